This design comes from an exercise in tuning for small area on the open sky130 flow, not from production work. RTL that was checked went through simulation tests only; none was proved equivalent to the original. Order is by start time. A run may have started before the one above it ended, and the first run may already hold edits. The series may have gaps, and a smaller design here may also do less where the tests do not look. For runs 5, 8 to 10 and 15, only the layout was checked, not whether the RTL still works.

==> flow/design.v <==
module fft(clk,rst,fir_data,fir_valid,fft_data,fft_valid,freq,fft_fin);
input clk;
input rst;
input fir_valid;
input [15:0] fir_data;
output reg fft_valid,fft_fin;
output reg [31:0] fft_data;
output reg [3:0] freq;
integer i;
parameter signed w0_r = 20'h10000, w0_i = 20'h00000;
parameter signed w1_r = 20'h0EC83, w1_i = 20'hF9E09;
parameter signed w2_r = 20'h0B504, w2_i = 20'hF4AFC;
parameter signed w3_r = 20'h061F7, w3_i = 20'hF137D;
parameter signed w4_r = 20'h00000, w4_i = 20'hF0000;
parameter signed w5_r = 20'hF9E09, w5_i = 20'hF137D;
parameter signed w6_r = 20'hF4AFC, w6_i = 20'hF4AFC;
parameter signed w7_r = 20'hF137D, w7_i = 20'hF9E09;
reg [ 3:0] count_st1;
reg      fft1_state;
reg      fft1_state_n;
reg [ 2:0] count_st2;
reg      fft2_state;
reg      fft2_state_n;
reg [ 1:0] count_st3;
reg      fft3_state;
reg      fft3_state_n;
reg [ 3:0]  count_st4;
reg      fft4_state;
reg      fft4_state_n;
reg [15:0] fft_fifo1 [7:0];
reg [23:0] fft_fifo2_r [3:0];
reg [23:0] fft_fifo2_i [3:0];
reg [15:0] fft_fifo3_r [1:0];
reg [15:0] fft_fifo3_i [1:0];
reg [15:0] fft_fifo4_r ;
reg [15:0] fft_fifo4_i ;
reg signed [19:0] fft_st1_coeff_r_r;
reg signed [19:0] fft_st1_coeff_i_r;
reg rounds1_r;
reg rounds1;
reg signed [19:0] fft_st2_coeff_r_r;
reg rounds2_r2;
reg rounds2_r;
reg rounds2;
reg signed [15:0] fft_st1_out_r;
reg               fft_st1_sel_r;
reg signed [19:0] fft_st1_coeff_r;
reg signed [19:0] fft_st1_coeff_i;
reg signed [23:0] fft_st1_mr_r;
reg signed [23:0] fft_st1_mi_r;
reg               fft_st1_sel_r2;
reg               fft_st2_en_r;
reg               fft_st2_en_r2;
reg signed [19:0] fft_st2_coeff_r;
reg signed [19:0] fft_st2_coeff_i;
reg signed [23:0] fft_st2_outr_r;
reg signed [23:0] fft_st2_outi_r;
reg signed [15:0] fft_st2_mr_r;
reg signed [15:0] fft_st2_mi_r;
reg               fft_st3_en_r;
reg               fft_st3_en_r2;
reg signed [15:0] fft_st3_outr_r;
reg signed [15:0] fft_st3_outi_r;
reg               fft_st4_en_r;
reg signed [15:0] fft_st4_outr_r;
reg signed [15:0] fft_st4_outi_r;
wire       fft_st1_sel = (count_st1>=4'd8);
wire[15:0] fft_fifo1_out = fft_fifo1[7]; 
wire[15:0] fft_st1_add = fft_fifo1_out+fir_data;  
wire[15:0] fft_st1_sub = fft_fifo1_out-fir_data;  
wire[15:0] fft_fifo1_in = (fft_st1_sel==1'b0)?fir_data:fft_st1_sub; 
wire[15:0] fft_st1_out  = (fft_st1_sel==1'b0)?fft_fifo1_out:fft_st1_add; 
wire signed [35:0] fft_st1_mr = fft_st1_coeff_r_r* fft_st1_out_r;
wire signed [35:0] fft_st1_mi = fft_st1_coeff_i_r* fft_st1_out_r;
wire       fft_st2_sel = (count_st2>=4'd4);
wire[23:0] fft_fifo2_r_out = fft_fifo2_r[3];
wire[23:0] fft_fifo2_i_out = fft_fifo2_i[3];
wire[23:0] fft_st2_r_add = fft_fifo2_r_out+fft_st1_mr_r;  
wire[23:0] fft_st2_i_add = fft_fifo2_i_out+fft_st1_mi_r;
wire[23:0] fft_st2_r_sub = fft_fifo2_r_out-fft_st1_mr_r; 
wire[23:0] fft_st2_i_sub = fft_fifo2_i_out-fft_st1_mi_r; 
wire[23:0] fft_fifo2_r_in = (fft_st2_sel==1'b0)?fft_st1_mr_r:fft_st2_r_sub;
wire[23:0] fft_fifo2_i_in = (fft_st2_sel==1'b0)?fft_st1_mi_r:fft_st2_i_sub;
reg [23:0] fft_fifo2_add ;
reg [23:0] fft_fifo2_sub ;
wire[23:0] fft_st2_r_out  = (fft_st2_sel==1'b0)?fft_fifo2_add:fft_st2_r_add;
wire[23:0] fft_st2_i_out  = (fft_st2_sel==1'b0)?fft_fifo2_sub:fft_st2_i_add;
wire signed [43:0] fft_st2_mr = fft_st2_coeff_r_r* fft_st2_outr_r;
wire signed [43:0] fft_st2_mi = fft_st2_coeff_r_r* fft_st2_outi_r;
wire       fft_st3_sel = (count_st3>=4'd2);
wire[15:0] fft_fifo3_r_out = fft_fifo3_r[1];
wire[15:0] fft_fifo3_i_out = fft_fifo3_i[1];
wire       rounds2r_r3 =fft_st2_mr_r[15]&rounds2_r2;
wire       rounds2i_r3 =fft_st2_mi_r[15]&rounds2_r2;
wire[15:0] fft_st3_r_add = fft_fifo3_r_out+fft_st2_mr_r+rounds2r_r3;  
wire[15:0] fft_st3_i_add = fft_fifo3_i_out+fft_st2_mi_r+rounds2i_r3;
wire[15:0] fft_st3_r_sub = fft_fifo3_r_out-fft_st2_mr_r-rounds2r_r3; 
wire[15:0] fft_st3_i_sub = fft_fifo3_i_out-fft_st2_mi_r-rounds2i_r3; 
wire[15:0] fft_fifo3_r_in = (fft_st3_sel==1'b0)?fft_st2_mr_r:fft_st3_r_sub;
wire[15:0] fft_fifo3_i_in = (fft_st3_sel==1'b0)?fft_st2_mi_r:fft_st3_i_sub;
wire[15:0] fft_st3_r_out  = (fft_st3_sel==1'b0)?fft_fifo3_r_out:fft_st3_r_add;
wire[15:0] fft_st3_i_out  = (fft_st3_sel==1'b0)?fft_fifo3_i_out:fft_st3_i_add;
wire[15:0] fft_st3_r_out2 = (count_st3==2'd1)? fft_st3_i_out:fft_st3_r_out;
wire[15:0] fft_st3_i_out2 = (count_st3==2'd1)? -fft_st3_r_out:fft_st3_i_out;
wire       fft_st4_sel = (count_st4[0]>=1'd1);
wire[15:0] fft_fifo4_r_out = fft_fifo4_r;
wire[15:0] fft_fifo4_i_out = fft_fifo4_i;
wire[15:0] fft_st4_r_add = fft_fifo4_r_out+fft_st3_outr_r;  
wire[15:0] fft_st4_i_add = fft_fifo4_i_out+fft_st3_outi_r;
wire[15:0] fft_st4_r_sub = fft_fifo4_r_out-fft_st3_outr_r; 
wire[15:0] fft_st4_i_sub = fft_fifo4_i_out-fft_st3_outi_r; 
wire[15:0] fft_fifo4_r_in = (fft_st4_sel==1'b0)?fft_st3_outr_r:fft_st4_r_sub;
wire[15:0] fft_fifo4_i_in = (fft_st4_sel==1'b0)?fft_st3_outi_r:fft_st4_i_sub;
wire[15:0] fft_st4_r_out  = (fft_st4_sel==1'b0)?fft_fifo4_r_out:fft_st4_r_add;
wire[15:0] fft_st4_i_out  = (fft_st4_sel==1'b0)?fft_fifo4_i_out:fft_st4_i_add;
reg [3:0] freq_o;
always@(posedge clk)
  if(rst)begin
    fft_data <=0;
    fft_valid<=0;
    freq<=0;
    fft_fin<=0;
  end
  else begin
   fft_data <= {fft_st4_r_out,fft_st4_i_out};
   fft_valid<= fft4_state;
   freq     <= freq_o;
   fft_fin  <= (count_st4==4'd0&fft4_state);
  end 
always@(*)
  case(count_st4)
  4'd1: freq_o = 4'd0;
  4'd2: freq_o = 4'd8;
  4'd3: freq_o = 4'd4;
  4'd4: freq_o = 4'd12;
  4'd5: freq_o = 4'd2;
  4'd6: freq_o = 4'd10;
  4'd7: freq_o = 4'd6;
  4'd8: freq_o = 4'd14;
  4'd9: freq_o = 4'd1;
  4'd10: freq_o = 4'd9;
  4'd11: freq_o = 4'd5;
  4'd12: freq_o = 4'd13;
  4'd13: freq_o = 4'd3;
  4'd14: freq_o = 4'd11;
  4'd15: freq_o = 4'd7;
  4'd0: freq_o = 4'd15;
  endcase
always@(*)
  case(fft4_state)
  1'b0: if(fft_st4_en_r==1'b1 & count_st4[0]>=1'd0) fft4_state_n=1'b1; else fft4_state_n=1'b0;
  1'b1: if(fft_st4_en_r==1'b0 & count_st4[0]==1'd0) fft4_state_n=1'b0; else fft4_state_n=1'b1;
  endcase
always@(posedge clk)
  if(rst) fft4_state <=  0;
  else    fft4_state <=  fft4_state_n;
always@(posedge clk)
  if(rst)                count_st4 <=0;
  else if(fft_st4_en_r||fft4_state) count_st4 <= count_st4+4'd1;
always@(posedge clk)
  if(rst) begin
    fft_fifo4_r<=0;
    fft_fifo4_i<=0;
  end
  else begin 
    fft_fifo4_r<=fft_fifo4_r_in;
    fft_fifo4_i<=fft_fifo4_i_in;
  end
always@(*)
  case(fft3_state)
  1'b0: if(fft_st3_en_r2==1'b1 & count_st3>=4'd1) fft3_state_n=1'b1; else fft3_state_n=1'b0;
  1'b1: if(fft_st3_en_r2==1'b0 & count_st3==4'd1) fft3_state_n=1'b0; else fft3_state_n=1'b1;
  endcase
always@(posedge clk)
  if(rst) fft3_state <=  0;
  else    fft3_state <=  fft3_state_n;
always@(posedge clk)begin 
  if(rst) begin
    count_st3 <=0;
  end
  else if(fft_st3_en_r2||fft3_state) begin 
    count_st3 <= count_st3+2'd1;
  end 
end
always@(posedge clk)begin 
  if(rst) begin
     for(i=0;i<=1;i=i+1)begin
       fft_fifo3_r[i]<=0;
       fft_fifo3_i[i]<=0;
     end
  end
  else begin 
    fft_fifo3_r[0]<=fft_fifo3_r_in;
    fft_fifo3_i[0]<=fft_fifo3_i_in;
    for(i=1;i<=1;i=i+1)begin
      fft_fifo3_r[i]<=fft_fifo3_r[i-1]; 
      fft_fifo3_i[i]<=fft_fifo3_i[i-1];
    end
  end 
end
always@(posedge clk)begin 
  if(rst) begin
   fft_st3_outr_r<=0;
   fft_st3_outi_r<=0;
    fft_st4_en_r  <=0;
  end
  else begin 
   fft_st3_outr_r<=fft_st3_r_out2;
   fft_st3_outi_r<=fft_st3_i_out2;
    fft_st4_en_r  <=fft3_state;
 end 
end
always@(posedge clk)begin
  if(rst)begin
    fft_st2_coeff_r_r<=0;
    rounds2_r<=0;
  end
  else begin
    fft_st2_coeff_r_r<= fft_st2_coeff_r;
    rounds2_r<=rounds2;
  end
end
always@(*)
  case(fft2_state)
  1'b0: if(fft_st2_en_r2==1'b1 & count_st2>=4'd3) fft2_state_n=1'b1; else fft2_state_n=1'b0;
  1'b1: if(fft_st2_en_r2==1'b0 & count_st2==4'd3) fft2_state_n=1'b0; else fft2_state_n=1'b1;
  endcase
always@(posedge clk)
  if(rst) fft2_state <=  0;
  else    fft2_state <=  fft2_state_n;
always@(posedge clk)begin 
  if(rst) begin
    count_st2 <=0;
  end
  else if(fft_st2_en_r2||fft2_state) begin 
    count_st2 <= count_st2+3'd1;
  end 
end
always@(posedge clk)begin 
  if(rst) begin
     for(i=0;i<=3;i=i+1)begin
       fft_fifo2_r[i]<=0;
       fft_fifo2_i[i]<=0;
     end
  end
  else begin 
    fft_fifo2_r[0]<=fft_fifo2_r_in;
    fft_fifo2_i[0]<=fft_fifo2_i_in;
    for(i=1;i<=3;i=i+1)begin
      fft_fifo2_r[i]<=fft_fifo2_r[i-1]; 
      fft_fifo2_i[i]<=fft_fifo2_i[i-1];
    end
  end 
end
always@(posedge clk)begin 
  if(rst) begin
   fft_st2_outr_r<=0;
   fft_st2_outi_r<=0;
    fft_st2_mr_r  <= 0;
    fft_st2_mi_r  <= 0;
    fft_st3_en_r  <=0;
    fft_st3_en_r2 <=0;
    rounds2_r2    <=0;    
  end
  else begin 
   fft_st2_outr_r<=fft_st2_r_out;
   fft_st2_outi_r<=fft_st2_i_out;
    fft_st2_mr_r  <= fft_st2_mr[39:24];
    fft_st2_mi_r  <= fft_st2_mi[39:24];
    fft_st3_en_r  <=fft2_state;
    fft_st3_en_r2 <=fft_st3_en_r;
    rounds2_r2    <=rounds2_r;
 end 
end
always@(*)begin
  rounds2 =1'b0;	
  case(count_st2)
  3'd1: begin fft_st2_coeff_r = w2_r;   rounds2 =1'b1; fft_fifo2_add = fft_fifo2_r_out+fft_fifo2_i_out;  fft_fifo2_sub = fft_fifo2_i_out-fft_fifo2_r_out; end
  3'd2: begin fft_st2_coeff_r = w0_r;   fft_fifo2_add = fft_fifo2_i_out;  fft_fifo2_sub = -fft_fifo2_r_out; end
  3'd3: begin fft_st2_coeff_r = w6_r;   rounds2 =1'b1; fft_fifo2_add = fft_fifo2_r_out-fft_fifo2_i_out;  fft_fifo2_sub = fft_fifo2_i_out+fft_fifo2_r_out;end
  default:  begin fft_st2_coeff_r = w0_r;  fft_fifo2_add = fft_fifo2_r_out;  fft_fifo2_sub = fft_fifo2_i_out;  end
  endcase
end
always@(posedge clk)begin
  if(rst)begin
    fft_st1_coeff_r_r<=0;
    fft_st1_coeff_i_r<=0;
    rounds1_r<=0;
  end
  else begin
    fft_st1_coeff_r_r<= fft_st1_coeff_r;
    fft_st1_coeff_i_r<= fft_st1_coeff_i;
    rounds1_r<=rounds1;
  end
end
always@(*)
  case(fft1_state)
  1'b0: if(fir_valid==1'b1 & count_st1>=4'd7) fft1_state_n=1'b1; else fft1_state_n=1'b0;
  1'b1: if(fir_valid==1'b0 & count_st1==4'd7) fft1_state_n=1'b0; else fft1_state_n=1'b1;
  endcase
always@(posedge clk)
  if(rst) fft1_state <=  0;
  else    fft1_state <=  fft1_state_n;
always@(posedge clk)begin 
  if(rst) begin
    count_st1 <=0;
  end
  else if(fir_valid||fft1_state) begin 
    count_st1 <= count_st1+4'd1;
  end 
end
always@(posedge clk)begin 
  if(rst) begin
    for(i=0;i<=7;i=i+1)
	  fft_fifo1[i]<=0;
  end
  else begin 
    fft_fifo1[0]<=fft_fifo1_in;
    for(i=1;i<=7;i=i+1)
	  fft_fifo1[i]<=fft_fifo1[i-1];
  end 
end
always@(posedge clk)begin 
  if(rst) begin
    fft_st1_out_r <=0;
    fft_st1_mr_r  <=0;
    fft_st1_mi_r  <=0;
    fft_st2_en_r  <=0;
    fft_st2_en_r2 <=0;
  end
  else begin 
    fft_st1_out_r <= fft_st1_out;
    fft_st1_mr_r  <= fft_st1_mr[31:8]+(rounds1_r&fft_st1_mr[35]);
    fft_st1_mi_r  <= fft_st1_mi[31:8]+(rounds1_r&fft_st1_mi[35]);
    fft_st2_en_r  <= fft1_state;
    fft_st2_en_r2 <= fft_st2_en_r;
  end 
end
always@(*)begin
  rounds1=1'b0;	
  case(count_st1)
  4'd1:  begin fft_st1_coeff_r = w1_r;  fft_st1_coeff_i = w1_i; rounds1=1'b1; end
  4'd2: begin fft_st1_coeff_r = w2_r;  fft_st1_coeff_i = w2_i;rounds1=1'b1; end
  4'd3: begin fft_st1_coeff_r = w3_r;  fft_st1_coeff_i = w3_i;rounds1=1'b1; end
  4'd4: begin fft_st1_coeff_r = w4_r;  fft_st1_coeff_i = w4_i; end
  4'd5: begin fft_st1_coeff_r = w5_r;  fft_st1_coeff_i = w5_i;rounds1=1'b1; end
  4'd6: begin fft_st1_coeff_r = w6_r;  fft_st1_coeff_i = w6_i;rounds1=1'b1; end
  4'd7: begin fft_st1_coeff_r = w7_r;  fft_st1_coeff_i = w7_i;rounds1=1'b1; end
  default:  begin fft_st1_coeff_r = w0_r;  fft_st1_coeff_i = w0_i; end
  endcase
end
endmodule 
==> flow/run.sh <==
#!/bin/bash
# synth_recipe.tcl (not shown) runs the flow's synth.tcl, then flattens the netlist and writes it again
# the make line also repeats each setting of config.mk as NAME=value (left out here)
make -C /OpenROAD-flow-scripts/flow DESIGN_CONFIG=/design/flow/config.mk WORK_HOME=/design/flow/orfs CLKGATE_MAP_FILE= SYNTH_SCRIPT=/design/flow/synth_recipe.tcl finish
==> flow/config.mk <==
export PLATFORM = sky130hd
export DESIGN_NAME = fft
export DESIGN_NICKNAME = fft
export VERILOG_FILES = /design/flow/design.v
export SDC_FILE = /design/flow/constraint.sdc
export NUM_CORES = 4
export LEC_CHECK = 0
export CAP_MARGIN = 20
export CORE_MARGIN = 2
export CORE_UTILIZATION = 40
export SLEW_MARGIN = 20
==> flow/constraint.sdc <==
create_clock -name core_clock -period 12.0 [get_ports {clk}]
set_input_delay 2.4000 -clock core_clock [delete_from_list [all_inputs] [get_ports {clk}]]
set_output_delay 2.4000 -clock core_clock [all_outputs]
set_load 0.01 [all_outputs]
==> results by group, run 1 <==
Critical path
  – Top fanout value on the critical path: 20
  – Setup crit end kind: flip-flop
  – Kind of critical path: flip-flop to flip-flop
  – Arr. time, crit path: 10220 ps
  – Worst setup SP type: flip-flop
  – CP max-delay cell: dfxtp_1
  – Slowest stage delay, CP: 890 ps
  – Crit path required time: 12580 ps

Timing
  – Tmin final: 9640 ps
  – Fin. Hold Viols: 0
  – Final Cycle Share: 0.803
  – Worst Skew: 43.7 ps
  – RSZ-0062 raised after global routing: false
  – Maximum clock frequency: 104 MHz
  – Post-route setup slack: 2360 ps
  – Max-slew violation count: 0
  – Setup TNS Final: 0 ps
  – Setup violations, final: 0
  – Worst slew pin tran: 1130 ps
  – Hold Slack: 412 ps
  – Slew headroom: 0.243

Placed design
  – Post-DP HPWL: 173000 um
  – Number of port buffers: 56
  – Pre-CTS setup slack: 2420 ps
  – GP Congestion: 0.942

Yosys
  – Simple-Gate Fraction of Synth Area: 0.133
  – Mux cell area share after synthesis: 0.00999
  – Synth Area in XOR/XNOR: 0.0403
  – Sequential share of the synthesized area: 0.168
  – Adder-Cell Fraction of Synth Area: 0.452
  – Main synth FF type: dfxtp_1
  – Synth Warn #: 6
  – Post-synth EDFFs: 0
  – Synth unique cells: 95
  – Compound-gate portion of the synthesized area: 0.0971
  – Ys async rst share: 0
  – Post-Synthesis Cells: 8735
  – Largest family of logic cells by synthesized area: adder cells
  – Syn_area_per_cell: 9.28 um^2
  – Cell Area, Synth: 0.0810 mm^2
  – Yosys reg bits: 678

Layout
  – Core Util, Final: 0.433
  – Multi-input gate area: 0.0594 mm^2
  – Fill cells: 19600
  – FF+latch area: 0.0136 mm^2
  – Share of layout cells above drive strength 1: 0.0310
  – Nets: 10800
  – P&R area growth vs syn: 7.80%
  – Most frequent cells in the layout: 1858 x inv_1, 1333 x fa_1, 794 x ha_1
  – Leading cell type in the layout, fill and taps excluded: inv_1

Route
  – DR iter-0 viols: 3338
  – Drt total wl: 211000 um
  – DR DRC count: 0
  – Antenna viol nets, final: 0
  – Post-DR vias/cell: 5.04
  – Drt wl/cell: 18.6 um
  – Via Count: 57200
  – Pre-antenna DRT Iters: 5

GRT
  – Grt total ovfl: 0
  – Largest net degree at the start of global routing: 181
  – Vias in the first global route: 59700
  – Total Routing Usage GR: 0.209
  – Initial antenna violation count: 6
  – First-pass GRT wire length: 340000 um

Floorplan
  – Rows: 165
  – Core area: 0.202 mm^2
  – Die Y: 454 um
  – I/O pin count: 57
  – Die span in x: 454 um
  – Die area: 0.206 mm^2
  – Initial core utilization: 0.402

Clocking
  – CTS tree: done
  – Postcts setup bufs: 0
  – Post-CTS Resized: 0
  – Post-CTS Hold Buffers: 0
  – Clk buf depth: 3
  – H-tree depth: 3
  – Worst-skew pair later-pin latency: 710 ps
  – CTS sink count: 678
  – Clock Pin Slew Worst Setup and Hold Paths: 70 ps
  – Clk root buf: clkbuf_16
  – Num CTS Buffers: 82

Job
  – Max_cap viols: 0

Worst hold path
  – Hold Path Class: flip-flop to flip-flop

Outcome
  – Status: no timing/DRC/antenna violations
-- area by class of cell --
cell class | count | area share
tap | 2672 | 0.0383
antenna | 1 | 0.0000287
clock inverter | 51 | 0.0102
clock buffer | 103 | 0.0261
timing repair buffer | 91 | 0.00977
inverter | 1860 | 0.0799
sequential | 678 | 0.156
multi-input combinational | 5907 | 0.680
-- sequential cells by signal, indices dropped and copies added, names as in the netlist, 3 cells and up --
register / cells
fft_st2_outr_r: 24
count_st2: 3
fft_st1_coeff_r_r: 12
fft_st1_out_r: 16
fft_fifo2_i: 96
fft_st2_mi_r: 16
fft_fifo3_i: 32
fft_fifo2_r: 96
fft_fifo4_i: 16
count_st4: 4
fft_st3_outr_r: 16
fft_st3_outi_r: 16
fft_fifo4_r: 16
freq: 4
fft_data: 32
fft_st2_outi_r: 24
fft_st2_mr_r: 16
fft_fifo1: 128
count_st1: 4
fft_fifo3_r: 32
fft_st2_coeff_r_r: 4
fft_st1_coeff_i_r: 8
fft_st1_mi_r: 24
fft_st1_mr_r: 24
-- cell families after synthesis --
| logic type | count (synthesis) |
|---|---|
| fa+ha+maj | 2129 |
| mux | 80 |
| buf+inv | 2150 |
| compound gates | 1175 |
| flops | 678 |
| xor+xnor | 371 |
| simple gates | 2152 |
-- Yosys cell counts, drive strengths merged (226+ instances only) --
master,count,area [um^2]
a21oi,331,1660
and2,242,1510
clkbuf,251,942
dfxtp,678,13600
fa,1333,26700
ha,795,9950
inv,1860,6980
nand2,514,1930
nor2,535,2010
nor2b,352,2200
o21ai,226,1130
xnor2,272,2380
-- final timing paths --
kind                           start                 end  slack [ps]  depth (start not counted)
hold reg to reg   fft_fifo2_i[2][11]  fft_fifo2_i[3][11]         410                          1
setup reg to reg    fft_st1_out_r[4]    fft_st1_mr_r[20]        2360                         34
hold / removal    fft_fifo2_i[2][11]  fft_fifo2_i[3][11]         410                          1
setup / recovery    fft_st1_out_r[4]    fft_st1_mr_r[20]        2360                         34
-- worst max-delay path, delay by kind of cell (launching register included) --
| family | cells | cell delay, ps |
|---|---|---|
| fa+ha+maj | 9 | 3690 |
| flops | 1 | 890 |
| mux | 1 | 360 |
| xor+xnor | 1 | 330 |
| compound gates | 10 | 2060 |
| buf+inv | 6 | 580 |
| simple gates | 7 | 1650 |
-- layer usage --
metal / global-route usage / vias to the layer above / part of all wire / wire [um]
li1: - / 27100 / - / -
met1: 0.294 / 28700 / 0.46 / 98000
met2: 0.342 / 1189 / 0.46 / 97800
met3: 0.0211 / 269 / 0.042 / 8950
met4: 0.0592 / 0 / 0.029 / 6120
met5: 0 / - / 0 / 0
-- stage by stage --
step	area (um^2)	cells
2_1_floorplan	81000	8735
6_report	87300	11400
4_1_cts	87300	11400
5_1_grt	87300	11400
3_5_place_dp	84200	11200
3_3_place_gp	84200	11200
Power of run 1 is not shown: the default activity estimate is doubtful for this run.
==> inputs of run 2 (changes only) <==
==> flow/design.v (replaced) <==
module fft(clk,rst,fir_data,fir_valid,fft_data,fft_valid,freq,fft_fin);
input clk;
input rst;
input fir_valid;
input [15:0] fir_data;
output fft_valid,fft_fin;
output [31:0] fft_data;
output [3:0] freq;
integer i;
reg [3:0] cnt;
reg       run, fv, outv;
wire      adv = fir_valid | run;
always @(posedge clk)
  if (rst) begin
    cnt <= 4'd0; run <= 1'b0; fv <= 1'b0; outv <= 1'b0;
  end else begin
    if (adv) cnt <= cnt + 4'd1;
    run <= adv;
    if (adv && cnt == 4'd15) fv <= fir_valid;
    if (run && cnt == 4'd1)  outv <= fv;
  end
wire [3:0] q1 = cnt - 4'd1;    
wire [3:0] q2 = cnt - 4'd2;    
wire [3:0] q3 = cnt - 4'd3;    
assign fft_valid = outv;
assign fft_fin   = outv & (cnt == 4'd1);
assign freq      = {q2[0], q2[1], q2[2], q2[3]};
reg  [15:0] f1 [0:7];
wire [15:0] f1o = f1[7];
wire [15:0] a1 = f1o + fir_data;
wire [15:0] b1 = f1o - fir_data;
reg  [15:0] s1r;
always @(posedge clk) begin
  f1[0] <= cnt[3] ? b1 : fir_data;
  for (i = 1; i < 8; i = i + 1) f1[i] <= f1[i-1];
  s1r <= cnt[3] ? a1 : f1o;
end
wire signed [31:0] se = {{16{s1r[15]}}, s1r};
wire signed [31:0] mA = (se <<< 16) - (se <<< 12) - (se <<< 10) + (se <<< 7) + (se <<< 2) - se;    
wire signed [31:0] mB = (se <<< 15) - (se <<< 13) + (se <<< 9) - (se <<< 3) - se;                 
wire signed [31:0] mC = (se <<< 15) + (se <<< 14) - (se <<< 12) + (se <<< 10) + (se <<< 8) + (se <<< 2);  
wire s_pos = ~s1r[15] & (|s1r);
wire s_neg = s1r[15];
wire z8 = ~(|s1r[7:0]);
wire z6 = ~(|s1r[5:0]);
reg [31:0] mr, mi;
reg negr, negi, lzr, lzi;
wire rnd1 = ~q1[3] & (|q1[1:0]);
always @* begin
  mr = se <<< 16; mi = 32'd0; negr = 1'b0; negi = 1'b0; lzr = 1'b1; lzi = 1'b1;
  if (!q1[3]) case (q1[2:0])
    3'd0: begin mr = se <<< 16; mi = 32'd0; end
    3'd1: begin mr = mA; mi = mB; negi = 1'b1; lzr = z8; lzi = z8; end
    3'd2: begin mr = mC; mi = mC; negi = 1'b1; lzr = z6; lzi = z6; end
    3'd3: begin mr = mB; mi = mA; negi = 1'b1; lzr = z8; lzi = z8; end
    3'd4: begin mr = 32'd0; mi = se <<< 16; negi = 1'b1; end
    3'd5: begin mr = mB; mi = mA; negr = 1'b1; negi = 1'b1; lzr = z8; lzi = z8; end
    3'd6: begin mr = mC; mi = mC; negr = 1'b1; negi = 1'b1; lzr = z6; lzi = z6; end
    3'd7: begin mr = mA; mi = mB; negr = 1'b1; negi = 1'b1; lzr = z8; lzi = z8; end
  endcase
end
wire [23:0] Br = (negr ? ~mr[31:8] : mr[31:8]) + (negr & lzr) + (rnd1 & (negr ? s_pos : s_neg));
wire [23:0] Bi = (negi ? ~mi[31:8] : mi[31:8]) + (negi & lzi) + (rnd1 & (negi ? s_pos : s_neg));
reg  [23:0] f2r [0:3];
reg  [23:0] f2i [0:3];
wire [23:0] Fr = f2r[3];
wire [23:0] Fi = f2i[3];
wire sel2 = q1[2];
wire [1:0] r2 = q1[1:0];
reg  [23:0] ar, br_, ai, bi_;
reg  cr, ci;
always @* begin
  if (sel2) begin
    ar = Fr; br_ = Br; cr = 1'b0;
    ai = Fi; bi_ = Bi; ci = 1'b0;
  end else case (r2)
    2'd0: begin ar = Fr; br_ = 24'd0; cr = 1'b0; ai = Fi; bi_ = 24'd0; ci = 1'b0; end
    2'd1: begin ar = Fr; br_ = Fi;    cr = 1'b0; ai = Fi; bi_ = ~Fr;   ci = 1'b1; end
    2'd2: begin ar = Fi; br_ = 24'd0; cr = 1'b0; ai = 24'd0; bi_ = ~Fr; ci = 1'b1; end
    default: begin ar = Fr; br_ = ~Fi; cr = 1'b1; ai = Fi; bi_ = Fr;  ci = 1'b0; end
  endcase
end
wire [23:0] vr = ar + br_ + cr;
wire [23:0] vi = ai + bi_ + ci;
wire [23:0] Dr = Fr - Br;
wire [23:0] Di = Fi - Bi;
always @(posedge clk) begin
  f2r[0] <= sel2 ? Dr : Br;
  f2i[0] <= sel2 ? Di : Bi;
  for (i = 1; i < 4; i = i + 1) begin f2r[i] <= f2r[i-1]; f2i[i] <= f2i[i-1]; end
end
wire mulC = ~sel2 & r2[0];
wire neg2 = ~sel2 & (r2 == 2'd3);
wire signed [39:0] vre = {{16{vr[23]}}, vr};
wire signed [39:0] vie = {{16{vi[23]}}, vi};
wire signed [39:0] Pr = (vre <<< 15) + (vre <<< 14) - (vre <<< 12) + (vre <<< 10) + (vre <<< 8) + (vre <<< 2);
wire signed [39:0] Pi = (vie <<< 15) + (vie <<< 14) - (vie <<< 12) + (vie <<< 10) + (vie <<< 8) + (vie <<< 2);
wire [15:0] or2 = mulC ? ((neg2 ? ~Pr[39:24] : Pr[39:24]) + (neg2 & ~(|vr[21:0]))) : vr[23:8];
wire [15:0] oi2 = mulC ? ((neg2 ? ~Pi[39:24] : Pi[39:24]) + (neg2 & ~(|vi[21:0]))) : vi[23:8];
reg [15:0] s2r, s2i;
reg rf;
always @(posedge clk) begin
  s2r <= or2; s2i <= oi2; rf <= mulC;
end
reg  [15:0] f3r [0:1];
reg  [15:0] f3i [0:1];
wire [15:0] Gr = f3r[1];
wire [15:0] Gi = f3i[1];
wire sel3 = q2[1];
wire rr3 = rf & s2r[15];
wire ri3 = rf & s2i[15];
wire [15:0] u_r = Gr + s2r + rr3;
wire [15:0] u_i = Gi + s2i + ri3;
wire [15:0] d_r = Gr - s2r - rr3;
wire [15:0] d_i = Gi - s2i - ri3;
wire rot3 = (q2[1:0] == 2'd1);
reg [15:0] s3r, s3i;
always @(posedge clk) begin
  f3r[0] <= sel3 ? d_r : s2r;
  f3i[0] <= sel3 ? d_i : s2i;
  f3r[1] <= f3r[0];
  f3i[1] <= f3i[0];
  s3r <= sel3 ? u_r : (rot3 ? Gi : Gr);
  s3i <= sel3 ? u_i : (rot3 ? -Gr : Gi);
end
reg  [15:0] f4r, f4i;
wire sel4 = q3[0];
always @(posedge clk) begin
  f4r <= sel4 ? f4r - s3r : s3r;
  f4i <= sel4 ? f4i - s3i : s3i;
end
assign fft_data = sel4 ? {f4r + s3r, f4i + s3i} : {f4r, f4i};
endmodule
==> run 2 against run 1 <==
The layout now fails its checks (negative setup slack). Count of clock-buffer cells in the layout is 34 lower. Synthesized cell count is 37% lower. Highest routed layer unchanged. Clock skew is 33 ps lower. Non-clock buffer count is 927 higher. Fmax is 22% lower. Via count is 29% lower. Worst setup slack worse by 2600 ps. Flip-flop and latch count is 174 lower. Hold slack worse by 97 ps.
==> results by group, run 2 <==
Outcome
  – Status: finished with violations
  – Layout Check Fails: negative setup slack

Critical path
  – Most used cell, CP: fa_1
  – Kind of critical path: flip-flop to flip-flop
  – Top fanout value on the critical path: 7
  – Crit path required time: 12600 ps
  – Slowest stage delay, CP: 540 ps
  – Setup crit end kind: flip-flop
  – CP max-delay cell: fa_1
  – Worst setup SP type: flip-flop
  – Arr. time, crit path: 12890 ps

Layout
  – Most frequent cells in the layout: 922 x buf_4, 735 x inv_1, 614 x ha_1
  – Multi-input gate area: 0.0359 mm^2
  – Leading cell type in the layout, fill and taps excluded: buf_4
  – FF+latch area: 0.0101 mm^2
  – Nets: 7372
  – Share of layout cells above drive strength 1: 0.238
  – Largest registers: f1: 128 flops, f2i: 96 flops, f2r: 96 flops
  – Max reg flops: 128
  – Ant. Diodes: 0
  – P&R area growth vs syn: 28.7%
  – Most flops, register: f1
  – Fill cells: 10900
  – Post-route insts no fill: 7971

Clocking
  – Clk buf depth: 3
  – Post-CTS Hold Buffers: 0
  – CTS sink count: 504
  – H-tree depth: 2
  – Worst-skew pair later-pin latency: 660 ps
  – Num CTS Buffers: 55
  – CTS tree: done
  – Clock Pin Slew Worst Setup and Hold Paths: 70 ps
  – Clk root buf: clkbuf_16

Floorplan
  – Core area: 0.118 mm^2
  – Die Y: 348 um
  – Initial core utilization: 0.402
  – Die span in x: 348 um
  – Die area: 0.121 mm^2
  – I/O pin count: 57
  – Rows: 126

Placed design
  – Number of port buffers: 56
  – Pre-CTS setup slack: -689 ps
  – Post-DP HPWL: 112000 um
  – DP Cell Count: 7764
  – GP Congestion: 0.942

GRT
  – Vias in the first global route: 41500
  – Grt total ovfl: 0
  – Largest net degree at the start of global routing: 99
  – Total Routing Usage GR: 0.223
  – Initial antenna violation count: 0
  – First-pass GRT wire length: 217000 um

Yosys
  – Post-synth EDFFs: 0
  – Sequential share of the synthesized area: 0.213
  – Area share of the largest cell type after synthesis: 0.213
  – Main synth FF type: dfxtp_1
  – Count leader, synth: inv_1
  – Synth Warn #: 6
  – Yosys reg bits: 504
  – Ys async rst share: 0
  – Post-Synthesis Cells: 5467
  – Cell Area, Synth: 0.0473 mm^2
  – Top cells by count, synth: 755 x inv_1, 656 x ha_1, 504 x dfxtp_1
  – Post-synth top area cell: dfxtp_1
  – Synth top area cells: dfxtp_1 21%, ha_1 17%, fa_1 13%
  – Syn_area_per_cell: 8.65 um^2
  – Synth unique cells: 117

Timing
  – Fin. Hold Viols: 0
  – Setup TNS Final: -692 ps
  – Final Cycle Share: 1.02
  – Tmin final: 12290 ps
  – Hold Slack: 315 ps
  – Worst Skew: 11.0 ps
  – Setup violations, final: 4
  – Max-slew violation count: 0
  – Post-route setup slack: -290 ps
  – Worst slew pin tran: 987 ps
  – Maximum clock frequency: 81.4 MHz
  – Slew headroom: 0.338
  – RSZ-0062 raised after global routing: true

Job
  – Max_cap viols: 0

Route
  – DR iter-0 viols: 1887
  – Drt total wl: 137000 um
  – DR DRC count: 0
  – Drt wl/cell: 17.2 um
  – Pre-antenna DRT Iters: 5
  – Antenna viol nets, final: 0
  – Post-DR vias/cell: 5.11
  – Via Count: 40700

Worst hold path
  – Hold Path Class: flip-flop to flip-flop
## run 2: cells by family (layout without fill, tap and decap cells)
group	Yosys count	count (layout)	share of synthesized area
mux	129	129	0.0285
xor+xnor	418	418	0.0782
fa+ha+maj	968	968	0.305
flops	504	504	0.213
buf+inv	913	1881	0.0731
simple gates	1265	1265	0.132
compound gates	1270	1270	0.170
## run 2: repair_timing
action,in CTS,in global routing
setup buffers,47,61
gates resized for setup,149,280
pin swaps,70,156
endpoints found under the setup margin,18,25
## run 2: routing by layer
layer  wire, um  GRT usage  up-vias
met3       4440     0.0222      274
li1           -          -    20400
met4       6930      0.103        0
met5          0          0        -
met1      56100      0.255    19300
met2      69900      0.416      740
## run 2: cell type report
| cell class | count | area share |
|---|---|---|
| clock buffers | 69 | 0.0253 |
| clock inverters | 34 | 0.00849 |
| inverters | 760 | 0.0470 |
| multi-input cells | 4050 | 0.590 |
| flip-flops and latches | 504 | 0.166 |
| well taps | 1536 | 0.0316 |
| repair buffers | 1018 | 0.132 |
## run 2: path summary, 6_finish.rpt
path | startpoint | end | slack [ps] | cells after the start
min reg2reg | f1[6][9] | f1[7][9] | 320 | 0
max | s1r[15] | s2r[15] | -290 | 54
min | f1[6][9] | f1[7][9] | 320 | 0
max reg2reg | s1r[15] | s2r[15] | -290 | 54
## run 2: through the flow
step,instance area [um^2],util
after floorplan,47700,-
after global placement,56100,0.477
after detailed placement,56100,0.477
after CTS,59200,0.503
after global routing,60900,0.518
final,60900,0.518
## run 2: worst max-delay path, delay by kind of cell, from the launching register on
| kind | cells | cell delay, ps |
|---|---|---|
| and+or+nand+nor | 13 | 3270 |
| xor gates and xnor gates | 6 | 1210 |
| DFF | 1 | 360 |
| buffers and inverters | 13 | 1190 |
| adders and majority gates | 9 | 3900 |
| muxes | 1 | 300 |
| AOI/OAI and AO/OA | 12 | 1990 |
Power of run 2 is not shown: default switching activity piles up to over one toggle a cycle in this logic, so the estimate is an artifact.
--- run 3: outline of the changes from run 2 ---
flow/design.v: 133 -> 2834 lines; modules unchanged: 0
  fft: edited, 133 -> 2821 lines, shown in part
  fft_rca: new, 13 lines
==> module fft, changes in run 3, first 46 of 2869 lines <==
@@ -18,16 +18,19 @@
     run <= adv;
     if (adv && cnt == 4'd15) fv <= fir_valid;
-    if (run && cnt == 4'd1)  outv <= fv;
+    if (run && cnt == 4'd2)  outv <= fv;
   end
 wire [3:0] q1 = cnt - 4'd1;    
-wire [3:0] q2 = cnt - 4'd2;    
-wire [3:0] q3 = cnt - 4'd3;    
+wire [3:0] qb = cnt - 4'd2;    
+wire [3:0] qv = cnt - 4'd3;    
+wire [3:0] qs = cnt - 4'd4;    
+wire [3:0] qo = cnt - 4'd3;    
 assign fft_valid = outv;
-assign fft_fin   = outv & (cnt == 4'd1);
-assign freq      = {q2[0], q2[1], q2[2], q2[3]};
+assign fft_fin   = outv & (cnt == 4'd2);
+assign freq      = {qo[0], qo[1], qo[2], qo[3]};
 reg  [15:0] f1 [0:7];
 wire [15:0] f1o = f1[7];
-wire [15:0] a1 = f1o + fir_data;
-wire [15:0] b1 = f1o - fir_data;
+wire [15:0] a1, b1;
+fft_rca #(16) u_a1 (.a(f1o), .b(fir_data),  .ci(1'b0), .s(a1));
+fft_rca #(16) u_b1 (.a(f1o), .b(~fir_data), .ci(1'b1), .s(b1));
 reg  [15:0] s1r;
 always @(posedge clk) begin
@@ -36,42 +39,1343 @@
   s1r <= cnt[3] ? a1 : f1o;
 end
-wire signed [31:0] se = {{16{s1r[15]}}, s1r};
-wire signed [31:0] mA = (se <<< 16) - (se <<< 12) - (se <<< 10) + (se <<< 7) + (se <<< 2) - se;    
-wire signed [31:0] mB = (se <<< 15) - (se <<< 13) + (se <<< 9) - (se <<< 3) - se;                 
-wire signed [31:0] mC = (se <<< 15) + (se <<< 14) - (se <<< 12) + (se <<< 10) + (se <<< 8) + (se <<< 2);  
-wire s_pos = ~s1r[15] & (|s1r);
-wire s_neg = s1r[15];
-wire z8 = ~(|s1r[7:0]);
-wire z6 = ~(|s1r[5:0]);
-reg [31:0] mr, mi;
-reg negr, negi, lzr, lzi;
-wire rnd1 = ~q1[3] & (|q1[1:0]);
-always @* begin
-  mr = se <<< 16; mi = 32'd0; negr = 1'b0; negi = 1'b0; lzr = 1'b1; lzi = 1'b1;
-  if (!q1[3]) case (q1[2:0])
-    3'd0: begin mr = se <<< 16; mi = 32'd0; end
-    3'd1: begin mr = mA; mi = mB; negi = 1'b1; lzr = z8; lzi = z8; end
==> module fft_rca as of run 3 <==
module fft_rca #(parameter W = 16) (a, b, ci, s);
input  [W-1:0] a;
input  [W-1:0] b;
input          ci;
output [W-1:0] s;
wire [W:0] c;
assign c[0] = ci;
genvar k;
generate for (k = 0; k < W; k = k + 1) begin : g
  assign s[k]   = a[k] ^ b[k] ^ c[k];
  assign c[k+1] = (a[k] & b[k]) | (a[k] & c[k]) | (b[k] & c[k]);
end endgenerate
endmodule
==> run 3 against run 2 <==
The run now finishes clean. Sequential share of layout area rose by 11 points. Wire length fell by 37%. Cell count fell by 36%. Largest cell class unchanged. Worst setup slack improved by 720 ps. Non-clock buffer count fell by 918. Flip-flop and latch count rose by 63. Area after synthesis fell by 20%. Clock skew rose by 9.2 ps. First-iteration DRC count fell by 14%. Synthesized cell count fell by 30%. Core utilization fell by 7.1 points. Hold slack improved by 2.0 ps.
==> results by group, run 3 <==
Critical path
  – Worst reg2reg setup slack: 720 ps
  – Arr. time, crit path: 9170 ps
  – Setup crit end kind: output port
  – Worst setup SP type: flip-flop
  – Worst reg-to-reg path cell count: 33
  – Reg2reg end: vrr[23]
  – Critical Path End: fft_data[15]
  – Top fanout value on the critical path: 3
  – Crit path required time: 9600 ps
  – FF-to-FF Start: cnt[1]
  – Worst Setup SP: s2i[15]
  – Kind of critical path: flip-flop to output port

Layout
  – Fill cells: 8888
  – Share of layout cells above drive strength 1: 0.0532
  – FF+latch area: 0.0114 mm^2
  – Most flops, register: f1
  – Largest registers: f1: 128 flops, f2i: 96 flops, f2r: 96 flops
  – Finished Cell Area: 0.0417 mm^2
  – Max reg flops: 128
  – Most frequent cells in the layout: 641 x inv_1, 564 x dfxtp_1, 504 x fa_1
  – Nets: 4467
  – P&R area growth vs syn: 10.3%
  – Multi-input gate area: 0.0234 mm^2
  – Leading cell type in the layout, fill and taps excluded: inv_1

Yosys
  – Post-synth EDFFs: 0
  – Area share of the largest cell type after synthesis: 0.300
  – Top cells by count, synth: 644 x inv_1, 567 x dfxtp_1, 526 x fa_1
  – Synth Warn #: 6
  – Main synth FF type: dfxtp_1
  – Count leader, synth: inv_1
  – Sequential share of the synthesized area: 0.300
  – Synth unique cells: 73
  – Yosys reg bits: 567
  – Post-synth top area cell: dfxtp_1
  – Cell Area, Synth: 0.0378 mm^2
  – Ys async rst share: 0
  – Synth top area cells: dfxtp_1 30%, fa_1 28%, inv_1 6.4%
  – Post-Synthesis Cells: 3839
  – Syn_area_per_cell: 9.86 um^2

Outcome
  – Status: no timing/DRC/antenna violations

Floorplan
  – Die area: 0.0971 mm^2
  – Die Y: 312 um
  – Core area: 0.0935 mm^2
  – I/O pin count: 57
  – Initial core utilization: 0.405
  – Rows: 112
  – Die span in x: 312 um

Timing
  – Worst slew pin tran: 980 ps
  – Maximum clock frequency: 86.4 MHz
  – Worst Skew: 20.1 ps
  – Max-slew violation count: 0
  – Final Cycle Share: 0.965
  – Tmin final: 11570 ps
  – Slew headroom: 0.342
  – Setup violations, final: 0
  – Fin. Hold Viols: 0

Clocking
  – Clk root buf: clkbuf_16
  – CTS sink count: 567
  – Clk buf depth: 3
  – CTS tree: done
  – Num CTS Buffers: 55
  – H-tree depth: 2
  – Clock Pin Slew Worst Setup and Hold Paths: 70 ps
  – Post-CTS Hold Buffers: 0
  – Worst-skew pair later-pin latency: 610 ps

Placed design
  – Number of port buffers: 56
  – Dpl cell area: 0.0396 mm^2
  – Post-DP HPWL: 68200 um
  – GP Congestion: 0.886

Route
  – Antenna viol nets, final: 0
  – Via Count: 24400
  – Pre-antenna DRT Iters: 5
  – DR iter-0 viols: 1629
  – Drt total wl: 86900 um
  – Post-DR vias/cell: 4.78
  – DR DRC count: 0
  – Drt wl/cell: 17.0 um

Job
  – Max_cap viols: 0

GRT
  – Largest net degree at the start of global routing: 153
  – Vias in the first global route: 25100
  – Grt total ovfl: 0
  – Initial antenna violation count: 1
  – Total Routing Usage GR: 0.181
  – First-pass GRT wire length: 140000 um

Worst hold path
  – Hold Path Class: flip-flop to flip-flop
[run 3: changes by cell type after synthesis, sizes merged, moves of 77 or more]
cell,delta
nor3,-77
nor2,-145
ha,-540
a21oi,-247
inv,-112
fa,+218
[run 3: logic make-up after synthesis]
family                   after synthesis  synth area share
adder cells (fa/ha/maj)              706             0.334
buffers and inverters                836            0.0837
flip-flops                           567             0.300
multiplexers                         138            0.0368
AND/OR/NAND/NOR                      673            0.0758
XOR/XNOR                             386            0.0904
AO/OA/AOI/OAI                        533            0.0796
[run 3: final cells by class]
| type | count | area share |
|---|---|---|
| Antenna cell | 2 | 0.000120 |
| Clock inverter | 32 | 0.0113 |
| Multi-Input combinational cell | 2436 | 0.561 |
| Sequential cell | 567 | 0.272 |
| Inverter | 646 | 0.0582 |
| Clock buffer | 70 | 0.0370 |
| Tap cell | 1254 | 0.0376 |
| Timing Repair Buffer | 100 | 0.0220 |
[run 3: worst max-delay path, stage by stage, from the launching register on]
cell and delay, ps:
dfxtp_1 390, nand3_1 160, fa_1 450, fa_1 410, fa_1 400, fa_1 390
fa_1 400, fa_1 400, fa_1 390, fa_1 440, nand2_1 70, o21ai_0 190
fa_2 420, fa_2 380, fa_1 420, fa_1 420, fa_1 420, fa_1 430
fa_1 430, fa_1 430, mux2i_1 180, xnor2_1 130, nand2_1 80, xnor2_1 140
clkdlybuf4s50_1 570
[run 3: timing repair]
item	CTS	global route
setup buffers	3	0
gates resized for setup	2	30
endpoints found under the setup margin	3	3
pin swaps	1	0
cloned	0	0
[run 3: worst min path at each step]
stage / cells past startpoint / from / to / slack, ps
3_5_place_dp: 0 / f1[0][1] / f1[1][1] / 310
3_3_place_gp: 0 / f3r[0][6] / f3r[1][6] / 310
2_1_floorplan: 0 / f1[0][0] / f1[1][0] / 310
6_report: 0 / f2i[2][19] / f2i[3][19] / 320
5_1_grt: 0 / f2i[2][10] / f2i[3][10] / 330
4_1_cts: 0 / f2i[2][19] / f2i[3][19] / 320
[run 3: stage by stage]
stage / util / worst slack (ps) / instances / hold WS (ps) / TNS, ps
6_report: 0.446 / 426 / 5107 / 317 / 0
5_1_grt: 0.446 / -14.0 / 5105 / 327 / -14.0
4_1_cts: 0.446 / 1.88 / 5104 / 322 / 0
3_5_place_dp: 0.424 / 539 / 4999 / 312 / 0
3_3_place_gp: 0.424 / 621 / 4999 / 310 / 0
2_1_floorplan: - / 644 / 3839 / 310 / 0
[run 3: per-layer routing]
metal | wire length [um] | GRT usage | up-vias
met5 | 0 | 0 | -
met4 | 1990 | 0.0438 | 0
met2 | 41000 | 0.301 | 481
met3 | 3400 | 0.0183 | 119
li1 | - | - | 11800
met1 | 40500 | 0.255 | 12000
Power of run 3 is left out for the same reason.
==> run 4: too many edits to list; what changed since run 3 <==
flow/design.v: 2834 -> 2385 lines; modules unchanged: 0
  fft: edited, 2821 -> 2367 lines, shown in part
  fft_rca: edited, 13 -> 12 lines
  fft_fa: new, 6 lines
==> module fft, changes in run 4, first 41 of 2575 lines <==
@@ -69,166 +69,125 @@
 wire tac_1;
 wire tac_2;
-assign tac_1 = ac6[0] ^ isA ^ kac[0];
-assign tac_2 = (ac6[0] & isA) | (ac6[0] & kac[0]) | (isA & kac[0]);
+fft_fa u_tac_1 (.a(ac6[0]), .b(isA), .c(kac[0]), .s(tac_1), .co(tac_2));
 wire tac_3;
 wire tac_4;
-assign tac_3 = ac6[1] ^ kac[1] ^ tac_2;
-assign tac_4 = (ac6[1] & kac[1]) | (ac6[1] & tac_2) | (kac[1] & tac_2);
+fft_fa u_tac_3 (.a(ac6[1]), .b(kac[1]), .c(tac_2), .s(tac_3), .co(tac_4));
 wire tac_5;
 wire tac_6;
-assign tac_5 = ac5[0] ^ ac6[2] ^ kac[2];
-assign tac_6 = (ac5[0] & ac6[2]) | (ac5[0] & kac[2]) | (ac6[2] & kac[2]);
+fft_fa u_tac_5 (.a(ac5[0]), .b(ac6[2]), .c(kac[2]), .s(tac_5), .co(tac_6));
 wire tac_7;
 wire tac_8;
-assign tac_7 = ac5[1] ^ ac6[3] ^ kac[3];
-assign tac_8 = (ac5[1] & ac6[3]) | (ac5[1] & kac[3]) | (ac6[3] & kac[3]);
+fft_fa u_tac_7 (.a(ac5[1]), .b(ac6[3]), .c(kac[3]), .s(tac_7), .co(tac_8));
 wire tac_9;
 wire tac_10;
-assign tac_9 = ac5[2] ^ ac6[4] ^ kac[4];
-assign tac_10 = (ac5[2] & ac6[4]) | (ac5[2] & kac[4]) | (ac6[4] & kac[4]);
+fft_fa u_tac_9 (.a(ac5[2]), .b(ac6[4]), .c(kac[4]), .s(tac_9), .co(tac_10));
 wire tac_11;
 wire tac_12;
-assign tac_11 = ac5[3] ^ ac6[5] ^ kac[5];
-assign tac_12 = (ac5[3] & ac6[5]) | (ac5[3] & kac[5]) | (ac6[5] & kac[5]);
+fft_fa u_tac_11 (.a(ac5[3]), .b(ac6[5]), .c(kac[5]), .s(tac_11), .co(tac_12));
 wire tac_13;
 wire tac_14;
-assign tac_13 = ac5[4] ^ ac6[6] ^ kac[6];
-assign tac_14 = (ac5[4] & ac6[6]) | (ac5[4] & kac[6]) | (ac6[6] & kac[6]);
+fft_fa u_tac_13 (.a(ac5[4]), .b(ac6[6]), .c(kac[6]), .s(tac_13), .co(tac_14));
 wire tac_15;
 wire tac_16;
-assign tac_15 = ac4[0] ^ ac5[5] ^ ac6[7];
-assign tac_16 = (ac4[0] & ac5[5]) | (ac4[0] & ac6[7]) | (ac5[5] & ac6[7]);
+fft_fa u_tac_15 (.a(ac4[0]), .b(ac5[5]), .c(ac6[7]), .s(tac_15), .co(tac_16));
==> module fft_rca as of run 4 <==
module fft_rca #(parameter W = 16) (a, b, ci, s);
input  [W-1:0] a;
input  [W-1:0] b;
input          ci;
output [W-1:0] s;
wire [W:0] c;
assign c[0] = ci;
genvar k;
generate for (k = 0; k < W; k = k + 1) begin : g
  fft_fa u (.a(a[k]), .b(b[k]), .c(c[k]), .s(s[k]), .co(c[k+1]));
end endgenerate
endmodule
==> module fft_fa as of run 4 <==
module fft_fa (a, b, c, s, co);
input  a, b, c;
output s, co;
assign s  = a ^ b ^ c;
assign co = (a & b) | (a & c) | (b & c);
endmodule
--- a/flow/config.mk
+++ b/flow/config.mk
@@ -10,2 +10,4 @@
 export CORE_UTILIZATION = 40
 export SLEW_MARGIN = 20
+export SYNTH_HIERARCHICAL = 1
+export SYNTH_MINIMUM_KEEP_SIZE = 0
==> run 4 against run 3 <==
Non-clock buffer count rose by 30. First-iteration DRC count fell by 19%. Wire length fell by 5.3%. Critical path type unchanged. Still clean on timing, DRC and antenna. Global-route usage fell by 0.12 points. Core utilization rose by 0.70 points. Critical path depth fell by 1. Final area fell by 0.10%. Count of clock-buffer cells in the layout did not move. Clock skew rose by 20 ps. Worst setup slack got worse by 160 ps. Area after synthesis fell by 1.8%.
==> results by group, run 4 <==
Clocking
  – H-tree depth: 2
  – Worst-skew pair later-pin latency: 650 ps
  – Post-CTS Hold Buffers: 0
  – CTS tree: done
  – CTS sink count: 567
  – Num CTS Buffers: 57
  – Clock Pin Slew Worst Setup and Hold Paths: 60 ps
  – Clk buf depth: 3
  – Clk root buf: clkbuf_16

GRT
  – First-pass GRT wire length: 133000 um
  – Largest net degree at the start of global routing: 98
  – Vias in the first global route: 24000
  – Initial antenna violation count: 1
  – Grt total ovfl: 0
  – Total Routing Usage GR: 0.180

Worst hold path
  – Hold Path Class: flip-flop to flip-flop

Floorplan
  – Die Y: 309 um
  – Initial core utilization: 0.404
  – I/O pin count: 57
  – Core area: 0.0919 mm^2
  – Die span in x: 309 um
  – Die area: 0.0954 mm^2
  – Rows: 111

Yosys
  – Area share of the largest cell type after synthesis: 0.379
  – Synth Warn #: 12
  – Synth top area cells: fa_1 38%, dfxtp_1 31%, mux2_2 3.8%
  – Post-synth EDFFs: 0
  – Top cells by count, synth: 703 x fa_1, 567 x dfxtp_1, 322 x nand2_1
  – Yosys reg bits: 567
  – Sequential share of the synthesized area: 0.305
  – Count leader, synth: fa_1
  – Synth unique cells: 73
  – Cell Area, Synth: 0.0372 mm^2
  – Ys async rst share: 0
  – Main synth FF type: dfxtp_1
  – Post-synth top area cell: fa_1
  – Syn_area_per_cell: 11.6 um^2
  – Post-Synthesis Cells: 3211

Job
  – Max_cap viols: 0

Critical path
  – Arr. time, crit path: 9330 ps
  – Top fanout value on the critical path: 8
  – Setup crit end kind: output port
  – Crit path required time: 9600 ps
  – Worst setup SP type: flip-flop
  – Kind of critical path: flip-flop to output port

Timing
  – RSZ-0062 raised after global routing: false
  – Tmin final: 11730 ps
  – Setup TNS Final: 0 ps
  – Setup violations, final: 0
  – Worst slew pin tran: 1100 ps
  – Worst Skew: 39.7 ps
  – Max-slew violation count: 0
  – Fin. Hold Viols: 0
  – Final Cycle Share: 0.978
  – Maximum clock frequency: 85.2 MHz
  – Slew headroom: 0.260

Placed design
  – Number of port buffers: 56
  – Post-DP HPWL: 66300 um
  – GP Congestion: 0.907

Layout
  – Ant. Diodes: 0
  – Share of layout cells above drive strength 1: 0.111
  – Largest registers: f1: 128 flops, f2i: 96 flops, f2r: 96 flops
  – Max reg flops: 128
  – Most frequent cells in the layout: 703 x fa_1, 562 x dfxtp_1, 320 x nand2_1
  – Nets: 4092
  – Leading cell type in the layout, fill and taps excluded: fa_1
  – Most flops, register: f1
  – P&R area growth vs syn: 12.1%

Route
  – Pre-antenna DRT Iters: 5
  – Antenna viol nets, final: 0
  – Drt total wl: 82300 um
  – DR iter-0 viols: 1315
  – DR DRC count: 0
  – Post-DR vias/cell: 4.84
  – Via Count: 22200
  – Drt wl/cell: 17.9 um

Outcome
  – Status: no timing/DRC/antenna violations
run 4: Yosys stat by module, one instance, submodules excluded, excerpt:
module  cell area [um^2]  flip-flops and latches  cells inside  times used
fft                23100                     567          2508           1
fft_fa              20.0                       0             1         703
run 4: area by class of cell:
class / instances / area (um^2)
inverters: 284 / 1070
fillers: 8564 / 50300
flip-flops and latches: 567 / 11400
clock buffers: 70 / 1560
well taps: 1243 / 1560
repair buffers: 130 / 1130
multi-input cells: 2256 / 24500
clock inverters: 38 / 499
run 4: final timing paths:
kind / start / end / slack (ps) / cells after the start
min: f2r[2][11] / f2r[3][11] / 300 / 0
min reg2reg: f2r[2][11] / f2r[3][11] / 300 / 0
max reg2reg: cnt[0] / vir[23] / 680 / 32
max: cnt[2] / fft_data[31] / 270 / 23
run 4: cells by family (layout without fill, tap and decap cells):
| kind of cell | after synthesis | count (layout) | synth area share |
|---|---|---|---|
| adders and majority gates | 781 | 781 | 0.405 |
| and+or+nand+nor | 690 | 690 | 0.0838 |
| DFF | 567 | 567 | 0.305 |
| buffers and inverters | 417 | 522 | 0.0429 |
| AOI/OAI and AO/OA | 372 | 372 | 0.0602 |
| muxes | 236 | 236 | 0.0679 |
| xor gates and xnor gates | 146 | 146 | 0.0349 |
| other | 2 | 31 | 0.000202 |
run 4: repair_timing:
action,in CTS,in global routing
pin swaps,0,9
setup buffers,0,9
setup endpoints to repair,1,2
gates resized for setup,2,34
run 4: routing by layer:
layer	up-vias	global-route usage	routed length [um]
met2	444	0.313	41000
met5	-	0	10
li1	10400	-	-
met4	2	0.0604	2520
met1	11200	0.231	35300
met3	150	0.0245	3420
run 4: through the flow:
stage,cell area (um^2),utilization,hold WS (ps),setup WS (ps),cells
final,41700,0.453,295,266,4588
after detailed placement,39400,0.429,312,463,4471
after CTS,41500,0.451,283,19.1,4579
after global placement,39400,0.429,310,587,4471
after global routing,41700,0.453,295,3.56,4588
after floorplan,37300,-,310,74.3,3240
run 4: critical path, stage by stage (launching register included):
cell             delay, ps
dfxtp_4                390
nand3_1                170
inv_1                   80
fa_1                   400
fa_1                   400
fa_1                   400
fa_1                   400
fa_1                   400
fa_1                   400
fa_1                   440
a21oi_1                290
inv_1                  100
fa_1                   440
fa_1                   420
fa_1                   420
fa_1                   400
fa_1                   400
fa_1                   400
fa_1                   390
fa_1                   400
fa_1                   400
fa_1                   430
mux2_2                 270
clkdlybuf4s50_1        470
Power of run 4 is left out for the same reason.
==> inputs of run 5 (changes only) <==
--- a/flow/design.v
+++ b/flow/design.v
@@ -18,13 +18,13 @@
     run <= adv;
     if (adv && cnt == 4'd15) fv <= fir_valid;
-    if (run && cnt == 4'd2)  outv <= fv;
+    if (run && cnt == 4'd1)  outv <= fv;
   end
-wire [3:0] q1 = cnt - 4'd1;    
-wire [3:0] qb = cnt - 4'd2;    
-wire [3:0] qv = cnt - 4'd3;    
-wire [3:0] qs = cnt - 4'd4;    
-wire [3:0] qo = cnt - 4'd3;    
+wire [3:0] q1 = cnt;           
+wire [3:0] qb = cnt - 4'd1;    
+wire [3:0] qv = cnt - 4'd2;    
+wire [3:0] qs = cnt - 4'd3;    
+wire [3:0] qo = cnt - 4'd2;    
 assign fft_valid = outv;
-assign fft_fin   = outv & (cnt == 4'd2);
+assign fft_fin   = outv & (cnt == 4'd1);
 assign freq      = {qo[0], qo[1], qo[2], qo[3]};
 reg  [15:0] f1 [0:7];
@@ -33,9 +33,8 @@
 fft_rca #(16) u_a1 (.a(f1o), .b(fir_data),  .ci(1'b0), .s(a1));
 fft_rca #(16) u_b1 (.a(f1o), .b(~fir_data), .ci(1'b1), .s(b1));
-reg  [15:0] s1r;
+wire [15:0] s1r = f1o;    
 always @(posedge clk) begin
   f1[0] <= cnt[3] ? b1 : fir_data;
   for (i = 1; i < 8; i = i + 1) f1[i] <= f1[i-1];
-  s1r <= cnt[3] ? a1 : f1o;
 end
 wire isA  = ~q1[3] & q1[0];
@@ -399,7 +398,7 @@
 assign tac_210 = tac_17 & tac_209;
 wire tac_211;
-assign tac_211 = tac_23 ^ 1'b0;
+assign tac_211 = tac_23 ^ tac_210;
 wire tac_212;
-assign tac_212 = tac_23 & 1'b0;
+assign tac_212 = tac_23 & tac_210;
 wire tac_213;
 assign tac_213 = tac_29 ^ tac_212;
@@ -429,179 +428,144 @@
 wire tac_226;
 fft_fa u_tac_225 (.a(tac_78), .b(tac_89), .c(tac_224), .s(tac_225), .co(tac_226));
+assign pAC[8] = tac_211;
+assign pAC[9] = tac_213;
+assign pAC[10] = tac_215;
+assign pAC[11] = tac_217;
+assign pAC[12] = tac_219;
+assign pAC[13] = tac_221;
+assign pAC[14] = tac_223;
+assign pAC[15] = tac_225;
 wire tac_227;
-assign tac_227 = tac_23 ^ 1'b1;
 wire tac_228;
-assign tac_228 = tac_23 & 1'b1;
+assign tac_227 = tac_90 ^ tac_101 ^ 1'b0;
+assign tac_228 = (tac_90 & tac_101) | (tac_90 & 1'b0) | (tac_101 & 1'b0);
 wire tac_229;
-assign tac_229 = tac_29 ^ tac_228;
 wire tac_230;
-assign tac_230 = tac_29 & tac_228;
+fft_fa u_tac_229 (.a(tac_102), .b(tac_111), .c(tac_228), .s(tac_229), .co(tac_230));
 wire tac_231;
-assign tac_231 = tac_37 ^ tac_230;
+assign tac_231 = tac_121 ^ tac_230;
 wire tac_232;
-assign tac_232 = tac_37 & tac_230;
+assign tac_232 = tac_121 & tac_230;
 wire tac_233;
-assign tac_233 = tac_45 ^ tac_232;
+assign tac_233 = tac_131 ^ tac_232;
 wire tac_234;
-assign tac_234 = tac_45 & tac_232;
+assign tac_234 = tac_131 & tac_232;
 wire tac_235;
-assign tac_235 = tac_55 ^ tac_234;
+assign tac_235 = tac_141 ^ tac_234;
 wire tac_236;
-assign tac_236 = tac_55 & tac_234;
+assign tac_236 = tac_141 & tac_234;
 wire tac_237;
-assign tac_237 = tac_65 ^ tac_236;
+assign tac_237 = tac_151 ^ tac_236;
 wire tac_238;
-assign tac_238 = tac_65 & tac_236;
+assign tac_238 = tac_151 & tac_236;
 wire tac_239;
-assign tac_239 = tac_77 ^ tac_238;
+assign tac_239 = tac_161 ^ tac_238;
 wire tac_240;
-assign tac_240 = tac_77 & tac_238;
+assign tac_240 = tac_161 & tac_238;
 wire tac_241;
 wire tac_242;
-fft_fa u_tac_241 (.a(tac_78), .b(tac_89), .c(tac_240), .s(tac_241), .co(tac_242));
-assign pAC[8] = tac_210 ? tac_227 : tac_211;
-assign pAC[9] = tac_210 ? tac_229 : tac_213;
-assign pAC[10] = tac_210 ? tac_231 : tac_215;
-assign pAC[11] = tac_210 ? tac_233 : tac_217;
-assign pAC[12] = tac_210 ? tac_235 : tac_219;
-assign pAC[13] = tac_210 ? tac_237 : tac_221;
-assign pAC[14] = tac_210 ? tac_239 : tac_223;
-assign pAC[15] = tac_210 ? tac_241 : tac_225;
+fft_fa u_tac_241 (.a(tac_162), .b(tac_169), .c(tac_240), .s(tac_241), .co(tac_242));
 wire tac_243;
-assign tac_243 = tac_210 ? tac_242 : tac_226;
+assign tac_243 = tac_177 ^ tac_242;
 wire tac_244;
+assign tac_244 = tac_177 & tac_242;
 wire tac_245;
-assign tac_244 = tac_90 ^ tac_101 ^ 1'b0;
-assign tac_245 = (tac_90 & tac_101) | (tac_90 & 1'b0) | (tac_101 & 1'b0);
 wire tac_246;
+fft_fa u_tac_245 (.a(tac_178), .b(tac_183), .c(tac_244), .s(tac_245), .co(tac_246));
 wire tac_247;
-fft_fa u_tac_246 (.a(tac_102), .b(tac_111), .c(tac_245), .s(tac_246), .co(tac_247));
+assign tac_247 = tac_189 ^ tac_246;
 wire tac_248;
-assign tac_248 = tac_121 ^ tac_247;
+assign tac_248 = tac_189 & tac_246;
 wire tac_249;
-assign tac_249 = tac_121 & tac_247;
 wire tac_250;
-assign tac_250 = tac_131 ^ tac_249;
+fft_fa u_tac_249 (.a(tac_190), .b(tac_193), .c(tac_248), .s(tac_249), .co(tac_250));
 wire tac_251;
-assign tac_251 = tac_131 & tac_249;
+assign tac_251 = tac_197 ^ tac_250;
 wire tac_252;
-assign tac_252 = tac_141 ^ tac_251;
+assign tac_252 = tac_197 & tac_250;
 wire tac_253;
-assign tac_253 = tac_141 & tac_251;
 wire tac_254;
-assign tac_254 = tac_151 ^ tac_253;
+fft_fa u_tac_253 (.a(tac_198), .b(tac_199), .c(tac_252), .s(tac_253), .co(tac_254));
 wire tac_255;
-assign tac_255 = tac_151 & tac_253;
+assign tac_255 = tac_201 ^ tac_254;
 wire tac_256;
-assign tac_256 = tac_161 ^ tac_255;
+assign tac_256 = tac_201 & tac_254;
 wire tac_257;
-assign tac_257 = tac_161 & tac_255;
+assign tac_257 = ~ac1[15] ^ tac_202 ^ tac_256;
 wire tac_258;
 wire tac_259;
-fft_fa u_tac_258 (.a(tac_162), .b(tac_169), .c(tac_257), .s(tac_258), .co(tac_259));
+assign tac_258 = tac_90 ^ tac_101 ^ 1'b1;
+assign tac_259 = (tac_90 & tac_101) | (tac_90 & 1'b1) | (tac_101 & 1'b1);
 wire tac_260;
 wire tac_261;
-assign tac_260 = tac_90 ^ tac_101 ^ 1'b1;
-assign tac_261 = (tac_90 & tac_101) | (tac_90 & 1'b1) | (tac_101 & 1'b1);
+fft_fa u_tac_260 (.a(tac_102), .b(tac_111), .c(tac_259), .s(tac_260), .co(tac_261));
 wire tac_262;
+assign tac_262 = tac_121 ^ tac_261;
 wire tac_263;
-fft_fa u_tac_262 (.a(tac_102), .b(tac_111), .c(tac_261), .s(tac_262), .co(tac_263));
+assign tac_263 = tac_121 & tac_261;
 wire tac_264;
-assign tac_264 = tac_121 ^ tac_263;
+assign tac_264 = tac_131 ^ tac_263;
 wire tac_265;
-assign tac_265 = tac_121 & tac_263;
+assign tac_265 = tac_131 & tac_263;
 wire tac_266;
-assign tac_266 = tac_131 ^ tac_265;
+assign tac_266 = tac_141 ^ tac_265;
 wire tac_267;
-assign tac_267 = tac_131 & tac_265;
+assign tac_267 = tac_141 & tac_265;
 wire tac_268;
-assign tac_268 = tac_141 ^ tac_267;
+assign tac_268 = tac_151 ^ tac_267;
 wire tac_269;
-assign tac_269 = tac_141 & tac_267;
+assign tac_269 = tac_151 & tac_267;
 wire tac_270;
-assign tac_270 = tac_151 ^ tac_269;
+assign tac_270 = tac_161 ^ tac_269;
 wire tac_271;
-assign tac_271 = tac_151 & tac_269;
+assign tac_271 = tac_161 & tac_269;
 wire tac_272;
-assign tac_272 = tac_161 ^ tac_271;
 wire tac_273;
-assign tac_273 = tac_161 & tac_271;
+fft_fa u_tac_272 (.a(tac_162), .b(tac_169), .c(tac_271), .s(tac_272), .co(tac_273));
 wire tac_274;
+assign tac_274 = tac_177 ^ tac_273;
 wire tac_275;
-fft_fa u_tac_274 (.a(tac_162), .b(tac_169), .c(tac_273), .s(tac_274), .co(tac_275));
-assign pAC[16] = tac_243 ? tac_260 : tac_244;
-assign pAC[17] = tac_243 ? tac_262 : tac_246;
-assign pAC[18] = tac_243 ? tac_264 : tac_248;
-assign pAC[19] = tac_243 ? tac_266 : tac_250;
-assign pAC[20] = tac_243 ? tac_268 : tac_252;
-assign pAC[21] = tac_243 ? tac_270 : tac_254;
-assign pAC[22] = tac_243 ? tac_272 : tac_256;
-assign pAC[23] = tac_243 ? tac_274 : tac_258;
+assign tac_275 = tac_177 & tac_273;
 wire tac_276;
-assign tac_276 = tac_243 ? tac_275 : tac_259;
 wire tac_277;
-assign tac_277 = tac_177 ^ 1'b0;
+fft_fa u_tac_276 (.a(tac_178), .b(tac_183), .c(tac_275), .s(tac_276), .co(tac_277));
 wire tac_278;
-assign tac_278 = tac_177 & 1'b0;
+assign tac_278 = tac_189 ^ tac_277;
 wire tac_279;
+assign tac_279 = tac_189 & tac_277;
 wire tac_280;
-fft_fa u_tac_279 (.a(tac_178), .b(tac_183), .c(tac_278), .s(tac_279), .co(tac_280));
 wire tac_281;
-assign tac_281 = tac_189 ^ tac_280;
+fft_fa u_tac_280 (.a(tac_190), .b(tac_193), .c(tac_279), .s(tac_280), .co(tac_281));
 wire tac_282;
-assign tac_282 = tac_189 & tac_280;
+assign tac_282 = tac_197 ^ tac_281;
 wire tac_283;
+assign tac_283 = tac_197 & tac_281;
 wire tac_284;
-fft_fa u_tac_283 (.a(tac_190), .b(tac_193), .c(tac_282), .s(tac_283), .co(tac_284));
 wire tac_285;
-assign tac_285 = tac_197 ^ tac_284;
+fft_fa u_tac_284 (.a(tac_198), .b(tac_199), .c(tac_283), .s(tac_284), .co(tac_285));
 wire tac_286;
-assign tac_286 = tac_197 & tac_284;
+assign tac_286 = tac_201 ^ tac_285;
 wire tac_287;
+assign tac_287 = tac_201 & tac_285;
 wire tac_288;
-fft_fa u_tac_287 (.a(tac_198), .b(tac_199), .c(tac_286), .s(tac_287), .co(tac_288));
+assign tac_288 = ~ac1[15] ^ tac_202 ^ tac_287;
+assign pAC[16] = tac_226 ? tac_258 : tac_227;
+assign pAC[17] = tac_226 ? tac_260 : tac_229;
+assign pAC[18] = tac_226 ? tac_262 : tac_231;
+assign pAC[19] = tac_226 ? tac_264 : tac_233;
+assign pAC[20] = tac_226 ? tac_266 : tac_235;
+assign pAC[21] = tac_226 ? tac_268 : tac_237;
+assign pAC[22] = tac_226 ? tac_270 : tac_239;
+assign pAC[23] = tac_226 ? tac_272 : tac_241;
+assign pAC[24] = tac_226 ? tac_274 : tac_243;
+assign pAC[25] = tac_226 ? tac_276 : tac_245;
+assign pAC[26] = tac_226 ? tac_278 : tac_247;
+assign pAC[27] = tac_226 ? tac_280 : tac_249;
+assign pAC[28] = tac_226 ? tac_282 : tac_251;
+assign pAC[29] = tac_226 ? tac_284 : tac_253;
+assign pAC[30] = tac_226 ? tac_286 : tac_255;
+assign pAC[31] = tac_226 ? tac_288 : tac_257;
 wire tac_289;
-assign tac_289 = tac_201 ^ tac_288;
-wire tac_290;
-assign tac_290 = tac_201 & tac_288;
-wire tac_291;
-assign tac_291 = ~ac1[15] ^ tac_202 ^ tac_290;
-wire tac_292;
-assign tac_292 = tac_177 ^ 1'b1;
-wire tac_293;
-assign tac_293 = tac_177 & 1'b1;
-wire tac_294;
-wire tac_295;
-fft_fa u_tac_294 (.a(tac_178), .b(tac_183), .c(tac_293), .s(tac_294), .co(tac_295));
-wire tac_296;
-assign tac_296 = tac_189 ^ tac_295;
-wire tac_297;
-assign tac_297 = tac_189 & tac_295;
-wire tac_298;
-wire tac_299;
-fft_fa u_tac_298 (.a(tac_190), .b(tac_193), .c(tac_297), .s(tac_298), .co(tac_299));
-wire tac_300;
-assign tac_300 = tac_197 ^ tac_299;
-wire tac_301;
-assign tac_301 = tac_197 & tac_299;
-wire tac_302;
-wire tac_303;
-fft_fa u_tac_302 (.a(tac_198), .b(tac_199), .c(tac_301), .s(tac_302), .co(tac_303));
-wire tac_304;
-assign tac_304 = tac_201 ^ tac_303;
-wire tac_305;
-assign tac_305 = tac_201 & tac_303;
-wire tac_306;
-assign tac_306 = ~ac1[15] ^ tac_202 ^ tac_305;
-assign pAC[24] = tac_276 ? tac_292 : tac_277;
-assign pAC[25] = tac_276 ? tac_294 : tac_279;
-assign pAC[26] = tac_276 ? tac_296 : tac_281;
-assign pAC[27] = tac_276 ? tac_298 : tac_283;
-assign pAC[28] = tac_276 ? tac_300 : tac_285;
-assign pAC[29] = tac_276 ? tac_302 : tac_287;
-assign pAC[30] = tac_276 ? tac_304 : tac_289;
-assign pAC[31] = tac_276 ? tac_306 : tac_291;
-wire tac_307;
-assign tac_307 = tac_276 ? tac_305 : tac_290;
+assign tac_289 = tac_226 ? tac_287 : tac_256;
 wire tbc_1;
 wire tbc_2;
@@ -946,7 +910,7 @@
 assign tbc_216 = tbc_27 & tbc_215;
 wire tbc_217;
-assign tbc_217 = tbc_33 ^ 1'b0;
+assign tbc_217 = tbc_33 ^ tbc_216;
 wire tbc_218;
-assign tbc_218 = tbc_33 & 1'b0;
+assign tbc_218 = tbc_33 & tbc_216;
 wire tbc_219;
 wire tbc_220;
@@ -970,177 +934,148 @@
 wire tbc_232;
 fft_fa u_tbc_231 (.a(tbc_80), .b(tbc_91), .c(tbc_230), .s(tbc_231), .co(tbc_232));
+assign pBC[8] = tbc_217;
+assign pBC[9] = tbc_219;
+assign pBC[10] = tbc_221;
+assign pBC[11] = tbc_223;
+assign pBC[12] = tbc_225;
+assign pBC[13] = tbc_227;
+assign pBC[14] = tbc_229;
+assign pBC[15] = tbc_231;
 wire tbc_233;
-assign tbc_233 = tbc_33 ^ 1'b1;
+assign tbc_233 = tbc_103 ^ 1'b0;
 wire tbc_234;
-assign tbc_234 = tbc_33 & 1'b1;
+assign tbc_234 = tbc_103 & 1'b0;
 wire tbc_235;
+assign tbc_235 = tbc_115 ^ tbc_234;
 wire tbc_236;
-fft_fa u_tbc_235 (.a(tbc_34), .b(tbc_39), .c(tbc_234), .s(tbc_235), .co(tbc_236));
+assign tbc_236 = tbc_115 & tbc_234;
 wire tbc_237;
+assign tbc_237 = tbc_127 ^ tbc_236;
 wire tbc_238;
-fft_fa u_tbc_237 (.a(tbc_40), .b(tbc_45), .c(tbc_236), .s(tbc_237), .co(tbc_238));
+assign tbc_238 = tbc_127 & tbc_236;
 wire tbc_239;
 wire tbc_240;
-fft_fa u_tbc_239 (.a(tbc_46), .b(tbc_51), .c(tbc_238), .s(tbc_239), .co(tbc_240));
+fft_fa u_tbc_239 (.a(tbc_128), .b(tbc_137), .c(tbc_238), .s(tbc_239), .co(tbc_240));
 wire tbc_241;
+assign tbc_241 = tbc_147 ^ tbc_240;
 wire tbc_242;
-fft_fa u_tbc_241 (.a(tbc_52), .b(tbc_59), .c(tbc_240), .s(tbc_241), .co(tbc_242));
+assign tbc_242 = tbc_147 & tbc_240;
 wire tbc_243;
+assign tbc_243 = tbc_157 ^ tbc_242;
 wire tbc_244;
-fft_fa u_tbc_243 (.a(tbc_60), .b(tbc_69), .c(tbc_242), .s(tbc_243), .co(tbc_244));
+assign tbc_244 = tbc_157 & tbc_242;
 wire tbc_245;
+assign tbc_245 = tbc_167 ^ tbc_244;
 wire tbc_246;
-fft_fa u_tbc_245 (.a(tbc_70), .b(tbc_79), .c(tbc_244), .s(tbc_245), .co(tbc_246));
+assign tbc_246 = tbc_167 & tbc_244;
 wire tbc_247;
 wire tbc_248;
-fft_fa u_tbc_247 (.a(tbc_80), .b(tbc_91), .c(tbc_246), .s(tbc_247), .co(tbc_248));
-assign pBC[8] = tbc_216 ? tbc_233 : tbc_217;
-assign pBC[9] = tbc_216 ? tbc_235 : tbc_219;
-assign pBC[10] = tbc_216 ? tbc_237 : tbc_221;
-assign pBC[11] = tbc_216 ? tbc_239 : tbc_223;
-assign pBC[12] = tbc_216 ? tbc_241 : tbc_225;
-assign pBC[13] = tbc_216 ? tbc_243 : tbc_227;
-assign pBC[14] = tbc_216 ? tbc_245 : tbc_229;
-assign pBC[15] = tbc_216 ? tbc_247 : tbc_231;
+fft_fa u_tbc_247 (.a(tbc_168), .b(tbc_175), .c(tbc_246), .s(tbc_247), .co(tbc_248));
 wire tbc_249;
-assign tbc_249 = tbc_216 ? tbc_248 : tbc_232;
+assign tbc_249 = tbc_183 ^ tbc_248;
 wire tbc_250;
-assign tbc_250 = tbc_103 ^ 1'b0;
+assign tbc_250 = tbc_183 & tbc_248;
 wire tbc_251;
-assign tbc_251 = tbc_103 & 1'b0;
 wire tbc_252;
-assign tbc_252 = tbc_115 ^ tbc_251;
+fft_fa u_tbc_251 (.a(tbc_184), .b(tbc_189), .c(tbc_250), .s(tbc_251), .co(tbc_252));
 wire tbc_253;
-assign tbc_253 = tbc_115 & tbc_251;
+assign tbc_253 = tbc_195 ^ tbc_252;
 wire tbc_254;
-assign tbc_254 = tbc_127 ^ tbc_253;
+assign tbc_254 = tbc_195 & tbc_252;
 wire tbc_255;
-assign tbc_255 = tbc_127 & tbc_253;
 wire tbc_256;
+fft_fa u_tbc_255 (.a(tbc_196), .b(tbc_199), .c(tbc_254), .s(tbc_255), .co(tbc_256));
 wire tbc_257;
-fft_fa u_tbc_256 (.a(tbc_128), .b(tbc_137), .c(tbc_255), .s(tbc_256), .co(tbc_257));
+assign tbc_257 = tbc_203 ^ tbc_256;
 wire tbc_258;
-assign tbc_258 = tbc_147 ^ tbc_257;
+assign tbc_258 = tbc_203 & tbc_256;
 wire tbc_259;
-assign tbc_259 = tbc_147 & tbc_257;
 wire tbc_260;
-assign tbc_260 = tbc_157 ^ tbc_259;
+fft_fa u_tbc_259 (.a(tbc_204), .b(tbc_205), .c(tbc_258), .s(tbc_259), .co(tbc_260));
 wire tbc_261;
-assign tbc_261 = tbc_157 & tbc_259;
+assign tbc_261 = tbc_207 ^ tbc_260;
 wire tbc_262;
-assign tbc_262 = tbc_167 ^ tbc_261;
+assign tbc_262 = tbc_207 & tbc_260;
 wire tbc_263;
-assign tbc_263 = tbc_167 & tbc_261;
+assign tbc_263 = ~bc1[16] ^ tbc_208 ^ tbc_262;
 wire tbc_264;
+assign tbc_264 = tbc_103 ^ 1'b1;
 wire tbc_265;
-fft_fa u_tbc_264 (.a(tbc_168), .b(tbc_175), .c(tbc_263), .s(tbc_264), .co(tbc_265));
+assign tbc_265 = tbc_103 & 1'b1;
 wire tbc_266;
-assign tbc_266 = tbc_103 ^ 1'b1;
+assign tbc_266 = tbc_115 ^ tbc_265;
 wire tbc_267;
-assign tbc_267 = tbc_103 & 1'b1;
+assign tbc_267 = tbc_115 & tbc_265;
 wire tbc_268;
-assign tbc_268 = tbc_115 ^ tbc_267;
+assign tbc_268 = tbc_127 ^ tbc_267;
 wire tbc_269;
-assign tbc_269 = tbc_115 & tbc_267;
+assign tbc_269 = tbc_127 & tbc_267;
 wire tbc_270;
-assign tbc_270 = tbc_127 ^ tbc_269;
 wire tbc_271;
-assign tbc_271 = tbc_127 & tbc_269;
+fft_fa u_tbc_270 (.a(tbc_128), .b(tbc_137), .c(tbc_269), .s(tbc_270), .co(tbc_271));
 wire tbc_272;
+assign tbc_272 = tbc_147 ^ tbc_271;
 wire tbc_273;
-fft_fa u_tbc_272 (.a(tbc_128), .b(tbc_137), .c(tbc_271), .s(tbc_272), .co(tbc_273));
+assign tbc_273 = tbc_147 & tbc_271;
 wire tbc_274;
-assign tbc_274 = tbc_147 ^ tbc_273;
+assign tbc_274 = tbc_157 ^ tbc_273;
 wire tbc_275;
-assign tbc_275 = tbc_147 & tbc_273;
+assign tbc_275 = tbc_157 & tbc_273;
 wire tbc_276;
-assign tbc_276 = tbc_157 ^ tbc_275;
+assign tbc_276 = tbc_167 ^ tbc_275;
 wire tbc_277;
-assign tbc_277 = tbc_157 & tbc_275;
+assign tbc_277 = tbc_167 & tbc_275;
 wire tbc_278;
-assign tbc_278 = tbc_167 ^ tbc_277;
 wire tbc_279;
-assign tbc_279 = tbc_167 & tbc_277;
+fft_fa u_tbc_278 (.a(tbc_168), .b(tbc_175), .c(tbc_277), .s(tbc_278), .co(tbc_279));
 wire tbc_280;
+assign tbc_280 = tbc_183 ^ tbc_279;
 wire tbc_281;
-fft_fa u_tbc_280 (.a(tbc_168), .b(tbc_175), .c(tbc_279), .s(tbc_280), .co(tbc_281));
-assign pBC[16] = tbc_249 ? tbc_266 : tbc_250;
-assign pBC[17] = tbc_249 ? tbc_268 : tbc_252;
-assign pBC[18] = tbc_249 ? tbc_270 : tbc_254;
-assign pBC[19] = tbc_249 ? tbc_272 : tbc_256;
-assign pBC[20] = tbc_249 ? tbc_274 : tbc_258;
-assign pBC[21] = tbc_249 ? tbc_276 : tbc_260;
-assign pBC[22] = tbc_249 ? tbc_278 : tbc_262;
-assign pBC[23] = tbc_249 ? tbc_280 : tbc_264;
+assign tbc_281 = tbc_183 & tbc_279;
 wire tbc_282;
-assign tbc_282 = tbc_249 ? tbc_281 : tbc_265;
 wire tbc_283;
-assign tbc_283 = tbc_183 ^ 1'b0;
+fft_fa u_tbc_282 (.a(tbc_184), .b(tbc_189), .c(tbc_281), .s(tbc_282), .co(tbc_283));
 wire tbc_284;
-assign tbc_284 = tbc_183 & 1'b0;
+assign tbc_284 = tbc_195 ^ tbc_283;
 wire tbc_285;
+assign tbc_285 = tbc_195 & tbc_283;
 wire tbc_286;
-fft_fa u_tbc_285 (.a(tbc_184), .b(tbc_189), .c(tbc_284), .s(tbc_285), .co(tbc_286));
 wire tbc_287;
-assign tbc_287 = tbc_195 ^ tbc_286;
+fft_fa u_tbc_286 (.a(tbc_196), .b(tbc_199), .c(tbc_285), .s(tbc_286), .co(tbc_287));
 wire tbc_288;
-assign tbc_288 = tbc_195 & tbc_286;
+assign tbc_288 = tbc_203 ^ tbc_287;
 wire tbc_289;
+assign tbc_289 = tbc_203 & tbc_287;
 wire tbc_290;
-fft_fa u_tbc_289 (.a(tbc_196), .b(tbc_199), .c(tbc_288), .s(tbc_289), .co(tbc_290));
 wire tbc_291;
-assign tbc_291 = tbc_203 ^ tbc_290;
+fft_fa u_tbc_290 (.a(tbc_204), .b(tbc_205), .c(tbc_289), .s(tbc_290), .co(tbc_291));
 wire tbc_292;
-assign tbc_292 = tbc_203 & tbc_290;
+assign tbc_292 = tbc_207 ^ tbc_291;
 wire tbc_293;
+assign tbc_293 = tbc_207 & tbc_291;
 wire tbc_294;
-fft_fa u_tbc_293 (.a(tbc_204), .b(tbc_205), .c(tbc_292), .s(tbc_293), .co(tbc_294));
+assign tbc_294 = ~bc1[16] ^ tbc_208 ^ tbc_293;
+assign pBC[16] = tbc_232 ? tbc_264 : tbc_233;
+assign pBC[17] = tbc_232 ? tbc_266 : tbc_235;
+assign pBC[18] = tbc_232 ? tbc_268 : tbc_237;
+assign pBC[19] = tbc_232 ? tbc_270 : tbc_239;
+assign pBC[20] = tbc_232 ? tbc_272 : tbc_241;
+assign pBC[21] = tbc_232 ? tbc_274 : tbc_243;
+assign pBC[22] = tbc_232 ? tbc_276 : tbc_245;
+assign pBC[23] = tbc_232 ? tbc_278 : tbc_247;
+assign pBC[24] = tbc_232 ? tbc_280 : tbc_249;
+assign pBC[25] = tbc_232 ? tbc_282 : tbc_251;
+assign pBC[26] = tbc_232 ? tbc_284 : tbc_253;
+assign pBC[27] = tbc_232 ? tbc_286 : tbc_255;
+assign pBC[28] = tbc_232 ? tbc_288 : tbc_257;
+assign pBC[29] = tbc_232 ? tbc_290 : tbc_259;
+assign pBC[30] = tbc_232 ? tbc_292 : tbc_261;
+assign pBC[31] = tbc_232 ? tbc_294 : tbc_263;
 wire tbc_295;
-assign tbc_295 = tbc_207 ^ tbc_294;
-wire tbc_296;
-assign tbc_296 = tbc_207 & tbc_294;
-wire tbc_297;
-assign tbc_297 = ~bc1[16] ^ tbc_208 ^ tbc_296;
-wire tbc_298;
-assign tbc_298 = tbc_183 ^ 1'b1;
-wire tbc_299;
-assign tbc_299 = tbc_183 & 1'b1;
-wire tbc_300;
-wire tbc_301;
-fft_fa u_tbc_300 (.a(tbc_184), .b(tbc_189), .c(tbc_299), .s(tbc_300), .co(tbc_301));
-wire tbc_302;
-assign tbc_302 = tbc_195 ^ tbc_301;
-wire tbc_303;
-assign tbc_303 = tbc_195 & tbc_301;
-wire tbc_304;
-wire tbc_305;
-fft_fa u_tbc_304 (.a(tbc_196), .b(tbc_199), .c(tbc_303), .s(tbc_304), .co(tbc_305));
-wire tbc_306;
-assign tbc_306 = tbc_203 ^ tbc_305;
-wire tbc_307;
-assign tbc_307 = tbc_203 & tbc_305;
-wire tbc_308;
-wire tbc_309;
-fft_fa u_tbc_308 (.a(tbc_204), .b(tbc_205), .c(tbc_307), .s(tbc_308), .co(tbc_309));
-wire tbc_310;
-assign tbc_310 = tbc_207 ^ tbc_309;
-wire tbc_311;
-assign tbc_311 = tbc_207 & tbc_309;
-wire tbc_312;
-assign tbc_312 = ~bc1[16] ^ tbc_208 ^ tbc_311;
-assign pBC[24] = tbc_282 ? tbc_298 : tbc_283;
-assign pBC[25] = tbc_282 ? tbc_300 : tbc_285;
-assign pBC[26] = tbc_282 ? tbc_302 : tbc_287;
-assign pBC[27] = tbc_282 ? tbc_304 : tbc_289;
-assign pBC[28] = tbc_282 ? tbc_306 : tbc_291;
-assign pBC[29] = tbc_282 ? tbc_308 : tbc_293;
-assign pBC[30] = tbc_282 ? tbc_310 : tbc_295;
-assign pBC[31] = tbc_282 ? tbc_312 : tbc_297;
-wire tbc_313;
-assign tbc_313 = tbc_282 ? tbc_311 : tbc_296;
+assign tbc_295 = tbc_232 ? tbc_293 : tbc_262;
 wire q35 = ~q1[3] & q1[0] & (q1[2] ^ q1[1]);
 wire q4  = ~q1[3] & (q1[2:0] == 3'd4);
 wire q0P = q1[3] | (q1[2:0] == 3'd0);
-wire [23:0] Br = q35 ? pBC[31:8] : (q4 ? 24'd0 : pAC[31:8]);
+wire [23:0] Br = cnt[3] ? {a1, 8'd0} : (q35 ? pBC[31:8] : (q4 ? 24'd0 : pAC[31:8]));
 wire [23:0] Bi = (q35 | q4) ? pAC[31:8] : (q0P ? 24'd0 : pBC[31:8]);
 reg  [23:0] Brr, Bir;
@@ -1556,5 +1491,5 @@
 assign xcr_238 = (xvr[5] & kxc[7]) | (xvr[5] & xcr_237) | (kxc[7] & xcr_237);
 wire xcr_239;
-assign xcr_239 = xcr_1 & 1'b0;
+assign xcr_239 = xcr_1 & xcr_238;
 wire xcr_240;
 assign xcr_240 = (xcr_2 & xcr_3) | (xcr_2 & xcr_239) | (xcr_3 & xcr_239);
@@ -1566,5 +1501,5 @@
 assign xcr_243 = xcr_17 & xcr_242;
 wire xcr_244;
-assign xcr_244 = xcr_25 & xcr_243;
+assign xcr_244 = xcr_25 & 1'b0;
 wire xcr_245;
 assign xcr_245 = (xcr_26 & xcr_33) | (xcr_26 & xcr_244) | (xcr_33 & xcr_244);
@@ -1572,187 +1507,173 @@
 assign xcr_246 = xcr_43 & xcr_245;
 wire xcr_247;
-assign xcr_247 = xcr_1 & 1'b1;
+assign xcr_247 = xcr_53 & xcr_246;
 wire xcr_248;
-assign xcr_248 = (xcr_2 & xcr_3) | (xcr_2 & xcr_247) | (xcr_3 & xcr_247);
+assign xcr_248 = xcr_63 & xcr_247;
 wire xcr_249;
-assign xcr_249 = xcr_7 & xcr_248;
+assign xcr_249 = xcr_73 & xcr_248;
 wire xcr_250;
-assign xcr_250 = (xcr_8 & xcr_11) | (xcr_8 & xcr_249) | (xcr_11 & xcr_249);
+assign xcr_250 = xcr_83 & xcr_249;
 wire xcr_251;
-assign xcr_251 = xcr_17 & xcr_250;
+assign xcr_251 = xcr_93 & xcr_250;
 wire xcr_252;
-assign xcr_252 = xcr_25 & xcr_251;
+assign xcr_252 = xcr_103 & xcr_251;
 wire xcr_253;
-assign xcr_253 = (xcr_26 & xcr_33) | (xcr_26 & xcr_252) | (xcr_33 & xcr_252);
+assign xcr_253 = xcr_113 & xcr_252;
 wire xcr_254;
-assign xcr_254 = xcr_43 & xcr_253;
+assign xcr_254 = xcr_123 & xcr_253;
 wire xcr_255;
-assign xcr_255 = xcr_238 ? xcr_254 : xcr_246;
+assign xcr_255 = xcr_133 ^ xcr_254;
 wire xcr_256;
-assign xcr_256 = xcr_53 & 1'b0;
+assign xcr_256 = xcr_133 & xcr_254;
 wire xcr_257;
-assign xcr_257 = xcr_63 & xcr_256;
 wire xcr_258;
-assign xcr_258 = xcr_73 & xcr_257;
+fft_fa u_xcr_257 (.a(xcr_134), .b(xcr_143), .c(xcr_256), .s(xcr_257), .co(xcr_258));
 wire xcr_259;
-assign xcr_259 = xcr_83 & xcr_258;
+assign xcr_259 = xcr_25 & 1'b1;
 wire xcr_260;
-assign xcr_260 = xcr_93 & xcr_259;
+assign xcr_260 = (xcr_26 & xcr_33) | (xcr_26 & xcr_259) | (xcr_33 & xcr_259);
 wire xcr_261;
-assign xcr_261 = xcr_103 & xcr_260;
+assign xcr_261 = xcr_43 & xcr_260;
 wire xcr_262;
-assign xcr_262 = xcr_113 & xcr_261;
+assign xcr_262 = xcr_53 & xcr_261;
 wire xcr_263;
-assign xcr_263 = xcr_123 & xcr_262;
+assign xcr_263 = xcr_63 & xcr_262;
 wire xcr_264;
-assign xcr_264 = xcr_53 & 1'b1;
+assign xcr_264 = xcr_73 & xcr_263;
 wire xcr_265;
-assign xcr_265 = xcr_63 & xcr_264;
+assign xcr_265 = xcr_83 & xcr_264;
 wire xcr_266;
-assign xcr_266 = xcr_73 & xcr_265;
+assign xcr_266 = xcr_93 & xcr_265;
 wire xcr_267;
-assign xcr_267 = xcr_83 & xcr_266;
+assign xcr_267 = xcr_103 & xcr_266;
 wire xcr_268;
-assign xcr_268 = xcr_93 & xcr_267;
+assign xcr_268 = xcr_113 & xcr_267;
 wire xcr_269;
-assign xcr_269 = xcr_103 & xcr_268;
+assign xcr_269 = xcr_123 & xcr_268;
 wire xcr_270;
-assign xcr_270 = xcr_113 & xcr_269;
+assign xcr_270 = xcr_133 ^ xcr_269;
 wire xcr_271;
-assign xcr_271 = xcr_123 & xcr_270;
+assign xcr_271 = xcr_133 & xcr_269;
 wire xcr_272;
-assign xcr_272 = xcr_255 ? xcr_271 : xcr_263;
 wire xcr_273;
-assign xcr_273 = xcr_133 ^ 1'b0;
+fft_fa u_xcr_272 (.a(xcr_134), .b(xcr_143), .c(xcr_271), .s(xcr_272), .co(xcr_273));
+assign Pr[24] = xcr_243 ? xcr_270 : xcr_255;
+assign Pr[25] = xcr_243 ? xcr_272 : xcr_257;
 wire xcr_274;
-assign xcr_274 = xcr_133 & 1'b0;
+assign xcr_274 = xcr_243 ? xcr_273 : xcr_258;
 wire xcr_275;
+assign xcr_275 = xcr_153 ^ 1'b0;
 wire xcr_276;
-fft_fa u_xcr_275 (.a(xcr_134), .b(xcr_143), .c(xcr_274), .s(xcr_275), .co(xcr_276));
+assign xcr_276 = xcr_153 & 1'b0;
 wire xcr_277;
-assign xcr_277 = xcr_153 ^ xcr_276;
+assign xcr_277 = xcr_163 ^ xcr_276;
 wire xcr_278;
-assign xcr_278 = xcr_153 & xcr_276;
+assign xcr_278 = xcr_163 & xcr_276;
 wire xcr_279;
-assign xcr_279 = xcr_163 ^ xcr_278;
+assign xcr_279 = xcr_173 ^ xcr_278;
 wire xcr_280;
-assign xcr_280 = xcr_163 & xcr_278;
+assign xcr_280 = xcr_173 & xcr_278;
 wire xcr_281;
-assign xcr_281 = xcr_173 ^ xcr_280;
+assign xcr_281 = xcr_183 ^ xcr_280;
 wire xcr_282;
-assign xcr_282 = xcr_173 & xcr_280;
+assign xcr_282 = xcr_183 & xcr_280;
 wire xcr_283;
-assign xcr_283 = xcr_183 ^ xcr_282;
+assign xcr_283 = xcr_193 ^ xcr_282;
 wire xcr_284;
-assign xcr_284 = xcr_183 & xcr_282;
+assign xcr_284 = xcr_193 & xcr_282;
 wire xcr_285;
-assign xcr_285 = xcr_193 ^ xcr_284;
 wire xcr_286;
-assign xcr_286 = xcr_193 & xcr_284;
+fft_fa u_xcr_285 (.a(xcr_194), .b(xcr_201), .c(xcr_284), .s(xcr_285), .co(xcr_286));
 wire xcr_287;
+assign xcr_287 = xcr_209 ^ xcr_286;
 wire xcr_288;
-fft_fa u_xcr_287 (.a(xcr_194), .b(xcr_201), .c(xcr_286), .s(xcr_287), .co(xcr_288));
+assign xcr_288 = xcr_209 & xcr_286;
 wire xcr_289;
-assign xcr_289 = xcr_133 ^ 1'b1;
 wire xcr_290;
-assign xcr_290 = xcr_133 & 1'b1;
+fft_fa u_xcr_289 (.a(xcr_210), .b(xcr_215), .c(xcr_288), .s(xcr_289), .co(xcr_290));
 wire xcr_291;
+assign xcr_291 = xcr_221 ^ xcr_290;
 wire xcr_292;
-fft_fa u_xcr_291 (.a(xcr_134), .b(xcr_143), .c(xcr_290), .s(xcr_291), .co(xcr_292));
+assign xcr_292 = xcr_221 & xcr_290;
 wire xcr_293;
-assign xcr_293 = xcr_153 ^ xcr_292;
 wire xcr_294;
-assign xcr_294 = xcr_153 & xcr_292;
+fft_fa u_xcr_293 (.a(xcr_222), .b(xcr_225), .c(xcr_292), .s(xcr_293), .co(xcr_294));
 wire xcr_295;
-assign xcr_295 = xcr_163 ^ xcr_294;
 wire xcr_296;
-assign xcr_296 = xcr_163 & xcr_294;
+fft_fa u_xcr_295 (.a(xcr_226), .b(xcr_227), .c(xcr_294), .s(xcr_295), .co(xcr_296));
 wire xcr_297;
-assign xcr_297 = xcr_173 ^ xcr_296;
+assign xcr_297 = xcr_229 ^ xcr_296;
 wire xcr_298;
-assign xcr_298 = xcr_173 & xcr_296;
+assign xcr_298 = xcr_229 & xcr_296;
 wire xcr_299;
-assign xcr_299 = xcr_183 ^ xcr_298;
 wire xcr_300;
-assign xcr_300 = xcr_183 & xcr_298;
+fft_fa u_xcr_299 (.a(~xvr[23]), .b(xcr_230), .c(xcr_298), .s(xcr_299), .co(xcr_300));
 wire xcr_301;
-assign xcr_301 = xcr_193 ^ xcr_300;
+assign xcr_301 = 1'b1 ^ xcr_300;
 wire xcr_302;
-assign xcr_302 = xcr_193 & xcr_300;
+assign xcr_302 = xcr_153 ^ 1'b1;
 wire xcr_303;
+assign xcr_303 = xcr_153 & 1'b1;
 wire xcr_304;
-fft_fa u_xcr_303 (.a(xcr_194), .b(xcr_201), .c(xcr_302), .s(xcr_303), .co(xcr_304));
-assign Pr[24] = xcr_272 ? xcr_289 : xcr_273;
-assign Pr[25] = xcr_272 ? xcr_291 : xcr_275;
-assign Pr[26] = xcr_272 ? xcr_293 : xcr_277;
-assign Pr[27] = xcr_272 ? xcr_295 : xcr_279;
-assign Pr[28] = xcr_272 ? xcr_297 : xcr_281;
-assign Pr[29] = xcr_272 ? xcr_299 : xcr_283;
-assign Pr[30] = xcr_272 ? xcr_301 : xcr_285;
-assign Pr[31] = xcr_272 ? xcr_303 : xcr_287;
+assign xcr_304 = xcr_163 ^ xcr_303;
 wire xcr_305;
-assign xcr_305 = xcr_272 ? xcr_304 : xcr_288;
+assign xcr_305 = xcr_163 & xcr_303;
 wire xcr_306;
-assign xcr_306 = xcr_209 ^ 1'b0;
+assign xcr_306 = xcr_173 ^ xcr_305;
 wire xcr_307;
-assign xcr_307 = xcr_209 & 1'b0;
+assign xcr_307 = xcr_173 & xcr_305;
 wire xcr_308;
+assign xcr_308 = xcr_183 ^ xcr_307;
 wire xcr_309;
-fft_fa u_xcr_308 (.a(xcr_210), .b(xcr_215), .c(xcr_307), .s(xcr_308), .co(xcr_309));
+assign xcr_309 = xcr_183 & xcr_307;
 wire xcr_310;
-assign xcr_310 = xcr_221 ^ xcr_309;
+assign xcr_310 = xcr_193 ^ xcr_309;
 wire xcr_311;
-assign xcr_311 = xcr_221 & xcr_309;
+assign xcr_311 = xcr_193 & xcr_309;
 wire xcr_312;
 wire xcr_313;
-fft_fa u_xcr_312 (.a(xcr_222), .b(xcr_225), .c(xcr_311), .s(xcr_312), .co(xcr_313));
+fft_fa u_xcr_312 (.a(xcr_194), .b(xcr_201), .c(xcr_311), .s(xcr_312), .co(xcr_313));
 wire xcr_314;
+assign xcr_314 = xcr_209 ^ xcr_313;
 wire xcr_315;
-fft_fa u_xcr_314 (.a(xcr_226), .b(xcr_227), .c(xcr_313), .s(xcr_314), .co(xcr_315));
+assign xcr_315 = xcr_209 & xcr_313;
 wire xcr_316;
-assign xcr_316 = xcr_229 ^ xcr_315;
 wire xcr_317;
-assign xcr_317 = xcr_229 & xcr_315;
+fft_fa u_xcr_316 (.a(xcr_210), .b(xcr_215), .c(xcr_315), .s(xcr_316), .co(xcr_317));
 wire xcr_318;
+assign xcr_318 = xcr_221 ^ xcr_317;
 wire xcr_319;
-fft_fa u_xcr_318 (.a(~xvr[23]), .b(xcr_230), .c(xcr_317), .s(xcr_318), .co(xcr_319));
+assign xcr_319 = xcr_221 & xcr_317;
 wire xcr_320;
-assign xcr_320 = 1'b1 ^ xcr_319;
 wire xcr_321;
-assign xcr_321 = xcr_209 ^ 1'b1;
+fft_fa u_xcr_320 (.a(xcr_222), .b(xcr_225), .c(xcr_319), .s(xcr_320), .co(xcr_321));
 wire xcr_322;
-assign xcr_322 = xcr_209 & 1'b1;
 wire xcr_323;
+fft_fa u_xcr_322 (.a(xcr_226), .b(xcr_227), .c(xcr_321), .s(xcr_322), .co(xcr_323));
 wire xcr_324;
-fft_fa u_xcr_323 (.a(xcr_210), .b(xcr_215), .c(xcr_322), .s(xcr_323), .co(xcr_324));
+assign xcr_324 = xcr_229 ^ xcr_323;
 wire xcr_325;
-assign xcr_325 = xcr_221 ^ xcr_324;
+assign xcr_325 = xcr_229 & xcr_323;
 wire xcr_326;
-assign xcr_326 = xcr_221 & xcr_324;
 wire xcr_327;
+fft_fa u_xcr_326 (.a(~xvr[23]), .b(xcr_230), .c(xcr_325), .s(xcr_326), .co(xcr_327));
 wire xcr_328;
-fft_fa u_xcr_327 (.a(xcr_222), .b(xcr_225), .c(xcr_326), .s(xcr_327), .co(xcr_328));
+assign xcr_328 = 1'b1 ^ xcr_327;
+assign Pr[26] = xcr_274 ? xcr_302 : xcr_275;
+assign Pr[27] = xcr_274 ? xcr_304 : xcr_277;
+assign Pr[28] = xcr_274 ? xcr_306 : xcr_279;
+assign Pr[29] = xcr_274 ? xcr_308 : xcr_281;
+assign Pr[30] = xcr_274 ? xcr_310 : xcr_283;
+assign Pr[31] = xcr_274 ? xcr_312 : xcr_285;
+assign Pr[32] = xcr_274 ? xcr_314 : xcr_287;
+assign Pr[33] = xcr_274 ? xcr_316 : xcr_289;
+assign Pr[34] = xcr_274 ? xcr_318 : xcr_291;
+assign Pr[35] = xcr_274 ? xcr_320 : xcr_293;
+assign Pr[36] = xcr_274 ? xcr_322 : xcr_295;
+assign Pr[37] = xcr_274 ? xcr_324 : xcr_297;
+assign Pr[38] = xcr_274 ? xcr_326 : xcr_299;
+assign Pr[39] = xcr_274 ? xcr_328 : xcr_301;
 wire xcr_329;
-wire xcr_330;
-fft_fa u_xcr_329 (.a(xcr_226), .b(xcr_227), .c(xcr_328), .s(xcr_329), .co(xcr_330));
-wire xcr_331;
-assign xcr_331 = xcr_229 ^ xcr_330;
-wire xcr_332;
-assign xcr_332 = xcr_229 & xcr_330;
-wire xcr_333;
-wire xcr_334;
-fft_fa u_xcr_333 (.a(~xvr[23]), .b(xcr_230), .c(xcr_332), .s(xcr_333), .co(xcr_334));
-wire xcr_335;
-assign xcr_335 = 1'b1 ^ xcr_334;
-assign Pr[32] = xcr_305 ? xcr_321 : xcr_306;
-assign Pr[33] = xcr_305 ? xcr_323 : xcr_308;
-assign Pr[34] = xcr_305 ? xcr_325 : xcr_310;
-assign Pr[35] = xcr_305 ? xcr_327 : xcr_312;
-assign Pr[36] = xcr_305 ? xcr_329 : xcr_314;
-assign Pr[37] = xcr_305 ? xcr_331 : xcr_316;
-assign Pr[38] = xcr_305 ? xcr_333 : xcr_318;
-assign Pr[39] = xcr_305 ? xcr_335 : xcr_320;
-wire xcr_336;
-assign xcr_336 = xcr_305 ? xcr_334 : xcr_319;
+assign xcr_329 = xcr_274 ? xcr_327 : xcr_300;
 wire xci_1;
 wire xci_2;
@@ -2127,5 +2048,5 @@
 assign xci_238 = (xvi[5] & kxc[7]) | (xvi[5] & xci_237) | (kxc[7] & xci_237);
 wire xci_239;
-assign xci_239 = xci_1 & 1'b0;
+assign xci_239 = xci_1 & xci_238;
 wire xci_240;
 assign xci_240 = (xci_2 & xci_3) | (xci_2 & xci_239) | (xci_3 & xci_239);
@@ -2137,5 +2058,5 @@
 assign xci_243 = xci_17 & xci_242;
 wire xci_244;
-assign xci_244 = xci_25 & xci_243;
+assign xci_244 = xci_25 & 1'b0;
 wire xci_245;
 assign xci_245 = (xci_26 & xci_33) | (xci_26 & xci_244) | (xci_33 & xci_244);
@@ -2143,187 +2064,173 @@
 assign xci_246 = xci_43 & xci_245;
 wire xci_247;
-assign xci_247 = xci_1 & 1'b1;
+assign xci_247 = xci_53 & xci_246;
 wire xci_248;
-assign xci_248 = (xci_2 & xci_3) | (xci_2 & xci_247) | (xci_3 & xci_247);
+assign xci_248 = xci_63 & xci_247;
 wire xci_249;
-assign xci_249 = xci_7 & xci_248;
+assign xci_249 = xci_73 & xci_248;
 wire xci_250;
-assign xci_250 = (xci_8 & xci_11) | (xci_8 & xci_249) | (xci_11 & xci_249);
+assign xci_250 = xci_83 & xci_249;
 wire xci_251;
-assign xci_251 = xci_17 & xci_250;
+assign xci_251 = xci_93 & xci_250;
 wire xci_252;
-assign xci_252 = xci_25 & xci_251;
+assign xci_252 = xci_103 & xci_251;
 wire xci_253;
-assign xci_253 = (xci_26 & xci_33) | (xci_26 & xci_252) | (xci_33 & xci_252);
+assign xci_253 = xci_113 & xci_252;
 wire xci_254;
-assign xci_254 = xci_43 & xci_253;
+assign xci_254 = xci_123 & xci_253;
 wire xci_255;
-assign xci_255 = xci_238 ? xci_254 : xci_246;
+assign xci_255 = xci_133 ^ xci_254;
 wire xci_256;
-assign xci_256 = xci_53 & 1'b0;
+assign xci_256 = xci_133 & xci_254;
 wire xci_257;
-assign xci_257 = xci_63 & xci_256;
 wire xci_258;
-assign xci_258 = xci_73 & xci_257;
+fft_fa u_xci_257 (.a(xci_134), .b(xci_143), .c(xci_256), .s(xci_257), .co(xci_258));
 wire xci_259;
-assign xci_259 = xci_83 & xci_258;
+assign xci_259 = xci_25 & 1'b1;
 wire xci_260;
-assign xci_260 = xci_93 & xci_259;
+assign xci_260 = (xci_26 & xci_33) | (xci_26 & xci_259) | (xci_33 & xci_259);
 wire xci_261;
-assign xci_261 = xci_103 & xci_260;
+assign xci_261 = xci_43 & xci_260;
 wire xci_262;
-assign xci_262 = xci_113 & xci_261;
+assign xci_262 = xci_53 & xci_261;
 wire xci_263;
-assign xci_263 = xci_123 & xci_262;
+assign xci_263 = xci_63 & xci_262;
 wire xci_264;
-assign xci_264 = xci_53 & 1'b1;
+assign xci_264 = xci_73 & xci_263;
 wire xci_265;
-assign xci_265 = xci_63 & xci_264;
+assign xci_265 = xci_83 & xci_264;
 wire xci_266;
-assign xci_266 = xci_73 & xci_265;
+assign xci_266 = xci_93 & xci_265;
 wire xci_267;
-assign xci_267 = xci_83 & xci_266;
+assign xci_267 = xci_103 & xci_266;
 wire xci_268;
-assign xci_268 = xci_93 & xci_267;
+assign xci_268 = xci_113 & xci_267;
 wire xci_269;
-assign xci_269 = xci_103 & xci_268;
+assign xci_269 = xci_123 & xci_268;
 wire xci_270;
-assign xci_270 = xci_113 & xci_269;
+assign xci_270 = xci_133 ^ xci_269;
 wire xci_271;
-assign xci_271 = xci_123 & xci_270;
+assign xci_271 = xci_133 & xci_269;
 wire xci_272;
-assign xci_272 = xci_255 ? xci_271 : xci_263;
 wire xci_273;
-assign xci_273 = xci_133 ^ 1'b0;
+fft_fa u_xci_272 (.a(xci_134), .b(xci_143), .c(xci_271), .s(xci_272), .co(xci_273));
+assign Pi[24] = xci_243 ? xci_270 : xci_255;
+assign Pi[25] = xci_243 ? xci_272 : xci_257;
 wire xci_274;
-assign xci_274 = xci_133 & 1'b0;
+assign xci_274 = xci_243 ? xci_273 : xci_258;
 wire xci_275;
+assign xci_275 = xci_153 ^ 1'b0;
 wire xci_276;
-fft_fa u_xci_275 (.a(xci_134), .b(xci_143), .c(xci_274), .s(xci_275), .co(xci_276));
+assign xci_276 = xci_153 & 1'b0;
 wire xci_277;
-assign xci_277 = xci_153 ^ xci_276;
+assign xci_277 = xci_163 ^ xci_276;
 wire xci_278;
-assign xci_278 = xci_153 & xci_276;
+assign xci_278 = xci_163 & xci_276;
 wire xci_279;
-assign xci_279 = xci_163 ^ xci_278;
+assign xci_279 = xci_173 ^ xci_278;
 wire xci_280;
-assign xci_280 = xci_163 & xci_278;
+assign xci_280 = xci_173 & xci_278;
 wire xci_281;
-assign xci_281 = xci_173 ^ xci_280;
+assign xci_281 = xci_183 ^ xci_280;
 wire xci_282;
-assign xci_282 = xci_173 & xci_280;
+assign xci_282 = xci_183 & xci_280;
 wire xci_283;
-assign xci_283 = xci_183 ^ xci_282;
+assign xci_283 = xci_193 ^ xci_282;
 wire xci_284;
-assign xci_284 = xci_183 & xci_282;
+assign xci_284 = xci_193 & xci_282;
 wire xci_285;
-assign xci_285 = xci_193 ^ xci_284;
 wire xci_286;
-assign xci_286 = xci_193 & xci_284;
+fft_fa u_xci_285 (.a(xci_194), .b(xci_201), .c(xci_284), .s(xci_285), .co(xci_286));
 wire xci_287;
+assign xci_287 = xci_209 ^ xci_286;
 wire xci_288;
-fft_fa u_xci_287 (.a(xci_194), .b(xci_201), .c(xci_286), .s(xci_287), .co(xci_288));
+assign xci_288 = xci_209 & xci_286;
 wire xci_289;
-assign xci_289 = xci_133 ^ 1'b1;
 wire xci_290;
-assign xci_290 = xci_133 & 1'b1;
+fft_fa u_xci_289 (.a(xci_210), .b(xci_215), .c(xci_288), .s(xci_289), .co(xci_290));
 wire xci_291;
+assign xci_291 = xci_221 ^ xci_290;
 wire xci_292;
-fft_fa u_xci_291 (.a(xci_134), .b(xci_143), .c(xci_290), .s(xci_291), .co(xci_292));
+assign xci_292 = xci_221 & xci_290;
 wire xci_293;
-assign xci_293 = xci_153 ^ xci_292;
 wire xci_294;
-assign xci_294 = xci_153 & xci_292;
+fft_fa u_xci_293 (.a(xci_222), .b(xci_225), .c(xci_292), .s(xci_293), .co(xci_294));
 wire xci_295;
-assign xci_295 = xci_163 ^ xci_294;
 wire xci_296;
-assign xci_296 = xci_163 & xci_294;
+fft_fa u_xci_295 (.a(xci_226), .b(xci_227), .c(xci_294), .s(xci_295), .co(xci_296));
 wire xci_297;
-assign xci_297 = xci_173 ^ xci_296;
+assign xci_297 = xci_229 ^ xci_296;
 wire xci_298;
-assign xci_298 = xci_173 & xci_296;
+assign xci_298 = xci_229 & xci_296;
 wire xci_299;
-assign xci_299 = xci_183 ^ xci_298;
 wire xci_300;
-assign xci_300 = xci_183 & xci_298;
+fft_fa u_xci_299 (.a(~xvi[23]), .b(xci_230), .c(xci_298), .s(xci_299), .co(xci_300));
 wire xci_301;
-assign xci_301 = xci_193 ^ xci_300;
+assign xci_301 = 1'b1 ^ xci_300;
 wire xci_302;
-assign xci_302 = xci_193 & xci_300;
+assign xci_302 = xci_153 ^ 1'b1;
 wire xci_303;
+assign xci_303 = xci_153 & 1'b1;
 wire xci_304;
-fft_fa u_xci_303 (.a(xci_194), .b(xci_201), .c(xci_302), .s(xci_303), .co(xci_304));
-assign Pi[24] = xci_272 ? xci_289 : xci_273;
-assign Pi[25] = xci_272 ? xci_291 : xci_275;
-assign Pi[26] = xci_272 ? xci_293 : xci_277;
-assign Pi[27] = xci_272 ? xci_295 : xci_279;
-assign Pi[28] = xci_272 ? xci_297 : xci_281;
-assign Pi[29] = xci_272 ? xci_299 : xci_283;
-assign Pi[30] = xci_272 ? xci_301 : xci_285;
-assign Pi[31] = xci_272 ? xci_303 : xci_287;
+assign xci_304 = xci_163 ^ xci_303;
 wire xci_305;
-assign xci_305 = xci_272 ? xci_304 : xci_288;
+assign xci_305 = xci_163 & xci_303;
 wire xci_306;
-assign xci_306 = xci_209 ^ 1'b0;
+assign xci_306 = xci_173 ^ xci_305;
 wire xci_307;
-assign xci_307 = xci_209 & 1'b0;
+assign xci_307 = xci_173 & xci_305;
 wire xci_308;
+assign xci_308 = xci_183 ^ xci_307;
 wire xci_309;
-fft_fa u_xci_308 (.a(xci_210), .b(xci_215), .c(xci_307), .s(xci_308), .co(xci_309));
+assign xci_309 = xci_183 & xci_307;
 wire xci_310;
-assign xci_310 = xci_221 ^ xci_309;
+assign xci_310 = xci_193 ^ xci_309;
 wire xci_311;
-assign xci_311 = xci_221 & xci_309;
+assign xci_311 = xci_193 & xci_309;
 wire xci_312;
 wire xci_313;
-fft_fa u_xci_312 (.a(xci_222), .b(xci_225), .c(xci_311), .s(xci_312), .co(xci_313));
+fft_fa u_xci_312 (.a(xci_194), .b(xci_201), .c(xci_311), .s(xci_312), .co(xci_313));
 wire xci_314;
+assign xci_314 = xci_209 ^ xci_313;
 wire xci_315;
-fft_fa u_xci_314 (.a(xci_226), .b(xci_227), .c(xci_313), .s(xci_314), .co(xci_315));
+assign xci_315 = xci_209 & xci_313;
 wire xci_316;
-assign xci_316 = xci_229 ^ xci_315;
 wire xci_317;
-assign xci_317 = xci_229 & xci_315;
+fft_fa u_xci_316 (.a(xci_210), .b(xci_215), .c(xci_315), .s(xci_316), .co(xci_317));
 wire xci_318;
+assign xci_318 = xci_221 ^ xci_317;
 wire xci_319;
-fft_fa u_xci_318 (.a(~xvi[23]), .b(xci_230), .c(xci_317), .s(xci_318), .co(xci_319));
+assign xci_319 = xci_221 & xci_317;
 wire xci_320;
-assign xci_320 = 1'b1 ^ xci_319;
 wire xci_321;
-assign xci_321 = xci_209 ^ 1'b1;
+fft_fa u_xci_320 (.a(xci_222), .b(xci_225), .c(xci_319), .s(xci_320), .co(xci_321));
 wire xci_322;
-assign xci_322 = xci_209 & 1'b1;
 wire xci_323;
+fft_fa u_xci_322 (.a(xci_226), .b(xci_227), .c(xci_321), .s(xci_322), .co(xci_323));
 wire xci_324;
-fft_fa u_xci_323 (.a(xci_210), .b(xci_215), .c(xci_322), .s(xci_323), .co(xci_324));
+assign xci_324 = xci_229 ^ xci_323;
 wire xci_325;
-assign xci_325 = xci_221 ^ xci_324;
+assign xci_325 = xci_229 & xci_323;
 wire xci_326;
-assign xci_326 = xci_221 & xci_324;
 wire xci_327;
+fft_fa u_xci_326 (.a(~xvi[23]), .b(xci_230), .c(xci_325), .s(xci_326), .co(xci_327));
 wire xci_328;
-fft_fa u_xci_327 (.a(xci_222), .b(xci_225), .c(xci_326), .s(xci_327), .co(xci_328));
+assign xci_328 = 1'b1 ^ xci_327;
+assign Pi[26] = xci_274 ? xci_302 : xci_275;
+assign Pi[27] = xci_274 ? xci_304 : xci_277;
+assign Pi[28] = xci_274 ? xci_306 : xci_279;
+assign Pi[29] = xci_274 ? xci_308 : xci_281;
+assign Pi[30] = xci_274 ? xci_310 : xci_283;
+assign Pi[31] = xci_274 ? xci_312 : xci_285;
+assign Pi[32] = xci_274 ? xci_314 : xci_287;
+assign Pi[33] = xci_274 ? xci_316 : xci_289;
+assign Pi[34] = xci_274 ? xci_318 : xci_291;
+assign Pi[35] = xci_274 ? xci_320 : xci_293;
+assign Pi[36] = xci_274 ? xci_322 : xci_295;
+assign Pi[37] = xci_274 ? xci_324 : xci_297;
+assign Pi[38] = xci_274 ? xci_326 : xci_299;
+assign Pi[39] = xci_274 ? xci_328 : xci_301;
 wire xci_329;
-wire xci_330;
-fft_fa u_xci_329 (.a(xci_226), .b(xci_227), .c(xci_328), .s(xci_329), .co(xci_330));
-wire xci_331;
-assign xci_331 = xci_229 ^ xci_330;
-wire xci_332;
-assign xci_332 = xci_229 & xci_330;
-wire xci_333;
-wire xci_334;
-fft_fa u_xci_333 (.a(~xvi[23]), .b(xci_230), .c(xci_332), .s(xci_333), .co(xci_334));
-wire xci_335;
-assign xci_335 = 1'b1 ^ xci_334;
-assign Pi[32] = xci_305 ? xci_321 : xci_306;
-assign Pi[33] = xci_305 ? xci_323 : xci_308;
-assign Pi[34] = xci_305 ? xci_325 : xci_310;
-assign Pi[35] = xci_305 ? xci_327 : xci_312;
-assign Pi[36] = xci_305 ? xci_329 : xci_314;
-assign Pi[37] = xci_305 ? xci_331 : xci_316;
-assign Pi[38] = xci_305 ? xci_333 : xci_318;
-assign Pi[39] = xci_305 ? xci_335 : xci_320;
-wire xci_336;
-assign xci_336 = xci_305 ? xci_334 : xci_319;
+assign xci_329 = xci_274 ? xci_327 : xci_300;
 reg [15:0] s2r, s2i;
 always @(posedge clk) begin
==> run 5 against run 4 <==
Area after synthesis fell by 2.2%. Die area is 2.1% lower. First-iteration DRC count shrank 5.7%. Core utilization hardly changed. Highest routed layer is now met4.
==> results by group, run 5 <==
Layout
  – Max reg flops: 128
  – P&R area growth vs syn: 12.1%
  – Leading cell type in the layout, fill and taps excluded: fa_1
  – Largest registers: f1: 128 flops, f2i: 96 flops, f2r: 96 flops
  – Finished Cell Area: 0.0408 mm^2
  – Post-route insts no fill: 4401
  – Share of layout cells above drive strength 1: 0.112
  – Nets: 3983
  – Core Util, Final: 0.453
  – Most flops, register: f1
  – Most frequent cells in the layout: 677 x fa_1, 549 x dfxtp_1, 277 x inv_1
  – Fill cells: 8329

Outcome
  – Status: no timing/DRC/antenna violations

Timing
  – Max-slew violation count: 0
  – Worst slew pin tran: 1020 ps
  – Setup violations, final: 0
  – Final Cycle Share: 0.976
  – Worst Skew: 59.3 ps
  – RSZ-0062 raised after global routing: true
  – Tmin final: 11710 ps
  – Fin. Hold Viols: 0
  – Post-route setup slack: 287 ps
  – Maximum clock frequency: 85.4 MHz
  – Slew headroom: 0.315

Critical path
  – Largest delay contributor family on the critical path: adder cells
  – FF-to-FF Start: cnt[0]
  – Setup crit end kind: output port
  – Worst setup SP type: flip-flop
  – Most used cell, CP: fa_1
  – Crit path required time: 9600 ps
  – Worst reg-to-reg path cell count: 30
  – Kind of critical path: flip-flop to output port
  – Worst reg2reg setup slack: 380 ps
  – Arr. time, crit path: 9310 ps
  – Top fanout value on the critical path: 4
  – Reg2reg end: vrr[23]
  – Slowest stage delay, CP: 480 ps
  – Worst path bufs/invs: 3
  – CP max-delay cell: fa_1

Placed design
  – Dpl cell area: 0.0386 mm^2
  – DP Cell Count: 4295
  – Number of port buffers: 56
  – Post-DP HPWL: 66000 um
  – GP Congestion: 0.877
  – Pre-CTS setup slack: 23.0 ps

Yosys
  – Sequential share of the synthesized area: 0.303
  – Cell Area, Synth: 0.0364 mm^2
  – Syn_area_per_cell: 11.8 um^2
  – Post-synth EDFFs: 0
  – Top cells by count, synth: 702 x fa_1, 551 x dfxtp_1, 278 x nand2_1
  – Post-synth top area cell: fa_1
  – Area share of the largest cell type after synthesis: 0.386
  – Synth Warn #: 12
  – Synth top area cells: fa_1 39%, dfxtp_1 30%, mux2_2 3.7%
  – Synth unique cells: 53
  – Post-Synthesis Cells: 3093
  – Count leader, synth: fa_1
  – Yosys reg bits: 551
  – Ys async rst share: 0
  – Main synth FF type: dfxtp_1

Route
  – Drt total wl: 82200 um
  – Post-DR vias/cell: 4.86
  – Drt wl/cell: 18.7 um
  – Antenna viol nets, final: 0
  – Pre-antenna DRT Iters: 5
  – DR DRC count: 0
  – Via Count: 21400
  – DR iter-0 viols: 1240

Clocking
  – Clock Pin Slew Worst Setup and Hold Paths: 60 ps
  – Num CTS Buffers: 56
  – CTS tree: done
  – Worst-skew pair later-pin latency: 650 ps
  – Clk buf depth: 3
  – Clk root buf: clkbuf_16
  – H-tree depth: 2
  – Post-CTS Hold Buffers: 0
  – CTS sink count: 551

Floorplan
  – Die area: 0.0933 mm^2
  – Die span in x: 306 um
  – Rows: 110
  – Die Y: 306 um
  – Core area: 0.0900 mm^2
  – I/O pin count: 57
  – Initial core utilization: 0.404

GRT
  – Vias in the first global route: 23100
  – Largest net degree at the start of global routing: 138
  – First-pass GRT wire length: 131000 um
  – Total Routing Usage GR: 0.182
  – Initial antenna violation count: 0
  – Grt total ovfl: 0

Worst hold path
  – Startpoint of the worst hold path: f3r[0][2]
  – Hold Path Depth: 0
  – Hold Path Class: flip-flop to flip-flop
  – Hold Path End: f3r[1][2]

Job
  – Max_cap viols: 0
-- run 5: per-stage QoR --
stage                     setup TNS [ps]  hold slack (ps)
final                                  0              309
after global routing               -18.5              306
after CTS                              0              301
after detailed placement               0              312
after global placement                 0              310
after floorplan                        0              310
-- run 5: routing by layer --
| layer | up-vias | GRT usage | routed length (um) |
|---|---|---|---|
| met4 | 0 | 0.0554 | 2300 |
| met1 | 10900 | 0.237 | 35600 |
| met3 | 106 | 0.0277 | 3550 |
| li1 | 9988 | - | - |
| met2 | 438 | 0.313 | 40700 |
| met5 | - | 0 | 0 |
-- run 5: final cells by class --
cell class | instances | area, um^2 | share of cell area
multi-input cells | 2153 | 24000 | 0.588
flip-flops and latches | 551 | 11000 | 0.271
clock buffers | 66 | 1490 | 0.0365
well taps | 1176 | 1470 | 0.0361
repair buffers | 136 | 1180 | 0.0291
inverters | 280 | 1050 | 0.0258
clock inverters | 38 | 554 | 0.0136
diodes | 1 | 2.50 | 0.0000614
-- run 5: how the worst max path moves through the flow --
stage | start | endpoint | slack [ps] | cells after the start
6_report | cnt[0] | fft_data[31] | 290 | 27
5_1_grt | cnt[0] | fft_data[15] | -10 | 29
4_1_cts | cnt[0] | fft_data[14] | 40 | 27
3_5_place_dp | cnt[0] | vrr[23] | 20 | 30
3_3_place_gp | cnt[0] | vrr[23] | 140 | 30
2_1_floorplan | cnt[0] | vrr[23] | 380 | 32
-- run 5: Yosys stat by module (local to each module, per instance), excerpt --
| module | area [um^2] | cells |
|---|---|---|
| fft | 22300 | 2391 |
| fft_fa | 20.0 | 1 |
-- run 5: cells by family after synthesis --
logic type,Yosys count,share of synthesized area
compound gates,365,0.0578
xor+xnor,138,0.0332
fa+ha+maj,790,0.416
buf+inv,413,0.0438
flops,551,0.303
mux,238,0.0696
other cells,2,0.000207
simple gates,596,0.0756
-- run 5: timing repair --
item	CTS	global route
pin swaps	0	1
endpoints found under the setup margin	3	5
hold endpoints to repair	0	0
resized for setup	32	21
buffers inserted	0	1
Power of run 5 is left out for the same reason.
==> inputs of run 6 (changes only) <==
--- a/flow/design.v
+++ b/flow/design.v
@@ -1087,4 +1087,6 @@
 wire [23:0] Fr = f2r[3];
 wire [23:0] Fi = f2i[3];
+wire [23:0] F2r = f2r[2];     
+wire [23:0] F2i = f2i[2];     
 wire sel2 = qb[2];
 wire [1:0] r2 = qb[1:0];
@@ -1096,8 +1098,8 @@
     ai = Fi; bi_ = Bir; ci = 1'b0;
   end else case (r2)
-    2'd0: begin ar = Fr; br_ = 24'd0; cr = 1'b0; ai = Fi; bi_ = 24'd0; ci = 1'b0; end
-    2'd1: begin ar = Fr; br_ = Fi;    cr = 1'b0; ai = Fi; bi_ = ~Fr;   ci = 1'b1; end
-    2'd2: begin ar = Fi; br_ = 24'd0; cr = 1'b0; ai = 24'd0; bi_ = ~Fr; ci = 1'b1; end
-    default: begin ar = Fr; br_ = ~Fi; cr = 1'b1; ai = Fi; bi_ = Fr;  ci = 1'b0; end
+    2'd0: begin ar = F2i; br_ = ~F2r; cr = 1'b1; ai = Fi;    bi_ = 24'd0; ci = 1'b0; end
+    2'd1: begin ar = Fr;  br_ = Fi;   cr = 1'b0; ai = Fi;    bi_ = ~Fr;   ci = 1'b1; end
+    2'd2: begin ar = F2i; br_ = F2r;  cr = 1'b0; ai = 24'd0; bi_ = ~Fr;   ci = 1'b1; end
+    default: begin ar = Fr; br_ = ~Fi; cr = 1'b1; ai = Fi;   bi_ = Fr;    ci = 1'b0; end
   endcase
 end
@@ -1107,15 +1109,18 @@
 fft_rca #(24) u_dr (.a(Fr), .b(~Brr), .ci(1'b1), .s(Dr));
 fft_rca #(24) u_di (.a(Fi), .b(~Bir), .ci(1'b1), .s(Di));
-reg [23:0] vrr, vir;
+reg [23:0] vrr, vir, wx;
 always @(posedge clk) begin
   f2r[0] <= sel2 ? Dr : Brr;
   f2i[0] <= sel2 ? Di : Bir;
   for (i = 1; i < 4; i = i + 1) begin f2r[i] <= f2r[i-1]; f2i[i] <= f2i[i-1]; end
-  vrr <= vr; vir <= vi;
+  vrr <= (~sel2 & ~r2[0]) ? (r2[1] ? Fi : Fr) : vr;
+  vir <= vi;
+  wx  <= vr;
 end
-wire mulC = ~qv[2] & qv[0];
-wire neg2 = ~qv[2] & (qv[1:0] == 2'd3);
-wire [23:0] xvr = vrr ^ {24{neg2}};
-wire [23:0] xvi = vir ^ {24{neg2}};
+wire tph  = ~qv[2];
+wire mulC = tph & qv[0];
+wire neg2 = tph & qv[1];
+wire [23:0] xin = (tph & ~qv[0]) ? wx : vrr;
+wire [23:0] xvr = xin ^ {24{neg2}};
 wire [15:0] kxc = neg2 ? 16'd46340 : 16'd0;
 wire xcr_1;
@@ -1676,565 +1681,9 @@
 wire xcr_329;
 assign xcr_329 = xcr_274 ? xcr_327 : xcr_300;
-wire xci_1;
-wire xci_2;
-fft_fa u_xci_1 (.a(xvi[0]), .b(xvi[6]), .c(kxc[8]), .s(xci_1), .co(xci_2));
-wire xci_3;
-wire xci_4;
-fft_fa u_xci_3 (.a(xvi[1]), .b(xvi[7]), .c(kxc[9]), .s(xci_3), .co(xci_4));
-wire xci_5;
-wire xci_6;
-fft_fa u_xci_5 (.a(xvi[0]), .b(xvi[2]), .c(xvi[8]), .s(xci_5), .co(xci_6));
-wire xci_7;
-wire xci_8;
-fft_fa u_xci_7 (.a(kxc[10]), .b(xci_4), .c(xci_5), .s(xci_7), .co(xci_8));
-wire xci_9;
-wire xci_10;
-fft_fa u_xci_9 (.a(xvi[1]), .b(xvi[3]), .c(xvi[9]), .s(xci_9), .co(xci_10));
-wire xci_11;
-wire xci_12;
-fft_fa u_xci_11 (.a(kxc[11]), .b(xci_6), .c(xci_9), .s(xci_11), .co(xci_12));
-wire xci_13;
-wire xci_14;
-fft_fa u_xci_13 (.a(xvi[0]), .b(xvi[2]), .c(xvi[4]), .s(xci_13), .co(xci_14));
-wire xci_15;
-wire xci_16;
-fft_fa u_xci_15 (.a(xvi[10]), .b(kxc[12]), .c(xci_10), .s(xci_15), .co(xci_16));
-wire xci_17;
-wire xci_18;
-fft_fa u_xci_17 (.a(xci_13), .b(xci_12), .c(xci_15), .s(xci_17), .co(xci_18));
-wire xci_19;
-wire xci_20;
-fft_fa u_xci_19 (.a(xvi[0]), .b(xvi[1]), .c(xvi[3]), .s(xci_19), .co(xci_20));
-wire xci_21;
-wire xci_22;
-fft_fa u_xci_21 (.a(xvi[5]), .b(xvi[11]), .c(kxc[13]), .s(xci_21), .co(xci_22));
-wire xci_23;
-wire xci_24;
-fft_fa u_xci_23 (.a(xci_14), .b(xci_19), .c(xci_21), .s(xci_23), .co(xci_24));
-wire xci_25;
-wire xci_26;
-fft_fa u_xci_25 (.a(xci_16), .b(xci_23), .c(xci_18), .s(xci_25), .co(xci_26));
-wire xci_27;
-wire xci_28;
-fft_fa u_xci_27 (.a(xvi[1]), .b(xvi[2]), .c(xvi[4]), .s(xci_27), .co(xci_28));
-wire xci_29;
-wire xci_30;
-fft_fa u_xci_29 (.a(xvi[6]), .b(xvi[12]), .c(kxc[14]), .s(xci_29), .co(xci_30));
-wire xci_31;
-wire xci_32;
-fft_fa u_xci_31 (.a(xci_20), .b(xci_22), .c(xci_27), .s(xci_31), .co(xci_32));
-wire xci_33;
-wire xci_34;
-fft_fa u_xci_33 (.a(xci_29), .b(xci_24), .c(xci_31), .s(xci_33), .co(xci_34));
-wire xci_35;
-wire xci_36;
-fft_fa u_xci_35 (.a(xvi[0]), .b(xvi[2]), .c(xvi[3]), .s(xci_35), .co(xci_36));
-wire xci_37;
-wire xci_38;
-fft_fa u_xci_37 (.a(xvi[5]), .b(xvi[7]), .c(xvi[13]), .s(xci_37), .co(xci_38));
-wire xci_39;
-wire xci_40;
-fft_fa u_xci_39 (.a(kxc[15]), .b(xci_28), .c(xci_30), .s(xci_39), .co(xci_40));
-wire xci_41;
-wire xci_42;
-fft_fa u_xci_41 (.a(xci_35), .b(xci_37), .c(xci_32), .s(xci_41), .co(xci_42));
-wire xci_43;
-wire xci_44;
-fft_fa u_xci_43 (.a(xci_39), .b(xci_34), .c(xci_41), .s(xci_43), .co(xci_44));
-wire xci_45;
-wire xci_46;
-fft_fa u_xci_45 (.a(xvi[1]), .b(xvi[3]), .c(xvi[4]), .s(xci_45), .co(xci_46));
-wire xci_47;
-wire xci_48;
-fft_fa u_xci_47 (.a(xvi[6]), .b(xvi[8]), .c(xvi[14]), .s(xci_47), .co(xci_48));
-wire xci_49;
-wire xci_50;
-fft_fa u_xci_49 (.a(xci_36), .b(xci_38), .c(xci_45), .s(xci_49), .co(xci_50));
-wire xci_51;
-wire xci_52;
-fft_fa u_xci_51 (.a(xci_47), .b(xci_40), .c(xci_49), .s(xci_51), .co(xci_52));
-wire xci_53;
-wire xci_54;
-fft_fa u_xci_53 (.a(xci_42), .b(xci_51), .c(xci_44), .s(xci_53), .co(xci_54));
-wire xci_55;
-wire xci_56;
-fft_fa u_xci_55 (.a(xvi[2]), .b(xvi[4]), .c(xvi[5]), .s(xci_55), .co(xci_56));
-wire xci_57;
-wire xci_58;
-fft_fa u_xci_57 (.a(xvi[7]), .b(xvi[9]), .c(xvi[15]), .s(xci_57), .co(xci_58));
-wire xci_59;
-wire xci_60;
-fft_fa u_xci_59 (.a(xci_46), .b(xci_48), .c(xci_55), .s(xci_59), .co(xci_60));
-wire xci_61;
-wire xci_62;
-fft_fa u_xci_61 (.a(xci_57), .b(xci_50), .c(xci_59), .s(xci_61), .co(xci_62));
-wire xci_63;
-wire xci_64;
-fft_fa u_xci_63 (.a(xci_52), .b(xci_61), .c(xci_54), .s(xci_63), .co(xci_64));
-wire xci_65;
-wire xci_66;
-fft_fa u_xci_65 (.a(xvi[3]), .b(xvi[5]), .c(xvi[6]), .s(xci_65), .co(xci_66));
-wire xci_67;
-wire xci_68;
-fft_fa u_xci_67 (.a(xvi[8]), .b(xvi[10]), .c(xvi[16]), .s(xci_67), .co(xci_68));
-wire xci_69;
-wire xci_70;
-fft_fa u_xci_69 (.a(xci_56), .b(xci_58), .c(xci_65), .s(xci_69), .co(xci_70));
-wire xci_71;
-wire xci_72;
-fft_fa u_xci_71 (.a(xci_67), .b(xci_60), .c(xci_69), .s(xci_71), .co(xci_72));
-wire xci_73;
-wire xci_74;
-fft_fa u_xci_73 (.a(xci_62), .b(xci_71), .c(xci_64), .s(xci_73), .co(xci_74));
-wire xci_75;
-wire xci_76;
-fft_fa u_xci_75 (.a(xvi[4]), .b(xvi[6]), .c(xvi[7]), .s(xci_75), .co(xci_76));
-wire xci_77;
-wire xci_78;
-fft_fa u_xci_77 (.a(xvi[9]), .b(xvi[11]), .c(xvi[17]), .s(xci_77), .co(xci_78));
-wire xci_79;
-wire xci_80;
-fft_fa u_xci_79 (.a(xci_66), .b(xci_68), .c(xci_75), .s(xci_79), .co(xci_80));
-wire xci_81;
-wire xci_82;
-fft_fa u_xci_81 (.a(xci_77), .b(xci_70), .c(xci_79), .s(xci_81), .co(xci_82));
-wire xci_83;
-wire xci_84;
-fft_fa u_xci_83 (.a(xci_72), .b(xci_81), .c(xci_74), .s(xci_83), .co(xci_84));
-wire xci_85;
-wire xci_86;
-fft_fa u_xci_85 (.a(xvi[5]), .b(xvi[7]), .c(xvi[8]), .s(xci_85), .co(xci_86));
-wire xci_87;
-wire xci_88;
-fft_fa u_xci_87 (.a(xvi[10]), .b(xvi[12]), .c(xvi[18]), .s(xci_87), .co(xci_88));
-wire xci_89;
-wire xci_90;
-fft_fa u_xci_89 (.a(xci_76), .b(xci_78), .c(xci_85), .s(xci_89), .co(xci_90));
-wire xci_91;
-wire xci_92;
-fft_fa u_xci_91 (.a(xci_87), .b(xci_80), .c(xci_89), .s(xci_91), .co(xci_92));
-wire xci_93;
-wire xci_94;
-fft_fa u_xci_93 (.a(xci_82), .b(xci_91), .c(xci_84), .s(xci_93), .co(xci_94));
-wire xci_95;
-wire xci_96;
-fft_fa u_xci_95 (.a(xvi[6]), .b(xvi[8]), .c(xvi[9]), .s(xci_95), .co(xci_96));
-wire xci_97;
-wire xci_98;
-fft_fa u_xci_97 (.a(xvi[11]), .b(xvi[13]), .c(xvi[19]), .s(xci_97), .co(xci_98));
-wire xci_99;
-wire xci_100;
-fft_fa u_xci_99 (.a(xci_86), .b(xci_88), .c(xci_95), .s(xci_99), .co(xci_100));
-wire xci_101;
-wire xci_102;
-fft_fa u_xci_101 (.a(xci_97), .b(xci_90), .c(xci_99), .s(xci_101), .co(xci_102));
-wire xci_103;
-wire xci_104;
-fft_fa u_xci_103 (.a(xci_92), .b(xci_101), .c(xci_94), .s(xci_103), .co(xci_104));
-wire xci_105;
-wire xci_106;
-fft_fa u_xci_105 (.a(xvi[7]), .b(xvi[9]), .c(xvi[10]), .s(xci_105), .co(xci_106));
-wire xci_107;
-wire xci_108;
-fft_fa u_xci_107 (.a(xvi[12]), .b(xvi[14]), .c(xvi[20]), .s(xci_107), .co(xci_108));
-wire xci_109;
-wire xci_110;
-fft_fa u_xci_109 (.a(xci_96), .b(xci_98), .c(xci_105), .s(xci_109), .co(xci_110));
-wire xci_111;
-wire xci_112;
-fft_fa u_xci_111 (.a(xci_107), .b(xci_100), .c(xci_109), .s(xci_111), .co(xci_112));
-wire xci_113;
-wire xci_114;
-fft_fa u_xci_113 (.a(xci_102), .b(xci_111), .c(xci_104), .s(xci_113), .co(xci_114));
-wire xci_115;
-wire xci_116;
-fft_fa u_xci_115 (.a(xvi[8]), .b(xvi[10]), .c(xvi[11]), .s(xci_115), .co(xci_116));
-wire xci_117;
-wire xci_118;
-fft_fa u_xci_117 (.a(xvi[13]), .b(xvi[15]), .c(xvi[21]), .s(xci_117), .co(xci_118));
-wire xci_119;
-wire xci_120;
-fft_fa u_xci_119 (.a(xci_106), .b(xci_108), .c(xci_115), .s(xci_119), .co(xci_120));
-wire xci_121;
-wire xci_122;
-fft_fa u_xci_121 (.a(xci_117), .b(xci_110), .c(xci_119), .s(xci_121), .co(xci_122));
-wire xci_123;
-wire xci_124;
-fft_fa u_xci_123 (.a(xci_112), .b(xci_121), .c(xci_114), .s(xci_123), .co(xci_124));
-wire xci_125;
-wire xci_126;
-fft_fa u_xci_125 (.a(xvi[9]), .b(xvi[11]), .c(xvi[12]), .s(xci_125), .co(xci_126));
-wire xci_127;
-wire xci_128;
-fft_fa u_xci_127 (.a(xvi[14]), .b(xvi[16]), .c(xvi[22]), .s(xci_127), .co(xci_128));
-wire xci_129;
-wire xci_130;
-fft_fa u_xci_129 (.a(xci_116), .b(xci_118), .c(xci_125), .s(xci_129), .co(xci_130));
-wire xci_131;
-wire xci_132;
-fft_fa u_xci_131 (.a(xci_127), .b(xci_120), .c(xci_129), .s(xci_131), .co(xci_132));
-wire xci_133;
-wire xci_134;
-fft_fa u_xci_133 (.a(xci_122), .b(xci_131), .c(xci_124), .s(xci_133), .co(xci_134));
-wire xci_135;
-wire xci_136;
-fft_fa u_xci_135 (.a(xvi[10]), .b(xvi[12]), .c(xvi[13]), .s(xci_135), .co(xci_136));
-wire xci_137;
-wire xci_138;
-fft_fa u_xci_137 (.a(xvi[15]), .b(xvi[17]), .c(~xvi[23]), .s(xci_137), .co(xci_138));
-wire xci_139;
-wire xci_140;
-assign xci_139 = 1'b1 ^ xci_126 ^ xci_128;
-assign xci_140 = (1'b1 & xci_126) | (1'b1 & xci_128) | (xci_126 & xci_128);
-wire xci_141;
-wire xci_142;
-fft_fa u_xci_141 (.a(xci_135), .b(xci_137), .c(xci_130), .s(xci_141), .co(xci_142));
-wire xci_143;
-wire xci_144;
-fft_fa u_xci_143 (.a(xci_139), .b(xci_132), .c(xci_141), .s(xci_143), .co(xci_144));
-wire xci_145;
-wire xci_146;
-fft_fa u_xci_145 (.a(xvi[11]), .b(xvi[13]), .c(xvi[14]), .s(xci_145), .co(xci_146));
-wire xci_147;
-wire xci_148;
-assign xci_147 = xvi[16] ^ xvi[18] ^ 1'b1;
-assign xci_148 = (xvi[16] & xvi[18]) | (xvi[16] & 1'b1) | (xvi[18] & 1'b1);
-wire xci_149;
-wire xci_150;
-fft_fa u_xci_149 (.a(xci_136), .b(xci_138), .c(xci_145), .s(xci_149), .co(xci_150));
-wire xci_151;
-wire xci_152;
-fft_fa u_xci_151 (.a(xci_147), .b(xci_140), .c(xci_149), .s(xci_151), .co(xci_152));
-wire xci_153;
-wire xci_154;
-fft_fa u_xci_153 (.a(xci_142), .b(xci_151), .c(xci_144), .s(xci_153), .co(xci_154));
-wire xci_155;
-wire xci_156;
-fft_fa u_xci_155 (.a(xvi[12]), .b(xvi[14]), .c(xvi[15]), .s(xci_155), .co(xci_156));
-wire xci_157;
-wire xci_158;
-assign xci_157 = xvi[17] ^ xvi[19] ^ 1'b1;
-assign xci_158 = (xvi[17] & xvi[19]) | (xvi[17] & 1'b1) | (xvi[19] & 1'b1);
-wire xci_159;
-wire xci_160;
-fft_fa u_xci_159 (.a(xci_146), .b(xci_148), .c(xci_155), .s(xci_159), .co(xci_160));
-wire xci_161;
-wire xci_162;
-fft_fa u_xci_161 (.a(xci_157), .b(xci_150), .c(xci_159), .s(xci_161), .co(xci_162));
-wire xci_163;
-wire xci_164;
-fft_fa u_xci_163 (.a(xci_152), .b(xci_161), .c(xci_154), .s(xci_163), .co(xci_164));
-wire xci_165;
-wire xci_166;
-fft_fa u_xci_165 (.a(xvi[13]), .b(xvi[15]), .c(xvi[16]), .s(xci_165), .co(xci_166));
-wire xci_167;
-wire xci_168;
-assign xci_167 = xvi[18] ^ xvi[20] ^ 1'b1;
-assign xci_168 = (xvi[18] & xvi[20]) | (xvi[18] & 1'b1) | (xvi[20] & 1'b1);
-wire xci_169;
-wire xci_170;
-fft_fa u_xci_169 (.a(xci_156), .b(xci_158), .c(xci_165), .s(xci_169), .co(xci_170));
-wire xci_171;
-wire xci_172;
-fft_fa u_xci_171 (.a(xci_167), .b(xci_160), .c(xci_169), .s(xci_171), .co(xci_172));
-wire xci_173;
-wire xci_174;
-fft_fa u_xci_173 (.a(xci_162), .b(xci_171), .c(xci_164), .s(xci_173), .co(xci_174));
-wire xci_175;
-wire xci_176;
-fft_fa u_xci_175 (.a(xvi[14]), .b(xvi[16]), .c(xvi[17]), .s(xci_175), .co(xci_176));
-wire xci_177;
-wire xci_178;
-assign xci_177 = xvi[19] ^ xvi[21] ^ 1'b1;
-assign xci_178 = (xvi[19] & xvi[21]) | (xvi[19] & 1'b1) | (xvi[21] & 1'b1);
-wire xci_179;
-wire xci_180;
-fft_fa u_xci_179 (.a(xci_166), .b(xci_168), .c(xci_175), .s(xci_179), .co(xci_180));
-wire xci_181;
-wire xci_182;
-fft_fa u_xci_181 (.a(xci_177), .b(xci_170), .c(xci_179), .s(xci_181), .co(xci_182));
-wire xci_183;
-wire xci_184;
-fft_fa u_xci_183 (.a(xci_172), .b(xci_181), .c(xci_174), .s(xci_183), .co(xci_184));
-wire xci_185;
-wire xci_186;
-fft_fa u_xci_185 (.a(xvi[15]), .b(xvi[17]), .c(xvi[18]), .s(xci_185), .co(xci_186));
-wire xci_187;
-wire xci_188;
-assign xci_187 = xvi[20] ^ xvi[22] ^ 1'b1;
-assign xci_188 = (xvi[20] & xvi[22]) | (xvi[20] & 1'b1) | (xvi[22] & 1'b1);
-wire xci_189;
-wire xci_190;
-fft_fa u_xci_189 (.a(xci_176), .b(xci_178), .c(xci_185), .s(xci_189), .co(xci_190));
-wire xci_191;
-wire xci_192;
-fft_fa u_xci_191 (.a(xci_187), .b(xci_180), .c(xci_189), .s(xci_191), .co(xci_192));
-wire xci_193;
-wire xci_194;
-fft_fa u_xci_193 (.a(xci_182), .b(xci_191), .c(xci_184), .s(xci_193), .co(xci_194));
-wire xci_195;
-wire xci_196;
-fft_fa u_xci_195 (.a(xvi[16]), .b(xvi[18]), .c(xvi[19]), .s(xci_195), .co(xci_196));
-wire xci_197;
-wire xci_198;
-fft_fa u_xci_197 (.a(xvi[21]), .b(~xvi[23]), .c(xci_186), .s(xci_197), .co(xci_198));
-wire xci_199;
-wire xci_200;
-fft_fa u_xci_199 (.a(xci_188), .b(xci_195), .c(xci_190), .s(xci_199), .co(xci_200));
-wire xci_201;
-wire xci_202;
-fft_fa u_xci_201 (.a(xci_197), .b(xci_192), .c(xci_199), .s(xci_201), .co(xci_202));
-wire xci_203;
-wire xci_204;
-fft_fa u_xci_203 (.a(xvi[17]), .b(xvi[19]), .c(xvi[20]), .s(xci_203), .co(xci_204));
-wire xci_205;
-wire xci_206;
-assign xci_205 = xvi[22] ^ 1'b1 ^ xci_196;
-assign xci_206 = (xvi[22] & 1'b1) | (xvi[22] & xci_196) | (1'b1 & xci_196);
-wire xci_207;
-wire xci_208;
-fft_fa u_xci_207 (.a(xci_203), .b(xci_198), .c(xci_205), .s(xci_207), .co(xci_208));
-wire xci_209;
-wire xci_210;
-fft_fa u_xci_209 (.a(xci_200), .b(xci_207), .c(xci_202), .s(xci_209), .co(xci_210));
-wire xci_211;
-wire xci_212;
-fft_fa u_xci_211 (.a(xvi[18]), .b(xvi[20]), .c(xvi[21]), .s(xci_211), .co(xci_212));
-wire xci_213;
-wire xci_214;
-fft_fa u_xci_213 (.a(~xvi[23]), .b(xci_204), .c(xci_211), .s(xci_213), .co(xci_214));
-wire xci_215;
-wire xci_216;
-fft_fa u_xci_215 (.a(xci_206), .b(xci_213), .c(xci_208), .s(xci_215), .co(xci_216));
-wire xci_217;
-wire xci_218;
-fft_fa u_xci_217 (.a(xvi[19]), .b(xvi[21]), .c(xvi[22]), .s(xci_217), .co(xci_218));
-wire xci_219;
-wire xci_220;
-assign xci_219 = 1'b1 ^ xci_212 ^ xci_217;
-assign xci_220 = (1'b1 & xci_212) | (1'b1 & xci_217) | (xci_212 & xci_217);
-wire xci_221;
-wire xci_222;
-fft_fa u_xci_221 (.a(xci_214), .b(xci_219), .c(xci_216), .s(xci_221), .co(xci_222));
-wire xci_223;
-wire xci_224;
-fft_fa u_xci_223 (.a(xvi[20]), .b(xvi[22]), .c(~xvi[23]), .s(xci_223), .co(xci_224));
-wire xci_225;
-wire xci_226;
-fft_fa u_xci_225 (.a(xci_218), .b(xci_223), .c(xci_220), .s(xci_225), .co(xci_226));
-wire xci_227;
-wire xci_228;
-fft_fa u_xci_227 (.a(xvi[21]), .b(~xvi[23]), .c(xci_224), .s(xci_227), .co(xci_228));
-wire xci_229;
-wire xci_230;
-assign xci_229 = xvi[22] ^ 1'b1 ^ xci_228;
-assign xci_230 = (xvi[22] & 1'b1) | (xvi[22] & xci_228) | (1'b1 & xci_228);
-wire [39:24] Pi;
-wire xci_231;
-assign xci_231 = kxc[0] & 1'b0;
-wire xci_232;
-assign xci_232 = kxc[1] & xci_231;
-wire xci_233;
-assign xci_233 = (xvi[0] & kxc[2]) | (xvi[0] & xci_232) | (kxc[2] & xci_232);
-wire xci_234;
-assign xci_234 = (xvi[1] & kxc[3]) | (xvi[1] & xci_233) | (kxc[3] & xci_233);
-wire xci_235;
-assign xci_235 = (xvi[2] & kxc[4]) | (xvi[2] & xci_234) | (kxc[4] & xci_234);
-wire xci_236;
-assign xci_236 = (xvi[3] & kxc[5]) | (xvi[3] & xci_235) | (kxc[5] & xci_235);
-wire xci_237;
-assign xci_237 = (xvi[4] & kxc[6]) | (xvi[4] & xci_236) | (kxc[6] & xci_236);
-wire xci_238;
-assign xci_238 = (xvi[5] & kxc[7]) | (xvi[5] & xci_237) | (kxc[7] & xci_237);
-wire xci_239;
-assign xci_239 = xci_1 & xci_238;
-wire xci_240;
-assign xci_240 = (xci_2 & xci_3) | (xci_2 & xci_239) | (xci_3 & xci_239);
-wire xci_241;
-assign xci_241 = xci_7 & xci_240;
-wire xci_242;
-assign xci_242 = (xci_8 & xci_11) | (xci_8 & xci_241) | (xci_11 & xci_241);
-wire xci_243;
-assign xci_243 = xci_17 & xci_242;
-wire xci_244;
-assign xci_244 = xci_25 & 1'b0;
-wire xci_245;
-assign xci_245 = (xci_26 & xci_33) | (xci_26 & xci_244) | (xci_33 & xci_244);
-wire xci_246;
-assign xci_246 = xci_43 & xci_245;
-wire xci_247;
-assign xci_247 = xci_53 & xci_246;
-wire xci_248;
-assign xci_248 = xci_63 & xci_247;
-wire xci_249;
-assign xci_249 = xci_73 & xci_248;
-wire xci_250;
-assign xci_250 = xci_83 & xci_249;
-wire xci_251;
-assign xci_251 = xci_93 & xci_250;
-wire xci_252;
-assign xci_252 = xci_103 & xci_251;
-wire xci_253;
-assign xci_253 = xci_113 & xci_252;
-wire xci_254;
-assign xci_254 = xci_123 & xci_253;
-wire xci_255;
-assign xci_255 = xci_133 ^ xci_254;
-wire xci_256;
-assign xci_256 = xci_133 & xci_254;
-wire xci_257;
-wire xci_258;
-fft_fa u_xci_257 (.a(xci_134), .b(xci_143), .c(xci_256), .s(xci_257), .co(xci_258));
-wire xci_259;
-assign xci_259 = xci_25 & 1'b1;
-wire xci_260;
-assign xci_260 = (xci_26 & xci_33) | (xci_26 & xci_259) | (xci_33 & xci_259);
-wire xci_261;
-assign xci_261 = xci_43 & xci_260;
-wire xci_262;
-assign xci_262 = xci_53 & xci_261;
-wire xci_263;
-assign xci_263 = xci_63 & xci_262;
-wire xci_264;
-assign xci_264 = xci_73 & xci_263;
-wire xci_265;
-assign xci_265 = xci_83 & xci_264;
-wire xci_266;
-assign xci_266 = xci_93 & xci_265;
-wire xci_267;
-assign xci_267 = xci_103 & xci_266;
-wire xci_268;
-assign xci_268 = xci_113 & xci_267;
-wire xci_269;
-assign xci_269 = xci_123 & xci_268;
-wire xci_270;
-assign xci_270 = xci_133 ^ xci_269;
-wire xci_271;
-assign xci_271 = xci_133 & xci_269;
-wire xci_272;
-wire xci_273;
-fft_fa u_xci_272 (.a(xci_134), .b(xci_143), .c(xci_271), .s(xci_272), .co(xci_273));
-assign Pi[24] = xci_243 ? xci_270 : xci_255;
-assign Pi[25] = xci_243 ? xci_272 : xci_257;
-wire xci_274;
-assign xci_274 = xci_243 ? xci_273 : xci_258;
-wire xci_275;
-assign xci_275 = xci_153 ^ 1'b0;
-wire xci_276;
-assign xci_276 = xci_153 & 1'b0;
-wire xci_277;
-assign xci_277 = xci_163 ^ xci_276;
-wire xci_278;
-assign xci_278 = xci_163 & xci_276;
-wire xci_279;
-assign xci_279 = xci_173 ^ xci_278;
-wire xci_280;
-assign xci_280 = xci_173 & xci_278;
-wire xci_281;
-assign xci_281 = xci_183 ^ xci_280;
-wire xci_282;
-assign xci_282 = xci_183 & xci_280;
-wire xci_283;
-assign xci_283 = xci_193 ^ xci_282;
-wire xci_284;
-assign xci_284 = xci_193 & xci_282;
-wire xci_285;
-wire xci_286;
-fft_fa u_xci_285 (.a(xci_194), .b(xci_201), .c(xci_284), .s(xci_285), .co(xci_286));
-wire xci_287;
-assign xci_287 = xci_209 ^ xci_286;
-wire xci_288;
-assign xci_288 = xci_209 & xci_286;
-wire xci_289;
-wire xci_290;
-fft_fa u_xci_289 (.a(xci_210), .b(xci_215), .c(xci_288), .s(xci_289), .co(xci_290));
-wire xci_291;
-assign xci_291 = xci_221 ^ xci_290;
-wire xci_292;
-assign xci_292 = xci_221 & xci_290;
-wire xci_293;
-wire xci_294;
-fft_fa u_xci_293 (.a(xci_222), .b(xci_225), .c(xci_292), .s(xci_293), .co(xci_294));
-wire xci_295;
-wire xci_296;
-fft_fa u_xci_295 (.a(xci_226), .b(xci_227), .c(xci_294), .s(xci_295), .co(xci_296));
-wire xci_297;
-assign xci_297 = xci_229 ^ xci_296;
-wire xci_298;
-assign xci_298 = xci_229 & xci_296;
-wire xci_299;
-wire xci_300;
-fft_fa u_xci_299 (.a(~xvi[23]), .b(xci_230), .c(xci_298), .s(xci_299), .co(xci_300));
-wire xci_301;
-assign xci_301 = 1'b1 ^ xci_300;
-wire xci_302;
-assign xci_302 = xci_153 ^ 1'b1;
-wire xci_303;
-assign xci_303 = xci_153 & 1'b1;
-wire xci_304;
-assign xci_304 = xci_163 ^ xci_303;
-wire xci_305;
-assign xci_305 = xci_163 & xci_303;
-wire xci_306;
-assign xci_306 = xci_173 ^ xci_305;
-wire xci_307;
-assign xci_307 = xci_173 & xci_305;
-wire xci_308;
-assign xci_308 = xci_183 ^ xci_307;
-wire xci_309;
-assign xci_309 = xci_183 & xci_307;
-wire xci_310;
-assign xci_310 = xci_193 ^ xci_309;
-wire xci_311;
-assign xci_311 = xci_193 & xci_309;
-wire xci_312;
-wire xci_313;
-fft_fa u_xci_312 (.a(xci_194), .b(xci_201), .c(xci_311), .s(xci_312), .co(xci_313));
-wire xci_314;
-assign xci_314 = xci_209 ^ xci_313;
-wire xci_315;
-assign xci_315 = xci_209 & xci_313;
-wire xci_316;
-wire xci_317;
-fft_fa u_xci_316 (.a(xci_210), .b(xci_215), .c(xci_315), .s(xci_316), .co(xci_317));
-wire xci_318;
-assign xci_318 = xci_221 ^ xci_317;
-wire xci_319;
-assign xci_319 = xci_221 & xci_317;
-wire xci_320;
-wire xci_321;
-fft_fa u_xci_320 (.a(xci_222), .b(xci_225), .c(xci_319), .s(xci_320), .co(xci_321));
-wire xci_322;
-wire xci_323;
-fft_fa u_xci_322 (.a(xci_226), .b(xci_227), .c(xci_321), .s(xci_322), .co(xci_323));
-wire xci_324;
-assign xci_324 = xci_229 ^ xci_323;
-wire xci_325;
-assign xci_325 = xci_229 & xci_323;
-wire xci_326;
-wire xci_327;
-fft_fa u_xci_326 (.a(~xvi[23]), .b(xci_230), .c(xci_325), .s(xci_326), .co(xci_327));
-wire xci_328;
-assign xci_328 = 1'b1 ^ xci_327;
-assign Pi[26] = xci_274 ? xci_302 : xci_275;
-assign Pi[27] = xci_274 ? xci_304 : xci_277;
-assign Pi[28] = xci_274 ? xci_306 : xci_279;
-assign Pi[29] = xci_274 ? xci_308 : xci_281;
-assign Pi[30] = xci_274 ? xci_310 : xci_283;
-assign Pi[31] = xci_274 ? xci_312 : xci_285;
-assign Pi[32] = xci_274 ? xci_314 : xci_287;
-assign Pi[33] = xci_274 ? xci_316 : xci_289;
-assign Pi[34] = xci_274 ? xci_318 : xci_291;
-assign Pi[35] = xci_274 ? xci_320 : xci_293;
-assign Pi[36] = xci_274 ? xci_322 : xci_295;
-assign Pi[37] = xci_274 ? xci_324 : xci_297;
-assign Pi[38] = xci_274 ? xci_326 : xci_299;
-assign Pi[39] = xci_274 ? xci_328 : xci_301;
-wire xci_329;
-assign xci_329 = xci_274 ? xci_327 : xci_300;
-reg [15:0] s2r, s2i;
+reg [15:0] s2r, s2i, h;
 always @(posedge clk) begin
+  h   <= Pr[39:24];
   s2r <= mulC ? Pr[39:24] : vrr[23:8];
-  s2i <= mulC ? Pi[39:24] : vir[23:8];
+  s2i <= mulC ? h : vir[23:8];
 end
 reg  [15:0] f3r [0:1];
--- a/flow/config.mk
+++ b/flow/config.mk
@@ -8,5 +8,6 @@
 export CAP_MARGIN = 20
 export CORE_MARGIN = 2
-export CORE_UTILIZATION = 40
+export CORE_UTILIZATION = 65
+export PLACE_DENSITY = 0.75
 export SLEW_MARGIN = 20
 export SYNTH_HIERARCHICAL = 1
==> run 6 against run 5 <==
Still clean on timing, DRC and antenna. Count of clock-buffer cells in the layout grew 7. Worst setup slack lost 8.1 ps. Global-route usage grew 12 points. Via count grew 2.1%. Highest routed layer is now met5.
==> results by group, run 6 <==
Outcome
  – Status: no timing/DRC/antenna violations

Yosys
  – Count leader, synth: fa_1
  – Synth top area cells: fa_1 33%, dfxtp_1 33%, mux2_2 4.2%
  – Main synth FF type: dfxtp_1
  – Post-synth EDFFs: 0
  – Synth unique cells: 52
  – Top cells by count, synth: 584 x fa_1, 583 x dfxtp_1, 314 x nand2_1
  – Syn_area_per_cell: 11.3 um^2
  – Ys async rst share: 0
  – Synth Warn #: 12
  – Post-synth top area cell: fa_1
  – Yosys reg bits: 583
  – Post-Synthesis Cells: 3099
  – Sequential share of the synthesized area: 0.334
  – Cell Area, Synth: 0.0350 mm^2
  – Area share of the largest cell type after synthesis: 0.334

Floorplan
  – Core area: 0.0529 mm^2
  – Die area: 0.0557 mm^2
  – Rows: 84
  – Die Y: 236 um
  – I/O pin count: 57
  – Die span in x: 236 um
  – Initial core utilization: 0.661

Timing
  – Tmin final: 11720 ps
  – Setup violations, final: 0
  – Worst slew pin tran: 1080 ps
  – Fin. Hold Viols: 0
  – Worst Skew: 17.8 ps
  – Maximum clock frequency: 85.3 MHz
  – Final Cycle Share: 0.977
  – RSZ-0062 raised after global routing: true
  – Slew headroom: 0.273
  – Post-route setup slack: 279 ps
  – Max-slew violation count: 0

Critical path
  – Top fanout value on the critical path: 3
  – Arr. time, crit path: 9320 ps
  – Largest delay contributor family on the critical path: adder cells
  – Crit path required time: 9600 ps
  – CP max-delay cell: fa_2
  – Most used cell, CP: fa_2
  – Worst reg-to-reg path cell count: 32
  – Worst reg2reg setup slack: 400 ps
  – Worst setup SP type: flip-flop
  – Slowest stage delay, CP: 540 ps
  – Worst path bufs/invs: 5
  – FF-to-FF Start: cnt[1]
  – Worst Setup SP: cnt[0]
  – Setup crit end kind: output port
  – Kind of critical path: flip-flop to output port
  – Reg2reg end: vrr[23]

Layout
  – Most flops, register: f1
  – Share of layout cells above drive strength 1: 0.117
  – Fill cells: 3678
  – Most frequent cells in the layout: 581 x dfxtp_1, 549 x fa_1, 310 x nand2_1
  – Multi-input gate area: 0.0219 mm^2
  – Max reg flops: 128
  – FF+latch area: 0.0117 mm^2
  – Ant. Diodes: 0
  – Largest registers: f1: 128 flops, f2i: 96 flops, f2r: 96 flops
  – Leading cell type in the layout, fill and taps excluded: dfxtp_1
  – P&R area growth vs syn: 10.4%
  – Post-route insts no fill: 3890
  – Nets: 3840

Clocking
  – Clk root buf: clkbuf_16
  – CTS sink count: 583
  – Clk buf depth: 3
  – Num CTS Buffers: 58
  – CTS tree: done
  – Clock Pin Slew Worst Setup and Hold Paths: 70 ps
  – Worst-skew pair later-pin latency: 610 ps
  – H-tree depth: 2

GRT
  – Largest net degree at the start of global routing: 122
  – Initial antenna violation count: 1
  – Grt total ovfl: 0
  – Total Routing Usage GR: 0.302
  – First-pass GRT wire length: 130000 um
  – Vias in the first global route: 23900

Placed design
  – Pre-CTS setup slack: 79.2 ps
  – Number of port buffers: 56
  – DP Cell Count: 3780
  – GP Congestion: 0.942
  – Post-DP HPWL: 62800 um

Route
  – Via Count: 21900
  – DR DRC count: 0
  – Drt wl/cell: 20.7 um
  – Pre-antenna DRT Iters: 6
  – Post-DR vias/cell: 5.62
  – DR iter-0 viols: 1640
  – Antenna viol nets, final: 0
  – Drt total wl: 80700 um

Job
  – Max_cap viols: 0

Worst hold path
  – Hold Path Depth: 0
  – Hold Path Class: flip-flop to flip-flop
  – Startpoint of the worst hold path: f2r[1][19]
  – Hold Path End: f2r[2][19]
## run 6: area by class of cell
class / count / share of cell area
multi-input cells: 2112 / 0.569
well taps: 688 / 0.0223
clock buffers: 73 / 0.0412
repair buffers: 127 / 0.0291
clock inverters: 33 / 0.00921
inverters: 274 / 0.0267
flip-flops and latches: 583 / 0.303
## run 6: cells by family (layout without fill, tap and decap cells)
kind of cell | after synthesis | after routing | share of synthesized area
compound gates | 437 | 437 | 0.0717
xor+xnor | 108 | 108 | 0.0271
fa+ha+maj | 669 | 669 | 0.365
buf+inv | 424 | 507 | 0.0461
flops | 583 | 583 | 0.334
mux | 259 | 259 | 0.0790
other cells | 2 | 22 | 0.000215
simple gates | 617 | 617 | 0.0775
## run 6: worst max path at each step
stage	to	cells past startpoint
after CTS	fft_data[15]	29
after global routing	fft_data[15]	29
after global placement	fft_data[15]	29
after floorplan	vrr[23]	33
after detailed placement	fft_data[15]	29
final	fft_data[15]	29
## run 6: per-module statistics from Yosys (local to each module, per instance), a selection
module,cells inside,area [um^2]
fft,2515,23300
fft_fa,1,20.0
## run 6: what timing repair did
item	4_1_cts	5_1_grt
buffers inserted	0	4
pin swaps	1	6
resized for setup	30	34
hold buffers	0	0
endpoints found under the setup margin	4	7
## run 6: layer usage
metal	track usage	up-vias	part of all wire
li1	-	10000	-
met1	0.397	11100	0.42
met2	0.513	596	0.49
met3	0.0394	181	0.047
met4	0.115	2	0.038
met5	0	-	0.00015
## run 6: metrics by stage
step | setup TNS [ps] | util | cell area [um^2] | hold slack (ps)
after floorplan | 0 | - | 35000 | 310
after global placement | 0 | 0.690 | 36500 | 310
after detailed placement | 0 | 0.690 | 36500 | 312
after CTS | -103 | 0.727 | 38500 | 313
after global routing | -72.2 | 0.730 | 38600 | 318
final | 0 | 0.730 | 38600 | 312
Power of run 6 is left out for the same reason.
==> inputs of run 7 (changes only) <==
--- a/flow/config.mk
+++ b/flow/config.mk
@@ -9,4 +9,6 @@
 export CORE_MARGIN = 2
 export CORE_UTILIZATION = 65
+export CTS_CLUSTER_DIAMETER = 50
+export CTS_CLUSTER_SIZE = 25
 export PLACE_DENSITY = 0.75
 export SLEW_MARGIN = 20
==> run 7 against run 6 <==
Core utilization barely moved. Wire length rose by 0.18%. Area after synthesis did not move. Still clean. Critical path depth fell by 1. Via count fell by 0.11%.
==> results by group, run 7 <==
Floorplan
  – Initial core utilization: 0.661
  – Die area: 0.0557 mm^2
  – Core area: 0.0529 mm^2
  – Die span in x: 236 um
  – Die Y: 236 um
  – Rows: 84
  – I/O pin count: 57

Yosys
  – Ys async rst share: 0
  – Cell Area, Synth: 0.0350 mm^2
  – Main synth FF type: dfxtp_1
  – Compound-gate portion of the synthesized area: 0.0717
  – Post-synth EDFFs: 0
  – Mux cell area share after synthesis: 0.0790
  – Post-synth top area cell: fa_1
  – Syn_area_per_cell: 11.3 um^2
  – Synth Area in XOR/XNOR: 0.0271
  – Synth Warn #: 12
  – Yosys reg bits: 583
  – Synth top area cells: fa_1 33%, dfxtp_1 33%, mux2_2 4.2%
  – Count leader, synth: fa_1
  – Post-Synthesis Cells: 3099
  – Largest family of logic cells by synthesized area: adder cells
  – Area share of the largest cell type after synthesis: 0.334
  – Sequential share of the synthesized area: 0.334
  – Synth unique cells: 52
  – Simple-Gate Fraction of Synth Area: 0.0775
  – Top cells by count, synth: 584 x fa_1, 583 x dfxtp_1, 314 x nand2_1
  – Adder-Cell Fraction of Synth Area: 0.365

Layout
  – Max reg flops: 128
  – Nets: 3833
  – Ant. Diodes: 0
  – Core Util, Final: 0.730
  – FF+latch area: 0.0117 mm^2
  – Most flops, register: f1
  – Share of layout cells above drive strength 1: 0.117
  – Fill cells: 3668
  – P&R area growth vs syn: 10.4%
  – Largest registers: f1: 128 flops, f2i: 96 flops, f2r: 96 flops
  – Multi-input gate area: 0.0219 mm^2
  – Leading cell type in the layout, fill and taps excluded: dfxtp_1
  – Most frequent cells in the layout: 581 x dfxtp_1, 543 x fa_1, 310 x nand2_1

Clocking
  – Num CTS Buffers: 51
  – H-tree depth: 2
  – Clock Pin Slew Worst Setup and Hold Paths: 80 ps
  – CTS sink count: 583
  – Clk root buf: clkbuf_16
  – Clk buf depth: 3
  – Post-CTS Hold Buffers: 0
  – Worst-skew pair later-pin latency: 620 ps
  – CTS tree: done

Timing
  – Slew headroom: 0.268
  – Tmin final: 11720 ps
  – Setup violations, final: 0
  – Hold Slack: 317 ps
  – Final Cycle Share: 0.977
  – Worst Skew: 30.6 ps
  – Maximum clock frequency: 85.3 MHz
  – Worst slew pin tran: 1090 ps
  – Fin. Hold Viols: 0
  – RSZ-0062 raised after global routing: false
  – Max-slew violation count: 0
  – Setup TNS Final: 0 ps

Critical path
  – Arr. time, crit path: 9320 ps
  – CP max-delay cell: fa_1
  – Top fanout value on the critical path: 3
  – Most used cell, CP: fa_1
  – Worst setup SP type: flip-flop
  – Worst Setup SP: cnt[0]
  – Crit path required time: 9600 ps
  – Kind of critical path: flip-flop to output port
  – Setup crit end kind: output port
  – Slowest stage delay, CP: 490 ps
  – FF-to-FF Start: cnt[1]

GRT
  – Largest net degree at the start of global routing: 122
  – Grt total ovfl: 0
  – Total Routing Usage GR: 0.303
  – Initial antenna violation count: 1
  – Vias in the first global route: 24100
  – First-pass GRT wire length: 131000 um

Outcome
  – Status: no timing/DRC/antenna violations

Route
  – Via Count: 21800
  – DR DRC count: 0
  – Drt total wl: 80800 um
  – Drt wl/cell: 20.8 um
  – Post-DR vias/cell: 5.63
  – Pre-antenna DRT Iters: 6
  – Antenna viol nets, final: 0
  – DR iter-0 viols: 1527

Job
  – Max_cap viols: 0

Placed design
  – GP Congestion: 0.942
  – Number of port buffers: 56
  – Post-DP HPWL: 62800 um

Worst hold path
  – Hold Path Class: flip-flop to flip-flop
  – Startpoint of the worst hold path: f2r[1][19]
==> run 7: layout make-up <==
| type | instances | area share |
|---|---|---|
| multi-input combinational | 2112 | 0.569 |
| sequential | 583 | 0.303 |
| clock buffer | 54 | 0.0344 |
| timing repair buffer | 127 | 0.0291 |
| inverter | 274 | 0.0267 |
| tap | 688 | 0.0223 |
| clock inverter | 42 | 0.0160 |
==> run 7: final timing paths <==
path	endpoint	slack, ps	cells after the start
hold / removal	f2r[2][19]	320	0
hold reg to reg	f2r[2][19]	320	0
setup / recovery	fft_data[31]	280	28
setup reg to reg	vrr[23]	480	32
==> run 7: stage by stage <==
stage	worst slack, ps	cell area, um^2	instances
after floorplan	246	35000	3119
after global placement	226	36500	3780
after detailed placement	79.2	36500	3780
after CTS	-31.7	38500	3876
after global routing	1.84	38600	3880
final	279	38600	3880
==> run 7: layer usage <==
metal | vias up | GRT usage | wire length [um] | share of wire
met4 | 2 | 0.118 | 3220 | 0.040
met3 | 185 | 0.0419 | 4160 | 0.052
li1 | 9987 | - | - | -
met1 | 11000 | 0.396 | 33400 | 0.41
met2 | 625 | 0.516 | 40000 | 0.50
met5 | - | 0 | 12 | 0.00015
==> run 7: worst max-delay path, delay by kind of cell (launching register included) <==
kind | cells | cell delay [ps]
AND/OR/NAND/NOR | 3 | 300
flip-flops | 1 | 370
buffers and inverters | 4 | 570
multiplexers | 1 | 260
adder cells (fa/ha/maj) | 19 | 7080
AO/OA/AOI/OAI | 1 | 130
==> run 7: logic make-up after synthesis <==
group / count (synthesis)
compound gates: 437
flops: 583
fa+ha+maj: 669
mux: 259
simple gates: 617
xor+xnor: 108
other cells: 2
buf+inv: 424
==> run 7: repair_timing <==
| item | CTS | global route |
|---|---|---|
| buffers inserted | 0 | 4 |
| pin swaps | 1 | 5 |
| gates resized for setup | 35 | 31 |
| setup endpoints to repair | 4 | 6 |
==> run 7: modules after synthesis, one instance, submodules excluded, excerpt <==
module / cells / area, um^2 / copies in the design
fft: 2515 / 23300 / 1
fft_fa: 1 / 20.0 / 584
Power of run 7 is left out for the same reason.
==> inputs of run 8 (changes only) <==
--- a/flow/design.v
+++ b/flow/design.v
@@ -1104,10 +1104,12 @@
   endcase
 end
-wire [23:0] vr, vi, Dr, Di;
+wire [23:0] vr, Dr, Di;
+wire [23:8] vi;
 fft_rca #(24) u_vr (.a(ar), .b(br_), .ci(cr), .s(vr));
-fft_rca #(24) u_vi (.a(ai), .b(bi_), .ci(ci), .s(vi));
+fft_rcah #(24, 8) u_vi (.a(ai), .b(bi_), .ci(ci), .s(vi[23:8]));
 fft_rca #(24) u_dr (.a(Fr), .b(~Brr), .ci(1'b1), .s(Dr));
 fft_rca #(24) u_di (.a(Fi), .b(~Bir), .ci(1'b1), .s(Di));
-reg [23:0] vrr, vir, wx;
+reg [23:0] vrr, wx;
+reg [23:8] vir;
 always @(posedge clk) begin
   f2r[0] <= sel2 ? Dr : Brr;
@@ -1695,10 +1697,10 @@
 wire rr3  = rf & s2r[15];
 wire ri3  = rf & s2i[15];
+wire rot3 = (qs[1:0] == 2'd1);
 wire [15:0] u_r, u_i, d_r, d_i;
-fft_rca #(16) u_ur (.a(Gr), .b(s2r),  .ci(rr3),  .s(u_r));
-fft_rca #(16) u_ui (.a(Gi), .b(s2i),  .ci(ri3),  .s(u_i));
+fft_rca #(16) u_ur (.a(rot3 ? Gi : Gr), .b(s2r & {16{sel3}}),  .ci(rr3 & sel3),  .s(u_r));
+fft_rca #(16) u_ui (.a(rot3 ? Gr : Gi), .b(s2i & {16{sel3}}),  .ci(ri3 & sel3),  .s(u_i));
 fft_rca #(16) u_dr3 (.a(Gr), .b(~s2r), .ci(~rr3), .s(d_r));
 fft_rca #(16) u_di3 (.a(Gi), .b(~s2i), .ci(~ri3), .s(d_i));
-wire rot3 = (qs[1:0] == 2'd1);
 always @(posedge clk) begin
   f3r[0] <= sel3 ? d_r : s2r;
@@ -1707,12 +1709,12 @@
   f3i[1] <= f3i[0];
 end
-wire [15:0] yr = sel3 ? u_r : (rot3 ? Gi : Gr);
-wire [15:0] yi = sel3 ? u_i : (rot3 ? Gr : Gi);
+wire [15:0] yr = u_r;
+wire [15:0] yi = u_i;
 reg  [15:0] f4r, f4i;
 wire sel4 = qs[0];
 wire [15:0] ar4, sr4, ai4, si4;
-fft_rca #(16) u_ar4 (.a(f4r), .b(yr),  .ci(1'b0), .s(ar4));
+fft_rca #(16) u_ar4 (.a(f4r), .b(yr & {16{sel4}}),  .ci(1'b0), .s(ar4));
 fft_rca #(16) u_sr4 (.a(f4r), .b(~yr), .ci(1'b1), .s(sr4));
-fft_rca #(16) u_ai4 (.a(f4i), .b(yi),  .ci(1'b0), .s(ai4));
+fft_rca #(16) u_ai4 (.a(f4i), .b(yi & {16{sel4}}),  .ci(1'b0), .s(ai4));
 fft_rca #(16) u_si4 (.a(f4i), .b(~yi), .ci(1'b1), .s(si4));
 always @(posedge clk) begin
@@ -1720,5 +1722,5 @@
   f4i <= sel4 ? (rot3 ? ai4 : si4) : yi;
 end
-assign fft_data = sel4 ? {ar4, (rot3 ? si4 : ai4)} : {f4r, f4i};
+assign fft_data = {ar4, (rot3 ? si4 : ai4)};
 endmodule
 module fft_rca #(parameter W = 16) (a, b, ci, s);
@@ -1734,4 +1736,20 @@
 end endgenerate
 endmodule
+module fft_rcah #(parameter W = 24, parameter L = 8) (a, b, ci, s);
+input  [W-1:0] a;
+input  [W-1:0] b;
+input          ci;
+output [W-1:L] s;
+wire [W:0] c;
+assign c[0] = ci;
+genvar k;
+generate for (k = 0; k < W; k = k + 1) begin : g
+  if (k < L) begin : lo
+    assign c[k+1] = (a[k] & b[k]) | (a[k] & c[k]) | (b[k] & c[k]);
+  end else begin : hi
+    fft_fa u (.a(a[k]), .b(b[k]), .c(c[k]), .s(s[k]), .co(c[k+1]));
+  end
+end endgenerate
+endmodule
 module fft_fa (a, b, c, s, co);
 input  a, b, c;
--- a/flow/config.mk
+++ b/flow/config.mk
@@ -9,6 +9,5 @@
 export CORE_MARGIN = 2
 export CORE_UTILIZATION = 65
-export CTS_CLUSTER_DIAMETER = 50
-export CTS_CLUSTER_SIZE = 25
+export CTS_BUF_LIST = sky130_fd_sc_hd__clkbuf_4
 export PLACE_DENSITY = 0.75
 export SLEW_MARGIN = 20
==> run 8 against run 7 <==
Still clean. Non-clock buffer count is 13 lower. Critical path depth is 2 lower. Clock skew is 45 ps higher. Sequential share of layout area is 0.38 points higher. Area after synthesis is 1.2% lower. Via count is 0.60% higher. Fmax is 0.77% lower. Worst setup slack worse by 91 ps. Synthesized cell count is 3.0% lower. Register-to-register slack worse by 40 ps. Final area is 1.2% lower. Critical path type unchanged.
==> results by group, run 8 <==
Outcome
  – Status: no timing/DRC/antenna violations

Yosys
  – Count leader, synth: dfxtp_1
  – Post-synth top area cell: dfxtp_1
  – Post-Synthesis Cells: 3006
  – Main synth FF type: dfxtp_1
  – Area share of the largest cell type after synthesis: 0.338
  – Ys async rst share: 0
  – Post-synth EDFFs: 0
  – Synth Warn #: 12
  – Cell Area, Synth: 0.0345 mm^2
  – Syn_area_per_cell: 11.5 um^2
  – Synth unique cells: 62
  – Sequential share of the synthesized area: 0.338
  – Top cells by count, synth: 583 x dfxtp_1, 576 x fa_1, 276 x inv_1
  – Synth top area cells: dfxtp_1 34%, fa_1 33%, mux2_2 4.9%
  – Yosys reg bits: 583

Route
  – Antenna viol nets, final: 0
  – Drt wl/cell: 20.8 um
  – DR DRC count: 0
  – DR iter-0 viols: 1412
  – Pre-antenna DRT Iters: 5
  – Post-DR vias/cell: 5.57
  – Met3 routed WL: 4490 um
  – Wire length on met1: 30700 um
  – Drt total wl: 82000 um
  – Via Count: 22000
  – Metal2 WL: 42000 um
  – Max Used Layer: met4

Placed design
  – Dpl cell area: 0.0359 mm^2
  – GP Congestion: 0.970
  – Number of port buffers: 56
  – Post-DP HPWL: 63900 um

Floorplan
  – Die Y: 235 um
  – Core area: 0.0526 mm^2
  – Initial core utilization: 0.657
  – Die span in x: 235 um
  – Die area: 0.0550 mm^2
  – Rows: 84
  – I/O pin count: 57

Layout
  – Max reg flops: 128
  – P&R area growth vs syn: 10.4%
  – Share of layout cells above drive strength 1: 0.165
  – Most frequent cells in the layout: 580 x dfxtp_1, 526 x fa_1, 263 x inv_1
  – Leading cell type in the layout, fill and taps excluded: dfxtp_1
  – Most flops, register: f1
  – Multi-input gate area: 0.0215 mm^2
  – Fill cells: 3744
  – Nets: 3821
  – Largest registers: f1: 128 flops, f2i: 96 flops, f2r: 96 flops
  – FF+latch area: 0.0117 mm^2
  – Finished Cell Area: 0.0381 mm^2

Critical path
  – FF-to-FF Start: cnt[0]
  – Worst setup SP type: flip-flop
  – Kind of critical path: flip-flop to output port
  – Top fanout value on the critical path: 3
  – Reg2reg end: vrr[23]
  – Worst reg-to-reg path cell count: 31
  – Setup crit end kind: output port
  – Arr. time, crit path: 9410 ps
  – Worst Setup SP: cnt[0]
  – Worst reg2reg setup slack: 440 ps
  – Crit path required time: 9600 ps
  – Critical Path End: fft_data[31]

Job
  – Max_cap viols: 0

GRT
  – Grt total ovfl: 0
  – Vias in the first global route: 24100
  – Total Routing Usage GR: 0.314
  – Initial antenna violation count: 2
  – Largest net degree at the start of global routing: 105
  – First-pass GRT wire length: 129000 um

Clocking
  – Clk buf depth: 3
  – CTS sink count: 583
  – CTS tree: done
  – Clock Pin Slew Worst Setup and Hold Paths: 70 ps
  – H-tree depth: 4
  – Num CTS Buffers: 148
  – Clk root buf: clkbuf_4
  – Worst-skew pair later-pin latency: 990 ps

Timing
  – Max-slew violation count: 0
  – Fin. Hold Viols: 0
  – Setup violations, final: 0
  – Slew headroom: 0.195
  – Setup TNS Final: 0 ps
  – Final Cycle Share: 0.984
  – Worst slew pin tran: 1210 ps
  – Maximum clock frequency: 84.7 MHz
  – Tmin final: 11810 ps
  – Worst Skew: 75.9 ps

Worst hold path
  – Hold Path Class: flip-flop to flip-flop
[run 8: worst min-delay path by stage]
stage	startpoint	endpoint	slack, ps	cells after the start
2_1_floorplan	f1[0][0]	f1[1][0]	310	0
3_3_place_gp	f3r[0][3]	f3r[1][3]	310	0
3_5_place_dp	f1[1][3]	f1[2][3]	310	0
4_1_cts	f2r[1][0]	f2r[2][0]	260	0
5_1_grt	f2r[0][23]	f2r[1][23]	280	0
6_report	f2r[0][23]	f2r[1][23]	270	0
[run 8: modules after synthesis, one instance, submodules excluded, a selection]
| module | cell area [um^2] | cells inside |
|---|---|---|
| fft | 22900 | 2417 |
| fft_fa | 20.0 | 1 |
[run 8: cell families after synthesis]
| logic type | share of synthesized area |
|---|---|
| other | 0.000217 |
| XOR/XNOR | 0.0281 |
| flip-flops | 0.338 |
| buffers and inverters | 0.0468 |
| multiplexers | 0.0784 |
| adder cells (fa/ha/maj) | 0.364 |
| AO/OA/AOI/OAI | 0.0657 |
| AND/OR/NAND/NOR | 0.0788 |
[run 8: critical path, cell delays in order (launching register included)]
cell             delay, ps
dfxtp_4                380
ha_2                   190
inv_2                   40
ha_1                   280
nor2b_4                150
buf_4                  140
and2_1                 160
fa_1                   380
fa_2                   380
fa_1                   390
fa_1                   400
fa_2                   360
fa_2                   350
fa_1                   400
fa_2                   370
fa_2                   360
fa_2                   370
fa_2                   400
fa_2                   360
fa_2                   360
fa_1                   480
inv_2                   90
nor2_1                  60
fa_1                   420
fa_1                   380
fa_1                   550
clkdlybuf4s15_2        240
[run 8: metal layers]
metal | track usage | vias to the layer above
li1 | - | 10000
met1 | 0.361 | 11000
met2 | 0.543 | 769
met3 | 0.0615 | 217
met4 | 0.191 | 0
met5 | 0 | -
[run 8: area by class of cell]
type | instances | share of cell area
Clock inverter | 50 | 0.0105
Inverter | 279 | 0.0276
Tap cell | 688 | 0.0226
Timing Repair Buffer | 114 | 0.0269
Clock buffer | 209 | 0.0412
Antenna cell | 4 | 0.000263
Sequential cell | 583 | 0.306
Multi-Input combinational cell | 2020 | 0.565
[run 8: through the flow]
stage | std cells | utilization | hold slack, ps | worst slack, ps
floorplan | 3026 | - | 310 | 325
global placement | 3680 | 0.684 | 310 | 319
detailed placement | 3680 | 0.684 | 312 | 93.9
CTS | 3942 | 0.724 | 261 | 7.36
global route | 3946 | 0.725 | 282 | -48.3
finish | 3947 | 0.725 | 267 | 189
[run 8: timing repair]
item / 4_1_cts / 5_1_grt
gates cloned: 0 / 0
setup buffers: 3 / 1
hold buffers: 0 / 0
pin swaps: 3 / 3
endpoints found under the setup margin: 6 / 5
resized for setup: 52 / 28
Power of run 8 is left out for the same reason.
==> inputs of run 9 (changes only) <==
--- a/flow/config.mk
+++ b/flow/config.mk
@@ -9,5 +9,7 @@
 export CORE_MARGIN = 2
 export CORE_UTILIZATION = 65
-export CTS_BUF_LIST = sky130_fd_sc_hd__clkbuf_4
+export CTS_BUF_LIST = sky130_fd_sc_hd__clkbuf_8
+export CTS_CLUSTER_DIAMETER = 50
+export CTS_CLUSTER_SIZE = 16
 export PLACE_DENSITY = 0.75
 export SLEW_MARGIN = 20
==> run 9 against run 8 <==
Final area shrank 2.6%. Global-route usage is 0.86 points lower. First-iteration DRC count down 3.2%. Synthesized cell count unchanged. Critical endpoint is now fft_data[15]. Wire length is 2.3% lower. Fmax increased by 0.69%. Non-clock buffer count stayed put. Core utilization down 1.9 points. Clock skew is 15 ps lower. Worst setup slack gained 81 ps. Critical path depth shrank 1. Area after synthesis is the same.
==> results by group, run 9 <==
Outcome
  – Status: no timing/DRC/antenna violations

Timing
  – Slew headroom: 0.220
  – Worst slew pin tran: 1170 ps
  – Setup TNS Final: 0 ps
  – Fin. Hold Viols: 0
  – Setup violations, final: 0
  – Maximum clock frequency: 85.2 MHz
  – Worst Skew: 61.3 ps
  – Tmin final: 11730 ps
  – Max-slew violation count: 0
  – RSZ-0062 raised after global routing: false
  – Final Cycle Share: 0.978

Clocking
  – Clk root buf: clkbuf_8
  – Worst-skew pair later-pin latency: 720 ps
  – CTS sink count: 583
  – Clock Pin Slew Worst Setup and Hold Paths: 110 ps
  – Num CTS Buffers: 54
  – CTS tree: done
  – H-tree depth: 2
  – Post-CTS Hold Buffers: 0
  – Clk buf depth: 3

GRT
  – Vias in the first global route: 23200
  – Largest net degree at the start of global routing: 105
  – Grt total ovfl: 0
  – Total Routing Usage GR: 0.306
  – First-pass GRT wire length: 127000 um
  – Initial antenna violation count: 0

Placed design
  – Post-DP HPWL: 63900 um
  – GP Congestion: 0.970
  – Number of port buffers: 56

Layout
  – Largest registers: f1: 128 flops, f2i: 96 flops, f2r: 96 flops
  – P&R area growth vs syn: 7.51%
  – Most flops, register: f1
  – Share of layout cells above drive strength 1: 0.118
  – Leading cell type in the layout, fill and taps excluded: dfxtp_1
  – Max reg flops: 128
  – Ant. Diodes: 0
  – Most frequent cells in the layout: 580 x dfxtp_1, 549 x fa_1, 269 x inv_1
  – Nets: 3727

Critical path
  – Top fanout value on the critical path: 3
  – Arr. time, crit path: 9330 ps
  – Slowest stage delay, CP: 560 ps
  – Worst path bufs/invs: 3
  – Setup crit end kind: output port
  – Kind of critical path: flip-flop to output port
  – CP max-delay cell: fa_2
  – Most used cell, CP: fa_1
  – Largest delay contributor family on the critical path: adder cells
  – Worst setup SP type: flip-flop
  – Crit path required time: 9600 ps

Route
  – Pre-antenna DRT Iters: 7
  – Antenna viol nets, final: 0
  – Post-DR vias/cell: 5.67
  – DR iter-0 viols: 1367
  – Via Count: 21400
  – Drt wl/cell: 21.2 um
  – Drt total wl: 80100 um
  – DR DRC count: 0

Floorplan
  – Rows: 84
  – Core area: 0.0526 mm^2
  – Initial core utilization: 0.657
  – Die area: 0.0550 mm^2
  – I/O pin count: 57
  – Die Y: 235 um
  – Die span in x: 235 um

Yosys
  – Mux cell area share after synthesis: 0.0784
  – Yosys reg bits: 583
  – Area share of the largest cell type after synthesis: 0.338
  – Top cells by count, synth: 583 x dfxtp_1, 576 x fa_1, 276 x inv_1
  – Syn_area_per_cell: 11.5 um^2
  – Synth unique cells: 62
  – Synth Warn #: 12
  – Largest family of logic cells by synthesized area: adder cells
  – Count leader, synth: dfxtp_1
  – Post-Synthesis Cells: 3006
  – Synth top area cells: dfxtp_1 34%, fa_1 33%, mux2_2 4.9%
  – Compound-gate portion of the synthesized area: 0.0657
  – Adder-Cell Fraction of Synth Area: 0.364
  – Post-synth top area cell: dfxtp_1
  – Main synth FF type: dfxtp_1
  – Synth Area in XOR/XNOR: 0.0281
  – Sequential share of the synthesized area: 0.338
  – Cell Area, Synth: 0.0345 mm^2
  – Ys async rst share: 0
  – Simple-Gate Fraction of Synth Area: 0.0788
  – Post-synth EDFFs: 0

Job
  – Max_cap viols: 0

Worst hold path
  – Hold Path Class: flip-flop to flip-flop
-- run 9: cell counts after synthesis --
No cell type changed its count.
-- run 9: what timing repair did --
action / 4_1_cts / 5_1_grt
endpoints found under the hold margin: 0 / 0
resized for setup: 16 / 37
setup buffers: 3 / 1
setup endpoints to repair: 4 / 5
pin swaps: 0 / 3
-- run 9: per-module statistics from Yosys, one instance, submodules excluded, a selection --
module / times used / cells / cell area, um^2 / flip-flops and latches
fft_fa: 576 / 1 / 20.0 / 0
fft: 1 / 2417 / 22900 / 583
-- run 9: path summary, 6_finish.rpt --
| path | from | to | slack [ps] | cells after the start |
|---|---|---|---|---|
| worst max register to register | cnt[0] | vrr[23] | 380 | 34 |
| worst min-delay path | f2r[0][17] | f2r[1][17] | 280 | 0 |
| worst max-delay path | cnt[0] | fft_data[15] | 270 | 25 |
| worst min register to register | f2r[0][17] | f2r[1][17] | 280 | 0 |
-- run 9: logic make-up (layout without fill, tap and decap cells) --
group                    after synthesis  after routing
multiplexers                         251            251
flip-flops                           583            583
AO/OA/AOI/OAI                        374            374
AND/OR/NAND/NOR                      603            603
XOR/XNOR                             110            110
other                                  2             22
buffers and inverters                423            482
adder cells (fa/ha/maj)              660            660
-- run 9: per-layer routing --
layer	GRT usage	share of wire
met4	0.169	0.065
met5	0	0
met3	0.0480	0.050
met2	0.536	0.51
met1	0.360	0.38
-- run 9: area by class of cell --
class | count | area, um^2
multi-input cells | 2020 | 21500
repair buffers | 114 | 1020
inverters | 279 | 1050
well taps | 688 | 861
clock buffers | 55 | 757
fillers | 3801 | 15400
clock inverters | 34 | 305
flip-flops and latches | 583 | 11700
-- run 9: stage by stage --
step	utilization	area, um^2	hold WS, ps	setup WS (ps)	std cells
floorplan	-	34600	310	325	3026
global placement	0.684	35900	310	319	3680
detailed placement	0.684	35900	312	93.9	3680
CTS	0.705	37100	283	1.48	3772
global route	0.707	37100	293	19.3	3773
finish	0.707	37100	281	269	3773
Power of run 9 is left out for the same reason.
==> inputs of run 10 (changes only) <==
--- a/flow/config.mk
+++ b/flow/config.mk
@@ -9,7 +9,5 @@
 export CORE_MARGIN = 2
 export CORE_UTILIZATION = 65
-export CTS_BUF_LIST = sky130_fd_sc_hd__clkbuf_8
-export CTS_CLUSTER_DIAMETER = 50
-export CTS_CLUSTER_SIZE = 16
+export CTS_BUF_LIST = sky130_fd_sc_hd__clkbuf_4 sky130_fd_sc_hd__clkbuf_8 sky130_fd_sc_hd__clkbuf_16
 export PLACE_DENSITY = 0.75
 export SLEW_MARGIN = 20
==> run 10 against run 9 <==
First-iteration DRC count grew 11%. Critical endpoint is now fft_data[31]. Clock skew down 25 ps. Count of clock-buffer cells in the layout is 17 higher. Non-clock buffer count unchanged. Global-route usage up 0.52 points. Core utilization rose by 1.9 points. Still clean. Wire length is 2.0% higher. Critical path type unchanged. Sequential share of layout area decreased by 0.83 points. Fmax fell by 1.3%. Largest cell class unchanged.
==> results by group, run 10 <==
Yosys
  – Post-Synthesis Cells: 3006
  – Count leader, synth: dfxtp_1
  – Area share of the largest cell type after synthesis: 0.338
  – Post-synth EDFFs: 0
  – Synth unique cells: 62
  – Cell Area, Synth: 0.0345 mm^2
  – Top cells by count, synth: 583 x dfxtp_1, 576 x fa_1, 276 x inv_1
  – Synth top area cells: dfxtp_1 34%, fa_1 33%, mux2_2 4.9%
  – Ys async rst share: 0
  – Post-synth top area cell: dfxtp_1
  – Sequential share of the synthesized area: 0.338
  – Main synth FF type: dfxtp_1
  – Synth Warn #: 12
  – Yosys reg bits: 583
  – Syn_area_per_cell: 11.5 um^2

Timing
  – Worst Skew: 36.2 ps
  – RSZ-0062 raised after global routing: true
  – Final Cycle Share: 0.990
  – Maximum clock frequency: 84.2 MHz
  – Setup TNS Final: 0 ps
  – Setup violations, final: 0
  – Fin. Hold Viols: 0
  – Max-slew violation count: 0
  – Worst slew pin tran: 1200 ps
  – Slew headroom: 0.197
  – Tmin final: 11880 ps

Layout
  – Finished Cell Area: 0.0381 mm^2
  – Ant. Diodes: 0
  – Largest registers: f1: 128 flops, f2i: 96 flops, f2r: 96 flops
  – Share of layout cells above drive strength 1: 0.116
  – Most flops, register: f1
  – P&R area growth vs syn: 10.4%
  – Core Util, Final: 0.726
  – Max reg flops: 128
  – Most frequent cells in the layout: 580 x dfxtp_1, 565 x fa_1, 274 x inv_1
  – Leading cell type in the layout, fill and taps excluded: dfxtp_1
  – Nets: 3730

Clocking
  – Clk root buf: clkbuf_16
  – Num CTS Buffers: 57
  – CTS sink count: 583
  – Worst-skew pair later-pin latency: 640 ps
  – Post-CTS Hold Buffers: 0
  – H-tree depth: 2
  – CTS tree: done
  – Clk buf depth: 3
  – Clock Pin Slew Worst Setup and Hold Paths: 60 ps

Critical path
  – Arr. time, crit path: 9480 ps
  – Worst reg-to-reg path cell count: 31
  – Worst setup SP type: flip-flop
  – Setup crit end kind: output port
  – Top fanout value on the critical path: 3
  – FF-to-FF Start: cnt[1]
  – Kind of critical path: flip-flop to output port
  – Crit path required time: 9600 ps
  – Reg2reg end: vrr[23]
  – Worst reg2reg setup slack: 310 ps

GRT
  – Initial antenna violation count: 0
  – Vias in the first global route: 23400
  – Largest net degree at the start of global routing: 105
  – Total Routing Usage GR: 0.311
  – Grt total ovfl: 0
  – First-pass GRT wire length: 129000 um

Worst hold path
  – Hold Path Depth: 0
  – Startpoint of the worst hold path: f2r[1][20]
  – Hold Path End: f2r[2][20]
  – Hold Path Class: flip-flop to flip-flop

Floorplan
  – Initial core utilization: 0.657
  – Die span in x: 235 um
  – I/O pin count: 57
  – Core area: 0.0526 mm^2
  – Rows: 84
  – Die area: 0.0550 mm^2
  – Die Y: 235 um

Placed design
  – Post-DP HPWL: 63900 um
  – GP Congestion: 0.970
  – Dpl cell area: 0.0359 mm^2
  – Number of port buffers: 56

Route
  – Drt total wl: 81700 um
  – Drt wl/cell: 21.5 um
  – DR DRC count: 0
  – Antenna viol nets, final: 0
  – Pre-antenna DRT Iters: 5
  – Post-DR vias/cell: 5.66
  – DR iter-0 viols: 1522
  – Via Count: 21500

Outcome
  – Status: no timing/DRC/antenna violations

Job
  – Max_cap viols: 0
run 10: changes by cell type in the layout (fill, tap and decap cells not counted), moves of 4 or more:
| cell | change |
|---|---|
| clkbuf_16 | +58 |
| bufinv_16 | +8 |
| inv_1 | +5 |
| fa_2 | -16 |
| inv_2 | -8 |
| fa_1 | +16 |
| clkbuf_8 | -45 |
| clkbuf_4 | +4 |
| inv_8 | -5 |
| clkinvlp_4 | +5 |
run 10: repair_timing:
action,in CTS,in global routing
pin swaps,0,2
hold endpoints to repair,0,0
setup endpoints to repair,4,5
gates cloned,0,0
buffers inserted,2,2
gates resized for setup,19,8
run 10: critical path: stages, from the launching register on:
cell             delay, ps
dfxtp_4                370
ha_2                   210
inv_2                   50
ha_1                   290
nor2b_4                150
buf_4                  140
and2_1                 160
fa_1                   380
fa_2                   380
fa_1                   390
fa_1                   390
fa_1                   400
fa_1                   400
fa_1                   390
fa_1                   400
fa_1                   410
fa_1                   400
fa_1                   390
fa_1                   410
fa_1                   420
fa_1                   470
inv_1                  120
nor2_1                  70
fa_1                   420
fa_1                   390
fa_1                   580
clkdlybuf4s15_1        250
run 10: cell families after synthesis:
group,share of synthesized area
compound gates,0.0657
xor+xnor,0.0281
fa+ha+maj,0.364
buf+inv,0.0468
flops,0.338
mux,0.0784
other cells,0.000217
simple gates,0.0788
run 10: worst max-delay path by stage:
stage | to | from | cells past startpoint | slack [ps]
CTS | fft_data[31] | cnt[0] | 26 | 7
floorplan | vrr[23] | cnt[0] | 33 | 330
global placement | fft_data[15] | cnt[1] | 26 | 320
detailed placement | fft_data[15] | cnt[1] | 26 | 90
global route | fft_data[31] | cnt[1] | 23 | -140
finish | fft_data[31] | cnt[0] | 26 | 120
run 10: layout make-up:
class / instances / area [um^2]
fillers: 3643 / 14400
inverters: 279 / 1050
flip-flops and latches: 583 / 11700
clock inverters: 36 / 492
clock buffers: 72 / 1620
multi-input cells: 2020 / 21400
well taps: 688 / 861
repair buffers: 114 / 1020
run 10: per-layer routing:
| layer | wire length (um) | up-vias | GRT usage | part of all wire |
|---|---|---|---|---|
| li1 | - | 9717 | - | - |
| met1 | 30600 | 10800 | 0.365 | 0.38 |
| met2 | 41600 | 695 | 0.543 | 0.51 |
| met3 | 4100 | 237 | 0.0477 | 0.050 |
| met4 | 5390 | 0 | 0.180 | 0.066 |
| met5 | 0 | - | 0 | 0 |
run 10: Yosys stat by module (local to each module, per instance), excerpt:
| module | cells | area, um^2 |
|---|---|---|
| fft | 2417 | 22900 |
| fft_fa | 1 | 20.0 |
run 10: through the flow:
step	setup WS (ps)	hold slack (ps)	instances
3_3_place_gp	319	310	3680
5_1_grt	-140	303	3792
2_1_floorplan	325	310	3026
4_1_cts	7.31	292	3790
6_report	119	292	3792
3_5_place_dp	93.9	312	3680
Power of run 10 is left out for the same reason.
==> inputs of run 11 (changes only) <==
--- a/flow/design.v
+++ b/flow/design.v
@@ -21,5 +21,4 @@
   end
 wire [3:0] q1 = cnt;           
-wire [3:0] qb = cnt - 4'd1;    
 wire [3:0] qv = cnt - 4'd2;    
 wire [3:0] qs = cnt - 4'd3;    
@@ -57,12 +56,11 @@
 wire [16:0] kac = sgA ? (isA ? 17'd60547 : (isC ? 17'd46340 : 17'd65536)) : 17'd0;
 wire        rac = e1 & snz & (s1r[15] ^ sgA);
-wire [16:0] bc1 = isA ? {sb[15], sb} : {sb, 1'b0};
-wire [16:0] bc2 = ~(isA ? {sb[15], sb} : {sb, 1'b0});
-wire [16:0] bc3 = isA ? {sb[15], sb} : {sb, 1'b0};
-wire [17:0] bc4 = isA ? ~{sb[15], sb, 1'b0} : {sb[15], sb[15], sb};
-wire [15:0] bc5 = {16{isA}} & ~sb;
-wire [15:0] bc6 = {16{isC}} & sb;
-wire [15:0] bc7 = {16{isC}} & ~sb;
-wire [15:0] kbc = sgB ? (isA ? 16'd25079 : 16'd46340) : 16'd0;
+wire [15:0] bc1 = sb;
+wire [15:0] bc2 = ~sb;
+wire [15:0] bc3 = sb;
+wire [15:0] bc4 = ~sb;
+wire [15:0] bc5 = ~sb;
+wire [15:0] kbc = sgB ? 16'd25079 : 16'd0;
+wire z2 = (|s1r) & ~(|s1r[5:0]);
 wire        rbc = e1 & snz & (s1r[15] ^ sgB);
 wire tac_1;
@@ -570,5 +568,6 @@
 wire tbc_1;
 wire tbc_2;
-fft_fa u_tbc_1 (.a(bc5[0]), .b(isA), .c(kbc[0]), .s(tbc_1), .co(tbc_2));
+assign tbc_1 = bc5[0] ^ 1'b1 ^ kbc[0];
+assign tbc_2 = (bc5[0] & 1'b1) | (bc5[0] & kbc[0]) | (1'b1 & kbc[0]);
 wire tbc_3;
 wire tbc_4;
@@ -576,510 +575,410 @@
 wire tbc_5;
 wire tbc_6;
-fft_fa u_tbc_5 (.a(bc4[0]), .b(isA), .c(bc5[2]), .s(tbc_5), .co(tbc_6));
+fft_fa u_tbc_5 (.a(bc5[2]), .b(kbc[2]), .c(tbc_4), .s(tbc_5), .co(tbc_6));
 wire tbc_7;
 wire tbc_8;
-fft_fa u_tbc_7 (.a(kbc[2]), .b(tbc_5), .c(tbc_4), .s(tbc_7), .co(tbc_8));
+assign tbc_7 = bc4[0] ^ 1'b1 ^ bc5[3];
+assign tbc_8 = (bc4[0] & 1'b1) | (bc4[0] & bc5[3]) | (1'b1 & bc5[3]);
 wire tbc_9;
 wire tbc_10;
-fft_fa u_tbc_9 (.a(bc4[1]), .b(bc5[3]), .c(kbc[3]), .s(tbc_9), .co(tbc_10));
+fft_fa u_tbc_9 (.a(kbc[3]), .b(tbc_7), .c(tbc_6), .s(tbc_9), .co(tbc_10));
 wire tbc_11;
 wire tbc_12;
-fft_fa u_tbc_11 (.a(tbc_6), .b(tbc_9), .c(tbc_8), .s(tbc_11), .co(tbc_12));
+fft_fa u_tbc_11 (.a(bc4[1]), .b(bc5[4]), .c(kbc[4]), .s(tbc_11), .co(tbc_12));
 wire tbc_13;
 wire tbc_14;
-fft_fa u_tbc_13 (.a(bc4[2]), .b(bc5[4]), .c(kbc[4]), .s(tbc_13), .co(tbc_14));
+fft_fa u_tbc_13 (.a(tbc_8), .b(tbc_11), .c(tbc_10), .s(tbc_13), .co(tbc_14));
 wire tbc_15;
 wire tbc_16;
-fft_fa u_tbc_15 (.a(tbc_10), .b(tbc_13), .c(tbc_12), .s(tbc_15), .co(tbc_16));
+fft_fa u_tbc_15 (.a(bc4[2]), .b(bc5[5]), .c(kbc[5]), .s(tbc_15), .co(tbc_16));
 wire tbc_17;
 wire tbc_18;
-fft_fa u_tbc_17 (.a(bc4[3]), .b(bc5[5]), .c(kbc[5]), .s(tbc_17), .co(tbc_18));
+fft_fa u_tbc_17 (.a(tbc_12), .b(tbc_15), .c(tbc_14), .s(tbc_17), .co(tbc_18));
 wire tbc_19;
 wire tbc_20;
-fft_fa u_tbc_19 (.a(tbc_14), .b(tbc_17), .c(tbc_16), .s(tbc_19), .co(tbc_20));
+fft_fa u_tbc_19 (.a(bc4[3]), .b(bc5[6]), .c(kbc[6]), .s(tbc_19), .co(tbc_20));
 wire tbc_21;
 wire tbc_22;
-fft_fa u_tbc_21 (.a(bc4[4]), .b(bc5[6]), .c(kbc[6]), .s(tbc_21), .co(tbc_22));
+fft_fa u_tbc_21 (.a(tbc_16), .b(tbc_19), .c(tbc_18), .s(tbc_21), .co(tbc_22));
 wire tbc_23;
 wire tbc_24;
-fft_fa u_tbc_23 (.a(tbc_18), .b(tbc_21), .c(tbc_20), .s(tbc_23), .co(tbc_24));
+fft_fa u_tbc_23 (.a(bc4[4]), .b(bc5[7]), .c(kbc[7]), .s(tbc_23), .co(tbc_24));
 wire tbc_25;
 wire tbc_26;
-fft_fa u_tbc_25 (.a(bc4[5]), .b(bc5[7]), .c(kbc[7]), .s(tbc_25), .co(tbc_26));
+fft_fa u_tbc_25 (.a(tbc_20), .b(tbc_23), .c(tbc_22), .s(tbc_25), .co(tbc_26));
 wire tbc_27;
 wire tbc_28;
-fft_fa u_tbc_27 (.a(tbc_22), .b(tbc_25), .c(tbc_24), .s(tbc_27), .co(tbc_28));
+fft_fa u_tbc_27 (.a(bc4[5]), .b(bc5[8]), .c(kbc[8]), .s(tbc_27), .co(tbc_28));
 wire tbc_29;
 wire tbc_30;
-fft_fa u_tbc_29 (.a(bc4[6]), .b(bc5[8]), .c(bc6[0]), .s(tbc_29), .co(tbc_30));
+fft_fa u_tbc_29 (.a(rbc), .b(tbc_24), .c(tbc_27), .s(tbc_29), .co(tbc_30));
 wire tbc_31;
 wire tbc_32;
-fft_fa u_tbc_31 (.a(kbc[8]), .b(rbc), .c(tbc_26), .s(tbc_31), .co(tbc_32));
+fft_fa u_tbc_31 (.a(bc3[0]), .b(bc4[6]), .c(bc5[9]), .s(tbc_31), .co(tbc_32));
 wire tbc_33;
 wire tbc_34;
-fft_fa u_tbc_33 (.a(tbc_29), .b(tbc_31), .c(tbc_28), .s(tbc_33), .co(tbc_34));
+fft_fa u_tbc_33 (.a(kbc[9]), .b(tbc_28), .c(tbc_31), .s(tbc_33), .co(tbc_34));
 wire tbc_35;
 wire tbc_36;
-fft_fa u_tbc_35 (.a(bc3[0]), .b(bc4[7]), .c(bc5[9]), .s(tbc_35), .co(tbc_36));
+fft_fa u_tbc_35 (.a(bc3[1]), .b(bc4[7]), .c(bc5[10]), .s(tbc_35), .co(tbc_36));
 wire tbc_37;
 wire tbc_38;
-fft_fa u_tbc_37 (.a(bc6[1]), .b(kbc[9]), .c(tbc_30), .s(tbc_37), .co(tbc_38));
+fft_fa u_tbc_37 (.a(kbc[10]), .b(tbc_32), .c(tbc_35), .s(tbc_37), .co(tbc_38));
 wire tbc_39;
 wire tbc_40;
-fft_fa u_tbc_39 (.a(tbc_35), .b(tbc_32), .c(tbc_37), .s(tbc_39), .co(tbc_40));
+fft_fa u_tbc_39 (.a(bc3[2]), .b(bc4[8]), .c(bc5[11]), .s(tbc_39), .co(tbc_40));
 wire tbc_41;
 wire tbc_42;
-fft_fa u_tbc_41 (.a(bc3[1]), .b(bc4[8]), .c(bc5[10]), .s(tbc_41), .co(tbc_42));
+fft_fa u_tbc_41 (.a(kbc[11]), .b(tbc_36), .c(tbc_39), .s(tbc_41), .co(tbc_42));
 wire tbc_43;
 wire tbc_44;
-fft_fa u_tbc_43 (.a(bc6[2]), .b(kbc[10]), .c(tbc_36), .s(tbc_43), .co(tbc_44));
+fft_fa u_tbc_43 (.a(bc3[3]), .b(bc4[9]), .c(bc5[12]), .s(tbc_43), .co(tbc_44));
 wire tbc_45;
 wire tbc_46;
-fft_fa u_tbc_45 (.a(tbc_41), .b(tbc_38), .c(tbc_43), .s(tbc_45), .co(tbc_46));
+fft_fa u_tbc_45 (.a(kbc[12]), .b(tbc_40), .c(tbc_43), .s(tbc_45), .co(tbc_46));
 wire tbc_47;
 wire tbc_48;
-fft_fa u_tbc_47 (.a(bc3[2]), .b(bc4[9]), .c(bc5[11]), .s(tbc_47), .co(tbc_48));
+assign tbc_47 = bc2[0] ^ 1'b1 ^ bc3[4];
+assign tbc_48 = (bc2[0] & 1'b1) | (bc2[0] & bc3[4]) | (1'b1 & bc3[4]);
 wire tbc_49;
 wire tbc_50;
-fft_fa u_tbc_49 (.a(bc6[3]), .b(kbc[11]), .c(tbc_42), .s(tbc_49), .co(tbc_50));
+fft_fa u_tbc_49 (.a(bc4[10]), .b(bc5[13]), .c(kbc[13]), .s(tbc_49), .co(tbc_50));
 wire tbc_51;
 wire tbc_52;
-fft_fa u_tbc_51 (.a(tbc_47), .b(tbc_44), .c(tbc_49), .s(tbc_51), .co(tbc_52));
+fft_fa u_tbc_51 (.a(tbc_44), .b(tbc_47), .c(tbc_49), .s(tbc_51), .co(tbc_52));
 wire tbc_53;
 wire tbc_54;
-fft_fa u_tbc_53 (.a(bc3[3]), .b(bc4[10]), .c(bc5[12]), .s(tbc_53), .co(tbc_54));
+fft_fa u_tbc_53 (.a(bc2[1]), .b(bc3[5]), .c(bc4[11]), .s(tbc_53), .co(tbc_54));
 wire tbc_55;
 wire tbc_56;
-fft_fa u_tbc_55 (.a(bc6[4]), .b(bc7[0]), .c(isC), .s(tbc_55), .co(tbc_56));
+fft_fa u_tbc_55 (.a(bc5[14]), .b(kbc[14]), .c(tbc_48), .s(tbc_55), .co(tbc_56));
 wire tbc_57;
 wire tbc_58;
-fft_fa u_tbc_57 (.a(kbc[12]), .b(tbc_48), .c(tbc_53), .s(tbc_57), .co(tbc_58));
+fft_fa u_tbc_57 (.a(tbc_50), .b(tbc_53), .c(tbc_52), .s(tbc_57), .co(tbc_58));
 wire tbc_59;
 wire tbc_60;
-fft_fa u_tbc_59 (.a(tbc_55), .b(tbc_50), .c(tbc_57), .s(tbc_59), .co(tbc_60));
+fft_fa u_tbc_59 (.a(bc1[0]), .b(bc2[2]), .c(bc3[6]), .s(tbc_59), .co(tbc_60));
 wire tbc_61;
 wire tbc_62;
-assign tbc_61 = bc2[0] ^ 1'b1 ^ bc3[4];
-assign tbc_62 = (bc2[0] & 1'b1) | (bc2[0] & bc3[4]) | (1'b1 & bc3[4]);
+fft_fa u_tbc_61 (.a(bc4[12]), .b(~bc5[15]), .c(kbc[15]), .s(tbc_61), .co(tbc_62));
 wire tbc_63;
 wire tbc_64;
-fft_fa u_tbc_63 (.a(bc4[11]), .b(bc5[13]), .c(bc6[5]), .s(tbc_63), .co(tbc_64));
+assign tbc_63 = 1'b1 ^ tbc_54 ^ tbc_59;
+assign tbc_64 = (1'b1 & tbc_54) | (1'b1 & tbc_59) | (tbc_54 & tbc_59);
 wire tbc_65;
 wire tbc_66;
-fft_fa u_tbc_65 (.a(bc7[1]), .b(kbc[13]), .c(tbc_54), .s(tbc_65), .co(tbc_66));
+fft_fa u_tbc_65 (.a(tbc_61), .b(tbc_56), .c(tbc_63), .s(tbc_65), .co(tbc_66));
 wire tbc_67;
 wire tbc_68;
-fft_fa u_tbc_67 (.a(tbc_56), .b(tbc_61), .c(tbc_63), .s(tbc_67), .co(tbc_68));
+fft_fa u_tbc_67 (.a(bc1[1]), .b(bc2[3]), .c(bc3[7]), .s(tbc_67), .co(tbc_68));
 wire tbc_69;
 wire tbc_70;
-fft_fa u_tbc_69 (.a(tbc_58), .b(tbc_65), .c(tbc_67), .s(tbc_69), .co(tbc_70));
+assign tbc_69 = bc4[13] ^ 1'b1 ^ tbc_60;
+assign tbc_70 = (bc4[13] & 1'b1) | (bc4[13] & tbc_60) | (1'b1 & tbc_60);
 wire tbc_71;
 wire tbc_72;
-fft_fa u_tbc_71 (.a(bc2[1]), .b(bc3[5]), .c(bc4[12]), .s(tbc_71), .co(tbc_72));
+fft_fa u_tbc_71 (.a(tbc_62), .b(tbc_67), .c(tbc_64), .s(tbc_71), .co(tbc_72));
 wire tbc_73;
 wire tbc_74;
-fft_fa u_tbc_73 (.a(bc5[14]), .b(bc6[6]), .c(bc7[2]), .s(tbc_73), .co(tbc_74));
+fft_fa u_tbc_73 (.a(tbc_69), .b(tbc_66), .c(tbc_71), .s(tbc_73), .co(tbc_74));
 wire tbc_75;
 wire tbc_76;
-fft_fa u_tbc_75 (.a(kbc[14]), .b(tbc_62), .c(tbc_64), .s(tbc_75), .co(tbc_76));
+fft_fa u_tbc_75 (.a(bc1[2]), .b(bc2[4]), .c(bc3[8]), .s(tbc_75), .co(tbc_76));
 wire tbc_77;
 wire tbc_78;
-fft_fa u_tbc_77 (.a(tbc_71), .b(tbc_73), .c(tbc_66), .s(tbc_77), .co(tbc_78));
+assign tbc_77 = bc4[14] ^ 1'b1 ^ tbc_68;
+assign tbc_78 = (bc4[14] & 1'b1) | (bc4[14] & tbc_68) | (1'b1 & tbc_68);
 wire tbc_79;
 wire tbc_80;
-fft_fa u_tbc_79 (.a(tbc_68), .b(tbc_75), .c(tbc_77), .s(tbc_79), .co(tbc_80));
+fft_fa u_tbc_79 (.a(tbc_75), .b(tbc_70), .c(tbc_77), .s(tbc_79), .co(tbc_80));
 wire tbc_81;
 wire tbc_82;
-fft_fa u_tbc_81 (.a(bc1[0]), .b(bc2[2]), .c(bc3[6]), .s(tbc_81), .co(tbc_82));
+fft_fa u_tbc_81 (.a(tbc_72), .b(tbc_79), .c(tbc_74), .s(tbc_81), .co(tbc_82));
 wire tbc_83;
 wire tbc_84;
-fft_fa u_tbc_83 (.a(bc4[13]), .b(~bc5[15]), .c(bc6[7]), .s(tbc_83), .co(tbc_84));
+fft_fa u_tbc_83 (.a(bc1[3]), .b(bc2[5]), .c(bc3[9]), .s(tbc_83), .co(tbc_84));
 wire tbc_85;
 wire tbc_86;
-assign tbc_85 = bc7[3] ^ kbc[15] ^ 1'b1;
-assign tbc_86 = (bc7[3] & kbc[15]) | (bc7[3] & 1'b1) | (kbc[15] & 1'b1);
+fft_fa u_tbc_85 (.a(~bc4[15]), .b(tbc_76), .c(tbc_83), .s(tbc_85), .co(tbc_86));
 wire tbc_87;
 wire tbc_88;
-fft_fa u_tbc_87 (.a(tbc_72), .b(tbc_74), .c(tbc_81), .s(tbc_87), .co(tbc_88));
+fft_fa u_tbc_87 (.a(tbc_78), .b(tbc_85), .c(tbc_80), .s(tbc_87), .co(tbc_88));
 wire tbc_89;
 wire tbc_90;
-fft_fa u_tbc_89 (.a(tbc_83), .b(tbc_85), .c(tbc_76), .s(tbc_89), .co(tbc_90));
+fft_fa u_tbc_89 (.a(bc1[4]), .b(bc2[6]), .c(bc3[10]), .s(tbc_89), .co(tbc_90));
 wire tbc_91;
 wire tbc_92;
-fft_fa u_tbc_91 (.a(tbc_87), .b(tbc_78), .c(tbc_89), .s(tbc_91), .co(tbc_92));
+assign tbc_91 = 1'b1 ^ tbc_84 ^ tbc_89;
+assign tbc_92 = (1'b1 & tbc_84) | (1'b1 & tbc_89) | (tbc_84 & tbc_89);
 wire tbc_93;
 wire tbc_94;
-fft_fa u_tbc_93 (.a(bc1[1]), .b(bc2[3]), .c(bc3[7]), .s(tbc_93), .co(tbc_94));
+fft_fa u_tbc_93 (.a(tbc_86), .b(tbc_91), .c(tbc_88), .s(tbc_93), .co(tbc_94));
 wire tbc_95;
 wire tbc_96;
-fft_fa u_tbc_95 (.a(bc4[14]), .b(bc6[8]), .c(bc7[4]), .s(tbc_95), .co(tbc_96));
+fft_fa u_tbc_95 (.a(bc1[5]), .b(bc2[7]), .c(bc3[11]), .s(tbc_95), .co(tbc_96));
 wire tbc_97;
 wire tbc_98;
-assign tbc_97 = 1'b1 ^ tbc_82 ^ tbc_84;
-assign tbc_98 = (1'b1 & tbc_82) | (1'b1 & tbc_84) | (tbc_82 & tbc_84);
+assign tbc_97 = 1'b1 ^ tbc_90 ^ tbc_95;
+assign tbc_98 = (1'b1 & tbc_90) | (1'b1 & tbc_95) | (tbc_90 & tbc_95);
 wire tbc_99;
 wire tbc_100;
-fft_fa u_tbc_99 (.a(tbc_86), .b(tbc_93), .c(tbc_95), .s(tbc_99), .co(tbc_100));
+fft_fa u_tbc_99 (.a(tbc_92), .b(tbc_97), .c(tbc_94), .s(tbc_99), .co(tbc_100));
 wire tbc_101;
 wire tbc_102;
-fft_fa u_tbc_101 (.a(tbc_88), .b(tbc_97), .c(tbc_99), .s(tbc_101), .co(tbc_102));
+fft_fa u_tbc_101 (.a(bc1[6]), .b(bc2[8]), .c(bc3[12]), .s(tbc_101), .co(tbc_102));
 wire tbc_103;
 wire tbc_104;
-fft_fa u_tbc_103 (.a(tbc_90), .b(tbc_101), .c(tbc_92), .s(tbc_103), .co(tbc_104));
+assign tbc_103 = 1'b1 ^ tbc_96 ^ tbc_101;
+assign tbc_104 = (1'b1 & tbc_96) | (1'b1 & tbc_101) | (tbc_96 & tbc_101);
 wire tbc_105;
 wire tbc_106;
-fft_fa u_tbc_105 (.a(bc1[2]), .b(bc2[4]), .c(bc3[8]), .s(tbc_105), .co(tbc_106));
+fft_fa u_tbc_105 (.a(tbc_98), .b(tbc_103), .c(tbc_100), .s(tbc_105), .co(tbc_106));
 wire tbc_107;
 wire tbc_108;
-fft_fa u_tbc_107 (.a(bc4[15]), .b(bc6[9]), .c(bc7[5]), .s(tbc_107), .co(tbc_108));
+fft_fa u_tbc_107 (.a(bc1[7]), .b(bc2[9]), .c(bc3[13]), .s(tbc_107), .co(tbc_108));
 wire tbc_109;
 wire tbc_110;
-assign tbc_109 = 1'b1 ^ tbc_94 ^ tbc_96;
-assign tbc_110 = (1'b1 & tbc_94) | (1'b1 & tbc_96) | (tbc_94 & tbc_96);
+assign tbc_109 = 1'b1 ^ tbc_102 ^ tbc_107;
+assign tbc_110 = (1'b1 & tbc_102) | (1'b1 & tbc_107) | (tbc_102 & tbc_107);
 wire tbc_111;
 wire tbc_112;
-fft_fa u_tbc_111 (.a(tbc_105), .b(tbc_107), .c(tbc_98), .s(tbc_111), .co(tbc_112));
+fft_fa u_tbc_111 (.a(tbc_104), .b(tbc_109), .c(tbc_106), .s(tbc_111), .co(tbc_112));
 wire tbc_113;
 wire tbc_114;
-fft_fa u_tbc_113 (.a(tbc_100), .b(tbc_109), .c(tbc_111), .s(tbc_113), .co(tbc_114));
+fft_fa u_tbc_113 (.a(bc1[8]), .b(bc2[10]), .c(bc3[14]), .s(tbc_113), .co(tbc_114));
 wire tbc_115;
 wire tbc_116;
-fft_fa u_tbc_115 (.a(tbc_102), .b(tbc_113), .c(tbc_104), .s(tbc_115), .co(tbc_116));
+assign tbc_115 = 1'b1 ^ tbc_108 ^ tbc_113;
+assign tbc_116 = (1'b1 & tbc_108) | (1'b1 & tbc_113) | (tbc_108 & tbc_113);
 wire tbc_117;
 wire tbc_118;
-fft_fa u_tbc_117 (.a(bc1[3]), .b(bc2[5]), .c(bc3[9]), .s(tbc_117), .co(tbc_118));
+fft_fa u_tbc_117 (.a(tbc_110), .b(tbc_115), .c(tbc_112), .s(tbc_117), .co(tbc_118));
 wire tbc_119;
 wire tbc_120;
-fft_fa u_tbc_119 (.a(bc4[16]), .b(bc6[10]), .c(bc7[6]), .s(tbc_119), .co(tbc_120));
+fft_fa u_tbc_119 (.a(bc1[9]), .b(bc2[11]), .c(~bc3[15]), .s(tbc_119), .co(tbc_120));
 wire tbc_121;
 wire tbc_122;
-assign tbc_121 = 1'b1 ^ tbc_106 ^ tbc_108;
-assign tbc_122 = (1'b1 & tbc_106) | (1'b1 & tbc_108) | (tbc_106 & tbc_108);
+fft_fa u_tbc_121 (.a(tbc_114), .b(tbc_119), .c(tbc_116), .s(tbc_121), .co(tbc_122));
 wire tbc_123;
 wire tbc_124;
-fft_fa u_tbc_123 (.a(tbc_117), .b(tbc_119), .c(tbc_110), .s(tbc_123), .co(tbc_124));
+assign tbc_123 = bc1[10] ^ bc2[12] ^ 1'b1;
+assign tbc_124 = (bc1[10] & bc2[12]) | (bc1[10] & 1'b1) | (bc2[12] & 1'b1);
 wire tbc_125;
 wire tbc_126;
-fft_fa u_tbc_125 (.a(tbc_121), .b(tbc_112), .c(tbc_123), .s(tbc_125), .co(tbc_126));
+fft_fa u_tbc_125 (.a(tbc_120), .b(tbc_123), .c(tbc_122), .s(tbc_125), .co(tbc_126));
 wire tbc_127;
 wire tbc_128;
-fft_fa u_tbc_127 (.a(tbc_114), .b(tbc_125), .c(tbc_116), .s(tbc_127), .co(tbc_128));
+assign tbc_127 = bc1[11] ^ bc2[13] ^ 1'b1;
+assign tbc_128 = (bc1[11] & bc2[13]) | (bc1[11] & 1'b1) | (bc2[13] & 1'b1);
 wire tbc_129;
 wire tbc_130;
-fft_fa u_tbc_129 (.a(bc1[4]), .b(bc2[6]), .c(bc3[10]), .s(tbc_129), .co(tbc_130));
+fft_fa u_tbc_129 (.a(tbc_124), .b(tbc_127), .c(tbc_126), .s(tbc_129), .co(tbc_130));
 wire tbc_131;
 wire tbc_132;
-fft_fa u_tbc_131 (.a(~bc4[17]), .b(bc6[11]), .c(bc7[7]), .s(tbc_131), .co(tbc_132));
+assign tbc_131 = bc1[12] ^ bc2[14] ^ 1'b1;
+assign tbc_132 = (bc1[12] & bc2[14]) | (bc1[12] & 1'b1) | (bc2[14] & 1'b1);
 wire tbc_133;
 wire tbc_134;
-fft_fa u_tbc_133 (.a(tbc_118), .b(tbc_120), .c(tbc_129), .s(tbc_133), .co(tbc_134));
+fft_fa u_tbc_133 (.a(tbc_128), .b(tbc_131), .c(tbc_130), .s(tbc_133), .co(tbc_134));
 wire tbc_135;
 wire tbc_136;
-fft_fa u_tbc_135 (.a(tbc_131), .b(tbc_122), .c(tbc_133), .s(tbc_135), .co(tbc_136));
+fft_fa u_tbc_135 (.a(bc1[13]), .b(~bc2[15]), .c(tbc_132), .s(tbc_135), .co(tbc_136));
 wire tbc_137;
 wire tbc_138;
-fft_fa u_tbc_137 (.a(tbc_124), .b(tbc_135), .c(tbc_126), .s(tbc_137), .co(tbc_138));
+assign tbc_137 = bc1[14] ^ 1'b1 ^ tbc_136;
+assign tbc_138 = (bc1[14] & 1'b1) | (bc1[14] & tbc_136) | (1'b1 & tbc_136);
+wire [31:8] pBC;
 wire tbc_139;
+assign tbc_139 = tbc_1 & 1'b0;
 wire tbc_140;
-fft_fa u_tbc_139 (.a(bc1[5]), .b(bc2[7]), .c(bc3[11]), .s(tbc_139), .co(tbc_140));
+assign tbc_140 = tbc_3 & tbc_139;
 wire tbc_141;
+assign tbc_141 = tbc_5 & tbc_140;
 wire tbc_142;
-assign tbc_141 = bc6[12] ^ bc7[8] ^ 1'b1;
-assign tbc_142 = (bc6[12] & bc7[8]) | (bc6[12] & 1'b1) | (bc7[8] & 1'b1);
+assign tbc_142 = tbc_9 & tbc_141;
 wire tbc_143;
+assign tbc_143 = tbc_13 & tbc_142;
 wire tbc_144;
-fft_fa u_tbc_143 (.a(tbc_130), .b(tbc_132), .c(tbc_139), .s(tbc_143), .co(tbc_144));
+assign tbc_144 = tbc_17 & tbc_143;
 wire tbc_145;
+assign tbc_145 = tbc_21 & tbc_144;
 wire tbc_146;
-fft_fa u_tbc_145 (.a(tbc_141), .b(tbc_134), .c(tbc_143), .s(tbc_145), .co(tbc_146));
+assign tbc_146 = tbc_25 & tbc_145;
 wire tbc_147;
 wire tbc_148;
-fft_fa u_tbc_147 (.a(tbc_136), .b(tbc_145), .c(tbc_138), .s(tbc_147), .co(tbc_148));
+fft_fa u_tbc_147 (.a(tbc_26), .b(tbc_29), .c(tbc_146), .s(tbc_147), .co(tbc_148));
 wire tbc_149;
 wire tbc_150;
-fft_fa u_tbc_149 (.a(bc1[6]), .b(bc2[8]), .c(bc3[12]), .s(tbc_149), .co(tbc_150));
+fft_fa u_tbc_149 (.a(tbc_30), .b(tbc_33), .c(tbc_148), .s(tbc_149), .co(tbc_150));
 wire tbc_151;
 wire tbc_152;
-assign tbc_151 = bc6[13] ^ bc7[9] ^ 1'b1;
-assign tbc_152 = (bc6[13] & bc7[9]) | (bc6[13] & 1'b1) | (bc7[9] & 1'b1);
+fft_fa u_tbc_151 (.a(tbc_34), .b(tbc_37), .c(tbc_150), .s(tbc_151), .co(tbc_152));
 wire tbc_153;
 wire tbc_154;
-fft_fa u_tbc_153 (.a(tbc_140), .b(tbc_142), .c(tbc_149), .s(tbc_153), .co(tbc_154));
+fft_fa u_tbc_153 (.a(tbc_38), .b(tbc_41), .c(tbc_152), .s(tbc_153), .co(tbc_154));
 wire tbc_155;
 wire tbc_156;
-fft_fa u_tbc_155 (.a(tbc_151), .b(tbc_144), .c(tbc_153), .s(tbc_155), .co(tbc_156));
+fft_fa u_tbc_155 (.a(tbc_42), .b(tbc_45), .c(tbc_154), .s(tbc_155), .co(tbc_156));
 wire tbc_157;
 wire tbc_158;
-fft_fa u_tbc_157 (.a(tbc_146), .b(tbc_155), .c(tbc_148), .s(tbc_157), .co(tbc_158));
+fft_fa u_tbc_157 (.a(tbc_46), .b(tbc_51), .c(tbc_156), .s(tbc_157), .co(tbc_158));
 wire tbc_159;
 wire tbc_160;
-fft_fa u_tbc_159 (.a(bc1[7]), .b(bc2[9]), .c(bc3[13]), .s(tbc_159), .co(tbc_160));
+fft_fa u_tbc_159 (.a(tbc_55), .b(tbc_57), .c(tbc_158), .s(tbc_159), .co(tbc_160));
 wire tbc_161;
 wire tbc_162;
-assign tbc_161 = bc6[14] ^ bc7[10] ^ 1'b1;
-assign tbc_162 = (bc6[14] & bc7[10]) | (bc6[14] & 1'b1) | (bc7[10] & 1'b1);
+fft_fa u_tbc_161 (.a(tbc_58), .b(tbc_65), .c(tbc_160), .s(tbc_161), .co(tbc_162));
+assign pBC[8] = tbc_147;
+assign pBC[9] = tbc_149;
+assign pBC[10] = tbc_151;
+assign pBC[11] = tbc_153;
+assign pBC[12] = tbc_155;
+assign pBC[13] = tbc_157;
+assign pBC[14] = tbc_159;
+assign pBC[15] = tbc_161;
 wire tbc_163;
+assign tbc_163 = tbc_73 ^ 1'b0;
 wire tbc_164;
-fft_fa u_tbc_163 (.a(tbc_150), .b(tbc_152), .c(tbc_159), .s(tbc_163), .co(tbc_164));
+assign tbc_164 = tbc_73 & 1'b0;
 wire tbc_165;
+assign tbc_165 = tbc_81 ^ tbc_164;
 wire tbc_166;
-fft_fa u_tbc_165 (.a(tbc_161), .b(tbc_154), .c(tbc_163), .s(tbc_165), .co(tbc_166));
+assign tbc_166 = tbc_81 & tbc_164;
 wire tbc_167;
 wire tbc_168;
-fft_fa u_tbc_167 (.a(tbc_156), .b(tbc_165), .c(tbc_158), .s(tbc_167), .co(tbc_168));
+fft_fa u_tbc_167 (.a(tbc_82), .b(tbc_87), .c(tbc_166), .s(tbc_167), .co(tbc_168));
 wire tbc_169;
+assign tbc_169 = tbc_93 ^ tbc_168;
 wire tbc_170;
-fft_fa u_tbc_169 (.a(bc1[8]), .b(bc2[10]), .c(bc3[14]), .s(tbc_169), .co(tbc_170));
+assign tbc_170 = tbc_93 & tbc_168;
 wire tbc_171;
+assign tbc_171 = tbc_99 ^ tbc_170;
 wire tbc_172;
-fft_fa u_tbc_171 (.a(~bc6[15]), .b(bc7[11]), .c(tbc_160), .s(tbc_171), .co(tbc_172));
+assign tbc_172 = tbc_99 & tbc_170;
 wire tbc_173;
+assign tbc_173 = tbc_105 ^ tbc_172;
 wire tbc_174;
-fft_fa u_tbc_173 (.a(tbc_162), .b(tbc_169), .c(tbc_164), .s(tbc_173), .co(tbc_174));
+assign tbc_174 = tbc_105 & tbc_172;
 wire tbc_175;
+assign tbc_175 = tbc_111 ^ tbc_174;
 wire tbc_176;
-fft_fa u_tbc_175 (.a(tbc_171), .b(tbc_166), .c(tbc_173), .s(tbc_175), .co(tbc_176));
+assign tbc_176 = tbc_111 & tbc_174;
 wire tbc_177;
+assign tbc_177 = tbc_117 ^ tbc_176;
 wire tbc_178;
-fft_fa u_tbc_177 (.a(bc1[9]), .b(bc2[11]), .c(bc3[15]), .s(tbc_177), .co(tbc_178));
+assign tbc_178 = tbc_117 & tbc_176;
 wire tbc_179;
 wire tbc_180;
-assign tbc_179 = bc7[12] ^ 1'b1 ^ tbc_170;
-assign tbc_180 = (bc7[12] & 1'b1) | (bc7[12] & tbc_170) | (1'b1 & tbc_170);
+fft_fa u_tbc_179 (.a(tbc_118), .b(tbc_121), .c(tbc_178), .s(tbc_179), .co(tbc_180));
 wire tbc_181;
+assign tbc_181 = tbc_125 ^ tbc_180;
 wire tbc_182;
-fft_fa u_tbc_181 (.a(tbc_177), .b(tbc_172), .c(tbc_179), .s(tbc_181), .co(tbc_182));
+assign tbc_182 = tbc_125 & tbc_180;
 wire tbc_183;
+assign tbc_183 = tbc_129 ^ tbc_182;
 wire tbc_184;
-fft_fa u_tbc_183 (.a(tbc_174), .b(tbc_181), .c(tbc_176), .s(tbc_183), .co(tbc_184));
+assign tbc_184 = tbc_129 & tbc_182;
 wire tbc_185;
+assign tbc_185 = tbc_133 ^ tbc_184;
 wire tbc_186;
-fft_fa u_tbc_185 (.a(bc1[10]), .b(bc2[12]), .c(~bc3[16]), .s(tbc_185), .co(tbc_186));
+assign tbc_186 = tbc_133 & tbc_184;
 wire tbc_187;
 wire tbc_188;
-fft_fa u_tbc_187 (.a(bc7[13]), .b(tbc_178), .c(tbc_185), .s(tbc_187), .co(tbc_188));
+fft_fa u_tbc_187 (.a(tbc_134), .b(tbc_135), .c(tbc_186), .s(tbc_187), .co(tbc_188));
 wire tbc_189;
+assign tbc_189 = tbc_137 ^ tbc_188;
 wire tbc_190;
-fft_fa u_tbc_189 (.a(tbc_180), .b(tbc_187), .c(tbc_182), .s(tbc_189), .co(tbc_190));
+assign tbc_190 = tbc_137 & tbc_188;
 wire tbc_191;
 wire tbc_192;
-fft_fa u_tbc_191 (.a(bc1[11]), .b(bc2[13]), .c(bc7[14]), .s(tbc_191), .co(tbc_192));
+fft_fa u_tbc_191 (.a(~bc1[15]), .b(tbc_138), .c(tbc_190), .s(tbc_191), .co(tbc_192));
 wire tbc_193;
+assign tbc_193 = 1'b1 ^ tbc_192;
 wire tbc_194;
-assign tbc_193 = 1'b1 ^ tbc_186 ^ tbc_191;
-assign tbc_194 = (1'b1 & tbc_186) | (1'b1 & tbc_191) | (tbc_186 & tbc_191);
+assign tbc_194 = tbc_73 ^ 1'b1;
 wire tbc_195;
+assign tbc_195 = tbc_73 & 1'b1;
 wire tbc_196;
-fft_fa u_tbc_195 (.a(tbc_188), .b(tbc_193), .c(tbc_190), .s(tbc_195), .co(tbc_196));
+assign tbc_196 = tbc_81 ^ tbc_195;
 wire tbc_197;
+assign tbc_197 = tbc_81 & tbc_195;
 wire tbc_198;
-fft_fa u_tbc_197 (.a(bc1[12]), .b(bc2[14]), .c(~bc7[15]), .s(tbc_197), .co(tbc_198));
 wire tbc_199;
+fft_fa u_tbc_198 (.a(tbc_82), .b(tbc_87), .c(tbc_197), .s(tbc_198), .co(tbc_199));
 wire tbc_200;
-fft_fa u_tbc_199 (.a(tbc_192), .b(tbc_197), .c(tbc_194), .s(tbc_199), .co(tbc_200));
+assign tbc_200 = tbc_93 ^ tbc_199;
 wire tbc_201;
+assign tbc_201 = tbc_93 & tbc_199;
 wire tbc_202;
-assign tbc_201 = bc1[13] ^ bc2[15] ^ 1'b1;
-assign tbc_202 = (bc1[13] & bc2[15]) | (bc1[13] & 1'b1) | (bc2[15] & 1'b1);
+assign tbc_202 = tbc_99 ^ tbc_201;
 wire tbc_203;
+assign tbc_203 = tbc_99 & tbc_201;
 wire tbc_204;
-fft_fa u_tbc_203 (.a(tbc_198), .b(tbc_201), .c(tbc_200), .s(tbc_203), .co(tbc_204));
+assign tbc_204 = tbc_105 ^ tbc_203;
 wire tbc_205;
+assign tbc_205 = tbc_105 & tbc_203;
 wire tbc_206;
-fft_fa u_tbc_205 (.a(bc1[14]), .b(~bc2[16]), .c(tbc_202), .s(tbc_205), .co(tbc_206));
+assign tbc_206 = tbc_111 ^ tbc_205;
 wire tbc_207;
+assign tbc_207 = tbc_111 & tbc_205;
 wire tbc_208;
-assign tbc_207 = bc1[15] ^ 1'b1 ^ tbc_206;
-assign tbc_208 = (bc1[15] & 1'b1) | (bc1[15] & tbc_206) | (1'b1 & tbc_206);
-wire [31:8] pBC;
+assign tbc_208 = tbc_117 ^ tbc_207;
 wire tbc_209;
-assign tbc_209 = tbc_1 & 1'b0;
+assign tbc_209 = tbc_117 & tbc_207;
 wire tbc_210;
-assign tbc_210 = tbc_3 & tbc_209;
 wire tbc_211;
-assign tbc_211 = tbc_7 & tbc_210;
+fft_fa u_tbc_210 (.a(tbc_118), .b(tbc_121), .c(tbc_209), .s(tbc_210), .co(tbc_211));
 wire tbc_212;
-assign tbc_212 = tbc_11 & tbc_211;
+assign tbc_212 = tbc_125 ^ tbc_211;
 wire tbc_213;
-assign tbc_213 = tbc_15 & tbc_212;
+assign tbc_213 = tbc_125 & tbc_211;
 wire tbc_214;
-assign tbc_214 = tbc_19 & tbc_213;
+assign tbc_214 = tbc_129 ^ tbc_213;
 wire tbc_215;
-assign tbc_215 = tbc_23 & tbc_214;
+assign tbc_215 = tbc_129 & tbc_213;
 wire tbc_216;
-assign tbc_216 = tbc_27 & tbc_215;
+assign tbc_216 = tbc_133 ^ tbc_215;
 wire tbc_217;
-assign tbc_217 = tbc_33 ^ tbc_216;
+assign tbc_217 = tbc_133 & tbc_215;
 wire tbc_218;
-assign tbc_218 = tbc_33 & tbc_216;
 wire tbc_219;
+fft_fa u_tbc_218 (.a(tbc_134), .b(tbc_135), .c(tbc_217), .s(tbc_218), .co(tbc_219));
 wire tbc_220;
-fft_fa u_tbc_219 (.a(tbc_34), .b(tbc_39), .c(tbc_218), .s(tbc_219), .co(tbc_220));
+assign tbc_220 = tbc_137 ^ tbc_219;
 wire tbc_221;
+assign tbc_221 = tbc_137 & tbc_219;
 wire tbc_222;
-fft_fa u_tbc_221 (.a(tbc_40), .b(tbc_45), .c(tbc_220), .s(tbc_221), .co(tbc_222));
 wire tbc_223;
+fft_fa u_tbc_222 (.a(~bc1[15]), .b(tbc_138), .c(tbc_221), .s(tbc_222), .co(tbc_223));
 wire tbc_224;
-fft_fa u_tbc_223 (.a(tbc_46), .b(tbc_51), .c(tbc_222), .s(tbc_223), .co(tbc_224));
+assign tbc_224 = 1'b1 ^ tbc_223;
+assign pBC[16] = tbc_162 ? tbc_194 : tbc_163;
+assign pBC[17] = tbc_162 ? tbc_196 : tbc_165;
+assign pBC[18] = tbc_162 ? tbc_198 : tbc_167;
+assign pBC[19] = tbc_162 ? tbc_200 : tbc_169;
+assign pBC[20] = tbc_162 ? tbc_202 : tbc_171;
+assign pBC[21] = tbc_162 ? tbc_204 : tbc_173;
+assign pBC[22] = tbc_162 ? tbc_206 : tbc_175;
+assign pBC[23] = tbc_162 ? tbc_208 : tbc_177;
+assign pBC[24] = tbc_162 ? tbc_210 : tbc_179;
+assign pBC[25] = tbc_162 ? tbc_212 : tbc_181;
+assign pBC[26] = tbc_162 ? tbc_214 : tbc_183;
+assign pBC[27] = tbc_162 ? tbc_216 : tbc_185;
+assign pBC[28] = tbc_162 ? tbc_218 : tbc_187;
+assign pBC[29] = tbc_162 ? tbc_220 : tbc_189;
+assign pBC[30] = tbc_162 ? tbc_222 : tbc_191;
+assign pBC[31] = tbc_162 ? tbc_224 : tbc_193;
 wire tbc_225;
-wire tbc_226;
-fft_fa u_tbc_225 (.a(tbc_52), .b(tbc_59), .c(tbc_224), .s(tbc_225), .co(tbc_226));
-wire tbc_227;
-wire tbc_228;
-fft_fa u_tbc_227 (.a(tbc_60), .b(tbc_69), .c(tbc_226), .s(tbc_227), .co(tbc_228));
-wire tbc_229;
-wire tbc_230;
-fft_fa u_tbc_229 (.a(tbc_70), .b(tbc_79), .c(tbc_228), .s(tbc_229), .co(tbc_230));
-wire tbc_231;
-wire tbc_232;
-fft_fa u_tbc_231 (.a(tbc_80), .b(tbc_91), .c(tbc_230), .s(tbc_231), .co(tbc_232));
-assign pBC[8] = tbc_217;
-assign pBC[9] = tbc_219;
-assign pBC[10] = tbc_221;
-assign pBC[11] = tbc_223;
-assign pBC[12] = tbc_225;
-assign pBC[13] = tbc_227;
-assign pBC[14] = tbc_229;
-assign pBC[15] = tbc_231;
-wire tbc_233;
-assign tbc_233 = tbc_103 ^ 1'b0;
-wire tbc_234;
-assign tbc_234 = tbc_103 & 1'b0;
-wire tbc_235;
-assign tbc_235 = tbc_115 ^ tbc_234;
-wire tbc_236;
-assign tbc_236 = tbc_115 & tbc_234;
-wire tbc_237;
-assign tbc_237 = tbc_127 ^ tbc_236;
-wire tbc_238;
-assign tbc_238 = tbc_127 & tbc_236;
-wire tbc_239;
-wire tbc_240;
-fft_fa u_tbc_239 (.a(tbc_128), .b(tbc_137), .c(tbc_238), .s(tbc_239), .co(tbc_240));
-wire tbc_241;
-assign tbc_241 = tbc_147 ^ tbc_240;
-wire tbc_242;
-assign tbc_242 = tbc_147 & tbc_240;
-wire tbc_243;
-assign tbc_243 = tbc_157 ^ tbc_242;
-wire tbc_244;
-assign tbc_244 = tbc_157 & tbc_242;
-wire tbc_245;
-assign tbc_245 = tbc_167 ^ tbc_244;
-wire tbc_246;
-assign tbc_246 = tbc_167 & tbc_244;
-wire tbc_247;
-wire tbc_248;
-fft_fa u_tbc_247 (.a(tbc_168), .b(tbc_175), .c(tbc_246), .s(tbc_247), .co(tbc_248));
-wire tbc_249;
-assign tbc_249 = tbc_183 ^ tbc_248;
-wire tbc_250;
-assign tbc_250 = tbc_183 & tbc_248;
-wire tbc_251;
-wire tbc_252;
-fft_fa u_tbc_251 (.a(tbc_184), .b(tbc_189), .c(tbc_250), .s(tbc_251), .co(tbc_252));
-wire tbc_253;
-assign tbc_253 = tbc_195 ^ tbc_252;
-wire tbc_254;
-assign tbc_254 = tbc_195 & tbc_252;
-wire tbc_255;
-wire tbc_256;
-fft_fa u_tbc_255 (.a(tbc_196), .b(tbc_199), .c(tbc_254), .s(tbc_255), .co(tbc_256));
-wire tbc_257;
-assign tbc_257 = tbc_203 ^ tbc_256;
-wire tbc_258;
-assign tbc_258 = tbc_203 & tbc_256;
-wire tbc_259;
-wire tbc_260;
-fft_fa u_tbc_259 (.a(tbc_204), .b(tbc_205), .c(tbc_258), .s(tbc_259), .co(tbc_260));
-wire tbc_261;
-assign tbc_261 = tbc_207 ^ tbc_260;
-wire tbc_262;
-assign tbc_262 = tbc_207 & tbc_260;
-wire tbc_263;
-assign tbc_263 = ~bc1[16] ^ tbc_208 ^ tbc_262;
-wire tbc_264;
-assign tbc_264 = tbc_103 ^ 1'b1;
-wire tbc_265;
-assign tbc_265 = tbc_103 & 1'b1;
-wire tbc_266;
-assign tbc_266 = tbc_115 ^ tbc_265;
-wire tbc_267;
-assign tbc_267 = tbc_115 & tbc_265;
-wire tbc_268;
-assign tbc_268 = tbc_127 ^ tbc_267;
-wire tbc_269;
-assign tbc_269 = tbc_127 & tbc_267;
-wire tbc_270;
-wire tbc_271;
-fft_fa u_tbc_270 (.a(tbc_128), .b(tbc_137), .c(tbc_269), .s(tbc_270), .co(tbc_271));
-wire tbc_272;
-assign tbc_272 = tbc_147 ^ tbc_271;
-wire tbc_273;
-assign tbc_273 = tbc_147 & tbc_271;
-wire tbc_274;
-assign tbc_274 = tbc_157 ^ tbc_273;
-wire tbc_275;
-assign tbc_275 = tbc_157 & tbc_273;
-wire tbc_276;
-assign tbc_276 = tbc_167 ^ tbc_275;
-wire tbc_277;
-assign tbc_277 = tbc_167 & tbc_275;
-wire tbc_278;
-wire tbc_279;
-fft_fa u_tbc_278 (.a(tbc_168), .b(tbc_175), .c(tbc_277), .s(tbc_278), .co(tbc_279));
-wire tbc_280;
-assign tbc_280 = tbc_183 ^ tbc_279;
-wire tbc_281;
-assign tbc_281 = tbc_183 & tbc_279;
-wire tbc_282;
-wire tbc_283;
-fft_fa u_tbc_282 (.a(tbc_184), .b(tbc_189), .c(tbc_281), .s(tbc_282), .co(tbc_283));
-wire tbc_284;
-assign tbc_284 = tbc_195 ^ tbc_283;
-wire tbc_285;
-assign tbc_285 = tbc_195 & tbc_283;
-wire tbc_286;
-wire tbc_287;
-fft_fa u_tbc_286 (.a(tbc_196), .b(tbc_199), .c(tbc_285), .s(tbc_286), .co(tbc_287));
-wire tbc_288;
-assign tbc_288 = tbc_203 ^ tbc_287;
-wire tbc_289;
-assign tbc_289 = tbc_203 & tbc_287;
-wire tbc_290;
-wire tbc_291;
-fft_fa u_tbc_290 (.a(tbc_204), .b(tbc_205), .c(tbc_289), .s(tbc_290), .co(tbc_291));
-wire tbc_292;
-assign tbc_292 = tbc_207 ^ tbc_291;
-wire tbc_293;
-assign tbc_293 = tbc_207 & tbc_291;
-wire tbc_294;
-assign tbc_294 = ~bc1[16] ^ tbc_208 ^ tbc_293;
-assign pBC[16] = tbc_232 ? tbc_264 : tbc_233;
-assign pBC[17] = tbc_232 ? tbc_266 : tbc_235;
-assign pBC[18] = tbc_232 ? tbc_268 : tbc_237;
-assign pBC[19] = tbc_232 ? tbc_270 : tbc_239;
-assign pBC[20] = tbc_232 ? tbc_272 : tbc_241;
-assign pBC[21] = tbc_232 ? tbc_274 : tbc_243;
-assign pBC[22] = tbc_232 ? tbc_276 : tbc_245;
-assign pBC[23] = tbc_232 ? tbc_278 : tbc_247;
-assign pBC[24] = tbc_232 ? tbc_280 : tbc_249;
-assign pBC[25] = tbc_232 ? tbc_282 : tbc_251;
-assign pBC[26] = tbc_232 ? tbc_284 : tbc_253;
-assign pBC[27] = tbc_232 ? tbc_286 : tbc_255;
-assign pBC[28] = tbc_232 ? tbc_288 : tbc_257;
-assign pBC[29] = tbc_232 ? tbc_290 : tbc_259;
-assign pBC[30] = tbc_232 ? tbc_292 : tbc_261;
-assign pBC[31] = tbc_232 ? tbc_294 : tbc_263;
-wire tbc_295;
-assign tbc_295 = tbc_232 ? tbc_293 : tbc_262;
+assign tbc_225 = tbc_162 ? tbc_223 : tbc_192;
 wire q35 = ~q1[3] & q1[0] & (q1[2] ^ q1[1]);
 wire q4  = ~q1[3] & (q1[2:0] == 3'd4);
 wire q0P = q1[3] | (q1[2:0] == 3'd0);
 wire [23:0] Br = cnt[3] ? {a1, 8'd0} : (q35 ? pBC[31:8] : (q4 ? 24'd0 : pAC[31:8]));
-wire [23:0] Bi = (q35 | q4) ? pAC[31:8] : (q0P ? 24'd0 : pBC[31:8]);
+wire q17 = ~q1[3] & q1[0] & ~(q1[2] ^ q1[1]);
+wire [23:0] Bi = q17 ? pBC[31:8] : (q0P ? 24'd0 : pAC[31:8]);
 reg  [23:0] Brr, Bir;
+reg         z2r;
 always @(posedge clk) begin
-  Brr <= Br; Bir <= Bi;
+  Brr <= Br; Bir <= Bi; z2r <= z2;
 end
 reg  [23:0] f2r [0:3];
@@ -1089,4 +988,10 @@
 wire [23:0] F2r = f2r[2];     
 wire [23:0] F2i = f2i[2];     
+reg  [2:0] qb;
+reg        t2;
+always @(posedge clk) begin
+  qb <= cnt[2:0];
+  t2 <= (cnt == 4'd2);
+end
 wire sel2 = qb[2];
 wire [1:0] r2 = qb[1:0];
@@ -1108,5 +1013,5 @@
 fft_rca #(24) u_vr (.a(ar), .b(br_), .ci(cr), .s(vr));
 fft_rcah #(24, 8) u_vi (.a(ai), .b(bi_), .ci(ci), .s(vi[23:8]));
-fft_rca #(24) u_dr (.a(Fr), .b(~Brr), .ci(1'b1), .s(Dr));
+fft_rca #(24) u_dr (.a(t2 ? {23'd0, z2r} : Fr), .b(~Brr), .ci(1'b1), .s(Dr));
 fft_rca #(24) u_di (.a(Fi), .b(~Bir), .ci(1'b1), .s(Di));
 reg [23:0] vrr, wx;
@@ -1114,5 +1019,5 @@
 always @(posedge clk) begin
   f2r[0] <= sel2 ? Dr : Brr;
-  f2i[0] <= sel2 ? Di : Bir;
+  f2i[0] <= sel2 ? Di : (t2 ? Dr : Bir);
   for (i = 1; i < 4; i = i + 1) begin f2r[i] <= f2r[i-1]; f2i[i] <= f2i[i-1]; end
   vrr <= (~sel2 & ~r2[0]) ? (r2[1] ? Fi : Fr) : vr;
--- a/flow/config.mk
+++ b/flow/config.mk
@@ -9,5 +9,7 @@
 export CORE_MARGIN = 2
 export CORE_UTILIZATION = 65
-export CTS_BUF_LIST = sky130_fd_sc_hd__clkbuf_4 sky130_fd_sc_hd__clkbuf_8 sky130_fd_sc_hd__clkbuf_16
+export CTS_BUF_LIST = sky130_fd_sc_hd__clkbuf_8
+export CTS_CLUSTER_DIAMETER = 50
+export CTS_CLUSTER_SIZE = 16
 export PLACE_DENSITY = 0.75
 export SLEW_MARGIN = 20
==> run 11 against run 10 <==
Critical endpoint is now fft_data[15]. Cell count down 2.4%. Non-clock buffer count decreased by 10. Still clean. Area after synthesis decreased by 3.0%. Critical path type unchanged. Synthesized cell count shrank 2.2%.
==> results by group, run 11 <==
Timing
  – Fin. Hold Viols: 0
  – Maximum clock frequency: 85.2 MHz
  – Final Cycle Share: 0.978
  – RSZ-0062 raised after global routing: true
  – Worst slew pin tran: 1070 ps
  – Slew headroom: 0.282
  – Worst Skew: 58.1 ps
  – Max-slew violation count: 0
  – Setup violations, final: 0
  – Tmin final: 11740 ps

Clocking
  – Clk buf depth: 3
  – Worst-skew pair later-pin latency: 690 ps
  – CTS sink count: 588
  – H-tree depth: 2
  – CTS tree: done
  – Num CTS Buffers: 54
  – Clock Pin Slew Worst Setup and Hold Paths: 100 ps
  – Clk root buf: clkbuf_8
  – Post-CTS Hold Buffers: 0

Yosys
  – Area share of the largest cell type after synthesis: 0.351
  – Syn_area_per_cell: 11.4 um^2
  – Yosys reg bits: 588
  – Ys async rst share: 0
  – Count leader, synth: dfxtp_1
  – Synth top area cells: dfxtp_1 35%, fa_1 32%, mux2_2 4.4%
  – Post-synth EDFFs: 0
  – Post-synth top area cell: dfxtp_1
  – Sequential share of the synthesized area: 0.351
  – Cell Area, Synth: 0.0335 mm^2
  – Synth Warn #: 12
  – Main synth FF type: dfxtp_1
  – Synth unique cells: 59
  – Post-Synthesis Cells: 2940
  – Top cells by count, synth: 588 x dfxtp_1, 537 x fa_1, 279 x inv_1

Floorplan
  – I/O pin count: 57
  – Core area: 0.0511 mm^2
  – Die Y: 231 um
  – Die span in x: 231 um
  – Initial core utilization: 0.655
  – Rows: 83
  – Die area: 0.0534 mm^2

Job
  – Max_cap viols: 0

GRT
  – Grt total ovfl: 0
  – Vias in the first global route: 22200
  – Largest net degree at the start of global routing: 88
  – First-pass GRT wire length: 121000 um
  – Total Routing Usage GR: 0.293
  – Initial antenna violation count: 0

Placed design
  – GP Congestion: 0.923
  – Dpl cell area: 0.0348 mm^2
  – Number of port buffers: 56
  – Post-DP HPWL: 59300 um

Outcome
  – Status: no timing/DRC/antenna violations

Critical path
  – Worst setup SP type: flip-flop
  – Worst path bufs/invs: 3
  – Crit path required time: 9600 ps
  – Most used cell, CP: fa_1
  – Top fanout value on the critical path: 6
  – Arr. time, crit path: 9340 ps
  – Slowest stage delay, CP: 560 ps
  – Worst reg2reg setup slack: 510 ps
  – FF-to-FF Start: qb[1]
  – CP max-delay cell: fa_2
  – Kind of critical path: flip-flop to output port
  – Worst Setup SP: cnt[1]
  – Largest delay contributor family on the critical path: adder cells
  – Setup crit end kind: output port

Route
  – DR iter-0 viols: 1565
  – Antenna viol nets, final: 0
  – Drt wl/cell: 20.1 um
  – Drt total wl: 74300 um
  – Pre-antenna DRT Iters: 5
  – DR DRC count: 0
  – Post-DR vias/cell: 5.55
  – Via Count: 20600

Worst hold path
  – Startpoint of the worst hold path: f3r[0][5]
  – Hold Path Class: flip-flop to flip-flop

Layout
  – Largest registers: f1: 128 flops, f2i: 96 flops, f2r: 96 flops
  – Max reg flops: 128
  – FF+latch area: 0.0118 mm^2
  – Most frequent cells in the layout: 583 x dfxtp_1, 518 x fa_1, 265 x inv_1
  – Leading cell type in the layout, fill and taps excluded: dfxtp_1
  – Nets: 3620
  – Fill cells: 3790
  – Finished Cell Area: 0.0361 mm^2
  – P&R area growth vs syn: 7.85%
  – Multi-input gate area: 0.0204 mm^2
  – Most flops, register: f1
  – Share of layout cells above drive strength 1: 0.111
  – Ant. Diodes: 0
-- run 11: cell count changes in the layout (fill, tap and decap cells not counted), sizes merged, moves of 19 or more --
cell	before	now
nor2	177	214
xnor2	78	47
a21oi	77	118
nand2	239	204
mux2i	99	118
o221ai	24	0
fa	576	537
nor2b	11	36
a211oi	25	49
mux2	152	131
-- run 11: timing repair --
item	in CTS	in global routing
pin swaps	0	3
buffers inserted	0	6
endpoints found under the setup margin	3	4
gates resized for setup	16	34
-- run 11: routing by layer --
metal  GRT usage  part of all wire  vias to the layer above  routed length (um)
li1            -                 -                     9478                   -
met1       0.381              0.41                    10300               30600
met2       0.508              0.51                      588               37800
met3      0.0353             0.042                      167                3120
met4       0.107             0.038                        0                2830
met5           0                 0                        -                   0
-- run 11: logic make-up (layout without fill, tap and decap cells) --
group | count (synthesis) | in the layout | synth area share
buf+inv | 415 | 472 | 0.0473
fa+ha+maj | 617 | 617 | 0.351
mux | 249 | 249 | 0.0794
other cells | 2 | 25 | 0.000224
xor+xnor | 87 | 87 | 0.0230
simple gates | 583 | 583 | 0.0778
flops | 588 | 588 | 0.351
compound gates | 399 | 399 | 0.0702
-- run 11: per-module statistics from Yosys (local to each module, per instance), a selection --
module  cells inside  flops+latches  area (um^2)
fft             2390            588        22600
fft_fa             1              0         20.0
-- run 11: path summary, 6_finish.rpt --
path	end	depth (start not counted)
worst max register to register	vrr[23]	33
worst min-delay path	f3r[1][5]	0
worst min register to register	f3r[1][5]	0
worst max-delay path	fft_data[15]	25
-- run 11: area by class of cell --
class / instances / area share
clock buffer: 61 / 0.0232
clock inverter: 27 / 0.00783
inverter: 280 / 0.0293
multi-input combinational: 1960 / 0.564
sequential: 588 / 0.326
tap: 680 / 0.0236
timing repair buffer: 104 / 0.0258
-- run 11: per-stage QoR --
stage	utilization	TNS [ps]	hold WS [ps]	setup slack (ps)	cells
finish	0.707	0	308	259	3700
global route	0.707	-23.3	301	-23.3	3700
CTS	0.704	0	295	0.367	3694
detailed placement	0.682	0	312	212	3606
global placement	0.681	0	310	485	3606
floorplan	-	0	310	390	2963
Power of run 11 is left out for the same reason.
==> inputs of run 12 (changes only) <==
--- a/flow/config.mk
+++ b/flow/config.mk
@@ -6,5 +6,5 @@
 export NUM_CORES = 4
 export LEC_CHECK = 0
-export CAP_MARGIN = 20
+export CAP_MARGIN = 0
 export CORE_MARGIN = 2
 export CORE_UTILIZATION = 65
@@ -13,5 +13,5 @@
 export CTS_CLUSTER_SIZE = 16
 export PLACE_DENSITY = 0.75
-export SLEW_MARGIN = 20
+export SLEW_MARGIN = 0
 export SYNTH_HIERARCHICAL = 1
 export SYNTH_MINIMUM_KEEP_SIZE = 0
==> run 12 against run 11 <==
Synthesized cell count unchanged. Core utilization hardly changed. Final area hardly changed. Critical endpoint unchanged. Non-clock buffer count is 1 higher. Via count down 0.35%. Hold slack improved by 7.3 ps. Global-route usage hardly changed. Register-to-register slack got worse by 40 ps. First-iteration DRC count down 0.64%. Clock skew shrank 23 ps.
==> results by group, run 12 <==
Yosys
  – Main synth FF type: dfxtp_1
  – Count leader, synth: dfxtp_1
  – Sequential share of the synthesized area: 0.351
  – Synth top area cells: dfxtp_1 35%, fa_1 32%, mux2_2 4.4%
  – Syn_area_per_cell: 11.4 um^2
  – Ys async rst share: 0
  – Post-synth EDFFs: 0
  – Yosys reg bits: 588
  – Synth unique cells: 59
  – Post-synth top area cell: dfxtp_1
  – Area share of the largest cell type after synthesis: 0.351
  – Top cells by count, synth: 588 x dfxtp_1, 537 x fa_1, 279 x inv_1
  – Synth Warn #: 12
  – Cell Area, Synth: 0.0335 mm^2
  – Post-Synthesis Cells: 2940

Critical path
  – Worst Setup SP: cnt[1]
  – Worst reg-to-reg path cell count: 33
  – Setup crit end kind: output port
  – FF-to-FF Start: qb[1]
  – Kind of critical path: flip-flop to output port
  – Worst setup SP type: flip-flop
  – Reg2reg end: vrr[23]
  – Critical Path End: fft_data[15]
  – Top fanout value on the critical path: 6
  – Crit path required time: 9600 ps
  – Arr. time, crit path: 9320 ps
  – Worst reg2reg setup slack: 470 ps

Layout
  – Leading cell type in the layout, fill and taps excluded: dfxtp_1
  – Nets: 3621
  – Core Util, Final: 0.707
  – Largest registers: f1: 128 flops, f2i: 96 flops, f2r: 96 flops
  – P&R area growth vs syn: 7.80%
  – Finished Cell Area: 0.0361 mm^2
  – Most frequent cells in the layout: 583 x dfxtp_1, 516 x fa_1, 267 x inv_1
  – Most flops, register: f1
  – Share of layout cells above drive strength 1: 0.110
  – Max reg flops: 128

Outcome
  – Status: no timing/DRC/antenna violations

Placed design
  – Dpl cell area: 0.0348 mm^2
  – Number of port buffers: 56
  – GP Congestion: 0.923
  – Post-DP HPWL: 59200 um

Clocking
  – Num CTS Buffers: 54
  – Worst-skew pair later-pin latency: 680 ps
  – Clock Pin Slew Worst Setup and Hold Paths: 90 ps
  – Clk root buf: clkbuf_8
  – H-tree depth: 2
  – CTS tree: done
  – Clk buf depth: 3
  – CTS sink count: 588

GRT
  – First-pass GRT wire length: 121000 um
  – Initial antenna violation count: 1
  – Grt total ovfl: 0
  – Largest net degree at the start of global routing: 88
  – Total Routing Usage GR: 0.293
  – Vias in the first global route: 22200

Floorplan
  – Initial core utilization: 0.655
  – Rows: 83
  – Die span in x: 231 um
  – Core area: 0.0511 mm^2
  – Die area: 0.0534 mm^2
  – Die Y: 231 um
  – I/O pin count: 57

Route
  – Via Count: 20500
  – Drt wl/cell: 20.1 um
  – Max Used Layer: met4
  – DR iter-0 viols: 1555
  – DR DRC count: 0
  – Wire length on met1: 30600 um
  – Met3 routed WL: 3120 um
  – Pre-antenna DRT Iters: 5
  – Post-DR vias/cell: 5.53
  – Antenna viol nets, final: 0
  – Metal2 WL: 37500 um
  – Drt total wl: 74300 um

Timing
  – Setup violations, final: 0
  – Worst slew pin tran: 1240 ps
  – Final Cycle Share: 0.977
  – Max-slew violation count: 0
  – Worst Skew: 35.1 ps
  – Slew headroom: 0.171
  – Fin. Hold Viols: 0
  – Maximum clock frequency: 85.3 MHz
  – Tmin final: 11720 ps

Worst hold path
  – Hold Path Class: flip-flop to flip-flop

Job
  – Max_cap viols: 0
[run 12: worst min-delay path by stage]
stage | endpoint | start | depth (start not counted)
floorplan | f1[1][0] | f1[0][0] | 0
global placement | f2r[2][5] | f2r[1][5] | 0
detailed placement | f1[5][5] | f1[4][5] | 0
CTS | f3r[1][5] | f3r[0][5] | 0
global route | f3r[1][5] | f3r[0][5] | 0
finish | f1[6][10] | f1[5][10] | 0
[run 12: area by class of cell]
cell class	instances	area (um^2)
clock inverters	27	287
flip-flops and latches	588	11800
inverters	280	1060
clock buffers	61	840
diodes	1	2.50
repair buffers	105	942
multi-input cells	1960	20300
well taps	680	851
fillers	3817	15000
[run 12: kinds of logic (layout without fill, tap and decap cells)]
group,Yosys count,in the layout,synth area share
adder cells (fa/ha/maj),617,617,0.351
flip-flops,588,588,0.351
AND/OR/NAND/NOR,583,583,0.0778
buffers and inverters,415,473,0.0473
AO/OA/AOI/OAI,399,399,0.0702
multiplexers,249,249,0.0794
XOR/XNOR,87,87,0.0230
other,2,26,0.000224
[run 12: what timing repair did]
| action | 4_1_cts | 5_1_grt |
|---|---|---|
| setup endpoints to repair | 3 | 4 |
| setup buffers | 0 | 7 |
| hold buffers | 0 | 0 |
| pin swaps | 0 | 3 |
| resized for setup | 16 | 34 |
[run 12: per-layer routing]
layer,up-vias,global-route usage
li1,9485,-
met1,10300,0.378
met2,534,0.507
met3,167,0.0340
met4,0,0.116
met5,-,0
[run 12: per-module statistics from Yosys (local to each module, per instance), excerpt]
module / flops+latches / cells / times used
fft: 588 / 2390 / 1
fft_fa: 0 / 1 / 537
[run 12: metrics by stage]
step / cells / setup slack [ps] / setup TNS (ps) / hold WS [ps]
floorplan: 2963 / 390 / 0 / 310
global placement: 3606 / 485 / 0 / 310
detailed placement: 3606 / 212 / 0 / 312
CTS: 3694 / 13.3 / 0 / 313
global route: 3702 / -13.5 / -13.5 / 311
finish: 3702 / 277 / 0 / 315
[run 12: critical path, cell delays in order (launching register included)]
cell and delay (ps):
dfxtp_4 410, ha_4 160, inv_1 50, ha_1 290, nor2b_4 150, and2_4 170, fa_1 450, fa_2 550
inv_1 70, fa_1 410, fa_1 380, fa_1 380, fa_1 380, fa_1 380, fa_1 390, fa_1 400
fa_1 390, fa_2 370, fa_2 350, fa_2 350, fa_1 400, fa_1 410, fa_2 370, fa_1 450
mux2_2 270, dlygate4sd2_1 280
Power of run 12 is left out for the same reason.
==> inputs of run 13 (changes only) <==
--- a/flow/design.v
+++ b/flow/design.v
@@ -426,16 +426,7 @@
 wire tac_226;
 fft_fa u_tac_225 (.a(tac_78), .b(tac_89), .c(tac_224), .s(tac_225), .co(tac_226));
-assign pAC[8] = tac_211;
-assign pAC[9] = tac_213;
-assign pAC[10] = tac_215;
-assign pAC[11] = tac_217;
-assign pAC[12] = tac_219;
-assign pAC[13] = tac_221;
-assign pAC[14] = tac_223;
-assign pAC[15] = tac_225;
 wire tac_227;
 wire tac_228;
-assign tac_227 = tac_90 ^ tac_101 ^ 1'b0;
-assign tac_228 = (tac_90 & tac_101) | (tac_90 & 1'b0) | (tac_101 & 1'b0);
+fft_fa u_tac_227 (.a(tac_90), .b(tac_101), .c(tac_226), .s(tac_227), .co(tac_228));
 wire tac_229;
 wire tac_230;
@@ -464,8 +455,24 @@
 wire tac_242;
 fft_fa u_tac_241 (.a(tac_162), .b(tac_169), .c(tac_240), .s(tac_241), .co(tac_242));
+assign pAC[8] = tac_211;
+assign pAC[9] = tac_213;
+assign pAC[10] = tac_215;
+assign pAC[11] = tac_217;
+assign pAC[12] = tac_219;
+assign pAC[13] = tac_221;
+assign pAC[14] = tac_223;
+assign pAC[15] = tac_225;
+assign pAC[16] = tac_227;
+assign pAC[17] = tac_229;
+assign pAC[18] = tac_231;
+assign pAC[19] = tac_233;
+assign pAC[20] = tac_235;
+assign pAC[21] = tac_237;
+assign pAC[22] = tac_239;
+assign pAC[23] = tac_241;
 wire tac_243;
-assign tac_243 = tac_177 ^ tac_242;
+assign tac_243 = tac_177 ^ 1'b0;
 wire tac_244;
-assign tac_244 = tac_177 & tac_242;
+assign tac_244 = tac_177 & 1'b0;
 wire tac_245;
 wire tac_246;
@@ -492,78 +499,40 @@
 assign tac_257 = ~ac1[15] ^ tac_202 ^ tac_256;
 wire tac_258;
+assign tac_258 = tac_177 ^ 1'b1;
 wire tac_259;
-assign tac_258 = tac_90 ^ tac_101 ^ 1'b1;
-assign tac_259 = (tac_90 & tac_101) | (tac_90 & 1'b1) | (tac_101 & 1'b1);
+assign tac_259 = tac_177 & 1'b1;
 wire tac_260;
 wire tac_261;
-fft_fa u_tac_260 (.a(tac_102), .b(tac_111), .c(tac_259), .s(tac_260), .co(tac_261));
+fft_fa u_tac_260 (.a(tac_178), .b(tac_183), .c(tac_259), .s(tac_260), .co(tac_261));
 wire tac_262;
-assign tac_262 = tac_121 ^ tac_261;
+assign tac_262 = tac_189 ^ tac_261;
 wire tac_263;
-assign tac_263 = tac_121 & tac_261;
+assign tac_263 = tac_189 & tac_261;
 wire tac_264;
-assign tac_264 = tac_131 ^ tac_263;
 wire tac_265;
-assign tac_265 = tac_131 & tac_263;
+fft_fa u_tac_264 (.a(tac_190), .b(tac_193), .c(tac_263), .s(tac_264), .co(tac_265));
 wire tac_266;
-assign tac_266 = tac_141 ^ tac_265;
+assign tac_266 = tac_197 ^ tac_265;
 wire tac_267;
-assign tac_267 = tac_141 & tac_265;
+assign tac_267 = tac_197 & tac_265;
 wire tac_268;
-assign tac_268 = tac_151 ^ tac_267;
 wire tac_269;
-assign tac_269 = tac_151 & tac_267;
+fft_fa u_tac_268 (.a(tac_198), .b(tac_199), .c(tac_267), .s(tac_268), .co(tac_269));
 wire tac_270;
-assign tac_270 = tac_161 ^ tac_269;
+assign tac_270 = tac_201 ^ tac_269;
 wire tac_271;
-assign tac_271 = tac_161 & tac_269;
+assign tac_271 = tac_201 & tac_269;
 wire tac_272;
+assign tac_272 = ~ac1[15] ^ tac_202 ^ tac_271;
+assign pAC[24] = tac_242 ? tac_258 : tac_243;
+assign pAC[25] = tac_242 ? tac_260 : tac_245;
+assign pAC[26] = tac_242 ? tac_262 : tac_247;
+assign pAC[27] = tac_242 ? tac_264 : tac_249;
+assign pAC[28] = tac_242 ? tac_266 : tac_251;
+assign pAC[29] = tac_242 ? tac_268 : tac_253;
+assign pAC[30] = tac_242 ? tac_270 : tac_255;
+assign pAC[31] = tac_242 ? tac_272 : tac_257;
 wire tac_273;
-fft_fa u_tac_272 (.a(tac_162), .b(tac_169), .c(tac_271), .s(tac_272), .co(tac_273));
-wire tac_274;
-assign tac_274 = tac_177 ^ tac_273;
-wire tac_275;
-assign tac_275 = tac_177 & tac_273;
-wire tac_276;
-wire tac_277;
-fft_fa u_tac_276 (.a(tac_178), .b(tac_183), .c(tac_275), .s(tac_276), .co(tac_277));
-wire tac_278;
-assign tac_278 = tac_189 ^ tac_277;
-wire tac_279;
-assign tac_279 = tac_189 & tac_277;
-wire tac_280;
-wire tac_281;
-fft_fa u_tac_280 (.a(tac_190), .b(tac_193), .c(tac_279), .s(tac_280), .co(tac_281));
-wire tac_282;
-assign tac_282 = tac_197 ^ tac_281;
-wire tac_283;
-assign tac_283 = tac_197 & tac_281;
-wire tac_284;
-wire tac_285;
-fft_fa u_tac_284 (.a(tac_198), .b(tac_199), .c(tac_283), .s(tac_284), .co(tac_285));
-wire tac_286;
-assign tac_286 = tac_201 ^ tac_285;
-wire tac_287;
-assign tac_287 = tac_201 & tac_285;
-wire tac_288;
-assign tac_288 = ~ac1[15] ^ tac_202 ^ tac_287;
-assign pAC[16] = tac_226 ? tac_258 : tac_227;
-assign pAC[17] = tac_226 ? tac_260 : tac_229;
-assign pAC[18] = tac_226 ? tac_262 : tac_231;
-assign pAC[19] = tac_226 ? tac_264 : tac_233;
-assign pAC[20] = tac_226 ? tac_266 : tac_235;
-assign pAC[21] = tac_226 ? tac_268 : tac_237;
-assign pAC[22] = tac_226 ? tac_270 : tac_239;
-assign pAC[23] = tac_226 ? tac_272 : tac_241;
-assign pAC[24] = tac_226 ? tac_274 : tac_243;
-assign pAC[25] = tac_226 ? tac_276 : tac_245;
-assign pAC[26] = tac_226 ? tac_278 : tac_247;
-assign pAC[27] = tac_226 ? tac_280 : tac_249;
-assign pAC[28] = tac_226 ? tac_282 : tac_251;
-assign pAC[29] = tac_226 ? tac_284 : tac_253;
-assign pAC[30] = tac_226 ? tac_286 : tac_255;
-assign pAC[31] = tac_226 ? tac_288 : tac_257;
-wire tac_289;
-assign tac_289 = tac_226 ? tac_287 : tac_256;
+assign tac_273 = tac_242 ? tac_271 : tac_256;
 wire tbc_1;
 wire tbc_2;
@@ -829,16 +798,8 @@
 wire tbc_162;
 fft_fa u_tbc_161 (.a(tbc_58), .b(tbc_65), .c(tbc_160), .s(tbc_161), .co(tbc_162));
-assign pBC[8] = tbc_147;
-assign pBC[9] = tbc_149;
-assign pBC[10] = tbc_151;
-assign pBC[11] = tbc_153;
-assign pBC[12] = tbc_155;
-assign pBC[13] = tbc_157;
-assign pBC[14] = tbc_159;
-assign pBC[15] = tbc_161;
 wire tbc_163;
-assign tbc_163 = tbc_73 ^ 1'b0;
+assign tbc_163 = tbc_73 ^ tbc_162;
 wire tbc_164;
-assign tbc_164 = tbc_73 & 1'b0;
+assign tbc_164 = tbc_73 & tbc_162;
 wire tbc_165;
 assign tbc_165 = tbc_81 ^ tbc_164;
@@ -868,7 +829,24 @@
 wire tbc_178;
 assign tbc_178 = tbc_117 & tbc_176;
+assign pBC[8] = tbc_147;
+assign pBC[9] = tbc_149;
+assign pBC[10] = tbc_151;
+assign pBC[11] = tbc_153;
+assign pBC[12] = tbc_155;
+assign pBC[13] = tbc_157;
+assign pBC[14] = tbc_159;
+assign pBC[15] = tbc_161;
+assign pBC[16] = tbc_163;
+assign pBC[17] = tbc_165;
+assign pBC[18] = tbc_167;
+assign pBC[19] = tbc_169;
+assign pBC[20] = tbc_171;
+assign pBC[21] = tbc_173;
+assign pBC[22] = tbc_175;
+assign pBC[23] = tbc_177;
 wire tbc_179;
 wire tbc_180;
-fft_fa u_tbc_179 (.a(tbc_118), .b(tbc_121), .c(tbc_178), .s(tbc_179), .co(tbc_180));
+assign tbc_179 = tbc_118 ^ tbc_121 ^ 1'b0;
+assign tbc_180 = (tbc_118 & tbc_121) | (tbc_118 & 1'b0) | (tbc_121 & 1'b0);
 wire tbc_181;
 assign tbc_181 = tbc_125 ^ tbc_180;
@@ -896,79 +874,41 @@
 assign tbc_193 = 1'b1 ^ tbc_192;
 wire tbc_194;
-assign tbc_194 = tbc_73 ^ 1'b1;
 wire tbc_195;
-assign tbc_195 = tbc_73 & 1'b1;
+assign tbc_194 = tbc_118 ^ tbc_121 ^ 1'b1;
+assign tbc_195 = (tbc_118 & tbc_121) | (tbc_118 & 1'b1) | (tbc_121 & 1'b1);
 wire tbc_196;
-assign tbc_196 = tbc_81 ^ tbc_195;
+assign tbc_196 = tbc_125 ^ tbc_195;
 wire tbc_197;
-assign tbc_197 = tbc_81 & tbc_195;
+assign tbc_197 = tbc_125 & tbc_195;
 wire tbc_198;
+assign tbc_198 = tbc_129 ^ tbc_197;
 wire tbc_199;
-fft_fa u_tbc_198 (.a(tbc_82), .b(tbc_87), .c(tbc_197), .s(tbc_198), .co(tbc_199));
+assign tbc_199 = tbc_129 & tbc_197;
 wire tbc_200;
-assign tbc_200 = tbc_93 ^ tbc_199;
+assign tbc_200 = tbc_133 ^ tbc_199;
 wire tbc_201;
-assign tbc_201 = tbc_93 & tbc_199;
+assign tbc_201 = tbc_133 & tbc_199;
 wire tbc_202;
-assign tbc_202 = tbc_99 ^ tbc_201;
 wire tbc_203;
-assign tbc_203 = tbc_99 & tbc_201;
+fft_fa u_tbc_202 (.a(tbc_134), .b(tbc_135), .c(tbc_201), .s(tbc_202), .co(tbc_203));
 wire tbc_204;
-assign tbc_204 = tbc_105 ^ tbc_203;
+assign tbc_204 = tbc_137 ^ tbc_203;
 wire tbc_205;
-assign tbc_205 = tbc_105 & tbc_203;
+assign tbc_205 = tbc_137 & tbc_203;
 wire tbc_206;
-assign tbc_206 = tbc_111 ^ tbc_205;
 wire tbc_207;
-assign tbc_207 = tbc_111 & tbc_205;
+fft_fa u_tbc_206 (.a(~bc1[15]), .b(tbc_138), .c(tbc_205), .s(tbc_206), .co(tbc_207));
 wire tbc_208;
-assign tbc_208 = tbc_117 ^ tbc_207;
+assign tbc_208 = 1'b1 ^ tbc_207;
+assign pBC[24] = tbc_178 ? tbc_194 : tbc_179;
+assign pBC[25] = tbc_178 ? tbc_196 : tbc_181;
+assign pBC[26] = tbc_178 ? tbc_198 : tbc_183;
+assign pBC[27] = tbc_178 ? tbc_200 : tbc_185;
+assign pBC[28] = tbc_178 ? tbc_202 : tbc_187;
+assign pBC[29] = tbc_178 ? tbc_204 : tbc_189;
+assign pBC[30] = tbc_178 ? tbc_206 : tbc_191;
+assign pBC[31] = tbc_178 ? tbc_208 : tbc_193;
 wire tbc_209;
-assign tbc_209 = tbc_117 & tbc_207;
-wire tbc_210;
-wire tbc_211;
-fft_fa u_tbc_210 (.a(tbc_118), .b(tbc_121), .c(tbc_209), .s(tbc_210), .co(tbc_211));
-wire tbc_212;
-assign tbc_212 = tbc_125 ^ tbc_211;
-wire tbc_213;
-assign tbc_213 = tbc_125 & tbc_211;
-wire tbc_214;
-assign tbc_214 = tbc_129 ^ tbc_213;
-wire tbc_215;
-assign tbc_215 = tbc_129 & tbc_213;
-wire tbc_216;
-assign tbc_216 = tbc_133 ^ tbc_215;
-wire tbc_217;
-assign tbc_217 = tbc_133 & tbc_215;
-wire tbc_218;
-wire tbc_219;
-fft_fa u_tbc_218 (.a(tbc_134), .b(tbc_135), .c(tbc_217), .s(tbc_218), .co(tbc_219));
-wire tbc_220;
-assign tbc_220 = tbc_137 ^ tbc_219;
-wire tbc_221;
-assign tbc_221 = tbc_137 & tbc_219;
-wire tbc_222;
-wire tbc_223;
-fft_fa u_tbc_222 (.a(~bc1[15]), .b(tbc_138), .c(tbc_221), .s(tbc_222), .co(tbc_223));
-wire tbc_224;
-assign tbc_224 = 1'b1 ^ tbc_223;
-assign pBC[16] = tbc_162 ? tbc_194 : tbc_163;
-assign pBC[17] = tbc_162 ? tbc_196 : tbc_165;
-assign pBC[18] = tbc_162 ? tbc_198 : tbc_167;
-assign pBC[19] = tbc_162 ? tbc_200 : tbc_169;
-assign pBC[20] = tbc_162 ? tbc_202 : tbc_171;
-assign pBC[21] = tbc_162 ? tbc_204 : tbc_173;
-assign pBC[22] = tbc_162 ? tbc_206 : tbc_175;
-assign pBC[23] = tbc_162 ? tbc_208 : tbc_177;
-assign pBC[24] = tbc_162 ? tbc_210 : tbc_179;
-assign pBC[25] = tbc_162 ? tbc_212 : tbc_181;
-assign pBC[26] = tbc_162 ? tbc_214 : tbc_183;
-assign pBC[27] = tbc_162 ? tbc_216 : tbc_185;
-assign pBC[28] = tbc_162 ? tbc_218 : tbc_187;
-assign pBC[29] = tbc_162 ? tbc_220 : tbc_189;
-assign pBC[30] = tbc_162 ? tbc_222 : tbc_191;
-assign pBC[31] = tbc_162 ? tbc_224 : tbc_193;
-wire tbc_225;
-assign tbc_225 = tbc_162 ? tbc_223 : tbc_192;
+assign tbc_209 = tbc_178 ? tbc_207 : tbc_192;
 wire q35 = ~q1[3] & q1[0] & (q1[2] ^ q1[1]);
 wire q4  = ~q1[3] & (q1[2:0] == 3'd4);
@@ -1413,5 +1353,5 @@
 assign xcr_243 = xcr_17 & xcr_242;
 wire xcr_244;
-assign xcr_244 = xcr_25 & 1'b0;
+assign xcr_244 = xcr_25 & xcr_243;
 wire xcr_245;
 assign xcr_245 = (xcr_26 & xcr_33) | (xcr_26 & xcr_244) | (xcr_33 & xcr_244);
@@ -1419,5 +1359,5 @@
 assign xcr_246 = xcr_43 & xcr_245;
 wire xcr_247;
-assign xcr_247 = xcr_53 & xcr_246;
+assign xcr_247 = xcr_53 & 1'b0;
 wire xcr_248;
 assign xcr_248 = xcr_63 & xcr_247;
@@ -1442,150 +1382,144 @@
 fft_fa u_xcr_257 (.a(xcr_134), .b(xcr_143), .c(xcr_256), .s(xcr_257), .co(xcr_258));
 wire xcr_259;
-assign xcr_259 = xcr_25 & 1'b1;
+assign xcr_259 = xcr_153 ^ xcr_258;
 wire xcr_260;
-assign xcr_260 = (xcr_26 & xcr_33) | (xcr_26 & xcr_259) | (xcr_33 & xcr_259);
+assign xcr_260 = xcr_153 & xcr_258;
 wire xcr_261;
-assign xcr_261 = xcr_43 & xcr_260;
+assign xcr_261 = xcr_163 ^ xcr_260;
 wire xcr_262;
-assign xcr_262 = xcr_53 & xcr_261;
+assign xcr_262 = xcr_163 & xcr_260;
 wire xcr_263;
-assign xcr_263 = xcr_63 & xcr_262;
+assign xcr_263 = xcr_53 & 1'b1;
 wire xcr_264;
-assign xcr_264 = xcr_73 & xcr_263;
+assign xcr_264 = xcr_63 & xcr_263;
 wire xcr_265;
-assign xcr_265 = xcr_83 & xcr_264;
+assign xcr_265 = xcr_73 & xcr_264;
 wire xcr_266;
-assign xcr_266 = xcr_93 & xcr_265;
+assign xcr_266 = xcr_83 & xcr_265;
 wire xcr_267;
-assign xcr_267 = xcr_103 & xcr_266;
+assign xcr_267 = xcr_93 & xcr_266;
 wire xcr_268;
-assign xcr_268 = xcr_113 & xcr_267;
+assign xcr_268 = xcr_103 & xcr_267;
 wire xcr_269;
-assign xcr_269 = xcr_123 & xcr_268;
+assign xcr_269 = xcr_113 & xcr_268;
 wire xcr_270;
-assign xcr_270 = xcr_133 ^ xcr_269;
+assign xcr_270 = xcr_123 & xcr_269;
 wire xcr_271;
-assign xcr_271 = xcr_133 & xcr_269;
+assign xcr_271 = xcr_133 ^ xcr_270;
 wire xcr_272;
+assign xcr_272 = xcr_133 & xcr_270;
 wire xcr_273;
-fft_fa u_xcr_272 (.a(xcr_134), .b(xcr_143), .c(xcr_271), .s(xcr_272), .co(xcr_273));
-assign Pr[24] = xcr_243 ? xcr_270 : xcr_255;
-assign Pr[25] = xcr_243 ? xcr_272 : xcr_257;
 wire xcr_274;
-assign xcr_274 = xcr_243 ? xcr_273 : xcr_258;
+fft_fa u_xcr_273 (.a(xcr_134), .b(xcr_143), .c(xcr_272), .s(xcr_273), .co(xcr_274));
 wire xcr_275;
-assign xcr_275 = xcr_153 ^ 1'b0;
+assign xcr_275 = xcr_153 ^ xcr_274;
 wire xcr_276;
-assign xcr_276 = xcr_153 & 1'b0;
+assign xcr_276 = xcr_153 & xcr_274;
 wire xcr_277;
 assign xcr_277 = xcr_163 ^ xcr_276;
 wire xcr_278;
 assign xcr_278 = xcr_163 & xcr_276;
+assign Pr[24] = xcr_246 ? xcr_271 : xcr_255;
+assign Pr[25] = xcr_246 ? xcr_273 : xcr_257;
+assign Pr[26] = xcr_246 ? xcr_275 : xcr_259;
+assign Pr[27] = xcr_246 ? xcr_277 : xcr_261;
 wire xcr_279;
-assign xcr_279 = xcr_173 ^ xcr_278;
+assign xcr_279 = xcr_246 ? xcr_278 : xcr_262;
 wire xcr_280;
-assign xcr_280 = xcr_173 & xcr_278;
+assign xcr_280 = xcr_173 ^ 1'b0;
 wire xcr_281;
-assign xcr_281 = xcr_183 ^ xcr_280;
+assign xcr_281 = xcr_173 & 1'b0;
 wire xcr_282;
-assign xcr_282 = xcr_183 & xcr_280;
+assign xcr_282 = xcr_183 ^ xcr_281;
 wire xcr_283;
-assign xcr_283 = xcr_193 ^ xcr_282;
+assign xcr_283 = xcr_183 & xcr_281;
 wire xcr_284;
-assign xcr_284 = xcr_193 & xcr_282;
+assign xcr_284 = xcr_193 ^ xcr_283;
 wire xcr_285;
+assign xcr_285 = xcr_193 & xcr_283;
 wire xcr_286;
-fft_fa u_xcr_285 (.a(xcr_194), .b(xcr_201), .c(xcr_284), .s(xcr_285), .co(xcr_286));
 wire xcr_287;
-assign xcr_287 = xcr_209 ^ xcr_286;
+fft_fa u_xcr_286 (.a(xcr_194), .b(xcr_201), .c(xcr_285), .s(xcr_286), .co(xcr_287));
 wire xcr_288;
-assign xcr_288 = xcr_209 & xcr_286;
+assign xcr_288 = xcr_209 ^ xcr_287;
 wire xcr_289;
+assign xcr_289 = xcr_209 & xcr_287;
 wire xcr_290;
-fft_fa u_xcr_289 (.a(xcr_210), .b(xcr_215), .c(xcr_288), .s(xcr_289), .co(xcr_290));
 wire xcr_291;
-assign xcr_291 = xcr_221 ^ xcr_290;
+fft_fa u_xcr_290 (.a(xcr_210), .b(xcr_215), .c(xcr_289), .s(xcr_290), .co(xcr_291));
 wire xcr_292;
-assign xcr_292 = xcr_221 & xcr_290;
+assign xcr_292 = xcr_221 ^ xcr_291;
 wire xcr_293;
+assign xcr_293 = xcr_221 & xcr_291;
 wire xcr_294;
-fft_fa u_xcr_293 (.a(xcr_222), .b(xcr_225), .c(xcr_292), .s(xcr_293), .co(xcr_294));
 wire xcr_295;
+fft_fa u_xcr_294 (.a(xcr_222), .b(xcr_225), .c(xcr_293), .s(xcr_294), .co(xcr_295));
 wire xcr_296;
-fft_fa u_xcr_295 (.a(xcr_226), .b(xcr_227), .c(xcr_294), .s(xcr_295), .co(xcr_296));
 wire xcr_297;
-assign xcr_297 = xcr_229 ^ xcr_296;
+fft_fa u_xcr_296 (.a(xcr_226), .b(xcr_227), .c(xcr_295), .s(xcr_296), .co(xcr_297));
 wire xcr_298;
-assign xcr_298 = xcr_229 & xcr_296;
+assign xcr_298 = xcr_229 ^ xcr_297;
 wire xcr_299;
+assign xcr_299 = xcr_229 & xcr_297;
 wire xcr_300;
-fft_fa u_xcr_299 (.a(~xvr[23]), .b(xcr_230), .c(xcr_298), .s(xcr_299), .co(xcr_300));
 wire xcr_301;
-assign xcr_301 = 1'b1 ^ xcr_300;
+fft_fa u_xcr_300 (.a(~xvr[23]), .b(xcr_230), .c(xcr_299), .s(xcr_300), .co(xcr_301));
 wire xcr_302;
-assign xcr_302 = xcr_153 ^ 1'b1;
+assign xcr_302 = 1'b1 ^ xcr_301;
 wire xcr_303;
-assign xcr_303 = xcr_153 & 1'b1;
+assign xcr_303 = xcr_173 ^ 1'b1;
 wire xcr_304;
-assign xcr_304 = xcr_163 ^ xcr_303;
+assign xcr_304 = xcr_173 & 1'b1;
 wire xcr_305;
-assign xcr_305 = xcr_163 & xcr_303;
+assign xcr_305 = xcr_183 ^ xcr_304;
 wire xcr_306;
-assign xcr_306 = xcr_173 ^ xcr_305;
+assign xcr_306 = xcr_183 & xcr_304;
 wire xcr_307;
-assign xcr_307 = xcr_173 & xcr_305;
+assign xcr_307 = xcr_193 ^ xcr_306;
 wire xcr_308;
-assign xcr_308 = xcr_183 ^ xcr_307;
+assign xcr_308 = xcr_193 & xcr_306;
 wire xcr_309;
-assign xcr_309 = xcr_183 & xcr_307;
 wire xcr_310;
-assign xcr_310 = xcr_193 ^ xcr_309;
+fft_fa u_xcr_309 (.a(xcr_194), .b(xcr_201), .c(xcr_308), .s(xcr_309), .co(xcr_310));
 wire xcr_311;
-assign xcr_311 = xcr_193 & xcr_309;
+assign xcr_311 = xcr_209 ^ xcr_310;
 wire xcr_312;
+assign xcr_312 = xcr_209 & xcr_310;
 wire xcr_313;
-fft_fa u_xcr_312 (.a(xcr_194), .b(xcr_201), .c(xcr_311), .s(xcr_312), .co(xcr_313));
 wire xcr_314;
-assign xcr_314 = xcr_209 ^ xcr_313;
+fft_fa u_xcr_313 (.a(xcr_210), .b(xcr_215), .c(xcr_312), .s(xcr_313), .co(xcr_314));
 wire xcr_315;
-assign xcr_315 = xcr_209 & xcr_313;
+assign xcr_315 = xcr_221 ^ xcr_314;
 wire xcr_316;
+assign xcr_316 = xcr_221 & xcr_314;
 wire xcr_317;
-fft_fa u_xcr_316 (.a(xcr_210), .b(xcr_215), .c(xcr_315), .s(xcr_316), .co(xcr_317));
 wire xcr_318;
-assign xcr_318 = xcr_221 ^ xcr_317;
+fft_fa u_xcr_317 (.a(xcr_222), .b(xcr_225), .c(xcr_316), .s(xcr_317), .co(xcr_318));
 wire xcr_319;
-assign xcr_319 = xcr_221 & xcr_317;
 wire xcr_320;
+fft_fa u_xcr_319 (.a(xcr_226), .b(xcr_227), .c(xcr_318), .s(xcr_319), .co(xcr_320));
 wire xcr_321;
-fft_fa u_xcr_320 (.a(xcr_222), .b(xcr_225), .c(xcr_319), .s(xcr_320), .co(xcr_321));
+assign xcr_321 = xcr_229 ^ xcr_320;
 wire xcr_322;
+assign xcr_322 = xcr_229 & xcr_320;
 wire xcr_323;
-fft_fa u_xcr_322 (.a(xcr_226), .b(xcr_227), .c(xcr_321), .s(xcr_322), .co(xcr_323));
 wire xcr_324;
-assign xcr_324 = xcr_229 ^ xcr_323;
+fft_fa u_xcr_323 (.a(~xvr[23]), .b(xcr_230), .c(xcr_322), .s(xcr_323), .co(xcr_324));
 wire xcr_325;
-assign xcr_325 = xcr_229 & xcr_323;
+assign xcr_325 = 1'b1 ^ xcr_324;
+assign Pr[28] = xcr_279 ? xcr_303 : xcr_280;
+assign Pr[29] = xcr_279 ? xcr_305 : xcr_282;
+assign Pr[30] = xcr_279 ? xcr_307 : xcr_284;
+assign Pr[31] = xcr_279 ? xcr_309 : xcr_286;
+assign Pr[32] = xcr_279 ? xcr_311 : xcr_288;
+assign Pr[33] = xcr_279 ? xcr_313 : xcr_290;
+assign Pr[34] = xcr_279 ? xcr_315 : xcr_292;
+assign Pr[35] = xcr_279 ? xcr_317 : xcr_294;
+assign Pr[36] = xcr_279 ? xcr_319 : xcr_296;
+assign Pr[37] = xcr_279 ? xcr_321 : xcr_298;
+assign Pr[38] = xcr_279 ? xcr_323 : xcr_300;
+assign Pr[39] = xcr_279 ? xcr_325 : xcr_302;
 wire xcr_326;
-wire xcr_327;
-fft_fa u_xcr_326 (.a(~xvr[23]), .b(xcr_230), .c(xcr_325), .s(xcr_326), .co(xcr_327));
-wire xcr_328;
-assign xcr_328 = 1'b1 ^ xcr_327;
-assign Pr[26] = xcr_274 ? xcr_302 : xcr_275;
-assign Pr[27] = xcr_274 ? xcr_304 : xcr_277;
-assign Pr[28] = xcr_274 ? xcr_306 : xcr_279;
-assign Pr[29] = xcr_274 ? xcr_308 : xcr_281;
-assign Pr[30] = xcr_274 ? xcr_310 : xcr_283;
-assign Pr[31] = xcr_274 ? xcr_312 : xcr_285;
-assign Pr[32] = xcr_274 ? xcr_314 : xcr_287;
-assign Pr[33] = xcr_274 ? xcr_316 : xcr_289;
-assign Pr[34] = xcr_274 ? xcr_318 : xcr_291;
-assign Pr[35] = xcr_274 ? xcr_320 : xcr_293;
-assign Pr[36] = xcr_274 ? xcr_322 : xcr_295;
-assign Pr[37] = xcr_274 ? xcr_324 : xcr_297;
-assign Pr[38] = xcr_274 ? xcr_326 : xcr_299;
-assign Pr[39] = xcr_274 ? xcr_328 : xcr_301;
-wire xcr_329;
-assign xcr_329 = xcr_274 ? xcr_327 : xcr_300;
+assign xcr_326 = xcr_279 ? xcr_324 : xcr_301;
 reg [15:0] s2r, s2i, h;
 always @(posedge clk) begin
--- a/flow/config.mk
+++ b/flow/config.mk
@@ -6,5 +6,6 @@
 export NUM_CORES = 4
 export LEC_CHECK = 0
-export CAP_MARGIN = 0
+export ABC_AREA = 1
+export CAP_MARGIN = 20
 export CORE_MARGIN = 2
 export CORE_UTILIZATION = 65
@@ -13,5 +14,5 @@
 export CTS_CLUSTER_SIZE = 16
 export PLACE_DENSITY = 0.75
-export SLEW_MARGIN = 0
+export SLEW_MARGIN = 20
 export SYNTH_HIERARCHICAL = 1
 export SYNTH_MINIMUM_KEEP_SIZE = 0
==> run 13 against run 12 <==
Clock skew is 46 ps higher. Flip-flop and latch count unchanged. Via count grew 7.1%. Largest cell class unchanged. Critical path type unchanged. Core utilization increased by 0.22 points. Die area is 1.4% lower. Final area shrank 1.5%. Area after synthesis down 1.4%. Critical path depth increased by 1. Count of clock-buffer cells in the layout shrank 4. Register-to-register slack better by 90 ps. First-iteration DRC count is 5.1% higher. Sequential share of layout area up 0.49 points.
==> results by group, run 13 <==
Yosys
  – Top cells by count, synth: 588 x dfxtp_1, 559 x nand2_1, 533 x fa_1
  – Count leader, synth: dfxtp_1
  – Synth unique cells: 44
  – Post-synth EDFFs: 0
  – Synth top area cells: dfxtp_1 36%, fa_1 32%, nand2_1 6.4%
  – Main synth FF type: dfxtp_1
  – Cell Area, Synth: 0.0330 mm^2
  – Yosys reg bits: 588
  – Post-Synthesis Cells: 3249
  – Synth Warn #: 12
  – Ys async rst share: 0
  – Post-synth top area cell: dfxtp_1
  – Area share of the largest cell type after synthesis: 0.356
  – Syn_area_per_cell: 10.2 um^2
  – Sequential share of the synthesized area: 0.356

Timing
  – Final Cycle Share: 0.982
  – Maximum clock frequency: 84.8 MHz
  – Tmin final: 11790 ps
  – Worst Skew: 80.7 ps
  – Max-slew violation count: 0
  – Slew headroom: 0.311
  – Setup violations, final: 0
  – Worst slew pin tran: 1030 ps
  – Hold Slack: 285 ps
  – Fin. Hold Viols: 0

Floorplan
  – Core area: 0.0502 mm^2
  – Die span in x: 229 um
  – Die area: 0.0526 mm^2
  – Initial core utilization: 0.658
  – I/O pin count: 57
  – Rows: 82
  – Die Y: 229 um

Route
  – Antenna viol nets, final: 0
  – Drt total wl: 76600 um
  – DR DRC count: 0
  – Post-DR vias/cell: 5.49
  – Drt wl/cell: 19.2 um
  – DR iter-0 viols: 1635
  – Via Count: 21900
  – Pre-antenna DRT Iters: 8

Critical path
  – Kind of critical path: flip-flop to output port
  – Slowest stage delay, CP: 530 ps
  – Setup crit end kind: output port
  – Crit path required time: 9600 ps
  – Arr. time, crit path: 9390 ps
  – CP max-delay cell: clkdlybuf4s50_1
  – Most used cell, CP: fa_1
  – Reg2reg end: vrr[23]
  – Worst setup SP type: flip-flop
  – Worst reg-to-reg path cell count: 32
  – Top fanout value on the critical path: 22
  – Worst reg2reg setup slack: 560 ps
  – FF-to-FF Start: qb[1]

GRT
  – Total Routing Usage GR: 0.305
  – Initial antenna violation count: 1
  – Grt total ovfl: 0
  – Largest net degree at the start of global routing: 74
  – Vias in the first global route: 23500
  – First-pass GRT wire length: 125000 um

Placed design
  – Post-DP HPWL: 59900 um
  – Number of port buffers: 56
  – GP Congestion: 0.983
  – Dpl cell area: 0.0343 mm^2
  – DP Cell Count: 3905

Clocking
  – CTS tree: done
  – Postcts setup bufs: 0
  – Clock Pin Slew Worst Setup and Hold Paths: 100 ps
  – Worst-skew pair later-pin latency: 710 ps
  – Clk root buf: clkbuf_8
  – Num CTS Buffers: 56
  – Post-CTS Hold Buffers: 0
  – Clk buf depth: 3
  – CTS sink count: 588
  – H-tree depth: 2

Worst hold path
  – Hold Path Class: flip-flop to flip-flop
  – Hold Path End: f2r[2][18]
  – Startpoint of the worst hold path: f2r[1][18]
  – Hold Path Depth: 0

Layout
  – Ant. Diodes: 0
  – Finished Cell Area: 0.0356 mm^2
  – Max reg flops: 128
  – Largest registers: f1: 128 flops, f2i: 96 flops, f2r: 96 flops
  – P&R area growth vs syn: 7.68%
  – Post-route insts no fill: 3995
  – Fill cells: 3749
  – Most flops, register: f1
  – Most frequent cells in the layout: 583 x dfxtp_1, 557 x nand2_1, 525 x fa_1
  – Leading cell type in the layout, fill and taps excluded: dfxtp_1
  – Nets: 3931
  – Share of layout cells above drive strength 1: 0.0599
  – Core Util, Final: 0.709

Job
  – Max_cap viols: 0

Outcome
  – Status: no timing/DRC/antenna violations
-- run 13: cell types whose count changed after synthesis, sizes merged, moves of 50 or more --
cell and change:
mux2 -117, nand2 +359, mux2i -104, a21oi -50
o21ai +67, inv +200, and2 -65
-- run 13: critical path: cells and delay by family (launching register included) --
kind	cells	cell delay, ps
buffers and inverters	5	1000
DFF	1	350
and+or+nand+nor	3	210
adders and majority gates	18	7140
-- run 13: layout make-up --
type	count	area, um^2	share of cell area
clock buffers	57	785	0.0221
clock inverters	33	384	0.0108
inverters	482	1810	0.0510
multi-input cells	2060	19000	0.535
flip-flops and latches	588	11800	0.331
well taps	672	841	0.0236
repair buffers	103	925	0.0260
-- run 13: worst max path at each step --
| stage | from | endpoint | slack [ps] |
|---|---|---|---|
| 6_report | cnt[0] | fft_data[31] | 210 |
| 5_1_grt | cnt[1] | fft_data[15] | -50 |
| 4_1_cts | cnt[0] | fft_data[31] | 1 |
| 3_5_place_dp | cnt[1] | fft_data[15] | 160 |
| 3_3_place_gp | cnt[1] | fft_data[15] | 460 |
| 2_1_floorplan | cnt[0] | fft_data[15] | 290 |
-- run 13: modules after synthesis, one instance, submodules excluded, excerpt --
module,cell area [um^2],flip-flops and latches,cells,times used
fft_fa,20.0,0,1,533
fft,22200,588,2677,1
-- run 13: logic make-up after synthesis --
| family | after synthesis | share of synthesized area |
|---|---|---|
| buf+inv | 625 | 0.0724 |
| simple gates | 826 | 0.0975 |
| fa+ha+maj | 621 | 0.356 |
| compound gates | 493 | 0.0902 |
| other cells | 2 | 0.000227 |
| xor+xnor | 66 | 0.0177 |
| flops | 588 | 0.356 |
| mux | 28 | 0.00902 |
-- run 13: metrics by stage --
step | setup TNS (ps) | setup WS [ps]
6_report | 0 | 210
5_1_grt | -64.1 | -46.4
4_1_cts | 0 | 1.43
3_5_place_dp | 0 | 165
3_3_place_gp | 0 | 455
2_1_floorplan | 0 | 294
-- run 13: repair_timing --
item | in CTS | in global routing
setup endpoints to repair | 4 | 3
gates resized for setup | 16 | 23
pin swaps | 1 | 3
-- run 13: layer usage --
layer	global-route usage	vias up	wire (um)	part of all wire
met5	0	-	0	0
met4	0.116	0	2970	0.039
met3	0.0452	163	4600	0.060
met2	0.523	717	38300	0.50
met1	0.395	10900	30700	0.40
li1	-	10100	-	-
Power of run 13 is left out for the same reason.
==> inputs of run 14 (changes only) <==
--- a/flow/config.mk
+++ b/flow/config.mk
@@ -9,9 +9,9 @@
 export CAP_MARGIN = 20
 export CORE_MARGIN = 2
-export CORE_UTILIZATION = 65
+export CORE_UTILIZATION = 80
 export CTS_BUF_LIST = sky130_fd_sc_hd__clkbuf_8
 export CTS_CLUSTER_DIAMETER = 50
 export CTS_CLUSTER_SIZE = 16
-export PLACE_DENSITY = 0.75
+export PLACE_DENSITY = 0.88
 export SLEW_MARGIN = 20
 export SYNTH_HIERARCHICAL = 1
==> run 14 against run 13 <==
Worst setup slack better by 25 ps. Register-to-register slack worse by 170 ps. Still clean. Die area is 18% lower.
==> results by group, run 14 <==
Clocking
  – Worst-skew pair later-pin latency: 700 ps
  – CTS sink count: 588
  – Num CTS Buffers: 51
  – Clk buf depth: 3
  – CTS tree: done
  – Post-CTS Hold Buffers: 0
  – H-tree depth: 2
  – Clk root buf: clkbuf_8
  – Clock Pin Slew Worst Setup and Hold Paths: 100 ps

GRT
  – Largest net degree at the start of global routing: 71
  – Vias in the first global route: 24800
  – Initial antenna violation count: 0
  – Total Routing Usage GR: 0.393
  – Grt total ovfl: 0
  – First-pass GRT wire length: 131000 um

Critical path
  – Slowest stage delay, CP: 530 ps
  – Crit path depth: 25
  – Worst path bufs/invs: 3
  – Worst setup SP type: flip-flop
  – Most used cell, CP: fa_1
  – Worst reg-to-reg path cell count: 32
  – CP max-delay cell: fa_1
  – Arr. time, crit path: 9360 ps
  – Top fanout value on the critical path: 5
  – Kind of critical path: flip-flop to output port
  – Crit path required time: 9600 ps
  – Reg2reg end: vrr[23]
  – Setup crit end kind: output port
  – Worst Setup SP: cnt[1]
  – Worst reg2reg setup slack: 390 ps
  – FF-to-FF Start: qb[1]
  – Critical Path End: fft_data[31]
  – Largest delay contributor family on the critical path: adder cells

Route
  – Drt wl/cell: 21.2 um
  – DR iter-0 viols: 2519
  – Via Count: 23100
  – Pre-antenna DRT Iters: 7
  – Antenna viol nets, final: 0
  – Drt total wl: 81200 um
  – DR DRC count: 0
  – Post-DR vias/cell: 6.02

Timing
  – Worst Skew: 59.8 ps
  – Tmin final: 11760 ps
  – Setup violations, final: 0
  – Max-slew violation count: 0
  – Final Cycle Share: 0.980
  – Worst slew pin tran: 1050 ps
  – Slew headroom: 0.300
  – Maximum clock frequency: 85.0 MHz
  – Fin. Hold Viols: 0

Layout
  – Nets: 3919
  – P&R area growth vs syn: 6.58%
  – Post-route insts no fill: 3837
  – Most frequent cells in the layout: 583 x dfxtp_1, 557 x nand2_1, 530 x fa_1
  – Largest registers: f1: 128 flops, f2i: 96 flops, f2r: 96 flops
  – Most flops, register: f1
  – Leading cell type in the layout, fill and taps excluded: dfxtp_1
  – Max reg flops: 128
  – Share of layout cells above drive strength 1: 0.0515
  – Fill cells: 2134

Yosys
  – Top cells by count, synth: 588 x dfxtp_1, 559 x nand2_1, 533 x fa_1
  – Synth top area cells: dfxtp_1 36%, fa_1 32%, nand2_1 6.4%
  – Synth unique cells: 44
  – Count leader, synth: dfxtp_1
  – Post-Synthesis Cells: 3249
  – Yosys reg bits: 588
  – Post-synth top area cell: dfxtp_1
  – Area share of the largest cell type after synthesis: 0.356
  – Synth Warn #: 12
  – Main synth FF type: dfxtp_1
  – Sequential share of the synthesized area: 0.356
  – Syn_area_per_cell: 10.2 um^2
  – Post-synth EDFFs: 0
  – Ys async rst share: 0
  – Cell Area, Synth: 0.0330 mm^2

Floorplan
  – Die area: 0.0429 mm^2
  – Die span in x: 207 um
  – Core area: 0.0408 mm^2
  – Initial core utilization: 0.809
  – I/O pin count: 57
  – Rows: 74
  – Die Y: 207 um

Outcome
  – Status: no timing/DRC/antenna violations

Worst hold path
  – Hold Path Class: flip-flop to flip-flop

Job
  – Max_cap viols: 0

Placed design
  – GP Congestion: 0.998
  – Number of port buffers: 56
  – DP Cell Count: 3756
  – Post-DP HPWL: 61500 um
[run 14: cell counts after synthesis]
Identical to the previous run, type by type.
[run 14: final cells by class]
type                       instances  area, um^2  area share
multi-input combinational       2060       19000       0.540
sequential                       588       11800       0.335
inverter                         482        1810      0.0515
timing repair buffer              96         892      0.0253
clock buffer                      51         702      0.0199
tap                              532         666      0.0189
clock inverter                    27         320     0.00910
antenna                            1        2.50   0.0000711
[run 14: layer usage]
metal	vias to the layer above	wire (um)	track usage	share of wire
li1	10100	-	-	-
met1	11400	29300	0.488	0.36
met2	1283	39500	0.644	0.49
met3	355	6710	0.0755	0.083
met4	0	5620	0.239	0.069
met5	-	0	0	0
[run 14: how the worst min path moves through the flow]
| stage | cells past startpoint | to | start | slack, ps |
|---|---|---|---|---|
| after floorplan | 0 | f1[1][0] | f1[0][0] | 310 |
| after global placement | 0 | f3r[1][14] | f3r[0][14] | 310 |
| after detailed placement | 0 | f1[5][7] | f1[4][7] | 310 |
| after CTS | 0 | f2r[1][19] | f2r[0][19] | 320 |
| after global routing | 0 | f2r[1][19] | f2r[0][19] | 310 |
| final | 0 | f2r[1][19] | f2r[0][19] | 310 |
[run 14: timing repair]
action / 4_1_cts / 5_1_grt
setup buffers: 0 / 1
gates cloned: 1 / 0
gates resized for setup: 10 / 16
setup endpoints to repair: 4 / 3
pin swaps: 0 / 3
[run 14: stage by stage]
| step | TNS, ps | util | hold slack, ps | setup WS, ps | area (um^2) |
|---|---|---|---|---|---|
| CTS | -29.2 | 0.861 | 316 | -29.2 | 35200 |
| finish | 0 | 0.862 | 307 | 236 | 35200 |
| detailed placement | 0 | 0.835 | 312 | 196 | 34100 |
| global route | -1.57 | 0.862 | 307 | -1.57 | 35200 |
| global placement | 0 | 0.835 | 310 | 516 | 34100 |
| floorplan | 0 | - | 310 | 294 | 33100 |
[run 14: cell families (layout without fill, tap and decap cells)]
family | Yosys count | after routing | share of synthesized area
flops | 588 | 588 | 0.356
mux | 28 | 28 | 0.00902
fa+ha+maj | 621 | 621 | 0.356
simple gates | 826 | 826 | 0.0975
other cells | 2 | 27 | 0.000227
buf+inv | 625 | 656 | 0.0724
compound gates | 493 | 493 | 0.0902
xor+xnor | 66 | 66 | 0.0177
[run 14: per-module statistics from Yosys (local to each module, per instance), excerpt]
module  cells  flip-flops and latches  copies in the design  cell area [um^2]
fft      2677                     588                     1             22200
fft_fa      1                       0                   533              20.0
Power of run 14 is left out for the same reason.
==> inputs of run 15 (changes only) <==
--- a/flow/design.v
+++ b/flow/design.v
@@ -936,17 +936,14 @@
 wire sel2 = qb[2];
 wire [1:0] r2 = qb[1:0];
-reg  [23:0] ar, br_, ai, bi_;
-reg  cr, ci;
-always @* begin
-  if (sel2) begin
-    ar = Fr; br_ = Brr; cr = 1'b0;
-    ai = Fi; bi_ = Bir; ci = 1'b0;
-  end else case (r2)
-    2'd0: begin ar = F2i; br_ = ~F2r; cr = 1'b1; ai = Fi;    bi_ = 24'd0; ci = 1'b0; end
-    2'd1: begin ar = Fr;  br_ = Fi;   cr = 1'b0; ai = Fi;    bi_ = ~Fr;   ci = 1'b1; end
-    2'd2: begin ar = F2i; br_ = F2r;  cr = 1'b0; ai = 24'd0; bi_ = ~Fr;   ci = 1'b1; end
-    default: begin ar = Fr; br_ = ~Fi; cr = 1'b1; ai = Fi;   bi_ = Fr;    ci = 1'b0; end
-  endcase
-end
+wire tb = ~sel2;
+wire [23:0] ar  = (tb & (r2 == 2'd2)) ? Fi : Fr;
+wire [23:0] br_ = sel2 ? Brr : ({24{r2[0]}} & (Fi ^ {24{r2[1]}}));
+wire        cr  = tb & (r2 == 2'd3);
+wire [23:0] ai  = {24{~(tb & r2[1])}} & Fi;
+wire [23:0] bi_ = sel2 ? Bir : ({24{r2[1]}} & ~Fr);
+wire        ci  = tb & r2[1];
+wire [23:0] adi = tb ? F2i : Fi;
+wire [23:0] bdi = sel2 ? ~Bir : (F2r ^ {24{~r2[1]}});
+wire        cdi = ~(tb & r2[1]);
 wire [23:0] vr, Dr, Di;
 wire [23:8] vi;
@@ -954,14 +951,15 @@
 fft_rcah #(24, 8) u_vi (.a(ai), .b(bi_), .ci(ci), .s(vi[23:8]));
 fft_rca #(24) u_dr (.a(t2 ? {23'd0, z2r} : Fr), .b(~Brr), .ci(1'b1), .s(Dr));
-fft_rca #(24) u_di (.a(Fi), .b(~Bir), .ci(1'b1), .s(Di));
+fft_rca #(24) u_di (.a(adi), .b(bdi), .ci(cdi), .s(Di));
 reg [23:0] vrr, wx;
 reg [23:8] vir;
+wire [15:0] Xo;
 always @(posedge clk) begin
   f2r[0] <= sel2 ? Dr : Brr;
   f2i[0] <= sel2 ? Di : (t2 ? Dr : Bir);
   for (i = 1; i < 4; i = i + 1) begin f2r[i] <= f2r[i-1]; f2i[i] <= f2i[i-1]; end
-  vrr <= (~sel2 & ~r2[0]) ? (r2[1] ? Fi : Fr) : vr;
+  vrr <= vr;
   vir <= vi;
-  wx  <= vr;
+  wx  <= (tb & r2[0]) ? {8'd0, Xo} : Di;
 end
 wire tph  = ~qv[2];
@@ -1522,9 +1520,9 @@
 wire xcr_326;
 assign xcr_326 = xcr_279 ? xcr_324 : xcr_301;
-reg [15:0] s2r, s2i, h;
+assign Xo = Pr[39:24];
+reg [15:0] s2r, s2i;
 always @(posedge clk) begin
-  h   <= Pr[39:24];
   s2r <= mulC ? Pr[39:24] : vrr[23:8];
-  s2i <= mulC ? h : vir[23:8];
+  s2i <= mulC ? wx[15:0] : vir[23:8];
 end
 reg  [15:0] f3r [0:1];
--- a/flow/config.mk
+++ b/flow/config.mk
@@ -9,9 +9,9 @@
 export CAP_MARGIN = 20
 export CORE_MARGIN = 2
-export CORE_UTILIZATION = 80
+export CORE_UTILIZATION = 88
 export CTS_BUF_LIST = sky130_fd_sc_hd__clkbuf_8
 export CTS_CLUSTER_DIAMETER = 50
 export CTS_CLUSTER_SIZE = 16
-export PLACE_DENSITY = 0.88
+export PLACE_DENSITY = 0.93
 export SLEW_MARGIN = 20
 export SYNTH_HIERARCHICAL = 1
==> run 15 against run 14 <==
The run now fails in 5_1_grt. Synthesized cell count down 1.9%. Area after synthesis down 1.9%.
==> results by group, run 15 <==
Yosys
  – Yosys reg bits: 572
  – Syn_area_per_cell: 10.2 um^2
  – Synth top area cells: dfxtp_1 35%, fa_1 33%, nand2_1 6.2%
  – Post-Synthesis Cells: 3186
  – Post-synth EDFFs: 0
  – Sequential share of the synthesized area: 0.354
  – Post-synth top area cell: dfxtp_1
  – Synth unique cells: 42
  – Main synth FF type: dfxtp_1
  – Synth Warn #: 12
  – Cell Area, Synth: 0.0324 mm^2
  – Count leader, synth: dfxtp_1
  – Top cells by count, synth: 572 x dfxtp_1, 537 x nand2_1, 533 x fa_1
  – Area share of the largest cell type after synthesis: 0.354
  – Ys async rst share: 0

Floorplan
  – Die Y: 196 um
  – Rows: 70
  – Initial core utilization: 0.889
  – Die span in x: 196 um
  – I/O pin count: 57

GRT
  – Grt total ovfl: 151
  – Total Routing Usage GR: 0.819
  – Initial antenna violation count: 26
  – Largest net degree at the start of global routing: 72

Placed design
  – Post-DP HPWL: 68500 um
  – GP Congestion: 1.00
  – Number of port buffers: 56

Clocking
  – Clk root buf: clkbuf_8
  – H-tree depth: 2
  – Num CTS Buffers: 50
  – CTS sink count: 572
  – Postcts setup bufs: 0
  – Post-CTS Hold Buffers: 0
  – Clk buf depth: 3

Timing
  – GR repair worst EP: fft_data[15]
  – Worst endpoint type: top-level output

Outcome
  – Halt Stage: 5_1_grt
  – Stop err: [ERROR GRT-0232] Routing congestion too high. Check the congestion heatmap in the GUI.
  – Status: stopped before the end
run 15: layer usage:
layer  GRT overflow  global-route usage
met5              3               0.397
met4             65               0.824
met3              7               0.707
met2             76               0.951
met1              0               0.816
run 15: kinds of logic after synthesis:
logic type / after synthesis / share of synthesized area
AO/OA/AOI/OAI: 454 / 0.0782
XOR/XNOR: 112 / 0.0303
adder cells (fa/ha/maj): 617 / 0.362
buffers and inverters: 626 / 0.0735
flip-flops: 572 / 0.354
multiplexers: 27 / 0.00873
other: 2 / 0.000232
AND/OR/NAND/NOR: 776 / 0.0933
run 15: worst max-delay path by stage:
stage	start	to	slack [ps]
2_1_floorplan	cnt[0]	fft_data[15]	370
4_1_cts	cnt[0]	fft_data[31]	10
3_5_place_dp	cnt[1]	fft_data[15]	300
3_3_place_gp	cnt[1]	fft_data[15]	660
run 15: Yosys stat by module (local to each module, per instance), excerpt:
module  times used  area, um^2  cells inside  flops+latches
fft_fa         533        20.0             1              0
fft              1       21500          2614            572
run 15: through the flow:
stage,cells,cell area (um^2),worst slack (ps),hold slack (ps)
4_1_cts,3708,34400,10.7,279
3_5_place_dp,3636,33400,303,312
3_3_place_gp,3636,33400,658,310
2_1_floorplan,3209,32500,373,310
run 15: what timing repair did:
item | CTS
endpoints found under the setup margin | 3
pin swaps | 1
cloned | 0
resized for setup | 15
==> inputs of run 16 (changes only) <==
==> flow/design.v (replaced) <==
module fft(clk,rst,fir_data,fir_valid,fft_data,fft_valid,freq,fft_fin);
input clk;
input rst;
input fir_valid;
input [15:0] fir_data;
output fft_valid,fft_fin;
output [31:0] fft_data;
output [3:0] freq;
integer i;
reg [3:0] cnt;
reg       run, fv, outv;
wire      adv = fir_valid | run;
always @(posedge clk)
  if (rst) begin
    cnt <= 4'd0; run <= 1'b0; fv <= 1'b0; outv <= 1'b0;
  end else begin
    if (adv) cnt <= cnt + 4'd1;
    run <= adv;
    if (adv && cnt == 4'd15) fv <= fir_valid;
    if (run && cnt == 4'd1)  outv <= fv;
  end
wire [3:0] q1 = cnt;           
wire [3:0] qv = cnt - 4'd2;    
wire [3:0] qs = cnt - 4'd3;    
wire [3:0] qo = cnt - 4'd2;    
assign fft_valid = outv;
assign fft_fin   = outv & (cnt == 4'd1);
assign freq      = {qo[0], qo[1], qo[2], qo[3]};
reg  [15:0] f1 [0:7];
wire [15:0] f1o = f1[7];
wire [15:0] a1, b1;
fft_rca #(16) u_a1 (.a(f1o), .b(fir_data),  .ci(1'b0), .s(a1));
fft_rca #(16) u_b1 (.a(f1o), .b(~fir_data), .ci(1'b1), .s(b1));
wire [15:0] s1r = f1o;    
always @(posedge clk) begin
  f1[0] <= cnt[3] ? b1 : fir_data;
  for (i = 1; i < 8; i = i + 1) f1[i] <= f1[i-1];
end
wire isA  = ~q1[3] & q1[0];
wire isC  = ~q1[3] & (q1[1:0] == 2'd2);
wire en_nP = isA | isC;
wire sgA  = ~q1[3] & (q1[2] | (q1[1] & q1[0]));
wire sgB  = ~(q1[2:0] == 3'd3);
wire e1   = ~q1[3] & (|q1[1:0]);
wire snz  = |s1r;
wire [15:0] sa = s1r ^ {16{sgA}};
wire [15:0] sb = s1r ^ {16{sgB}};
wire [15:0] ac1 = sa;
wire [15:0] ac2 = {16{en_nP}} & ~sa;
wire [15:0] ac3 = {16{en_nP}} & (sa ^ {16{isA}});
wire        ac2c = en_nP & ~sgA;
wire        ac3c = en_nP & (isA ^ sgA);
wire        ac4a = isA & sgA;
wire        ac4c = isC & sgA;
wire        ac5c = en_nP & sgA;
wire        ac6c = isA & ~sgA;
wire        ac7c = isC & ~sgA;
wire [16:0] ac4 = isA ? {sa[15], sa} : (isC ? {sa, 1'b0} : 17'd0);
wire [15:0] ac5 = {16{en_nP}} & sa;
wire [15:0] ac6 = {16{isA}} & ~sa;
wire [15:0] ac7 = {16{isC}} & ~sa;
wire        rac = e1 & snz & (s1r[15] ^ sgA);
wire [15:0] bc1 = sb;
wire [15:0] bc2 = ~sb;
wire [15:0] bc3 = sb;
wire [15:0] bc4 = ~sb;
wire [15:0] bc5 = ~sb;
wire z2 = (|s1r) & ~(|s1r[5:0]);
wire        rbc = e1 & snz & (s1r[15] ^ sgB);
wire tac_1;
wire tac_2;
fft_fa u_tac_1 (.a(ac5[0]), .b(ac5c), .c(ac6[2]), .s(tac_1), .co(tac_2));
wire tac_3;
wire tac_4;
fft_fa u_tac_3 (.a(ac5[1]), .b(ac6[3]), .c(tac_2), .s(tac_3), .co(tac_4));
wire tac_5;
wire tac_6;
fft_fa u_tac_5 (.a(ac5[2]), .b(ac6[4]), .c(tac_4), .s(tac_5), .co(tac_6));
wire tac_7;
wire tac_8;
fft_fa u_tac_7 (.a(ac5[3]), .b(ac6[5]), .c(tac_6), .s(tac_7), .co(tac_8));
wire tac_9;
wire tac_10;
fft_fa u_tac_9 (.a(ac5[4]), .b(ac6[6]), .c(tac_8), .s(tac_9), .co(tac_10));
wire tac_11;
wire tac_12;
fft_fa u_tac_11 (.a(ac4[0]), .b(ac4a), .c(ac5[5]), .s(tac_11), .co(tac_12));
wire tac_13;
wire tac_14;
fft_fa u_tac_13 (.a(ac6[7]), .b(tac_11), .c(tac_10), .s(tac_13), .co(tac_14));
wire tac_15;
wire tac_16;
fft_fa u_tac_15 (.a(ac4[1]), .b(ac4c), .c(ac5[6]), .s(tac_15), .co(tac_16));
wire tac_17;
wire tac_18;
fft_fa u_tac_17 (.a(ac6[8]), .b(rac), .c(tac_12), .s(tac_17), .co(tac_18));
wire tac_19;
wire tac_20;
fft_fa u_tac_19 (.a(tac_15), .b(tac_17), .c(tac_14), .s(tac_19), .co(tac_20));
wire tac_21;
wire tac_22;
fft_fa u_tac_21 (.a(ac4[2]), .b(ac5[7]), .c(ac6[9]), .s(tac_21), .co(tac_22));
wire tac_23;
wire tac_24;
fft_fa u_tac_23 (.a(tac_16), .b(tac_21), .c(tac_18), .s(tac_23), .co(tac_24));
wire tac_25;
wire tac_26;
fft_fa u_tac_25 (.a(ac3[0]), .b(ac3c), .c(ac4[3]), .s(tac_25), .co(tac_26));
wire tac_27;
wire tac_28;
fft_fa u_tac_27 (.a(ac5[8]), .b(ac6[10]), .c(tac_22), .s(tac_27), .co(tac_28));
wire tac_29;
wire tac_30;
fft_fa u_tac_29 (.a(tac_25), .b(tac_27), .c(tac_24), .s(tac_29), .co(tac_30));
wire tac_31;
wire tac_32;
fft_fa u_tac_31 (.a(ac3[1]), .b(ac4[4]), .c(ac5[9]), .s(tac_31), .co(tac_32));
wire tac_33;
wire tac_34;
fft_fa u_tac_33 (.a(ac6[11]), .b(tac_26), .c(tac_31), .s(tac_33), .co(tac_34));
wire tac_35;
wire tac_36;
fft_fa u_tac_35 (.a(tac_28), .b(tac_33), .c(tac_30), .s(tac_35), .co(tac_36));
wire tac_37;
wire tac_38;
fft_fa u_tac_37 (.a(ac2[0]), .b(ac2c), .c(ac3[2]), .s(tac_37), .co(tac_38));
wire tac_39;
wire tac_40;
fft_fa u_tac_39 (.a(ac4[5]), .b(ac5[10]), .c(ac6[12]), .s(tac_39), .co(tac_40));
wire tac_41;
wire tac_42;
fft_fa u_tac_41 (.a(tac_32), .b(tac_37), .c(tac_39), .s(tac_41), .co(tac_42));
wire tac_43;
wire tac_44;
fft_fa u_tac_43 (.a(tac_34), .b(tac_41), .c(tac_36), .s(tac_43), .co(tac_44));
wire tac_45;
wire tac_46;
fft_fa u_tac_45 (.a(ac2[1]), .b(ac3[3]), .c(ac4[6]), .s(tac_45), .co(tac_46));
wire tac_47;
wire tac_48;
fft_fa u_tac_47 (.a(ac5[11]), .b(ac6[13]), .c(tac_38), .s(tac_47), .co(tac_48));
wire tac_49;
wire tac_50;
fft_fa u_tac_49 (.a(tac_40), .b(tac_45), .c(tac_42), .s(tac_49), .co(tac_50));
wire tac_51;
wire tac_52;
fft_fa u_tac_51 (.a(tac_47), .b(tac_49), .c(tac_44), .s(tac_51), .co(tac_52));
wire tac_53;
wire tac_54;
fft_fa u_tac_53 (.a(ac2[2]), .b(ac3[4]), .c(ac4[7]), .s(tac_53), .co(tac_54));
wire tac_55;
wire tac_56;
fft_fa u_tac_55 (.a(ac5[12]), .b(ac6[14]), .c(ac7[0]), .s(tac_55), .co(tac_56));
wire tac_57;
wire tac_58;
fft_fa u_tac_57 (.a(ac7c), .b(tac_46), .c(tac_53), .s(tac_57), .co(tac_58));
wire tac_59;
wire tac_60;
fft_fa u_tac_59 (.a(tac_55), .b(tac_48), .c(tac_57), .s(tac_59), .co(tac_60));
wire tac_61;
wire tac_62;
fft_fa u_tac_61 (.a(tac_50), .b(tac_59), .c(tac_52), .s(tac_61), .co(tac_62));
wire tac_63;
wire tac_64;
fft_fa u_tac_63 (.a(ac2[3]), .b(ac3[5]), .c(ac4[8]), .s(tac_63), .co(tac_64));
wire tac_65;
wire tac_66;
fft_fa u_tac_65 (.a(ac5[13]), .b(~ac6[15]), .c(ac7[1]), .s(tac_65), .co(tac_66));
wire tac_67;
wire tac_68;
assign tac_67 = 1'b1 ^ tac_54 ^ tac_56;
assign tac_68 = (1'b1 & tac_54) | (1'b1 & tac_56) | (tac_54 & tac_56);
wire tac_69;
wire tac_70;
fft_fa u_tac_69 (.a(tac_63), .b(tac_65), .c(tac_58), .s(tac_69), .co(tac_70));
wire tac_71;
wire tac_72;
fft_fa u_tac_71 (.a(tac_67), .b(tac_60), .c(tac_69), .s(tac_71), .co(tac_72));
wire tac_73;
wire tac_74;
fft_fa u_tac_73 (.a(ac1[0]), .b(sgA), .c(ac2[4]), .s(tac_73), .co(tac_74));
wire tac_75;
wire tac_76;
fft_fa u_tac_75 (.a(ac3[6]), .b(ac4[9]), .c(ac5[14]), .s(tac_75), .co(tac_76));
wire tac_77;
wire tac_78;
assign tac_77 = ac7[2] ^ 1'b1 ^ tac_64;
assign tac_78 = (ac7[2] & 1'b1) | (ac7[2] & tac_64) | (1'b1 & tac_64);
wire tac_79;
wire tac_80;
fft_fa u_tac_79 (.a(tac_66), .b(tac_73), .c(tac_75), .s(tac_79), .co(tac_80));
wire tac_81;
wire tac_82;
fft_fa u_tac_81 (.a(tac_68), .b(tac_77), .c(tac_79), .s(tac_81), .co(tac_82));
wire tac_83;
wire tac_84;
fft_fa u_tac_83 (.a(tac_70), .b(tac_81), .c(tac_72), .s(tac_83), .co(tac_84));
wire tac_85;
wire tac_86;
fft_fa u_tac_85 (.a(ac1[1]), .b(ac2[5]), .c(ac3[7]), .s(tac_85), .co(tac_86));
wire tac_87;
wire tac_88;
fft_fa u_tac_87 (.a(ac4[10]), .b(~ac5[15]), .c(ac7[3]), .s(tac_87), .co(tac_88));
wire tac_89;
wire tac_90;
fft_fa u_tac_89 (.a(tac_74), .b(tac_76), .c(tac_85), .s(tac_89), .co(tac_90));
wire tac_91;
wire tac_92;
fft_fa u_tac_91 (.a(tac_87), .b(tac_78), .c(tac_80), .s(tac_91), .co(tac_92));
wire tac_93;
wire tac_94;
fft_fa u_tac_93 (.a(tac_89), .b(tac_82), .c(tac_91), .s(tac_93), .co(tac_94));
wire tac_95;
wire tac_96;
fft_fa u_tac_95 (.a(ac1[2]), .b(ac2[6]), .c(ac3[8]), .s(tac_95), .co(tac_96));
wire tac_97;
wire tac_98;
assign tac_97 = ac4[11] ^ ac7[4] ^ 1'b1;
assign tac_98 = (ac4[11] & ac7[4]) | (ac4[11] & 1'b1) | (ac7[4] & 1'b1);
wire tac_99;
wire tac_100;
fft_fa u_tac_99 (.a(tac_86), .b(tac_88), .c(tac_95), .s(tac_99), .co(tac_100));
wire tac_101;
wire tac_102;
fft_fa u_tac_101 (.a(tac_97), .b(tac_90), .c(tac_99), .s(tac_101), .co(tac_102));
wire tac_103;
wire tac_104;
fft_fa u_tac_103 (.a(tac_92), .b(tac_101), .c(tac_94), .s(tac_103), .co(tac_104));
wire tac_105;
wire tac_106;
fft_fa u_tac_105 (.a(ac1[3]), .b(ac2[7]), .c(ac3[9]), .s(tac_105), .co(tac_106));
wire tac_107;
wire tac_108;
assign tac_107 = ac4[12] ^ ac7[5] ^ 1'b1;
assign tac_108 = (ac4[12] & ac7[5]) | (ac4[12] & 1'b1) | (ac7[5] & 1'b1);
wire tac_109;
wire tac_110;
fft_fa u_tac_109 (.a(tac_96), .b(tac_98), .c(tac_105), .s(tac_109), .co(tac_110));
wire tac_111;
wire tac_112;
fft_fa u_tac_111 (.a(tac_107), .b(tac_100), .c(tac_109), .s(tac_111), .co(tac_112));
wire tac_113;
wire tac_114;
fft_fa u_tac_113 (.a(tac_102), .b(tac_111), .c(tac_104), .s(tac_113), .co(tac_114));
wire tac_115;
wire tac_116;
fft_fa u_tac_115 (.a(ac1[4]), .b(ac2[8]), .c(ac3[10]), .s(tac_115), .co(tac_116));
wire tac_117;
wire tac_118;
assign tac_117 = ac4[13] ^ ac7[6] ^ 1'b1;
assign tac_118 = (ac4[13] & ac7[6]) | (ac4[13] & 1'b1) | (ac7[6] & 1'b1);
wire tac_119;
wire tac_120;
fft_fa u_tac_119 (.a(tac_106), .b(tac_108), .c(tac_115), .s(tac_119), .co(tac_120));
wire tac_121;
wire tac_122;
fft_fa u_tac_121 (.a(tac_117), .b(tac_110), .c(tac_119), .s(tac_121), .co(tac_122));
wire tac_123;
wire tac_124;
fft_fa u_tac_123 (.a(tac_112), .b(tac_121), .c(tac_114), .s(tac_123), .co(tac_124));
wire tac_125;
wire tac_126;
fft_fa u_tac_125 (.a(ac1[5]), .b(ac2[9]), .c(ac3[11]), .s(tac_125), .co(tac_126));
wire tac_127;
wire tac_128;
assign tac_127 = ac4[14] ^ ac7[7] ^ 1'b1;
assign tac_128 = (ac4[14] & ac7[7]) | (ac4[14] & 1'b1) | (ac7[7] & 1'b1);
wire tac_129;
wire tac_130;
fft_fa u_tac_129 (.a(tac_116), .b(tac_118), .c(tac_125), .s(tac_129), .co(tac_130));
wire tac_131;
wire tac_132;
fft_fa u_tac_131 (.a(tac_127), .b(tac_120), .c(tac_129), .s(tac_131), .co(tac_132));
wire tac_133;
wire tac_134;
fft_fa u_tac_133 (.a(tac_122), .b(tac_131), .c(tac_124), .s(tac_133), .co(tac_134));
wire tac_135;
wire tac_136;
fft_fa u_tac_135 (.a(ac1[6]), .b(ac2[10]), .c(ac3[12]), .s(tac_135), .co(tac_136));
wire tac_137;
wire tac_138;
assign tac_137 = ac4[15] ^ ac7[8] ^ 1'b1;
assign tac_138 = (ac4[15] & ac7[8]) | (ac4[15] & 1'b1) | (ac7[8] & 1'b1);
wire tac_139;
wire tac_140;
fft_fa u_tac_139 (.a(tac_126), .b(tac_128), .c(tac_135), .s(tac_139), .co(tac_140));
wire tac_141;
wire tac_142;
fft_fa u_tac_141 (.a(tac_137), .b(tac_130), .c(tac_139), .s(tac_141), .co(tac_142));
wire tac_143;
wire tac_144;
fft_fa u_tac_143 (.a(tac_132), .b(tac_141), .c(tac_134), .s(tac_143), .co(tac_144));
wire tac_145;
wire tac_146;
fft_fa u_tac_145 (.a(ac1[7]), .b(ac2[11]), .c(ac3[13]), .s(tac_145), .co(tac_146));
wire tac_147;
wire tac_148;
fft_fa u_tac_147 (.a(~ac4[16]), .b(ac7[9]), .c(tac_136), .s(tac_147), .co(tac_148));
wire tac_149;
wire tac_150;
fft_fa u_tac_149 (.a(tac_138), .b(tac_145), .c(tac_140), .s(tac_149), .co(tac_150));
wire tac_151;
wire tac_152;
fft_fa u_tac_151 (.a(tac_147), .b(tac_142), .c(tac_149), .s(tac_151), .co(tac_152));
wire tac_153;
wire tac_154;
fft_fa u_tac_153 (.a(ac1[8]), .b(ac2[12]), .c(ac3[14]), .s(tac_153), .co(tac_154));
wire tac_155;
wire tac_156;
assign tac_155 = ac7[10] ^ 1'b1 ^ tac_146;
assign tac_156 = (ac7[10] & 1'b1) | (ac7[10] & tac_146) | (1'b1 & tac_146);
wire tac_157;
wire tac_158;
fft_fa u_tac_157 (.a(tac_153), .b(tac_148), .c(tac_155), .s(tac_157), .co(tac_158));
wire tac_159;
wire tac_160;
fft_fa u_tac_159 (.a(tac_150), .b(tac_157), .c(tac_152), .s(tac_159), .co(tac_160));
wire tac_161;
wire tac_162;
fft_fa u_tac_161 (.a(ac1[9]), .b(ac2[13]), .c(~ac3[15]), .s(tac_161), .co(tac_162));
wire tac_163;
wire tac_164;
fft_fa u_tac_163 (.a(ac7[11]), .b(tac_154), .c(tac_161), .s(tac_163), .co(tac_164));
wire tac_165;
wire tac_166;
fft_fa u_tac_165 (.a(tac_156), .b(tac_163), .c(tac_158), .s(tac_165), .co(tac_166));
wire tac_167;
wire tac_168;
fft_fa u_tac_167 (.a(ac1[10]), .b(ac2[14]), .c(ac7[12]), .s(tac_167), .co(tac_168));
wire tac_169;
wire tac_170;
assign tac_169 = 1'b1 ^ tac_162 ^ tac_167;
assign tac_170 = (1'b1 & tac_162) | (1'b1 & tac_167) | (tac_162 & tac_167);
wire tac_171;
wire tac_172;
fft_fa u_tac_171 (.a(tac_164), .b(tac_169), .c(tac_166), .s(tac_171), .co(tac_172));
wire tac_173;
wire tac_174;
fft_fa u_tac_173 (.a(ac1[11]), .b(~ac2[15]), .c(ac7[13]), .s(tac_173), .co(tac_174));
wire tac_175;
wire tac_176;
fft_fa u_tac_175 (.a(tac_168), .b(tac_173), .c(tac_170), .s(tac_175), .co(tac_176));
wire tac_177;
wire tac_178;
assign tac_177 = ac1[12] ^ ac7[14] ^ 1'b1;
assign tac_178 = (ac1[12] & ac7[14]) | (ac1[12] & 1'b1) | (ac7[14] & 1'b1);
wire tac_179;
wire tac_180;
fft_fa u_tac_179 (.a(tac_174), .b(tac_177), .c(tac_176), .s(tac_179), .co(tac_180));
wire tac_181;
wire tac_182;
fft_fa u_tac_181 (.a(ac1[13]), .b(~ac7[15]), .c(tac_178), .s(tac_181), .co(tac_182));
wire tac_183;
wire tac_184;
assign tac_183 = ac1[14] ^ 1'b1 ^ tac_182;
assign tac_184 = (ac1[14] & 1'b1) | (ac1[14] & tac_182) | (1'b1 & tac_182);
wire [31:8] pAC;
wire tac_185;
assign tac_185 = (ac6[0] & ac6c) | (ac6[0] & 1'b0) | (ac6c & 1'b0);
wire tac_186;
assign tac_186 = ac6[1] & tac_185;
wire tac_187;
assign tac_187 = tac_1 & tac_186;
wire tac_188;
assign tac_188 = tac_3 & tac_187;
wire tac_189;
assign tac_189 = tac_5 & tac_188;
wire tac_190;
assign tac_190 = tac_7 & tac_189;
wire tac_191;
assign tac_191 = tac_9 & tac_190;
wire tac_192;
assign tac_192 = tac_13 & tac_191;
wire tac_193;
assign tac_193 = tac_19 ^ tac_192;
wire tac_194;
assign tac_194 = tac_19 & tac_192;
wire tac_195;
wire tac_196;
fft_fa u_tac_195 (.a(tac_20), .b(tac_23), .c(tac_194), .s(tac_195), .co(tac_196));
wire tac_197;
assign tac_197 = tac_29 ^ tac_196;
wire tac_198;
assign tac_198 = tac_29 & tac_196;
wire tac_199;
assign tac_199 = tac_35 ^ tac_198;
wire tac_200;
assign tac_200 = tac_35 & tac_198;
wire tac_201;
assign tac_201 = tac_43 ^ tac_200;
wire tac_202;
assign tac_202 = tac_43 & tac_200;
wire tac_203;
assign tac_203 = tac_51 ^ tac_202;
wire tac_204;
assign tac_204 = tac_51 & tac_202;
wire tac_205;
assign tac_205 = tac_61 ^ tac_204;
wire tac_206;
assign tac_206 = tac_61 & tac_204;
wire tac_207;
wire tac_208;
fft_fa u_tac_207 (.a(tac_62), .b(tac_71), .c(tac_206), .s(tac_207), .co(tac_208));
wire tac_209;
assign tac_209 = tac_83 ^ tac_208;
wire tac_210;
assign tac_210 = tac_83 & tac_208;
wire tac_211;
wire tac_212;
fft_fa u_tac_211 (.a(tac_84), .b(tac_93), .c(tac_210), .s(tac_211), .co(tac_212));
wire tac_213;
assign tac_213 = tac_103 ^ tac_212;
wire tac_214;
assign tac_214 = tac_103 & tac_212;
wire tac_215;
assign tac_215 = tac_113 ^ tac_214;
wire tac_216;
assign tac_216 = tac_113 & tac_214;
wire tac_217;
assign tac_217 = tac_123 ^ tac_216;
wire tac_218;
assign tac_218 = tac_123 & tac_216;
wire tac_219;
assign tac_219 = tac_133 ^ tac_218;
wire tac_220;
assign tac_220 = tac_133 & tac_218;
wire tac_221;
assign tac_221 = tac_143 ^ tac_220;
wire tac_222;
assign tac_222 = tac_143 & tac_220;
wire tac_223;
wire tac_224;
fft_fa u_tac_223 (.a(tac_144), .b(tac_151), .c(tac_222), .s(tac_223), .co(tac_224));
wire tac_225;
assign tac_225 = tac_159 ^ tac_224;
wire tac_226;
assign tac_226 = tac_159 & tac_224;
wire tac_227;
wire tac_228;
fft_fa u_tac_227 (.a(tac_160), .b(tac_165), .c(tac_226), .s(tac_227), .co(tac_228));
wire tac_229;
assign tac_229 = tac_171 ^ tac_228;
wire tac_230;
assign tac_230 = tac_171 & tac_228;
wire tac_231;
wire tac_232;
fft_fa u_tac_231 (.a(tac_172), .b(tac_175), .c(tac_230), .s(tac_231), .co(tac_232));
wire tac_233;
assign tac_233 = tac_179 ^ tac_232;
wire tac_234;
assign tac_234 = tac_179 & tac_232;
wire tac_235;
wire tac_236;
fft_fa u_tac_235 (.a(tac_180), .b(tac_181), .c(tac_234), .s(tac_235), .co(tac_236));
wire tac_237;
assign tac_237 = tac_183 ^ tac_236;
wire tac_238;
assign tac_238 = tac_183 & tac_236;
wire tac_239;
assign tac_239 = ~ac1[15] ^ tac_184 ^ tac_238;
assign pAC[8] = tac_193;
assign pAC[9] = tac_195;
assign pAC[10] = tac_197;
assign pAC[11] = tac_199;
assign pAC[12] = tac_201;
assign pAC[13] = tac_203;
assign pAC[14] = tac_205;
assign pAC[15] = tac_207;
assign pAC[16] = tac_209;
assign pAC[17] = tac_211;
assign pAC[18] = tac_213;
assign pAC[19] = tac_215;
assign pAC[20] = tac_217;
assign pAC[21] = tac_219;
assign pAC[22] = tac_221;
assign pAC[23] = tac_223;
assign pAC[24] = tac_225;
assign pAC[25] = tac_227;
assign pAC[26] = tac_229;
assign pAC[27] = tac_231;
assign pAC[28] = tac_233;
assign pAC[29] = tac_235;
assign pAC[30] = tac_237;
assign pAC[31] = tac_239;
wire tbc_1;
wire tbc_2;
fft_fa u_tbc_1 (.a(bc4[0]), .b(~sgB), .c(bc5[3]), .s(tbc_1), .co(tbc_2));
wire tbc_3;
wire tbc_4;
fft_fa u_tbc_3 (.a(bc4[1]), .b(bc5[4]), .c(tbc_2), .s(tbc_3), .co(tbc_4));
wire tbc_5;
wire tbc_6;
fft_fa u_tbc_5 (.a(bc4[2]), .b(bc5[5]), .c(tbc_4), .s(tbc_5), .co(tbc_6));
wire tbc_7;
wire tbc_8;
fft_fa u_tbc_7 (.a(bc4[3]), .b(bc5[6]), .c(tbc_6), .s(tbc_7), .co(tbc_8));
wire tbc_9;
wire tbc_10;
fft_fa u_tbc_9 (.a(bc4[4]), .b(bc5[7]), .c(tbc_8), .s(tbc_9), .co(tbc_10));
wire tbc_11;
wire tbc_12;
fft_fa u_tbc_11 (.a(bc4[5]), .b(bc5[8]), .c(rbc), .s(tbc_11), .co(tbc_12));
wire tbc_13;
wire tbc_14;
fft_fa u_tbc_13 (.a(bc3[0]), .b(sgB), .c(bc4[6]), .s(tbc_13), .co(tbc_14));
wire tbc_15;
wire tbc_16;
fft_fa u_tbc_15 (.a(bc5[9]), .b(tbc_12), .c(tbc_13), .s(tbc_15), .co(tbc_16));
wire tbc_17;
wire tbc_18;
fft_fa u_tbc_17 (.a(bc3[1]), .b(bc4[7]), .c(bc5[10]), .s(tbc_17), .co(tbc_18));
wire tbc_19;
wire tbc_20;
fft_fa u_tbc_19 (.a(tbc_14), .b(tbc_17), .c(tbc_16), .s(tbc_19), .co(tbc_20));
wire tbc_21;
wire tbc_22;
fft_fa u_tbc_21 (.a(bc3[2]), .b(bc4[8]), .c(bc5[11]), .s(tbc_21), .co(tbc_22));
wire tbc_23;
wire tbc_24;
fft_fa u_tbc_23 (.a(tbc_18), .b(tbc_21), .c(tbc_20), .s(tbc_23), .co(tbc_24));
wire tbc_25;
wire tbc_26;
fft_fa u_tbc_25 (.a(bc3[3]), .b(bc4[9]), .c(bc5[12]), .s(tbc_25), .co(tbc_26));
wire tbc_27;
wire tbc_28;
fft_fa u_tbc_27 (.a(tbc_22), .b(tbc_25), .c(tbc_24), .s(tbc_27), .co(tbc_28));
wire tbc_29;
wire tbc_30;
fft_fa u_tbc_29 (.a(bc2[0]), .b(~sgB), .c(bc3[4]), .s(tbc_29), .co(tbc_30));
wire tbc_31;
wire tbc_32;
fft_fa u_tbc_31 (.a(bc4[10]), .b(bc5[13]), .c(tbc_26), .s(tbc_31), .co(tbc_32));
wire tbc_33;
wire tbc_34;
fft_fa u_tbc_33 (.a(tbc_29), .b(tbc_31), .c(tbc_28), .s(tbc_33), .co(tbc_34));
wire tbc_35;
wire tbc_36;
fft_fa u_tbc_35 (.a(bc2[1]), .b(bc3[5]), .c(bc4[11]), .s(tbc_35), .co(tbc_36));
wire tbc_37;
wire tbc_38;
fft_fa u_tbc_37 (.a(bc5[14]), .b(tbc_30), .c(tbc_35), .s(tbc_37), .co(tbc_38));
wire tbc_39;
wire tbc_40;
fft_fa u_tbc_39 (.a(tbc_32), .b(tbc_37), .c(tbc_34), .s(tbc_39), .co(tbc_40));
wire tbc_41;
wire tbc_42;
fft_fa u_tbc_41 (.a(bc1[0]), .b(sgB), .c(bc2[2]), .s(tbc_41), .co(tbc_42));
wire tbc_43;
wire tbc_44;
fft_fa u_tbc_43 (.a(bc3[6]), .b(bc4[12]), .c(~bc5[15]), .s(tbc_43), .co(tbc_44));
wire tbc_45;
wire tbc_46;
assign tbc_45 = 1'b1 ^ tbc_36 ^ tbc_41;
assign tbc_46 = (1'b1 & tbc_36) | (1'b1 & tbc_41) | (tbc_36 & tbc_41);
wire tbc_47;
wire tbc_48;
fft_fa u_tbc_47 (.a(tbc_43), .b(tbc_38), .c(tbc_45), .s(tbc_47), .co(tbc_48));
wire tbc_49;
wire tbc_50;
fft_fa u_tbc_49 (.a(bc1[1]), .b(bc2[3]), .c(bc3[7]), .s(tbc_49), .co(tbc_50));
wire tbc_51;
wire tbc_52;
assign tbc_51 = bc4[13] ^ 1'b1 ^ tbc_42;
assign tbc_52 = (bc4[13] & 1'b1) | (bc4[13] & tbc_42) | (1'b1 & tbc_42);
wire tbc_53;
wire tbc_54;
fft_fa u_tbc_53 (.a(tbc_44), .b(tbc_49), .c(tbc_46), .s(tbc_53), .co(tbc_54));
wire tbc_55;
wire tbc_56;
fft_fa u_tbc_55 (.a(tbc_51), .b(tbc_48), .c(tbc_53), .s(tbc_55), .co(tbc_56));
wire tbc_57;
wire tbc_58;
fft_fa u_tbc_57 (.a(bc1[2]), .b(bc2[4]), .c(bc3[8]), .s(tbc_57), .co(tbc_58));
wire tbc_59;
wire tbc_60;
assign tbc_59 = bc4[14] ^ 1'b1 ^ tbc_50;
assign tbc_60 = (bc4[14] & 1'b1) | (bc4[14] & tbc_50) | (1'b1 & tbc_50);
wire tbc_61;
wire tbc_62;
fft_fa u_tbc_61 (.a(tbc_57), .b(tbc_52), .c(tbc_59), .s(tbc_61), .co(tbc_62));
wire tbc_63;
wire tbc_64;
fft_fa u_tbc_63 (.a(tbc_54), .b(tbc_61), .c(tbc_56), .s(tbc_63), .co(tbc_64));
wire tbc_65;
wire tbc_66;
fft_fa u_tbc_65 (.a(bc1[3]), .b(bc2[5]), .c(bc3[9]), .s(tbc_65), .co(tbc_66));
wire tbc_67;
wire tbc_68;
fft_fa u_tbc_67 (.a(~bc4[15]), .b(tbc_58), .c(tbc_65), .s(tbc_67), .co(tbc_68));
wire tbc_69;
wire tbc_70;
fft_fa u_tbc_69 (.a(tbc_60), .b(tbc_67), .c(tbc_62), .s(tbc_69), .co(tbc_70));
wire tbc_71;
wire tbc_72;
fft_fa u_tbc_71 (.a(bc1[4]), .b(bc2[6]), .c(bc3[10]), .s(tbc_71), .co(tbc_72));
wire tbc_73;
wire tbc_74;
assign tbc_73 = 1'b1 ^ tbc_66 ^ tbc_71;
assign tbc_74 = (1'b1 & tbc_66) | (1'b1 & tbc_71) | (tbc_66 & tbc_71);
wire tbc_75;
wire tbc_76;
fft_fa u_tbc_75 (.a(tbc_68), .b(tbc_73), .c(tbc_70), .s(tbc_75), .co(tbc_76));
wire tbc_77;
wire tbc_78;
fft_fa u_tbc_77 (.a(bc1[5]), .b(bc2[7]), .c(bc3[11]), .s(tbc_77), .co(tbc_78));
wire tbc_79;
wire tbc_80;
assign tbc_79 = 1'b1 ^ tbc_72 ^ tbc_77;
assign tbc_80 = (1'b1 & tbc_72) | (1'b1 & tbc_77) | (tbc_72 & tbc_77);
wire tbc_81;
wire tbc_82;
fft_fa u_tbc_81 (.a(tbc_74), .b(tbc_79), .c(tbc_76), .s(tbc_81), .co(tbc_82));
wire tbc_83;
wire tbc_84;
fft_fa u_tbc_83 (.a(bc1[6]), .b(bc2[8]), .c(bc3[12]), .s(tbc_83), .co(tbc_84));
wire tbc_85;
wire tbc_86;
assign tbc_85 = 1'b1 ^ tbc_78 ^ tbc_83;
assign tbc_86 = (1'b1 & tbc_78) | (1'b1 & tbc_83) | (tbc_78 & tbc_83);
wire tbc_87;
wire tbc_88;
fft_fa u_tbc_87 (.a(tbc_80), .b(tbc_85), .c(tbc_82), .s(tbc_87), .co(tbc_88));
wire tbc_89;
wire tbc_90;
fft_fa u_tbc_89 (.a(bc1[7]), .b(bc2[9]), .c(bc3[13]), .s(tbc_89), .co(tbc_90));
wire tbc_91;
wire tbc_92;
assign tbc_91 = 1'b1 ^ tbc_84 ^ tbc_89;
assign tbc_92 = (1'b1 & tbc_84) | (1'b1 & tbc_89) | (tbc_84 & tbc_89);
wire tbc_93;
wire tbc_94;
fft_fa u_tbc_93 (.a(tbc_86), .b(tbc_91), .c(tbc_88), .s(tbc_93), .co(tbc_94));
wire tbc_95;
wire tbc_96;
fft_fa u_tbc_95 (.a(bc1[8]), .b(bc2[10]), .c(bc3[14]), .s(tbc_95), .co(tbc_96));
wire tbc_97;
wire tbc_98;
assign tbc_97 = 1'b1 ^ tbc_90 ^ tbc_95;
assign tbc_98 = (1'b1 & tbc_90) | (1'b1 & tbc_95) | (tbc_90 & tbc_95);
wire tbc_99;
wire tbc_100;
fft_fa u_tbc_99 (.a(tbc_92), .b(tbc_97), .c(tbc_94), .s(tbc_99), .co(tbc_100));
wire tbc_101;
wire tbc_102;
fft_fa u_tbc_101 (.a(bc1[9]), .b(bc2[11]), .c(~bc3[15]), .s(tbc_101), .co(tbc_102));
wire tbc_103;
wire tbc_104;
fft_fa u_tbc_103 (.a(tbc_96), .b(tbc_101), .c(tbc_98), .s(tbc_103), .co(tbc_104));
wire tbc_105;
wire tbc_106;
assign tbc_105 = bc1[10] ^ bc2[12] ^ 1'b1;
assign tbc_106 = (bc1[10] & bc2[12]) | (bc1[10] & 1'b1) | (bc2[12] & 1'b1);
wire tbc_107;
wire tbc_108;
fft_fa u_tbc_107 (.a(tbc_102), .b(tbc_105), .c(tbc_104), .s(tbc_107), .co(tbc_108));
wire tbc_109;
wire tbc_110;
assign tbc_109 = bc1[11] ^ bc2[13] ^ 1'b1;
assign tbc_110 = (bc1[11] & bc2[13]) | (bc1[11] & 1'b1) | (bc2[13] & 1'b1);
wire tbc_111;
wire tbc_112;
fft_fa u_tbc_111 (.a(tbc_106), .b(tbc_109), .c(tbc_108), .s(tbc_111), .co(tbc_112));
wire tbc_113;
wire tbc_114;
assign tbc_113 = bc1[12] ^ bc2[14] ^ 1'b1;
assign tbc_114 = (bc1[12] & bc2[14]) | (bc1[12] & 1'b1) | (bc2[14] & 1'b1);
wire tbc_115;
wire tbc_116;
fft_fa u_tbc_115 (.a(tbc_110), .b(tbc_113), .c(tbc_112), .s(tbc_115), .co(tbc_116));
wire tbc_117;
wire tbc_118;
fft_fa u_tbc_117 (.a(bc1[13]), .b(~bc2[15]), .c(tbc_114), .s(tbc_117), .co(tbc_118));
wire tbc_119;
wire tbc_120;
assign tbc_119 = bc1[14] ^ 1'b1 ^ tbc_118;
assign tbc_120 = (bc1[14] & 1'b1) | (bc1[14] & tbc_118) | (1'b1 & tbc_118);
wire [31:8] pBC;
wire tbc_121;
assign tbc_121 = (bc5[0] & ~sgB) | (bc5[0] & 1'b0) | (~sgB & 1'b0);
wire tbc_122;
assign tbc_122 = bc5[1] & tbc_121;
wire tbc_123;
assign tbc_123 = bc5[2] & tbc_122;
wire tbc_124;
assign tbc_124 = tbc_1 & tbc_123;
wire tbc_125;
assign tbc_125 = tbc_3 & tbc_124;
wire tbc_126;
assign tbc_126 = tbc_5 & tbc_125;
wire tbc_127;
assign tbc_127 = tbc_7 & tbc_126;
wire tbc_128;
assign tbc_128 = tbc_9 & tbc_127;
wire tbc_129;
wire tbc_130;
fft_fa u_tbc_129 (.a(tbc_10), .b(tbc_11), .c(tbc_128), .s(tbc_129), .co(tbc_130));
wire tbc_131;
assign tbc_131 = tbc_15 ^ tbc_130;
wire tbc_132;
assign tbc_132 = tbc_15 & tbc_130;
wire tbc_133;
assign tbc_133 = tbc_19 ^ tbc_132;
wire tbc_134;
assign tbc_134 = tbc_19 & tbc_132;
wire tbc_135;
assign tbc_135 = tbc_23 ^ tbc_134;
wire tbc_136;
assign tbc_136 = tbc_23 & tbc_134;
wire tbc_137;
assign tbc_137 = tbc_27 ^ tbc_136;
wire tbc_138;
assign tbc_138 = tbc_27 & tbc_136;
wire tbc_139;
assign tbc_139 = tbc_33 ^ tbc_138;
wire tbc_140;
assign tbc_140 = tbc_33 & tbc_138;
wire tbc_141;
assign tbc_141 = tbc_39 ^ tbc_140;
wire tbc_142;
assign tbc_142 = tbc_39 & tbc_140;
wire tbc_143;
wire tbc_144;
fft_fa u_tbc_143 (.a(tbc_40), .b(tbc_47), .c(tbc_142), .s(tbc_143), .co(tbc_144));
wire tbc_145;
assign tbc_145 = tbc_55 ^ tbc_144;
wire tbc_146;
assign tbc_146 = tbc_55 & tbc_144;
wire tbc_147;
assign tbc_147 = tbc_63 ^ tbc_146;
wire tbc_148;
assign tbc_148 = tbc_63 & tbc_146;
wire tbc_149;
wire tbc_150;
fft_fa u_tbc_149 (.a(tbc_64), .b(tbc_69), .c(tbc_148), .s(tbc_149), .co(tbc_150));
wire tbc_151;
assign tbc_151 = tbc_75 ^ tbc_150;
wire tbc_152;
assign tbc_152 = tbc_75 & tbc_150;
wire tbc_153;
assign tbc_153 = tbc_81 ^ tbc_152;
wire tbc_154;
assign tbc_154 = tbc_81 & tbc_152;
wire tbc_155;
assign tbc_155 = tbc_87 ^ tbc_154;
wire tbc_156;
assign tbc_156 = tbc_87 & tbc_154;
wire tbc_157;
assign tbc_157 = tbc_93 ^ tbc_156;
wire tbc_158;
assign tbc_158 = tbc_93 & tbc_156;
wire tbc_159;
assign tbc_159 = tbc_99 ^ tbc_158;
wire tbc_160;
assign tbc_160 = tbc_99 & tbc_158;
wire tbc_161;
wire tbc_162;
fft_fa u_tbc_161 (.a(tbc_100), .b(tbc_103), .c(tbc_160), .s(tbc_161), .co(tbc_162));
wire tbc_163;
assign tbc_163 = tbc_107 ^ tbc_162;
wire tbc_164;
assign tbc_164 = tbc_107 & tbc_162;
wire tbc_165;
assign tbc_165 = tbc_111 ^ tbc_164;
wire tbc_166;
assign tbc_166 = tbc_111 & tbc_164;
wire tbc_167;
assign tbc_167 = tbc_115 ^ tbc_166;
wire tbc_168;
assign tbc_168 = tbc_115 & tbc_166;
wire tbc_169;
wire tbc_170;
fft_fa u_tbc_169 (.a(tbc_116), .b(tbc_117), .c(tbc_168), .s(tbc_169), .co(tbc_170));
wire tbc_171;
assign tbc_171 = tbc_119 ^ tbc_170;
wire tbc_172;
assign tbc_172 = tbc_119 & tbc_170;
wire tbc_173;
wire tbc_174;
fft_fa u_tbc_173 (.a(~bc1[15]), .b(tbc_120), .c(tbc_172), .s(tbc_173), .co(tbc_174));
wire tbc_175;
assign tbc_175 = 1'b1 ^ tbc_174;
assign pBC[8] = tbc_129;
assign pBC[9] = tbc_131;
assign pBC[10] = tbc_133;
assign pBC[11] = tbc_135;
assign pBC[12] = tbc_137;
assign pBC[13] = tbc_139;
assign pBC[14] = tbc_141;
assign pBC[15] = tbc_143;
assign pBC[16] = tbc_145;
assign pBC[17] = tbc_147;
assign pBC[18] = tbc_149;
assign pBC[19] = tbc_151;
assign pBC[20] = tbc_153;
assign pBC[21] = tbc_155;
assign pBC[22] = tbc_157;
assign pBC[23] = tbc_159;
assign pBC[24] = tbc_161;
assign pBC[25] = tbc_163;
assign pBC[26] = tbc_165;
assign pBC[27] = tbc_167;
assign pBC[28] = tbc_169;
assign pBC[29] = tbc_171;
assign pBC[30] = tbc_173;
assign pBC[31] = tbc_175;
wire q35 = ~q1[3] & q1[0] & (q1[2] ^ q1[1]);
wire q4  = ~q1[3] & (q1[2:0] == 3'd4);
wire q0P = q1[3] | (q1[2:0] == 3'd0);
wire [23:0] Br = cnt[3] ? {a1, 8'd0} : (q35 ? pBC[31:8] : (q4 ? 24'd0 : pAC[31:8]));
wire q17 = ~q1[3] & q1[0] & ~(q1[2] ^ q1[1]);
wire [23:0] Bi = q17 ? pBC[31:8] : (q0P ? 24'd0 : pAC[31:8]);
reg  [23:0] Brr, Bir;
reg         z2r;
always @(posedge clk) begin
  Brr <= Br; Bir <= Bi; z2r <= z2;
end
reg  [23:0] f2r [0:3];
reg  [23:0] f2i [0:3];
wire [23:0] Fr = f2r[3];
wire [23:0] Fi = f2i[3];
wire [23:0] F2r = f2r[2];     
wire [23:0] F2i = f2i[2];     
reg  [2:0] qb;
reg        t2;
always @(posedge clk) begin
  qb <= cnt[2:0];
  t2 <= (cnt == 4'd2);
end
wire sel2 = qb[2];
wire [1:0] r2 = qb[1:0];
wire tb = ~sel2;
wire [23:0] ar  = (tb & (r2 == 2'd2)) ? Fi : Fr;
wire [23:0] br_ = sel2 ? Brr : ({24{r2[0]}} & (Fi ^ {24{r2[1]}}));
wire        cr  = tb & (r2 == 2'd3);
wire [23:0] ai  = {24{~(tb & r2[1])}} & Fi;
wire [23:0] bi_ = sel2 ? Bir : ({24{r2[1]}} & ~Fr);
wire        ci  = tb & r2[1];
wire [23:0] adi = tb ? F2i : Fi;
wire [23:0] bdi = sel2 ? ~Bir : (F2r ^ {24{~r2[1]}});
wire        cdi = ~(tb & r2[1]);
wire [23:0] vr, Dr, Di;
wire [23:8] vi;
fft_rca #(24) u_vr (.a(ar), .b(br_), .ci(cr), .s(vr));
fft_rcah #(24, 8) u_vi (.a(ai), .b(bi_), .ci(ci), .s(vi[23:8]));
fft_rca #(24) u_dr (.a(t2 ? {23'd0, z2r} : Fr), .b(~Brr), .ci(1'b1), .s(Dr));
fft_rca #(24) u_di (.a(adi), .b(bdi), .ci(cdi), .s(Di));
reg [23:0] vrr, wx;
reg [23:8] vir;
wire [15:0] Xo;
always @(posedge clk) begin
  f2r[0] <= sel2 ? Dr : Brr;
  f2i[0] <= sel2 ? Di : (t2 ? Dr : Bir);
  for (i = 1; i < 4; i = i + 1) begin f2r[i] <= f2r[i-1]; f2i[i] <= f2i[i-1]; end
  vrr <= vr;
  vir <= vi;
  wx  <= (tb & r2[0]) ? {8'd0, Xo} : Di;
end
wire tph  = ~qv[2];
wire mulC = tph & qv[0];
wire neg2 = tph & qv[1];
wire [23:0] xin = (tph & ~qv[0]) ? wx : vrr;
wire [23:0] xvr = xin ^ {24{neg2}};
wire [15:0] kxc = neg2 ? 16'd46340 : 16'd0;
wire xcr_1;
wire xcr_2;
fft_fa u_xcr_1 (.a(xvr[0]), .b(xvr[6]), .c(kxc[8]), .s(xcr_1), .co(xcr_2));
wire xcr_3;
wire xcr_4;
fft_fa u_xcr_3 (.a(xvr[1]), .b(xvr[7]), .c(kxc[9]), .s(xcr_3), .co(xcr_4));
wire xcr_5;
wire xcr_6;
fft_fa u_xcr_5 (.a(xvr[0]), .b(xvr[2]), .c(xvr[8]), .s(xcr_5), .co(xcr_6));
wire xcr_7;
wire xcr_8;
fft_fa u_xcr_7 (.a(kxc[10]), .b(xcr_4), .c(xcr_5), .s(xcr_7), .co(xcr_8));
wire xcr_9;
wire xcr_10;
fft_fa u_xcr_9 (.a(xvr[1]), .b(xvr[3]), .c(xvr[9]), .s(xcr_9), .co(xcr_10));
wire xcr_11;
wire xcr_12;
fft_fa u_xcr_11 (.a(kxc[11]), .b(xcr_6), .c(xcr_9), .s(xcr_11), .co(xcr_12));
wire xcr_13;
wire xcr_14;
fft_fa u_xcr_13 (.a(xvr[0]), .b(xvr[2]), .c(xvr[4]), .s(xcr_13), .co(xcr_14));
wire xcr_15;
wire xcr_16;
fft_fa u_xcr_15 (.a(xvr[10]), .b(kxc[12]), .c(xcr_10), .s(xcr_15), .co(xcr_16));
wire xcr_17;
wire xcr_18;
fft_fa u_xcr_17 (.a(xcr_13), .b(xcr_12), .c(xcr_15), .s(xcr_17), .co(xcr_18));
wire xcr_19;
wire xcr_20;
fft_fa u_xcr_19 (.a(xvr[0]), .b(xvr[1]), .c(xvr[3]), .s(xcr_19), .co(xcr_20));
wire xcr_21;
wire xcr_22;
fft_fa u_xcr_21 (.a(xvr[5]), .b(xvr[11]), .c(kxc[13]), .s(xcr_21), .co(xcr_22));
wire xcr_23;
wire xcr_24;
fft_fa u_xcr_23 (.a(xcr_14), .b(xcr_19), .c(xcr_21), .s(xcr_23), .co(xcr_24));
wire xcr_25;
wire xcr_26;
fft_fa u_xcr_25 (.a(xcr_16), .b(xcr_23), .c(xcr_18), .s(xcr_25), .co(xcr_26));
wire xcr_27;
wire xcr_28;
fft_fa u_xcr_27 (.a(xvr[1]), .b(xvr[2]), .c(xvr[4]), .s(xcr_27), .co(xcr_28));
wire xcr_29;
wire xcr_30;
fft_fa u_xcr_29 (.a(xvr[6]), .b(xvr[12]), .c(kxc[14]), .s(xcr_29), .co(xcr_30));
wire xcr_31;
wire xcr_32;
fft_fa u_xcr_31 (.a(xcr_20), .b(xcr_22), .c(xcr_27), .s(xcr_31), .co(xcr_32));
wire xcr_33;
wire xcr_34;
fft_fa u_xcr_33 (.a(xcr_29), .b(xcr_24), .c(xcr_31), .s(xcr_33), .co(xcr_34));
wire xcr_35;
wire xcr_36;
fft_fa u_xcr_35 (.a(xvr[0]), .b(xvr[2]), .c(xvr[3]), .s(xcr_35), .co(xcr_36));
wire xcr_37;
wire xcr_38;
fft_fa u_xcr_37 (.a(xvr[5]), .b(xvr[7]), .c(xvr[13]), .s(xcr_37), .co(xcr_38));
wire xcr_39;
wire xcr_40;
fft_fa u_xcr_39 (.a(kxc[15]), .b(xcr_28), .c(xcr_30), .s(xcr_39), .co(xcr_40));
wire xcr_41;
wire xcr_42;
fft_fa u_xcr_41 (.a(xcr_35), .b(xcr_37), .c(xcr_32), .s(xcr_41), .co(xcr_42));
wire xcr_43;
wire xcr_44;
fft_fa u_xcr_43 (.a(xcr_39), .b(xcr_34), .c(xcr_41), .s(xcr_43), .co(xcr_44));
wire xcr_45;
wire xcr_46;
fft_fa u_xcr_45 (.a(xvr[1]), .b(xvr[3]), .c(xvr[4]), .s(xcr_45), .co(xcr_46));
wire xcr_47;
wire xcr_48;
fft_fa u_xcr_47 (.a(xvr[6]), .b(xvr[8]), .c(xvr[14]), .s(xcr_47), .co(xcr_48));
wire xcr_49;
wire xcr_50;
fft_fa u_xcr_49 (.a(xcr_36), .b(xcr_38), .c(xcr_45), .s(xcr_49), .co(xcr_50));
wire xcr_51;
wire xcr_52;
fft_fa u_xcr_51 (.a(xcr_47), .b(xcr_40), .c(xcr_49), .s(xcr_51), .co(xcr_52));
wire xcr_53;
wire xcr_54;
fft_fa u_xcr_53 (.a(xcr_42), .b(xcr_51), .c(xcr_44), .s(xcr_53), .co(xcr_54));
wire xcr_55;
wire xcr_56;
fft_fa u_xcr_55 (.a(xvr[2]), .b(xvr[4]), .c(xvr[5]), .s(xcr_55), .co(xcr_56));
wire xcr_57;
wire xcr_58;
fft_fa u_xcr_57 (.a(xvr[7]), .b(xvr[9]), .c(xvr[15]), .s(xcr_57), .co(xcr_58));
wire xcr_59;
wire xcr_60;
fft_fa u_xcr_59 (.a(xcr_46), .b(xcr_48), .c(xcr_55), .s(xcr_59), .co(xcr_60));
wire xcr_61;
wire xcr_62;
fft_fa u_xcr_61 (.a(xcr_57), .b(xcr_50), .c(xcr_59), .s(xcr_61), .co(xcr_62));
wire xcr_63;
wire xcr_64;
fft_fa u_xcr_63 (.a(xcr_52), .b(xcr_61), .c(xcr_54), .s(xcr_63), .co(xcr_64));
wire xcr_65;
wire xcr_66;
fft_fa u_xcr_65 (.a(xvr[3]), .b(xvr[5]), .c(xvr[6]), .s(xcr_65), .co(xcr_66));
wire xcr_67;
wire xcr_68;
fft_fa u_xcr_67 (.a(xvr[8]), .b(xvr[10]), .c(xvr[16]), .s(xcr_67), .co(xcr_68));
wire xcr_69;
wire xcr_70;
fft_fa u_xcr_69 (.a(xcr_56), .b(xcr_58), .c(xcr_65), .s(xcr_69), .co(xcr_70));
wire xcr_71;
wire xcr_72;
fft_fa u_xcr_71 (.a(xcr_67), .b(xcr_60), .c(xcr_69), .s(xcr_71), .co(xcr_72));
wire xcr_73;
wire xcr_74;
fft_fa u_xcr_73 (.a(xcr_62), .b(xcr_71), .c(xcr_64), .s(xcr_73), .co(xcr_74));
wire xcr_75;
wire xcr_76;
fft_fa u_xcr_75 (.a(xvr[4]), .b(xvr[6]), .c(xvr[7]), .s(xcr_75), .co(xcr_76));
wire xcr_77;
wire xcr_78;
fft_fa u_xcr_77 (.a(xvr[9]), .b(xvr[11]), .c(xvr[17]), .s(xcr_77), .co(xcr_78));
wire xcr_79;
wire xcr_80;
fft_fa u_xcr_79 (.a(xcr_66), .b(xcr_68), .c(xcr_75), .s(xcr_79), .co(xcr_80));
wire xcr_81;
wire xcr_82;
fft_fa u_xcr_81 (.a(xcr_77), .b(xcr_70), .c(xcr_79), .s(xcr_81), .co(xcr_82));
wire xcr_83;
wire xcr_84;
fft_fa u_xcr_83 (.a(xcr_72), .b(xcr_81), .c(xcr_74), .s(xcr_83), .co(xcr_84));
wire xcr_85;
wire xcr_86;
fft_fa u_xcr_85 (.a(xvr[5]), .b(xvr[7]), .c(xvr[8]), .s(xcr_85), .co(xcr_86));
wire xcr_87;
wire xcr_88;
fft_fa u_xcr_87 (.a(xvr[10]), .b(xvr[12]), .c(xvr[18]), .s(xcr_87), .co(xcr_88));
wire xcr_89;
wire xcr_90;
fft_fa u_xcr_89 (.a(xcr_76), .b(xcr_78), .c(xcr_85), .s(xcr_89), .co(xcr_90));
wire xcr_91;
wire xcr_92;
fft_fa u_xcr_91 (.a(xcr_87), .b(xcr_80), .c(xcr_89), .s(xcr_91), .co(xcr_92));
wire xcr_93;
wire xcr_94;
fft_fa u_xcr_93 (.a(xcr_82), .b(xcr_91), .c(xcr_84), .s(xcr_93), .co(xcr_94));
wire xcr_95;
wire xcr_96;
fft_fa u_xcr_95 (.a(xvr[6]), .b(xvr[8]), .c(xvr[9]), .s(xcr_95), .co(xcr_96));
wire xcr_97;
wire xcr_98;
fft_fa u_xcr_97 (.a(xvr[11]), .b(xvr[13]), .c(xvr[19]), .s(xcr_97), .co(xcr_98));
wire xcr_99;
wire xcr_100;
fft_fa u_xcr_99 (.a(xcr_86), .b(xcr_88), .c(xcr_95), .s(xcr_99), .co(xcr_100));
wire xcr_101;
wire xcr_102;
fft_fa u_xcr_101 (.a(xcr_97), .b(xcr_90), .c(xcr_99), .s(xcr_101), .co(xcr_102));
wire xcr_103;
wire xcr_104;
fft_fa u_xcr_103 (.a(xcr_92), .b(xcr_101), .c(xcr_94), .s(xcr_103), .co(xcr_104));
wire xcr_105;
wire xcr_106;
fft_fa u_xcr_105 (.a(xvr[7]), .b(xvr[9]), .c(xvr[10]), .s(xcr_105), .co(xcr_106));
wire xcr_107;
wire xcr_108;
fft_fa u_xcr_107 (.a(xvr[12]), .b(xvr[14]), .c(xvr[20]), .s(xcr_107), .co(xcr_108));
wire xcr_109;
wire xcr_110;
fft_fa u_xcr_109 (.a(xcr_96), .b(xcr_98), .c(xcr_105), .s(xcr_109), .co(xcr_110));
wire xcr_111;
wire xcr_112;
fft_fa u_xcr_111 (.a(xcr_107), .b(xcr_100), .c(xcr_109), .s(xcr_111), .co(xcr_112));
wire xcr_113;
wire xcr_114;
fft_fa u_xcr_113 (.a(xcr_102), .b(xcr_111), .c(xcr_104), .s(xcr_113), .co(xcr_114));
wire xcr_115;
wire xcr_116;
fft_fa u_xcr_115 (.a(xvr[8]), .b(xvr[10]), .c(xvr[11]), .s(xcr_115), .co(xcr_116));
wire xcr_117;
wire xcr_118;
fft_fa u_xcr_117 (.a(xvr[13]), .b(xvr[15]), .c(xvr[21]), .s(xcr_117), .co(xcr_118));
wire xcr_119;
wire xcr_120;
fft_fa u_xcr_119 (.a(xcr_106), .b(xcr_108), .c(xcr_115), .s(xcr_119), .co(xcr_120));
wire xcr_121;
wire xcr_122;
fft_fa u_xcr_121 (.a(xcr_117), .b(xcr_110), .c(xcr_119), .s(xcr_121), .co(xcr_122));
wire xcr_123;
wire xcr_124;
fft_fa u_xcr_123 (.a(xcr_112), .b(xcr_121), .c(xcr_114), .s(xcr_123), .co(xcr_124));
wire xcr_125;
wire xcr_126;
fft_fa u_xcr_125 (.a(xvr[9]), .b(xvr[11]), .c(xvr[12]), .s(xcr_125), .co(xcr_126));
wire xcr_127;
wire xcr_128;
fft_fa u_xcr_127 (.a(xvr[14]), .b(xvr[16]), .c(xvr[22]), .s(xcr_127), .co(xcr_128));
wire xcr_129;
wire xcr_130;
fft_fa u_xcr_129 (.a(xcr_116), .b(xcr_118), .c(xcr_125), .s(xcr_129), .co(xcr_130));
wire xcr_131;
wire xcr_132;
fft_fa u_xcr_131 (.a(xcr_127), .b(xcr_120), .c(xcr_129), .s(xcr_131), .co(xcr_132));
wire xcr_133;
wire xcr_134;
fft_fa u_xcr_133 (.a(xcr_122), .b(xcr_131), .c(xcr_124), .s(xcr_133), .co(xcr_134));
wire xcr_135;
wire xcr_136;
fft_fa u_xcr_135 (.a(xvr[10]), .b(xvr[12]), .c(xvr[13]), .s(xcr_135), .co(xcr_136));
wire xcr_137;
wire xcr_138;
fft_fa u_xcr_137 (.a(xvr[15]), .b(xvr[17]), .c(~xvr[23]), .s(xcr_137), .co(xcr_138));
wire xcr_139;
wire xcr_140;
assign xcr_139 = 1'b1 ^ xcr_126 ^ xcr_128;
assign xcr_140 = (1'b1 & xcr_126) | (1'b1 & xcr_128) | (xcr_126 & xcr_128);
wire xcr_141;
wire xcr_142;
fft_fa u_xcr_141 (.a(xcr_135), .b(xcr_137), .c(xcr_130), .s(xcr_141), .co(xcr_142));
wire xcr_143;
wire xcr_144;
fft_fa u_xcr_143 (.a(xcr_139), .b(xcr_132), .c(xcr_141), .s(xcr_143), .co(xcr_144));
wire xcr_145;
wire xcr_146;
fft_fa u_xcr_145 (.a(xvr[11]), .b(xvr[13]), .c(xvr[14]), .s(xcr_145), .co(xcr_146));
wire xcr_147;
wire xcr_148;
assign xcr_147 = xvr[16] ^ xvr[18] ^ 1'b1;
assign xcr_148 = (xvr[16] & xvr[18]) | (xvr[16] & 1'b1) | (xvr[18] & 1'b1);
wire xcr_149;
wire xcr_150;
fft_fa u_xcr_149 (.a(xcr_136), .b(xcr_138), .c(xcr_145), .s(xcr_149), .co(xcr_150));
wire xcr_151;
wire xcr_152;
fft_fa u_xcr_151 (.a(xcr_147), .b(xcr_140), .c(xcr_149), .s(xcr_151), .co(xcr_152));
wire xcr_153;
wire xcr_154;
fft_fa u_xcr_153 (.a(xcr_142), .b(xcr_151), .c(xcr_144), .s(xcr_153), .co(xcr_154));
wire xcr_155;
wire xcr_156;
fft_fa u_xcr_155 (.a(xvr[12]), .b(xvr[14]), .c(xvr[15]), .s(xcr_155), .co(xcr_156));
wire xcr_157;
wire xcr_158;
assign xcr_157 = xvr[17] ^ xvr[19] ^ 1'b1;
assign xcr_158 = (xvr[17] & xvr[19]) | (xvr[17] & 1'b1) | (xvr[19] & 1'b1);
wire xcr_159;
wire xcr_160;
fft_fa u_xcr_159 (.a(xcr_146), .b(xcr_148), .c(xcr_155), .s(xcr_159), .co(xcr_160));
wire xcr_161;
wire xcr_162;
fft_fa u_xcr_161 (.a(xcr_157), .b(xcr_150), .c(xcr_159), .s(xcr_161), .co(xcr_162));
wire xcr_163;
wire xcr_164;
fft_fa u_xcr_163 (.a(xcr_152), .b(xcr_161), .c(xcr_154), .s(xcr_163), .co(xcr_164));
wire xcr_165;
wire xcr_166;
fft_fa u_xcr_165 (.a(xvr[13]), .b(xvr[15]), .c(xvr[16]), .s(xcr_165), .co(xcr_166));
wire xcr_167;
wire xcr_168;
assign xcr_167 = xvr[18] ^ xvr[20] ^ 1'b1;
assign xcr_168 = (xvr[18] & xvr[20]) | (xvr[18] & 1'b1) | (xvr[20] & 1'b1);
wire xcr_169;
wire xcr_170;
fft_fa u_xcr_169 (.a(xcr_156), .b(xcr_158), .c(xcr_165), .s(xcr_169), .co(xcr_170));
wire xcr_171;
wire xcr_172;
fft_fa u_xcr_171 (.a(xcr_167), .b(xcr_160), .c(xcr_169), .s(xcr_171), .co(xcr_172));
wire xcr_173;
wire xcr_174;
fft_fa u_xcr_173 (.a(xcr_162), .b(xcr_171), .c(xcr_164), .s(xcr_173), .co(xcr_174));
wire xcr_175;
wire xcr_176;
fft_fa u_xcr_175 (.a(xvr[14]), .b(xvr[16]), .c(xvr[17]), .s(xcr_175), .co(xcr_176));
wire xcr_177;
wire xcr_178;
assign xcr_177 = xvr[19] ^ xvr[21] ^ 1'b1;
assign xcr_178 = (xvr[19] & xvr[21]) | (xvr[19] & 1'b1) | (xvr[21] & 1'b1);
wire xcr_179;
wire xcr_180;
fft_fa u_xcr_179 (.a(xcr_166), .b(xcr_168), .c(xcr_175), .s(xcr_179), .co(xcr_180));
wire xcr_181;
wire xcr_182;
fft_fa u_xcr_181 (.a(xcr_177), .b(xcr_170), .c(xcr_179), .s(xcr_181), .co(xcr_182));
wire xcr_183;
wire xcr_184;
fft_fa u_xcr_183 (.a(xcr_172), .b(xcr_181), .c(xcr_174), .s(xcr_183), .co(xcr_184));
wire xcr_185;
wire xcr_186;
fft_fa u_xcr_185 (.a(xvr[15]), .b(xvr[17]), .c(xvr[18]), .s(xcr_185), .co(xcr_186));
wire xcr_187;
wire xcr_188;
assign xcr_187 = xvr[20] ^ xvr[22] ^ 1'b1;
assign xcr_188 = (xvr[20] & xvr[22]) | (xvr[20] & 1'b1) | (xvr[22] & 1'b1);
wire xcr_189;
wire xcr_190;
fft_fa u_xcr_189 (.a(xcr_176), .b(xcr_178), .c(xcr_185), .s(xcr_189), .co(xcr_190));
wire xcr_191;
wire xcr_192;
fft_fa u_xcr_191 (.a(xcr_187), .b(xcr_180), .c(xcr_189), .s(xcr_191), .co(xcr_192));
wire xcr_193;
wire xcr_194;
fft_fa u_xcr_193 (.a(xcr_182), .b(xcr_191), .c(xcr_184), .s(xcr_193), .co(xcr_194));
wire xcr_195;
wire xcr_196;
fft_fa u_xcr_195 (.a(xvr[16]), .b(xvr[18]), .c(xvr[19]), .s(xcr_195), .co(xcr_196));
wire xcr_197;
wire xcr_198;
fft_fa u_xcr_197 (.a(xvr[21]), .b(~xvr[23]), .c(xcr_186), .s(xcr_197), .co(xcr_198));
wire xcr_199;
wire xcr_200;
fft_fa u_xcr_199 (.a(xcr_188), .b(xcr_195), .c(xcr_190), .s(xcr_199), .co(xcr_200));
wire xcr_201;
wire xcr_202;
fft_fa u_xcr_201 (.a(xcr_197), .b(xcr_192), .c(xcr_199), .s(xcr_201), .co(xcr_202));
wire xcr_203;
wire xcr_204;
fft_fa u_xcr_203 (.a(xvr[17]), .b(xvr[19]), .c(xvr[20]), .s(xcr_203), .co(xcr_204));
wire xcr_205;
wire xcr_206;
assign xcr_205 = xvr[22] ^ 1'b1 ^ xcr_196;
assign xcr_206 = (xvr[22] & 1'b1) | (xvr[22] & xcr_196) | (1'b1 & xcr_196);
wire xcr_207;
wire xcr_208;
fft_fa u_xcr_207 (.a(xcr_203), .b(xcr_198), .c(xcr_205), .s(xcr_207), .co(xcr_208));
wire xcr_209;
wire xcr_210;
fft_fa u_xcr_209 (.a(xcr_200), .b(xcr_207), .c(xcr_202), .s(xcr_209), .co(xcr_210));
wire xcr_211;
wire xcr_212;
fft_fa u_xcr_211 (.a(xvr[18]), .b(xvr[20]), .c(xvr[21]), .s(xcr_211), .co(xcr_212));
wire xcr_213;
wire xcr_214;
fft_fa u_xcr_213 (.a(~xvr[23]), .b(xcr_204), .c(xcr_211), .s(xcr_213), .co(xcr_214));
wire xcr_215;
wire xcr_216;
fft_fa u_xcr_215 (.a(xcr_206), .b(xcr_213), .c(xcr_208), .s(xcr_215), .co(xcr_216));
wire xcr_217;
wire xcr_218;
fft_fa u_xcr_217 (.a(xvr[19]), .b(xvr[21]), .c(xvr[22]), .s(xcr_217), .co(xcr_218));
wire xcr_219;
wire xcr_220;
assign xcr_219 = 1'b1 ^ xcr_212 ^ xcr_217;
assign xcr_220 = (1'b1 & xcr_212) | (1'b1 & xcr_217) | (xcr_212 & xcr_217);
wire xcr_221;
wire xcr_222;
fft_fa u_xcr_221 (.a(xcr_214), .b(xcr_219), .c(xcr_216), .s(xcr_221), .co(xcr_222));
wire xcr_223;
wire xcr_224;
fft_fa u_xcr_223 (.a(xvr[20]), .b(xvr[22]), .c(~xvr[23]), .s(xcr_223), .co(xcr_224));
wire xcr_225;
wire xcr_226;
fft_fa u_xcr_225 (.a(xcr_218), .b(xcr_223), .c(xcr_220), .s(xcr_225), .co(xcr_226));
wire xcr_227;
wire xcr_228;
fft_fa u_xcr_227 (.a(xvr[21]), .b(~xvr[23]), .c(xcr_224), .s(xcr_227), .co(xcr_228));
wire xcr_229;
wire xcr_230;
assign xcr_229 = xvr[22] ^ 1'b1 ^ xcr_228;
assign xcr_230 = (xvr[22] & 1'b1) | (xvr[22] & xcr_228) | (1'b1 & xcr_228);
wire [39:24] Pr;
wire xcr_231;
assign xcr_231 = kxc[0] & 1'b0;
wire xcr_232;
assign xcr_232 = kxc[1] & xcr_231;
wire xcr_233;
assign xcr_233 = (xvr[0] & kxc[2]) | (xvr[0] & xcr_232) | (kxc[2] & xcr_232);
wire xcr_234;
assign xcr_234 = (xvr[1] & kxc[3]) | (xvr[1] & xcr_233) | (kxc[3] & xcr_233);
wire xcr_235;
assign xcr_235 = (xvr[2] & kxc[4]) | (xvr[2] & xcr_234) | (kxc[4] & xcr_234);
wire xcr_236;
assign xcr_236 = (xvr[3] & kxc[5]) | (xvr[3] & xcr_235) | (kxc[5] & xcr_235);
wire xcr_237;
assign xcr_237 = (xvr[4] & kxc[6]) | (xvr[4] & xcr_236) | (kxc[6] & xcr_236);
wire xcr_238;
assign xcr_238 = (xvr[5] & kxc[7]) | (xvr[5] & xcr_237) | (kxc[7] & xcr_237);
wire xcr_239;
assign xcr_239 = xcr_1 & xcr_238;
wire xcr_240;
assign xcr_240 = (xcr_2 & xcr_3) | (xcr_2 & xcr_239) | (xcr_3 & xcr_239);
wire xcr_241;
assign xcr_241 = xcr_7 & xcr_240;
wire xcr_242;
assign xcr_242 = (xcr_8 & xcr_11) | (xcr_8 & xcr_241) | (xcr_11 & xcr_241);
wire xcr_243;
assign xcr_243 = xcr_17 & xcr_242;
wire xcr_244;
assign xcr_244 = xcr_25 & xcr_243;
wire xcr_245;
assign xcr_245 = (xcr_26 & xcr_33) | (xcr_26 & xcr_244) | (xcr_33 & xcr_244);
wire xcr_246;
assign xcr_246 = xcr_43 & xcr_245;
wire xcr_247;
assign xcr_247 = xcr_53 & xcr_246;
wire xcr_248;
assign xcr_248 = xcr_63 & xcr_247;
wire xcr_249;
assign xcr_249 = xcr_73 & 1'b0;
wire xcr_250;
assign xcr_250 = xcr_83 & xcr_249;
wire xcr_251;
assign xcr_251 = xcr_93 & xcr_250;
wire xcr_252;
assign xcr_252 = xcr_103 & xcr_251;
wire xcr_253;
assign xcr_253 = xcr_113 & xcr_252;
wire xcr_254;
assign xcr_254 = xcr_123 & xcr_253;
wire xcr_255;
assign xcr_255 = xcr_133 ^ xcr_254;
wire xcr_256;
assign xcr_256 = xcr_133 & xcr_254;
wire xcr_257;
wire xcr_258;
fft_fa u_xcr_257 (.a(xcr_134), .b(xcr_143), .c(xcr_256), .s(xcr_257), .co(xcr_258));
wire xcr_259;
assign xcr_259 = xcr_153 ^ xcr_258;
wire xcr_260;
assign xcr_260 = xcr_153 & xcr_258;
wire xcr_261;
assign xcr_261 = xcr_163 ^ xcr_260;
wire xcr_262;
assign xcr_262 = xcr_163 & xcr_260;
wire xcr_263;
assign xcr_263 = xcr_173 ^ xcr_262;
wire xcr_264;
assign xcr_264 = xcr_173 & xcr_262;
wire xcr_265;
assign xcr_265 = xcr_183 ^ xcr_264;
wire xcr_266;
assign xcr_266 = xcr_183 & xcr_264;
wire xcr_267;
assign xcr_267 = xcr_73 & 1'b1;
wire xcr_268;
assign xcr_268 = xcr_83 & xcr_267;
wire xcr_269;
assign xcr_269 = xcr_93 & xcr_268;
wire xcr_270;
assign xcr_270 = xcr_103 & xcr_269;
wire xcr_271;
assign xcr_271 = xcr_113 & xcr_270;
wire xcr_272;
assign xcr_272 = xcr_123 & xcr_271;
wire xcr_273;
assign xcr_273 = xcr_133 ^ xcr_272;
wire xcr_274;
assign xcr_274 = xcr_133 & xcr_272;
wire xcr_275;
wire xcr_276;
fft_fa u_xcr_275 (.a(xcr_134), .b(xcr_143), .c(xcr_274), .s(xcr_275), .co(xcr_276));
wire xcr_277;
assign xcr_277 = xcr_153 ^ xcr_276;
wire xcr_278;
assign xcr_278 = xcr_153 & xcr_276;
wire xcr_279;
assign xcr_279 = xcr_163 ^ xcr_278;
wire xcr_280;
assign xcr_280 = xcr_163 & xcr_278;
wire xcr_281;
assign xcr_281 = xcr_173 ^ xcr_280;
wire xcr_282;
assign xcr_282 = xcr_173 & xcr_280;
wire xcr_283;
assign xcr_283 = xcr_183 ^ xcr_282;
wire xcr_284;
assign xcr_284 = xcr_183 & xcr_282;
assign Pr[24] = xcr_248 ? xcr_273 : xcr_255;
assign Pr[25] = xcr_248 ? xcr_275 : xcr_257;
assign Pr[26] = xcr_248 ? xcr_277 : xcr_259;
assign Pr[27] = xcr_248 ? xcr_279 : xcr_261;
assign Pr[28] = xcr_248 ? xcr_281 : xcr_263;
assign Pr[29] = xcr_248 ? xcr_283 : xcr_265;
wire xcr_285;
assign xcr_285 = xcr_248 ? xcr_284 : xcr_266;
wire xcr_286;
assign xcr_286 = xcr_193 ^ 1'b0;
wire xcr_287;
assign xcr_287 = xcr_193 & 1'b0;
wire xcr_288;
wire xcr_289;
fft_fa u_xcr_288 (.a(xcr_194), .b(xcr_201), .c(xcr_287), .s(xcr_288), .co(xcr_289));
wire xcr_290;
assign xcr_290 = xcr_209 ^ xcr_289;
wire xcr_291;
assign xcr_291 = xcr_209 & xcr_289;
wire xcr_292;
wire xcr_293;
fft_fa u_xcr_292 (.a(xcr_210), .b(xcr_215), .c(xcr_291), .s(xcr_292), .co(xcr_293));
wire xcr_294;
assign xcr_294 = xcr_221 ^ xcr_293;
wire xcr_295;
assign xcr_295 = xcr_221 & xcr_293;
wire xcr_296;
wire xcr_297;
fft_fa u_xcr_296 (.a(xcr_222), .b(xcr_225), .c(xcr_295), .s(xcr_296), .co(xcr_297));
wire xcr_298;
wire xcr_299;
fft_fa u_xcr_298 (.a(xcr_226), .b(xcr_227), .c(xcr_297), .s(xcr_298), .co(xcr_299));
wire xcr_300;
assign xcr_300 = xcr_229 ^ xcr_299;
wire xcr_301;
assign xcr_301 = xcr_229 & xcr_299;
wire xcr_302;
wire xcr_303;
fft_fa u_xcr_302 (.a(~xvr[23]), .b(xcr_230), .c(xcr_301), .s(xcr_302), .co(xcr_303));
wire xcr_304;
assign xcr_304 = 1'b1 ^ xcr_303;
wire xcr_305;
assign xcr_305 = xcr_193 ^ 1'b1;
wire xcr_306;
assign xcr_306 = xcr_193 & 1'b1;
wire xcr_307;
wire xcr_308;
fft_fa u_xcr_307 (.a(xcr_194), .b(xcr_201), .c(xcr_306), .s(xcr_307), .co(xcr_308));
wire xcr_309;
assign xcr_309 = xcr_209 ^ xcr_308;
wire xcr_310;
assign xcr_310 = xcr_209 & xcr_308;
wire xcr_311;
wire xcr_312;
fft_fa u_xcr_311 (.a(xcr_210), .b(xcr_215), .c(xcr_310), .s(xcr_311), .co(xcr_312));
wire xcr_313;
assign xcr_313 = xcr_221 ^ xcr_312;
wire xcr_314;
assign xcr_314 = xcr_221 & xcr_312;
wire xcr_315;
wire xcr_316;
fft_fa u_xcr_315 (.a(xcr_222), .b(xcr_225), .c(xcr_314), .s(xcr_315), .co(xcr_316));
wire xcr_317;
wire xcr_318;
fft_fa u_xcr_317 (.a(xcr_226), .b(xcr_227), .c(xcr_316), .s(xcr_317), .co(xcr_318));
wire xcr_319;
assign xcr_319 = xcr_229 ^ xcr_318;
wire xcr_320;
assign xcr_320 = xcr_229 & xcr_318;
wire xcr_321;
wire xcr_322;
fft_fa u_xcr_321 (.a(~xvr[23]), .b(xcr_230), .c(xcr_320), .s(xcr_321), .co(xcr_322));
wire xcr_323;
assign xcr_323 = 1'b1 ^ xcr_322;
assign Pr[30] = xcr_285 ? xcr_305 : xcr_286;
assign Pr[31] = xcr_285 ? xcr_307 : xcr_288;
assign Pr[32] = xcr_285 ? xcr_309 : xcr_290;
assign Pr[33] = xcr_285 ? xcr_311 : xcr_292;
assign Pr[34] = xcr_285 ? xcr_313 : xcr_294;
assign Pr[35] = xcr_285 ? xcr_315 : xcr_296;
assign Pr[36] = xcr_285 ? xcr_317 : xcr_298;
assign Pr[37] = xcr_285 ? xcr_319 : xcr_300;
assign Pr[38] = xcr_285 ? xcr_321 : xcr_302;
assign Pr[39] = xcr_285 ? xcr_323 : xcr_304;
wire xcr_324;
assign xcr_324 = xcr_285 ? xcr_322 : xcr_303;
assign Xo = Pr[39:24];
reg [15:0] s2r, s2i;
always @(posedge clk) begin
  s2r <= mulC ? Pr[39:24] : vrr[23:8];
  s2i <= mulC ? wx[15:0] : vir[23:8];
end
reg  [15:0] f3r [0:1];
reg  [15:0] f3i [0:1];
wire [15:0] Gr = f3r[1];
wire [15:0] Gi = f3i[1];
wire sel3 = qs[1];
wire rf   = ~qs[2] & qs[0];
wire rr3  = rf & s2r[15];
wire ri3  = rf & s2i[15];
wire rot3 = (qs[1:0] == 2'd1);
wire [15:0] u_r, u_i, d_r, d_i;
fft_rca #(16) u_ur (.a(rot3 ? Gi : Gr), .b(s2r & {16{sel3}}),  .ci(rr3 & sel3),  .s(u_r));
fft_rca #(16) u_ui (.a(rot3 ? Gr : Gi), .b(s2i & {16{sel3}}),  .ci(ri3 & sel3),  .s(u_i));
fft_rca #(16) u_dr3 (.a(Gr), .b(~s2r), .ci(~rr3), .s(d_r));
fft_rca #(16) u_di3 (.a(Gi), .b(~s2i), .ci(~ri3), .s(d_i));
always @(posedge clk) begin
  f3r[0] <= sel3 ? d_r : s2r;
  f3i[0] <= sel3 ? d_i : s2i;
  f3r[1] <= f3r[0];
  f3i[1] <= f3i[0];
end
wire [15:0] yr = u_r;
wire [15:0] yi = u_i;
reg  [15:0] f4r, f4i;
wire sel4 = qs[0];
wire [15:0] ar4, sr4, ai4, si4;
fft_rca #(16) u_ar4 (.a(f4r), .b(yr & {16{sel4}}),  .ci(1'b0), .s(ar4));
fft_rca #(16) u_sr4 (.a(f4r), .b(~yr), .ci(1'b1), .s(sr4));
fft_rca #(16) u_ai4 (.a(f4i), .b(yi & {16{sel4}}),  .ci(1'b0), .s(ai4));
fft_rca #(16) u_si4 (.a(f4i), .b(~yi), .ci(1'b1), .s(si4));
always @(posedge clk) begin
  f4r <= sel4 ? sr4 : yr;
  f4i <= sel4 ? (rot3 ? ai4 : si4) : yi;
end
assign fft_data = {ar4, (rot3 ? si4 : ai4)};
endmodule
module fft_rca #(parameter W = 16) (a, b, ci, s);
input  [W-1:0] a;
input  [W-1:0] b;
input          ci;
output [W-1:0] s;
wire [W:0] c;
assign c[0] = ci;
genvar k;
generate for (k = 0; k < W; k = k + 1) begin : g
  fft_fa u (.a(a[k]), .b(b[k]), .c(c[k]), .s(s[k]), .co(c[k+1]));
end endgenerate
endmodule
module fft_rcah #(parameter W = 24, parameter L = 8) (a, b, ci, s);
input  [W-1:0] a;
input  [W-1:0] b;
input          ci;
output [W-1:L] s;
wire [W:0] c;
assign c[0] = ci;
genvar k;
generate for (k = 0; k < W; k = k + 1) begin : g
  if (k < L) begin : lo
    assign c[k+1] = (a[k] & b[k]) | (a[k] & c[k]) | (b[k] & c[k]);
  end else begin : hi
    fft_fa u (.a(a[k]), .b(b[k]), .c(c[k]), .s(s[k]), .co(c[k+1]));
  end
end endgenerate
endmodule
module fft_fa (a, b, c, s, co);
input  a, b, c;
output s, co;
assign s  = a ^ b ^ c;
assign co = (a & b) | (a & c) | (b & c);
endmodule
--- a/flow/config.mk
+++ b/flow/config.mk
@@ -9,9 +9,9 @@
 export CAP_MARGIN = 20
 export CORE_MARGIN = 2
-export CORE_UTILIZATION = 88
+export CORE_UTILIZATION = 80
 export CTS_BUF_LIST = sky130_fd_sc_hd__clkbuf_8
 export CTS_CLUSTER_DIAMETER = 50
 export CTS_CLUSTER_SIZE = 16
-export PLACE_DENSITY = 0.93
+export PLACE_DENSITY = 0.88
 export SLEW_MARGIN = 20
 export SYNTH_HIERARCHICAL = 1
==> run 16 against run 15 <==
Now clean on timing, DRC and antenna. Area after synthesis shrank 1.5%. Synthesized cell count shrank 1.4%.
==> results by group, run 16 <==
GRT
  – Initial antenna violation count: 0
  – First-pass GRT wire length: 125000 um
  – Largest net degree at the start of global routing: 72
  – Grt total ovfl: 0
  – Vias in the first global route: 23600
  – Total Routing Usage GR: 0.397

Yosys
  – Ys async rst share: 0
  – Post-Synthesis Cells: 3142
  – Sequential share of the synthesized area: 0.359
  – Count leader, synth: dfxtp_1
  – Synth Warn #: 12
  – Yosys reg bits: 572
  – Syn_area_per_cell: 10.1 um^2
  – Cell Area, Synth: 0.0319 mm^2
  – Top cells by count, synth: 572 x dfxtp_1, 513 x nand2_1, 508 x fa_1
  – Post-synth EDFFs: 0
  – Main synth FF type: dfxtp_1
  – Post-synth top area cell: dfxtp_1
  – Area share of the largest cell type after synthesis: 0.359
  – Synth unique cells: 47
  – Synth top area cells: dfxtp_1 36%, fa_1 32%, nand2_1 6.0%

Critical path
  – Crit path required time: 9600 ps
  – Arr. time, crit path: 9250 ps
  – Setup crit end kind: output port
  – Top fanout value on the critical path: 10
  – Kind of critical path: flip-flop to output port
  – Slowest stage delay, CP: 560 ps
  – Most used cell, CP: fa_1
  – Worst reg-to-reg path cell count: 40
  – CP max-delay cell: clkdlybuf4s50_1
  – Worst setup SP type: flip-flop

Timing
  – RSZ-0062 raised after global routing: false
  – Final Cycle Share: 0.970
  – Slew headroom: 0.336
  – Worst slew pin tran: 992 ps
  – Setup TNS Final: 0 ps
  – Maximum clock frequency: 85.9 MHz
  – Worst Skew: 61.3 ps
  – Fin. Hold Viols: 0
  – Setup violations, final: 0
  – Max-slew violation count: 0
  – Tmin final: 11650 ps

Floorplan
  – Die Y: 204 um
  – Core area: 0.0395 mm^2
  – Rows: 73
  – Die span in x: 204 um
  – Die area: 0.0415 mm^2
  – Initial core utilization: 0.806
  – I/O pin count: 57

Clocking
  – H-tree depth: 2
  – Worst-skew pair later-pin latency: 690 ps
  – Num CTS Buffers: 51
  – CTS tree: done
  – CTS sink count: 572
  – Clk root buf: clkbuf_8
  – Post-CTS Hold Buffers: 0
  – Clock Pin Slew Worst Setup and Hold Paths: 100 ps
  – Clk buf depth: 3

Route
  – Drt wl/cell: 21.3 um
  – Post-DR vias/cell: 5.99
  – Drt total wl: 79500 um
  – Antenna viol nets, final: 0
  – DR DRC count: 0
  – Pre-antenna DRT Iters: 11
  – Via Count: 22400
  – DR iter-0 viols: 2202

Layout
  – Leading cell type in the layout, fill and taps excluded: dfxtp_1
  – Ant. Diodes: 0
  – Largest registers: f1: 128 flops, f2i: 96 flops, f2r: 96 flops
  – Nets: 3802
  – P&R area growth vs syn: 6.79%
  – Most flops, register: f1
  – Most frequent cells in the layout: 566 x dfxtp_1, 513 x nand2_1, 503 x fa_1
  – Share of layout cells above drive strength 1: 0.0571
  – Max reg flops: 128

Worst hold path
  – Hold Path Depth: 0
  – Hold Path Class: flip-flop to flip-flop

Placed design
  – Post-DP HPWL: 61400 um
  – GP Congestion: 0.983
  – Number of port buffers: 56

Outcome
  – Status: no timing/DRC/antenna violations

Job
  – Max_cap viols: 0
run 16: Yosys stat by module (local to each module, per instance), excerpt:
| module | times used | area, um^2 | cells inside | flops+latches |
|---|---|---|---|---|
| fft_fa | 508 | 20.0 | 1 | 0 |
| fft | 1 | 21500 | 2595 | 572 |
run 16: cell type report:
class	count	area, um^2
Multi-Input combinational cell	1957	18100
Sequential cell	572	11500
Fill cell	1966	5510
Inverter	488	1840
Timing Repair Buffer	108	963
Clock buffer	56	771
Tap cell	525	657
Clock inverter	24	236
run 16: worst max-delay path: cells and delay by family (launching register included):
kind	cells	cell delay, ps
AOI/OAI and AO/OA	1	150
adders and majority gates	17	6810
buffers and inverters	6	1060
DFF	1	390
and+or+nand+nor	2	140
run 16: path summary, 6_finish.rpt:
| path | endpoint | slack, ps | startpoint |
|---|---|---|---|
| setup / recovery | fft_data[14] | 350 | cnt[1] |
| hold reg to reg | f2r[2][10] | 300 | f2r[1][10] |
| hold / removal | f2r[2][10] | 300 | f2r[1][10] |
| setup reg to reg | Brr[23] | 420 | cnt[2] |
run 16: kinds of logic after synthesis:
logic type | Yosys count | share of synthesized area
simple gates | 770 | 0.0946
buf+inv | 623 | 0.0757
fa+ha+maj | 605 | 0.357
flops | 572 | 0.359
compound gates | 442 | 0.0769
xor+xnor | 106 | 0.0291
mux | 22 | 0.00722
other cells | 2 | 0.000236
run 16: through the flow:
step | utilization | std cells | hold WS, ps | cell area, um^2 | worst slack [ps]
2_1_floorplan | - | 3152 | 310 | 31900 | 345
3_3_place_gp | 0.833 | 3646 | 310 | 32900 | 725
3_5_place_dp | 0.833 | 3646 | 312 | 32900 | 384
4_1_cts | 0.859 | 3726 | 300 | 34000 | 18.0
5_1_grt | 0.861 | 3730 | 309 | 34000 | 19.7
6_report | 0.861 | 3730 | 303 | 34000 | 354
run 16: routing by layer:
metal | up-vias | track usage | routed length (um) | share of wire
li1 | 9670 | - | - | -
met1 | 11000 | 0.483 | 28500 | 0.36
met2 | 1314 | 0.667 | 39200 | 0.49
met3 | 360 | 0.0670 | 6320 | 0.080
met4 | 0 | 0.241 | 5440 | 0.068
met5 | - | 0 | 0 | 0
run 16: repair_timing:
action,in CTS,in global routing
resized for setup,6,19
setup endpoints to repair,2,3
buffers inserted,0,4
pin swaps,0,2
hold endpoints to repair,0,0
Power of run 16 is left out for the same reason.
==> inputs of run 17 (changes only) <==
--- a/flow/design.v
+++ b/flow/design.v
@@ -810,8 +810,10 @@
 wire q17 = ~q1[3] & q1[0] & ~(q1[2] ^ q1[1]);
 wire [23:0] Bi = q17 ? pBC[31:8] : (q0P ? 24'd0 : pAC[31:8]);
-reg  [23:0] Brr, Bir;
+reg  [23:0] nBr, nBi;         
+wire [23:0] Brr = ~nBr;
+wire [23:0] Bir = ~nBi;
 reg         z2r;
 always @(posedge clk) begin
-  Brr <= Br; Bir <= Bi; z2r <= z2;
+  nBr <= ~Br; nBi <= ~Bi; z2r <= z2;
 end
 reg  [23:0] f2r [0:3];
@@ -1410,8 +1412,10 @@
 assign xcr_324 = xcr_285 ? xcr_322 : xcr_303;
 assign Xo = Pr[39:24];
-reg [15:0] s2r, s2i;
+reg [15:0] n2r, n2i;
+wire [15:0] s2r = ~n2r;
+wire [15:0] s2i = ~n2i;
 always @(posedge clk) begin
-  s2r <= mulC ? Pr[39:24] : vrr[23:8];
-  s2i <= mulC ? wx[15:0] : vir[23:8];
+  n2r <= ~(mulC ? Pr[39:24] : vrr[23:8]);
+  n2i <= ~(mulC ? wx[15:0] : vir[23:8]);
 end
 reg  [15:0] f3r [0:1];
--- a/flow/config.mk
+++ b/flow/config.mk
@@ -9,9 +9,9 @@
 export CAP_MARGIN = 20
 export CORE_MARGIN = 2
-export CORE_UTILIZATION = 80
+export CORE_UTILIZATION = 70
 export CTS_BUF_LIST = sky130_fd_sc_hd__clkbuf_8
 export CTS_CLUSTER_DIAMETER = 50
 export CTS_CLUSTER_SIZE = 16
-export PLACE_DENSITY = 0.88
+export PLACE_DENSITY = 0.8
 export SLEW_MARGIN = 20
 export SYNTH_HIERARCHICAL = 1
==> run 17 against run 16 <==
Final area fell by 1.3%. Cell count fell by 3.8%. Via count fell by 9.4%. Core utilization fell by 10 points. Global-route usage fell by 6.3 points. Wire length fell by 6.9%. Still clean. Fmax fell by 0.62%. Die area rose by 12%. Critical path depth rose by 1. Non-clock buffer count rose by 3.
==> results by group, run 17 <==
Floorplan
  – Initial core utilization: 0.710
  – Rows: 77
  – Core area: 0.0442 mm^2
  – I/O pin count: 57
  – Die area: 0.0465 mm^2
  – Die Y: 216 um
  – Die span in x: 216 um

Yosys
  – Synth Warn #: 12
  – Yosys reg bits: 572
  – Area share of the largest cell type after synthesis: 0.365
  – Top cells by count, synth: 572 x dfxtp_1, 508 x fa_1, 378 x nand2_1
  – Main synth FF type: dfxtp_1
  – Post-synth EDFFs: 0
  – Cell Area, Synth: 0.0314 mm^2
  – Post-Synthesis Cells: 2938
  – Syn_area_per_cell: 10.7 um^2
  – Sequential share of the synthesized area: 0.365
  – Synth top area cells: dfxtp_1 36%, fa_1 32%, o21ai_0 5.0%
  – Synth unique cells: 45
  – Post-synth top area cell: dfxtp_1
  – Ys async rst share: 0
  – Count leader, synth: dfxtp_1

Clocking
  – CTS sink count: 572
  – H-tree depth: 2
  – Worst-skew pair later-pin latency: 680 ps
  – Clock Pin Slew Worst Setup and Hold Paths: 100 ps
  – Num CTS Buffers: 49
  – CTS tree: done
  – Clk buf depth: 3
  – Clk root buf: clkbuf_8

GRT
  – Total Routing Usage GR: 0.334
  – Initial antenna violation count: 0
  – Vias in the first global route: 21800
  – Grt total ovfl: 0
  – Largest net degree at the start of global routing: 98
  – First-pass GRT wire length: 119000 um

Critical path
  – Most used cell, CP: fa_1
  – Worst path bufs/invs: 4
  – Slowest stage delay, CP: 500 ps
  – Top fanout value on the critical path: 5
  – Kind of critical path: flip-flop to output port
  – Worst setup SP type: flip-flop
  – Largest delay contributor family on the critical path: adder cells
  – CP max-delay cell: fa_1
  – Crit path required time: 9600 ps
  – Setup crit end kind: output port
  – Arr. time, crit path: 9320 ps
  – Worst Setup SP: cnt[1]
  – FF-to-FF Start: qb[2]

Layout
  – Largest registers: f1: 128 flops, f2i: 96 flops, f2r: 96 flops
  – Fill cells: 2933
  – Leading cell type in the layout, fill and taps excluded: dfxtp_1
  – Share of layout cells above drive strength 1: 0.0624
  – Ant. Diodes: 0
  – Nets: 3598
  – Max reg flops: 128
  – P&R area growth vs syn: 7.05%
  – Core Util, Final: 0.760
  – Most flops, register: f1
  – Most frequent cells in the layout: 566 x dfxtp_1, 505 x fa_1, 377 x nand2_1

Worst hold path
  – Startpoint of the worst hold path: f2r[0][3]
  – Hold Path Class: flip-flop to flip-flop

Timing
  – Max-slew violation count: 0
  – Slew headroom: 0.324
  – RSZ-0062 raised after global routing: true
  – Worst Skew: 44.9 ps
  – Maximum clock frequency: 85.3 MHz
  – Final Cycle Share: 0.977
  – Fin. Hold Viols: 0
  – Tmin final: 11720 ps
  – Worst slew pin tran: 1010 ps
  – Setup violations, final: 0

Route
  – DR iter-0 viols: 1777
  – Pre-antenna DRT Iters: 6
  – Drt wl/cell: 20.6 um
  – Antenna viol nets, final: 0
  – Drt total wl: 74000 um
  – DR DRC count: 0
  – Post-DR vias/cell: 5.65
  – Via Count: 20300

Placed design
  – Post-DP HPWL: 59300 um
  – Number of port buffers: 56
  – GP Congestion: 1.04

Outcome
  – Status: no timing/DRC/antenna violations

Job
  – Max_cap viols: 0
run 17: final cells by class:
type                            count  area (um^2)  area share
Sequential cell                   572        11500       0.341
Clock buffer                       50          688      0.0205
Inverter                          360         1360      0.0405
Tap cell                          592          741      0.0221
Clock inverter                     23          275     0.00820
Multi-Input combinational cell   1880        18100       0.538
Timing Repair Buffer              111          990      0.0295
run 17: worst paths after layout:
check / to / slack (ps) / depth (start not counted)
max reg2reg: vrr[23] / 810 / 30
max: fft_data[15] / 280 / 27
min reg2reg: f2r[1][3] / 320 / 0
min: f2r[1][3] / 320 / 0
run 17: modules after synthesis, one instance, submodules excluded, a selection:
module,cell area (um^2),flops+latches,copies in the design
fft,21000,572,1
fft_fa,20.0,0,508
run 17: cell families after synthesis:
kind of cell,after synthesis,synth area share
muxes,41,0.0137
xor gates and xnor gates,106,0.0303
adders and majority gates,605,0.363
and+or+nand+nor,640,0.0806
DFF,572,0.365
other,2,0.000239
buffers and inverters,496,0.0615
AOI/OAI and AO/OA,476,0.0859
run 17: per-layer routing:
metal / wire length [um] / track usage / vias to the layer above
met4: 3100 / 0.134 / 0
li1: - / - / 9233
met5: 0 / 0 / -
met2: 36100 / 0.553 / 755
met1: 30100 / 0.447 / 10100
met3: 4780 / 0.0492 / 175
run 17: what timing repair did:
| action | 4_1_cts | 5_1_grt |
|---|---|---|
| setup buffers | 2 | 0 |
| resized for setup | 12 | 12 |
| setup endpoints to repair | 2 | 3 |
| endpoints found under the hold margin | 0 | 0 |
| cloned | 0 | 0 |
| hold buffers | 0 | 0 |
| pin swaps | 1 | 1 |
run 17: per-stage QoR:
| step | setup TNS, ps | setup slack (ps) | hold WS (ps) | instance area, um^2 | instances |
|---|---|---|---|---|---|
| after floorplan | 0 | 460 | 310 | 31400 | 2948 |
| after global placement | 0 | 656 | 309 | 32500 | 3512 |
| after detailed placement | 0 | 388 | 312 | 32500 | 3512 |
| after CTS | 0 | 23.4 | 318 | 33600 | 3587 |
| after global routing | -24.8 | -24.8 | 312 | 33600 | 3588 |
| final | 0 | 282 | 316 | 33600 | 3588 |
Power of run 17 is left out for the same reason.
==> inputs of run 18 (changes only) <==
--- a/flow/config.mk
+++ b/flow/config.mk
@@ -11,6 +11,6 @@
 export CORE_UTILIZATION = 70
 export CTS_BUF_LIST = sky130_fd_sc_hd__clkbuf_8
-export CTS_CLUSTER_DIAMETER = 50
-export CTS_CLUSTER_SIZE = 16
+export CTS_CLUSTER_DIAMETER = 45
+export CTS_CLUSTER_SIZE = 22
 export PLACE_DENSITY = 0.8
 export SLEW_MARGIN = 20
==> run 18 against run 17 <==
Critical path depth is the same. Largest cell class unchanged. Non-clock buffer count decreased by 1. Wire length rose by 0.50%. Fmax down 0.17%. Synthesized cell count stayed put. Critical path type unchanged. Register-to-register slack improved by 20 ps.
==> results by group, run 18 <==
Yosys
  – Synth top area cells: dfxtp_1 36%, fa_1 32%, o21ai_0 5.0%
  – Area share of the largest cell type after synthesis: 0.365
  – Cell Area, Synth: 0.0314 mm^2
  – Post-Synthesis Cells: 2938
  – Main synth FF type: dfxtp_1
  – Ys async rst share: 0
  – Post-synth top area cell: dfxtp_1
  – Yosys reg bits: 572
  – Count leader, synth: dfxtp_1
  – Synth Warn #: 12
  – Sequential share of the synthesized area: 0.365
  – Syn_area_per_cell: 10.7 um^2
  – Top cells by count, synth: 572 x dfxtp_1, 508 x fa_1, 378 x nand2_1
  – Synth unique cells: 45
  – Post-synth EDFFs: 0

Clocking
  – Clk buf depth: 3
  – Clock Pin Slew Worst Setup and Hold Paths: 110 ps
  – CTS sink count: 572
  – CTS tree: done
  – Num CTS Buffers: 53
  – Post-CTS Hold Buffers: 0
  – Worst-skew pair later-pin latency: 690 ps
  – Clk root buf: clkbuf_8
  – H-tree depth: 2

Layout
  – Leading cell type in the layout, fill and taps excluded: dfxtp_1
  – P&R area growth vs syn: 8.04%
  – Post-route insts no fill: 3610
  – Max reg flops: 128
  – FF+latch area: 0.0115 mm^2
  – Ant. Diodes: 0
  – Share of layout cells above drive strength 1: 0.0716
  – Largest registers: f1: 128 flops, f2i: 96 flops, f2r: 96 flops
  – Most flops, register: f1
  – Nets: 3601
  – Most frequent cells in the layout: 566 x dfxtp_1, 505 x fa_1, 377 x nand2_1
  – Finished Cell Area: 0.0339 mm^2
  – Fill cells: 2897
  – Multi-input gate area: 0.0181 mm^2

Timing
  – Max-slew violation count: 0
  – Maximum clock frequency: 85.2 MHz
  – Post-route setup slack: 262 ps
  – Worst Skew: 50.2 ps
  – Tmin final: 11740 ps
  – Setup violations, final: 0
  – Worst slew pin tran: 1020 ps
  – Final Cycle Share: 0.978
  – Fin. Hold Viols: 0
  – RSZ-0062 raised after global routing: true
  – Slew headroom: 0.319

Route
  – Post-DR vias/cell: 5.64
  – DR DRC count: 0
  – DR iter-0 viols: 1655
  – Via Count: 20400
  – Antenna viol nets, final: 0
  – Pre-antenna DRT Iters: 6
  – Drt wl/cell: 20.6 um
  – Drt total wl: 74400 um

Placed design
  – Post-DP HPWL: 59300 um
  – Dpl cell area: 0.0325 mm^2
  – DP Cell Count: 3512
  – GP Congestion: 1.04
  – Number of port buffers: 56
  – Pre-CTS setup slack: 388 ps

Critical path
  – Worst reg-to-reg path cell count: 30
  – Worst setup SP type: flip-flop
  – FF-to-FF Start: qb[2]
  – Arr. time, crit path: 9340 ps
  – Kind of critical path: flip-flop to output port
  – Setup crit end kind: output port
  – Reg2reg end: vrr[23]
  – Worst reg2reg setup slack: 830 ps
  – Top fanout value on the critical path: 4
  – Crit path required time: 9600 ps

Outcome
  – Status: no timing/DRC/antenna violations

GRT
  – Grt total ovfl: 0
  – Total Routing Usage GR: 0.335
  – Initial antenna violation count: 0
  – Largest net degree at the start of global routing: 98
  – Vias in the first global route: 22000
  – First-pass GRT wire length: 119000 um

Floorplan
  – Die area: 0.0465 mm^2
  – Die span in x: 216 um
  – Die Y: 216 um
  – Rows: 77
  – Core area: 0.0442 mm^2
  – I/O pin count: 57
  – Initial core utilization: 0.710

Worst hold path
  – Hold Path Class: flip-flop to flip-flop
  – Startpoint of the worst hold path: f2r[0][18]
  – Hold Path Depth: 0
  – Hold Path End: f2r[1][18]

Job
  – Max_cap viols: 0
run 18: cell counts after synthesis:
Identical to the previous run, type by type.
run 18: how the worst max path moves through the flow:
stage / cells past startpoint / endpoint / from / slack (ps)
after detailed placement: 26 / fft_data[15] / cnt[1] / 390
after floorplan: 30 / fft_data[15] / cnt[0] / 460
after CTS: 27 / fft_data[15] / cnt[0] / 40
final: 27 / fft_data[15] / cnt[0] / 260
after global placement: 26 / fft_data[15] / cnt[1] / 660
after global routing: 27 / fft_data[15] / cnt[0] / -70
run 18: worst max-delay path: stages, from the launching register on:
cell	delay [ps]
dfxtp_2	370
buf_4	150
inv_4	60
ha_2	320
clkinv_1	140
nor2_1	220
fa_1	480
inv_2	110
nor2_1	70
fa_1	420
fa_1	390
fa_1	400
fa_1	400
fa_1	390
fa_1	390
fa_1	380
fa_1	390
fa_1	410
fa_1	410
fa_2	370
fa_1	380
fa_1	390
fa_1	390
fa_1	390
fa_1	500
inv_1	50
o21ai_1	120
clkbuf_2	150
run 18: cell families after synthesis:
family / Yosys count / share of synthesized area
muxes: 41 / 0.0137
and+or+nand+nor: 640 / 0.0806
adders and majority gates: 605 / 0.363
other: 2 / 0.000239
xor gates and xnor gates: 106 / 0.0303
AOI/OAI and AO/OA: 476 / 0.0859
buffers and inverters: 496 / 0.0615
DFF: 572 / 0.365
run 18: metal layers:
metal  part of all wire  vias up  track usage
met2               0.49      736        0.556
li1                   -     9267            -
met5                  0        -            0
met3              0.059      171       0.0454
met4              0.043        0        0.141
met1               0.41    10200        0.447
run 18: per-stage QoR:
stage / util / TNS [ps] / hold slack, ps
floorplan: - / 0 / 310
detailed placement: 0.736 / 0 / 312
global placement: 0.736 / 0 / 309
finish: 0.767 / 0 / 320
global route: 0.767 / -67.7 / 321
CTS: 0.766 / 0 / 319
run 18: what timing repair did:
item,in CTS,in global routing
setup buffers,1,0
pin swaps,1,1
gates resized for setup,15,13
endpoints found under the setup margin,2,3
run 18: layout make-up:
cell class                 instances  share of cell area
clock buffer                      55              0.0223
clock inverter                    41              0.0155
inverter                         360              0.0400
multi-input combinational       1880               0.533
sequential                       572               0.338
tap                              592              0.0219
timing repair buffer             110              0.0291
run 18: Yosys stat by module, one instance, submodules excluded, excerpt:
module,copies in the design,area (um^2),cells,flip-flops and latches
fft,1,21000,2391,572
fft_fa,508,20.0,1,0
Power of run 18 is left out for the same reason.
==> inputs of run 19 (changes only) <==
--- a/flow/design.v
+++ b/flow/design.v
@@ -856,5 +856,5 @@
   vrr <= vr;
   vir <= vi;
-  wx  <= (tb & r2[0]) ? {8'd0, Xo} : Di;
+  wx  <= {Di[23:16], (tb & r2[0]) ? Xo : Di[15:0]};
 end
 wire tph  = ~qv[2];
--- a/flow/config.mk
+++ b/flow/config.mk
@@ -11,6 +11,6 @@
 export CORE_UTILIZATION = 70
 export CTS_BUF_LIST = sky130_fd_sc_hd__clkbuf_8
-export CTS_CLUSTER_DIAMETER = 45
-export CTS_CLUSTER_SIZE = 22
+export CTS_CLUSTER_DIAMETER = 50
+export CTS_CLUSTER_SIZE = 16
 export PLACE_DENSITY = 0.8
 export SLEW_MARGIN = 20
==> run 19 against run 18 <==
Fmax is 0.28% higher. Area after synthesis hardly changed. Synthesized cell count is 0.82% lower. Via count is 0.72% lower. Hold slack worse by 6.4 ps. Global-route usage is 0.18 points higher. Non-clock buffer count is 1 higher. First-iteration DRC count is 10% higher. Flip-flop and latch count stayed put. Worst setup slack better by 33 ps. Sequential share of layout area is 0.26 points higher. Largest cell class unchanged. Highest routed layer is now met5.
==> results by group, run 19 <==
Route
  – Pre-antenna DRT Iters: 6
  – Antenna viol nets, final: 0
  – DR iter-0 viols: 1820
  – DR DRC count: 0
  – Via Count: 20200
  – Drt total wl: 74300 um
  – Post-DR vias/cell: 5.66
  – Drt wl/cell: 20.8 um

Floorplan
  – Initial core utilization: 0.709
  – Die area: 0.0465 mm^2
  – Die Y: 216 um
  – Rows: 77
  – Core area: 0.0442 mm^2
  – Die span in x: 216 um
  – I/O pin count: 57

Yosys
  – Synth unique cells: 45
  – Cell Area, Synth: 0.0314 mm^2
  – Synth Warn #: 12
  – Synth top area cells: dfxtp_1 37%, fa_1 32%, o21ai_0 4.7%
  – Sequential share of the synthesized area: 0.365
  – Main synth FF type: dfxtp_1
  – Ys async rst share: 0
  – Area share of the largest cell type after synthesis: 0.365
  – Count leader, synth: dfxtp_1
  – Post-Synthesis Cells: 2914
  – Yosys reg bits: 572
  – Top cells by count, synth: 572 x dfxtp_1, 508 x fa_1, 371 x nand2_1
  – Post-synth EDFFs: 0
  – Post-synth top area cell: dfxtp_1
  – Syn_area_per_cell: 10.8 um^2

Clocking
  – CTS sink count: 572
  – Worst-skew pair later-pin latency: 690 ps
  – Num CTS Buffers: 52
  – Post-CTS Hold Buffers: 0
  – CTS tree: done
  – Clock Pin Slew Worst Setup and Hold Paths: 100 ps
  – Clk buf depth: 3
  – H-tree depth: 2
  – Clk root buf: clkbuf_8

GRT
  – First-pass GRT wire length: 120000 um
  – Initial antenna violation count: 2
  – Vias in the first global route: 21900
  – Largest net degree at the start of global routing: 107
  – Total Routing Usage GR: 0.337
  – Grt total ovfl: 0

Critical path
  – Worst setup SP type: flip-flop
  – Worst reg-to-reg path cell count: 29
  – Top fanout value on the critical path: 4
  – Setup crit end kind: output port
  – Worst Setup SP: cnt[0]
  – Crit path required time: 9600 ps
  – FF-to-FF Start: qb[1]
  – Kind of critical path: flip-flop to output port
  – Arr. time, crit path: 9310 ps

Worst hold path
  – Startpoint of the worst hold path: f2r[0][15]
  – Hold Path Class: flip-flop to flip-flop
  – Hold Path Depth: 0

Timing
  – Worst slew pin tran: 1010 ps
  – Maximum clock frequency: 85.4 MHz
  – Final Cycle Share: 0.975
  – Setup violations, final: 0
  – Worst Skew: 43.1 ps
  – Tmin final: 11710 ps
  – Fin. Hold Viols: 0
  – Slew headroom: 0.326
  – Setup TNS Final: 0 ps
  – Max-slew violation count: 0

Layout
  – Leading cell type in the layout, fill and taps excluded: dfxtp_1
  – Core Util, Final: 0.761
  – P&R area growth vs syn: 7.30%
  – Largest registers: f1: 128 flops, f2i: 96 flops, f2r: 96 flops
  – Finished Cell Area: 0.0336 mm^2
  – Most frequent cells in the layout: 566 x dfxtp_1, 503 x fa_1, 370 x nand2_1
  – Share of layout cells above drive strength 1: 0.0688
  – Max reg flops: 128
  – Nets: 3577
  – Most flops, register: f1

Outcome
  – Status: no timing/DRC/antenna violations

Placed design
  – GP Congestion: 0.925
  – Number of port buffers: 56
  – Post-DP HPWL: 58800 um
  – Dpl cell area: 0.0325 mm^2

Job
  – Max_cap viols: 0
run 19: cell types whose count changed after synthesis, moves of 7 or more:
cell	previous run	this run
nand2_1	378	371
o21a_1	3	11
nor2_1	204	196
inv_1	349	341
o21ai_0	311	296
o211ai_1	12	20
run 19: timing repair:
item,in CTS,in global routing
buffers inserted,2,0
resized for setup,9,17
pin swaps,1,2
endpoints found under the setup margin,3,4
run 19: final timing paths:
path | endpoint | slack, ps
max | fft_data[15] | 290
min | f2r[1][15] | 310
max reg2reg | vrr[23] | 840
min reg2reg | f2r[1][15] | 310
run 19: cells by family after synthesis:
kind of cell,after synthesis,share of synthesized area
simple gates,625,0.0794
fa+ha+maj,605,0.363
flops,572,0.365
buf+inv,488,0.0609
compound gates,475,0.0871
xor+xnor,106,0.0303
mux,41,0.0137
other cells,2,0.000240
run 19: cell type report:
cell class	instances	area, um^2
diodes	1	2.50
clock buffers	54	743
clock inverters	26	314
fillers	2947	10600
inverters	352	1330
multi-input cells	1864	18100
flip-flops and latches	572	11500
well taps	592	741
repair buffers	111	972
run 19: routing by layer:
layer  vias up  share of wire  global-route usage
met5         -        0.00017                   0
met4         2          0.042               0.136
met3       174          0.055              0.0554
met2       695           0.50               0.573
met1     10100           0.40               0.433
li1       9202              -                   -
run 19: critical path, stage by stage (launching register included):
cell and delay (ps):
dfxtp_4 390, ha_2 200, inv_1 90, ha_4 310
nand3b_1 150, nor2_2 170, fa_1 440, inv_2 100
nor2_1 60, fa_2 390, fa_1 390, fa_1 400
fa_1 390, fa_1 390, fa_2 360, fa_1 380
fa_1 390, fa_1 400, fa_1 400, fa_1 390
fa_2 350, fa_1 390, fa_1 410, fa_1 410
fa_1 490, inv_1 50, o21ai_1 110, clkdlybuf4s15_2 240
run 19: modules after synthesis (local to each module, per instance), a selection:
module  cells  flops+latches  cell area, um^2  copies in the design
fft      2367            572            21000                     1
fft_fa      1              0             20.0                   508
run 19: metrics by stage:
step	instances	hold slack [ps]	setup slack [ps]
2_1_floorplan	2924	310	326
3_3_place_gp	3489	309	564
3_5_place_dp	3489	312	357
4_1_cts	3571	306	19.5
5_1_grt	3572	317	-9.67
6_report	3572	314	295
Power of run 19 is left out for the same reason.
==> inputs of run 20 (changes only) <==
--- a/flow/config.mk
+++ b/flow/config.mk
@@ -9,9 +9,9 @@
 export CAP_MARGIN = 20
 export CORE_MARGIN = 2
-export CORE_UTILIZATION = 70
+export CORE_UTILIZATION = 78
 export CTS_BUF_LIST = sky130_fd_sc_hd__clkbuf_8
 export CTS_CLUSTER_DIAMETER = 50
 export CTS_CLUSTER_SIZE = 16
-export PLACE_DENSITY = 0.8
+export PLACE_DENSITY = 0.86
 export SLEW_MARGIN = 20
 export SYNTH_HIERARCHICAL = 1
==> run 20 against run 19 <==
First-iteration DRC count increased by 23%. Global-route usage grew 7.2 points. Count of clock-buffer cells in the layout is 3 lower. Area after synthesis stayed put. Critical path type unchanged. Largest cell class unchanged.
==> results by group, run 20 <==
GRT
  – Met1 Use GR: 0.495
  – Largest net degree at the start of global routing: 106
  – Initial antenna violation count: 5
  – First-pass GRT wire length: 127000 um
  – Vias in the first global route: 23200
  – Grt total ovfl: 0
  – Total Routing Usage GR: 0.408
  – Gr busiest metal: met2
  – GR Util met2: 0.659
  – Met3 Usage GRT: 0.0970

Outcome
  – Status: no timing/DRC/antenna violations

Layout
  – Max reg flops: 128
  – Core Util, Final: 0.843
  – Nets: 3571
  – Leading cell type in the layout, fill and taps excluded: dfxtp_1
  – P&R area growth vs syn: 6.78%
  – Most flops, register: f1
  – Most frequent cells in the layout: 566 x dfxtp_1, 498 x fa_1, 370 x nand2_1
  – Multi-input gate area: 0.0181 mm^2
  – Largest registers: f1: 128 flops, f2i: 96 flops, f2r: 96 flops
  – Post-route insts no fill: 3496
  – FF+latch area: 0.0115 mm^2
  – Fill cells: 2096
  – Share of layout cells above drive strength 1: 0.0677

Critical path
  – Worst path bufs/invs: 5
  – Arr. time, crit path: 9370 ps
  – FF-to-FF Start: cnt[2]
  – Slowest stage delay, CP: 520 ps
  – Worst reg-to-reg path cell count: 32
  – Setup crit end kind: output port
  – Reg2reg end: wx[10]
  – Crit path depth: 25
  – Most used cell, CP: fa_1
  – Worst reg2reg setup slack: 660 ps
  – Crit path required time: 9600 ps
  – CP max-delay cell: fa_1
  – Top fanout value on the critical path: 14
  – Kind of critical path: flip-flop to output port
  – Largest delay contributor family on the critical path: adder cells
  – Worst setup SP type: flip-flop

Route
  – Drt total wl: 80400 um
  – Antenna viol nets, final: 0
  – DR iter-0 viols: 2241
  – DR DRC count: 0
  – Via Count: 21400
  – Pre-antenna DRT Iters: 7
  – Post-DR vias/cell: 6.12
  – Drt wl/cell: 23.0 um

Placed design
  – Post-DP HPWL: 59800 um
  – GP Congestion: 0.943
  – DP Cell Count: 3420
  – Number of port buffers: 56

Timing
  – Final Cycle Share: 0.981
  – Worst Skew: 53.9 ps
  – Maximum clock frequency: 84.9 MHz
  – RSZ-0062 raised after global routing: true
  – Slew headroom: 0.278
  – Setup violations, final: 0
  – Tmin final: 11770 ps
  – Hold Slack: 298 ps
  – Fin. Hold Viols: 0
  – Worst slew pin tran: 1070 ps
  – Max-slew violation count: 0
  – Setup TNS Final: 0 ps

Floorplan
  – Initial core utilization: 0.789
  – Core area: 0.0397 mm^2
  – Die Y: 204 um
  – Die span in x: 204 um
  – I/O pin count: 57
  – Rows: 73
  – Die area: 0.0418 mm^2

Clocking
  – Clk root buf: clkbuf_8
  – Worst-skew pair later-pin latency: 700 ps
  – Post-CTS Hold Buffers: 0
  – Clock Pin Slew Worst Setup and Hold Paths: 100 ps
  – Clk buf depth: 3
  – Num CTS Buffers: 48
  – CTS tree: done
  – H-tree depth: 2
  – CTS sink count: 572

Yosys
  – Synth top area cells: dfxtp_1 37%, fa_1 32%, o21ai_0 4.7%
  – Main synth FF type: dfxtp_1
  – Post-Synthesis Cells: 2914
  – Sequential share of the synthesized area: 0.365
  – Synth unique cells: 45
  – Synth Warn #: 12
  – Top cells by count, synth: 572 x dfxtp_1, 508 x fa_1, 371 x nand2_1
  – Yosys reg bits: 572
  – Syn_area_per_cell: 10.8 um^2
  – Cell Area, Synth: 0.0314 mm^2
  – Ys async rst share: 0
  – Area share of the largest cell type after synthesis: 0.365
  – Post-synth top area cell: dfxtp_1
  – Post-synth EDFFs: 0
  – Count leader, synth: dfxtp_1

Worst hold path
  – Startpoint of the worst hold path: f2i[0][17]
  – Hold Path End: f2i[1][17]
  – Hold Path Depth: 0
  – Hold Path Class: flip-flop to flip-flop

Job
  – Max_cap viols: 0
-- run 20: metal layers --
| metal | wire (um) | part of all wire |
|---|---|---|
| met5 | 52 | 0.00065 |
| met4 | 6200 | 0.077 |
| met3 | 6620 | 0.082 |
| met2 | 38400 | 0.48 |
| met1 | 29100 | 0.36 |
-- run 20: kinds of logic after synthesis --
| logic type | after synthesis | synth area share |
|---|---|---|
| compound gates | 475 | 0.0871 |
| xor+xnor | 106 | 0.0303 |
| mux | 41 | 0.0137 |
| fa+ha+maj | 605 | 0.363 |
| flops | 572 | 0.365 |
| buf+inv | 488 | 0.0609 |
| other cells | 2 | 0.000240 |
| simple gates | 625 | 0.0794 |
-- run 20: worst max path at each step --
stage               startpoint           end  slack (ps)
global route            cnt[0]  fft_data[15]         -30
floorplan               cnt[0]  fft_data[15]         330
finish                  cnt[0]  fft_data[31]         230
CTS                     cnt[0]  fft_data[15]         -90
global placement        cnt[1]  fft_data[15]         540
detailed placement      cnt[1]  fft_data[15]         380
-- run 20: metrics by stage --
| step | area [um^2] | setup WS (ps) |
|---|---|---|
| after global placement | 32400 | 538 |
| after detailed placement | 32400 | 378 |
| after CTS | 33400 | -89.3 |
| after floorplan | 31400 | 326 |
| after global routing | 33500 | -28.3 |
| final | 33500 | 226 |
-- run 20: cell type report --
cell class                      count  share of cell area
Antenna cell                        2            0.000149
Clock inverter                     21             0.00789
Tap cell                          525              0.0196
Inverter                          352              0.0397
Timing Repair Buffer              109              0.0286
Multi-Input combinational cell   1864               0.541
Clock buffer                       51              0.0210
Sequential cell                   572               0.342
-- run 20: worst register-to-register path, delay by kind of cell, from the launching register on --
family	cells	cell delay, ps
adder cells (fa/ha/maj)	21	8110
flip-flops	1	430
AO/OA/AOI/OAI	1	110
AND/OR/NAND/NOR	4	680
multiplexers	2	700
buffers and inverters	3	590
XOR/XNOR	1	620
-- run 20: Yosys stat by module, one instance, submodules excluded, a selection --
module	cell area, um^2	times used
fft	21000	1
fft_fa	20.0	508
-- run 20: timing repair --
item | in CTS | in global routing
setup buffers | 1 | 1
setup endpoints to repair | 3 | 5
resized for setup | 10 | 26
pin swaps | 0 | 7
Power of run 20 is left out for the same reason.
==> inputs of run 21 (changes only) <==
--- a/flow/config.mk
+++ b/flow/config.mk
@@ -9,9 +9,10 @@
 export CAP_MARGIN = 20
 export CORE_MARGIN = 2
-export CORE_UTILIZATION = 78
+export CORE_UTILIZATION = 70
 export CTS_BUF_LIST = sky130_fd_sc_hd__clkbuf_8
 export CTS_CLUSTER_DIAMETER = 50
 export CTS_CLUSTER_SIZE = 16
-export PLACE_DENSITY = 0.86
+export GPL_TIMING_DRIVEN = 0
+export PLACE_DENSITY = 0.8
 export SLEW_MARGIN = 20
 export SYNTH_HIERARCHICAL = 1
==> run 21 against run 20 <==
Still clean on timing, DRC and antenna. Critical path depth up 8. Synthesized cell count unchanged. Count of clock-buffer cells in the layout up 2. Final area up 1.9%. Via count about the same. Sequential share of layout area down 0.66 points. First-iteration DRC count down 8.7%. Critical endpoint is now fft_data[15]. Largest cell class unchanged.
==> results by group, run 21 <==
Floorplan
  – Initial core utilization: 0.709
  – Die span in x: 216 um
  – I/O pin count: 57
  – Core area: 0.0442 mm^2
  – Die Y: 216 um
  – Die area: 0.0465 mm^2
  – Rows: 77

Clocking
  – Clk buf depth: 3
  – Clk root buf: clkbuf_8
  – Num CTS Buffers: 49
  – Post-CTS Hold Buffers: 0
  – CTS sink count: 572
  – H-tree depth: 2
  – Clock Pin Slew Worst Setup and Hold Paths: 100 ps
  – CTS tree: done
  – Worst-skew pair later-pin latency: 690 ps

Timing
  – Tmin final: 11900 ps
  – Setup violations, final: 0
  – Max-slew violation count: 0
  – Setup TNS Final: 0 ps
  – Worst Skew: 48.0 ps
  – RSZ-0062 raised after global routing: true
  – Fin. Hold Viols: 0
  – Maximum clock frequency: 84.1 MHz
  – Final Cycle Share: 0.991
  – Worst slew pin tran: 1080 ps
  – Slew headroom: 0.281

Placed design
  – GP Congestion: 1.02
  – Post-DP HPWL: 68000 um
  – Number of port buffers: 56
  – Dpl cell area: 0.0327 mm^2

Layout
  – Nets: 3670
  – Max reg flops: 128
  – Share of layout cells above drive strength 1: 0.0882
  – Most frequent cells in the layout: 569 x dfxtp_1, 458 x fa_1, 371 x nand2_1
  – Leading cell type in the layout, fill and taps excluded: dfxtp_1
  – Fill cells: 2821
  – P&R area growth vs syn: 8.84%
  – Most flops, register: f1
  – Finished Cell Area: 0.0341 mm^2
  – Largest registers: f1: 128 flops, f2i: 96 flops, f2r: 96 flops

Yosys
  – Sequential share of the synthesized area: 0.365
  – Yosys reg bits: 572
  – Top cells by count, synth: 572 x dfxtp_1, 508 x fa_1, 371 x nand2_1
  – Synth Warn #: 12
  – Post-synth top area cell: dfxtp_1
  – Ys async rst share: 0
  – Cell Area, Synth: 0.0314 mm^2
  – Syn_area_per_cell: 10.8 um^2
  – Post-synth EDFFs: 0
  – Post-Synthesis Cells: 2914
  – Synth unique cells: 45
  – Synth top area cells: dfxtp_1 37%, fa_1 32%, o21ai_0 4.7%
  – Count leader, synth: dfxtp_1
  – Area share of the largest cell type after synthesis: 0.365
  – Main synth FF type: dfxtp_1

Critical path
  – Arr. time, crit path: 9500 ps
  – Top fanout value on the critical path: 11
  – Setup crit end kind: output port
  – Worst setup SP type: flip-flop
  – CP max-delay cell: fa_1
  – Largest delay contributor family on the critical path: adder cells
  – FF-to-FF Start: qb[1]
  – Kind of critical path: flip-flop to output port
  – Worst reg2reg setup slack: 180 ps
  – Reg2reg end: f2i[0][23]
  – Slowest stage delay, CP: 520 ps
  – Most used cell, CP: fa_2
  – Crit path required time: 9600 ps
  – Worst reg-to-reg path cell count: 30
  – Worst path bufs/invs: 11

GRT
  – Vias in the first global route: 23500
  – Total Routing Usage GR: 0.380
  – Initial antenna violation count: 1
  – First-pass GRT wire length: 133000 um
  – Largest net degree at the start of global routing: 20
  – Grt total ovfl: 0

Worst hold path
  – Startpoint of the worst hold path: f2i[0][14]
  – Hold Path Depth: 0
  – Hold Path End: f2i[1][14]
  – Hold Path Class: flip-flop to flip-flop

Route
  – Drt wl/cell: 23.1 um
  – Via Count: 21400
  – Antenna viol nets, final: 0
  – DR iter-0 viols: 2046
  – DR DRC count: 0
  – Drt total wl: 84600 um
  – Pre-antenna DRT Iters: 5
  – Post-DR vias/cell: 5.84

Job
  – Max_cap viols: 0

Outcome
  – Status: no timing/DRC/antenna violations
==> run 21: cell types whose count changed in the layout (fill, tap and decap cells not counted), sizes merged <==
cell	before	now
clkbuf	52	151
clkinvlp	4	8
bufinv	4	1
clkinv	7	9
buf	53	54
clkdlybuf4s15	0	1
diode	2	1
dlygate4sd2	2	1
==> run 21: kinds of logic (layout without fill, tap and decap cells) <==
group	Yosys count	in the layout	share of synthesized area
AO/OA/AOI/OAI	475	475	0.0871
XOR/XNOR	106	106	0.0303
adder cells (fa/ha/maj)	605	605	0.363
buffers and inverters	488	636	0.0609
flip-flops	572	572	0.365
multiplexers	41	41	0.0137
other	2	13	0.000240
AND/OR/NAND/NOR	625	625	0.0794
==> run 21: Yosys stat by module, one instance, submodules excluded, excerpt <==
module | area [um^2] | times used | flip-flops and latches | cells inside
fft_fa | 20.0 | 508 | 0 | 1
fft | 21000 | 1 | 572 | 2367
==> run 21: how the worst max path moves through the flow <==
stage	depth (start not counted)	endpoint	slack, ps	start
5_1_grt	33	fft_data[15]	-70	cnt[0]
3_3_place_gp	32	fft_data[15]	-2200	cnt[0]
4_1_cts	29	fft_data[31]	4	cnt[0]
6_report	33	fft_data[15]	100	cnt[0]
3_5_place_dp	32	fft_data[15]	-2360	cnt[0]
2_1_floorplan	31	fft_data[15]	330	cnt[0]
==> run 21: area by class of cell <==
class,instances,area (um^2),area share
multi-input cells,1864,18200,0.534
plain buffers,135,706,0.0207
repair buffers,72,679,0.0199
diodes,1,2.50,0.0000733
clock buffers,53,729,0.0214
flip-flops and latches,572,11500,0.336
clock inverters,24,236,0.00693
well taps,592,741,0.0217
inverters,352,1350,0.0395
==> run 21: routing by layer <==
metal,track usage,routed length (um)
met4,0.198,4960
met3,0.0568,5260
met2,0.658,42600
met1,0.465,31700
met5,0,13
==> run 21: per-stage QoR <==
step                      cells   util  worst slack [ps]  hold WS (ps)
after floorplan            2924      -               326           310
after global placement     3572  0.739             -2200           310
after detailed placement   3573  0.740             -2360           312
after CTS                  3663  0.769              3.63           299
after global routing       3665  0.772             -70.1           321
final                      3665  0.772               104           314
==> run 21: what timing repair did <==
item,4_1_cts,5_1_grt
resized for setup,113,43
gates cloned,0,0
buffers inserted,14,1
pin swaps,4,6
endpoints found under the setup margin,20,13
Power of run 21 is left out for the same reason.
==> inputs of run 22 (changes only) <==
==> flow/flow/run.sh (new file) <==
#!/bin/bash
# The standard layout (standard.sh, unchanged synthesis and steps), with the
# port buffers that global placement adds made of the smallest buffer cell.
export BUFFER_PORTS_ARGS="-buffer_cell sky130_fd_sc_hd__buf_2"
bash standard.sh > standard.log 2>&1
==> flow/standard.sh (new file) <==
#!/bin/bash
# synth_recipe.tcl (not shown) runs the flow's synth.tcl, then flattens the netlist and writes it again
# the make line also repeats each setting of config.mk as NAME=value (left out here)
make -C /OpenROAD-flow-scripts/flow DESIGN_CONFIG=/design/flow/config.mk WORK_HOME=/design/flow/orfs CLKGATE_MAP_FILE= SYNTH_SCRIPT=/design/flow/synth_recipe.tcl "${@:-finish}"
--- a/flow/config.mk
+++ b/flow/config.mk
@@ -9,10 +9,9 @@
 export CAP_MARGIN = 20
 export CORE_MARGIN = 2
-export CORE_UTILIZATION = 70
+export CORE_UTILIZATION = 78
 export CTS_BUF_LIST = sky130_fd_sc_hd__clkbuf_8
 export CTS_CLUSTER_DIAMETER = 50
 export CTS_CLUSTER_SIZE = 16
-export GPL_TIMING_DRIVEN = 0
-export PLACE_DENSITY = 0.8
+export PLACE_DENSITY = 0.86
 export SLEW_MARGIN = 20
 export SYNTH_HIERARCHICAL = 1
removed: flow/run.sh
==> run 22 against run 21 <==
Sequential share of layout area up 1.0 points. Flip-flop and latch count did not move. Critical endpoint is now fft_data[31]. Fmax increased by 0.42%. Core utilization increased by 6.2 points. Die area decreased by 10%. Highest routed layer unchanged. Count of clock-buffer cells in the layout is 1 higher. Critical path depth shrank 9. Hold slack improved by 12 ps. Clock skew down 22 ps. Global-route usage is 0.080 points lower.
==> results by group, run 22 <==
Route
  – DR DRC count: 0
  – Via Count: 20900
  – Post-DR vias/cell: 5.99
  – DR iter-0 viols: 1918
  – Antenna viol nets, final: 0
  – Drt total wl: 76200 um
  – Drt wl/cell: 21.9 um
  – Pre-antenna DRT Iters: 8

Yosys
  – Sequential share of the synthesized area: 0.365
  – Top cells by count, synth: 572 x dfxtp_1, 508 x fa_1, 371 x nand2_1
  – Synth Warn #: 12
  – Area share of the largest cell type after synthesis: 0.365
  – Post-synth EDFFs: 0
  – Main synth FF type: dfxtp_1
  – Count leader, synth: dfxtp_1
  – Ys async rst share: 0
  – Synth unique cells: 45
  – Syn_area_per_cell: 10.8 um^2
  – Post-Synthesis Cells: 2914
  – Cell Area, Synth: 0.0314 mm^2
  – Yosys reg bits: 572
  – Synth top area cells: dfxtp_1 37%, fa_1 32%, o21ai_0 4.7%
  – Post-synth top area cell: dfxtp_1

Floorplan
  – Die area: 0.0418 mm^2
  – Die span in x: 204 um
  – Rows: 73
  – Core area: 0.0397 mm^2
  – Die Y: 204 um
  – I/O pin count: 57
  – Initial core utilization: 0.789

Clocking
  – Worst-skew pair later-pin latency: 680 ps
  – CTS tree: done
  – Clk root buf: clkbuf_8
  – CTS sink count: 572
  – H-tree depth: 2
  – Clock Pin Slew Worst Setup and Hold Paths: 100 ps
  – Clk buf depth: 3
  – Num CTS Buffers: 49

Placed design
  – DP Cell Count: 3409
  – Number of port buffers: 56
  – GP Congestion: 0.962
  – Post-DP HPWL: 58600 um

Timing
  – Worst Skew: 25.7 ps
  – Worst slew pin tran: 1060 ps
  – Setup violations, final: 0
  – Max-slew violation count: 0
  – Tmin final: 11850 ps
  – Fin. Hold Viols: 0
  – Maximum clock frequency: 84.4 MHz
  – Final Cycle Share: 0.987
  – Slew headroom: 0.293

Layout
  – Most flops, register: f1
  – Fill cells: 2170
  – Max reg flops: 128
  – Multi-input gate area: 0.0181 mm^2
  – Most frequent cells in the layout: 565 x dfxtp_1, 503 x fa_1, 370 x nand2_1
  – P&R area growth vs syn: 5.59%
  – FF+latch area: 0.0115 mm^2
  – Leading cell type in the layout, fill and taps excluded: dfxtp_1
  – Nets: 3560
  – Share of layout cells above drive strength 1: 0.0800
  – Largest registers: f1: 128 flops, f2i: 96 flops, f2r: 96 flops
  – Post-route insts no fill: 3488

Critical path
  – Top fanout value on the critical path: 54
  – Slowest stage delay, CP: 480 ps
  – Kind of critical path: flip-flop to output port
  – Worst setup SP type: flip-flop
  – Crit path required time: 9600 ps
  – Critical-path cell list: inv_1, ha_2, buf_12, o21ai_0, fa_1, fa_1, inv_1, nor2_1, fa_1, fa_1, fa_1, fa_1, fa_1, fa_1, fa_1, fa_1, fa_1, fa_1, fa_1, fa_1, fa_1, fa_1, fa_1, buf_2
  – Setup crit end kind: output port
  – Arr. time, crit path: 9450 ps
  – Most used cell, CP: fa_1
  – CP max-delay cell: fa_1

GRT
  – Largest net degree at the start of global routing: 96
  – Vias in the first global route: 22400
  – Grt total ovfl: 0
  – First-pass GRT wire length: 120000 um
  – Total Routing Usage GR: 0.379
  – Initial antenna violation count: 2

Job
  – Max_cap viols: 0

Outcome
  – Status: no timing/DRC/antenna violations

Worst hold path
  – Hold Path Class: flip-flop to flip-flop
run 22: cell counts after synthesis:
No cell type changed its count.
run 22: Yosys stat by module, one instance, submodules excluded, a selection:
module | times used | cells inside | flip-flops and latches | area, um^2
fft | 1 | 2367 | 572 | 21000
fft_fa | 508 | 1 | 0 | 20.0
run 22: layout make-up:
cell class / instances / area share
multi-input cells: 1864 / 0.546
flip-flops and latches: 572 / 0.346
inverters: 352 / 0.0402
clock buffers: 54 / 0.0224
well taps: 525 / 0.0198
repair buffers: 97 / 0.0185
clock inverters: 23 / 0.00688
diodes: 1 / 0.0000756
run 22: path summary, 6_finish.rpt:
check,endpoint,slack (ps),from,cells after the start
setup reg to reg,nBr[23],690,cnt[0],42
hold reg to reg,f2r[2][15],330,f2r[1][15],0
hold / removal,f2r[2][15],330,f2r[1][15],0
setup / recovery,fft_data[31],150,cnt[1],24
run 22: routing by layer:
metal  vias to the layer above  GRT usage  share of wire
li1                       9159          -              -
met1                     10300      0.480           0.38
met2                      1103      0.627           0.49
met3                       289     0.0619          0.071
met4                         2      0.218          0.062
met5                         -          0        0.00017
run 22: cells by family (layout without fill, tap and decap cells):
family | after synthesis | count (layout) | share of synthesized area
muxes | 41 | 41 | 0.0137
buffers and inverters | 488 | 526 | 0.0609
and+or+nand+nor | 625 | 625 | 0.0794
other | 2 | 13 | 0.000240
AOI/OAI and AO/OA | 475 | 475 | 0.0871
DFF | 572 | 572 | 0.365
xor gates and xnor gates | 106 | 106 | 0.0303
adders and majority gates | 605 | 605 | 0.363
run 22: worst max-delay path: cells and delay by family (launching register included):
family,cells,cell delay [ps]
flops,1,360
buf+inv,4,730
fa+ha+maj,18,7380
simple gates,1,100
compound gates,1,180
run 22: through the flow:
stage / hold WS (ps) / cell area, um^2 / util / setup TNS [ps] / setup slack [ps]
3_3_place_gp: 310 / 32100 / 0.807 / 0 / 818
6_report: 326 / 33100 / 0.833 / 0 / 154
5_1_grt: 314 / 33100 / 0.833 / -45.4 / -38.6
3_5_place_dp: 312 / 32100 / 0.807 / 0 / 446
4_1_cts: 318 / 33100 / 0.832 / 0 / 4.37
2_1_floorplan: 310 / 31400 / - / 0 / 326
run 22: repair_timing:
action,in CTS,in global routing
endpoints found under the setup margin,1,2
pin swaps,0,1
buffers inserted,1,0
gates resized for setup,8,16
hold buffers,0,0
Power of run 22 is left out for the same reason.

what the ideal ports hide:
Ports are ideal in the flow. The routed layouts listed here were re-timed in OpenROAD.
Step 1: set_driving_cell puts a clkbuf_16 on clk and a buf_2 on each other input, an assumption about the parent block.
Step 2 adds t to the input delays and takes it off the output delays; t is the mean of the earliest and latest rising clock arrival at the registers after step 1. Input paths then give back, and output paths get back, about the clock's delay inside the block.
Slacks: ideal / step 1 / step 2; pairs: ideal / step 1.
run	shift t [ns]	slack for setup (ns)	slew at the worst register clock pin (ns)
run 1	0.752	2.358 / 2.358 / 2.358	0.07 / 0.07
run 2	0.730	-0.290 / -0.290 / -0.290	0.07 / 0.07
run 3	0.665	0.426 / 0.363 / 0.718	0.07 / 0.07
run 4	0.699	0.266 / 0.201 / 0.679	0.07 / 0.07
run 5	0.691	0.287 / 0.219 / 0.383	0.07 / 0.07
run 6	0.665	0.279 / 0.218 / 0.399	0.07 / 0.07
run 7	0.666	0.279 / 0.216 / 0.477	0.09 / 0.09
run 8	1.007	0.189 / 0.127 / 0.435	0.10 / 0.10
run 9	0.746	0.269 / 0.214 / 0.385	0.11 / 0.11
run 10	0.676	0.119 / 0.063 / 0.311	0.07 / 0.07
run 11	0.717	0.259 / 0.200 / 0.511	0.10 / 0.10
run 12	0.715	0.277 / 0.220 / 0.466	0.10 / 0.10
run 13	0.724	0.210 / 0.153 / 0.564	0.10 / 0.10
run 14	0.715	0.236 / 0.187 / 0.389	0.10 / 0.10
run 16	0.720	0.354 / 0.299 / 0.420	0.11 / 0.11
run 17	0.713	0.282 / 0.226 / 0.815	0.11 / 0.11
run 18	0.720	0.262 / 0.206 / 0.830	0.12 / 0.12
run 19	0.726	0.295 / 0.240 / 0.838	0.10 / 0.10
run 20	0.722	0.226 / 0.174 / 0.659	0.10 / 0.10
run 21	0.722	0.104 / 0.048 / 0.180	0.10 / 0.10
run 22	0.722	0.154 / 0.098 / 0.694	0.11 / 0.11
